This is an optimization exercise on Yosys and OpenROAD, whose aim is small area, a short achievable clock period and few clock cycles per item, not a production implementation. At most, simulation tests tie the RTL to the original design; equivalence was not proved. Runs are listed by start time; runs that overlapped did not see each other's results, and the first one shown may already differ from the original design. Some runs may be left out. An edit can pass the tests and still lose a function that they never use. For runs 2 to 9, 11, 12, 20, 21, 37, 46 and 47, only the layout was checked, not whether the RTL still works. Power is estimated from default activity; no workload was simulated.

==> design/flow/design.v <==
module mult8(clk, nRST, c_ALL, m_busy, a_data, b_data, mult_out, m_finish);
input clk;
input nRST;
input c_ALL;
input m_busy;
input [7:0] a_data;
input [7:0] b_data;
output m_finish;
reg m_finish;
output [15:0] mult_out;
reg [15:0] mult_out;
always @(posedge clk or negedge nRST)
begin
    if(nRST == 1'b0)
        m_finish <= 1'b0;
    else if(c_ALL == 1'b1)
        m_finish <= 1'b0;
    else if(m_busy == 1'b0)
        m_finish <= 1'b1;
end
always @(posedge clk)
begin
    if(m_busy == 1'b0)
        mult_out <= {{8{a_data[7]}}, a_data} * {{8{b_data[7]}}, b_data};
end
endmodule
==> design/flow/run.sh <==
#!/bin/bash
# synth_recipe.tcl (not shown) runs the flow's synth.tcl, then flattens the netlist and writes it again
# the make line also repeats each setting of config.mk as NAME=value (left out here)
make -C /OpenROAD-flow-scripts/flow DESIGN_CONFIG=/design/flow/config.mk WORK_HOME=/design/flow/orfs CLKGATE_MAP_FILE= SYNTH_SCRIPT=/design/flow/synth_recipe.tcl finish
==> design/flow/config.mk <==
export PLATFORM = sky130hd
export DESIGN_NAME = mult8
export DESIGN_NICKNAME = mult8
export VERILOG_FILES = /design/flow/design.v
export SDC_FILE = /design/flow/constraint.sdc
export NUM_CORES = 4
export LEC_CHECK = 0
export CAP_MARGIN = 20
export CORE_MARGIN = 2
export CORE_UTILIZATION = 40
export PLACE_DENSITY = 0.6
export SLEW_MARGIN = 20
==> design/flow/constraint.sdc <==
create_clock -name core_clock -period 5.0 [get_ports {clk}]
set_input_delay 1.0000 -clock core_clock [delete_from_list [all_inputs] [get_ports {clk}]]
set_output_delay 1.0000 -clock core_clock [all_outputs]
set_load 0.01 [all_outputs]
==> results of run 1 <==
## cell families (layout without fill, tap and decap cells)
| group | count (synthesis) | in the layout |
|---|---|---|
| buf+inv | 85 | 177 |
| fa+ha+maj | 84 | 84 |
| simple gates | 81 | 81 |
| compound gates | 22 | 22 |
| flops | 17 | 17 |
| xor+xnor | 15 | 15 |
| mux | 1 | 1 |
## cells in the final DEF (no fill, tap or decap), types with 5 or more instances in the layout
master / n
a21oi_1: 8
and2_1: 39
and2_4: 6
buf_2: 5
buf_4: 48
buf_6: 6
clkbuf_2: 9
clkdlybuf4s50_1: 20
edfxtp_1: 16
fa_1: 53
ha_1: 21
ha_4: 6
inv_1: 78
inv_2: 7
nand2_1: 12
nor2_1: 7
nor2b_1: 5
xnor2_1: 14
## worst max-delay path, cell delays in order
cell	delay (ns)
buf_2	0.14
and2_4	0.15
fa_1	0.51
inv_2	0.04
fa_1	0.48
inv_2	0.04
fa_1	0.54
inv_2	0.04
fa_1	0.54
inv_2	0.04
ha_4	0.16
a211oi_2	0.16
o21bai_2	0.11
or4_4	0.55
a221oi_2	0.25
xnor2_1	0.09
## cell type report
| class | count | share of cell area (%) |
|---|---|---|
| clock buffer | 3 | 1.02 |
| clock inverter | 1 | 0.124 |
| inverter | 85 | 7.89 |
| multi-input combinational | 203 | 58.1 |
| sequential | 17 | 12.5 |
| tap | 99 | 3.07 |
| timing repair buffer | 88 | 17.3 |
## power by group
group / total [mW] / switching [mW] / internal, mW
logic: 1.54 / 0.717 / 0.826
registers: 0.287 / 0.0130 / 0.274
clock network: 0.102 / 0.0469 / 0.0553
total: 1.93 / 0.777 / 1.16
## flip-flops by register name (all words and copies together) (netlist names)
signal	flops
m_finish	1
mult_out	16
## repair_timing
action / 4_1_cts / 5_1_grt
gates resized for setup: 45 / 56
buffers inserted: 1 / 1
setup endpoints to repair: 6 / 4
hold endpoints to repair: 0 / 0
pin swaps: 17 / 23
## stage by stage
step	utilization (%)	total power, mW	worst slack [ns]	hold WS [ns]
3_3_place_gp	53.4	1.74	-0.557	0.502
4_1_cts	54.9	1.91	0.00756	0.535
2_1_floorplan	-	1.21	0.0672	0.542
5_1_grt	55.4	2.18	0.0126	0.568
3_5_place_dp	53.4	1.75	-0.582	0.524
6_report	55.4	1.93	0.140	0.524
## per-layer routing
metal / share of wire [%] / GRT usage (%) / vias up / wire [um]
li1: - / - / 1103 / -
met1: 42 / 19.1 / 1119 / 2430
met2: 54 / 29.3 / 25 / 3150
met3: 2.0 / 2.07 / 10 / 116
met4: 1.7 / 2.90 / 0 / 100
met5: 0 / 0 / - / 0
## worst max-delay path by stage
stage | from | to | cells after the start
after floorplan | b_data[4] | mult_out[14]$_DFFE_PN_ | 15
after global placement | b_data[4] | mult_out[14]$_DFFE_PN_ | 16
after detailed placement | b_data[4] | mult_out[14]$_DFFE_PN_ | 16
after CTS | b_data[2] | mult_out[14]$_DFFE_PN_ | 15
after global routing | a_data[7] | mult_out[14]$_DFFE_PN_ | 16
final | a_data[7] | mult_out[14]$_DFFE_PN_ | 16
==> impl_metrics.tcl, run 1 <==
set metrics [dict create \
    status "no timing/DRC/antenna violations" \
    netlist_top_cells_area "fa_1 (36%), edfxtp_1 (16%), ha_1 (12%)" \
    clkLatencyLatePin_ns 0.25 \
    io_buffer_count 36 \
    setup_tns_ns 0 \
    antenna_found_initial 0 \
    synth_top_family_by_area "adder cells" \
    critPathKind "in -> reg" \
    synth.most_common_cell "inv_1" \
    root_buffer "clkbuf_8" \
    cp-end-kind "flip-flop" \
    final_cells 496 \
    synthMuxAreaShare_pct 0.371 \
    required_ns 5.01 \
    rsz0062_at_grt "no" \
    setup_viol 0 \
    synth_cell_types 29 \
    postLayoutCellArea_um2 4040 \
    nets 502 \
    drt_iter0_markers 62 \
    syn_to_final_growth_pct 33.1 \
    die_x_um 91.1 \
    final.fill_count 716 \
    vias_per_cell 4.55 \
    clk_transition_reported_paths_ns 0.07 \
    tightest_slew_ns 0.606 \
    synthCells 305 \
    gp_congestion 0.778 \
    post_drt_wl_per_cell_um 11.7 \
    ys_seq_area_share_pct 16.7 \
    drive_above_1_share_pct 27.5 \
    multiInputGateArea_um2 2350 \
    ctsHoldBuffers 0 \
    synth_edf_count 16 \
    die_h_um 91.1 \
    slew_viol_final 0 \
    fmax_ghz 0.206 \
    boundaryPins 37 \
    synth-compound-area-share_pct 4.86 \
    ys_ff_latch 17 \
    drv_cap 0 \
    synth.top_cell.area_share_pct 36.3 \
    regArea_um2 505 \
    holdCritPathClass "reg -> reg" \
    cp_max_fo 8 \
    syn-num-nets 409 \
    fin_crit_sh_pct 97.2 \
    syn-cell-area_um2 3040 \
    placed_cells 490 \
    vias 2257 \
    grt_max_degree 17 \
    drc 0 \
    first_pass_iters 4 \
    core_um2 7290 \
    fp-row-count 31 \
    reg2reg_to "m_finish$_DFFE_PN0P_" \
    yosys_warnings 1 \
    dieArea_um2 8300 \
    antenna_left 0 \
    cts-htree-levels 1 \
    r2r_slack_ns 4.40 \
    wl_mm 5.79 \
    finClkSkew_ns 0 \
    grt_pass1_vias 2437 \
    hold_path_depth 2 \
    min_from "m_finish$_DFFE_PN0P_" \
    dp_hpwl_mm 5.11 \
    crit_path_start_kind "input pin" \
    postSynthAreaPerCell_um2 9.95 \
    yosys.area_share.xor_xnor_pct 4.33 \
    ff2ff_path_depth 2 \
    hold_viol 0 \
    n_antenna_cell 0 \
    r2r_start "m_finish$_DFFE_PN0P_" \
    initial_core_util_pct 41.6 \
    leakage_nw 1.96 \
    max-slew-margin-rel_pct 59.6 \
    synthSimpleGateAreaFrac_pct 15.0 \
    cts_buffers 3 \
    async_flop_share_pct 5.88 \
    power.density_nw_per_um2 478 \
    synth_fa_ha_area_share_pct 48.2 \
    grt_pass1_wl_mm 10.5 \
    cts_buffer_depth 2 \
    arrival_ns 4.87 \
    period_minus_slack_ns 4.86 \
    ys.flop_type "edfxtp_1" \
    synth_top_cell_by_area "fa_1" \
    track_usage_pct 15.6 \
    synth.top_cells.by_count "inv_1 (85), fa_1 (55), and2_1 (45)" \
    placed_cell_area_um2 3890 \
    gr-total-overflow 0 \
    peakVddDrop_mv 0.400 \
    cts.sinks 17 \
    min_to "m_finish$_DFFE_PN0P_" \
    tritoncts "built" \
]
Testbench counts, summed over its fixed seeds: cycles 3,200, items 3,200.
==> run 2, diff against run 1 <==
==> design/flow/design.v (replaced) <==
module mult8(clk, nRST, c_ALL, m_busy, a_data, b_data, mult_out, m_finish);
input clk;
input nRST;
input c_ALL;
input m_busy;
input [7:0] a_data;
input [7:0] b_data;
output m_finish;
reg m_finish;
output [15:0] mult_out;
reg [15:0] mult_out;
wire pp_0_0;
wire pp_0_1;
wire pp_0_2;
wire pp_0_3;
wire pp_0_4;
wire pp_0_5;
wire pp_0_6;
wire pp_0_7;
wire pp_1_0;
wire pp_1_1;
wire pp_1_2;
wire pp_1_3;
wire pp_1_4;
wire pp_1_5;
wire pp_1_6;
wire pp_1_7;
wire pp_2_0;
wire pp_2_1;
wire pp_2_2;
wire pp_2_3;
wire pp_2_4;
wire pp_2_5;
wire pp_2_6;
wire pp_2_7;
wire pp_3_0;
wire pp_3_1;
wire pp_3_2;
wire pp_3_3;
wire pp_3_4;
wire pp_3_5;
wire pp_3_6;
wire pp_3_7;
wire pp_4_0;
wire pp_4_1;
wire pp_4_2;
wire pp_4_3;
wire pp_4_4;
wire pp_4_5;
wire pp_4_6;
wire pp_4_7;
wire pp_5_0;
wire pp_5_1;
wire pp_5_2;
wire pp_5_3;
wire pp_5_4;
wire pp_5_5;
wire pp_5_6;
wire pp_5_7;
wire pp_6_0;
wire pp_6_1;
wire pp_6_2;
wire pp_6_3;
wire pp_6_4;
wire pp_6_5;
wire pp_6_6;
wire pp_6_7;
wire pp_7_0;
wire pp_7_1;
wire pp_7_2;
wire pp_7_3;
wire pp_7_4;
wire pp_7_5;
wire pp_7_6;
wire pp_7_7;
wire s1;
wire c2;
wire s3;
wire c4;
wire s5;
wire c6;
wire s7;
wire c8;
wire s9;
wire c10;
wire s11;
wire c12;
wire s13;
wire c14;
wire s15;
wire c16;
wire s17;
wire c18;
wire s19;
wire c20;
wire s21;
wire c22;
wire s23;
wire c24;
wire s25;
wire c26;
wire s27;
wire c28;
wire s29;
wire c30;
wire s31;
wire c32;
wire s33;
wire c34;
wire s35;
wire c36;
wire s37;
wire c38;
wire s39;
wire c40;
wire s41;
wire c42;
wire s43;
wire c44;
wire s45;
wire c46;
wire s47;
wire c48;
wire s49;
wire c50;
wire s51;
wire c52;
wire s53;
wire c54;
wire s55;
wire c56;
wire s57;
wire c58;
wire s59;
wire c60;
wire s61;
wire c62;
wire s63;
wire c64;
wire s65;
wire c66;
wire s67;
wire c68;
wire s69;
wire c70;
wire s71;
wire c72;
wire s73;
wire c74;
wire s75;
wire c76;
wire s77;
wire c78;
wire s79;
wire c80;
wire s81;
wire c82;
wire s83;
wire c84;
wire [15:0] row_a, row_b, prod;
assign pp_0_0 = a_data[0] & b_data[0];
assign pp_0_1 = a_data[0] & b_data[1];
assign pp_0_2 = a_data[0] & b_data[2];
assign pp_0_3 = a_data[0] & b_data[3];
assign pp_0_4 = a_data[0] & b_data[4];
assign pp_0_5 = a_data[0] & b_data[5];
assign pp_0_6 = a_data[0] & b_data[6];
assign pp_0_7 = ~(a_data[0] & b_data[7]);
assign pp_1_0 = a_data[1] & b_data[0];
assign pp_1_1 = a_data[1] & b_data[1];
assign pp_1_2 = a_data[1] & b_data[2];
assign pp_1_3 = a_data[1] & b_data[3];
assign pp_1_4 = a_data[1] & b_data[4];
assign pp_1_5 = a_data[1] & b_data[5];
assign pp_1_6 = a_data[1] & b_data[6];
assign pp_1_7 = ~(a_data[1] & b_data[7]);
assign pp_2_0 = a_data[2] & b_data[0];
assign pp_2_1 = a_data[2] & b_data[1];
assign pp_2_2 = a_data[2] & b_data[2];
assign pp_2_3 = a_data[2] & b_data[3];
assign pp_2_4 = a_data[2] & b_data[4];
assign pp_2_5 = a_data[2] & b_data[5];
assign pp_2_6 = a_data[2] & b_data[6];
assign pp_2_7 = ~(a_data[2] & b_data[7]);
assign pp_3_0 = a_data[3] & b_data[0];
assign pp_3_1 = a_data[3] & b_data[1];
assign pp_3_2 = a_data[3] & b_data[2];
assign pp_3_3 = a_data[3] & b_data[3];
assign pp_3_4 = a_data[3] & b_data[4];
assign pp_3_5 = a_data[3] & b_data[5];
assign pp_3_6 = a_data[3] & b_data[6];
assign pp_3_7 = ~(a_data[3] & b_data[7]);
assign pp_4_0 = a_data[4] & b_data[0];
assign pp_4_1 = a_data[4] & b_data[1];
assign pp_4_2 = a_data[4] & b_data[2];
assign pp_4_3 = a_data[4] & b_data[3];
assign pp_4_4 = a_data[4] & b_data[4];
assign pp_4_5 = a_data[4] & b_data[5];
assign pp_4_6 = a_data[4] & b_data[6];
assign pp_4_7 = ~(a_data[4] & b_data[7]);
assign pp_5_0 = a_data[5] & b_data[0];
assign pp_5_1 = a_data[5] & b_data[1];
assign pp_5_2 = a_data[5] & b_data[2];
assign pp_5_3 = a_data[5] & b_data[3];
assign pp_5_4 = a_data[5] & b_data[4];
assign pp_5_5 = a_data[5] & b_data[5];
assign pp_5_6 = a_data[5] & b_data[6];
assign pp_5_7 = ~(a_data[5] & b_data[7]);
assign pp_6_0 = a_data[6] & b_data[0];
assign pp_6_1 = a_data[6] & b_data[1];
assign pp_6_2 = a_data[6] & b_data[2];
assign pp_6_3 = a_data[6] & b_data[3];
assign pp_6_4 = a_data[6] & b_data[4];
assign pp_6_5 = a_data[6] & b_data[5];
assign pp_6_6 = a_data[6] & b_data[6];
assign pp_6_7 = ~(a_data[6] & b_data[7]);
assign pp_7_0 = ~(a_data[7] & b_data[0]);
assign pp_7_1 = ~(a_data[7] & b_data[1]);
assign pp_7_2 = ~(a_data[7] & b_data[2]);
assign pp_7_3 = ~(a_data[7] & b_data[3]);
assign pp_7_4 = ~(a_data[7] & b_data[4]);
assign pp_7_5 = ~(a_data[7] & b_data[5]);
assign pp_7_6 = ~(a_data[7] & b_data[6]);
assign pp_7_7 = a_data[7] & b_data[7];
assign s1 = pp_0_6 ^ pp_1_5;
assign c2 = pp_0_6 & pp_1_5;
assign s3 = pp_0_7 ^ pp_1_6 ^ pp_2_5;
assign c4 = (pp_0_7 & pp_1_6) | (pp_2_5 & (pp_0_7 ^ pp_1_6));
assign s5 = pp_3_4 ^ pp_4_3;
assign c6 = pp_3_4 & pp_4_3;
assign s7 = pp_1_7 ^ pp_2_6 ^ pp_3_5;
assign c8 = (pp_1_7 & pp_2_6) | (pp_3_5 & (pp_1_7 ^ pp_2_6));
assign s9 = pp_4_4 ^ pp_5_3 ^ pp_6_2;
assign c10 = (pp_4_4 & pp_5_3) | (pp_6_2 & (pp_4_4 ^ pp_5_3));
assign s11 = pp_2_7 ^ pp_3_6 ^ pp_4_5;
assign c12 = (pp_2_7 & pp_3_6) | (pp_4_5 & (pp_2_7 ^ pp_3_6));
assign s13 = pp_0_4 ^ pp_1_3;
assign c14 = pp_0_4 & pp_1_3;
assign s15 = pp_0_5 ^ pp_1_4 ^ pp_2_3;
assign c16 = (pp_0_5 & pp_1_4) | (pp_2_3 & (pp_0_5 ^ pp_1_4));
assign s17 = pp_3_2 ^ pp_4_1;
assign c18 = pp_3_2 & pp_4_1;
assign s19 = s1 ^ pp_2_4 ^ pp_3_3;
assign c20 = (s1 & pp_2_4) | (pp_3_3 & (s1 ^ pp_2_4));
assign s21 = pp_4_2 ^ pp_5_1 ^ pp_6_0;
assign c22 = (pp_4_2 & pp_5_1) | (pp_6_0 & (pp_4_2 ^ pp_5_1));
assign s23 = s3 ^ s5 ^ pp_5_2;
assign c24 = (s3 & s5) | (pp_5_2 & (s3 ^ s5));
assign s25 = pp_6_1 ^ pp_7_0 ^ c2;
assign c26 = (pp_6_1 & pp_7_0) | (c2 & (pp_6_1 ^ pp_7_0));
assign s27 = s7 ^ s9 ^ pp_7_1;
assign c28 = (s7 & s9) | (pp_7_1 & (s7 ^ s9));
assign s29 = 1'b1 ^ c4 ^ c6;
assign c30 = (1'b1 & c4) | (c6 & (1'b1 ^ c4));
assign s31 = s11 ^ pp_5_4 ^ pp_6_3;
assign c32 = (s11 & pp_5_4) | (pp_6_3 & (s11 ^ pp_5_4));
assign s33 = pp_7_2 ^ c8 ^ c10;
assign c34 = (pp_7_2 & c8) | (c10 & (pp_7_2 ^ c8));
assign s35 = pp_3_7 ^ pp_4_6 ^ pp_5_5;
assign c36 = (pp_3_7 & pp_4_6) | (pp_5_5 & (pp_3_7 ^ pp_4_6));
assign s37 = pp_6_4 ^ pp_7_3 ^ c12;
assign c38 = (pp_6_4 & pp_7_3) | (c12 & (pp_6_4 ^ pp_7_3));
assign s39 = pp_4_7 ^ pp_5_6 ^ pp_6_5;
assign c40 = (pp_4_7 & pp_5_6) | (pp_6_5 & (pp_4_7 ^ pp_5_6));
assign s41 = pp_0_3 ^ pp_1_2;
assign c42 = pp_0_3 & pp_1_2;
assign s43 = s13 ^ pp_2_2 ^ pp_3_1;
assign c44 = (s13 & pp_2_2) | (pp_3_1 & (s13 ^ pp_2_2));
assign s45 = s15 ^ s17 ^ pp_5_0;
assign c46 = (s15 & s17) | (pp_5_0 & (s15 ^ s17));
assign s47 = s19 ^ s21 ^ c16;
assign c48 = (s19 & s21) | (c16 & (s19 ^ s21));
assign s49 = s23 ^ s25 ^ c20;
assign c50 = (s23 & s25) | (c20 & (s23 ^ s25));
assign s51 = s27 ^ s29 ^ c24;
assign c52 = (s27 & s29) | (c24 & (s27 ^ s29));
assign s53 = s31 ^ s33 ^ c28;
assign c54 = (s31 & s33) | (c28 & (s31 ^ s33));
assign s55 = s35 ^ s37 ^ c32;
assign c56 = (s35 & s37) | (c32 & (s35 ^ s37));
assign s57 = s39 ^ pp_7_4 ^ c36;
assign c58 = (s39 & pp_7_4) | (c36 & (s39 ^ pp_7_4));
assign s59 = pp_5_7 ^ pp_6_6 ^ pp_7_5;
assign c60 = (pp_5_7 & pp_6_6) | (pp_7_5 & (pp_5_7 ^ pp_6_6));
assign s61 = pp_0_2 ^ pp_1_1;
assign c62 = pp_0_2 & pp_1_1;
assign s63 = s41 ^ pp_2_1 ^ pp_3_0;
assign c64 = (s41 & pp_2_1) | (pp_3_0 & (s41 ^ pp_2_1));
assign s65 = s43 ^ pp_4_0 ^ c42;
assign c66 = (s43 & pp_4_0) | (c42 & (s43 ^ pp_4_0));
assign s67 = s45 ^ c14 ^ c44;
assign c68 = (s45 & c14) | (c44 & (s45 ^ c14));
assign s69 = s47 ^ c18 ^ c46;
assign c70 = (s47 & c18) | (c46 & (s47 ^ c18));
assign s71 = s49 ^ c22 ^ c48;
assign c72 = (s49 & c22) | (c48 & (s49 ^ c22));
assign s73 = s51 ^ c26 ^ c50;
assign c74 = (s51 & c26) | (c50 & (s51 ^ c26));
assign s75 = s53 ^ c30 ^ c52;
assign c76 = (s53 & c30) | (c52 & (s53 ^ c30));
assign s77 = s55 ^ c34 ^ c54;
assign c78 = (s55 & c34) | (c54 & (s55 ^ c34));
assign s79 = s57 ^ c38 ^ c56;
assign c80 = (s57 & c38) | (c56 & (s57 ^ c38));
assign s81 = s59 ^ c40 ^ c58;
assign c82 = (s59 & c40) | (c58 & (s59 ^ c40));
assign s83 = pp_6_7 ^ pp_7_6 ^ c60;
assign c84 = (pp_6_7 & pp_7_6) | (c60 & (pp_6_7 ^ pp_7_6));
assign row_a = {1'b1, pp_7_7, s83, s81, s79, s77, s75, s73, s71, s69, s67, s65, s63, s61, pp_0_1, pp_0_0};
assign row_b = {1'b0, c84, c82, c80, c78, c76, c74, c72, c70, c68, c66, c64, c62, pp_2_0, pp_1_0, 1'b0};
assign prod[0:0] = row_a[0:0];
assign prod[15:1] = row_a[15:1] + row_b[15:1];
always @(posedge clk or negedge nRST)
begin
    if(nRST == 1'b0)
        m_finish <= 1'b0;
    else if(c_ALL == 1'b1)
        m_finish <= 1'b0;
    else if(m_busy == 1'b0)
        m_finish <= 1'b1;
end
always @(posedge clk)
begin
    if(m_busy == 1'b0)
        mult_out <= prod;
end
endmodule
==> impl_metrics.tcl, run 2 <==
set metrics [dict create \
    status "no timing/DRC/antenna violations" \
    antenna_left 0 \
    n_antenna_cell 0 \
    die_x_um 83.0 \
    top_register "mult_out" \
    drv_cap 0 \
    largest_reg_flops 16 \
    critPathKind "in -> reg" \
    gr-total-overflow 0 \
    initial_core_util_pct 41.7 \
    cts.sinks 17 \
    ctsHoldBuffers 0 \
    synth_edf_count 16 \
    synth.most_common_cell "inv_1" \
    syn-num-nets 339 \
    root_buffer "clkbuf_8" \
    syn_to_final_growth_pct 33.5 \
    fp-row-count 28 \
    drt_iter0_markers 59 \
    tightest_slew_ns 0.601 \
    fmax_ghz 0.207 \
    vias 2046 \
    cts_buffers 3 \
    peakVddDrop_mv 0.270 \
    tritoncts "built" \
    netlist_top_cells_area "fa_1 (29%), edfxtp_1 (19%), and2_1 (11%)" \
    power_mw 1.49 \
    core_um2 5990 \
    final_cell_mix "inv_1 (55), and2_1 (41), buf_4 (41)" \
    post_drt_wl_per_cell_um 12.5 \
    synth_top_cell_by_area "fa_1" \
    leakage_nw 1.60 \
    io_buffer_count 36 \
    dp_hpwl_mm 4.51 \
    ys_ff_latch 17 \
    cp_max_fo 3 \
    synth.top_cells.by_count "inv_1 (55), and2_1 (45), fa_1 (36)" \
    power.density_nw_per_um2 448 \
    synthCells 262 \
    max-slew-margin-rel_pct 59.9 \
    cp-end-kind "flip-flop" \
    fin_crit_sh_pct 96.6 \
    slew_viol_final 0 \
    wl_mm 5.21 \
    pwr-share-clk_pct 6.9 \
    vias_per_cell 4.91 \
    yosys_warnings 1 \
    internal-power_mw 0.884 \
    grt_pass1_wl_mm 9.53 \
    p_sw_mw 0.610 \
    track_usage_pct 16.4 \
    ys_seq_area_share_pct 20.2 \
    power_frac_comb_pct 75.7 \
    final_common_cell "inv_1" \
    nets 420 \
    cts-htree-levels 1 \
    synth.top_cell.area_share_pct 28.8 \
    setup_tns_ns 0 \
    synth_cell_types 34 \
    cts_buffer_depth 2 \
    postSynthAreaPerCell_um2 9.54 \
    placed_cells 412 \
    die_h_um 83.0 \
    antenna_found_initial 0 \
    required_ns 5.08 \
    drive_above_1_share_pct 17.0 \
    finClkSkew_ns 0 \
    async_flop_share_pct 5.88 \
    holdCritPathClass "reg -> reg" \
    grt_max_degree 17 \
    first_pass_iters 5 \
    ys.flop_type "edfxtp_1" \
    final_cells 417 \
    setup_viol 0 \
    reg.largest.list "mult_out: 16 flops, m_finish: 1 flops" \
    clkLatencyLatePin_ns 0.25 \
    gp_congestion 0.831 \
    drc 0 \
    boundaryPins 37 \
    postLayoutCoreUtil_pct 55.7 \
    arrival_ns 4.91 \
    grt_pass1_vias 2126 \
    p_sw_share_pct 40.8 \
    dieArea_um2 6890 \
    seqPwrFrac_pct 17.4 \
    fin_hold_ws_ns 0.516 \
    crit_path_start_kind "input pin" \
    period_minus_slack_ns 4.83 \
    clk_transition_reported_paths_ns 0.07 \
    hold_viol 0 \
    syn-cell-area_um2 2500 \
]
run 2: cell count changes after synthesis, sizes merged, moves of 4 or more:
cell   previous run  this run
nor2b             6         0
fa               55        36
nor3              2         6
nand2            14        26
inv              85        55
ha               29        21
xnor2            14         3
run 2: kinds of logic (layout without fill, tap and decap cells):
group / count (synthesis) / count (layout) / synth area share (%)
buffers and inverters: 56 / 136 / 8.41
AND/OR/NAND/NOR: 88 / 88 / 18.8
flip-flops: 17 / 17 / 20.2
AO/OA/AOI/OAI: 38 / 38 / 11.1
adder cells (fa/ha/maj): 57 / 57 / 39.4
XOR/XNOR: 6 / 6 / 2.10
run 2: path summary, 6_finish.rpt:
check / slack [ns] / to / from / depth (start not counted)
setup / recovery: 0.17 / mult_out[15]$_DFFE_PN_ / a_data[6] / 14
hold / removal: 0.52 / m_finish$_DFFE_PN0P_ / m_finish$_DFFE_PN0P_ / 2
setup reg to reg: 4.41 / m_finish$_DFFE_PN0P_ / m_finish$_DFFE_PN0P_ / 2
hold reg to reg: 0.52 / m_finish$_DFFE_PN0P_ / m_finish$_DFFE_PN0P_ / 2
max in group asynchronous: 4.02 / m_finish$_DFFE_PN0P_ / nRST / 1
min in group asynchronous: 0.88 / m_finish$_DFFE_PN0P_ / nRST / 1
run 2: metrics by stage:
step | setup WS [ns] | instance area [um2]
3_3_place_gp | -0.371 | 3250
2_1_floorplan | 0.108 | 2500
6_report | 0.170 | 3340
4_1_cts | 0.0406 | 3310
3_5_place_dp | -0.487 | 3250
5_1_grt | -0.00305 | 3340
run 2: area by class of cell:
| type | instances | area (um2) |
|---|---|---|
| Fill cell | 589 | 2660 |
| Clock buffer | 3 | 41.3 |
| Inverter | 55 | 206 |
| Clock inverter | 1 | 5.00 |
| Multi-Input combinational cell | 189 | 1820 |
| Sequential cell | 17 | 505 |
| Tap cell | 75 | 93.8 |
| Timing Repair Buffer | 77 | 664 |
run 2: worst max-delay path, stage by stage:
cell and delay, ns:
clkdlybuf4s50_1 0.43, and2_4 0.15, fa_1 0.49, fa_1 0.50, inv_1 0.05, fa_1 0.46
fa_1 0.49, inv_1 0.06, ha_4 0.22, a211oi_2 0.17, nor2_1 0.07, a311o_1 0.37
buf_4 0.17, a221oi_2 0.27
run 2: what timing repair did:
action / in CTS / in global routing
resized for setup: 12 / 12
buffers inserted: 1 / 0
cloned: 0 / 0
pin swaps: 4 / 10
endpoints found under the setup margin: 6 / 5
run 2: routing by layer:
layer	track usage (%)	part of all wire, %	vias up
li1	-	-	1013
met5	0	0	-
met4	3.58	0.65	0
met3	0.696	2.9	2
met1	22.6	46	982
met2	28.7	50	49
run 2: power groups by stage:
stage / combinational, mW / sequential, mW / clock [mW]
2_1_floorplan: 0.612 / 0.294 / 0
3_3_place_gp: 1.06 / 0.264 / 0
3_5_place_dp: 1.07 / 0.265 / 0
4_1_cts: 1.11 / 0.262 / 0.107
5_1_grt: 1.28 / 0.267 / 0.111
6_report: 1.13 / 0.260 / 0.103
==> run 3, diff against run 2 <==
--- a/design/flow/config.mk
+++ b/design/flow/config.mk
@@ -8,5 +8,6 @@
 export CAP_MARGIN = 20
 export CORE_MARGIN = 2
 export CORE_UTILIZATION = 40
+export GPL_TIMING_DRIVEN = 0
 export PLACE_DENSITY = 0.6
 export SLEW_MARGIN = 20
==> impl_metrics.tcl, run 3 <==
set metrics [dict create \
    wl_mm 4.77 \
    slew_viol_final 0 \
    critPathTopFamily "adder cells" \
    gp_congestion 0.780 \
    leakage_nw 1.38 \
    final_cells 378 \
    ys_seq_area_share_pct 20.2 \
    hold_viol 0 \
    ys_ff_latch 17 \
    placed_cell_area_um2 2950 \
    postLayoutCellArea_um2 3000 \
    power_frac_comb_pct 72.2 \
    power.density_nw_per_um2 438 \
    internal-power_mw 0.747 \
    grt_max_degree 17 \
    synth_cell_types 34 \
    root_buffer "clkbuf_8" \
    final_common_cell "inv_1" \
    boundaryPins 37 \
    cts.sinks 17 \
    peakVddDrop_mv 0.262 \
    period_minus_slack_ns 4.83 \
    reg.largest.list "mult_out: 16 flops, m_finish: 1 flops" \
    yosys_warnings 1 \
    initial_core_util_pct 41.7 \
    io_buffer_count 36 \
    power_mw 1.31 \
    rsz0062_at_grt "no" \
    synth.top_cell.area_share_pct 28.8 \
    crit_chain "clkdlybuf4s15_2 > and2_1 > fa_1 > fa_1 > inv_1 > fa_1 > fa_1 > inv_1 > ha_2 > o21ai_1 > nor2_1 > a311o_1 > buf_4 > nand4_1 > nand4b_1" \
    final_cell_mix "inv_1 (55), and2_1 (44), fa_1 (36)" \
    die_x_um 83.0 \
    critPathKind "in -> reg" \
    critPathBufInv 4 \
    cp_max_fo 8 \
    synth.top_cells.by_count "inv_1 (55), and2_1 (45), fa_1 (36)" \
    finClkSkew_ns 0 \
    holdCritPathClass "reg -> reg" \
    top_register "mult_out" \
    seqPwrFrac_pct 19.8 \
    async_flop_share_pct 5.88 \
    synth.most_common_cell "inv_1" \
    postSynthAreaPerCell_um2 9.54 \
    gr-total-overflow 0 \
    die_h_um 83.0 \
    first_pass_iters 4 \
    final.fill_count 571 \
    dpl_worst_slack_ns -0.752 \
    setup_viol 0 \
    drc 0 \
    synth_top_cell_by_area "fa_1" \
    fin_hold_ws_ns 0.509 \
    p_sw_mw 0.566 \
    arrival_ns 4.82 \
    synth_edf_count 16 \
    setup_ws_ns 0.165 \
    vias 1909 \
    cts_buffers 3 \
    cp-end-kind "flip-flop" \
    synthCells 262 \
    clkLatencyLatePin_ns 0.25 \
    multiInputGateArea_um2 1820 \
    cts_buffer_depth 2 \
    pwr-share-clk_pct 8.0 \
    syn-num-nets 339 \
    drt_iter0_markers 85 \
    cts-htree-levels 1 \
    dieArea_um2 6890 \
    cp_common_cell "fa_1" \
    netlist_top_cells_area "fa_1 (29%), edfxtp_1 (19%), and2_1 (11%)" \
    nets 381 \
    fin_crit_sh_pct 96.7 \
    max-slew-margin-rel_pct 58.1 \
    tritoncts "built" \
    core_um2 5990 \
    ys.flop_type "edfxtp_1" \
    status "no timing/DRC/antenna violations" \
    required_ns 4.99 \
    drv_cap 0 \
    syn-cell-area_um2 2500 \
    n_antenna_cell 0 \
    track_usage_pct 14.7 \
    dp_hpwl_mm 3.94 \
    antenna_found_initial 0 \
    crit_path_start_kind "input pin" \
    grt_pass1_vias 1894 \
    fp-row-count 28 \
    drive_above_1_share_pct 9.24 \
    vias_per_cell 5.05 \
    tightest_slew_ns 0.629 \
    placed_cells 373 \
    regArea_um2 505 \
    p_sw_share_pct 43.1 \
    clk_transition_reported_paths_ns 0.07 \
    setup_tns_ns 0 \
    antenna_left 0 \
    grt_pass1_wl_mm 8.61 \
    syn_to_final_growth_pct 20.1 \
    postLayoutCoreUtil_pct 50.1 \
    largest_reg_flops 16 \
    slowest_delay_ns 0.55 \
    slowest_stage "fa_1" \
    post_drt_wl_per_cell_um 12.6 \
    fmax_ghz 0.207 \
]
==> run 3: area by class of cell <==
type | instances | area share [%]
Buffer | 1 | 0.125
Clock buffer | 3 | 1.38
Clock inverter | 1 | 0.167
Inverter | 55 | 6.88
Multi-Input combinational cell | 189 | 60.6
Sequential cell | 17 | 16.8
Tap cell | 75 | 3.13
Timing Repair Buffer | 37 | 10.9
==> run 3: path summary, 6_finish.rpt <==
check	startpoint	endpoint	slack, ns	cells past startpoint
min in group asynchronous	nRST	m_finish$_DFFE_PN0P_	0.88	1
worst max-delay path	a_data[4]	mult_out[13]$_DFFE_PN_	0.17	15
max in group asynchronous	nRST	m_finish$_DFFE_PN0P_	4.02	1
worst min register to register	m_finish$_DFFE_PN0P_	m_finish$_DFFE_PN0P_	0.51	2
worst min-delay path	m_finish$_DFFE_PN0P_	m_finish$_DFFE_PN0P_	0.51	2
worst max register to register	m_finish$_DFFE_PN0P_	m_finish$_DFFE_PN0P_	4.42	2
==> run 3: cells by family after synthesis <==
logic type / after synthesis / synth area share [%]
AOI/OAI and AO/OA: 38 / 11.1
xor gates and xnor gates: 6 / 2.10
DFF: 17 / 20.2
and+or+nand+nor: 88 / 18.8
adders and majority gates: 57 / 39.4
buffers and inverters: 56 / 8.41
==> run 3: repair_timing <==
item,4_1_cts,5_1_grt
setup endpoints to repair,6,5
hold buffers,0,0
pin swaps,1,6
gates cloned,0,0
buffers inserted,1,0
gates resized for setup,29,27
==> run 3: worst reg2reg max path, stage by stage, from the launching register on <==
cell and delay, ns:
dfrtp_1 0.38, inv_1 0.05, a21oi_1 0.05
==> run 3: power groups by stage <==
stage / combinational [mW] / sequential [mW] / clock, mW
final: 0.949 / 0.260 / 0.104
after global routing: 1.09 / 0.266 / 0.113
after CTS: 0.923 / 0.261 / 0.108
after detailed placement: 0.887 / 0.264 / 0
after global placement: 0.885 / 0.262 / 0
after floorplan: 0.612 / 0.294 / 0
==> run 3: routing by layer <==
layer / track usage, % / up-vias / share of wire, %
met3: 0.795 / 5 / 3.2
met4: 3.58 / 0 / 1.1
met5: 0 / - / 0
met2: 25.3 / 46 / 48
met1: 20.5 / 927 / 48
li1: - / 931 / -
==> run 4, diff against run 3 <==
--- a/design/flow/config.mk
+++ b/design/flow/config.mk
@@ -10,4 +10,5 @@
 export CORE_UTILIZATION = 40
 export GPL_TIMING_DRIVEN = 0
 export PLACE_DENSITY = 0.6
+export SETUP_SLACK_MARGIN = 1.5
 export SLEW_MARGIN = 20
==> impl_metrics.tcl, run 4 <==
set metrics [dict create \
    cp_max_fo 4 \
    crit_chain "buf_12 > and2_4 > fa_1 > fa_1 > inv_1 > fa_2 > fa_1 > inv_2 > ha_4 > a211oi_2 > nor2_1 > a311o_1 > a2111oi_4 > nand4b_1" \
    endpoint "mult_out[13]$_DFFE_PN_" \
    reg.largest.list "mult_out: 16 flops, m_finish: 1 flops" \
    leakage_nw 1.50 \
    gr-total-overflow 0 \
    root_buffer "clkbuf_8" \
    yosys_warnings 1 \
    postSynthAreaPerCell_um2 9.54 \
    nets 389 \
    vias_per_cell 5.11 \
    period_minus_slack_ns 4.47 \
    clkLatencyLatePin_ns 0.26 \
    grt_max_degree 17 \
    slew_viol_final 0 \
    track_usage_pct 17.3 \
    hold_path_depth 2 \
    gp_congestion 0.857 \
    ff2ff_path_depth 2 \
    antenna_left 0 \
    cp.depth 14 \
    synth_cell_types 34 \
    n_antenna_cell 0 \
    synth_edf_count 16 \
    critPathKind "in -> reg" \
    wl_mm 5.39 \
    dp_hpwl_mm 4.34 \
    drive_above_1_share_pct 26.4 \
    status "no timing/DRC/antenna violations" \
    power.density_nw_per_um2 495 \
    largest_reg_flops 16 \
    critPathTopFamily "adder cells" \
    top_register "mult_out" \
    synth_top_cell_by_area "fa_1" \
    fmax_ghz 0.224 \
    crit_path_start_kind "input pin" \
    hold_viol 0 \
    async_flop_share_pct 5.88 \
    cp-startpoint "a_data[4]" \
    io_buffer_count 36 \
    final_cell_mix "inv_1 (48), and2_1 (35), fa_1 (34)" \
    die_x_um 83.0 \
    ctsHoldBuffers 0 \
    syn-cell-area_um2 2500 \
    power_mw 1.69 \
    slowest_delay_ns 0.52 \
    placed_cells 373 \
    clk_transition_reported_paths_ns 0.07 \
    synthCells 262 \
    multiInputGateArea_um2 2070 \
    boundaryPins 37 \
    tritoncts "built" \
    grt_pass1_vias 2138 \
    arrival_ns 4.58 \
    cts.sinks 17 \
    syn_to_final_growth_pct 36.6 \
    max-slew-margin-rel_pct 59.6 \
    fin_crit_sh_pct 89.4 \
    antenna_found_initial 0 \
    first_pass_iters 4 \
    drv_cap 0 \
    critPathBufInv 3 \
    setup_tns_ns 0 \
    synth.most_common_cell "inv_1" \
    ys_seq_area_share_pct 20.2 \
    holdCritPathClass "reg -> reg" \
    r2r_start "m_finish$_DFFE_PN0P_" \
    final_common_cell "inv_1" \
    netlist_top_cells_area "fa_1 (29%), edfxtp_1 (19%), and2_1 (11%)" \
    regArea_um2 505 \
    slowest_stage "fa_1" \
    ys_ff_latch 17 \
    ys.flop_type "edfxtp_1" \
    setup_viol 0 \
    final_cells 386 \
    required_ns 5.11 \
    core_um2 5990 \
    synth.top_cells.by_count "inv_1 (55), and2_1 (45), fa_1 (36)" \
    cts_buffer_depth 2 \
    finClkSkew_ns 0 \
    die_h_um 83.0 \
    cts_buffers 3 \
    reg2reg_to "m_finish$_DFFE_PN0P_" \
    final.fill_count 537 \
    drc 0 \
    vias 1973 \
    synth.top_cell.area_share_pct 28.8 \
    fp-row-count 28 \
    dieArea_um2 6890 \
    grt_pass1_wl_mm 9.79 \
    r2r_slack_ns 4.42 \
    post_drt_wl_per_cell_um 14.0 \
    rsz0062_at_grt "yes" \
    peakVddDrop_mv 0.316 \
    tightest_slew_ns 0.606 \
    cts-htree-levels 1 \
    cp_common_cell "fa_1" \
    drt_iter0_markers 28 \
    initial_core_util_pct 41.7 \
    syn-num-nets 339 \
    cp-end-kind "flip-flop" \
]
==> run 4: cell counts after synthesis <==
No cell type changed its count.
==> run 4: report_power, final <==
group / internal (mW) / total (mW) / switching (mW)
logic: 0.659 / 1.32 / 0.664
registers: 0.249 / 0.262 / 0.0134
clock network: 0.0554 / 0.104 / 0.0482
total: 0.963 / 1.69 / 0.726
==> run 4: per-stage QoR <==
step           hold slack [ns]  utilization [%]  instance area [um2]  worst slack, ns
2_1_floorplan            0.542                -                 2640            0.536
3_3_place_gp             0.499             51.6                 3090           -0.344
3_5_place_dp             0.504             51.6                 3090           -0.370
4_1_cts                  0.515             54.4                 3260            0.472
5_1_grt                  0.534             57.0                 3410            0.369
6_report                 0.509             57.0                 3410            0.531
==> run 4: worst min-delay path by stage <==
stage                               startpoint                   end
final                     m_finish$_DFFE_PN0P_  m_finish$_DFFE_PN0P_
after global routing      m_finish$_DFFE_PN0P_  m_finish$_DFFE_PN0P_
after CTS                 m_finish$_DFFE_PN0P_  m_finish$_DFFE_PN0P_
after detailed placement  m_finish$_DFFE_PN0P_  m_finish$_DFFE_PN0P_
after global placement    m_finish$_DFFE_PN0P_  m_finish$_DFFE_PN0P_
after floorplan           m_finish$_DFFE_PN0P_  m_finish$_DFFE_PN0P_
==> run 4: cells by family after synthesis <==
logic type               Yosys count  synth area share [%]
XOR/XNOR                           6                  2.10
AND/OR/NAND/NOR                   88                  18.8
buffers and inverters             56                  8.41
adder cells (fa/ha/maj)           57                  39.4
AO/OA/AOI/OAI                     38                  11.1
flip-flops                        17                  20.2
==> run 4: what timing repair did <==
item	in CTS	in global routing
cloned	0	0
pin swaps	12	17
gates resized for setup	113	28
buffers inserted	4	5
setup endpoints to repair	12	10
==> run 4: tightest hold or removal path, cell delays in order, from the launching register on <==
cell	delay [ns]
dfrtp_1	0.37
inv_1	0.05
a21oi_1	0.05
==> run 4: final cells by class <==
| class | instances | area share (%) |
|---|---|---|
| Clock inverter | 1 | 0.147 |
| Tap cell | 75 | 2.75 |
| Timing Repair Buffer | 45 | 14.2 |
| Buffer | 1 | 0.147 |
| Clock buffer | 3 | 1.21 |
| Inverter | 55 | 6.12 |
| Multi-Input combinational cell | 189 | 60.7 |
| Sequential cell | 17 | 14.8 |
==> run 4: per-layer routing <==
| metal | global-route usage, % | up-vias | wire, um |
|---|---|---|---|
| met5 | 0 | - | 0 |
| met2 | 32.3 | 44 | 2890 |
| met1 | 20.8 | 972 | 2290 |
| met3 | 2.19 | 8 | 145 |
| met4 | 4.32 | 0 | 70 |
| li1 | - | 949 | - |
==> run 5, diff against run 4 <==
--- a/design/flow/config.mk
+++ b/design/flow/config.mk
@@ -10,5 +10,5 @@
 export CORE_UTILIZATION = 40
 export GPL_TIMING_DRIVEN = 0
 export PLACE_DENSITY = 0.6
-export SETUP_SLACK_MARGIN = 1.5
+export SETUP_SLACK_MARGIN = 2.5
 export SLEW_MARGIN = 20
==> impl_metrics.tcl, run 5 <==
set metrics [dict create \
    grt_pass1_wl_mm 9.80 \
    r2r_start "m_finish$_DFFE_PN0P_" \
    synth.most_common_cell "inv_1" \
    ys_ff_latch 17 \
    synth.top_cell.area_share_pct 28.8 \
    period_minus_slack_ns 4.47 \
    root_buffer "clkbuf_8" \
    cts_buffer_depth 2 \
    power_mw 1.66 \
    endpoint "mult_out[13]$_DFFE_PN_" \
    drive_above_1_share_pct 28.4 \
    holdCritPathClass "reg -> reg" \
    leakage_nw 1.52 \
    wl_mm 5.27 \
    cp_common_cell "fa_1" \
    rsz0062_at_grt "yes" \
    peakVddDrop_mv 0.400 \
    slowest_stage "fa_1" \
    gr-total-overflow 0 \
    critPathKind "in -> reg" \
    finClkSkew_ns 0 \
    nets 395 \
    antenna_left 0 \
    cts_buffers 3 \
    ff2ff_path_depth 2 \
    synth_cell_types 34 \
    dieArea_um2 6890 \
    critPathTopFamily "adder cells" \
    syn_to_final_growth_pct 37.6 \
    final_cell_mix "inv_1 (46), fa_1 (35), and2_1 (32)" \
    drc 0 \
    tritoncts "built" \
    syn-num-nets 339 \
    dp_hpwl_mm 4.17 \
    ys_seq_area_share_pct 20.2 \
    slew_viol_final 0 \
    async_flop_share_pct 5.88 \
    netlist_top_cells_area "fa_1 (29%), edfxtp_1 (19%), and2_1 (11%)" \
    die_h_um 83.0 \
    drv_cap 0 \
    dpl_worst_slack_ns -0.303 \
    postSynthAreaPerCell_um2 9.54 \
    clkLatencyLatePin_ns 0.26 \
    final_common_cell "inv_1" \
    io_buffer_count 36 \
    synth_top_cell_by_area "fa_1" \
    placed_cells 373 \
    max-slew-margin-rel_pct 58.2 \
    vias_per_cell 5.05 \
    synth_edf_count 16 \
    track_usage_pct 17.0 \
    ys.flop_type "edfxtp_1" \
    reg.largest.list "mult_out: 16 flops, m_finish: 1 flops" \
    fin_crit_sh_pct 89.4 \
    critPathBufInv 3 \
    r2r_slack_ns 4.42 \
    largest_reg_flops 16 \
    placed_cell_area_um2 3140 \
    drt_iter0_markers 53 \
    grt_pass1_vias 2149 \
    fp-row-count 28 \
    power.density_nw_per_um2 484 \
    grt_max_degree 17 \
    cp-end-kind "flip-flop" \
    fin_hold_ws_ns 0.510 \
    setup_tns_ns 0 \
    gp_congestion 0.801 \
    boundaryPins 37 \
    status "no timing/DRC/antenna violations" \
    hold_viol 0 \
    required_ns 5.11 \
    post_drt_wl_per_cell_um 13.4 \
    cts-htree-levels 1 \
    setup_ws_ns 0.532 \
    core_um2 5990 \
    n_antenna_cell 0 \
    arrival_ns 4.58 \
    yosys_warnings 1 \
    syn-cell-area_um2 2500 \
    cts.sinks 17 \
    clk_transition_reported_paths_ns 0.07 \
    setup_viol 0 \
    tightest_slew_ns 0.626 \
    initial_core_util_pct 41.7 \
    reg2reg_to "m_finish$_DFFE_PN0P_" \
    cp-startpoint "a_data[4]" \
    crit_path_start_kind "input pin" \
    antenna_found_initial 0 \
    top_register "mult_out" \
    postLayoutCellArea_um2 3440 \
    postLayoutCoreUtil_pct 57.4 \
    vias 1980 \
    die_x_um 83.0 \
    crit_chain "buf_12 > and2_4 > fa_1 > fa_1 > inv_1 > fa_1 > fa_1 > inv_2 > ha_4 > a211oi_2 > nor2_1 > a311o_1 > a2111oi_2 > nand4b_1" \
    cp_max_fo 5 \
    synth.top_cells.by_count "inv_1 (55), and2_1 (45), fa_1 (36)" \
    synthCells 262 \
    final_cells 392 \
    slowest_delay_ns 0.52 \
    first_pass_iters 5 \
    cp.depth 14 \
    fmax_ghz 0.224 \
]
==> run 5: cell counts after synthesis <==
No cell type changed its count.
==> run 5: per-layer routing <==
metal / up-vias / wire (um) / track usage [%]
met2: 27 / 2950 / 32.0
li1: 959 / - / -
met5: - / 0 / 0
met1: 988 / 2160 / 21.1
met3: 6 / 113 / 2.58
met4: 0 / 40 / 2.09
==> run 5: cell type report <==
| class | count | area (um2) |
|---|---|---|
| Buffer | 1 | 5.00 |
| Clock buffer | 3 | 41.3 |
| Clock inverter | 1 | 5.00 |
| Fill cell | 539 | 2550 |
| Inverter | 55 | 209 |
| Multi-Input combinational cell | 189 | 2060 |
| Sequential cell | 17 | 505 |
| Tap cell | 75 | 93.8 |
| Timing Repair Buffer | 51 | 514 |
==> run 5: repair_timing <==
action | in CTS | in global routing
pin swaps | 20 | 12
hold buffers | 0 | 0
setup endpoints to repair | 14 | 13
buffers inserted | 10 | 5
resized for setup | 123 | 10
==> run 5: cell families after synthesis <==
logic type	share of synthesized area, %
simple gates	18.8
fa+ha+maj	39.4
buf+inv	8.41
compound gates	11.1
flops	20.2
xor+xnor	2.10
==> run 5: worst min path at each step <==
stage	startpoint	end	slack [ns]	cells after the start
CTS	m_finish$_DFFE_PN0P_	m_finish$_DFFE_PN0P_	0.52	2
global placement	m_finish$_DFFE_PN0P_	m_finish$_DFFE_PN0P_	0.50	2
detailed placement	m_finish$_DFFE_PN0P_	m_finish$_DFFE_PN0P_	0.51	2
global route	m_finish$_DFFE_PN0P_	m_finish$_DFFE_PN0P_	0.55	2
floorplan	m_finish$_DFFE_PN0P_	m_finish$_DFFE_PN0P_	0.54	2
finish	m_finish$_DFFE_PN0P_	m_finish$_DFFE_PN0P_	0.51	2
==> run 5: power breakdown <==
group          internal (mW)  switching, mW  leakage (nW)
registers              0.249         0.0109         0.169
clock network         0.0554         0.0497        0.0255
logic                  0.673          0.625          1.32
total                  0.977          0.686          1.52
==> run 5: worst reg2reg max path: cells and delay by family (launching register included) <==
kind	cells	cell delay, ns
flip-flops	1	0.38
AO/OA/AOI/OAI	1	0.05
buffers and inverters	1	0.05
==> run 6, diff against run 5 <==
==> design/flow/flow/run.sh (new file) <==
#!/bin/bash
# Own layout flow: the standard flow (standard.sh), with its synthesis
# script swapped for flow/synth.tcl, which sources the standard script
# synth_recipe.tcl but skips full-adder extraction and maps with flow/map.abc.
set -euo pipefail
work=$(pwd)
export MY_WORK_DIR=$work
export MY_FLOW_DIR=$work/flow
sed -e "s#SYNTH_SCRIPT=[^ ]*#SYNTH_SCRIPT=$work/flow/synth.tcl ADDER_MAP_FILE=#" standard.sh > own_standard.sh
bash own_standard.sh > own_flow.log 2>&1
==> design/flow/flow/map.abc (new file) <==
strash
dch
map -D 2000
topo
stime -c
buffer -c
upsize -c -D 2000
dnsize -c -D 2000
stime -c
==> design/flow/flow/synth.tcl (new file) <==
# Standard synthesis (synth_recipe.tcl, sourced unchanged) with two changes made
# from outside it: no full-adder extraction (ADDER_MAP_FILE is left empty on
# make's command line) and ABC mapped with a delay-driven script.
set my_abc_script $::env(MY_FLOW_DIR)/map.abc

proc abc {args} {
  set out {}
  set skip 0
  foreach a $args {
    if {$skip} { set skip 0; continue }
    if {$a eq "-script" || $a eq "-D"} { set skip 1; continue }
    lappend out $a
  }
  puts "abc override: -script $::my_abc_script"
  yosys abc -script $::my_abc_script {*}$out
}
source $::env(MY_WORK_DIR)/synth_recipe.tcl
==> design/flow/standard.sh (new file) <==
#!/bin/bash
# synth_recipe.tcl (not shown) runs the flow's synth.tcl, then flattens the netlist and writes it again
# the make line also repeats each setting of config.mk as NAME=value (left out here)
make -C /OpenROAD-flow-scripts/flow DESIGN_CONFIG=/design/flow/config.mk WORK_HOME=/design/flow/orfs CLKGATE_MAP_FILE= SYNTH_SCRIPT=/design/flow/synth_recipe.tcl "${@:-finish}"
--- a/design/flow/config.mk
+++ b/design/flow/config.mk
@@ -10,5 +10,4 @@
 export CORE_UTILIZATION = 40
 export GPL_TIMING_DRIVEN = 0
 export PLACE_DENSITY = 0.6
-export SETUP_SLACK_MARGIN = 2.5
 export SLEW_MARGIN = 20
removed: design/flow/run.sh
==> impl_metrics.tcl, run 6 <==
set metrics [dict create \
    status "no timing/DRC/antenna violations" \
    busiest_layer "met2" \
    grtUsageMet1_pct 27.1 \
    clk_transition_reported_paths_ns 0.07 \
    synth_top_cell_by_area "edfxtp_1" \
    r2r_start "m_finish$_DFFE_PN0P_" \
    tightest_slew_ns 0.612 \
    syn-num-nets 464 \
    vias 2925 \
    fin_crit_sh_pct 83.4 \
    async_flop_share_pct 5.88 \
    leakage_nw 1.57 \
    synthSimpleGateAreaFrac_pct 42.5 \
    post_drt_wl_per_cell_um 11.9 \
    placed_cell_area_um2 3270 \
    rsz0062_at_grt "no" \
    tritoncts "built" \
    synth_top_family_by_area "simple AND/OR/NAND/NOR gates" \
    nets 498 \
    peakVddDrop_mv 0.0891 \
    final_cell_mix "nand2_1 (123), inv_1 (37), nand3_1 (37)" \
    fmax_ghz 0.240 \
    synth_cell_types 51 \
    first_pass_iters 4 \
    placed_cells 569 \
    largest_reg_flops 16 \
    synth.top_cell.area_share_pct 16.8 \
    core_um2 6870 \
    seqPwrFrac_pct 22.8 \
    top_register "mult_out" \
    drc 0 \
    ys_ff_latch 17 \
    final.fill_count 726 \
    reg.largest.list "mult_out: 16 flops, m_finish: 1 flops" \
    power_frac_comb_pct 67.1 \
    cp-end-kind "flip-flop" \
    regArea_um2 505 \
    cts_resized 0 \
    yosys.area_share.xor_xnor_pct 11.3 \
    postSynthAreaPerCell_um2 6.45 \
    vias_per_cell 5.10 \
    ys.flop_type "edfxtp_1" \
    finClkSkew_ns 0 \
    required_ns 5.00 \
    io_buffer_count 29 \
    die_x_um 88.6 \
    setup_tns_ns 0 \
    min_from "m_finish$_DFFE_PN0P_" \
    n_antenna_cell 0 \
    wl_mm 6.82 \
    grt_pass1_vias 2668 \
    netlist_top_cells_area "edfxtp_1 (17%), nand2_1 (16%), nand3_1 (6.5%)" \
    critPathKind "in -> reg" \
    grtUsageMet2_pct 30.8 \
    met3_usage_pct 1.21 \
    dp_hpwl_mm 5.80 \
    crit_path_start_kind "input pin" \
    cts-htree-levels 1 \
    synthMuxAreaShare_pct 0 \
    ys_seq_area_share_pct 17.7 \
    grt_max_degree 18 \
    gp_congestion 0.895 \
    max-slew-margin-rel_pct 59.2 \
    setup_viol 0 \
    final_cells 573 \
    cp_max_fo 7 \
    hold_viol 0 \
    initial_core_util_pct 41.7 \
    die_h_um 88.6 \
    cts_buffer_depth 2 \
    drt_iter0_markers 92 \
    synth_fa_ha_area_share_pct 0 \
    slew_viol_final 0 \
    gr-total-overflow 0 \
    ctsHoldBuffers 0 \
    synth_edf_count 16 \
    drv_cap 0 \
    p_sw_share_pct 44.3 \
    internal-power_mw 0.568 \
    syn_to_final_growth_pct 16.0 \
    postLayoutCellArea_um2 3320 \
    fin_hold_ws_ns 0.508 \
    track_usage_pct 18.8 \
    fp-row-count 30 \
    pwr-share-clk_pct 10.1 \
    period_minus_slack_ns 4.17 \
    synth.most_common_cell "nand2_1" \
    cts_buffers 3 \
    power.density_nw_per_um2 307 \
    arrival_ns 4.17 \
    cts_setup_buffers 0 \
    yosys_warnings 1 \
    cp-startpoint "b_data[2]" \
    final_common_cell "nand2_1" \
    grt_pass1_wl_mm 12.0 \
    multiInputGateArea_um2 2120 \
    root_buffer "clkbuf_8" \
    holdCritPathClass "reg -> reg" \
    antenna_left 0 \
    synth.top_cells.by_count "nand2_1 (123), inv_1 (37), nand3_1 (37)" \
    cts.sinks 17 \
    antenna_found_initial 0 \
    synthCells 444 \
    drive_above_1_share_pct 11.5 \
    syn-cell-area_um2 2860 \
    dieArea_um2 7850 \
    p_sw_mw 0.451 \
    boundaryPins 37 \
    synth-compound-area-share_pct 20.1 \
    clkLatencyLatePin_ns 0.26 \
]
## run 6: cell count changes in the layout (fill, tap and decap cells not counted), moves of 12 or more
cell     change
buf_6       -12
nand4_1     +18
o21ai_1     +12
nand2_1    +100
o21ai_0     +17
and2_1      -32
fa_1        -35
nor2_1      +28
and2_4      -13
nand3_1     +36
xor2_1      +16
## run 6: layout make-up
class / count / share of cell area, %
clock buffer: 3 / 1.24
buffer: 10 / 1.96
clock inverter: 1 / 0.151
timing repair buffer: 29 / 8.74
tap: 96 / 3.62
multi-input combinational: 370 / 63.7
inverter: 47 / 5.31
sequential: 17 / 15.2
## run 6: worst max-delay path, cell delays in order
cell	delay [ns]
clkdlybuf4s50_1	0.71
nand4_1	0.34
nand2_1	0.15
o21ai_0	0.09
nand2_1	0.09
xor2_1	0.22
xor2_1	0.13
o21ai_0	0.25
inv_1	0.13
o211ai_2	0.19
nand2_1	0.11
o211ai_1	0.16
nand2_1	0.14
o22ai_4	0.21
nand3_2	0.10
nand3_1	0.08
nand2_1	0.05
## run 6: power by group through the flow
stage	combinational [mW]	sequential, mW	clock (mW)
floorplan	0.478	0.262	0
global placement	0.675	0.235	0
detailed placement	0.683	0.236	0
CTS	0.684	0.233	0.106
global route	0.779	0.238	0.110
finish	0.683	0.232	0.103
## run 6: kinds of logic after synthesis
kind of cell,Yosys count
xor gates and xnor gates,32
DFF,17
AOI/OAI and AO/OA,87
buffers and inverters,57
and+or+nand+nor,251
## run 6: worst paths after layout
| check | endpoint | slack (ns) | cells past startpoint |
|---|---|---|---|
| setup / recovery | mult_out[14]$_DFFE_PN_ | 0.83 | 17 |
| setup reg to reg | m_finish$_DFFE_PN0P_ | 4.37 | 2 |
| min in group asynchronous | m_finish$_DFFE_PN0P_ | 0.88 | 1 |
| hold / removal | m_finish$_DFFE_PN0P_ | 0.51 | 2 |
| max in group asynchronous | m_finish$_DFFE_PN0P_ | 4.03 | 1 |
| hold reg to reg | m_finish$_DFFE_PN0P_ | 0.51 | 2 |
## run 6: through the flow
| step | setup WS [ns] | total power [mW] | utilization (%) |
|---|---|---|---|
| 2_1_floorplan | 1.54 | 0.740 | - |
| 3_3_place_gp | 0.544 | 0.911 | 47.7 |
| 3_5_place_dp | 0.629 | 0.919 | 47.7 |
| 4_1_cts | 0.882 | 1.02 | 48.3 |
| 5_1_grt | 0.459 | 1.13 | 48.3 |
| 6_report | 0.832 | 1.02 | 48.3 |
## run 6: metal layers
layer	vias up	wire length, um
met5	-	0
met4	0	69
met3	7	235
met2	72	2960
met1	1255	3550
li1	1591	-
==> run 7, diff against run 6 <==
--- a/design/flow/config.mk
+++ b/design/flow/config.mk
@@ -10,4 +10,5 @@
 export CORE_UTILIZATION = 40
 export GPL_TIMING_DRIVEN = 0
 export PLACE_DENSITY = 0.6
+export SETUP_SLACK_MARGIN = 1.5
 export SLEW_MARGIN = 20
==> impl_metrics.tcl, run 7 <==
set metrics [dict create \
    grt_max_degree 18 \
    async_flop_share_pct 5.88 \
    die_h_um 88.6 \
    peakVddDrop_mv 0.124 \
    holdCritPathClass "reg -> reg" \
    synthSimpleGateAreaFrac_pct 42.5 \
    wl_met3_um 356 \
    reg2reg_to "m_finish$_DFFE_PN0P_" \
    setup_viol 0 \
    gr-total-overflow 0 \
    fin_hold_ws_ns 0.508 \
    multiInputGateArea_um2 2500 \
    core_um2 6870 \
    syn-num-nets 464 \
    synth-compound-area-share_pct 20.1 \
    first_pass_iters 6 \
    drive_above_1_share_pct 31.4 \
    boundaryPins 37 \
    r2r_start "m_finish$_DFFE_PN0P_" \
    fin_crit_sh_pct 72.1 \
    postSynthAreaPerCell_um2 6.45 \
    tritoncts "built" \
    wl_mm 7.80 \
    gp_congestion 0.895 \
    arrival_ns 3.60 \
    postLayoutCoreUtil_pct 57.8 \
    nets 527 \
    dr_wl_met2_mm 3.74 \
    antenna_left 0 \
    leakage_nw 1.80 \
    clkLatencyLatePin_ns 0.26 \
    min_from "m_finish$_DFFE_PN0P_" \
    vias_per_cell 5.29 \
    final_cell_mix "nand2_1 (103), buf_4 (33), inv_1 (33)" \
    critPathKind "in -> reg" \
    synthCells 444 \
    cts_buffer_depth 2 \
    vias 3184 \
    ctsHoldBuffers 0 \
    n_antenna_cell 0 \
    synthMuxAreaShare_pct 0 \
    status "no timing/DRC/antenna violations" \
    critPathTopFamily "simple AND/OR/NAND/NOR gates" \
    synth.top_cell.area_share_pct 16.8 \
    power.density_nw_per_um2 298 \
    yosys.area_share.xor_xnor_pct 11.3 \
    slew_viol_final 0 \
    grt_pass1_vias 2836 \
    antenna_found_initial 0 \
    syn-cell-area_um2 2860 \
    syn_to_final_growth_pct 38.7 \
    required_ns 4.99 \
    drv_cap 0 \
    finClkSkew_ns 0 \
    regArea_um2 505 \
    track_usage_pct 19.6 \
    post_drt_wl_per_cell_um 13.0 \
    cp_max_fo 7 \
    rsz0062_at_grt "yes" \
    largest_reg_flops 16 \
    ys.flop_type "edfxtp_1" \
    fmax_ghz 0.278 \
    synth.most_common_cell "nand2_1" \
    slowest_stage "or3b_4" \
    power_mw 1.18 \
    cts_buffers 3 \
    period_minus_slack_ns 3.60 \
    final.fill_count 655 \
    placed_cells 569 \
    critPathBufInv 2 \
    clk_transition_reported_paths_ns 0.07 \
    synth_edf_count 16 \
    ff2ff_path_depth 2 \
    cts.sinks 17 \
    initial_core_util_pct 41.7 \
    synth_top_cell_by_area "edfxtp_1" \
    synth.top_cells.by_count "nand2_1 (123), inv_1 (37), nand3_1 (37)" \
    setup_tns_ns 0 \
    hold_path_depth 2 \
    r2r_slack_ns 4.37 \
    final_common_cell "nand2_1" \
    dp_hpwl_mm 5.80 \
    drc 0 \
    netlist_top_cells_area "edfxtp_1 (17%), nand2_1 (16%), nand3_1 (6.5%)" \
    top_register "mult_out" \
    grt_pass1_wl_mm 12.5 \
    max-slew-margin-rel_pct 59.3 \
    cts-htree-levels 1 \
    wl_met1_mm 3.55 \
    dieArea_um2 7850 \
    crit_chain "buf_8 > buf_8 > nand2_4 > nand3_4 > nand2_4 > xor2_2 > nand3b_1 > a21oi_2 > or3b_4 > nand2_2 > nand2_1 > nand3b_1 > nand3_2 > nand2_2 > nand3_4 > o21ai_1 > a31oi_2 > nand3_2 > a31oi_1" \
    highest_layer "met4" \
    ys_ff_latch 17 \
    drt_iter0_markers 134 \
    synth_fa_ha_area_share_pct 0 \
    io_buffer_count 29 \
    cp-end-kind "flip-flop" \
    crit_path_start_kind "input pin" \
    die_x_um 88.6 \
    tightest_slew_ns 0.609 \
    synth_top_family_by_area "simple AND/OR/NAND/NOR gates" \
    slowest_delay_ns 0.42 \
    root_buffer "clkbuf_8" \
    final_cells 602 \
    fp-row-count 30 \
    hold_viol 0 \
    yosys_warnings 1 \
    reg.largest.list "mult_out: 16 flops, m_finish: 1 flops" \
    min_to "m_finish$_DFFE_PN0P_" \
    synth_cell_types 51 \
    ys_seq_area_share_pct 17.7 \
]
[run 7: cell count changes in the layout (fill, tap and decap cells not counted), sizes merged]
cell,before,now
buf,10,43
clkbuf,3,6
clkdlybuf4s15,0,1
clkdlybuf4s50,29,20
clkinvlp,0,1
dlygate4sd2,0,1
inv,47,46
[run 7: timing repair]
item / in CTS / in global routing
gates resized for setup: 80 / 75
endpoints found under the setup margin: 11 / 8
hold endpoints to repair: 0 / 0
pin swaps: 21 / 32
setup buffers: 16 / 13
[run 7: layout make-up]
type,count,area share [%]
Tap cell,96,3.03
Sequential cell,17,12.7
Multi-Input combinational cell,370,63.1
Inverter,47,4.92
Timing Repair Buffer,58,12.7
Clock inverter,1,0.126
Clock buffer,3,1.04
Buffer,10,2.40
[run 7: cell families after synthesis]
logic type	Yosys count
and+or+nand+nor	251
xor gates and xnor gates	32
buffers and inverters	57
DFF	17
AOI/OAI and AO/OA	87
[run 7: routing by layer]
metal,up-vias,GRT usage [%]
met1,1407,27.2
li1,1652,-
met3,19,1.49
met4,0,7.30
met2,106,31.9
met5,-,0
[run 7: worst max-delay path by stage]
stage               from                     end  slack [ns]  cells after the start
2_1_floorplan  a_data[0]  mult_out[14]$_DFFE_PN_        1.54                     18
3_3_place_gp   b_data[2]  mult_out[14]$_DFFE_PN_        0.54                     17
3_5_place_dp   b_data[2]  mult_out[14]$_DFFE_PN_        0.63                     17
4_1_cts        b_data[3]  mult_out[14]$_DFFE_PN_        1.50                     20
5_1_grt        b_data[6]  mult_out[15]$_DFFE_PN_        1.20                     20
6_report       b_data[6]  mult_out[15]$_DFFE_PN_        1.40                     19
[run 7: power breakdown]
part	switching, mW	total [mW]	internal [mW]
clock network	0.0476	0.103	0.0553
registers	0.00981	0.232	0.223
logic	0.476	0.848	0.373
[run 7: worst register-to-register path, stage by stage (launching register included)]
cell,delay [ns]
dfrtp_1,0.38
nor2_1,0.10
nor2_1,0.05
[run 7: through the flow]
stage               worst slack [ns]  area, um2
floorplan                       1.54       2860
global placement               0.544       3270
detailed placement             0.629       3270
CTS                             1.50       3590
global route                    1.20       3970
finish                          1.40       3970
==> run 8, diff against run 7 <==
--- a/design/flow/config.mk
+++ b/design/flow/config.mk
@@ -10,5 +10,5 @@
 export CORE_UTILIZATION = 40
 export GPL_TIMING_DRIVEN = 0
 export PLACE_DENSITY = 0.6
-export SETUP_SLACK_MARGIN = 1.5
+export SETUP_SLACK_MARGIN = 2.0
 export SLEW_MARGIN = 20
==> impl_metrics.tcl, run 8 <==
set metrics [dict create \
    status "no timing/DRC/antenna violations" \
    tritoncts "built" \
    die_h_um 88.6 \
    n_antenna_cell 0 \
    synthSimpleGateAreaFrac_pct 42.5 \
    netlist_top_cells_area "edfxtp_1 (17%), nand2_1 (16%), nand3_1 (6.5%)" \
    drv_cap 0 \
    period_minus_slack_ns 3.63 \
    boundaryPins 37 \
    dpl_worst_slack_ns 0.583 \
    reg.largest.list "mult_out: 16 flops, m_finish: 1 flops" \
    async_flop_share_pct 5.88 \
    synth.top_cell.area_share_pct 16.8 \
    power.density_nw_per_um2 302 \
    cts-htree-levels 1 \
    cp_max_fo 7 \
    nets 545 \
    dp_hpwl_mm 5.93 \
    yosys_warnings 1 \
    fmax_ghz 0.275 \
    synth_cell_types 51 \
    setup_tns_ns 0 \
    wl_mm 8.32 \
    cp-end-kind "flip-flop" \
    track_usage_pct 20.0 \
    syn-cell-area_um2 2860 \
    clkLatencyLatePin_ns 0.26 \
    synth_edf_count 16 \
    setup_ws_ns 1.37 \
    drc 0 \
    yosys.area_share.xor_xnor_pct 11.3 \
    grt_pass1_vias 2823 \
    tightest_slew_ns 0.620 \
    fin_crit_sh_pct 72.6 \
    drt_iter0_markers 116 \
    dieArea_um2 7850 \
    syn-num-nets 464 \
    gp_congestion 0.872 \
    synthMuxAreaShare_pct 0 \
    postSynthAreaPerCell_um2 6.45 \
    synth-compound-area-share_pct 20.1 \
    grt_pass1_wl_mm 12.7 \
    drive_above_1_share_pct 39.3 \
    cts_buffers 3 \
    ctsHoldBuffers 0 \
    placed_cell_area_um2 3410 \
    core_um2 6870 \
    grt_max_degree 18 \
    synth.most_common_cell "nand2_1" \
    clk_transition_reported_paths_ns 0.07 \
    antenna_left 0 \
    initial_core_util_pct 41.7 \
    peakVddDrop_mv 0.115 \
    synth_top_family_by_area "simple AND/OR/NAND/NOR gates" \
    crit_path_start_kind "input pin" \
    largest_reg_flops 16 \
    top_register "mult_out" \
    ys.flop_type "edfxtp_1" \
    ys_seq_area_share_pct 17.7 \
    syn_to_final_growth_pct 50.0 \
    gr-total-overflow 0 \
    antenna_found_initial 0 \
    vias_per_cell 5.34 \
    ys_ff_latch 17 \
    fp-row-count 30 \
    vias 3308 \
    synthCells 444 \
    synth_fa_ha_area_share_pct 0 \
    io_buffer_count 29 \
    final.fill_count 596 \
    cts.sinks 17 \
    hold_viol 0 \
    setup_viol 0 \
    critPathKind "in -> reg" \
    finClkSkew_ns 0 \
    required_ns 5.00 \
    holdCritPathClass "reg -> reg" \
    die_x_um 88.6 \
    leakage_nw 1.91 \
    synth_top_cell_by_area "edfxtp_1" \
    final_cell_mix "nand2_1 (87), buf_4 (46), nand2_2 (34)" \
    root_buffer "clkbuf_8" \
    first_pass_iters 4 \
    synth.top_cells.by_count "nand2_1 (123), inv_1 (37), nand3_1 (37)" \
    rsz0062_at_grt "yes" \
    slew_viol_final 0 \
    max-slew-margin-rel_pct 58.6 \
    r2r_slack_ns 4.36 \
    final_common_cell "nand2_1" \
    cts_buffer_depth 2 \
    post_drt_wl_per_cell_um 13.4 \
    postLayoutCellArea_um2 4290 \
    arrival_ns 3.63 \
]
[run 8: cell counts after synthesis]
Identical to the previous run, type by type.
[run 8: cell families (layout without fill, tap and decap cells)]
kind of cell,Yosys count,in the layout
and+or+nand+nor,251,251
AOI/OAI and AO/OA,87,87
buffers and inverters,57,137
xor gates and xnor gates,32,32
DFF,17,17
[run 8: layout make-up]
| class | count | area, um2 | area share [%] |
|---|---|---|---|
| timing repair buffer | 76 | 651 | 15.2 |
| inverter | 47 | 201 | 4.69 |
| tap | 96 | 120 | 2.80 |
| multi-input combinational | 370 | 2640 | 61.6 |
| clock inverter | 1 | 5.00 | 0.117 |
| buffer | 10 | 126 | 2.94 |
| sequential | 17 | 505 | 11.8 |
| clock buffer | 3 | 41.3 | 0.962 |
[run 8: metrics by stage]
step / utilization (%) / power [mW] / std cells / hold slack, ns
finish: 62.5 / 1.30 / 620 / 0.507
global route: 62.5 / 1.40 / 620 / 0.537
CTS: 55.1 / 1.15 / 591 / 0.520
detailed placement: 49.6 / 0.943 / 569 / 0.504
global placement: 49.6 / 0.932 / 569 / 0.480
floorplan: - / 0.761 / 444 / 0.535
[run 8: critical path, cell delays in order]
cell and delay (ns):
buf_6 0.08, buf_8 0.12, nand2_1 0.06, nand3_2 0.08, nand4_1 0.21, nand4_1 0.20, nand2_2 0.11, o31ai_4 0.27
o21bai_4 0.18, nand2_2 0.07, nand3_2 0.06, nand2_2 0.06, or2_4 0.25, nand3_2 0.08, nand2_2 0.07, inv_2 0.08
nand2_1 0.09, nor2_2 0.14, nand3b_1 0.18, nand3_2 0.14, a31oi_1 0.09
[run 8: worst paths after layout]
kind	from	endpoint	cells after the start
max	b_data[6]	mult_out[15]$_DFFE_PN_	21
min	m_finish$_DFFE_PN0P_	m_finish$_DFFE_PN0P_	2
max reg2reg	m_finish$_DFFE_PN0P_	m_finish$_DFFE_PN0P_	2
min reg2reg	m_finish$_DFFE_PN0P_	m_finish$_DFFE_PN0P_	2
max in group asynchronous	nRST	m_finish$_DFFE_PN0P_	1
min in group asynchronous	nRST	m_finish$_DFFE_PN0P_	1
[run 8: metal layers]
| metal | track usage, % | vias to the layer above | part of all wire [%] |
|---|---|---|---|
| met3 | 1.59 | 19 | 3.0 |
| met1 | 27.7 | 1523 | 45 |
| met2 | 32.5 | 76 | 50 |
| met4 | 7.30 | 0 | 2.5 |
| met5 | 0 | - | 0 |
| li1 | - | 1690 | - |
[run 8: power by group]
group | internal [mW] | switching, mW
sequential | 0.223 | 0.0104
clock | 0.0553 | 0.0483
combinational | 0.434 | 0.525
total | 0.712 | 0.584
[run 8: repair_timing]
item | in CTS | in global routing
buffers inserted | 18 | 29
setup endpoints to repair | 12 | 11
hold endpoints to repair | 0 | 0
pin swaps | 36 | 64
gates resized for setup | 93 | 74
==> run 9, diff against run 8 <==
--- a/design/flow/flow/run.sh
+++ b/design/flow/flow/run.sh
@@ -6,5 +6,5 @@
 work=$(pwd)
 export MY_WORK_DIR=$work
 export MY_FLOW_DIR=$work/flow
-sed -e "s#SYNTH_SCRIPT=[^ ]*#SYNTH_SCRIPT=$work/flow/synth.tcl ADDER_MAP_FILE=#" standard.sh > own_standard.sh
+sed -e "s#SYNTH_SCRIPT=[^ ]*#SYNTH_SCRIPT=$work/flow/synth.tcl ADDER_MAP_FILE= BUFFER_PORTS_ARGS=\"-buffer_cell sky130_fd_sc_hd__buf_2\"#" standard.sh > own_standard.sh
 bash own_standard.sh > own_flow.log 2>&1
--- a/design/flow/config.mk
+++ b/design/flow/config.mk
@@ -10,5 +10,4 @@
 export CORE_UTILIZATION = 40
 export GPL_TIMING_DRIVEN = 0
 export PLACE_DENSITY = 0.6
-export SETUP_SLACK_MARGIN = 2.0
 export SLEW_MARGIN = 20
==> impl_metrics.tcl, run 9 <==
set metrics [dict create \
    fin_hold_ws_ns 0.509 \
    grt_max_degree 18 \
    rsz0062_at_grt "no" \
    regArea_um2 505 \
    top_register "mult_out" \
    drc 0 \
    tightest_slew_ns 0.608 \
    vias 2882 \
    cts-htree-levels 1 \
    cts_buffer_depth 2 \
    cp-end-kind "flip-flop" \
    antenna_left 0 \
    core_um2 6870 \
    leakage_nw 1.57 \
    final_common_cell "nand2_1" \
    clk_transition_reported_paths_ns 0.07 \
    syn-cell-area_um2 2860 \
    async_flop_share_pct 5.88 \
    synthCells 444 \
    boundaryPins 37 \
    multiInputGateArea_um2 2120 \
    synth.most_common_cell "nand2_1" \
    track_usage_pct 17.6 \
    clkLatencyLatePin_ns 0.25 \
    setup_viol 0 \
    root_buffer "clkbuf_8" \
    ctsHoldBuffers 0 \
    postSynthAreaPerCell_um2 6.45 \
    critPathKind "in -> reg" \
    post_drt_wl_per_cell_um 11.5 \
    internal-power_mw 0.521 \
    p_sw_mw 0.446 \
    arrival_ns 3.69 \
    p_sw_share_pct 46.1 \
    syn_to_final_growth_pct 10.9 \
    gr-total-overflow 0 \
    final_cell_mix "nand2_1 (123), inv_1 (37), nand3_1 (37)" \
    grt_pass1_vias 2511 \
    required_ns 4.99 \
    cts_buffers 3 \
    r2r_slack_ns 4.36 \
    cts.sinks 17 \
    vias_per_cell 5.03 \
    setup_tns_ns 0 \
    drt_iter0_markers 147 \
    ys_ff_latch 17 \
    cts_resized 0 \
    first_pass_iters 4 \
    grt_pass1_wl_mm 11.2 \
    netlist_top_cells_area "edfxtp_1 (17%), nand2_1 (16%), nand3_1 (6.5%)" \
    cts_setup_buffers 0 \
    yosys_warnings 1 \
    initial_core_util_pct 41.7 \
    synth_edf_count 16 \
    peakVddDrop_mv 0.0787 \
    max-slew-margin-rel_pct 59.4 \
    tritoncts "built" \
    synth.top_cells.by_count "nand2_1 (123), inv_1 (37), nand3_1 (37)" \
    power_frac_comb_pct 65.5 \
    drv_cap 0 \
    setup_ws_ns 1.30 \
    synth.top_cell.area_share_pct 16.8 \
    drive_above_1_share_pct 17.6 \
    holdCritPathClass "in -> async" \
    io_buffer_count 29 \
    pwr-share-clk_pct 10.6 \
    die_h_um 88.6 \
    fmax_ghz 0.271 \
    synth_cell_types 51 \
    period_minus_slack_ns 3.70 \
    reg2reg_to "m_finish$_DFFE_PN0P_" \
    nets 498 \
    n_antenna_cell 0 \
    dieArea_um2 7850 \
    gp_congestion 0.902 \
    power.density_nw_per_um2 304 \
    crit_path_start_kind "input pin" \
    finClkSkew_ns 0 \
    ys_seq_area_share_pct 17.7 \
    die_x_um 88.6 \
    largest_reg_flops 16 \
    power_mw 0.966 \
    hold_viol 0 \
    synth_top_cell_by_area "edfxtp_1" \
    syn-num-nets 464 \
    fp-row-count 30 \
    status "no timing/DRC/antenna violations" \
    ff2ff_path_depth 2 \
    slew_viol_final 0 \
    postLayoutCoreUtil_pct 46.2 \
    reg.largest.list "mult_out: 16 flops, m_finish: 1 flops" \
    r2r_start "m_finish$_DFFE_PN0P_" \
    antenna_found_initial 0 \
    final.fill_count 731 \
    cp_max_fo 10 \
    fin_crit_sh_pct 73.9 \
    wl_mm 6.60 \
    dpl_worst_slack_ns 1.05 \
    dp_hpwl_mm 5.72 \
    seqPwrFrac_pct 23.9 \
    ys.flop_type "edfxtp_1" \
]
[run 9: routing by layer]
metal / up-vias / track usage (%) / wire (um)
li1: 1590 / - / -
met2: 52 / 28.9 / 2810
met4: 0 / 3.44 / 72
met3: 6 / 1.40 / 200
met1: 1234 / 25.5 / 3510
met5: - / 0 / 0
[run 9: how the worst max path moves through the flow]
stage | start | endpoint | slack [ns] | cells past startpoint
floorplan | a_data[0] | mult_out[14]$_DFFE_PN_ | 1.54 | 18
global placement | b_data[7] | mult_out[15]$_DFFE_PN_ | 1.09 | 21
detailed placement | b_data[7] | mult_out[15]$_DFFE_PN_ | 1.05 | 21
CTS | b_data[7] | mult_out[15]$_DFFE_PN_ | 1.31 | 21
global route | b_data[7] | mult_out[15]$_DFFE_PN_ | 0.91 | 20
finish | b_data[7] | mult_out[15]$_DFFE_PN_ | 1.30 | 20
[run 9: cell type report]
| cell class | count | area share, % |
|---|---|---|
| Buffer | 10 | 2.05 |
| Clock buffer | 3 | 1.30 |
| Clock inverter | 1 | 0.158 |
| Inverter | 47 | 5.56 |
| Multi-Input combinational cell | 370 | 66.7 |
| Sequential cell | 17 | 15.9 |
| Tap cell | 96 | 3.78 |
| Timing Repair Buffer | 29 | 4.57 |
[run 9: metrics by stage]
step                cell area [um2]  std cells
global route                   3170        573
detailed placement             3130        569
finish                         3170        573
floorplan                      2860        444
CTS                            3170        573
global placement               3130        569
[run 9: power by group through the flow]
stage               Sequential [mW]  Combinational (mW)  Clock (mW)
floorplan                     0.262               0.478           0
global placement              0.234               0.627           0
detailed placement            0.234               0.634           0
CTS                           0.231               0.635       0.105
global route                  0.237               0.730       0.110
finish                        0.231               0.633       0.103
[run 9: cells by family after synthesis]
logic type	Yosys count	share of synthesized area [%]
AOI/OAI and AO/OA	87	20.1
xor gates and xnor gates	32	11.3
buffers and inverters	57	8.44
DFF	17	17.7
and+or+nand+nor	251	42.5
[run 9: worst max-delay path: stages]
cell      delay [ns]
buf_2           0.11
buf_4           0.17
nand2_1         0.07
nand3_2         0.10
nand4_1         0.16
nand4_1         0.16
nand2_1         0.09
o31ai_1         0.31
nand2_1         0.16
nand3_1         0.14
nand2_1         0.09
or2_1           0.26
nand3_1         0.10
nand2_1         0.07
inv_1           0.09
nand2_1         0.06
nor2_1          0.14
nand3b_1        0.15
nand3_1         0.15
a31oi_1         0.08
==> run 10, diff against run 9 <==
--- a/design/flow/design.v
+++ b/design/flow/design.v
@@ -8,7 +8,6 @@
 output m_finish;
 reg m_finish;
 output [15:0] mult_out;
-reg [15:0] mult_out;
 wire pp_0_0;
 wire pp_0_1;
 wire pp_0_2;
@@ -157,7 +156,7 @@
 wire c82;
 wire s83;
 wire c84;
-wire [15:0] row_a, row_b, prod;
+wire [15:0] row_a, row_b;
 assign pp_0_0 = a_data[0] & b_data[0];
 assign pp_0_1 = a_data[0] & b_data[1];
 assign pp_0_2 = a_data[0] & b_data[2];
@@ -308,8 +307,13 @@
 assign c84 = (pp_6_7 & pp_7_6) | (c60 & (pp_6_7 ^ pp_7_6));
 assign row_a = {1'b1, pp_7_7, s83, s81, s79, s77, s75, s73, s71, s69, s67, s65, s63, s61, pp_0_1, pp_0_0};
 assign row_b = {1'b0, c84, c82, c80, c78, c76, c74, c72, c70, c68, c66, c64, c62, pp_2_0, pp_1_0, 1'b0};
-assign prod[0:0] = row_a[0:0];
-assign prod[15:1] = row_a[15:1] + row_b[15:1];
+wire [6:0] lo_sum;
+assign lo_sum[0:0] = row_a[0:0];
+assign lo_sum[6:1] = row_a[5:1] + row_b[5:1];
+reg [5:0] lo_q;
+reg lo_c;
+reg [8:0] hi_a;
+reg [8:0] hi_b;
 always @(posedge clk or negedge nRST)
 begin
     if(nRST == 1'b0)
@@ -322,6 +326,13 @@
 always @(posedge clk)
 begin
     if(m_busy == 1'b0)
-        mult_out <= prod;
+    begin
+        lo_q <= lo_sum[5:0];
+        lo_c <= lo_sum[6];
+        hi_a <= {row_a[14], row_a[13], row_a[12], row_a[11], row_a[10], row_a[9], row_a[8], row_a[7], row_a[6]};
+        hi_b <= {row_b[14], row_b[13], row_b[12], row_b[11], row_b[10], row_b[9], row_b[8], row_b[7], row_b[6]};
+    end
 end
+assign mult_out[5:0] = lo_q;
+assign mult_out[15:6] = {1'b1, hi_a[8], hi_a[7], hi_a[6], hi_a[5], hi_a[4], hi_a[3], hi_a[2], hi_a[1], hi_a[0]} + {1'b0, hi_b[8], hi_b[7], hi_b[6], hi_b[5], hi_b[4], hi_b[3], hi_b[2], hi_b[1], hi_b[0]} + lo_c;
 endmodule
==> impl_metrics.tcl, run 10 <==
set metrics [dict create \
    synthCells 389 \
    nets 443 \
    wl_mm 6.24 \
    cp_max_fo 3 \
    cp-startpoint "lo_c$_DFFE_PN_" \
    clk_transition_reported_paths_ns 0.10 \
    rsz0062_at_grt "no" \
    max-slew-margin-rel_pct 33.2 \
    peakVddDrop_mv 0.163 \
    io_buffer_count 29 \
    leakage_nw 1.45 \
    track_usage_pct 17.7 \
    ff2ff_path_depth 2 \
    hold_viol 0 \
    slowest_delay_ns 0.42 \
    synth.top_cells.by_count "nand2_1 (93), nor2_1 (48), inv_1 (44)" \
    vias 2550 \
    required_ns 4.00 \
    antenna_left 0 \
    tritoncts "built" \
    async_flop_share_pct 3.85 \
    root_buffer "clkbuf_8" \
    clkLatencyLatePin_ns 0.28 \
    period_minus_slack_ns 3.64 \
    cts-htree-levels 1 \
    ys.flop_type "edfxtp_1" \
    fin_crit_sh_pct 72.8 \
    power.density_nw_per_um2 333 \
    dp_hpwl_mm 4.90 \
    grt_pass1_wl_mm 10.6 \
    setup_tns_ns 0 \
    holdCritPathClass "in -> async" \
    die_h_um 85.6 \
    postLayoutCellArea_um2 2970 \
    boundaryPins 37 \
    synth_edf_count 25 \
    setup_ws_ns 1.36 \
    reg.largest.list "hi_a: 9 flops, hi_b: 9 flops, lo_q: 6 flops" \
    syn-num-nets 409 \
    drt_iter0_markers 107 \
    postSynthAreaPerCell_um2 6.84 \
    placed_cell_area_um2 2900 \
    cts.sinks 26 \
    arrival_ns 2.64 \
    slew_viol_final 0 \
    r2r_start "m_finish$_DFFE_PN0P_" \
    finClkSkew_ns 0 \
    ys_seq_area_share_pct 29.2 \
    netlist_top_cells_area "edfxtp_1 (28%), nand2_1 (13%), xor2_1 (11%)" \
    slowest_stage "edfxtp_1" \
    gr-total-overflow 0 \
    drv_cap 0 \
    fp-row-count 29 \
    post_drt_wl_per_cell_um 12.5 \
    cp-end-kind "primary output" \
    synth_cell_types 34 \
    status "no timing/DRC/antenna violations" \
    fmax_ghz 0.275 \
    cts_buffer_depth 2 \
    ys_ff_latch 26 \
    r2r_slack_ns 4.36 \
    crit_path_start_kind "flip-flop" \
    antenna_found_initial 0 \
    syn-cell-area_um2 2660 \
    grt_pass1_vias 2284 \
    cts_resized 0 \
    synth.top_cell.area_share_pct 28.2 \
    cts_buffers 3 \
    die_x_um 85.6 \
    setup_viol 0 \
    first_pass_iters 5 \
    dpl_worst_slack_ns 1.62 \
    n_antenna_cell 0 \
    final_cell_mix "nand2_1 (93), nor2_1 (48), inv_1 (44)" \
    power_mw 0.990 \
    initial_core_util_pct 41.7 \
    dieArea_um2 7320 \
    cts_setup_buffers 0 \
    drc 0 \
    yosys_warnings 1 \
    reg2reg_to "m_finish$_DFFE_PN0P_" \
    vias_per_cell 5.11 \
    core_um2 6390 \
    final_common_cell "nand2_1" \
    synth_top_cell_by_area "edfxtp_1" \
    cp_common_cell "a21oi_1" \
    synth.most_common_cell "nand2_1" \
    critPathKind "reg -> out" \
    ctsHoldBuffers 0 \
    grt_max_degree 27 \
    crit_chain "maj3_1 > a21oi_1 > o21ai_0 > a21oi_1 > a21oi_1 > nor2_1 > nor2_1 > a311oi_1 > xnor2_1 > buf_2" \
    tightest_slew_ns 1.00 \
    drive_above_1_share_pct 10.9 \
    syn_to_final_growth_pct 11.8 \
    gp_congestion 0.907 \
]
==> run 10: cell count changes after synthesis, moves of 9 or more <==
| cell | previous run | this run |
|---|---|---|
| edfxtp_1 | 16 | 25 |
| inv_2 | 10 | 1 |
| nand2_1 | 123 | 93 |
| nand3_2 | 11 | 0 |
| nor2_1 | 33 | 48 |
| o21ai_1 | 13 | 1 |
| xor2_1 | 19 | 32 |
==> run 10: layout make-up <==
| cell class | instances | area [um2] |
|---|---|---|
| repair buffers | 29 | 145 |
| plain buffers | 7 | 40.0 |
| flip-flops and latches | 26 | 776 |
| clock inverters | 1 | 30.0 |
| well taps | 77 | 96.3 |
| fillers | 697 | 3410 |
| inverters | 45 | 169 |
| multi-input cells | 311 | 1680 |
| clock buffers | 3 | 41.3 |
==> run 10: layer usage <==
| metal | vias to the layer above | share of wire, % | GRT usage, % |
|---|---|---|---|
| li1 | 1356 | - | - |
| met1 | 1127 | 51 | 25.7 |
| met2 | 62 | 44 | 27.6 |
| met3 | 5 | 4.1 | 1.54 |
| met4 | 0 | 1.0 | 5.92 |
| met5 | - | 0 | 0 |
==> run 10: logic make-up after synthesis <==
logic type	count (synthesis)	share of synthesized area [%]
xor gates and xnor gates	44	14.5
AOI/OAI and AO/OA	61	14.1
buffers and inverters	52	7.85
adders and majority gates	5	1.88
and+or+nand+nor	201	32.5
DFF	26	29.2
==> run 10: worst max-delay path by stage <==
stage | endpoint | slack, ns | cells after the start
floorplan | hi_a[3]$_DFFE_PN_ | 1.95 | 16
global placement | mult_out[14] | 1.63 | 10
detailed placement | mult_out[14] | 1.62 | 10
CTS | mult_out[14] | 1.29 | 10
global route | mult_out[14] | 1.10 | 10
finish | mult_out[14] | 1.36 | 10
==> run 10: where the power goes <==
part	switching (mW)	internal, mW
Combinational	0.288	0.200
Sequential	0.0183	0.302
Clock	0.0742	0.107
==> run 10: stage by stage <==
| stage | hold slack, ns | utilization, % | std cells |
|---|---|---|---|
| after floorplan | 0.535 | - | 389 |
| after global placement | 0.474 | 45.4 | 495 |
| after detailed placement | 0.490 | 45.4 | 495 |
| after CTS | 0.468 | 46.6 | 499 |
| after global routing | 0.458 | 46.6 | 499 |
| final | 0.470 | 46.6 | 499 |
==> run 10: worst max-delay path, delay by kind of cell (launching register included) <==
family          cells  cell delay, ns
buf+inv             1            0.14
flops               1            0.42
xor+xnor            1            0.15
compound gates      5            1.05
fa+ha+maj           1            0.41
simple gates        2            0.20
Testbench counts for the RTL of run 10, summed over its fixed seeds: cycles 3,200, items 3,200.
==> run 11, diff against run 10 <==
--- a/design/flow/design.v
+++ b/design/flow/design.v
@@ -307,13 +307,13 @@
 assign c84 = (pp_6_7 & pp_7_6) | (c60 & (pp_6_7 ^ pp_7_6));
 assign row_a = {1'b1, pp_7_7, s83, s81, s79, s77, s75, s73, s71, s69, s67, s65, s63, s61, pp_0_1, pp_0_0};
 assign row_b = {1'b0, c84, c82, c80, c78, c76, c74, c72, c70, c68, c66, c64, c62, pp_2_0, pp_1_0, 1'b0};
-wire [6:0] lo_sum;
+wire [10:0] lo_sum;
 assign lo_sum[0:0] = row_a[0:0];
-assign lo_sum[6:1] = row_a[5:1] + row_b[5:1];
-reg [5:0] lo_q;
+assign lo_sum[10:1] = row_a[9:1] + row_b[9:1];
+reg [9:0] lo_q;
 reg lo_c;
-reg [8:0] hi_a;
-reg [8:0] hi_b;
+reg [4:0] hi_a;
+reg [4:0] hi_b;
 always @(posedge clk or negedge nRST)
 begin
     if(nRST == 1'b0)
@@ -327,12 +327,12 @@
 begin
     if(m_busy == 1'b0)
     begin
-        lo_q <= lo_sum[5:0];
-        lo_c <= lo_sum[6];
-        hi_a <= {row_a[14], row_a[13], row_a[12], row_a[11], row_a[10], row_a[9], row_a[8], row_a[7], row_a[6]};
-        hi_b <= {row_b[14], row_b[13], row_b[12], row_b[11], row_b[10], row_b[9], row_b[8], row_b[7], row_b[6]};
+        lo_q <= lo_sum[9:0];
+        lo_c <= lo_sum[10];
+        hi_a <= {row_a[14], row_a[13], row_a[12], row_a[11], row_a[10]};
+        hi_b <= {row_b[14], row_b[13], row_b[12], row_b[11], row_b[10]};
     end
 end
-assign mult_out[5:0] = lo_q;
-assign mult_out[15:6] = {1'b1, hi_a[8], hi_a[7], hi_a[6], hi_a[5], hi_a[4], hi_a[3], hi_a[2], hi_a[1], hi_a[0]} + {1'b0, hi_b[8], hi_b[7], hi_b[6], hi_b[5], hi_b[4], hi_b[3], hi_b[2], hi_b[1], hi_b[0]} + lo_c;
+assign mult_out[9:0] = lo_q;
+assign mult_out[15:10] = {1'b1, hi_a[4], hi_a[3], hi_a[2], hi_a[1], hi_a[0]} + {1'b0, hi_b[4], hi_b[3], hi_b[2], hi_b[1], hi_b[0]} + lo_c;
 endmodule
==> impl_metrics.tcl, run 11 <==
set metrics [dict create \
    die_x_um 88.4 \
    gr-total-overflow 0 \
    fin_crit_sh_pct 68.9 \
    grt_pass1_wl_mm 10.6 \
    synth.most_common_cell "nand2_1" \
    cts_setup_buffers 0 \
    synth.top_cells.by_count "nand2_1 (105), nor2_1 (30), inv_1 (29), nand3_1 (29), xor2_1 (27)" \
    final.fill_count 733 \
    gp_congestion 0.942 \
    leakage_nw 1.51 \
    critPathTopFamily "simple AND/OR/NAND/NOR gates" \
    antenna_found_initial 0 \
    holdCritPathClass "in -> async" \
    setup_viol 0 \
    tritoncts "built" \
    cts.sinks 22 \
    largest_reg_flops 10 \
    cts_resized 0 \
    syn-num-nets 419 \
    dp_hpwl_mm 5.18 \
    power_frac_comb_pct 58.5 \
    track_usage_pct 17.1 \
    internal-power_mw 0.570 \
    p_sw_mw 0.413 \
    status "no timing/DRC/antenna violations" \
    slowest_delay_ns 0.26 \
    clk_transition_reported_paths_ns 0.08 \
    io_buffer_count 27 \
    drv_cap 0 \
    drt_iter0_markers 150 \
    crit_path_start_kind "input pin" \
    cp-end-kind "flip-flop" \
    postSynthAreaPerCell_um2 7.14 \
    power.density_nw_per_um2 311 \
    max-slew-margin-rel_pct 46.8 \
    arrival_ns 3.42 \
    core_um2 6830 \
    wl_mm 6.34 \
    slowest_stage "o22ai_1" \
    postLayoutCellArea_um2 3160 \
    seqPwrFrac_pct 28.8 \
    tightest_slew_ns 0.797 \
    ys.flop_type "edfxtp_1" \
    synth_edf_count 21 \
    highest_layer "met4" \
    p_sw_share_pct 42.0 \
    hold_viol 0 \
    ys_ff_latch 22 \
    cp_max_fo 10 \
    multiInputGateArea_um2 1980 \
    top_register "lo_q" \
    cp_common_cell "nand2_1" \
    nets 451 \
    period_minus_slack_ns 3.45 \
    dr_wl_met2_mm 2.86 \
    synth.top_cell.area_share_pct 22.1 \
    required_ns 4.97 \
    placed_cell_area_um2 3110 \
    drc 0 \
    pwr-share-clk_pct 12.7 \
    syn_to_final_growth_pct 10.9 \
    regArea_um2 656 \
    grt_max_degree 23 \
    synth_cell_types 50 \
    die_h_um 88.4 \
    cts_buffers 3 \
    async_flop_share_pct 4.55 \
    post_drt_wl_per_cell_um 12.1 \
    rsz0062_at_grt "no" \
    wl_met3_um 313 \
    syn-cell-area_um2 2850 \
    vias_per_cell 5.06 \
    dieArea_um2 7820 \
    first_pass_iters 4 \
    grt_pass1_vias 2417 \
    initial_core_util_pct 41.7 \
    netlist_top_cells_area "edfxtp_1 (22%), nand2_1 (14%), xor2_1 (8.3%)" \
    crit_chain "buf_2 > inv_1 > o22ai_1 > a22oi_1 > nor3_1 > inv_1 > nand2_1 > nand2_1 > nand2_1 > xor2_2 > xor2_1 > o21ai_1 > nand2_1 > nand2_1 > a21oi_2 > nand2_1 > nand2_1 > o221ai_1" \
    antenna_left 0 \
    ys_seq_area_share_pct 23.0 \
    cts-htree-levels 1 \
    slew_viol_final 0 \
    finClkSkew_ns 0 \
    boundaryPins 37 \
    ctsHoldBuffers 0 \
    fmax_ghz 0.290 \
    n_antenna_cell 0 \
    critPathBufInv 3 \
    peakVddDrop_mv 0.0897 \
    critPathKind "in -> reg" \
    wl_met1_mm 3.05 \
    clkLatencyLatePin_ns 0.26 \
    reg.largest.list "lo_q: 10 flops, hi_a: 5 flops, hi_b: 5 flops" \
    setup_tns_ns 0 \
    vias 2660 \
    yosys_warnings 1 \
    fp-row-count 30 \
    synthCells 399 \
    cts_buffer_depth 2 \
    synth_top_cell_by_area "edfxtp_1" \
    final_common_cell "nand2_1" \
    final_cell_mix "nand2_1 (105), nor2_1 (30), buf_2 (30)" \
    root_buffer "clkbuf_8" \
    drive_above_1_share_pct 20.7 \
]
-- run 11: cell count changes after synthesis, moves of 7 or more --
cell,delta
inv_1,-15
inv_2,+9
nand2_1,+12
nor2_1,-18
o21ai_0,-9
o21ai_1,+7
o21bai_1,-7
-- run 11: worst paths after layout --
path                                      start                    to  slack (ns)  cells past startpoint
setup / recovery                      b_data[6]        lo_c$_DFFE_PN_        1.55                     18
hold / removal                             nRST  m_finish$_DFFE_PN0P_        0.49                      1
setup reg to reg           m_finish$_DFFE_PN0P_  m_finish$_DFFE_PN0P_        4.37                      2
hold reg to reg            m_finish$_DFFE_PN0P_  m_finish$_DFFE_PN0P_        0.50                      2
max in group asynchronous                  nRST  m_finish$_DFFE_PN0P_        4.43                      1
min in group core_clock    m_finish$_DFFE_PN0P_  m_finish$_DFFE_PN0P_        0.50                      2
-- run 11: kinds of logic after synthesis --
family                     synth area share, %
xor gates and xnor gates                  15.9
adders and majority gates                 2.46
and+or+nand+nor                           36.2
buffers and inverters                     7.37
DFF                                       23.0
AOI/OAI and AO/OA                         15.1
-- run 11: power groups by stage --
stage | clock network [mW] | registers [mW] | logic [mW]
2_1_floorplan | 0 | 0.299 | 0.433
3_3_place_gp | 0 | 0.287 | 0.567
3_5_place_dp | 0 | 0.288 | 0.577
4_1_cts | 0.128 | 0.284 | 0.579
5_1_grt | 0.138 | 0.288 | 0.651
6_report | 0.125 | 0.283 | 0.575
-- run 11: area by class of cell --
| class | count | share of cell area [%] |
|---|---|---|
| Buffer | 10 | 2.02 |
| Clock buffer | 4 | 1.74 |
| Inverter | 39 | 4.63 |
| Multi-Input combinational cell | 328 | 62.8 |
| Sequential cell | 22 | 20.7 |
| Tap cell | 96 | 3.80 |
| Timing Repair Buffer | 27 | 4.28 |
-- run 11: metrics by stage --
stage / setup slack (ns) / instances / power, mW / hold slack (ns) / util (%)
finish: 1.55 / 526 / 0.983 / 0.492 / 46.3
global route: 1.19 / 526 / 1.08 / 0.485 / 46.3
CTS: 1.60 / 526 / 0.991 / 0.488 / 46.3
detailed placement: 1.33 / 522 / 0.865 / 0.483 / 45.5
global placement: 1.37 / 522 / 0.854 / 0.474 / 45.5
floorplan: 1.73 / 399 / 0.731 / 0.535 / -
-- run 11: routing by layer --
| metal | vias up | track usage [%] |
|---|---|---|
| li1 | 1401 | - |
| met1 | 1183 | 22.6 |
| met2 | 68 | 29.0 |
| met3 | 8 | 1.21 |
| met4 | 0 | 6.89 |
| met5 | - | 0 |
==> run 12, diff against run 11 <==
--- a/design/flow/design.v
+++ b/design/flow/design.v
@@ -307,13 +307,13 @@
 assign c84 = (pp_6_7 & pp_7_6) | (c60 & (pp_6_7 ^ pp_7_6));
 assign row_a = {1'b1, pp_7_7, s83, s81, s79, s77, s75, s73, s71, s69, s67, s65, s63, s61, pp_0_1, pp_0_0};
 assign row_b = {1'b0, c84, c82, c80, c78, c76, c74, c72, c70, c68, c66, c64, c62, pp_2_0, pp_1_0, 1'b0};
-wire [10:0] lo_sum;
+wire [12:0] lo_sum;
 assign lo_sum[0:0] = row_a[0:0];
-assign lo_sum[10:1] = row_a[9:1] + row_b[9:1];
-reg [9:0] lo_q;
+assign lo_sum[12:1] = row_a[11:1] + row_b[11:1];
+reg [11:0] lo_q;
 reg lo_c;
-reg [4:0] hi_a;
-reg [4:0] hi_b;
+reg [2:0] hi_a;
+reg [2:0] hi_b;
 always @(posedge clk or negedge nRST)
 begin
     if(nRST == 1'b0)
@@ -327,12 +327,12 @@
 begin
     if(m_busy == 1'b0)
     begin
-        lo_q <= lo_sum[9:0];
-        lo_c <= lo_sum[10];
-        hi_a <= {row_a[14], row_a[13], row_a[12], row_a[11], row_a[10]};
-        hi_b <= {row_b[14], row_b[13], row_b[12], row_b[11], row_b[10]};
+        lo_q <= lo_sum[11:0];
+        lo_c <= lo_sum[12];
+        hi_a <= {row_a[14], row_a[13], row_a[12]};
+        hi_b <= {row_b[14], row_b[13], row_b[12]};
     end
 end
-assign mult_out[9:0] = lo_q;
-assign mult_out[15:10] = {1'b1, hi_a[4], hi_a[3], hi_a[2], hi_a[1], hi_a[0]} + {1'b0, hi_b[4], hi_b[3], hi_b[2], hi_b[1], hi_b[0]} + lo_c;
+assign mult_out[11:0] = lo_q;
+assign mult_out[15:12] = {1'b1, hi_a[2], hi_a[1], hi_a[0]} + {1'b0, hi_b[2], hi_b[1], hi_b[0]} + lo_c;
 endmodule
==> impl_metrics.tcl, run 12 <==
set metrics [dict create \
    boundaryPins 37 \
    setup_tns_ns 0 \
    tritoncts "built" \
    largest_reg_flops 12 \
    arrival_ns 3.61 \
    cts.sinks 20 \
    yosys_warnings 1 \
    cts_resized 0 \
    drt_iter0_markers 103 \
    vias 2674 \
    track_usage_pct 17.8 \
    root_buffer "clkbuf_8" \
    final.fill_count 748 \
    peakVddDrop_mv 0.135 \
    cp_max_fo 10 \
    cts_setup_buffers 0 \
    fin_crit_sh_pct 71.9 \
    vias_per_cell 4.97 \
    reg.largest.list "lo_q: 12 flops, hi_a: 3 flops, hi_b: 3 flops" \
    postSynthAreaPerCell_um2 6.97 \
    grt_pass1_vias 2546 \
    fmax_ghz 0.278 \
    r2r_slack_ns 4.36 \
    core_um2 6830 \
    dp_hpwl_mm 5.36 \
    period_minus_slack_ns 3.59 \
    grt_pass1_wl_mm 11.2 \
    synthCells 407 \
    drv_cap 0 \
    synth_edf_count 19 \
    nets 463 \
    drc 0 \
    cts-htree-levels 1 \
    ys.flop_type "edfxtp_1" \
    ctsHoldBuffers 0 \
    synth.top_cell.area_share_pct 20.1 \
    slew_viol_final 0 \
    max-slew-margin-rel_pct 46.2 \
    clkLatencyLatePin_ns 0.27 \
    die_x_um 88.2 \
    grt_max_degree 21 \
    final_common_cell "nand2_1" \
    dieArea_um2 7780 \
    power_mw 1.05 \
    required_ns 5.02 \
    clk_transition_reported_paths_ns 0.09 \
    syn-num-nets 427 \
    io_buffer_count 31 \
    drive_above_1_share_pct 21.3 \
    syn_to_final_growth_pct 12.2 \
    antenna_found_initial 0 \
    hold_viol 0 \
    r2r_start "m_finish$_DFFE_PN0P_" \
    fp-row-count 30 \
    gr-total-overflow 0 \
    first_pass_iters 4 \
    async_flop_share_pct 5.00 \
    antenna_left 0 \
    leakage_nw 1.57 \
    final_cell_mix "nand2_1 (107), buf_2 (34), nor2_1 (34)" \
    ys_seq_area_share_pct 21.0 \
    synth_top_cell_by_area "edfxtp_1" \
    cp-end-kind "flip-flop" \
    die_h_um 88.2 \
    power.density_nw_per_um2 329 \
    top_register "lo_q" \
    tightest_slew_ns 0.805 \
    ff2ff_path_depth 2 \
    syn-cell-area_um2 2840 \
    ys_ff_latch 20 \
    status "no timing/DRC/antenna violations" \
    netlist_top_cells_area "edfxtp_1 (20%), nand2_1 (14%), xor2_1 (7.4%)" \
    synth.most_common_cell "nand2_1" \
    n_antenna_cell 0 \
    wl_mm 6.53 \
    initial_core_util_pct 41.5 \
    synth_cell_types 52 \
    cts_buffer_depth 2 \
    crit_path_start_kind "input pin" \
    gp_congestion 0.944 \
    critPathKind "in -> reg" \
    reg2reg_to "m_finish$_DFFE_PN0P_" \
    setup_viol 0 \
    synth.top_cells.by_count "nand2_1 (107), nor2_1 (34), inv_1 (31)" \
    cts_buffers 3 \
    finClkSkew_ns 0 \
    post_drt_wl_per_cell_um 12.1 \
    rsz0062_at_grt "no" \
    holdCritPathClass "in -> async" \
]
## run 12: layer usage
layer / routed length, um / vias to the layer above / part of all wire [%] / GRT usage (%)
li1: - / 1439 / - / -
met3: 307 / 2 / 4.7 / 2.24
met4: 35 / 0 / 0.54 / 3.58
met5: 0 / - / 0 / 0
met2: 3170 / 49 / 48 / 31.1
met1: 3020 / 1184 / 46 / 23.6
## run 12: area by class of cell
cell class / count / area (um2) / area share [%]
multi-input combinational: 335 / 2020 / 63.5
sequential: 20 / 596 / 18.7
inverter: 43 / 161 / 5.07
timing repair buffer: 31 / 155 / 4.87
tap: 96 / 120 / 3.77
buffer: 9 / 60.1 / 1.89
clock buffer: 3 / 41.3 / 1.30
clock inverter: 1 / 30.0 / 0.943
## run 12: per-stage QoR
| stage | setup WS, ns | hold WS [ns] | cells | cell area (um2) | utilization (%) |
|---|---|---|---|---|---|
| 6_report | 1.41 | 0.487 | 538 | 3180 | 46.6 |
| 3_3_place_gp | 1.14 | 0.473 | 534 | 3110 | 45.6 |
| 3_5_place_dp | 1.13 | 0.485 | 534 | 3110 | 45.6 |
| 5_1_grt | 1.07 | 0.477 | 538 | 3180 | 46.6 |
| 4_1_cts | 1.39 | 0.483 | 538 | 3180 | 46.6 |
| 2_1_floorplan | 1.62 | 0.535 | 407 | 2840 | - |
## run 12: worst max path at each step
| stage | end | slack [ns] | start |
|---|---|---|---|
| floorplan | lo_c$_DFFE_PN_ | 1.62 | a_data[0] |
| global placement | lo_c$_DFFE_PN_ | 1.14 | a_data[1] |
| detailed placement | lo_c$_DFFE_PN_ | 1.13 | a_data[1] |
| CTS | lo_c$_DFFE_PN_ | 1.39 | a_data[1] |
| global route | lo_c$_DFFE_PN_ | 1.07 | b_data[4] |
| finish | lo_c$_DFFE_PN_ | 1.41 | a_data[1] |
## run 12: kinds of logic after synthesis
family          after synthesis  synth area share, %
xor+xnor                     42                 14.5
simple gates                218                 36.5
fa+ha+maj                     5                 1.76
buf+inv                      52                 7.80
compound gates               70                 18.5
flops                        20                 21.0
## run 12: worst max-delay path, stage by stage
cell     delay, ns
buf_2         0.11
buf_4         0.17
nand4_1       0.21
a22oi_1       0.29
nor2_1        0.08
nand2_1       0.08
nand2_1       0.06
or2_1         0.24
nand2_1       0.10
xnor3_1       0.25
xnor2_1       0.20
nand2_1       0.14
a21oi_4       0.20
o21ai_1       0.12
nand3_1       0.14
nand2_1       0.09
nand2_1       0.07
o21ai_1       0.06
## run 12: where the power goes
group	internal [mW]	switching (mW)
clock	0.107	0.0627
combinational	0.252	0.363
sequential	0.250	0.0135
total	0.609	0.439
==> run 13, diff against run 12 <==
--- a/design/flow/design.v
+++ b/design/flow/design.v
@@ -307,13 +307,13 @@
 assign c84 = (pp_6_7 & pp_7_6) | (c60 & (pp_6_7 ^ pp_7_6));
 assign row_a = {1'b1, pp_7_7, s83, s81, s79, s77, s75, s73, s71, s69, s67, s65, s63, s61, pp_0_1, pp_0_0};
 assign row_b = {1'b0, c84, c82, c80, c78, c76, c74, c72, c70, c68, c66, c64, c62, pp_2_0, pp_1_0, 1'b0};
-wire [12:0] lo_sum;
+wire [6:0] lo_sum;
 assign lo_sum[0:0] = row_a[0:0];
-assign lo_sum[12:1] = row_a[11:1] + row_b[11:1];
-reg [11:0] lo_q;
+assign lo_sum[6:1] = row_a[5:1] + row_b[5:1];
+reg [5:0] lo_q;
 reg lo_c;
-reg [2:0] hi_a;
-reg [2:0] hi_b;
+reg [8:0] hi_a;
+reg [8:0] hi_b;
 always @(posedge clk or negedge nRST)
 begin
     if(nRST == 1'b0)
@@ -327,12 +327,12 @@
 begin
     if(m_busy == 1'b0)
     begin
-        lo_q <= lo_sum[11:0];
-        lo_c <= lo_sum[12];
-        hi_a <= {row_a[14], row_a[13], row_a[12]};
-        hi_b <= {row_b[14], row_b[13], row_b[12]};
+        lo_q <= lo_sum[5:0];
+        lo_c <= lo_sum[6];
+        hi_a <= {row_a[14], row_a[13], row_a[12], row_a[11], row_a[10], row_a[9], row_a[8], row_a[7], row_a[6]};
+        hi_b <= {row_b[14], row_b[13], row_b[12], row_b[11], row_b[10], row_b[9], row_b[8], row_b[7], row_b[6]};
     end
 end
-assign mult_out[11:0] = lo_q;
-assign mult_out[15:12] = {1'b1, hi_a[2], hi_a[1], hi_a[0]} + {1'b0, hi_b[2], hi_b[1], hi_b[0]} + lo_c;
+assign mult_out[5:0] = lo_q;
+assign mult_out[15:6] = {1'b1, hi_a[8], hi_a[7], hi_a[6], hi_a[5], hi_a[4], hi_a[3], hi_a[2], hi_a[1], hi_a[0]} + {1'b0, hi_b[8], hi_b[7], hi_b[6], hi_b[5], hi_b[4], hi_b[3], hi_b[2], hi_b[1], hi_b[0]} + lo_c;
 endmodule
==> design/flow/flow/map_out.abc (new file) <==
strash
dch
map -D 600
topo
stime -c
buffer -c
upsize -c -D 600
dnsize -c -D 600
stime -c
==> design/flow/flow/synth.tcl (replaced) <==
# Standard synthesis (synth_recipe.tcl, sourced unchanged) with two changes made
# from outside it: no full-adder extraction (ADDER_MAP_FILE is left empty on
# make's command line) and ABC technology mapping with delay-driven scripts:
# flow/map_out.abc for the logic between the registers and the outputs, then
# flow/map.abc for the rest.
proc abc {args} {
  set out {}
  set skip 0
  foreach a $args {
    if {$skip} { set skip 0; continue }
    if {$a eq "-script" || $a eq "-D"} { set skip 1; continue }
    lappend out $a
  }
  set dir $::env(MY_FLOW_DIR)
  if {[file exists $dir/map_out.abc]} {
    yosys select -set outcone o:* %ci*:-sky130_fd_sc_hd__edfxtp_1:-sky130_fd_sc_hd__dfrtp_1:-sky130_fd_sc_hd__dfxtp_1 t:\$_* %i
    puts "abc override: output cone with $dir/map_out.abc"
    yosys abc -script $dir/map_out.abc {*}$out @outcone
  }
  puts "abc override: rest with $dir/map.abc"
  yosys abc -script $dir/map.abc {*}$out
}
source $::env(MY_WORK_DIR)/synth_recipe.tcl
==> impl_metrics.tcl, run 13 <==
set metrics [dict create \
    syn_to_final_growth_pct 11.5 \
    status "no timing/DRC/antenna violations" \
    track_usage_pct 17.0 \
    postSynthAreaPerCell_um2 6.79 \
    cp-end-kind "flip-flop" \
    tritoncts "built" \
    netlist_top_cells_area "edfxtp_1 (26%), nand2_1 (14%), xor2_1 (7.3%)" \
    antenna_left 0 \
    setup_tns_ns 0 \
    ys_ff_latch 26 \
    die_x_um 89.1 \
    cts_buffers 3 \
    final_common_cell "nand2_1" \
    ys_seq_area_share_pct 26.8 \
    fmax_ghz 0.318 \
    wl_met3_um 269 \
    rsz0062_at_grt "no" \
    internal-power_mw 0.613 \
    synth.top_cells.by_count "nand2_1 (108), inv_1 (47), nor2_1 (46)" \
    drt_iter0_markers 116 \
    clk_transition_reported_paths_ns 0.09 \
    leakage_nw 1.56 \
    p_sw_mw 0.449 \
    reg.largest.list "hi_a: 9 flops, hi_b: 9 flops, lo_q: 6 flops" \
    dieArea_um2 7940 \
    io_buffer_count 31 \
    gp_congestion 0.933 \
    cp_max_fo 8 \
    finClkSkew_ns 0 \
    synthCells 427 \
    drive_above_1_share_pct 14.5 \
    period_minus_slack_ns 3.15 \
    cts_buffer_depth 2 \
    postLayoutCellArea_um2 3230 \
    cts.sinks 26 \
    nets 483 \
    cts_setup_buffers 0 \
    power.density_nw_per_um2 329 \
    boundaryPins 37 \
    cts-htree-levels 1 \
    root_buffer "clkbuf_8" \
    synth_cell_types 43 \
    gr-total-overflow 0 \
    cts_resized 0 \
    synth.top_cell.area_share_pct 25.9 \
    n_antenna_cell 0 \
    grt_pass1_vias 2456 \
    initial_core_util_pct 40.6 \
    dr_wl_met2_mm 2.80 \
    grt_max_degree 27 \
    synth.most_common_cell "nand2_1" \
    pwr-share-clk_pct 12.6 \
    vias 2763 \
    async_flop_share_pct 3.85 \
    power_mw 1.06 \
    core_um2 7140 \
    max-slew-margin-rel_pct 36.8 \
    fp-row-count 31 \
    peakVddDrop_mv 0.108 \
    synth_top_cell_by_area "edfxtp_1" \
    syn-num-nets 447 \
    yosys_warnings 1 \
    syn-cell-area_um2 2900 \
    vias_per_cell 4.93 \
    antenna_found_initial 0 \
    fin_hold_ws_ns 0.490 \
    highest_layer "met4" \
    fin_crit_sh_pct 62.9 \
    wl_mm 6.47 \
    ys.flop_type "edfxtp_1" \
    synth_edf_count 25 \
    tightest_slew_ns 0.947 \
    drc 0 \
    holdCritPathClass "in -> async" \
    ctsHoldBuffers 0 \
    post_drt_wl_per_cell_um 11.5 \
    critPathKind "in -> reg" \
    drv_cap 0 \
    arrival_ns 3.17 \
    p_sw_share_pct 42.3 \
    power_frac_comb_pct 56.8 \
    setup_viol 0 \
    hold_viol 0 \
    final_cell_mix "nand2_1 (108), inv_1 (47), nor2_1 (46)" \
    final_cells 561 \
    required_ns 5.02 \
    die_h_um 89.1 \
    grt_pass1_wl_mm 10.9 \
    placed_cell_area_um2 3180 \
    dp_hpwl_mm 5.36 \
    placed_cells 557 \
    wl_met1_mm 3.32 \
    crit_path_start_kind "input pin" \
    slew_viol_final 0 \
    seqPwrFrac_pct 30.6 \
    first_pass_iters 4 \
    clkLatencyLatePin_ns 0.26 \
    r2r_slack_ns 4.36 \
]
## run 13: metal layers
metal	global-route usage, %	vias to the layer above
met4	4.75	0
met2	27.9	64
met1	24.4	1200
met3	0.831	8
li1	-	1491
met5	0	-
## run 13: worst paths after layout
check | from | to | cells after the start
min reg2reg | m_finish$_DFFE_PN0P_ | m_finish$_DFFE_PN0P_ | 2
max in group asynchronous | nRST | m_finish$_DFFE_PN0P_ | 1
min | nRST | m_finish$_DFFE_PN0P_ | 1
max reg2reg | m_finish$_DFFE_PN0P_ | m_finish$_DFFE_PN0P_ | 2
max | a_data[4] | hi_a[3]$_DFFE_PN_ | 12
min in group core_clock | m_finish$_DFFE_PN0P_ | m_finish$_DFFE_PN0P_ | 2
## run 13: area by class of cell
class	count	area [um2]
Fill cell	789	3910
Multi-Input combinational cell	345	1910
Sequential cell	26	776
Inverter	51	191
Timing Repair Buffer	31	155
Tap cell	99	124
Clock buffer	4	55.1
Buffer	5	22.5
## run 13: critical path, stage by stage
cell	delay, ns
clkbuf_1	0.32
inv_1	0.23
o21ai_0	0.26
nand4_1	0.15
and2_1	0.20
o21bai_1	0.17
a22o_1	0.25
nand2_1	0.06
nand3_1	0.05
and2_1	0.16
xor2_1	0.16
xor2_1	0.15
## run 13: power by group through the flow
stage	Sequential, mW	Combinational (mW)	Clock, mW
floorplan	0.331	0.464	0
detailed placement	0.330	0.607	0
CTS	0.325	0.608	0.139
global placement	0.329	0.600	0
finish	0.325	0.604	0.134
global route	0.332	0.685	0.146
## run 13: logic make-up after synthesis
family                   synth area share (%)
buffers and inverters                    7.38
AO/OA/AOI/OAI                            16.2
AND/OR/NAND/NOR                          36.5
XOR/XNOR                                 11.8
adder cells (fa/ha/maj)                  1.38
flip-flops                               26.8
## run 13: stage by stage
stage          utilization, %  setup slack [ns]
2_1_floorplan               -              1.97
3_3_place_gp             44.5              1.54
3_5_place_dp             44.5              1.54
4_1_cts                  45.3              1.83
5_1_grt                  45.3              1.61
6_report                 45.3              1.85
Testbench counts for the RTL of run 13, summed over its fixed seeds: cycles 3,200, items 3,200.
==> run 14, diff against run 13 <==
==> design/flow/flow/map_out.abc (replaced) <==
strash
dch
map -D 900
topo
stime -c
buffer -c
upsize -c -D 900
dnsize -c -D 900
stime -c
==> impl_metrics.tcl, run 14 <==
set metrics [dict create \
    die_x_um 87.5 \
    boundaryPins 37 \
    finClkSkew_ns 0 \
    grt_pass1_vias 2268 \
    final_cell_mix "nand2_1 (96), nor2_1 (44), inv_1 (42)" \
    cts_buffer_depth 2 \
    max-slew-margin-rel_pct 38.8 \
    vias 2599 \
    setup_viol 0 \
    final_common_cell "nand2_1" \
    peakVddDrop_mv 0.118 \
    cts_buffers 3 \
    core_um2 6760 \
    gr-total-overflow 0 \
    synth.top_cells.by_count "nand2_1 (96), nor2_1 (44), inv_1 (42)" \
    rsz0062_at_grt "no" \
    dieArea_um2 7660 \
    final.fill_count 721 \
    root_buffer "clkbuf_8" \
    die_h_um 87.5 \
    clk_transition_reported_paths_ns 0.09 \
    grt_max_degree 27 \
    arrival_ns 3.25 \
    cts_setup_buffers 0 \
    cp_max_fo 8 \
    synthCells 398 \
    antenna_left 0 \
    clkLatencyLatePin_ns 0.27 \
    wl_mm 6.23 \
    syn_to_final_growth_pct 11.1 \
    track_usage_pct 16.9 \
    cts-htree-levels 1 \
    reg.largest.list "hi_a: 9 flops, hi_b: 9 flops, lo_q: 6 flops" \
    fmax_ghz 0.310 \
    drive_above_1_share_pct 13.9 \
    dp_hpwl_mm 5.15 \
    synth_cell_types 42 \
    postSynthAreaPerCell_um2 7.01 \
    multiInputGateArea_um2 1830 \
    synth.most_common_cell "nand2_1" \
    netlist_top_cells_area "edfxtp_1 (27%), nand2_1 (13%), xor2_1 (8.8%)" \
    cts.sinks 26 \
    final_cells 513 \
    hold_viol 0 \
    tritoncts "built" \
    synth_edf_count 25 \
    fp-row-count 30 \
    holdCritPathClass "in -> async" \
    ys_ff_latch 26 \
    setup_tns_ns 0 \
    ys.flop_type "edfxtp_1" \
    ctsHoldBuffers 0 \
    period_minus_slack_ns 3.23 \
    first_pass_iters 4 \
    critPathKind "in -> reg" \
    fin_crit_sh_pct 64.6 \
    n_antenna_cell 0 \
    nets 454 \
    io_buffer_count 31 \
    slew_viol_final 0 \
    ys_seq_area_share_pct 27.8 \
    leakage_nw 1.48 \
    status "no timing/DRC/antenna violations" \
    synth.top_cell.area_share_pct 26.9 \
    drc 0 \
    required_ns 5.02 \
    initial_core_util_pct 41.3 \
    r2r_slack_ns 4.36 \
    async_flop_share_pct 3.85 \
    grt_pass1_wl_mm 10.4 \
    drv_cap 0 \
    regArea_um2 776 \
    antenna_found_initial 0 \
    syn-num-nets 418 \
    post_drt_wl_per_cell_um 12.1 \
    drt_iter0_markers 163 \
    synth_top_cell_by_area "edfxtp_1" \
    power.density_nw_per_um2 335 \
    fin_hold_ws_ns 0.483 \
    crit_path_start_kind "input pin" \
    cp-end-kind "flip-flop" \
    placed_cells 509 \
    syn-cell-area_um2 2790 \
    vias_per_cell 5.07 \
    tightest_slew_ns 0.918 \
    yosys_warnings 1 \
    cts_resized 0 \
    gp_congestion 0.950 \
]
## run 14: power breakdown
part	internal (mW)	leakage, nW	switching [mW]
logic	0.239	1.20	0.344
registers	0.302	0.256	0.0190
clock network	0.0704	0.0288	0.0641
## run 14: logic make-up after synthesis
kind of cell	count (synthesis)	synth area share [%]
AND/OR/NAND/NOR	208	34.2
XOR/XNOR	44	13.8
AO/OA/AOI/OAI	68	16.2
buffers and inverters	48	6.59
adder cells (fa/ha/maj)	4	1.43
flip-flops	26	27.8
## run 14: final timing paths
kind,startpoint,end,cells after the start
min,nRST,m_finish$_DFFE_PN0P_,1
min reg2reg,m_finish$_DFFE_PN0P_,m_finish$_DFFE_PN0P_,2
min in group core_clock,m_finish$_DFFE_PN0P_,m_finish$_DFFE_PN0P_,2
max reg2reg,m_finish$_DFFE_PN0P_,m_finish$_DFFE_PN0P_,2
max,a_data[4],hi_a[3]$_DFFE_PN_,12
max in group asynchronous,nRST,m_finish$_DFFE_PN0P_,1
## run 14: per-layer routing
metal  GRT usage, %  share of wire (%)  vias up
li1               -                  -     1407
met3           1.04                4.2        5
met2           27.0                 44       57
met1           25.2                 51     1130
met4           3.92               0.93        0
met5              0                  0        -
## run 14: stage by stage
step                util [%]  setup WS, ns  power, mW  area [um2]
floorplan                  -          1.97      0.772        2790
global placement        45.1          1.52      0.906        3050
detailed placement      45.1          1.50      0.916        3050
CTS                     45.9          1.79       1.05        3100
global route            45.9          1.58       1.13        3100
finish                  45.9          1.77       1.04        3100
## run 14: cell type report
cell class                      instances  area share, %
Multi-Input combinational cell        324           59.1
Tap cell                               80           3.23
Buffer                                  5          0.726
Timing Repair Buffer                   31           5.00
Inverter                               43           5.20
Clock buffer                            4           1.77
Sequential cell                        26           25.0
## run 14: critical path, stage by stage
cell and delay, ns:
clkbuf_1 0.36, inv_1 0.25, o21ai_0 0.27, nand4_1 0.16, and2_1 0.21, o21bai_1 0.18
a22o_1 0.25, nand2_1 0.06, nand3_1 0.05, and2_1 0.16, xor2_1 0.16, xor2_1 0.14
==> run 15, diff against run 14 <==
--- a/design/flow/config.mk
+++ b/design/flow/config.mk
@@ -10,4 +10,5 @@
 export CORE_UTILIZATION = 40
 export GPL_TIMING_DRIVEN = 0
 export PLACE_DENSITY = 0.6
+export SETUP_SLACK_MARGIN = 2.0
 export SLEW_MARGIN = 20
==> impl_metrics.tcl, run 15 <==
set metrics [dict create \
    status "no timing/DRC/antenna violations" \
    dieArea_um2 7660 \
    cts_buffers 3 \
    syn-num-nets 418 \
    critPathKind "in -> reg" \
    cts_buffer_depth 2 \
    core_um2 6760 \
    ys_ff_latch 26 \
    r2r_start "m_finish$_DFFE_PN0P_" \
    vias_per_cell 5.16 \
    drive_above_1_share_pct 21.8 \
    final_common_cell "nand2_1" \
    postSynthAreaPerCell_um2 7.01 \
    max-slew-margin-rel_pct 37.2 \
    synthCells 398 \
    synth.top_cell.area_share_pct 26.9 \
    synth.top_cells.by_count "nand2_1 (96), nor2_1 (44), inv_1 (42)" \
    dp_hpwl_mm 5.25 \
    nets 462 \
    holdCritPathClass "in -> async" \
    clk_transition_reported_paths_ns 0.09 \
    leakage_nw 1.55 \
    post_drt_wl_per_cell_um 12.5 \
    arrival_ns 2.92 \
    syn_to_final_growth_pct 17.7 \
    first_pass_iters 4 \
    fin_crit_sh_pct 57.9 \
    hold_viol 0 \
    peakVddDrop_mv 0.108 \
    antenna_found_initial 0 \
    final.fill_count 702 \
    yosys_warnings 1 \
    postLayoutCoreUtil_pct 48.6 \
    gp_congestion 0.949 \
    n_antenna_cell 0 \
    die_x_um 87.5 \
    finClkSkew_ns 0 \
    regArea_um2 776 \
    vias 2689 \
    multiInputGateArea_um2 1920 \
    ys_seq_area_share_pct 27.8 \
    netlist_top_cells_area "edfxtp_1 (27%), nand2_1 (13%), xor2_1 (8.8%)" \
    synth.most_common_cell "nand2_1" \
    drt_iter0_markers 128 \
    power.density_nw_per_um2 326 \
    synth_edf_count 25 \
    syn-cell-area_um2 2790 \
    required_ns 5.03 \
    tightest_slew_ns 0.941 \
    reg.largest.list "hi_a: 9 flops, hi_b: 9 flops, lo_q: 6 flops" \
    rsz0062_at_grt "yes" \
    clkLatencyLatePin_ns 0.27 \
    drv_cap 0 \
    tritoncts "built" \
    wl_mm 6.51 \
    synth_top_cell_by_area "edfxtp_1" \
    period_minus_slack_ns 2.89 \
    placed_cell_area_um2 3050 \
    die_h_um 87.5 \
    grt_pass1_vias 2317 \
    drc 0 \
    setup_viol 0 \
    antenna_left 0 \
    fp-row-count 30 \
    cts-htree-levels 1 \
    fmax_ghz 0.346 \
    boundaryPins 37 \
    grt_pass1_wl_mm 10.8 \
    root_buffer "clkbuf_8" \
    postLayoutCellArea_um2 3290 \
    cp_max_fo 10 \
    io_buffer_count 31 \
    initial_core_util_pct 41.3 \
    ctsHoldBuffers 0 \
    setup_tns_ns 0 \
    cp-startpoint "a_data[2]" \
    setup_ws_ns 2.11 \
    final_cell_mix "nand2_1 (92), nor2_1 (40), inv_1 (34)" \
    cts.sinks 26 \
    crit_path_start_kind "input pin" \
    cp-end-kind "flip-flop" \
    slew_viol_final 0 \
    track_usage_pct 17.6 \
    synth_cell_types 42 \
    gr-total-overflow 0 \
    ys.flop_type "edfxtp_1" \
    async_flop_share_pct 3.85 \
    dpl_worst_slack_ns 1.72 \
    grt_max_degree 27 \
]
==> run 15: cell counts after synthesis <==
Identical to the previous run, type by type.
==> run 15: area by class of cell <==
| type | instances | area share, % |
|---|---|---|
| multi-input cells | 324 | 58.5 |
| flip-flops and latches | 26 | 23.6 |
| well taps | 80 | 3.05 |
| repair buffers | 39 | 7.04 |
| inverters | 43 | 5.22 |
| plain buffers | 5 | 0.914 |
| clock buffers | 4 | 1.68 |
==> run 15: cells by family after synthesis <==
logic type,synth area share (%)
AOI/OAI and AO/OA,16.2
and+or+nand+nor,34.2
DFF,27.8
xor gates and xnor gates,13.8
adders and majority gates,1.43
buffers and inverters,6.59
==> run 15: critical path, cell delays in order <==
cell and delay [ns]:
buf_4 0.15, inv_4 0.08, o21bai_1 0.19, nand4_1 0.24, buf_4 0.21, nand4_1 0.09, nand3_1 0.14, a22o_1 0.25
nand2_1 0.06, nand3_1 0.05, and2_1 0.17, xor2_2 0.16, xor2_1 0.14
==> run 15: final timing paths <==
kind | end | slack [ns] | cells past startpoint
max | hi_a[3]$_DFFE_PN_ | 2.11 | 13
min | m_finish$_DFFE_PN0P_ | 0.48 | 1
max reg2reg | m_finish$_DFFE_PN0P_ | 4.37 | 2
min reg2reg | m_finish$_DFFE_PN0P_ | 0.50 | 2
max in group asynchronous | m_finish$_DFFE_PN0P_ | 4.44 | 1
min in group core_clock | m_finish$_DFFE_PN0P_ | 0.50 | 2
==> run 15: layer usage <==
layer  track usage [%]  share of wire (%)  up-vias
li1                  -                  -     1421
met4              4.62                1.1        0
met1              26.0                 49     1211
met2              28.0                 46       52
met5                 0                  0        -
met3              1.23                3.5        5
==> run 15: per-stage QoR <==
step,std cells,power [mW],hold WS (ns)
2_1_floorplan,398,0.773,0.535
6_report,521,1.07,0.483
3_3_place_gp,509,0.907,0.473
5_1_grt,521,1.16,0.469
4_1_cts,513,1.05,0.477
3_5_place_dp,509,0.916,0.487
==> run 15: repair_timing <==
action,4_1_cts,5_1_grt
resized for setup,0,46
buffers inserted,0,8
endpoints found under the setup margin,0,12
==> run 15: report_power, final <==
group	internal (mW)	leakage, nW	total (mW)	switching, mW
combinational	0.259	1.26	0.615	0.356
clock	0.0704	0.0288	0.135	0.0648
sequential	0.302	0.256	0.321	0.0192
==> run 16, diff against run 15 <==
--- a/design/flow/config.mk
+++ b/design/flow/config.mk
@@ -10,5 +10,5 @@
 export CORE_UTILIZATION = 40
 export GPL_TIMING_DRIVEN = 0
 export PLACE_DENSITY = 0.6
-export SETUP_SLACK_MARGIN = 2.0
+export SETUP_SLACK_MARGIN = 2.3
 export SLEW_MARGIN = 20
==> impl_metrics.tcl, run 16 <==
set metrics [dict create \
    syn_to_final_growth_pct 45.0 \
    synth_cell_types 42 \
    root_buffer "clkbuf_8" \
    power_mw 1.27 \
    async_flop_share_pct 3.85 \
    slowest_delay_ns 0.25 \
    grt_pass1_vias 2481 \
    synth.top_cells.by_count "nand2_1 (96), nor2_1 (44), inv_1 (42)" \
    status "no timing/DRC/antenna violations" \
    cts.sinks 26 \
    vias_per_cell 5.18 \
    clk_transition_reported_paths_ns 0.09 \
    cts_buffer_depth 2 \
    postSynthAreaPerCell_um2 7.01 \
    synth_edf_count 25 \
    arrival_ns 2.80 \
    synth.most_common_cell "nand2_1" \
    max-slew-margin-rel_pct 37.1 \
    netlist_top_cells_area "edfxtp_1 (27%), nand2_1 (13%), xor2_1 (8.8%)" \
    grt_max_degree 27 \
    first_pass_iters 4 \
    dieArea_um2 7660 \
    drv_cap 0 \
    drc 0 \
    ys.flop_type "edfxtp_1" \
    reg.largest.list "hi_a: 9 flops, hi_b: 9 flops, lo_q: 6 flops" \
    final.fill_count 615 \
    ys_seq_area_share_pct 27.8 \
    tightest_slew_ns 0.943 \
    grt_pass1_wl_mm 11.3 \
    fmax_ghz 0.360 \
    synth_top_cell_by_area "edfxtp_1" \
    critPathKind "in -> reg" \
    nets 494 \
    core_um2 6760 \
    wl_mm 7.17 \
    gr-total-overflow 0 \
    holdCritPathClass "in -> async" \
    setup_tns_ns 0 \
    n_antenna_cell 0 \
    leakage_nw 1.84 \
    initial_core_util_pct 41.3 \
    drt_iter0_markers 93 \
    cp-end-kind "flip-flop" \
    period_minus_slack_ns 2.78 \
    syn-num-nets 418 \
    cts-htree-levels 1 \
    crit_chain "clkbuf_16 > inv_1 > o21ai_1 > nand2_1 > o21ai_0 > and2_1 > o21bai_1 > a22o_1 > nand2_1 > nand3_1 > and2_4 > xor2_2 > xor2_1" \
    dp_hpwl_mm 5.25 \
    final_cells 553 \
    die_x_um 87.5 \
    ff2ff_path_depth 2 \
    synth.top_cell.area_share_pct 26.9 \
    tritoncts "built" \
    setup_viol 0 \
    placed_cells 509 \
    final_cell_mix "nand2_1 (77), buf_4 (38), nor2_1 (28)" \
    wl_met1_mm 3.36 \
    peakVddDrop_mv 0.131 \
    io_buffer_count 31 \
    ys_ff_latch 26 \
    fin_crit_sh_pct 55.5 \
    post_drt_wl_per_cell_um 13.0 \
    cp_max_fo 8 \
    die_h_um 87.5 \
    track_usage_pct 18.3 \
    r2r_start "m_finish$_DFFE_PN0P_" \
    clkLatencyLatePin_ns 0.27 \
    wl_met3_um 160 \
    boundaryPins 37 \
    syn-cell-area_um2 2790 \
    highest_layer "met4" \
    power.density_nw_per_um2 313 \
    reg2reg_to "m_finish$_DFFE_PN0P_" \
    rsz0062_at_grt "yes" \
    gp_congestion 0.921 \
    drive_above_1_share_pct 41.6 \
    cts_buffers 3 \
    dr_wl_met2_mm 3.57 \
    finClkSkew_ns 0 \
    slew_viol_final 0 \
    hold_viol 0 \
    vias 2866 \
    critPathBufInv 2 \
    antenna_left 0 \
    slowest_stage "inv_1" \
    critPathTopFamily "compound AO/OA/AOI/OAI gates" \
    synthCells 398 \
    final_common_cell "nand2_1" \
    cp_common_cell "nand2_1" \
    crit_path_start_kind "input pin" \
    ctsHoldBuffers 0 \
    fp-row-count 30 \
    antenna_found_initial 0 \
    required_ns 5.02 \
    yosys_warnings 1 \
    r2r_slack_ns 4.36 \
]
## run 16: routing by layer
layer / GRT usage, % / up-vias
li1: - / 1488
met1: 25.1 / 1322
met2: 31.4 / 50
met3: 1.13 / 6
met4: 4.62 / 0
met5: 0 / -
## run 16: stage by stage
| stage | hold WS (ns) | instance area, um2 | utilization, % | setup slack (ns) |
|---|---|---|---|---|
| final | 0.479 | 4050 | 59.9 | 2.22 |
| after global routing | 0.475 | 4050 | 59.9 | 2.10 |
| after CTS | 0.474 | 3630 | 53.8 | 2.25 |
| after detailed placement | 0.482 | 3240 | 47.9 | 1.71 |
| after global placement | 0.474 | 3240 | 47.9 | 1.74 |
| after floorplan | 0.535 | 2980 | - | 2.17 |
## run 16: what timing repair did
| item | in CTS | in global routing |
|---|---|---|
| setup buffers | 25 | 15 |
| resized for setup | 46 | 78 |
| pin swaps | 33 | 50 |
| endpoints found under the setup margin | 19 | 21 |
## run 16: worst max path at each step
stage          depth (start not counted)                 to               from  slack, ns
2_1_floorplan                         14  hi_a[3]$_DFFE_PN_          b_data[7]       2.17
3_3_place_gp                          13  lo_q[5]$_DFFE_PN_          b_data[4]       1.74
3_5_place_dp                          13  lo_q[5]$_DFFE_PN_          b_data[4]       1.71
4_1_cts                                7       mult_out[13]  hi_b[0]$_DFFE_PN_       2.25
5_1_grt                               12  lo_q[5]$_DFFE_PN_          a_data[3]       2.10
6_report                              13  hi_a[3]$_DFFE_PN_          a_data[4]       2.22
## run 16: report_power, final
| part | internal [mW] | switching, mW |
|---|---|---|
| Sequential | 0.302 | 0.0238 |
| Clock | 0.0704 | 0.0660 |
| Combinational | 0.383 | 0.422 |
| Total | 0.756 | 0.512 |
## run 16: layout make-up
| type | count | area [um2] | share of cell area, % |
|---|---|---|---|
| multi-input combinational | 324 | 2270 | 56.1 |
| sequential | 26 | 776 | 19.2 |
| timing repair buffer | 71 | 548 | 13.5 |
| inverter | 43 | 203 | 5.01 |
| tap | 80 | 100 | 2.47 |
| buffer | 5 | 96.3 | 2.38 |
| clock buffer | 4 | 55.1 | 1.36 |
## run 16: kinds of logic after synthesis
| logic type | count (synthesis) | share of synthesized area (%) |
|---|---|---|
| adder cells (fa/ha/maj) | 4 | 1.43 |
| buffers and inverters | 48 | 6.59 |
| AO/OA/AOI/OAI | 68 | 16.2 |
| AND/OR/NAND/NOR | 208 | 34.2 |
| XOR/XNOR | 44 | 13.8 |
| flip-flops | 26 | 27.8 |
==> run 17, diff against run 16 <==
==> design/flow/flow/map.abc (replaced) <==
strash
dch
map -D 1400
topo
stime -c
buffer -c
upsize -c -D 1400
dnsize -c -D 1400
stime -c
--- a/design/flow/config.mk
+++ b/design/flow/config.mk
@@ -10,5 +10,5 @@
 export CORE_UTILIZATION = 40
 export GPL_TIMING_DRIVEN = 0
 export PLACE_DENSITY = 0.6
-export SETUP_SLACK_MARGIN = 2.3
+export SETUP_SLACK_MARGIN = 2.2
 export SLEW_MARGIN = 20
==> impl_metrics.tcl, run 17 <==
set metrics [dict create \
    status "no timing/DRC/antenna violations" \
    cts.sinks 26 \
    crit_path_start_kind "flip-flop" \
    cp_max_fo 3 \
    crit_chain "nor2_2 > o21ai_2 > a21o_2 > a21oi_4 > o221ai_2 > xor2_1 > buf_2" \
    antenna_found_initial 0 \
    p_sw_share_pct 41.4 \
    n_antenna_cell 0 \
    dieArea_um2 8120 \
    reg.largest.list "hi_a: 9 flops, hi_b: 9 flops, lo_q: 6 flops" \
    tightest_slew_ns 0.959 \
    grt_max_degree 27 \
    dp_hpwl_mm 5.65 \
    root_buffer "clkbuf_8" \
    critPathBufInv 1 \
    drive_above_1_share_pct 21.7 \
    boundaryPins 37 \
    grt_pass1_vias 2713 \
    placed_cell_area_um2 3230 \
    slew_viol_final 0 \
    die_h_um 90.1 \
    fin_crit_sh_pct 54.8 \
    async_flop_share_pct 3.85 \
    dpl_worst_slack_ns 2.00 \
    regArea_um2 776 \
    holdCritPathClass "in -> async" \
    postLayoutCoreUtil_pct 47.6 \
    io_buffer_count 27 \
    power_frac_comb_pct 56.8 \
    ys_seq_area_share_pct 26.1 \
    tritoncts "built" \
    nets 496 \
    slowest_stage "edfxtp_1" \
    synth.top_cell.area_share_pct 25.3 \
    rsz0062_at_grt "yes" \
    syn_to_final_growth_pct 15.8 \
    setup_viol 0 \
    gp_congestion 0.875 \
    required_ns 4.00 \
    yosys_warnings 1 \
    clk_transition_reported_paths_ns 0.10 \
    die_x_um 90.1 \
    slowest_delay_ns 0.41 \
    synth.top_cells.by_count "nand2_1 (134), nand3_1 (42), nor2_1 (36)" \
    drc 0 \
    hold_viol 0 \
    cts_buffers 3 \
    vias 2983 \
    syn-cell-area_um2 2970 \
    synthCells 434 \
    power.density_nw_per_um2 305 \
    core_um2 7210 \
    max-slew-margin-rel_pct 36.0 \
    fmax_ghz 0.365 \
    wl_mm 7.08 \
    syn-num-nets 454 \
    fp-row-count 31 \
    setup_ws_ns 2.26 \
    initial_core_util_pct 41.1 \
    multiInputGateArea_um2 2040 \
    fin_hold_ws_ns 0.481 \
    netlist_top_cells_area "edfxtp_1 (25%), nand2_1 (17%), nand3_1 (7.1%)" \
    gr-total-overflow 0 \
    leakage_nw 1.71 \
    internal-power_mw 0.613 \
    peakVddDrop_mv 0.100 \
    ys_ff_latch 26 \
    cts_buffer_depth 2 \
    first_pass_iters 4 \
    final_cells 574 \
    clkLatencyLatePin_ns 0.27 \
    critPathTopFamily "compound AO/OA/AOI/OAI gates" \
    seqPwrFrac_pct 29.9 \
    cts-htree-levels 1 \
    cp-end-kind "primary output" \
    synth_top_cell_by_area "edfxtp_1" \
    drt_iter0_markers 118 \
    post_drt_wl_per_cell_um 12.3 \
    placed_cells 560 \
    finClkSkew_ns 0 \
    final_cell_mix "nand2_1 (133), nand3_1 (38), nor2_1 (33)" \
    power_mw 1.05 \
    antenna_left 0 \
    ys.flop_type "edfxtp_1" \
    arrival_ns 1.74 \
    final_common_cell "nand2_1" \
    synth.most_common_cell "nand2_1" \
    drv_cap 0 \
    postLayoutCellArea_um2 3440 \
    track_usage_pct 17.9 \
    synth_edf_count 25 \
    postSynthAreaPerCell_um2 6.84 \
    pwr-share-clk_pct 13.2 \
    period_minus_slack_ns 2.74 \
    critPathKind "reg -> out" \
    final.fill_count 785 \
    setup_tns_ns 0 \
    vias_per_cell 5.20 \
    grt_pass1_wl_mm 12.2 \
    synth_cell_types 51 \
    p_sw_mw 0.433 \
]
[run 17: changes by cell type after synthesis, moves of 4 or more]
cell / before / now
nand4_1: 14 / 19
buf_4: 0 / 4
o21ai_0: 23 / 15
nor2_1: 44 / 36
o21bai_1: 9 / 3
and2_1: 7 / 3
inv_2: 1 / 8
o21ai_1: 1 / 10
inv_1: 42 / 34
nand2_1: 96 / 134
xor2_1: 28 / 15
nand3_1: 26 / 42
or2_2: 4 / 0
xnor2_1: 16 / 11
[run 17: what timing repair did]
item | in CTS | in global routing
gates resized for setup | 1 | 21
endpoints found under the setup margin | 1 | 16
setup buffers | 0 | 10
hold buffers | 0 | 0
pin swaps | 0 | 7
[run 17: layer usage]
layer	GRT usage (%)	part of all wire, %	vias up
li1	-	-	1558
met1	25.0	48	1328
met2	30.1	45	91
met3	1.59	5.1	6
met4	4.10	1.1	0
met5	0	0	-
[run 17: power groups by stage]
stage	Clock (mW)	Combinational [mW]	Sequential [mW]
4_1_cts	0.147	0.569	0.313
5_1_grt	0.153	0.665	0.319
2_1_floorplan	0	0.428	0.318
6_report	0.139	0.595	0.313
3_5_place_dp	0	0.565	0.317
3_3_place_gp	0	0.553	0.316
[run 17: path summary, 6_finish.rpt]
check | end | cells past startpoint | slack [ns] | from
worst max-delay path | mult_out[13] | 7 | 2.26 | hi_a[0]$_DFFE_PN_
worst min-delay path | m_finish$_DFFE_PN0P_ | 1 | 0.48 | nRST
worst max register to register | m_finish$_DFFE_PN0P_ | 2 | 4.36 | m_finish$_DFFE_PN0P_
worst min register to register | m_finish$_DFFE_PN0P_ | 2 | 0.51 | m_finish$_DFFE_PN0P_
max in group asynchronous | m_finish$_DFFE_PN0P_ | 1 | 4.44 | nRST
min in group core_clock | m_finish$_DFFE_PN0P_ | 2 | 0.51 | m_finish$_DFFE_PN0P_
[run 17: cell type report]
type | count | area share (%)
Tap cell | 99 | 3.61
Inverter | 42 | 4.77
Timing Repair Buffer | 37 | 6.26
Multi-Input combinational cell | 357 | 59.4
Buffer | 9 | 1.78
Clock buffer | 4 | 1.60
Sequential cell | 26 | 22.6
[run 17: cells by family after synthesis]
group           share of synthesized area (%)
flops                                    26.1
compound gates                           15.6
xor+xnor                                 9.78
buf+inv                                  7.17
simple gates                             40.6
fa+ha+maj                               0.675
[run 17: worst register-to-register path, cell delays in order, from the launching register on]
cell     delay [ns]
dfrtp_1        0.38
nor2_1         0.10
nor2_1         0.06
==> run 18, diff against run 17 <==
--- a/design/flow/config.mk
+++ b/design/flow/config.mk
@@ -10,5 +10,4 @@
 export CORE_UTILIZATION = 40
 export GPL_TIMING_DRIVEN = 0
 export PLACE_DENSITY = 0.6
-export SETUP_SLACK_MARGIN = 2.2
 export SLEW_MARGIN = 20
==> impl_metrics.tcl, run 18 <==
set metrics [dict create \
    clkLatencyLatePin_ns 0.27 \
    grt_pass1_vias 2715 \
    power_frac_comb_pct 55.6 \
    cts_resized 0 \
    fp-row-count 31 \
    arrival_ns 1.79 \
    r2r_slack_ns 4.36 \
    cp_max_fo 3 \
    rsz0062_at_grt "no" \
    synthCells 434 \
    drc 0 \
    p_sw_share_pct 41.7 \
    ctsHoldBuffers 0 \
    syn-cell-area_um2 2970 \
    cts_setup_buffers 0 \
    final_cells 564 \
    vias_per_cell 5.10 \
    cts-htree-levels 1 \
    yosys_warnings 1 \
    regArea_um2 776 \
    track_usage_pct 17.9 \
    internal-power_mw 0.589 \
    die_h_um 90.1 \
    placed_cells 560 \
    grt_max_degree 27 \
    netlist_top_cells_area "edfxtp_1 (25%), nand2_1 (17%), nand3_1 (7.1%)" \
    antenna_found_initial 0 \
    syn_to_final_growth_pct 10.6 \
    final.fill_count 800 \
    cts_buffer_depth 2 \
    status "no timing/DRC/antenna violations" \
    synth.top_cell.area_share_pct 25.3 \
    postSynthAreaPerCell_um2 6.84 \
    synth_top_cell_by_area "edfxtp_1" \
    nets 486 \
    pwr-share-clk_pct 13.7 \
    cts_buffers 3 \
    fin_crit_sh_pct 55.7 \
    crit_path_start_kind "flip-flop" \
    tightest_slew_ns 0.949 \
    syn-num-nets 454 \
    antenna_left 0 \
    boundaryPins 37 \
    fmax_ghz 0.359 \
    io_buffer_count 27 \
    post_drt_wl_per_cell_um 12.3 \
    slowest_stage "edfxtp_1" \
    setup_viol 0 \
    dp_hpwl_mm 5.65 \
    leakage_nw 1.64 \
    clk_transition_reported_paths_ns 0.09 \
    critPathTopFamily "XOR/XNOR gates" \
    n_antenna_cell 0 \
    setup_ws_ns 2.21 \
    wl_mm 6.93 \
    core_um2 7210 \
    hold_viol 0 \
    synth_cell_types 51 \
    setup_tns_ns 0 \
    dieArea_um2 8120 \
    max-slew-margin-rel_pct 36.6 \
    initial_core_util_pct 41.1 \
    tritoncts "built" \
    critPathBufInv 2 \
    postLayoutCoreUtil_pct 45.5 \
    synth.top_cells.by_count "nand2_1 (134), nand3_1 (42), nor2_1 (36)" \
    synth.most_common_cell "nand2_1" \
    vias 2879 \
    ys.flop_type "edfxtp_1" \
    crit_chain "xnor2_1 > inv_1 > a21oi_1 > o221ai_2 > xor2_1 > buf_2" \
    root_buffer "clkbuf_8" \
    peakVddDrop_mv 0.0997 \
    final_cell_mix "nand2_1 (134), nand3_1 (42), nor2_1 (36)" \
    gp_congestion 0.875 \
    drv_cap 0 \
    power_mw 1.01 \
    async_flop_share_pct 3.85 \
    power.density_nw_per_um2 308 \
    drive_above_1_share_pct 16.6 \
    first_pass_iters 4 \
    holdCritPathClass "in -> async" \
    ys_ff_latch 26 \
    ys_seq_area_share_pct 26.1 \
    critPathKind "reg -> out" \
    seqPwrFrac_pct 30.8 \
    gr-total-overflow 0 \
    synth_edf_count 25 \
    final_common_cell "nand2_1" \
    period_minus_slack_ns 2.79 \
    multiInputGateArea_um2 1980 \
    dpl_worst_slack_ns 2.00 \
    finClkSkew_ns 0 \
    die_x_um 90.1 \
    reg.largest.list "hi_a: 9 flops, hi_b: 9 flops, lo_q: 6 flops" \
    p_sw_mw 0.422 \
    required_ns 4.00 \
    cp-end-kind "primary output" \
    slew_viol_final 0 \
    drt_iter0_markers 115 \
    grt_pass1_wl_mm 12.2 \
    slowest_delay_ns 0.41 \
    cts.sinks 26 \
]
[run 18: cell families (layout without fill, tap and decap cells)]
| kind of cell | after synthesis | after routing | share of synthesized area [%] |
|---|---|---|---|
| fa+ha+maj | 2 | 2 | 0.675 |
| flops | 26 | 26 | 26.1 |
| simple gates | 259 | 259 | 40.6 |
| compound gates | 67 | 67 | 15.6 |
| xor+xnor | 29 | 29 | 9.78 |
| buf+inv | 51 | 82 | 7.17 |
[run 18: worst paths after layout]
kind | from | to | cells after the start
min in group core_clock | m_finish$_DFFE_PN0P_ | m_finish$_DFFE_PN0P_ | 2
max in group asynchronous | nRST | m_finish$_DFFE_PN0P_ | 1
setup reg to reg | m_finish$_DFFE_PN0P_ | m_finish$_DFFE_PN0P_ | 2
hold / removal | nRST | m_finish$_DFFE_PN0P_ | 1
setup / recovery | hi_a[6]$_DFFE_PN_ | mult_out[13] | 6
hold reg to reg | m_finish$_DFFE_PN0P_ | m_finish$_DFFE_PN0P_ | 2
[run 18: final cells by class]
| type | count | area share [%] |
|---|---|---|
| multi-input cells | 357 | 60.3 |
| flip-flops and latches | 26 | 23.6 |
| inverters | 42 | 4.81 |
| repair buffers | 27 | 4.12 |
| well taps | 99 | 3.78 |
| clock buffers | 4 | 1.68 |
| plain buffers | 9 | 1.68 |
[run 18: metrics by stage]
| step | instance area (um2) | hold WS (ns) |
|---|---|---|
| finish | 3280 | 0.481 |
| global route | 3280 | 0.465 |
| CTS | 3280 | 0.467 |
| detailed placement | 3230 | 0.491 |
| global placement | 3230 | 0.474 |
| floorplan | 2970 | 0.535 |
[run 18: power groups by stage]
stage                     sequential (mW)  clock (mW)  combinational [mW]
after floorplan                     0.318           0               0.428
after global placement              0.316           0               0.553
after detailed placement            0.317           0               0.565
after CTS                           0.312       0.147               0.567
after global routing                0.317       0.153               0.631
final                               0.311       0.138               0.562
[run 18: per-layer routing]
metal | wire length, um | GRT usage (%) | vias up
li1 | - | - | 1538
met1 | 3380 | 25.1 | 1278
met2 | 3160 | 30.1 | 59
met3 | 323 | 1.59 | 4
met4 | 67 | 4.10 | 0
met5 | 0 | 0 | -
==> run 19, diff against run 18 <==
==> design/flow/flow/map_out.abc (replaced) <==
strash
dch
map -D 600
topo
stime -c
buffer -c
upsize -c -D 600
dnsize -c -D 600
stime -c
==> impl_metrics.tcl, run 19 <==
set metrics [dict create \
    cts.sinks 26 \
    cp_max_fo 8 \
    arrival_ns 2.72 \
    gr-total-overflow 0 \
    cts_setup_buffers 0 \
    ys_ff_latch 26 \
    postSynthAreaPerCell_um2 6.64 \
    rsz0062_at_grt "no" \
    cts_buffers 3 \
    netlist_top_cells_area "edfxtp_1 (24%), nand2_1 (18%), nand3_1 (7.5%)" \
    synth_edf_count 25 \
    boundaryPins 37 \
    slowest_delay_ns 0.34 \
    seqPwrFrac_pct 30.9 \
    vias 3004 \
    grt_pass1_wl_mm 12.2 \
    wl_mm 7.02 \
    synth.top_cells.by_count "nand2_1 (146), nand3_1 (46), inv_1 (39)" \
    max-slew-margin-rel_pct 34.3 \
    required_ns 5.02 \
    holdCritPathClass "in -> async" \
    crit_path_start_kind "input pin" \
    p_sw_share_pct 43.4 \
    synth.top_cell.area_share_pct 24.4 \
    async_flop_share_pct 3.85 \
    n_antenna_cell 0 \
    setup_viol 0 \
    antenna_found_initial 0 \
    track_usage_pct 17.3 \
    grt_pass1_vias 2745 \
    fp-row-count 31 \
    postLayoutCellArea_um2 3380 \
    dp_hpwl_mm 5.72 \
    critPathBufInv 2 \
    tritoncts "built" \
    drv_cap 0 \
    tightest_slew_ns 0.985 \
    antenna_left 0 \
    ys_seq_area_share_pct 25.2 \
    cts_buffer_depth 2 \
    final_common_cell "nand2_1" \
    status "no timing/DRC/antenna violations" \
    ctsHoldBuffers 0 \
    post_drt_wl_per_cell_um 11.8 \
    dieArea_um2 8400 \
    first_pass_iters 4 \
    io_buffer_count 27 \
    placed_cell_area_um2 3330 \
    fin_crit_sh_pct 53.9 \
    peakVddDrop_mv 0.124 \
    grt_max_degree 27 \
    drt_iter0_markers 148 \
    vias_per_cell 5.07 \
    cts-htree-levels 1 \
    fmax_ghz 0.371 \
    drive_above_1_share_pct 16.8 \
    final.fill_count 759 \
    cp-end-kind "flip-flop" \
    clk_transition_reported_paths_ns 0.09 \
    die_x_um 91.7 \
    synth_cell_types 49 \
    power.density_nw_per_um2 302 \
    p_sw_mw 0.443 \
    final_cell_mix "nand2_1 (146), nand3_1 (46), inv_1 (39)" \
    dpl_worst_slack_ns 2.02 \
    gp_congestion 0.898 \
    die_h_um 91.7 \
    syn-cell-area_um2 3070 \
    clkLatencyLatePin_ns 0.27 \
    ys.flop_type "edfxtp_1" \
    critPathKind "in -> reg" \
    slowest_stage "xnor3_1" \
    initial_core_util_pct 41.9 \
    cts_resized 0 \
    pwr-share-clk_pct 12.6 \
    yosys_warnings 1 \
    setup_tns_ns 0 \
    drc 0 \
    syn-num-nets 483 \
    syn_to_final_growth_pct 9.89 \
    slew_viol_final 0 \
    hold_viol 0 \
    internal-power_mw 0.577 \
    power_frac_comb_pct 56.6 \
    reg.largest.list "hi_a: 9 flops, hi_b: 9 flops, lo_q: 6 flops" \
    setup_ws_ns 2.31 \
    root_buffer "clkbuf_8" \
    synthCells 463 \
    synth.most_common_cell "nand2_1" \
    core_um2 7330 \
    critPathTopFamily "simple AND/OR/NAND/NOR gates" \
    nets 515 \
    leakage_nw 1.71 \
    finClkSkew_ns 0 \
    fin_hold_ws_ns 0.483 \
    crit_chain "buf_2 > inv_1 > nor2_1 > nand3_1 > nand4_1 > nand2_1 > o21ai_0 > nand2_1 > or2_1 > nand2_1 > nand2_1 > xnor3_1" \
    period_minus_slack_ns 2.69 \
    cp_common_cell "nand2_1" \
    synth_top_cell_by_area "edfxtp_1" \
]
==> run 19: logic make-up (layout without fill, tap and decap cells) <==
| logic type | count (synthesis) | in the layout | synth area share [%] |
|---|---|---|---|
| simple gates | 283 | 283 | 42.5 |
| xor+xnor | 24 | 24 | 8.02 |
| buf+inv | 59 | 90 | 7.90 |
| fa+ha+maj | 2 | 2 | 0.651 |
| flops | 26 | 26 | 25.2 |
| compound gates | 69 | 69 | 15.7 |
==> run 19: path summary, 6_finish.rpt <==
path | start | end | slack, ns | cells after the start
setup / recovery | b_data[2] | lo_q[4]$_DFFE_PN_ | 2.31 | 12
hold / removal | nRST | m_finish$_DFFE_PN0P_ | 0.48 | 1
setup reg to reg | m_finish$_DFFE_PN0P_ | m_finish$_DFFE_PN0P_ | 4.36 | 2
hold reg to reg | m_finish$_DFFE_PN0P_ | m_finish$_DFFE_PN0P_ | 0.51 | 2
max in group asynchronous | nRST | m_finish$_DFFE_PN0P_ | 4.44 | 1
min in group core_clock | m_finish$_DFFE_PN0P_ | m_finish$_DFFE_PN0P_ | 0.51 | 2
==> run 19: final cells by class <==
class                   instances  area [um2]  share of cell area (%)
repair buffers                 27         135                    4.00
flip-flops and latches         26         776                    23.0
well taps                      99         124                    3.67
plain buffers                   9        55.1                    1.63
multi-input cells             378        2050                    60.8
clock buffers                   4        45.0                    1.33
inverters                      50         188                    5.56
==> run 19: power groups by stage <==
stage / combinational [mW] / sequential, mW / clock (mW)
floorplan: 0.446 / 0.321 / 0
global placement: 0.571 / 0.320 / 0
finish: 0.577 / 0.315 / 0.128
CTS: 0.581 / 0.315 / 0.135
global route: 0.654 / 0.322 / 0.140
detailed placement: 0.579 / 0.320 / 0
==> run 19: per-stage QoR <==
stage	utilization [%]	std cells	total power, mW
finish	46.1	593	1.02
global route	46.1	593	1.12
CTS	46.1	593	1.03
detailed placement	45.5	589	0.900
global placement	45.5	589	0.891
floorplan	-	463	0.767
==> run 19: routing by layer <==
metal	wire length (um)	track usage, %	vias up
li1	-	-	1623
met2	3180	29.4	53
met5	0	0	-
met3	277	1.97	4
met1	3510	24.0	1324
met4	48	3.16	0
==> run 20, diff against run 19 <==
--- a/design/flow/design.v
+++ b/design/flow/design.v
@@ -221,99 +221,99 @@
 assign pp_7_5 = ~(a_data[7] & b_data[5]);
 assign pp_7_6 = ~(a_data[7] & b_data[6]);
 assign pp_7_7 = a_data[7] & b_data[7];
-assign s1 = pp_0_6 ^ pp_1_5;
-assign c2 = pp_0_6 & pp_1_5;
-assign s3 = pp_0_7 ^ pp_1_6 ^ pp_2_5;
-assign c4 = (pp_0_7 & pp_1_6) | (pp_2_5 & (pp_0_7 ^ pp_1_6));
-assign s5 = pp_3_4 ^ pp_4_3;
-assign c6 = pp_3_4 & pp_4_3;
-assign s7 = pp_1_7 ^ pp_2_6 ^ pp_3_5;
-assign c8 = (pp_1_7 & pp_2_6) | (pp_3_5 & (pp_1_7 ^ pp_2_6));
-assign s9 = pp_4_4 ^ pp_5_3 ^ pp_6_2;
-assign c10 = (pp_4_4 & pp_5_3) | (pp_6_2 & (pp_4_4 ^ pp_5_3));
-assign s11 = pp_2_7 ^ pp_3_6 ^ pp_4_5;
-assign c12 = (pp_2_7 & pp_3_6) | (pp_4_5 & (pp_2_7 ^ pp_3_6));
-assign s13 = pp_0_4 ^ pp_1_3;
-assign c14 = pp_0_4 & pp_1_3;
-assign s15 = pp_0_5 ^ pp_1_4 ^ pp_2_3;
-assign c16 = (pp_0_5 & pp_1_4) | (pp_2_3 & (pp_0_5 ^ pp_1_4));
-assign s17 = pp_3_2 ^ pp_4_1;
-assign c18 = pp_3_2 & pp_4_1;
-assign s19 = s1 ^ pp_2_4 ^ pp_3_3;
-assign c20 = (s1 & pp_2_4) | (pp_3_3 & (s1 ^ pp_2_4));
-assign s21 = pp_4_2 ^ pp_5_1 ^ pp_6_0;
-assign c22 = (pp_4_2 & pp_5_1) | (pp_6_0 & (pp_4_2 ^ pp_5_1));
-assign s23 = s3 ^ s5 ^ pp_5_2;
-assign c24 = (s3 & s5) | (pp_5_2 & (s3 ^ s5));
-assign s25 = pp_6_1 ^ pp_7_0 ^ c2;
-assign c26 = (pp_6_1 & pp_7_0) | (c2 & (pp_6_1 ^ pp_7_0));
-assign s27 = s7 ^ s9 ^ pp_7_1;
-assign c28 = (s7 & s9) | (pp_7_1 & (s7 ^ s9));
-assign s29 = 1'b1 ^ c4 ^ c6;
-assign c30 = (1'b1 & c4) | (c6 & (1'b1 ^ c4));
-assign s31 = s11 ^ pp_5_4 ^ pp_6_3;
-assign c32 = (s11 & pp_5_4) | (pp_6_3 & (s11 ^ pp_5_4));
-assign s33 = pp_7_2 ^ c8 ^ c10;
-assign c34 = (pp_7_2 & c8) | (c10 & (pp_7_2 ^ c8));
-assign s35 = pp_3_7 ^ pp_4_6 ^ pp_5_5;
-assign c36 = (pp_3_7 & pp_4_6) | (pp_5_5 & (pp_3_7 ^ pp_4_6));
-assign s37 = pp_6_4 ^ pp_7_3 ^ c12;
-assign c38 = (pp_6_4 & pp_7_3) | (c12 & (pp_6_4 ^ pp_7_3));
-assign s39 = pp_4_7 ^ pp_5_6 ^ pp_6_5;
-assign c40 = (pp_4_7 & pp_5_6) | (pp_6_5 & (pp_4_7 ^ pp_5_6));
-assign s41 = pp_0_3 ^ pp_1_2;
-assign c42 = pp_0_3 & pp_1_2;
-assign s43 = s13 ^ pp_2_2 ^ pp_3_1;
-assign c44 = (s13 & pp_2_2) | (pp_3_1 & (s13 ^ pp_2_2));
-assign s45 = s15 ^ s17 ^ pp_5_0;
-assign c46 = (s15 & s17) | (pp_5_0 & (s15 ^ s17));
-assign s47 = s19 ^ s21 ^ c16;
-assign c48 = (s19 & s21) | (c16 & (s19 ^ s21));
-assign s49 = s23 ^ s25 ^ c20;
-assign c50 = (s23 & s25) | (c20 & (s23 ^ s25));
-assign s51 = s27 ^ s29 ^ c24;
-assign c52 = (s27 & s29) | (c24 & (s27 ^ s29));
-assign s53 = s31 ^ s33 ^ c28;
-assign c54 = (s31 & s33) | (c28 & (s31 ^ s33));
-assign s55 = s35 ^ s37 ^ c32;
-assign c56 = (s35 & s37) | (c32 & (s35 ^ s37));
-assign s57 = s39 ^ pp_7_4 ^ c36;
-assign c58 = (s39 & pp_7_4) | (c36 & (s39 ^ pp_7_4));
-assign s59 = pp_5_7 ^ pp_6_6 ^ pp_7_5;
-assign c60 = (pp_5_7 & pp_6_6) | (pp_7_5 & (pp_5_7 ^ pp_6_6));
-assign s61 = pp_0_2 ^ pp_1_1;
-assign c62 = pp_0_2 & pp_1_1;
-assign s63 = s41 ^ pp_2_1 ^ pp_3_0;
-assign c64 = (s41 & pp_2_1) | (pp_3_0 & (s41 ^ pp_2_1));
-assign s65 = s43 ^ pp_4_0 ^ c42;
-assign c66 = (s43 & pp_4_0) | (c42 & (s43 ^ pp_4_0));
-assign s67 = s45 ^ c14 ^ c44;
-assign c68 = (s45 & c14) | (c44 & (s45 ^ c14));
-assign s69 = s47 ^ c18 ^ c46;
-assign c70 = (s47 & c18) | (c46 & (s47 ^ c18));
-assign s71 = s49 ^ c22 ^ c48;
-assign c72 = (s49 & c22) | (c48 & (s49 ^ c22));
-assign s73 = s51 ^ c26 ^ c50;
-assign c74 = (s51 & c26) | (c50 & (s51 ^ c26));
-assign s75 = s53 ^ c30 ^ c52;
-assign c76 = (s53 & c30) | (c52 & (s53 ^ c30));
-assign s77 = s55 ^ c34 ^ c54;
-assign c78 = (s55 & c34) | (c54 & (s55 ^ c34));
-assign s79 = s57 ^ c38 ^ c56;
-assign c80 = (s57 & c38) | (c56 & (s57 ^ c38));
-assign s81 = s59 ^ c40 ^ c58;
-assign c82 = (s59 & c40) | (c58 & (s59 ^ c40));
-assign s83 = pp_6_7 ^ pp_7_6 ^ c60;
-assign c84 = (pp_6_7 & pp_7_6) | (c60 & (pp_6_7 ^ pp_7_6));
-assign row_a = {1'b1, pp_7_7, s83, s81, s79, s77, s75, s73, s71, s69, s67, s65, s63, s61, pp_0_1, pp_0_0};
-assign row_b = {1'b0, c84, c82, c80, c78, c76, c74, c72, c70, c68, c66, c64, c62, pp_2_0, pp_1_0, 1'b0};
+assign s1 = pp_0_2 ^ pp_1_1 ^ pp_2_0;
+assign c2 = (pp_0_2 & pp_1_1) | (pp_2_0 & (pp_0_2 ^ pp_1_1));
+assign s3 = pp_0_3 ^ pp_1_2 ^ pp_2_1;
+assign c4 = (pp_0_3 & pp_1_2) | (pp_2_1 & (pp_0_3 ^ pp_1_2));
+assign s5 = pp_3_0 ^ c2 ^ s3;
+assign c6 = (pp_3_0 & c2) | (s3 & (pp_3_0 ^ c2));
+assign s7 = pp_0_4 ^ pp_1_3 ^ pp_2_2;
+assign c8 = (pp_0_4 & pp_1_3) | (pp_2_2 & (pp_0_4 ^ pp_1_3));
+assign s9 = pp_3_1 ^ pp_4_0 ^ c4;
+assign c10 = (pp_3_1 & pp_4_0) | (c4 & (pp_3_1 ^ pp_4_0));
+assign s11 = s7 ^ c6 ^ s9;
+assign c12 = (s7 & c6) | (s9 & (s7 ^ c6));
+assign s13 = pp_0_5 ^ pp_1_4 ^ pp_2_3;
+assign c14 = (pp_0_5 & pp_1_4) | (pp_2_3 & (pp_0_5 ^ pp_1_4));
+assign s15 = pp_3_2 ^ pp_4_1 ^ pp_5_0;
+assign c16 = (pp_3_2 & pp_4_1) | (pp_5_0 & (pp_3_2 ^ pp_4_1));
+assign s17 = c8 ^ s13 ^ s15;
+assign c18 = (c8 & s13) | (s15 & (c8 ^ s13));
+assign s19 = c10 ^ s17 ^ c12;
+assign c20 = (c10 & s17) | (c12 & (c10 ^ s17));
+assign s21 = pp_0_6 ^ pp_1_5 ^ pp_2_4;
+assign c22 = (pp_0_6 & pp_1_5) | (pp_2_4 & (pp_0_6 ^ pp_1_5));
+assign s23 = pp_3_3 ^ pp_4_2 ^ pp_5_1;
+assign c24 = (pp_3_3 & pp_4_2) | (pp_5_1 & (pp_3_3 ^ pp_4_2));
+assign s25 = pp_6_0 ^ c14 ^ c16;
+assign c26 = (pp_6_0 & c14) | (c16 & (pp_6_0 ^ c14));
+assign s27 = s21 ^ s23 ^ c18;
+assign c28 = (s21 & s23) | (c18 & (s21 ^ s23));
+assign s29 = s25 ^ s27 ^ c20;
+assign c30 = (s25 & s27) | (c20 & (s25 ^ s27));
+assign s31 = pp_0_7 ^ pp_1_6 ^ pp_2_5;
+assign c32 = (pp_0_7 & pp_1_6) | (pp_2_5 & (pp_0_7 ^ pp_1_6));
+assign s33 = pp_3_4 ^ pp_4_3 ^ pp_5_2;
+assign c34 = (pp_3_4 & pp_4_3) | (pp_5_2 & (pp_3_4 ^ pp_4_3));
+assign s35 = pp_6_1 ^ pp_7_0 ^ c22;
+assign c36 = (pp_6_1 & pp_7_0) | (c22 & (pp_6_1 ^ pp_7_0));
+assign s37 = c24 ^ s31 ^ s33;
+assign c38 = (c24 & s31) | (s33 & (c24 ^ s31));
+assign s39 = c26 ^ s35 ^ s37;
+assign c40 = (c26 & s35) | (s37 & (c26 ^ s35));
+assign s41 = c28 ^ s39 ^ c30;
+assign c42 = (c28 & s39) | (c30 & (c28 ^ s39));
+assign s43 = 1'b1 ^ pp_1_7 ^ pp_2_6;
+assign c44 = (1'b1 & pp_1_7) | (pp_2_6 & (1'b1 ^ pp_1_7));
+assign s45 = pp_3_5 ^ pp_4_4 ^ pp_5_3;
+assign c46 = (pp_3_5 & pp_4_4) | (pp_5_3 & (pp_3_5 ^ pp_4_4));
+assign s47 = pp_6_2 ^ pp_7_1 ^ c32;
+assign c48 = (pp_6_2 & pp_7_1) | (c32 & (pp_6_2 ^ pp_7_1));
+assign s49 = c34 ^ s43 ^ s45;
+assign c50 = (c34 & s43) | (s45 & (c34 ^ s43));
+assign s51 = c36 ^ c38 ^ s47;
+assign c52 = (c36 & c38) | (s47 & (c36 ^ c38));
+assign s53 = s49 ^ c40 ^ s51;
+assign c54 = (s49 & c40) | (s51 & (s49 ^ c40));
+assign s55 = pp_2_7 ^ pp_3_6 ^ pp_4_5;
+assign c56 = (pp_2_7 & pp_3_6) | (pp_4_5 & (pp_2_7 ^ pp_3_6));
+assign s57 = pp_5_4 ^ pp_6_3 ^ pp_7_2;
+assign c58 = (pp_5_4 & pp_6_3) | (pp_7_2 & (pp_5_4 ^ pp_6_3));
+assign s59 = c44 ^ c46 ^ s55;
+assign c60 = (c44 & c46) | (s55 & (c44 ^ c46));
+assign s61 = s57 ^ c48 ^ c50;
+assign c62 = (s57 & c48) | (c50 & (s57 ^ c48));
+assign s63 = s59 ^ c52 ^ s61;
+assign c64 = (s59 & c52) | (s61 & (s59 ^ c52));
+assign s65 = pp_3_7 ^ pp_4_6 ^ pp_5_5;
+assign c66 = (pp_3_7 & pp_4_6) | (pp_5_5 & (pp_3_7 ^ pp_4_6));
+assign s67 = pp_6_4 ^ pp_7_3 ^ c56;
+assign c68 = (pp_6_4 & pp_7_3) | (c56 & (pp_6_4 ^ pp_7_3));
+assign s69 = c58 ^ s65 ^ c60;
+assign c70 = (c58 & s65) | (c60 & (c58 ^ s65));
+assign s71 = s67 ^ c62 ^ s69;
+assign c72 = (s67 & c62) | (s69 & (s67 ^ c62));
+assign s73 = pp_4_7 ^ pp_5_6 ^ pp_6_5;
+assign c74 = (pp_4_7 & pp_5_6) | (pp_6_5 & (pp_4_7 ^ pp_5_6));
+assign s75 = pp_7_4 ^ c66 ^ s73;
+assign c76 = (pp_7_4 & c66) | (s73 & (pp_7_4 ^ c66));
+assign s77 = c68 ^ s75 ^ c70;
+assign c78 = (c68 & s75) | (c70 & (c68 ^ s75));
+assign s79 = pp_5_7 ^ pp_6_6 ^ pp_7_5;
+assign c80 = (pp_5_7 & pp_6_6) | (pp_7_5 & (pp_5_7 ^ pp_6_6));
+assign s81 = c74 ^ s79 ^ c76;
+assign c82 = (c74 & s79) | (c76 & (c74 ^ s79));
+assign s83 = pp_6_7 ^ pp_7_6 ^ c80;
+assign c84 = (pp_6_7 & pp_7_6) | (c80 & (pp_6_7 ^ pp_7_6));
+assign row_a = {1'b1, pp_7_7, c82, c78, c72, c64, c54, c42, s41, s29, s19, s11, s5, s1, pp_0_1, pp_0_0};
+assign row_b = {1'b0, c84, s83, s81, s77, s71, s63, s53, 1'b0, 1'b0, 1'b0, 1'b0, 1'b0, 1'b0, pp_1_0, 1'b0};
 wire [6:0] lo_sum;
 assign lo_sum[0:0] = row_a[0:0];
 assign lo_sum[6:1] = row_a[5:1] + row_b[5:1];
 reg [5:0] lo_q;
 reg lo_c;
 reg [8:0] hi_a;
-reg [8:0] hi_b;
+reg [6:0] hi_b;
 always @(posedge clk or negedge nRST)
 begin
     if(nRST == 1'b0)
@@ -330,9 +330,9 @@
         lo_q <= lo_sum[5:0];
         lo_c <= lo_sum[6];
         hi_a <= {row_a[14], row_a[13], row_a[12], row_a[11], row_a[10], row_a[9], row_a[8], row_a[7], row_a[6]};
-        hi_b <= {row_b[14], row_b[13], row_b[12], row_b[11], row_b[10], row_b[9], row_b[8], row_b[7], row_b[6]};
+        hi_b <= {row_b[14], row_b[13], row_b[12], row_b[11], row_b[10], row_b[9], row_b[8]};
     end
 end
 assign mult_out[5:0] = lo_q;
-assign mult_out[15:6] = {1'b1, hi_a[8], hi_a[7], hi_a[6], hi_a[5], hi_a[4], hi_a[3], hi_a[2], hi_a[1], hi_a[0]} + {1'b0, hi_b[8], hi_b[7], hi_b[6], hi_b[5], hi_b[4], hi_b[3], hi_b[2], hi_b[1], hi_b[0]} + lo_c;
+assign mult_out[15:6] = {1'b1, hi_a[8], hi_a[7], hi_a[6], hi_a[5], hi_a[4], hi_a[3], hi_a[2], hi_a[1], hi_a[0]} + {1'b0, hi_b[6], hi_b[5], hi_b[4], hi_b[3], hi_b[2], hi_b[1], hi_b[0], 1'b0, 1'b0} + lo_c;
 endmodule
==> design/flow/flow/map_out.abc (replaced) <==
strash
dch
map -D 900
topo
stime -c
buffer -c
upsize -c -D 900
dnsize -c -D 900
stime -c
==> impl_metrics.tcl, run 20 <==
set metrics [dict create \
    cts_setup_buffers 0 \
    ff2ff_path_depth 2 \
    die_h_um 89.1 \
    fp-row-count 31 \
    required_ns 5.01 \
    synth.most_common_cell "nand2_1" \
    setup_viol 0 \
    initial_core_util_pct 40.6 \
    cp-end-kind "flip-flop" \
    ys_seq_area_share_pct 24.7 \
    largest_reg_flops 9 \
    cp_common_cell "nand2_1" \
    cts-htree-levels 1 \
    ys.flop_type "edfxtp_1" \
    peakVddDrop_mv 0.0913 \
    dpl_worst_slack_ns 1.90 \
    syn-num-nets 431 \
    rsz0062_at_grt "no" \
    dp_hpwl_mm 5.50 \
    fmax_ghz 0.351 \
    grt_pass1_vias 2491 \
    final_cell_mix "nand2_1 (115), inv_1 (34), nand3_1 (33)" \
    root_buffer "clkbuf_8" \
    drt_iter0_markers 179 \
    fin_crit_sh_pct 57.0 \
    dieArea_um2 7930 \
    synth_edf_count 23 \
    clk_transition_reported_paths_ns 0.08 \
    placed_cells 536 \
    post_drt_wl_per_cell_um 12.1 \
    tritoncts "built" \
    vias 2751 \
    reg2reg_to "m_finish$_DFFE_PN0P_" \
    grt_max_degree 25 \
    max-slew-margin-rel_pct 41.5 \
    synthCells 411 \
    die_x_um 89.1 \
    critPathKind "in -> reg" \
    slowest_stage "xnor3_1" \
    top_register "hi_a" \
    tightest_slew_ns 0.877 \
    syn_to_final_growth_pct 10.7 \
    vias_per_cell 5.09 \
    clkLatencyLatePin_ns 0.27 \
    drive_above_1_share_pct 18.1 \
    grt_pass1_wl_mm 11.2 \
    async_flop_share_pct 4.17 \
    status "no timing/DRC/antenna violations" \
    ys_ff_latch 24 \
    wl_mm 6.53 \
    synth.top_cell.area_share_pct 23.9 \
    ctsHoldBuffers 0 \
    synth_top_cell_by_area "edfxtp_1" \
    antenna_found_initial 0 \
    postSynthAreaPerCell_um2 7.04 \
    first_pass_iters 4 \
    gr-total-overflow 0 \
    postLayoutCoreUtil_pct 44.9 \
    synth_cell_types 51 \
    slew_viol_final 0 \
    cts.sinks 24 \
    finClkSkew_ns 0 \
    antenna_left 0 \
    io_buffer_count 26 \
    gp_congestion 0.944 \
    drc 0 \
    setup_ws_ns 2.15 \
    cts_buffer_depth 2 \
    syn-cell-area_um2 2890 \
    synth.top_cells.by_count "nand2_1 (115), inv_1 (34), nand3_1 (33)" \
    crit_path_start_kind "input pin" \
    r2r_slack_ns 4.36 \
    setup_tns_ns 0 \
    hold_viol 0 \
    final_common_cell "nand2_1" \
    cp_max_fo 8 \
    reg.largest.list "hi_a: 9 flops, hi_b: 7 flops, lo_q: 6 flops" \
    slowest_delay_ns 0.25 \
    critPathBufInv 2 \
    n_antenna_cell 0 \
    power.density_nw_per_um2 315 \
    crit_chain "buf_2 > inv_1 > o21ai_2 > nand2_1 > o21ai_1 > nand2_1 > xnor2_2 > nand3_1 > nand2_1 > nor2_1 > o21ai_1 > xnor3_1" \
    yosys_warnings 1 \
    leakage_nw 1.58 \
    period_minus_slack_ns 2.85 \
    drv_cap 0 \
    cts_resized 0 \
    critPathTopFamily "compound AO/OA/AOI/OAI gates" \
    r2r_start "m_finish$_DFFE_PN0P_" \
    track_usage_pct 17.4 \
    netlist_top_cells_area "edfxtp_1 (24%), nand2_1 (15%), xor2_1 (6.4%)" \
    boundaryPins 37 \
    holdCritPathClass "in -> async" \
    power_mw 1.01 \
    nets 462 \
    cts_buffers 3 \
    arrival_ns 2.86 \
    final_cells 540 \
    core_um2 7140 \
]
## run 20: layer usage
metal	GRT usage, %	routed length, um	vias up
li1	-	-	1456
met1	25.1	3420	1227
met2	28.5	2840	61
met3	1.11	211	7
met4	4.48	61	0
met5	0	0	-
## run 20: logic make-up (layout without fill, tap and decap cells)
family	count (synthesis)	count (layout)	share of synthesized area, %
DFF	24	24	24.7
xor gates and xnor gates	37	37	12.5
AOI/OAI and AO/OA	69	69	15.6
and+or+nand+nor	231	231	39.6
adders and majority gates	2	2	0.692
buffers and inverters	48	78	6.96
## run 20: worst max-delay path by stage
stage                     startpoint                end  slack [ns]  cells after the start
after floorplan            b_data[7]  hi_b[1]$_DFFE_PN_        2.24                     10
after global placement     b_data[7]  hi_b[1]$_DFFE_PN_        1.89                     12
after detailed placement   b_data[7]  hi_b[1]$_DFFE_PN_        1.90                     12
after CTS                  b_data[7]  hi_b[1]$_DFFE_PN_        2.18                     12
after global routing       b_data[7]  hi_b[1]$_DFFE_PN_        1.97                     12
final                      b_data[7]  hi_b[1]$_DFFE_PN_        2.15                     12
## run 20: area by class of cell
cell class / instances / area, um2
tap: 99 / 124
clock buffer: 4 / 55.1
fill: 774 / 3930
buffer: 10 / 58.8
inverter: 38 / 143
multi-input combinational: 339 / 1980
timing repair buffer: 26 / 130
sequential: 24 / 716
## run 20: power by group
part           total [mW]  internal [mW]  switching [mW]
registers           0.303          0.282          0.0207
clock network       0.131         0.0703          0.0610
logic               0.574          0.236           0.338
total                1.01          0.588           0.420
## run 20: worst register-to-register path, delay by kind of cell (launching register included)
family / cells / cell delay (ns)
simple gates: 2 / 0.16
flops: 1 / 0.38
## run 20: per-stage QoR
step	cell area [um2]	hold slack, ns
after floorplan	2890	0.535
final	3200	0.486
after global placement	3150	0.474
after CTS	3200	0.486
after detailed placement	3150	0.494
after global routing	3200	0.478
==> run 21, diff against run 20 <==
==> design/flow/flow/map.abc (replaced) <==
strash
dch
map -D 1600
topo
stime -c
buffer -c
upsize -c -D 1600
dnsize -c -D 1600
stime -c
==> impl_metrics.tcl, run 21 <==
set metrics [dict create \
    syn-cell-area_um2 2810 \
    holdCritPathClass "in -> async" \
    setup_viol 0 \
    initial_core_util_pct 41.4 \
    cts_setup_buffers 0 \
    antenna_left 0 \
    clkLatencyLatePin_ns 0.26 \
    syn-num-nets 422 \
    gr-total-overflow 0 \
    post_drt_wl_per_cell_um 11.4 \
    largest_reg_flops 9 \
    period_minus_slack_ns 2.94 \
    ys.flop_type "edfxtp_1" \
    final.fill_count 685 \
    ctsHoldBuffers 0 \
    rsz0062_at_grt "no" \
    die_h_um 87.8 \
    crit_path_start_kind "input pin" \
    final_cells 531 \
    ys_seq_area_share_pct 25.5 \
    finClkSkew_ns 0 \
    top_register "hi_a" \
    cp_max_fo 8 \
    clk_transition_reported_paths_ns 0.09 \
    critPathKind "in -> reg" \
    grt_pass1_wl_mm 10.8 \
    yosys_warnings 1 \
    placed_cells 527 \
    vias 2618 \
    placed_cell_area_um2 3080 \
    io_buffer_count 29 \
    netlist_top_cells_area "edfxtp_1 (25%), nand2_1 (15%), xor2_1 (8.4%)" \
    setup_ws_ns 2.06 \
    nets 456 \
    grt_max_degree 25 \
    synth.most_common_cell "nand2_1" \
    peakVddDrop_mv 0.117 \
    cp_common_cell "nand2_1" \
    leakage_nw 1.50 \
    fmax_ghz 0.340 \
    synthCells 402 \
    max-slew-margin-rel_pct 44.5 \
    cts_buffers 3 \
    drc 0 \
    drt_iter0_markers 61 \
    final_cell_mix "nand2_1 (110), nor2_1 (37), buf_2 (32)" \
    postLayoutCellArea_um2 3150 \
    setup_tns_ns 0 \
    multiInputGateArea_um2 1900 \
    synth.top_cell.area_share_pct 24.6 \
    antenna_found_initial 0 \
    tritoncts "built" \
    dieArea_um2 7710 \
    cts.sinks 24 \
    cts_buffer_depth 2 \
    dpl_worst_slack_ns 1.77 \
    die_x_um 87.8 \
    drive_above_1_share_pct 17.9 \
    fp-row-count 30 \
    track_usage_pct 17.1 \
    hold_viol 0 \
    power.density_nw_per_um2 336 \
    wl_mm 6.06 \
    crit_chain "buf_4 > inv_1 > o22ai_2 > nand4_1 > nand2_1 > xnor2_1 > xnor2_1 > xor2_1 > nand2_1 > o21ai_1 > a21oi_1 > nand3_1 > nand2_1" \
    regArea_um2 716 \
    fin_crit_sh_pct 58.8 \
    vias_per_cell 4.93 \
    async_flop_share_pct 4.17 \
    n_antenna_cell 0 \
    reg.largest.list "hi_a: 9 flops, hi_b: 7 flops, lo_q: 6 flops" \
    dp_hpwl_mm 5.22 \
    cts-htree-levels 1 \
    gp_congestion 0.876 \
    ys_ff_latch 24 \
    postSynthAreaPerCell_um2 6.99 \
    boundaryPins 37 \
    syn_to_final_growth_pct 12.0 \
    arrival_ns 2.97 \
    slew_viol_final 0 \
    core_um2 6790 \
    ff2ff_path_depth 2 \
    root_buffer "clkbuf_8" \
    synth_edf_count 23 \
    synth_cell_types 52 \
    cp-end-kind "flip-flop" \
    grt_pass1_vias 2375 \
    first_pass_iters 5 \
    status "no timing/DRC/antenna violations" \
    slowest_delay_ns 0.27 \
    required_ns 5.03 \
    final_common_cell "nand2_1" \
    synth.top_cells.by_count "nand2_1 (110), nor2_1 (37), inv_1 (30)" \
    drv_cap 0 \
    cts_resized 0 \
    tightest_slew_ns 0.832 \
    synth_top_cell_by_area "edfxtp_1" \
    slowest_stage "xnor2_1" \
]
run 21: cell types whose count changed in the layout (fill, tap and decap cells not counted), moves of 5 or more:
| cell | change |
|---|---|
| nand3_2 | -5 |
| nor2_1 | +6 |
| o21ai_1 | +5 |
| xor2_1 | +6 |
| nand2_1 | -5 |
| inv_2 | +6 |
| nand3_1 | -9 |
| xnor2_1 | +8 |
| o21ai_0 | -7 |
run 21: per-stage QoR:
step / power (mW) / util [%] / hold slack [ns]
after CTS: 1.07 / 46.3 / 0.483
after detailed placement: 0.902 / 45.3 / 0.494
after global routing: 1.16 / 46.3 / 0.477
after global placement: 0.893 / 45.3 / 0.474
final: 1.06 / 46.3 / 0.487
after floorplan: 0.757 / - / 0.535
run 21: worst paths after layout:
path	startpoint	endpoint	slack (ns)
max	a_data[1]	hi_a[1]$_DFFE_PN_	2.06
min	nRST	m_finish$_DFFE_PN0P_	0.49
max reg2reg	m_finish$_DFFE_PN0P_	m_finish$_DFFE_PN0P_	4.36
min reg2reg	m_finish$_DFFE_PN0P_	m_finish$_DFFE_PN0P_	0.51
max in group asynchronous	nRST	m_finish$_DFFE_PN0P_	4.43
min in group core_clock	m_finish$_DFFE_PN0P_	m_finish$_DFFE_PN0P_	0.51
run 21: cell type report:
class,instances,area share (%)
multi-input cells,330,60.4
flip-flops and latches,24,22.7
inverters,41,4.89
repair buffers,29,4.61
well taps,96,3.82
clock buffers,3,1.31
plain buffers,7,1.31
clock inverters,1,0.954
run 21: logic make-up (layout without fill, tap and decap cells):
family,Yosys count,count (layout),share of synthesized area [%]
AND/OR/NAND/NOR,212,212,35.0
AO/OA/AOI/OAI,66,66,16.0
XOR/XNOR,49,49,15.5
buffers and inverters,48,81,6.95
flip-flops,24,24,25.5
adder cells (fa/ha/maj),3,3,1.11
run 21: layer usage:
layer / up-vias / part of all wire, % / track usage, %
met5: - / 0 / 0
met4: 0 / 0.30 / 2.94
met3: 2 / 2.9 / 1.13
met2: 42 / 49 / 30.4
met1: 1169 / 48 / 23.0
li1: 1405 / - / -
run 21: power breakdown:
part	leakage [nW]	total [mW]	internal [mW]	switching [mW]
clock	0.0357	0.167	0.107	0.0596
sequential	0.237	0.307	0.285	0.0218
combinational	1.23	0.585	0.240	0.345
total	1.50	1.06	0.632	0.426
run 21: critical path, delay by kind of cell:
kind	cells	cell delay, ns
AO/OA/AOI/OAI	3	0.46
XOR/XNOR	3	0.71
buffers and inverters	2	0.29
AND/OR/NAND/NOR	5	0.50
==> run 22, diff against run 21 <==
==> design/flow/design.v (replaced) <==
module mult8(clk, nRST, c_ALL, m_busy, a_data, b_data, mult_out, m_finish);
input clk;
input nRST;
input c_ALL;
input m_busy;
input [7:0] a_data;
input [7:0] b_data;
output m_finish;
reg m_finish;
output [15:0] mult_out;
wire bo_0;
wire bt_0;
wire bn_0;
wire pp_0_0;
wire pp_0_1;
wire pp_0_2;
wire pp_0_3;
wire pp_0_4;
wire pp_0_5;
wire pp_0_6;
wire pp_0_7;
wire pe_0;
wire bo_1;
wire bt_1;
wire bn_1;
wire pp_1_0;
wire pp_1_1;
wire pp_1_2;
wire pp_1_3;
wire pp_1_4;
wire pp_1_5;
wire pp_1_6;
wire pp_1_7;
wire pe_1;
wire bo_2;
wire bt_2;
wire bn_2;
wire pp_2_0;
wire pp_2_1;
wire pp_2_2;
wire pp_2_3;
wire pp_2_4;
wire pp_2_5;
wire pp_2_6;
wire pp_2_7;
wire pe_2;
wire bo_3;
wire bt_3;
wire bn_3;
wire pp_3_0;
wire pp_3_1;
wire pp_3_2;
wire pp_3_3;
wire pp_3_4;
wire pp_3_5;
wire pp_3_6;
wire pp_3_7;
wire pe_3;
wire s1;
wire c2;
wire s3;
wire c4;
wire s5;
wire c6;
wire s7;
wire c8;
wire s9;
wire c10;
wire s11;
wire c12;
wire s13;
wire c14;
wire s15;
wire c16;
wire s17;
wire c18;
wire s19;
wire c20;
wire s21;
wire c22;
wire s23;
wire c24;
wire s25;
wire c26;
wire s27;
wire c28;
wire s29;
wire c30;
wire s31;
wire c32;
wire s33;
wire c34;
wire s35;
wire c36;
wire s37;
wire c38;
wire s39;
wire c40;
wire s41;
wire c42;
wire s43;
wire c44;
wire s45;
wire c46;
wire s47;
wire c48;
wire [15:0] row_a, row_b;
assign bo_0 = b_data[0] ^ 1'b0;
assign bt_0 = (b_data[1] & ~b_data[0] & ~1'b0) | (~b_data[1] & b_data[0] & 1'b0);
assign bn_0 = b_data[1];
assign pp_0_0 = ((bo_0 & a_data[0]) | (bt_0 & 1'b0)) ^ bn_0;
assign pp_0_1 = ((bo_0 & a_data[1]) | (bt_0 & a_data[0])) ^ bn_0;
assign pp_0_2 = ((bo_0 & a_data[2]) | (bt_0 & a_data[1])) ^ bn_0;
assign pp_0_3 = ((bo_0 & a_data[3]) | (bt_0 & a_data[2])) ^ bn_0;
assign pp_0_4 = ((bo_0 & a_data[4]) | (bt_0 & a_data[3])) ^ bn_0;
assign pp_0_5 = ((bo_0 & a_data[5]) | (bt_0 & a_data[4])) ^ bn_0;
assign pp_0_6 = ((bo_0 & a_data[6]) | (bt_0 & a_data[5])) ^ bn_0;
assign pp_0_7 = ((bo_0 & a_data[7]) | (bt_0 & a_data[6])) ^ bn_0;
assign pe_0 = ~(((bo_0 | bt_0) & a_data[7]) ^ bn_0);
assign bo_1 = b_data[2] ^ b_data[1];
assign bt_1 = (b_data[3] & ~b_data[2] & ~b_data[1]) | (~b_data[3] & b_data[2] & b_data[1]);
assign bn_1 = b_data[3];
assign pp_1_0 = ((bo_1 & a_data[0]) | (bt_1 & 1'b0)) ^ bn_1;
assign pp_1_1 = ((bo_1 & a_data[1]) | (bt_1 & a_data[0])) ^ bn_1;
assign pp_1_2 = ((bo_1 & a_data[2]) | (bt_1 & a_data[1])) ^ bn_1;
assign pp_1_3 = ((bo_1 & a_data[3]) | (bt_1 & a_data[2])) ^ bn_1;
assign pp_1_4 = ((bo_1 & a_data[4]) | (bt_1 & a_data[3])) ^ bn_1;
assign pp_1_5 = ((bo_1 & a_data[5]) | (bt_1 & a_data[4])) ^ bn_1;
assign pp_1_6 = ((bo_1 & a_data[6]) | (bt_1 & a_data[5])) ^ bn_1;
assign pp_1_7 = ((bo_1 & a_data[7]) | (bt_1 & a_data[6])) ^ bn_1;
assign pe_1 = ~(((bo_1 | bt_1) & a_data[7]) ^ bn_1);
assign bo_2 = b_data[4] ^ b_data[3];
assign bt_2 = (b_data[5] & ~b_data[4] & ~b_data[3]) | (~b_data[5] & b_data[4] & b_data[3]);
assign bn_2 = b_data[5];
assign pp_2_0 = ((bo_2 & a_data[0]) | (bt_2 & 1'b0)) ^ bn_2;
assign pp_2_1 = ((bo_2 & a_data[1]) | (bt_2 & a_data[0])) ^ bn_2;
assign pp_2_2 = ((bo_2 & a_data[2]) | (bt_2 & a_data[1])) ^ bn_2;
assign pp_2_3 = ((bo_2 & a_data[3]) | (bt_2 & a_data[2])) ^ bn_2;
assign pp_2_4 = ((bo_2 & a_data[4]) | (bt_2 & a_data[3])) ^ bn_2;
assign pp_2_5 = ((bo_2 & a_data[5]) | (bt_2 & a_data[4])) ^ bn_2;
assign pp_2_6 = ((bo_2 & a_data[6]) | (bt_2 & a_data[5])) ^ bn_2;
assign pp_2_7 = ((bo_2 & a_data[7]) | (bt_2 & a_data[6])) ^ bn_2;
assign pe_2 = ~(((bo_2 | bt_2) & a_data[7]) ^ bn_2);
assign bo_3 = b_data[6] ^ b_data[5];
assign bt_3 = (b_data[7] & ~b_data[6] & ~b_data[5]) | (~b_data[7] & b_data[6] & b_data[5]);
assign bn_3 = b_data[7];
assign pp_3_0 = ((bo_3 & a_data[0]) | (bt_3 & 1'b0)) ^ bn_3;
assign pp_3_1 = ((bo_3 & a_data[1]) | (bt_3 & a_data[0])) ^ bn_3;
assign pp_3_2 = ((bo_3 & a_data[2]) | (bt_3 & a_data[1])) ^ bn_3;
assign pp_3_3 = ((bo_3 & a_data[3]) | (bt_3 & a_data[2])) ^ bn_3;
assign pp_3_4 = ((bo_3 & a_data[4]) | (bt_3 & a_data[3])) ^ bn_3;
assign pp_3_5 = ((bo_3 & a_data[5]) | (bt_3 & a_data[4])) ^ bn_3;
assign pp_3_6 = ((bo_3 & a_data[6]) | (bt_3 & a_data[5])) ^ bn_3;
assign pp_3_7 = ((bo_3 & a_data[7]) | (bt_3 & a_data[6])) ^ bn_3;
assign pe_3 = ~(((bo_3 | bt_3) & a_data[7]) ^ bn_3);
assign s1 = pp_0_2 ^ pp_1_0 ^ bn_1;
assign c2 = (pp_0_2 & pp_1_0) | (bn_1 & (pp_0_2 ^ pp_1_0));
assign s3 = pp_0_3 ^ pp_1_1 ^ c2;
assign c4 = (pp_0_3 & pp_1_1) | (c2 & (pp_0_3 ^ pp_1_1));
assign s5 = pp_0_4 ^ pp_1_2 ^ pp_2_0;
assign c6 = (pp_0_4 & pp_1_2) | (pp_2_0 & (pp_0_4 ^ pp_1_2));
assign s7 = bn_2 ^ s5 ^ c4;
assign c8 = (bn_2 & s5) | (c4 & (bn_2 ^ s5));
assign s9 = pp_0_5 ^ pp_1_3 ^ pp_2_1;
assign c10 = (pp_0_5 & pp_1_3) | (pp_2_1 & (pp_0_5 ^ pp_1_3));
assign s11 = c6 ^ s9 ^ c8;
assign c12 = (c6 & s9) | (c8 & (c6 ^ s9));
assign s13 = pp_0_6 ^ pp_1_4 ^ pp_2_2;
assign c14 = (pp_0_6 & pp_1_4) | (pp_2_2 & (pp_0_6 ^ pp_1_4));
assign s15 = pp_3_0 ^ bn_3 ^ c10;
assign c16 = (pp_3_0 & bn_3) | (c10 & (pp_3_0 ^ bn_3));
assign s17 = s13 ^ s15 ^ c12;
assign c18 = (s13 & s15) | (c12 & (s13 ^ s15));
assign s19 = pp_0_7 ^ pp_1_5 ^ pp_2_3;
assign c20 = (pp_0_7 & pp_1_5) | (pp_2_3 & (pp_0_7 ^ pp_1_5));
assign s21 = pp_3_1 ^ c14 ^ s19;
assign c22 = (pp_3_1 & c14) | (s19 & (pp_3_1 ^ c14));
assign s23 = c16 ^ s21 ^ c18;
assign c24 = (c16 & s21) | (c18 & (c16 ^ s21));
assign s25 = 1'b1 ^ pe_0 ^ pp_1_6;
assign c26 = (1'b1 & pe_0) | (pp_1_6 & (1'b1 ^ pe_0));
assign s27 = pp_2_4 ^ pp_3_2 ^ c20;
assign c28 = (pp_2_4 & pp_3_2) | (c20 & (pp_2_4 ^ pp_3_2));
assign s29 = s25 ^ c22 ^ s27;
assign c30 = (s25 & c22) | (s27 & (s25 ^ c22));
assign s31 = 1'b1 ^ pp_1_7 ^ pp_2_5;
assign c32 = (1'b1 & pp_1_7) | (pp_2_5 & (1'b1 ^ pp_1_7));
assign s33 = pp_3_3 ^ c26 ^ s31;
assign c34 = (pp_3_3 & c26) | (s31 & (pp_3_3 ^ c26));
assign s35 = c28 ^ s33 ^ c30;
assign c36 = (c28 & s33) | (c30 & (c28 ^ s33));
assign s37 = pe_1 ^ pp_2_6 ^ pp_3_4;
assign c38 = (pe_1 & pp_2_6) | (pp_3_4 & (pe_1 ^ pp_2_6));
assign s39 = c32 ^ s37 ^ c34;
assign c40 = (c32 & s37) | (c34 & (c32 ^ s37));
assign s41 = 1'b1 ^ pp_2_7 ^ pp_3_5;
assign c42 = (1'b1 & pp_2_7) | (pp_3_5 & (1'b1 ^ pp_2_7));
assign s43 = c38 ^ s41 ^ c40;
assign c44 = (c38 & s41) | (c40 & (c38 ^ s41));
assign s45 = pe_2 ^ pp_3_6 ^ c42;
assign c46 = (pe_2 & pp_3_6) | (c42 & (pe_2 ^ pp_3_6));
assign s47 = 1'b1 ^ pp_3_7 ^ c46;
assign c48 = (1'b1 & pp_3_7) | (c46 & (1'b1 ^ pp_3_7));
assign row_a = {1'b1, pe_3, s47, c44, s43, c36, s35, c24, s23, s17, s11, s7, s3, s1, pp_0_1, pp_0_0};
assign row_b = {1'b0, c48, 1'b0, s45, 1'b0, s39, 1'b0, s29, 1'b0, 1'b0, 1'b0, 1'b0, 1'b0, 1'b0, 1'b0, bn_0};
wire [6:0] lo_sum;
assign lo_sum[6:0] = row_a[5:0] + row_b[5:0];
reg [5:0] lo_q;
reg lo_c;
reg [8:0] hi_a;
reg [3:0] hi_b;
always @(posedge clk or negedge nRST)
begin
    if(nRST == 1'b0)
        m_finish <= 1'b0;
    else if(c_ALL == 1'b1)
        m_finish <= 1'b0;
    else if(m_busy == 1'b0)
        m_finish <= 1'b1;
end
always @(posedge clk)
begin
    if(m_busy == 1'b0)
    begin
        lo_q <= lo_sum[5:0];
        lo_c <= lo_sum[6];
        hi_a <= {row_a[14], row_a[13], row_a[12], row_a[11], row_a[10], row_a[9], row_a[8], row_a[7], row_a[6]};
        hi_b <= {row_b[14], row_b[12], row_b[10], row_b[8]};
    end
end
assign mult_out[5:0] = lo_q;
assign mult_out[15:6] = {1'b1, hi_a[8], hi_a[7], hi_a[6], hi_a[5], hi_a[4], hi_a[3], hi_a[2], hi_a[1], hi_a[0]} + {1'b0, hi_b[3], 1'b0, hi_b[2], 1'b0, hi_b[1], 1'b0, hi_b[0], 1'b0, 1'b0} + lo_c;
endmodule
==> design/flow/flow/map.abc (replaced) <==
strash
dch
map -D 1400
topo
stime -c
buffer -c
upsize -c -D 1400
dnsize -c -D 1400
stime -c
==> impl_metrics.tcl, run 22 <==
set metrics [dict create \
    r2r_start "m_finish$_DFFE_PN0P_" \
    post_drt_wl_per_cell_um 11.5 \
    async_flop_share_pct 4.76 \
    crit_path_start_kind "input pin" \
    n_antenna_cell 0 \
    cts.sinks 21 \
    reg2reg_to "m_finish$_DFFE_PN0P_" \
    synth_edf_count 20 \
    syn_to_final_growth_pct 12.1 \
    fmax_ghz 0.340 \
    power.density_nw_per_um2 339 \
    setup_ws_ns 2.06 \
    synth.top_cells.by_count "nand2_1 (83), xor2_1 (39), inv_1 (35)" \
    yosys_warnings 1 \
    ys.flop_type "edfxtp_1" \
    vias 2440 \
    tightest_slew_ns 0.787 \
    postLayoutCoreUtil_pct 45.9 \
    finClkSkew_ns 0 \
    dieArea_um2 7110 \
    synth_top_cell_by_area "edfxtp_1" \
    tritoncts "built" \
    antenna_left 0 \
    final_common_cell "nand2_1" \
    boundaryPins 37 \
    drt_iter0_markers 81 \
    drv_cap 0 \
    cp-end-kind "flip-flop" \
    final_cell_mix "nand2_1 (83), xor2_1 (39), buf_2 (37)" \
    arrival_ns 2.97 \
    ys_seq_area_share_pct 24.2 \
    synth.most_common_cell "nand2_1" \
    setup_tns_ns 0 \
    track_usage_pct 16.1 \
    gp_congestion 0.919 \
    postSynthAreaPerCell_um2 7.06 \
    cp_max_fo 8 \
    ff2ff_path_depth 2 \
    netlist_top_cells_area "edfxtp_1 (23%), xor2_1 (13%), nand2_1 (12%)" \
    first_pass_iters 4 \
    root_buffer "clkbuf_8" \
    core_um2 6310 \
    slew_viol_final 0 \
    cts_setup_buffers 0 \
    grt_pass1_vias 2242 \
    clkLatencyLatePin_ns 0.26 \
    fp-row-count 29 \
    syn-cell-area_um2 2580 \
    wl_mm 5.52 \
    period_minus_slack_ns 2.94 \
    r2r_slack_ns 4.37 \
    cts_buffers 3 \
    cts_resized 0 \
    synth.top_cell.area_share_pct 23.3 \
    drc 0 \
    synthCells 366 \
    rsz0062_at_grt "no" \
    wl_met1_mm 2.71 \
    antenna_found_initial 0 \
    ctsHoldBuffers 0 \
    fin_crit_sh_pct 58.9 \
    dp_hpwl_mm 4.51 \
    cts_buffer_depth 2 \
    gr-total-overflow 0 \
    reg.largest.list "hi_a: 9 flops, lo_q: 6 flops, hi_b: 4 flops" \
    critPathKind "in -> reg" \
    wl_met3_um 197 \
    required_ns 5.03 \
    clk_transition_reported_paths_ns 0.08 \
    die_h_um 84.4 \
    dpl_worst_slack_ns 1.77 \
    top_register "hi_a" \
    peakVddDrop_mv 0.193 \
    cts-htree-levels 1 \
    synth_cell_types 48 \
    dr_wl_met2_mm 2.54 \
    initial_core_util_pct 40.9 \
    nets 425 \
    io_buffer_count 34 \
    highest_layer "met4" \
    grt_max_degree 22 \
    status "no timing/DRC/antenna violations" \
    die_x_um 84.4 \
    max-slew-margin-rel_pct 47.5 \
    holdCritPathClass "in -> async" \
    ys_ff_latch 21 \
    syn-num-nets 386 \
    drive_above_1_share_pct 19.6 \
    vias_per_cell 5.07 \
    hold_viol 0 \
    largest_reg_flops 9 \
    setup_viol 0 \
    leakage_nw 1.40 \
    grt_pass1_wl_mm 9.74 \
]
==> run 22: cell count changes in the layout (fill, tap and decap cells not counted), moves of 5 or more <==
cell / previous run / this run
nand2_1: 110 / 83
xnor2_1: 21 / 8
o21ai_1: 8 / 2
inv_1: 30 / 35
nand4_1: 9 / 2
o211ai_1: 5 / 0
o21ai_0: 15 / 6
xor2_1: 27 / 39
o22ai_1: 4 / 23
buf_2: 32 / 37
==> run 22: power breakdown <==
group,leakage (nW),total [mW],switching [mW],internal (mW)
sequential,0.208,0.279,0.0235,0.255
clock,0.0255,0.115,0.0598,0.0557
combinational,1.17,0.586,0.351,0.235
==> run 22: how the worst max path moves through the flow <==
stage                    from                end  slack [ns]
finish              b_data[3]  hi_a[4]$_DFFE_PN_        2.06
global route        b_data[7]  hi_a[1]$_DFFE_PN_        1.79
CTS                 b_data[3]  hi_a[4]$_DFFE_PN_        2.05
detailed placement  b_data[3]  hi_a[4]$_DFFE_PN_        1.77
global placement    b_data[3]  hi_a[4]$_DFFE_PN_        1.82
floorplan           b_data[1]  hi_a[2]$_DFFE_PN_        2.14
==> run 22: kinds of logic (layout without fill, tap and decap cells) <==
logic type / after synthesis / count (layout) / share of synthesized area [%]
compound gates: 77 / 77 / 21.0
simple gates: 175 / 175 / 31.6
buf+inv: 46 / 84 / 7.22
flops: 21 / 21 / 24.2
xor+xnor: 47 / 47 / 15.9
==> run 22: routing by layer <==
metal | vias up | global-route usage [%]
met1 | 1065 | 22.1
met3 | 5 | 1.77
met4 | 0 | 4.62
met2 | 48 | 26.8
met5 | - | 0
li1 | 1322 | -
==> run 22: metrics by stage <==
| step | instance area, um2 | std cells | power, mW | hold slack [ns] |
|---|---|---|---|---|
| after floorplan | 2580 | 366 | 0.737 | 0.535 |
| after global placement | 2850 | 477 | 0.859 | 0.474 |
| after detailed placement | 2850 | 477 | 0.873 | 0.492 |
| after CTS | 2900 | 481 | 0.989 | 0.481 |
| after global routing | 2900 | 481 | 1.08 | 0.479 |
| final | 2900 | 481 | 0.980 | 0.488 |
==> run 22: cell type report <==
class                      instances  area [um2]
fill                             687        3420
tap                               77        96.3
multi-input combinational        299        1770
sequential                        21         626
timing repair buffer              34         170
clock buffer                       3        41.3
buffer                             4        26.3
inverter                          42         160
clock inverter                     1        5.00
==> run 22: worst max-delay path, stage by stage <==
cell      delay [ns]
buf_2           0.12
inv_2           0.19
nand2_1         0.14
o21ai_4         0.15
o22ai_2         0.13
or2_0           0.24
nand3b_2        0.11
a21boi_2        0.23
nand2_1         0.11
nand4_4         0.14
a21o_1          0.17
o21ai_1         0.09
nand3_1         0.08
nand2_1         0.05
Testbench counts for the RTL of run 22, summed over its fixed seeds: cycles 3,200, items 3,200.
==> run 23, diff against run 22 <==
==> design/flow/flow/map.abc (replaced) <==
strash
dch
map -D 1600
topo
stime -c
buffer -c
upsize -c -D 1600
dnsize -c -D 1600
stime -c
==> impl_metrics.tcl, run 23 <==
set metrics [dict create \
    nets 382 \
    critPathBufInv 2 \
    drt_iter0_markers 82 \
    vias 2148 \
    crit_path_start_kind "input pin" \
    cts_setup_buffers 0 \
    drv_cap 0 \
    grt_pass1_vias 1950 \
    power.density_nw_per_um2 372 \
    internal-power_mw 0.586 \
    clk_transition_reported_paths_ns 0.08 \
    hold_viol 0 \
    p_sw_share_pct 43.3 \
    peakVddDrop_mv 0.194 \
    slowest_stage "xnor2_2" \
    gr-total-overflow 0 \
    cts_buffers 3 \
    root_buffer "clkbuf_8" \
    synthCells 323 \
    rsz0062_at_grt "no" \
    regArea_um2 626 \
    r2r_slack_ns 4.35 \
    arrival_ns 3.00 \
    clkLatencyLatePin_ns 0.27 \
    setup_tns_ns 0 \
    cts-htree-levels 1 \
    ff2ff_path_depth 2 \
    p_sw_mw 0.448 \
    reg2reg_to "m_finish$_DFFE_PN0P_" \
    fin_crit_sh_pct 59.5 \
    setup_viol 0 \
    multiInputGateArea_um2 1670 \
    dp_hpwl_mm 3.94 \
    synth_top_cell_by_area "edfxtp_1" \
    async_flop_share_pct 4.76 \
    cts_buffer_depth 2 \
    fmax_ghz 0.336 \
    ctsHoldBuffers 0 \
    dieArea_um2 6820 \
    die_h_um 82.6 \
    cp_max_fo 10 \
    r2r_start "m_finish$_DFFE_PN0P_" \
    status "no timing/DRC/antenna violations" \
    slew_viol_final 0 \
    die_x_um 82.6 \
    antenna_left 0 \
    top_register "hi_a" \
    wl_mm 4.84 \
    synth_cell_types 49 \
    leakage_nw 1.33 \
    grt_max_degree 22 \
    synth.top_cells.by_count "nand2_1 (63), xor2_1 (38), nor2_1 (29)" \
    largest_reg_flops 9 \
    core_um2 5960 \
    syn-num-nets 343 \
    fin_hold_ws_ns 0.485 \
    netlist_top_cells_area "edfxtp_1 (24%), xor2_1 (13%), nand2_1 (9.6%)" \
    n_antenna_cell 0 \
    syn-cell-area_um2 2470 \
    gp_congestion 0.935 \
    vias_per_cell 4.93 \
    cts_resized 0 \
    final.fill_count 616 \
    synth.most_common_cell "nand2_1" \
    final_cell_mix "nand2_1 (63), xor2_1 (38), buf_2 (35)" \
    final_common_cell "nand2_1" \
    seqPwrFrac_pct 28.3 \
    synth.top_cell.area_share_pct 24.3 \
    pwr-share-clk_pct 11.3 \
    postLayoutCoreUtil_pct 46.6 \
    track_usage_pct 15.7 \
    io_buffer_count 34 \
    slowest_delay_ns 0.38 \
    reg.largest.list "hi_a: 9 flops, lo_q: 6 flops, hi_b: 4 flops" \
    ys_seq_area_share_pct 25.3 \
    power_frac_comb_pct 60.4 \
    initial_core_util_pct 41.4 \
    ys.flop_type "edfxtp_1" \
    post_drt_wl_per_cell_um 11.1 \
    yosys_warnings 1 \
    synth_edf_count 20 \
    tritoncts "built" \
    drc 0 \
    antenna_found_initial 0 \
    drive_above_1_share_pct 23.5 \
    ys_ff_latch 21 \
    boundaryPins 37 \
    period_minus_slack_ns 2.98 \
    tightest_slew_ns 0.801 \
    finClkSkew_ns 0 \
    max-slew-margin-rel_pct 46.6 \
    syn_to_final_growth_pct 12.5 \
    grt_pass1_wl_mm 8.31 \
    required_ns 5.02 \
    fp-row-count 28 \
    postSynthAreaPerCell_um2 7.64 \
    critPathTopFamily "XOR/XNOR gates" \
    cp-end-kind "flip-flop" \
    first_pass_iters 4 \
    critPathKind "in -> reg" \
    cts.sinks 21 \
    crit_chain "buf_2 > buf_4 > xnor2_2 > nor2_1 > xor2_1 > o21bai_1 > nand3_1 > nand2_2 > o21ai_1 > nand3_1 > nand2_1 > a21oi_1 > o21bai_1" \
    holdCritPathClass "in -> async" \
]
## run 23: final cells by class
type                    instances  area share (%)
flip-flops and latches         21            22.5
clock buffers                   4            1.62
repair buffers                 34            6.13
inverters                      35            4.82
multi-input cells             263            60.3
plain buffers                   4            1.26
well taps                      75            3.38
## run 23: how the worst max path moves through the flow
stage              start                end  slack (ns)  cells past startpoint
2_1_floorplan  b_data[1]  hi_a[1]$_DFFE_PN_        2.11                     14
3_3_place_gp   b_data[3]  hi_a[2]$_DFFE_PN_        1.76                     13
3_5_place_dp   b_data[3]  hi_a[2]$_DFFE_PN_        1.74                     13
4_1_cts        b_data[3]  hi_a[2]$_DFFE_PN_        2.02                     13
5_1_grt        b_data[3]  hi_a[2]$_DFFE_PN_        1.71                     13
6_report       b_data[3]  hi_a[2]$_DFFE_PN_        2.02                     13
## run 23: kinds of logic (layout without fill, tap and decap cells)
kind of cell / count (synthesis) / after routing / share of synthesized area (%)
XOR/XNOR: 54 / 54 / 20.7
buffers and inverters: 39 / 77 / 6.84
AO/OA/AOI/OAI: 62 / 62 / 18.1
AND/OR/NAND/NOR: 147 / 147 / 29.0
flip-flops: 21 / 21 / 25.3
## run 23: layer usage
| layer | routed length, um | vias up | track usage (%) |
|---|---|---|---|
| li1 | - | 1166 | - |
| met1 | 2270 | 938 | 19.0 |
| met2 | 2300 | 37 | 28.4 |
| met3 | 164 | 7 | 1.20 |
| met4 | 99 | 0 | 6.72 |
| met5 | 0 | - | 0 |
## run 23: worst register-to-register path: cells and delay by family, from the launching register on
kind | cells | cell delay (ns)
DFF | 1 | 0.38
and+or+nand+nor | 2 | 0.16
## run 23: power by group through the flow
stage               combinational, mW  clock [mW]  sequential (mW)
finish                          0.625       0.117            0.293
global route                    0.723       0.124            0.300
global placement                0.621           0            0.295
floorplan                       0.491           0            0.299
CTS                             0.634       0.118            0.293
detailed placement              0.632           0            0.297
## run 23: metrics by stage
step | instances | power (mW) | setup WS, ns | instance area, um2
6_report | 436 | 1.03 | 2.02 | 2780
5_1_grt | 436 | 1.15 | 1.71 | 2780
4_1_cts | 436 | 1.04 | 2.02 | 2780
3_5_place_dp | 432 | 0.929 | 1.74 | 2730
3_3_place_gp | 432 | 0.917 | 1.76 | 2730
2_1_floorplan | 323 | 0.790 | 2.11 | 2470
==> run 24, diff against run 23 <==
--- a/design/flow/config.mk
+++ b/design/flow/config.mk
@@ -10,4 +10,5 @@
 export CORE_UTILIZATION = 40
 export GPL_TIMING_DRIVEN = 0
 export PLACE_DENSITY = 0.6
+export SETUP_SLACK_MARGIN = 2.2
 export SLEW_MARGIN = 20
==> impl_metrics.tcl, run 24 <==
set metrics [dict create \
    status "no timing/DRC/antenna violations" \
    p_sw_share_pct 43.4 \
    cp_max_fo 5 \
    synth.top_cell.area_share_pct 24.3 \
    postSynthAreaPerCell_um2 7.64 \
    power.density_nw_per_um2 349 \
    top_register "hi_a" \
    period_minus_slack_ns 2.85 \
    dpl_worst_slack_ns 1.80 \
    max-slew-margin-rel_pct 49.0 \
    crit_path_start_kind "input pin" \
    peakVddDrop_mv 0.172 \
    die_h_um 82.6 \
    synth_cell_types 49 \
    cts_buffers 3 \
    tritoncts "built" \
    n_antenna_cell 0 \
    final_cells 459 \
    core_um2 5960 \
    dp_hpwl_mm 4.00 \
    fmax_ghz 0.351 \
    gr-total-overflow 0 \
    root_buffer "clkbuf_8" \
    grt_pass1_vias 1977 \
    ff2ff_path_depth 2 \
    drive_above_1_share_pct 38.3 \
    synth_edf_count 20 \
    hold_viol 0 \
    initial_core_util_pct 41.4 \
    vias_per_cell 4.97 \
    async_flop_share_pct 4.76 \
    synth_top_cell_by_area "edfxtp_1" \
    holdCritPathClass "in -> async" \
    cts.sinks 21 \
    postLayoutCellArea_um2 3290 \
    cp-end-kind "flip-flop" \
    tightest_slew_ns 0.764 \
    ys_ff_latch 21 \
    wl_mm 5.38 \
    synthCells 323 \
    grt_max_degree 22 \
    post_drt_wl_per_cell_um 11.7 \
    cts-htree-levels 1 \
    rsz0062_at_grt "yes" \
    die_x_um 82.6 \
    ctsHoldBuffers 0 \
    setup_tns_ns 0 \
    vias 2283 \
    required_ns 5.02 \
    nets 405 \
    placed_cell_area_um2 2820 \
    syn-cell-area_um2 2470 \
    syn_to_final_growth_pct 33.4 \
    grt_pass1_wl_mm 8.59 \
    seqPwrFrac_pct 25.6 \
    ys.flop_type "edfxtp_1" \
    reg.largest.list "hi_a: 9 flops, lo_q: 6 flops, hi_b: 4 flops" \
    boundaryPins 37 \
    drv_cap 0 \
    placed_cells 432 \
    syn-num-nets 343 \
    clkLatencyLatePin_ns 0.26 \
    clk_transition_reported_paths_ns 0.08 \
    io_buffer_count 34 \
    fin_crit_sh_pct 56.9 \
    final_cell_mix "nand2_1 (58), xor2_1 (34), buf_2 (31)" \
    finClkSkew_ns 0 \
    arrival_ns 2.87 \
    first_pass_iters 6 \
    track_usage_pct 15.8 \
    synth.most_common_cell "nand2_1" \
    final_common_cell "nand2_1" \
    gp_congestion 0.863 \
    cts_buffer_depth 2 \
    netlist_top_cells_area "edfxtp_1 (24%), xor2_1 (13%), nand2_1 (9.6%)" \
    setup_viol 0 \
    p_sw_mw 0.498 \
    critPathKind "in -> reg" \
    antenna_found_initial 0 \
    postLayoutCoreUtil_pct 55.3 \
    leakage_nw 1.50 \
    antenna_left 0 \
    power_frac_comb_pct 64.5 \
    slew_viol_final 0 \
    yosys_warnings 1 \
    fp-row-count 28 \
    ys_seq_area_share_pct 25.3 \
    drt_iter0_markers 73 \
    internal-power_mw 0.650 \
    synth.top_cells.by_count "nand2_1 (63), xor2_1 (38), nor2_1 (29)" \
    drc 0 \
    setup_ws_ns 2.15 \
    largest_reg_flops 9 \
    pwr-share-clk_pct 9.9 \
    dieArea_um2 6820 \
]
[run 24: critical path: stages]
cell and delay [ns]:
buf_12 0.09, clkinv_8 0.05, o21ai_4 0.25, buf_12 0.15, o22ai_4 0.06, xor2_2 0.19
xor2_1 0.19, xnor2_1 0.26, a21o_1 0.19, a21oi_2 0.08, buf_4 0.14, o22ai_2 0.15
nand2_1 0.07
[run 24: timing repair]
item                                    CTS  global route
resized for setup                        18            38
endpoints found under the setup margin    9            13
pin swaps                                15            19
buffers inserted                         10            13
endpoints found under the hold margin     0             0
[run 24: logic make-up (layout without fill, tap and decap cells)]
family / count (synthesis) / count (layout) / share of synthesized area (%)
buffers and inverters: 39 / 100 / 6.84
flip-flops: 21 / 21 / 25.3
XOR/XNOR: 54 / 54 / 20.7
AND/OR/NAND/NOR: 147 / 147 / 29.0
AO/OA/AOI/OAI: 62 / 62 / 18.1
[run 24: metal layers]
metal | up-vias | global-route usage [%] | routed length, um | share of wire (%)
met5 | - | 0 | 0 | 0
met4 | 0 | 5.25 | 75 | 1.4
met3 | 7 | 1.30 | 143 | 2.7
met2 | 44 | 26.0 | 2660 | 49
met1 | 1017 | 21.7 | 2500 | 47
li1 | 1215 | - | - | -
[run 24: stage by stage]
step           power, mW  hold slack [ns]
2_1_floorplan      0.803            0.535
3_3_place_gp       0.932            0.475
3_5_place_dp       0.943            0.488
4_1_cts             1.09            0.492
5_1_grt             1.25            0.483
6_report            1.15            0.490
[run 24: worst paths after layout]
kind | startpoint | endpoint | slack [ns]
worst max-delay path | b_data[3] | hi_a[1]$_DFFE_PN_ | 2.15
worst min-delay path | nRST | m_finish$_DFFE_PN0P_ | 0.49
worst max register to register | m_finish$_DFFE_PN0P_ | m_finish$_DFFE_PN0P_ | 4.37
worst min register to register | m_finish$_DFFE_PN0P_ | m_finish$_DFFE_PN0P_ | 0.50
max in group asynchronous | nRST | m_finish$_DFFE_PN0P_ | 4.43
min in group core_clock | m_finish$_DFFE_PN0P_ | m_finish$_DFFE_PN0P_ | 0.50
[run 24: final cells by class]
class | count | area (um2)
multi-input cells | 263 | 1910
fillers | 587 | 2660
clock inverters | 1 | 5.00
well taps | 75 | 93.8
plain buffers | 4 | 62.6
repair buffers | 57 | 383
inverters | 35 | 169
flip-flops and latches | 21 | 626
clock buffers | 3 | 41.3
[run 24: power by group through the flow]
stage	Sequential [mW]	Clock [mW]	Combinational, mW
4_1_cts	0.293	0.114	0.681
3_5_place_dp	0.297	0	0.646
5_1_grt	0.303	0.120	0.826
6_report	0.294	0.114	0.740
3_3_place_gp	0.296	0	0.637
2_1_floorplan	0.299	0	0.504
==> run 25, diff against run 24 <==
==> design/flow/flow/map.abc (replaced) <==
strash
dch
map -D 1800
topo
stime -c
buffer -c
upsize -c -D 1800
dnsize -c -D 1800
stime -c
--- a/design/flow/config.mk
+++ b/design/flow/config.mk
@@ -10,5 +10,4 @@
 export CORE_UTILIZATION = 40
 export GPL_TIMING_DRIVEN = 0
 export PLACE_DENSITY = 0.6
-export SETUP_SLACK_MARGIN = 2.2
 export SLEW_MARGIN = 20
==> impl_metrics.tcl, run 25 <==
set metrics [dict create \
    status "no timing/DRC/antenna violations" \
    rsz0062_at_grt "no" \
    dp_hpwl_mm 3.55 \
    critPathKind "in -> reg" \
    boundaryPins 37 \
    synth.top_cell.area_share_pct 25.5 \
    required_ns 5.02 \
    nets 369 \
    cts-htree-levels 1 \
    yosys_warnings 1 \
    leakage_nw 1.25 \
    core_um2 5610 \
    ctsHoldBuffers 0 \
    max-slew-margin-rel_pct 50.6 \
    postSynthAreaPerCell_um2 7.59 \
    antenna_left 0 \
    netlist_top_cells_area "edfxtp_1 (25%), xor2_1 (16%), nand2_1 (10%)" \
    root_buffer "clkbuf_8" \
    syn-cell-area_um2 2360 \
    cts_setup_buffers 0 \
    postLayoutCellArea_um2 2660 \
    antenna_found_initial 0 \
    grt_pass1_wl_mm 7.69 \
    final_common_cell "nand2_1" \
    async_flop_share_pct 4.76 \
    slowest_delay_ns 0.49 \
    power.density_nw_per_um2 392 \
    synth_top_cell_by_area "edfxtp_1" \
    fin_crit_sh_pct 63.3 \
    fp-row-count 27 \
    synth.top_cells.by_count "nand2_1 (63), xor2_1 (44), nor2_1 (29)" \
    reg.largest.list "hi_a: 9 flops, lo_q: 6 flops, hi_b: 4 flops" \
    grt_pass1_vias 1785 \
    slew_viol_final 0 \
    fmax_ghz 0.316 \
    drive_above_1_share_pct 22.4 \
    tightest_slew_ns 0.740 \
    tritoncts "built" \
    initial_core_util_pct 42.1 \
    clkLatencyLatePin_ns 0.25 \
    post_drt_wl_per_cell_um 10.4 \
    final_cell_mix "nand2_1 (63), xor2_1 (44), buf_2 (34)" \
    largest_reg_flops 9 \
    gr-total-overflow 0 \
    peakVddDrop_mv 0.215 \
    fin_hold_ws_ns 0.502 \
    drc 0 \
    crit_path_start_kind "input pin" \
    finClkSkew_ns 0 \
    synthCells 311 \
    syn_to_final_growth_pct 12.7 \
    cp-end-kind "flip-flop" \
    setup_ws_ns 1.83 \
    ys.flop_type "edfxtp_1" \
    period_minus_slack_ns 3.17 \
    dpl_worst_slack_ns 1.58 \
    cp_max_fo 7 \
    top_register "hi_a" \
    crit_chain "buf_2 > clkinv_1 > o21ai_1 > o22ai_1 > xor2_1 > nand3_1 > nand2_1 > xnor2_1 > xor2_1 > xor2_1 > a21o_1 > nand2_1" \
    synth_edf_count 20 \
    cts_buffer_depth 2 \
    wl_mm 4.36 \
    cts_buffers 3 \
    n_antenna_cell 0 \
    hold_viol 0 \
    clk_transition_reported_paths_ns 0.07 \
    die_h_um 80.8 \
    setup_tns_ns 0 \
    gp_congestion 0.832 \
    arrival_ns 3.18 \
    track_usage_pct 14.5 \
    first_pass_iters 4 \
    drt_iter0_markers 87 \
    die_x_um 80.8 \
    holdCritPathClass "in -> async" \
    syn-num-nets 331 \
    synth_cell_types 41 \
    setup_viol 0 \
    drv_cap 0 \
    synth.most_common_cell "nand2_1" \
    ys_ff_latch 21 \
    slowest_stage "o21ai_1" \
    cts_resized 0 \
    io_buffer_count 33 \
    vias 2002 \
    grt_max_degree 22 \
    placed_cell_area_um2 2620 \
    ys_seq_area_share_pct 26.5 \
    cts.sinks 21 \
    vias_per_cell 4.77 \
    dieArea_um2 6530 \
    cp_common_cell "xor2_1" \
]
[run 25: cell count changes after synthesis, sizes merged, moves of 2 or more]
cell	before	now
xor2	39	46
inv	35	29
nand3	23	18
clkinv	0	4
o21ai	10	7
a21oi	9	7
nand3b	3	1
o211ai	2	0
o21bai	2	0
or2	11	13
[run 25: path summary, 6_finish.rpt]
| path | startpoint | end | slack, ns | depth (start not counted) |
|---|---|---|---|---|
| min reg2reg | m_finish$_DFFE_PN0P_ | m_finish$_DFFE_PN0P_ | 0.50 | 2 |
| min | nRST | m_finish$_DFFE_PN0P_ | 0.50 | 1 |
| max in group asynchronous | nRST | m_finish$_DFFE_PN0P_ | 4.41 | 1 |
| max reg2reg | m_finish$_DFFE_PN0P_ | m_finish$_DFFE_PN0P_ | 4.37 | 2 |
| min in group core_clock | m_finish$_DFFE_PN0P_ | m_finish$_DFFE_PN0P_ | 0.50 | 2 |
| max | b_data[5] | hi_a[1]$_DFFE_PN_ | 1.83 | 12 |
[run 25: routing by layer]
layer | share of wire [%] | GRT usage (%) | up-vias | wire length, um
li1 | - | - | 1109 | -
met4 | 1.1 | 4.41 | 0 | 48
met5 | 0 | 0 | - | 0
met2 | 42 | 23.4 | 42 | 1840
met3 | 3.5 | 0.667 | 4 | 153
met1 | 53 | 21.1 | 847 | 2320
[run 25: final cells by class]
| cell class | instances | area [um2] |
|---|---|---|
| Timing Repair Buffer | 33 | 165 |
| Buffer | 4 | 31.3 |
| Sequential cell | 21 | 626 |
| Inverter | 33 | 126 |
| Tap cell | 72 | 90.1 |
| Fill cell | 571 | 2950 |
| Multi-Input combinational cell | 253 | 1580 |
| Clock buffer | 4 | 45.0 |
[run 25: power by group]
| part | switching, mW | internal, mW |
|---|---|---|
| Combinational | 0.363 | 0.269 |
| Sequential | 0.0299 | 0.274 |
| Clock | 0.0506 | 0.0566 |
[run 25: cells by family (layout without fill, tap and decap cells)]
group           after synthesis  after routing  share of synthesized area [%]
simple gates                140            140                           27.8
xor+xnor                     62             62                           24.4
flops                        21             21                           26.5
compound gates               51             51                           14.6
buf+inv                      37             74                           6.68
[run 25: stage by stage]
| stage | std cells | util, % | total power, mW |
|---|---|---|---|
| 5_1_grt | 420 | 47.4 | 1.15 |
| 2_1_floorplan | 311 | - | 0.805 |
| 6_report | 420 | 47.4 | 1.04 |
| 3_3_place_gp | 416 | 46.6 | 0.935 |
| 4_1_cts | 420 | 47.4 | 1.06 |
| 3_5_place_dp | 416 | 46.6 | 0.946 |
[run 25: worst max-delay path, delay by kind of cell]
family | cells | cell delay [ns]
xor+xnor | 4 | 0.86
simple gates | 3 | 0.26
compound gates | 3 | 0.74
buf+inv | 2 | 0.31
==> run 26, diff against run 25 <==
==> design/flow/flow/run.sh (replaced) <==
#!/bin/bash
# Own layout flow: the standard flow (standard.sh), with its synthesis
# script swapped for flow/synth.tcl, which sources the standard script
# synth_recipe.tcl but skips full-adder extraction and maps with flow/map.abc.
set -euo pipefail
work=$(pwd)
export MY_WORK_DIR=$work
export MY_FLOW_DIR=$work/flow
sed -e "s#SYNTH_SCRIPT=[^ ]*#SYNTH_SCRIPT=$work/flow/synth.tcl ADDER_MAP_FILE= BUFFER_PORTS_ARGS=\"-buffer_cell sky130_fd_sc_hd__buf_1\"#" standard.sh > own_standard.sh
bash own_standard.sh > own_flow.log 2>&1
==> design/flow/flow/map.abc (replaced) <==
strash
dch
map -D 1600
topo
stime -c
buffer -c
upsize -c -D 1600
dnsize -c -D 1600
stime -c
==> impl_metrics.tcl, run 26 <==
set metrics [dict create \
    io_buffer_count 34 \
    reg.largest.list "hi_a: 9 flops, lo_q: 6 flops, hi_b: 4 flops" \
    r2r_slack_ns 4.36 \
    power_mw 1.02 \
    post_drt_wl_per_cell_um 11.3 \
    largest_reg_flops 9 \
    finClkSkew_ns 0 \
    synth_top_cell_by_area "edfxtp_1" \
    hold_viol 0 \
    grt_pass1_wl_mm 8.35 \
    wl_mm 4.91 \
    drc 0 \
    reg2reg_to "m_finish$_DFFE_PN0P_" \
    synth.top_cell.area_share_pct 24.3 \
    cts.sinks 21 \
    final_common_cell "nand2_1" \
    root_buffer "clkbuf_8" \
    grt_pass1_vias 1908 \
    peakVddDrop_mv 0.205 \
    holdCritPathClass "in -> async" \
    n_antenna_cell 0 \
    initial_core_util_pct 41.4 \
    p_sw_share_pct 44.7 \
    ys.flop_type "edfxtp_1" \
    clk_transition_reported_paths_ns 0.08 \
    max-slew-margin-rel_pct 47.5 \
    netlist_top_cells_area "edfxtp_1 (24%), xor2_1 (13%), nand2_1 (9.6%)" \
    antenna_found_initial 0 \
    slowest_stage "xnor2_2" \
    ctsHoldBuffers 0 \
    top_register "hi_a" \
    final.fill_count 641 \
    tritoncts "built" \
    dieArea_um2 6820 \
    synth.most_common_cell "nand2_1" \
    placed_cell_area_um2 2690 \
    tightest_slew_ns 0.787 \
    critPathTopFamily "XOR/XNOR gates" \
    setup_tns_ns 0 \
    postLayoutCoreUtil_pct 45.9 \
    drive_above_1_share_pct 14.4 \
    required_ns 5.03 \
    cp-end-kind "flip-flop" \
    yosys_warnings 1 \
    drt_iter0_markers 73 \
    grt_max_degree 22 \
    p_sw_mw 0.457 \
    pwr-share-clk_pct 11.4 \
    synth.top_cells.by_count "nand2_1 (63), xor2_1 (38), nor2_1 (29)" \
    regArea_um2 626 \
    nets 382 \
    r2r_start "m_finish$_DFFE_PN0P_" \
    seqPwrFrac_pct 28.7 \
    power.density_nw_per_um2 373 \
    gp_congestion 0.927 \
    internal-power_mw 0.564 \
    slowest_delay_ns 0.36 \
    power_frac_comb_pct 59.9 \
    ff2ff_path_depth 2 \
    synthCells 323 \
    vias_per_cell 4.97 \
    cts_setup_buffers 0 \
    setup_viol 0 \
    cts-htree-levels 1 \
    cts_buffer_depth 2 \
    async_flop_share_pct 4.76 \
    ys_seq_area_share_pct 25.3 \
    rsz0062_at_grt "no" \
    arrival_ns 3.01 \
    drv_cap 0 \
    antenna_left 0 \
    syn_to_final_growth_pct 10.8 \
    fp-row-count 28 \
    final_cell_mix "nand2_1 (63), xor2_1 (38), buf_1 (34)" \
    first_pass_iters 4 \
    critPathBufInv 2 \
    track_usage_pct 15.7 \
    postLayoutCellArea_um2 2740 \
    boundaryPins 37 \
    die_x_um 82.6 \
    cts_buffers 3 \
    dp_hpwl_mm 4.00 \
    period_minus_slack_ns 2.98 \
    status "no timing/DRC/antenna violations" \
    syn-cell-area_um2 2470 \
    fin_crit_sh_pct 59.6 \
    leakage_nw 1.24 \
    clkLatencyLatePin_ns 0.27 \
    synth_cell_types 49 \
    postSynthAreaPerCell_um2 7.64 \
    core_um2 5960 \
    syn-num-nets 343 \
    critPathKind "in -> reg" \
    multiInputGateArea_um2 1670 \
    crit_chain "buf_1 > buf_4 > xnor2_2 > nor2_1 > xor2_1 > o21bai_1 > nand3_1 > nand2_2 > o21ai_1 > nand3_1 > nand2_1 > a21oi_1 > o21bai_1" \
    vias 2168 \
    ys_ff_latch 21 \
    crit_path_start_kind "input pin" \
    slew_viol_final 0 \
    cp_max_fo 10 \
    synth_edf_count 20 \
    gr-total-overflow 0 \
    fmax_ghz 0.336 \
    die_h_um 82.6 \
    cts_resized 0 \
]
## run 26: cell count changes after synthesis, moves of 4 or more
cell / delta
xor2_1: -6
xnor2_2: +4
or2_1: +5
xnor2_1: -4
or2_2: -5
clkinv_1: -4
nand3_1: +6
## run 26: layout make-up
class                      count  share of cell area (%)
clock inverter                 1                   0.183
multi-input combinational    263                    61.2
clock buffer                   3                    1.51
sequential                    21                    22.9
buffer                         4                    1.28
inverter                      35                    4.89
timing repair buffer          34                    4.66
tap                           75                    3.43
## run 26: worst max path at each step
stage | end | cells past startpoint | slack, ns | start
3_5_place_dp | hi_a[1]$_DFFE_PN_ | 14 | 1.76 | b_data[3]
4_1_cts | hi_a[1]$_DFFE_PN_ | 14 | 2.04 | b_data[3]
3_3_place_gp | hi_a[2]$_DFFE_PN_ | 13 | 1.77 | b_data[3]
5_1_grt | hi_a[1]$_DFFE_PN_ | 15 | 1.74 | b_data[3]
6_report | hi_a[2]$_DFFE_PN_ | 13 | 2.02 | b_data[3]
2_1_floorplan | hi_a[1]$_DFFE_PN_ | 14 | 2.11 | b_data[1]
## run 26: power by group through the flow
| stage | registers (mW) | clock network [mW] | logic [mW] |
|---|---|---|---|
| after floorplan | 0.299 | 0 | 0.491 |
| after global placement | 0.296 | 0 | 0.603 |
| after detailed placement | 0.297 | 0 | 0.616 |
| after CTS | 0.293 | 0.119 | 0.619 |
| after global routing | 0.299 | 0.122 | 0.706 |
| final | 0.293 | 0.117 | 0.612 |
## run 26: stage by stage
step | hold WS (ns) | worst slack (ns) | std cells
2_1_floorplan | 0.535 | 2.11 | 323
3_3_place_gp | 0.479 | 1.77 | 432
3_5_place_dp | 0.498 | 1.76 | 432
4_1_cts | 0.475 | 2.04 | 436
5_1_grt | 0.483 | 1.74 | 436
6_report | 0.476 | 2.02 | 436
## run 26: logic make-up (layout without fill, tap and decap cells)
family	Yosys count	in the layout	synth area share, %
compound gates	62	62	18.1
xor+xnor	54	54	20.7
buf+inv	39	77	6.84
flops	21	21	25.3
simple gates	147	147	29.0
## run 26: per-layer routing
| layer | share of wire, % | vias up | GRT usage (%) |
|---|---|---|---|
| li1 | - | 1163 | - |
| met1 | 46 | 961 | 20.3 |
| met2 | 49 | 38 | 27.3 |
| met3 | 3.0 | 6 | 1.30 |
| met4 | 1.9 | 0 | 5.90 |
| met5 | 0 | - | 0 |
==> run 27, diff against run 26 <==
==> design/flow/flow/map_out.abc (replaced) <==
strash
dch
map -D 1200
topo
stime -c
buffer -c
upsize -c -D 1200
dnsize -c -D 1200
stime -c
--- a/design/flow/config.mk
+++ b/design/flow/config.mk
@@ -7,7 +7,7 @@
 export LEC_CHECK = 0
 export CAP_MARGIN = 20
 export CORE_MARGIN = 2
-export CORE_UTILIZATION = 40
+export CORE_UTILIZATION = 65
 export GPL_TIMING_DRIVEN = 0
-export PLACE_DENSITY = 0.6
+export PLACE_DENSITY = 0.75
 export SLEW_MARGIN = 20
==> impl_metrics.tcl, run 27 <==
set metrics [dict create \
    power_mw 0.995 \
    largest_reg_flops 9 \
    r2r_slack_ns 4.35 \
    die_h_um 65.0 \
    cts_buffers 3 \
    top_register "hi_a" \
    antenna_left 0 \
    fin_crit_sh_pct 60.9 \
    rsz0062_at_grt "no" \
    dieArea_um2 4230 \
    synthCells 318 \
    synth_edf_count 20 \
    ys.flop_type "edfxtp_1" \
    clkLatencyLatePin_ns 0.26 \
    tritoncts "built" \
    vias 2193 \
    fmax_ghz 0.328 \
    synth_top_cell_by_area "edfxtp_1" \
    syn-cell-area_um2 2420 \
    cts.sinks 21 \
    finClkSkew_ns 0 \
    post_drt_wl_per_cell_um 11.8 \
    root_buffer "clkbuf_8" \
    final_common_cell "nand2_1" \
    peakVddDrop_mv 0.136 \
    critPathKind "in -> reg" \
    cts_buffer_depth 2 \
    n_antenna_cell 0 \
    antenna_found_initial 0 \
    boundaryPins 37 \
    multiInputGateArea_um2 1640 \
    gp_congestion 0.883 \
    grt_pass1_vias 1993 \
    regArea_um2 626 \
    arrival_ns 3.06 \
    initial_core_util_pct 66.7 \
    dp_hpwl_mm 3.83 \
    tightest_slew_ns 0.775 \
    core_um2 3630 \
    required_ns 5.01 \
    setup_viol 0 \
    synth.most_common_cell "nand2_1" \
    critPathBufInv 2 \
    crit_path_start_kind "input pin" \
    first_pass_iters 4 \
    cts-htree-levels 1 \
    status "no timing/DRC/antenna violations" \
    grt_pass1_wl_mm 8.18 \
    slew_viol_final 0 \
    hold_viol 0 \
    die_x_um 65.0 \
    postSynthAreaPerCell_um2 7.62 \
    cp-end-kind "flip-flop" \
    netlist_top_cells_area "edfxtp_1 (25%), xor2_1 (14%), nand2_1 (10%)" \
    grt_max_degree 22 \
    leakage_nw 1.22 \
    max-slew-margin-rel_pct 48.3 \
    gr-total-overflow 0 \
    nets 377 \
    fp-row-count 22 \
    final_cell_mix "nand2_1 (65), xor2_1 (38), buf_1 (34)" \
    yosys_warnings 1 \
    synth_cell_types 45 \
    vias_per_cell 5.43 \
    holdCritPathClass "in -> async" \
    drt_iter0_markers 94 \
    async_flop_share_pct 4.76 \
    setup_tns_ns 0 \
    ys_seq_area_share_pct 25.8 \
    period_minus_slack_ns 3.05 \
    drive_above_1_share_pct 11.5 \
    track_usage_pct 24.0 \
    slowest_stage "xnor2_2" \
    wl_mm 4.75 \
    reg.largest.list "hi_a: 9 flops, lo_q: 6 flops, hi_b: 4 flops" \
    reg2reg_to "m_finish$_DFFE_PN0P_" \
    clk_transition_reported_paths_ns 0.08 \
    drv_cap 0 \
    r2r_start "m_finish$_DFFE_PN0P_" \
    synth.top_cells.by_count "nand2_1 (65), xor2_1 (38), nor2_1 (27)" \
    synth.top_cell.area_share_pct 24.8 \
    ctsHoldBuffers 0 \
    crit_chain "buf_1 > buf_4 > xnor2_2 > nor2_1 > xor2_1 > o21bai_1 > nand3_1 > nand2_2 > o21ai_1 > nand3_1 > nand2_1 > a21oi_1 > o21bai_1" \
    power.density_nw_per_um2 375 \
    ys_ff_latch 21 \
    final.fill_count 323 \
    cts_resized 0 \
    slowest_delay_ns 0.37 \
    critPathTopFamily "XOR/XNOR gates" \
    cp_max_fo 10 \
    syn-num-nets 338 \
    syn_to_final_growth_pct 9.61 \
    cts_setup_buffers 0 \
    io_buffer_count 34 \
    drc 0 \
    ff2ff_path_depth 2 \
]
## run 27: cell types whose count changed in the layout (fill, tap and decap cells not counted), moves of 2 or more
cell     delta
a21oi_1     +2
inv_2       -2
inv_1       -2
nand2_1     +2
nor2_1      -2
nand2_2     -2
nand3_1     +3
## run 27: worst reg2reg max path, delay by kind of cell (launching register included)
| kind | cells | cell delay (ns) |
|---|---|---|
| simple gates | 2 | 0.17 |
| flops | 1 | 0.38 |
## run 27: cell type report
type                    count  share of cell area, %
multi-input cells         262                   61.9
flip-flops and latches     21                   23.6
repair buffers             34                   4.81
inverters                  31                   4.48
well taps                  48                   2.26
clock buffers               4                   1.70
plain buffers               4                   1.32
## run 27: metrics by stage
stage	worst slack (ns)	utilization [%]	cell area, um2	instances	hold WS (ns)
2_1_floorplan	2.11	-	2420	318	0.535
5_1_grt	1.82	73.1	2660	404	0.482
3_3_place_gp	1.83	71.8	2610	400	0.482
3_5_place_dp	1.72	71.8	2610	400	0.508
4_1_cts	1.99	73.1	2660	404	0.490
6_report	1.95	73.1	2660	404	0.488
## run 27: per-layer routing
metal / wire, um / vias up / GRT usage (%)
li1: - / 1159 / -
met1: 2260 / 952 / 31.9
met2: 2180 / 71 / 42.0
met3: 201 / 11 / 1.04
met4: 110 / 0 / 8.07
met5: 0 / - / 0
## run 27: worst max-delay path by stage
stage	to	slack (ns)	start	cells after the start
5_1_grt	hi_a[2]$_DFFE_PN_	1.82	b_data[3]	15
6_report	hi_a[2]$_DFFE_PN_	1.95	b_data[3]	13
2_1_floorplan	hi_a[1]$_DFFE_PN_	2.11	b_data[1]	14
3_5_place_dp	hi_a[2]$_DFFE_PN_	1.72	b_data[3]	13
4_1_cts	hi_a[2]$_DFFE_PN_	1.99	b_data[3]	13
3_3_place_gp	hi_a[2]$_DFFE_PN_	1.83	b_data[3]	13
## run 27: cell families (layout without fill, tap and decap cells)
group           count (synthesis)  in the layout  share of synthesized area (%)
simple gates                  145            145                           28.6
compound gates                 63             63                           18.2
xor+xnor                       54             54                           21.1
buf+inv                        35             73                           6.35
flops                          21             21                           25.8
## run 27: power by group
part / total [mW] / internal (mW) / switching [mW] / leakage (nW)
registers: 0.292 / 0.266 / 0.0255 / 0.208
clock network: 0.111 / 0.0568 / 0.0545 / 0.0228
logic: 0.592 / 0.234 / 0.358 / 0.985
==> run 28, diff against run 27 <==
--- a/design/flow/config.mk
+++ b/design/flow/config.mk
@@ -7,7 +7,7 @@
 export LEC_CHECK = 0
 export CAP_MARGIN = 20
 export CORE_MARGIN = 2
-export CORE_UTILIZATION = 65
+export CORE_UTILIZATION = 40
 export GPL_TIMING_DRIVEN = 0
-export PLACE_DENSITY = 0.75
+export PLACE_DENSITY = 0.6
 export SLEW_MARGIN = 20
==> impl_metrics.tcl, run 28 <==
set metrics [dict create \
    vias_per_cell 4.90 \
    vias 2111 \
    cts_buffers 3 \
    synth_cell_types 45 \
    initial_core_util_pct 41.2 \
    ys_seq_area_share_pct 25.8 \
    synthCells 318 \
    arrival_ns 2.99 \
    synth.top_cell.area_share_pct 24.8 \
    crit_chain "buf_1 > buf_4 > nor2_1 > o21ai_2 > o22ai_1 > xor2_1 > nand3_2 > nand2_1 > nand2_1 > a21o_1 > a21oi_1 > nor2_1 > nand3_1 > nand2_1" \
    cts_resized 0 \
    netlist_top_cells_area "edfxtp_1 (25%), xor2_1 (14%), nand2_1 (10%)" \
    r2r_slack_ns 4.37 \
    leakage_nw 1.22 \
    die_x_um 81.8 \
    finClkSkew_ns 0 \
    regArea_um2 626 \
    ys_ff_latch 21 \
    antenna_found_initial 0 \
    holdCritPathClass "in -> async" \
    clkLatencyLatePin_ns 0.26 \
    ctsHoldBuffers 0 \
    gp_congestion 0.821 \
    slowest_stage "o21ai_2" \
    rsz0062_at_grt "no" \
    reg.largest.list "hi_a: 9 flops, lo_q: 6 flops, hi_b: 4 flops" \
    grt_max_degree 22 \
    grt_pass1_wl_mm 8.19 \
    period_minus_slack_ns 2.97 \
    synth.top_cells.by_count "nand2_1 (65), xor2_1 (38), nor2_1 (27)" \
    cts-htree-levels 1 \
    max-slew-margin-rel_pct 49.0 \
    slew_viol_final 0 \
    drv_cap 0 \
    drive_above_1_share_pct 11.5 \
    synth.most_common_cell "nand2_1" \
    final_common_cell "nand2_1" \
    fmax_ghz 0.337 \
    syn-num-nets 338 \
    n_antenna_cell 0 \
    drc 0 \
    crit_path_start_kind "input pin" \
    async_flop_share_pct 4.76 \
    cp-end-kind "flip-flop" \
    synth_top_cell_by_area "edfxtp_1" \
    track_usage_pct 15.6 \
    grt_pass1_vias 1902 \
    hold_viol 0 \
    critPathBufInv 2 \
    post_drt_wl_per_cell_um 11.0 \
    setup_viol 0 \
    wl_mm 4.72 \
    final.fill_count 604 \
    setup_tns_ns 0 \
    top_register "hi_a" \
    critPathKind "in -> reg" \
    largest_reg_flops 9 \
    multiInputGateArea_um2 1640 \
    syn_to_final_growth_pct 11.0 \
    tightest_slew_ns 0.764 \
    setup_ws_ns 2.03 \
    dieArea_um2 6690 \
    first_pass_iters 4 \
    status "no timing/DRC/antenna violations" \
    final_cell_mix "nand2_1 (65), xor2_1 (38), buf_1 (34)" \
    dpl_worst_slack_ns 1.76 \
    syn-cell-area_um2 2420 \
    cp_max_fo 10 \
    root_buffer "clkbuf_8" \
    io_buffer_count 34 \
    power.density_nw_per_um2 368 \
    r2r_start "m_finish$_DFFE_PN0P_" \
    fp-row-count 28 \
    fin_crit_sh_pct 59.3 \
    tritoncts "built" \
    ys.flop_type "edfxtp_1" \
    synth_edf_count 20 \
    boundaryPins 37 \
    ff2ff_path_depth 2 \
    clk_transition_reported_paths_ns 0.08 \
    cp_common_cell "nand2_1" \
    cts_buffer_depth 2 \
    required_ns 5.02 \
    dp_hpwl_mm 3.83 \
    cts.sinks 21 \
    die_h_um 81.8 \
    cts_setup_buffers 0 \
    slowest_delay_ns 0.30 \
    critPathTopFamily "compound AO/OA/AOI/OAI gates" \
    peakVddDrop_mv 0.136 \
    antenna_left 0 \
    yosys_warnings 1 \
    reg2reg_to "m_finish$_DFFE_PN0P_" \
    nets 377 \
    postSynthAreaPerCell_um2 7.62 \
    core_um2 5890 \
    drt_iter0_markers 76 \
    gr-total-overflow 0 \
]
==> run 28: layout make-up <==
cell class	instances	area share, %
Inverter	31	4.42
Clock buffer	4	1.68
Buffer	4	1.30
Multi-Input combinational cell	262	61.1
Timing Repair Buffer	34	4.75
Sequential cell	21	23.3
Tap cell	75	3.49
==> run 28: cell families after synthesis <==
kind of cell / Yosys count / synth area share [%]
and+or+nand+nor: 145 / 28.6
AOI/OAI and AO/OA: 63 / 18.2
xor gates and xnor gates: 54 / 21.1
buffers and inverters: 35 / 6.35
DFF: 21 / 25.8
==> run 28: layer usage <==
layer  vias up  part of all wire [%]  GRT usage, %
met4         0                   1.4          5.00
li1       1153                     -             -
met1       921                    50          21.2
met2        31                    46          26.2
met5         -                     0             0
met3         6                   3.0          1.32
==> run 28: per-stage QoR <==
stage               cell area (um2)  util, %  hold slack [ns]  power [mW]  instances
floorplan                      2420        -            0.535       0.763        318
global placement               2640     44.9            0.478       0.878        427
detailed placement             2640     44.9            0.487       0.888        427
CTS                            2690     45.7            0.481       0.998        431
global route                   2690     45.7            0.474        1.10        431
finish                         2690     45.7            0.484       0.990        431
==> run 28: worst max path at each step <==
stage	startpoint	depth (start not counted)	endpoint
6_report	b_data[3]	14	hi_a[1]$_DFFE_PN_
5_1_grt	b_data[3]	14	hi_a[1]$_DFFE_PN_
4_1_cts	b_data[3]	14	hi_a[1]$_DFFE_PN_
3_5_place_dp	b_data[3]	14	hi_a[1]$_DFFE_PN_
3_3_place_gp	b_data[3]	13	hi_a[2]$_DFFE_PN_
2_1_floorplan	b_data[1]	14	hi_a[1]$_DFFE_PN_
==> run 28: where the power goes <==
| part | internal, mW | switching, mW | total [mW] |
|---|---|---|---|
| Combinational | 0.234 | 0.356 | 0.590 |
| Clock | 0.0568 | 0.0532 | 0.110 |
| Sequential | 0.266 | 0.0246 | 0.291 |
==> run 29, diff against run 28 <==
--- a/design/flow/config.mk
+++ b/design/flow/config.mk
@@ -8,6 +8,8 @@
 export CAP_MARGIN = 20
 export CORE_MARGIN = 2
 export CORE_UTILIZATION = 40
+export CTS_BUF_LIST = sky130_fd_sc_hd__clkbuf_4
+export CTS_CLUSTER_SIZE = 8
 export GPL_TIMING_DRIVEN = 0
 export PLACE_DENSITY = 0.6
 export SLEW_MARGIN = 20
==> impl_metrics.tcl, run 29 <==
set metrics [dict create \
    dieArea_um2 6690 \
    max-slew-margin-rel_pct 49.1 \
    tritoncts "built" \
    p_sw_share_pct 44.6 \
    slew_viol_final 0 \
    die_x_um 81.8 \
    boundaryPins 37 \
    drive_above_1_share_pct 11.8 \
    synthCells 318 \
    root_buffer "clkbuf_4" \
    post_drt_wl_per_cell_um 10.9 \
    antenna_left 0 \
    pwr-share-clk_pct 9.0 \
    synth_edf_count 20 \
    initial_core_util_pct 41.2 \
    critPathKind "in -> reg" \
    io_buffer_count 34 \
    netlist_top_cells_area "edfxtp_1 (25%), xor2_1 (14%), nand2_1 (10%)" \
    setup_tns_ns 0 \
    holdCritPathClass "in -> async" \
    nets 377 \
    fin_hold_ws_ns 0.427 \
    crit_chain "buf_1 > buf_4 > xnor2_2 > o22ai_1 > xor2_1 > nand3_2 > nand2_1 > nand2_1 > a21o_1 > a21oi_1 > nor2_1 > nand3_1 > nand2_1" \
    ys_seq_area_share_pct 25.8 \
    setup_viol 0 \
    grt_pass1_wl_mm 8.18 \
    cts.sinks 21 \
    cts_buffer_depth 2 \
    power_frac_comb_pct 61.0 \
    syn-num-nets 338 \
    period_minus_slack_ns 2.92 \
    vias 2111 \
    hold_viol 0 \
    cts_buffers 3 \
    internal-power_mw 0.536 \
    clk_transition_reported_paths_ns 0.12 \
    dp_hpwl_mm 3.83 \
    wl_mm 4.71 \
    async_flop_share_pct 4.76 \
    clkLatencyLatePin_ns 0.31 \
    largest_reg_flops 9 \
    final_cell_mix "nand2_1 (65), xor2_1 (38), buf_1 (34)" \
    required_ns 5.08 \
    grt_max_degree 22 \
    cts-htree-levels 1 \
    grt_pass1_vias 1889 \
    final_common_cell "nand2_1" \
    synth_cell_types 45 \
    ctsHoldBuffers 0 \
    vias_per_cell 4.90 \
    antenna_found_initial 0 \
    die_h_um 81.8 \
    ys.flop_type "edfxtp_1" \
    postLayoutCoreUtil_pct 45.4 \
    reg.largest.list "hi_a: 9 flops, lo_q: 6 flops, hi_b: 4 flops" \
    crit_path_start_kind "input pin" \
    postSynthAreaPerCell_um2 7.62 \
    critPathTopFamily "XOR/XNOR gates" \
    n_antenna_cell 0 \
    peakVddDrop_mv 0.137 \
    p_sw_mw 0.431 \
    synth.most_common_cell "nand2_1" \
    rsz0062_at_grt "no" \
    cp_common_cell "nand2_1" \
    tightest_slew_ns 0.763 \
    drt_iter0_markers 79 \
    status "no timing/DRC/antenna violations" \
    critPathBufInv 2 \
    fp-row-count 28 \
    fmax_ghz 0.343 \
    syn-cell-area_um2 2420 \
    yosys_warnings 1 \
    seqPwrFrac_pct 30.0 \
    fin_crit_sh_pct 58.4 \
    finClkSkew_ns 0 \
    arrival_ns 2.99 \
    gp_congestion 0.821 \
    slowest_delay_ns 0.41 \
    syn_to_final_growth_pct 10.4 \
    synth_top_cell_by_area "edfxtp_1" \
    cp-end-kind "flip-flop" \
    leakage_nw 1.21 \
    gr-total-overflow 0 \
    core_um2 5890 \
    track_usage_pct 15.6 \
    ys_ff_latch 21 \
    slowest_stage "xnor2_2" \
    drc 0 \
    drv_cap 0 \
    power.density_nw_per_um2 362 \
    cts_resized 0 \
    cts_setup_buffers 0 \
    synth.top_cell.area_share_pct 24.8 \
    top_register "hi_a" \
    first_pass_iters 4 \
    synth.top_cells.by_count "nand2_1 (65), xor2_1 (38), nor2_1 (27)" \
    cp_max_fo 10 \
]
## run 29: cell counts after synthesis
No cell type changed its count.
## run 29: power by group through the flow
stage / combinational [mW] / clock, mW / sequential, mW
after floorplan: 0.467 / 0 / 0.296
after global placement: 0.583 / 0 / 0.294
after detailed placement: 0.592 / 0 / 0.296
after CTS: 0.594 / 0.0893 / 0.291
after global routing: 0.682 / 0.0972 / 0.298
final: 0.590 / 0.0870 / 0.290
## run 29: worst paths after layout
| kind | to | slack, ns | cells after the start | from |
|---|---|---|---|---|
| setup / recovery | hi_a[1]$_DFFE_PN_ | 2.08 | 13 | b_data[3] |
| hold / removal | m_finish$_DFFE_PN0P_ | 0.43 | 1 | nRST |
| setup reg to reg | m_finish$_DFFE_PN0P_ | 4.36 | 2 | m_finish$_DFFE_PN0P_ |
| hold reg to reg | m_finish$_DFFE_PN0P_ | 0.51 | 2 | m_finish$_DFFE_PN0P_ |
| max in group asynchronous | m_finish$_DFFE_PN0P_ | 4.48 | 1 | nRST |
| min in group core_clock | m_finish$_DFFE_PN0P_ | 0.51 | 2 | m_finish$_DFFE_PN0P_ |
## run 29: area by class of cell
class,instances,area [um2]
fillers,609,3210
well taps,75,93.8
repair buffers,34,128
flip-flops and latches,21,626
clock buffers,4,30.0
multi-input cells,262,1640
plain buffers,4,35.0
inverters,31,119
## run 29: logic make-up (layout without fill, tap and decap cells)
kind of cell / after synthesis / after routing / synth area share [%]
AOI/OAI and AO/OA: 63 / 63 / 18.2
xor gates and xnor gates: 54 / 54 / 21.1
buffers and inverters: 35 / 73 / 6.35
and+or+nand+nor: 145 / 145 / 28.6
DFF: 21 / 21 / 25.8
## run 29: metrics by stage
stage | area, um2 | worst slack, ns | power (mW) | cells
2_1_floorplan | 2420 | 2.11 | 0.763 | 318
3_3_place_gp | 2640 | 1.76 | 0.878 | 427
3_5_place_dp | 2640 | 1.76 | 0.888 | 427
4_1_cts | 2670 | 2.05 | 0.975 | 431
5_1_grt | 2670 | 1.81 | 1.08 | 431
6_report | 2670 | 2.08 | 0.967 | 431
## run 29: per-layer routing
| layer | vias up | global-route usage, % | wire (um) |
|---|---|---|---|
| li1 | 1152 | - | - |
| met1 | 927 | 21.2 | 2360 |
| met2 | 27 | 26.0 | 2170 |
| met3 | 5 | 1.65 | 118 |
| met4 | 0 | 5.00 | 67 |
| met5 | - | 0 | 0 |
==> run 30, diff against run 29 <==
--- a/design/flow/config.mk
+++ b/design/flow/config.mk
@@ -9,7 +9,6 @@
 export CORE_MARGIN = 2
 export CORE_UTILIZATION = 40
 export CTS_BUF_LIST = sky130_fd_sc_hd__clkbuf_4
-export CTS_CLUSTER_SIZE = 8
-export GPL_TIMING_DRIVEN = 0
+export GPL_TIMING_DRIVEN = 1
 export PLACE_DENSITY = 0.6
 export SLEW_MARGIN = 20
==> impl_metrics.tcl, run 30 <==
set metrics [dict create \
    hold_viol 0 \
    critPathKind "in -> reg" \
    grt_max_degree 22 \
    boundaryPins 37 \
    root_buffer "clkbuf_4" \
    syn-cell-area_um2 2420 \
    tritoncts "built" \
    cts_buffers 3 \
    internal-power_mw 0.534 \
    cts.sinks 21 \
    peakVddDrop_mv 0.153 \
    synth.top_cells.by_count "nand2_1 (65), xor2_1 (38), nor2_1 (27)" \
    grt_pass1_vias 1954 \
    cp-end-kind "flip-flop" \
    fp-row-count 28 \
    reg.largest.list "hi_a: 9 flops, lo_q: 6 flops, hi_b: 4 flops" \
    ys_seq_area_share_pct 25.8 \
    rsz0062_at_grt "no" \
    power_frac_comb_pct 61.0 \
    top_register "hi_a" \
    slowest_delay_ns 0.42 \
    n_antenna_cell 0 \
    nets 376 \
    dieArea_um2 6690 \
    multiInputGateArea_um2 1640 \
    pwr-share-clk_pct 8.9 \
    cts-htree-levels 1 \
    seqPwrFrac_pct 30.1 \
    synthCells 318 \
    yosys.area_share.xor_xnor_pct 21.1 \
    regArea_um2 626 \
    vias 2142 \
    synth.most_common_cell "nand2_1" \
    yosys_warnings 1 \
    fin_crit_sh_pct 66.4 \
    die_h_um 81.8 \
    synth_cell_types 45 \
    gr-total-overflow 0 \
    clk_transition_reported_paths_ns 0.12 \
    wl_met3_um 198 \
    max-slew-margin-rel_pct 48.0 \
    synth-compound-area-share_pct 18.2 \
    clkLatencyLatePin_ns 0.31 \
    power.density_nw_per_um2 363 \
    cts_setup_buffers 0 \
    ys_ff_latch 21 \
    ys.flop_type "edfxtp_1" \
    wl_met1_mm 2.49 \
    crit_chain "buf_1 > inv_2 > o21ai_4 > o22ai_1 > or2_1 > nand3b_2 > nand3_2 > nand2_1 > nand2_1 > a21o_1 > a21oi_1 > nor2_1 > nand3_1 > nand2_1" \
    first_pass_iters 4 \
    initial_core_util_pct 41.2 \
    slew_viol_final 0 \
    grt_pass1_wl_mm 8.37 \
    drive_above_1_share_pct 11.0 \
    final_cell_mix "nand2_1 (65), xor2_1 (38), buf_1 (36)" \
    antenna_found_initial 0 \
    vias_per_cell 4.98 \
    status "no timing/DRC/antenna violations" \
    synth_top_cell_by_area "edfxtp_1" \
    synth.top_cell.area_share_pct 24.8 \
    synth_fa_ha_area_share_pct 0 \
    critPathBufInv 2 \
    track_usage_pct 15.7 \
    antenna_left 0 \
    final.fill_count 614 \
    p_sw_share_pct 44.5 \
    io_buffer_count 36 \
    setup_tns_ns 0 \
    cts_resized 0 \
    synth_top_family_by_area "simple AND/OR/NAND/NOR gates" \
    netlist_top_cells_area "edfxtp_1 (25%), xor2_1 (14%), nand2_1 (10%)" \
    synthMuxAreaShare_pct 0 \
    period_minus_slack_ns 3.32 \
    async_flop_share_pct 4.76 \
    syn_to_final_growth_pct 9.56 \
    cts_buffer_depth 2 \
    synthSimpleGateAreaFrac_pct 28.6 \
    drv_cap 0 \
    largest_reg_flops 9 \
    gp_congestion 0.838 \
    drc 0 \
    crit_path_start_kind "input pin" \
    highest_layer "met4" \
    final_common_cell "nand2_1" \
    finClkSkew_ns 0 \
    arrival_ns 3.39 \
    ctsHoldBuffers 0 \
    syn-num-nets 338 \
    postSynthAreaPerCell_um2 7.62 \
    postLayoutCoreUtil_pct 45.1 \
    core_um2 5890 \
    die_x_um 81.8 \
    fmax_ghz 0.301 \
    wl_mm 4.88 \
    required_ns 5.07 \
    synth_edf_count 20 \
    critPathTopFamily "simple AND/OR/NAND/NOR gates" \
    holdCritPathClass "in -> async" \
    tightest_slew_ns 0.780 \
    drt_iter0_markers 56 \
    p_sw_mw 0.429 \
    dr_wl_met2_mm 2.11 \
    post_drt_wl_per_cell_um 11.3 \
    leakage_nw 1.20 \
    setup_viol 0 \
    cp_max_fo 11 \
    slowest_stage "buf_1" \
    cp_common_cell "nand2_1" \
    dp_hpwl_mm 3.92 \
]
## run 30: layout make-up
cell class,count,area share [%]
multi-input cells,262,61.9
flip-flops and latches,21,23.6
repair buffers,37,5.37
inverters,31,4.48
well taps,75,3.54
clock buffers,4,1.13
## run 30: path summary, 6_finish.rpt
kind	start	to	slack (ns)	depth (start not counted)
setup / recovery	b_data[3]	hi_a[1]$_DFFE_PN_	1.68	14
hold / removal	nRST	m_finish$_DFFE_PN0P_	0.43	1
setup reg to reg	m_finish$_DFFE_PN0P_	m_finish$_DFFE_PN0P_	4.36	2
hold reg to reg	m_finish$_DFFE_PN0P_	m_finish$_DFFE_PN0P_	0.51	2
max in group asynchronous	nRST	m_finish$_DFFE_PN0P_	4.48	1
min in group core_clock	m_finish$_DFFE_PN0P_	m_finish$_DFFE_PN0P_	0.51	2
## run 30: metrics by stage
stage | setup WS (ns) | power [mW] | cell area, um2 | hold WS (ns) | std cells
after global placement | 1.49 | 0.879 | 2620 | 0.478 | 426
final | 1.68 | 0.963 | 2650 | 0.427 | 430
after global routing | 1.46 | 1.07 | 2650 | 0.408 | 430
after floorplan | 2.11 | 0.763 | 2420 | 0.535 | 318
after CTS | 1.73 | 0.974 | 2650 | 0.417 | 430
after detailed placement | 1.39 | 0.886 | 2620 | 0.487 | 426
## run 30: power groups by stage
| stage | Sequential, mW | Clock (mW) | Combinational (mW) |
|---|---|---|---|
| final | 0.290 | 0.0858 | 0.587 |
| after global routing | 0.299 | 0.0977 | 0.675 |
| after CTS | 0.291 | 0.0901 | 0.593 |
| after detailed placement | 0.296 | 0 | 0.591 |
| after global placement | 0.294 | 0 | 0.585 |
| after floorplan | 0.296 | 0 | 0.467 |
## run 30: cell families after synthesis
logic type	after synthesis
AO/OA/AOI/OAI	63
flip-flops	21
AND/OR/NAND/NOR	145
XOR/XNOR	54
buffers and inverters	35
## run 30: worst register-to-register path: stages, from the launching register on
cell and delay, ns:
dfrtp_1 0.39, nor2_1 0.10, nor2_1 0.05
## run 30: per-layer routing
metal / GRT usage (%) / vias to the layer above
met2: 26.1 / 41
met3: 2.09 / 6
li1: - / 1159
met5: 0 / -
met4: 5.33 / 0
met1: 20.8 / 936
==> run 31, diff against run 30 <==
--- a/design/flow/config.mk
+++ b/design/flow/config.mk
@@ -9,6 +9,6 @@
 export CORE_MARGIN = 2
 export CORE_UTILIZATION = 40
 export CTS_BUF_LIST = sky130_fd_sc_hd__clkbuf_4
-export GPL_TIMING_DRIVEN = 1
+export GPL_TIMING_DRIVEN = 0
 export PLACE_DENSITY = 0.6
 export SLEW_MARGIN = 20
==> impl_metrics.tcl, run 31 <==
set metrics [dict create \
    tightest_slew_ns 0.763 \
    drive_above_1_share_pct 11.8 \
    die_x_um 81.8 \
    async_flop_share_pct 4.76 \
    fin_crit_sh_pct 58.4 \
    die_h_um 81.8 \
    nets 377 \
    dp_hpwl_mm 3.83 \
    boundaryPins 37 \
    top_register "hi_a" \
    vias 2111 \
    first_pass_iters 4 \
    vias_per_cell 4.90 \
    track_usage_pct 15.6 \
    fmax_ghz 0.343 \
    syn-cell-area_um2 2420 \
    core_um2 5890 \
    placed_cells 427 \
    root_buffer "clkbuf_4" \
    setup_viol 0 \
    drc 0 \
    grt_max_degree 22 \
    power.density_nw_per_um2 362 \
    antenna_left 0 \
    multiInputGateArea_um2 1640 \
    dr_wl_met2_mm 2.17 \
    cts.sinks 21 \
    dieArea_um2 6690 \
    arrival_ns 2.99 \
    finClkSkew_ns 0 \
    ys.flop_type "edfxtp_1" \
    critPathKind "in -> reg" \
    grt_pass1_wl_mm 8.18 \
    gp_congestion 0.821 \
    setup_tns_ns 0 \
    initial_core_util_pct 41.2 \
    cts_buffer_depth 2 \
    io_buffer_count 34 \
    post_drt_wl_per_cell_um 10.9 \
    drv_cap 0 \
    grt_pass1_vias 1889 \
    fp-row-count 28 \
    power_mw 0.967 \
    slew_viol_final 0 \
    syn_to_final_growth_pct 10.4 \
    leakage_nw 1.21 \
    cp_max_fo 10 \
    yosys_warnings 1 \
    reg.largest.list "hi_a: 9 flops, lo_q: 6 flops, hi_b: 4 flops" \
    drt_iter0_markers 79 \
    hold_viol 0 \
    cp-startpoint "b_data[3]" \
    synth.top_cell.area_share_pct 24.8 \
    highest_layer "met4" \
    tritoncts "built" \
    antenna_found_initial 0 \
    gr-total-overflow 0 \
    synth_cell_types 45 \
    syn-num-nets 338 \
    r2r_start "m_finish$_DFFE_PN0P_" \
    synth.most_common_cell "nand2_1" \
    wl_met3_um 118 \
    ctsHoldBuffers 0 \
    fin_hold_ws_ns 0.427 \
    period_minus_slack_ns 2.92 \
    required_ns 5.08 \
    n_antenna_cell 0 \
    synth.top_cells.by_count "nand2_1 (65), xor2_1 (38), nor2_1 (27)" \
    wl_met1_mm 2.36 \
    ys_ff_latch 21 \
    cts-htree-levels 1 \
    final_cell_mix "nand2_1 (65), xor2_1 (38), buf_1 (34)" \
    clkLatencyLatePin_ns 0.31 \
    largest_reg_flops 9 \
    final.fill_count 609 \
    cts_setup_buffers 0 \
    status "no timing/DRC/antenna violations" \
    holdCritPathClass "in -> async" \
    cts_resized 0 \
    cp-end-kind "flip-flop" \
    netlist_top_cells_area "edfxtp_1 (25%), xor2_1 (14%), nand2_1 (10%)" \
    wl_mm 4.71 \
    final_common_cell "nand2_1" \
    peakVddDrop_mv 0.137 \
    synth_top_cell_by_area "edfxtp_1" \
    ys_seq_area_share_pct 25.8 \
    regArea_um2 626 \
    synth_edf_count 20 \
    max-slew-margin-rel_pct 49.1 \
    synthCells 318 \
    cts_buffers 3 \
    postLayoutCoreUtil_pct 45.4 \
    postSynthAreaPerCell_um2 7.62 \
    rsz0062_at_grt "no" \
    clk_transition_reported_paths_ns 0.12 \
    final_cells 431 \
    crit_path_start_kind "input pin" \
]
[run 31: layout make-up]
type                            count  share of cell area (%)
Buffer                              4                    1.31
Clock buffer                        4                    1.12
Inverter                           31                    4.45
Multi-Input combinational cell    262                    61.4
Tap cell                           75                    3.51
Sequential cell                    21                    23.4
Timing Repair Buffer               34                    4.77
[run 31: layer usage]
| metal | track usage [%] | vias up |
|---|---|---|
| met5 | 0 | - |
| met4 | 5.00 | 0 |
| met3 | 1.65 | 5 |
| met2 | 26.0 | 27 |
| met1 | 21.2 | 927 |
| li1 | - | 1152 |
[run 31: final timing paths]
check | end | slack (ns) | depth (start not counted)
worst max-delay path | hi_a[1]$_DFFE_PN_ | 2.08 | 13
worst min-delay path | m_finish$_DFFE_PN0P_ | 0.43 | 1
worst max register to register | m_finish$_DFFE_PN0P_ | 4.36 | 2
worst min register to register | m_finish$_DFFE_PN0P_ | 0.51 | 2
max in group asynchronous | m_finish$_DFFE_PN0P_ | 4.48 | 1
min in group core_clock | m_finish$_DFFE_PN0P_ | 0.51 | 2
[run 31: through the flow]
stage,setup WS (ns),area [um2]
after global routing,1.81,2670
final,2.08,2670
after global placement,1.76,2640
after CTS,2.05,2670
after floorplan,2.11,2420
after detailed placement,1.76,2640
[run 31: worst max-delay path, stage by stage]
cell and delay, ns:
buf_1 0.09, buf_4 0.18, xnor2_2 0.41, o22ai_1 0.15
xor2_1 0.22, nand3_2 0.13, nand2_1 0.09, nand2_1 0.06
a21o_1 0.21, a21oi_1 0.22, nor2_1 0.08, nand3_1 0.08
nand2_1 0.05
[run 31: cell families (layout without fill, tap and decap cells)]
group	Yosys count	after routing	share of synthesized area (%)
simple gates	145	145	28.6
xor+xnor	54	54	21.1
flops	21	21	25.8
compound gates	63	63	18.2
buf+inv	35	73	6.35
[run 31: power by group]
part | total (mW) | internal [mW] | leakage, nW | switching [mW]
combinational | 0.590 | 0.234 | 0.985 | 0.356
sequential | 0.290 | 0.266 | 0.208 | 0.0246
clock | 0.0870 | 0.0366 | 0.0184 | 0.0505
total | 0.967 | 0.536 | 1.21 | 0.431
==> run 32, diff against run 31 <==
==> design/flow/flow/map_out.abc (replaced) <==
strash
dch
map -D 1500
topo
stime -c
buffer -c
upsize -c -D 1500
dnsize -c -D 1500
stime -c
==> impl_metrics.tcl, run 32 <==
set metrics [dict create \
    status "no timing/DRC/antenna violations" \
    vias 2147 \
    cp-startpoint "b_data[3]" \
    syn-cell-area_um2 2430 \
    period_minus_slack_ns 2.93 \
    ff2ff_path_depth 2 \
    tightest_slew_ns 0.770 \
    cp_common_cell "xor2_1" \
    boundaryPins 37 \
    ys_seq_area_share_pct 25.8 \
    core_um2 5890 \
    async_flop_share_pct 4.76 \
    postLayoutCoreUtil_pct 45.5 \
    top_register "hi_a" \
    setup_tns_ns 0 \
    postLayoutCellArea_um2 2680 \
    leakage_nw 1.22 \
    cts_resized 0 \
    gr-total-overflow 0 \
    peakVddDrop_mv 0.170 \
    fp-row-count 28 \
    grt_pass1_vias 1926 \
    syn_to_final_growth_pct 10.4 \
    cts_setup_buffers 0 \
    tritoncts "built" \
    slowest_stage "xnor2_2" \
    cp-end-kind "flip-flop" \
    hold_viol 0 \
    critPathKind "in -> reg" \
    track_usage_pct 15.3 \
    fin_crit_sh_pct 58.7 \
    vias_per_cell 4.97 \
    drc 0 \
    ctsHoldBuffers 0 \
    antenna_left 0 \
    synth_edf_count 20 \
    rsz0062_at_grt "no" \
    die_x_um 81.9 \
    clkLatencyLatePin_ns 0.29 \
    gp_congestion 0.804 \
    syn-num-nets 339 \
    slowest_delay_ns 0.40 \
    antenna_found_initial 0 \
    synth.top_cells.by_count "nand2_1 (64), xor2_1 (39), nor2_1 (28)" \
    nets 378 \
    required_ns 5.05 \
    power.density_nw_per_um2 360 \
    drive_above_1_share_pct 11.8 \
    cp.depth 10 \
    cts_buffer_depth 2 \
    arrival_ns 2.99 \
    postSynthAreaPerCell_um2 7.61 \
    first_pass_iters 4 \
    wl_mm 4.76 \
    synth_top_cell_by_area "edfxtp_1" \
    drt_iter0_markers 82 \
    final_common_cell "nand2_1" \
    synth_cell_types 45 \
    yosys_warnings 1 \
    final_cell_mix "nand2_1 (64), xor2_1 (39), buf_1 (34)" \
    holdCritPathClass "in -> async" \
    finClkSkew_ns 0 \
    io_buffer_count 34 \
    crit_path_start_kind "input pin" \
    r2r_start "m_finish$_DFFE_PN0P_" \
    grt_max_degree 22 \
    cts_buffers 3 \
    root_buffer "clkbuf_4" \
    synth.most_common_cell "nand2_1" \
    setup_viol 0 \
    crit_chain "buf_1 > buf_4 > xnor2_2 > o22ai_1 > xor2_1 > xor2_1 > or2_1 > a21boi_1 > o21ai_2 > xnor2_1" \
    cts-htree-levels 1 \
    placed_cell_area_um2 2650 \
    grt_pass1_wl_mm 8.20 \
    largest_reg_flops 9 \
    critPathTopFamily "XOR/XNOR gates" \
    cp_max_fo 10 \
    post_drt_wl_per_cell_um 11.0 \
    ys_ff_latch 21 \
    netlist_top_cells_area "edfxtp_1 (25%), xor2_1 (14%), nand2_1 (9.9%)" \
    dieArea_um2 6710 \
    initial_core_util_pct 41.3 \
    fin_hold_ws_ns 0.438 \
    slew_viol_final 0 \
    synth.top_cell.area_share_pct 24.7 \
    cts.sinks 21 \
    reg.largest.list "hi_a: 9 flops, lo_q: 6 flops, hi_b: 4 flops" \
    synthCells 319 \
    critPathBufInv 2 \
    n_antenna_cell 0 \
    dp_hpwl_mm 3.91 \
    ys.flop_type "edfxtp_1" \
    die_h_um 81.9 \
    drv_cap 0 \
    clk_transition_reported_paths_ns 0.11 \
    max-slew-margin-rel_pct 48.6 \
    fmax_ghz 0.341 \
]
run 32: changes by cell type in the layout (fill, tap and decap cells not counted), sizes merged:
cell   change
inv        +1
nand2      -1
nor2       +1
o21a       +1
o21ai      -1
xnor2      -1
xor2       +1
run 32: metal layers:
layer | vias to the layer above | global-route usage (%) | share of wire [%]
li1 | 1159 | - | -
met1 | 954 | 21.2 | 51
met2 | 32 | 25.3 | 46
met3 | 2 | 1.32 | 2.6
met4 | 0 | 4.50 | 0.71
met5 | - | 0 | 0
run 32: worst paths after layout:
| path | end | slack (ns) |
|---|---|---|
| min in group core_clock | m_finish$_DFFE_PN0P_ | 0.51 |
| max | hi_a[5]$_DFFE_PN_ | 2.07 |
| min | m_finish$_DFFE_PN0P_ | 0.44 |
| max in group asynchronous | m_finish$_DFFE_PN0P_ | 4.47 |
| max reg2reg | m_finish$_DFFE_PN0P_ | 4.36 |
| min reg2reg | m_finish$_DFFE_PN0P_ | 0.51 |
run 32: cell type report:
class / count / area [um2]
timing repair buffer: 34 / 128
multi-input combinational: 262 / 1650
fill: 632 / 3210
buffer: 4 / 35.0
tap: 75 / 93.8
inverter: 32 / 123
sequential: 21 / 626
clock buffer: 4 / 30.0
run 32: per-stage QoR:
stage | setup slack [ns] | power, mW | std cells
2_1_floorplan | 2.11 | 0.765 | 319
3_3_place_gp | 1.78 | 0.879 | 428
3_5_place_dp | 1.76 | 0.890 | 428
4_1_cts | 2.08 | 0.977 | 432
5_1_grt | 1.84 | 1.07 | 432
6_report | 2.07 | 0.965 | 432
run 32: logic make-up after synthesis:
group	share of synthesized area [%]
AND/OR/NAND/NOR	28.5
AO/OA/AOI/OAI	18.2
XOR/XNOR	21.0
buffers and inverters	6.49
flip-flops	25.8
run 32: power breakdown:
group	internal, mW	total [mW]	switching (mW)
sequential	0.266	0.290	0.0242
combinational	0.235	0.590	0.356
clock	0.0364	0.0846	0.0482
total	0.537	0.965	0.428
==> run 33, diff against run 32 <==
==> design/flow/flow/map_out.abc (replaced) <==
strash
dch
map -D 1200
topo
stime -c
buffer -c
upsize -c -D 1200
dnsize -c -D 1200
stime -c
--- a/design/flow/config.mk
+++ b/design/flow/config.mk
@@ -10,5 +10,5 @@
 export CORE_UTILIZATION = 40
 export CTS_BUF_LIST = sky130_fd_sc_hd__clkbuf_4
 export GPL_TIMING_DRIVEN = 0
-export PLACE_DENSITY = 0.6
+export PLACE_DENSITY = 0.5
 export SLEW_MARGIN = 20
==> impl_metrics.tcl, run 33 <==
set metrics [dict create \
    die_x_um 81.8 \
    reg2reg_to "m_finish$_DFFE_PN0P_" \
    cp_common_cell "nand2_1" \
    finClkSkew_ns 0 \
    gp_congestion 0.817 \
    cp.depth 14 \
    synth.top_cell.area_share_pct 24.8 \
    drive_above_1_share_pct 11.8 \
    seqPwrFrac_pct 30.1 \
    drt_iter0_markers 65 \
    synthCells 318 \
    netlist_top_cells_area "edfxtp_1 (25%), xor2_1 (14%), nand2_1 (10%)" \
    drc 0 \
    syn-cell-area_um2 2420 \
    ff2ff_path_depth 2 \
    internal-power_mw 0.536 \
    synth_fa_ha_area_share_pct 0 \
    setup_tns_ns 0 \
    clk_transition_reported_paths_ns 0.11 \
    required_ns 5.07 \
    dieArea_um2 6690 \
    p_sw_share_pct 44.4 \
    root_buffer "clkbuf_4" \
    cp_max_fo 10 \
    tritoncts "built" \
    syn_to_final_growth_pct 10.4 \
    max-slew-margin-rel_pct 47.2 \
    setup_viol 0 \
    ys_ff_latch 21 \
    die_h_um 81.8 \
    ys.flop_type "edfxtp_1" \
    wl_mm 5.03 \
    peakVddDrop_mv 0.192 \
    nets 377 \
    ctsHoldBuffers 0 \
    fp-row-count 28 \
    synth_cell_types 45 \
    arrival_ns 3.01 \
    boundaryPins 37 \
    n_antenna_cell 0 \
    dp_hpwl_mm 4.09 \
    first_pass_iters 4 \
    cts_setup_buffers 0 \
    async_flop_share_pct 4.76 \
    vias 2085 \
    largest_reg_flops 9 \
    critPathTopFamily "compound AO/OA/AOI/OAI gates" \
    crit_path_start_kind "input pin" \
    synth.most_common_cell "nand2_1" \
    cts_buffers 3 \
    critPathBufInv 2 \
    reg.largest.list "hi_a: 9 flops, lo_q: 6 flops, hi_b: 4 flops" \
    core_um2 5890 \
    slew_viol_final 0 \
    ys_seq_area_share_pct 25.8 \
    antenna_found_initial 0 \
    crit_chain "buf_1 > buf_4 > nor2_1 > o21ai_2 > o22ai_1 > xor2_1 > nand3_2 > nand2_1 > nand2_1 > a21o_1 > a21oi_1 > nor2_1 > nand3_1 > nand2_1" \
    grt_max_degree 22 \
    slowest_delay_ns 0.31 \
    yosys_warnings 1 \
    fmax_ghz 0.340 \
    top_register "hi_a" \
    final_common_cell "nand2_1" \
    synth_top_cell_by_area "edfxtp_1" \
    p_sw_mw 0.429 \
    postSynthAreaPerCell_um2 7.62 \
    fin_hold_ws_ns 0.431 \
    grt_pass1_vias 1854 \
    status "no timing/DRC/antenna violations" \
    drv_cap 0 \
    postLayoutCoreUtil_pct 45.4 \
    synthSimpleGateAreaFrac_pct 28.6 \
    cts-htree-levels 1 \
    final.fill_count 638 \
    vias_per_cell 4.84 \
    hold_viol 0 \
    yosys.area_share.xor_xnor_pct 21.1 \
    placed_cell_area_um2 2640 \
    cts_resized 0 \
    io_buffer_count 34 \
    postLayoutCellArea_um2 2670 \
    track_usage_pct 16.3 \
    power_frac_comb_pct 60.8 \
    slowest_stage "o21ai_2" \
    syn-num-nets 338 \
    synth.top_cells.by_count "nand2_1 (65), xor2_1 (38), nor2_1 (27)" \
    r2r_start "m_finish$_DFFE_PN0P_" \
    synth_edf_count 20 \
    cts_buffer_depth 2 \
    antenna_left 0 \
    tightest_slew_ns 0.791 \
    cts.sinks 21 \
    pwr-share-clk_pct 9.1 \
    gr-total-overflow 0 \
    dpl_worst_slack_ns 1.73 \
    grt_pass1_wl_mm 8.53 \
    cp-end-kind "flip-flop" \
    initial_core_util_pct 41.2 \
    period_minus_slack_ns 2.94 \
    clkLatencyLatePin_ns 0.30 \
    r2r_slack_ns 4.35 \
    setup_ws_ns 2.06 \
    leakage_nw 1.21 \
    holdCritPathClass "in -> async" \
    critPathKind "in -> reg" \
    power.density_nw_per_um2 361 \
    synth-compound-area-share_pct 18.2 \
    synth_top_family_by_area "simple AND/OR/NAND/NOR gates" \
    fin_crit_sh_pct 58.8 \
    post_drt_wl_per_cell_um 11.7 \
    synthMuxAreaShare_pct 0 \
    final_cell_mix "nand2_1 (65), xor2_1 (38), buf_1 (34)" \
    rsz0062_at_grt "no" \
]
==> run 33: changes by cell type after synthesis <==
cell and delta:
xnor2_1 +1, nand2_1 +1, o21ai_0 +1, nor2_1 -1, o21a_1 -1, xor2_1 -1, inv_1 -1
==> run 33: area by class of cell <==
| cell class | instances | area (um2) | share of cell area, % |
|---|---|---|---|
| inverters | 31 | 119 | 4.45 |
| flip-flops and latches | 21 | 626 | 23.4 |
| plain buffers | 4 | 35.0 | 1.31 |
| repair buffers | 34 | 128 | 4.77 |
| multi-input cells | 262 | 1640 | 61.4 |
| clock buffers | 4 | 30.0 | 1.12 |
| well taps | 75 | 93.8 | 3.51 |
==> run 33: power groups by stage <==
| stage | Clock, mW | Combinational, mW | Sequential (mW) |
|---|---|---|---|
| 6_report | 0.0874 | 0.586 | 0.291 |
| 5_1_grt | 0.0984 | 0.675 | 0.298 |
| 4_1_cts | 0.0908 | 0.593 | 0.292 |
| 3_3_place_gp | 0 | 0.585 | 0.294 |
| 3_5_place_dp | 0 | 0.591 | 0.296 |
| 2_1_floorplan | 0 | 0.467 | 0.296 |
==> run 33: per-layer routing <==
layer  share of wire, %  wire (um)  vias up  global-route usage (%)
met2                 43       2180       26                    25.4
met5                  0          0        -                       0
met1                 54       2700      897                    24.0
li1                   -          -     1157                       -
met3                1.7         86        5                    1.32
met4                1.3         66        0                    5.00
==> run 33: kinds of logic after synthesis <==
group | Yosys count
buffers and inverters | 35
AND/OR/NAND/NOR | 145
flip-flops | 21
AO/OA/AOI/OAI | 63
XOR/XNOR | 54
==> run 33: worst max-delay path by stage <==
stage	start	endpoint	slack, ns
after floorplan	b_data[1]	hi_a[1]$_DFFE_PN_	2.11
after CTS	b_data[3]	hi_a[2]$_DFFE_PN_	2.06
after global placement	b_data[3]	hi_a[2]$_DFFE_PN_	1.74
final	b_data[3]	hi_a[1]$_DFFE_PN_	2.06
after global routing	b_data[3]	hi_a[1]$_DFFE_PN_	1.82
after detailed placement	b_data[3]	hi_a[1]$_DFFE_PN_	1.73
==> run 33: worst reg2reg max path, stage by stage (launching register included) <==
cell and delay [ns]:
dfrtp_1 0.40, nor2_1 0.10, nor2_1 0.06
==> run 33: stage by stage <==
step	total power, mW	cells
after global routing	1.07	431
after detailed placement	0.887	427
after global placement	0.880	427
after CTS	0.975	431
after floorplan	0.763	318
final	0.965	431
==> run 34, diff against run 33 <==
==> design/flow/flow/run.sh (replaced) <==
#!/bin/bash
# Own layout flow: the standard flow (standard.sh), with its synthesis
# script swapped for flow/synth.tcl, which sources the standard script
# synth_recipe.tcl but skips full-adder extraction and maps with flow/map.abc.
set -euo pipefail
work=$(pwd)
export MY_WORK_DIR=$work
export MY_FLOW_DIR=$work/flow
sed -e "s#SYNTH_SCRIPT=[^ ]*#SYNTH_SCRIPT=$work/flow/synth.tcl ADDER_MAP_FILE= SETUP_MOVE_SEQUENCE=unbuffer,sizeup,swap BUFFER_PORTS_ARGS=\"-buffer_cell sky130_fd_sc_hd__buf_1\"#" standard.sh > own_standard.sh
bash own_standard.sh > own_flow.log 2>&1
--- a/design/flow/config.mk
+++ b/design/flow/config.mk
@@ -10,5 +10,7 @@
 export CORE_UTILIZATION = 40
 export CTS_BUF_LIST = sky130_fd_sc_hd__clkbuf_4
 export GPL_TIMING_DRIVEN = 0
-export PLACE_DENSITY = 0.5
+export PLACE_DENSITY = 0.6
+export SETUP_SLACK_MARGIN = 2.2
 export SLEW_MARGIN = 20
+export TNS_END_PERCENT = 5
==> impl_metrics.tcl, run 34 <==
set metrics [dict create \
    status "no timing/DRC/antenna violations" \
    tightest_slew_ns 0.788 \
    die_h_um 81.8 \
    synth_top_cell_by_area "edfxtp_1" \
    cts.sinks 21 \
    r2r_slack_ns 4.36 \
    antenna_found_initial 0 \
    boundaryPins 37 \
    wl_mm 5.00 \
    syn-cell-area_um2 2420 \
    required_ns 5.06 \
    ys_ff_latch 21 \
    postLayoutCellArea_um2 2940 \
    ys.flop_type "edfxtp_1" \
    cp-end-kind "flip-flop" \
    clkLatencyLatePin_ns 0.31 \
    setup_tns_ns 0 \
    placed_cell_area_um2 2640 \
    cts_buffers 3 \
    fmax_ghz 0.357 \
    highest_layer "met4" \
    post_drt_wl_per_cell_um 11.6 \
    reg.largest.list "hi_a: 9 flops, lo_q: 6 flops, hi_b: 4 flops" \
    wl_met3_um 124 \
    cts-htree-levels 1 \
    hold_viol 0 \
    first_pass_iters 4 \
    die_x_um 81.8 \
    clk_transition_reported_paths_ns 0.12 \
    synth.most_common_cell "nand2_1" \
    holdCritPathClass "in -> async" \
    largest_reg_flops 9 \
    crit_path_start_kind "input pin" \
    setup_viol 0 \
    syn_to_final_growth_pct 21.5 \
    drive_above_1_share_pct 24.4 \
    vias 2153 \
    vias_per_cell 5.00 \
    track_usage_pct 15.8 \
    drc 0 \
    yosys_warnings 1 \
    postSynthAreaPerCell_um2 7.62 \
    dp_hpwl_mm 3.95 \
    io_buffer_count 34 \
    antenna_left 0 \
    grt_pass1_vias 1934 \
    synth.top_cell.area_share_pct 24.8 \
    critPathKind "in -> reg" \
    synth.top_cells.by_count "nand2_1 (65), xor2_1 (38), nor2_1 (27)" \
    tritoncts "built" \
    synth_cell_types 45 \
    final_common_cell "nand2_1" \
    grt_max_degree 22 \
    n_antenna_cell 0 \
    finClkSkew_ns 0 \
    async_flop_share_pct 4.76 \
    period_minus_slack_ns 2.80 \
    ff2ff_path_depth 2 \
    rsz0062_at_grt "yes" \
    leakage_nw 1.29 \
    final.fill_count 611 \
    slew_viol_final 0 \
    initial_core_util_pct 41.2 \
    synth_edf_count 20 \
    ys_seq_area_share_pct 25.8 \
    syn-num-nets 338 \
    root_buffer "clkbuf_4" \
    ctsHoldBuffers 0 \
    top_register "hi_a" \
    grt_pass1_wl_mm 8.34 \
    arrival_ns 2.86 \
    peakVddDrop_mv 0.189 \
    cts_buffer_depth 2 \
    max-slew-margin-rel_pct 47.4 \
    r2r_start "m_finish$_DFFE_PN0P_" \
    dieArea_um2 6690 \
    final_cell_mix "nand2_1 (58), xor2_1 (31), buf_1 (29)" \
    fp-row-count 28 \
    power.density_nw_per_um2 351 \
    synthCells 318 \
    gr-total-overflow 0 \
    drv_cap 0 \
    drt_iter0_markers 70 \
    fin_crit_sh_pct 56.0 \
    cp_max_fo 10 \
    core_um2 5890 \
    gp_congestion 0.824 \
    wl_met1_mm 2.41 \
    netlist_top_cells_area "edfxtp_1 (25%), xor2_1 (14%), nand2_1 (10%)" \
    dr_wl_met2_mm 2.40 \
    nets 377 \
    cts_setup_buffers 0 \
    reg2reg_to "m_finish$_DFFE_PN0P_" \
]
## run 34: cell count changes in the layout (fill, tap and decap cells not counted), moves of 4 or more
cell,previous run,this run
o22ai_2,3,11
a21oi_1,10,5
nand2_1,65,58
xor2_1,38,31
buf_1,34,29
a21oi_2,0,4
xor2_2,1,8
nand2_2,3,9
o22ai_1,25,17
## run 34: critical path, cell delays in order
cell      delay (ns)
clkbuf_2        0.11
buf_8           0.16
nor2_1          0.08
o21ai_2         0.29
o22ai_2         0.16
xor2_2          0.19
xnor2_1         0.15
or2_1           0.28
a21boi_2        0.19
o21ai_2         0.14
xnor2_1         0.09
## run 34: where the power goes
| group | total [mW] | internal [mW] | switching, mW |
|---|---|---|---|
| combinational | 0.651 | 0.265 | 0.386 |
| clock | 0.0877 | 0.0366 | 0.0512 |
| sequential | 0.294 | 0.266 | 0.0276 |
## run 34: layer usage
layer	vias to the layer above	GRT usage, %
met5	-	0
met1	959	21.0
met4	0	5.00
met2	32	26.9
li1	1157	-
met3	5	1.32
## run 34: layout make-up
cell class	count	area (um2)	area share, %
clock buffers	4	30.0	1.02
plain buffers	4	55.1	1.87
multi-input cells	262	1860	63.2
inverters	31	131	4.46
well taps	75	93.8	3.19
flip-flops and latches	21	626	21.2
repair buffers	34	146	4.97
## run 34: worst max path at each step
stage                              to  slack [ns]              start  cells after the start
global route        hi_a[2]$_DFFE_PN_        2.07          b_data[1]                     15
CTS                      mult_out[15]        2.18  hi_a[0]$_DFFE_PN_                      7
finish              hi_a[5]$_DFFE_PN_        2.20          b_data[5]                     11
global placement    hi_a[2]$_DFFE_PN_        1.76          b_data[3]                     13
floorplan           hi_a[1]$_DFFE_PN_        2.11          b_data[1]                     14
detailed placement  hi_a[2]$_DFFE_PN_        1.74          b_data[3]                     13
## run 34: through the flow
| stage | instances | power [mW] | util, % | hold slack, ns | setup slack [ns] |
|---|---|---|---|---|---|
| after floorplan | 318 | 0.763 | - | 0.535 | 2.11 |
| after global placement | 427 | 0.878 | 44.9 | 0.478 | 1.76 |
| after detailed placement | 427 | 0.890 | 44.9 | 0.486 | 1.74 |
| after CTS | 431 | 1.00 | 47.0 | 0.418 | 2.18 |
| after global routing | 431 | 1.14 | 50.0 | 0.406 | 2.07 |
| final | 431 | 1.03 | 50.0 | 0.424 | 2.20 |
## run 34: logic make-up after synthesis
family	synth area share, %
AOI/OAI and AO/OA	18.2
xor gates and xnor gates	21.1
buffers and inverters	6.35
DFF	25.8
and+or+nand+nor	28.6
## run 34: what timing repair did
| action | CTS | global route |
|---|---|---|
| gates cloned | 0 | 0 |
| setup endpoints to repair | 13 | 17 |
| hold endpoints to repair | 0 | 0 |
| pin swaps | 12 | 23 |
| gates resized for setup | 22 | 45 |
==> run 35, diff against run 34 <==
==> design/flow/flow/run.sh (replaced) <==
#!/bin/bash
# Own layout flow: the standard flow (standard.sh), with its synthesis
# script swapped for flow/synth.tcl, which sources the standard script
# synth_recipe.tcl but skips full-adder extraction and maps with flow/map.abc.
set -euo pipefail
work=$(pwd)
export MY_WORK_DIR=$work
export MY_FLOW_DIR=$work/flow
sed -e "s#SYNTH_SCRIPT=[^ ]*#SYNTH_SCRIPT=$work/flow/synth.tcl ADDER_MAP_FILE= BUFFER_PORTS_ARGS=\"-buffer_cell sky130_fd_sc_hd__buf_1\"#" standard.sh > own_standard.sh
bash own_standard.sh > own_flow.log 2>&1
==> design/flow/flow/map.abc (replaced) <==
strash
dch
map -D 1600
topo
upsize -c -D 1600
dnsize -c -D 1600
--- a/design/flow/config.mk
+++ b/design/flow/config.mk
@@ -11,6 +11,4 @@
 export CTS_BUF_LIST = sky130_fd_sc_hd__clkbuf_4
 export GPL_TIMING_DRIVEN = 0
 export PLACE_DENSITY = 0.6
-export SETUP_SLACK_MARGIN = 2.2
 export SLEW_MARGIN = 20
-export TNS_END_PERCENT = 5
==> impl_metrics.tcl, run 35 <==
set metrics [dict create \
    synth.most_common_cell "nand2_1" \
    syn_to_final_growth_pct 10.9 \
    fin_crit_sh_pct 68.6 \
    cp_max_fo 11 \
    power.density_nw_per_um2 364 \
    critPathTopFamily "compound AO/OA/AOI/OAI gates" \
    regArea_um2 626 \
    leakage_nw 1.12 \
    synthSimpleGateAreaFrac_pct 28.7 \
    async_flop_share_pct 4.76 \
    synth.top_cells.by_count "nand2_1 (70), xor2_1 (38), nor2_1 (27)" \
    root_buffer "clkbuf_4" \
    cp_common_cell "nand2_1" \
    dp_hpwl_mm 3.91 \
    die_h_um 81.0 \
    drive_above_1_share_pct 9.89 \
    vias 2173 \
    ys_seq_area_share_pct 26.4 \
    drc 0 \
    die_x_um 81.0 \
    largest_reg_flops 9 \
    post_drt_wl_per_cell_um 11.3 \
    synth_top_family_by_area "simple AND/OR/NAND/NOR gates" \
    peakVddDrop_mv 0.150 \
    hold_viol 0 \
    slew_viol_final 0 \
    cts_buffer_depth 2 \
    ys.flop_type "edfxtp_1" \
    finClkSkew_ns 0 \
    r2r_slack_ns 4.35 \
    wl_mm 4.85 \
    final_common_cell "nand2_1" \
    track_usage_pct 16.0 \
    n_antenna_cell 0 \
    status "no timing/DRC/antenna violations" \
    drv_cap 0 \
    first_pass_iters 4 \
    antenna_left 0 \
    multiInputGateArea_um2 1630 \
    synth_fa_ha_area_share_pct 0 \
    fin_hold_ws_ns 0.426 \
    rsz0062_at_grt "no" \
    tightest_slew_ns 0.725 \
    critPathKind "in -> reg" \
    core_um2 5820 \
    yosys_warnings 1 \
    netlist_top_cells_area "edfxtp_1 (25%), xor2_1 (14%), nand2_1 (11%)" \
    grt_pass1_vias 1948 \
    holdCritPathClass "in -> async" \
    cts_setup_buffers 0 \
    gr-total-overflow 0 \
    initial_core_util_pct 40.7 \
    vias_per_cell 5.07 \
    crit_path_start_kind "input pin" \
    synth_edf_count 20 \
    cts_buffers 3 \
    cp-end-kind "flip-flop" \
    ctsHoldBuffers 0 \
    nets 375 \
    slowest_delay_ns 0.54 \
    yosys.area_share.xor_xnor_pct 21.5 \
    final_cells 429 \
    clk_transition_reported_paths_ns 0.12 \
    syn-cell-area_um2 2370 \
    setup_viol 0 \
    crit_chain "buf_1 > inv_2 > o21ai_2 > o22ai_1 > xor2_1 > nand3_2 > nand2_1 > nand2_1 > a21o_1 > a21oi_1 > nor2_1 > nand3_1 > nand2_1" \
    synthCells 314 \
    dieArea_um2 6560 \
    drt_iter0_markers 78 \
    period_minus_slack_ns 3.43 \
    cts-htree-levels 1 \
    synth_cell_types 41 \
    power_mw 0.958 \
    synth.top_cell.area_share_pct 25.3 \
    boundaryPins 37 \
    fp-row-count 28 \
    grt_max_degree 22 \
    grt_pass1_wl_mm 8.40 \
    synthMuxAreaShare_pct 0 \
    critPathBufInv 2 \
    fmax_ghz 0.292 \
    setup_tns_ns 0 \
    cts.sinks 21 \
    synth_top_cell_by_area "edfxtp_1" \
    ys_ff_latch 21 \
    slowest_stage "buf_1" \
    final.fill_count 655 \
    placed_cells 425 \
    top_register "hi_a" \
    synth-compound-area-share_pct 18.4 \
    final_cell_mix "nand2_1 (70), xor2_1 (38), buf_1 (36)" \
    max-slew-margin-rel_pct 51.7 \
    required_ns 5.07 \
    reg.largest.list "hi_a: 9 flops, lo_q: 6 flops, hi_b: 4 flops" \
    io_buffer_count 36 \
    antenna_found_initial 0 \
    postSynthAreaPerCell_um2 7.55 \
    tritoncts "built" \
    syn-num-nets 334 \
    arrival_ns 3.50 \
    cts_resized 0 \
    clkLatencyLatePin_ns 0.31 \
    gp_congestion 0.861 \
]
==> run 35: changes by cell type after synthesis, sizes merged <==
cell	before	now
inv	31	12
clkinv	0	19
buf	4	0
==> run 35: metal layers <==
metal	vias to the layer above	track usage (%)	share of wire, %
li1	1156	-	-
met1	963	22.7	50
met2	45	25.8	45
met3	9	1.11	3.4
met4	0	5.59	1.8
met5	-	0	0
==> run 35: layout make-up <==
class / count / area share [%]
tap: 75 / 3.57
sequential: 21 / 23.8
multi-input combinational: 262 / 61.8
inverter: 31 / 4.52
clock buffer: 4 / 1.14
timing repair buffer: 36 / 5.14
==> run 35: metrics by stage <==
| step | instance area (um2) | util [%] | worst slack, ns |
|---|---|---|---|
| floorplan | 2370 | - | 2.07 |
| CTS | 2630 | 45.2 | 1.62 |
| global placement | 2600 | 44.7 | 1.30 |
| detailed placement | 2600 | 44.7 | 1.29 |
| global route | 2630 | 45.2 | 1.33 |
| finish | 2630 | 45.2 | 1.57 |
==> run 35: cell families after synthesis <==
family / count (synthesis)
AOI/OAI and AO/OA: 63
and+or+nand+nor: 145
DFF: 21
xor gates and xnor gates: 54
buffers and inverters: 31
==> run 35: final timing paths <==
check / start / to / cells after the start
setup / recovery: b_data[5] / hi_a[1]$_DFFE_PN_ / 13
setup reg to reg: m_finish$_DFFE_PN0P_ / m_finish$_DFFE_PN0P_ / 2
max in group asynchronous: nRST / m_finish$_DFFE_PN0P_ / 1
min in group core_clock: m_finish$_DFFE_PN0P_ / m_finish$_DFFE_PN0P_ / 2
hold / removal: nRST / m_finish$_DFFE_PN0P_ / 1
hold reg to reg: m_finish$_DFFE_PN0P_ / m_finish$_DFFE_PN0P_ / 2
==> run 35: where the power goes <==
group,internal (mW),switching [mW],leakage [nW],total [mW]
logic,0.231,0.349,0.890,0.580
clock network,0.0366,0.0505,0.0184,0.0871
registers,0.266,0.0251,0.208,0.291
total,0.533,0.425,1.12,0.958
==> run 36, diff against run 35 <==
==> design/flow/flow/map.abc (replaced) <==
strash
dch
map -D 1500
topo
stime -c
buffer -c
upsize -c -D 1500
dnsize -c -D 1500
stime -c
==> impl_metrics.tcl, run 36 <==
set metrics [dict create \
    synthMuxAreaShare_pct 0 \
    grt_max_degree 22 \
    first_pass_iters 5 \
    vias 2219 \
    required_ns 5.08 \
    ys_ff_latch 21 \
    synthCells 326 \
    final_cell_mix "nand2_1 (67), xor2_1 (36), buf_1 (34)" \
    cts.sinks 21 \
    antenna_left 0 \
    hold_viol 0 \
    arrival_ns 3.07 \
    holdCritPathClass "in -> async" \
    grt_pass1_wl_mm 8.78 \
    top_register "hi_a" \
    clkLatencyLatePin_ns 0.31 \
    synth.top_cells.by_count "nand2_1 (67), xor2_1 (36), nor2_1 (33)" \
    io_buffer_count 34 \
    gp_congestion 0.865 \
    max-slew-margin-rel_pct 48.0 \
    synth.most_common_cell "nand2_1" \
    ys_seq_area_share_pct 25.6 \
    synth_cell_types 48 \
    setup_viol 0 \
    regArea_um2 626 \
    synth_top_family_by_area "simple AND/OR/NAND/NOR gates" \
    wl_mm 4.92 \
    reg.largest.list "hi_a: 9 flops, lo_q: 6 flops, hi_b: 4 flops" \
    placed_cell_area_um2 2660 \
    post_drt_wl_per_cell_um 11.2 \
    critPathKind "in -> reg" \
    finClkSkew_ns 0 \
    multiInputGateArea_um2 1680 \
    peakVddDrop_mv 0.186 \
    syn-num-nets 346 \
    track_usage_pct 16.6 \
    status "no timing/DRC/antenna violations" \
    drive_above_1_share_pct 11.3 \
    syn-cell-area_um2 2440 \
    pwr-share-clk_pct 9.1 \
    cts_buffer_depth 2 \
    p_sw_share_pct 44.4 \
    nets 385 \
    drt_iter0_markers 61 \
    p_sw_mw 0.406 \
    synth_top_cell_by_area "edfxtp_1" \
    power_frac_comb_pct 60.1 \
    dp_hpwl_mm 4.08 \
    yosys.area_share.xor_xnor_pct 17.9 \
    cts-htree-levels 1 \
    grt_pass1_vias 2016 \
    synth_edf_count 20 \
    async_flop_share_pct 4.76 \
    synth.top_cell.area_share_pct 24.6 \
    fp-row-count 28 \
    final_common_cell "nand2_1" \
    die_h_um 82.1 \
    final.fill_count 631 \
    netlist_top_cells_area "edfxtp_1 (25%), xor2_1 (13%), nand2_1 (10%)" \
    tritoncts "built" \
    vias_per_cell 5.05 \
    cp-startpoint "b_data[5]" \
    die_x_um 82.1 \
    fin_crit_sh_pct 59.8 \
    rsz0062_at_grt "no" \
    core_um2 5920 \
    drc 0 \
    postSynthAreaPerCell_um2 7.49 \
    postLayoutCellArea_um2 2690 \
    gr-total-overflow 0 \
    setup_tns_ns 0 \
    cts_buffers 3 \
    drv_cap 0 \
    n_antenna_cell 0 \
    antenna_found_initial 0 \
    syn_to_final_growth_pct 10.2 \
    root_buffer "clkbuf_4" \
    power_mw 0.913 \
    synth-compound-area-share_pct 18.9 \
    power.density_nw_per_um2 339 \
    yosys_warnings 1 \
    cts_setup_buffers 0 \
    seqPwrFrac_pct 30.7 \
    dieArea_um2 6750 \
    clk_transition_reported_paths_ns 0.12 \
    synth_fa_ha_area_share_pct 0 \
    cts_resized 0 \
    crit_path_start_kind "input pin" \
    ctsHoldBuffers 0 \
    tightest_slew_ns 0.779 \
    largest_reg_flops 9 \
    cp-end-kind "flip-flop" \
    slew_viol_final 0 \
    ys.flop_type "edfxtp_1" \
    boundaryPins 37 \
    fmax_ghz 0.334 \
    internal-power_mw 0.507 \
    period_minus_slack_ns 2.99 \
    synthSimpleGateAreaFrac_pct 31.9 \
    initial_core_util_pct 41.3 \
    r2r_start "m_finish$_DFFE_PN0P_" \
    cp_max_fo 7 \
    leakage_nw 1.20 \
]
run 36: cell count changes after synthesis, moves of 4 or more:
cell      change
xnor2_2       -4
inv_1        +18
nor2_1        +6
clkinv_1     -17
nand3b_1      +5
run 36: routing by layer:
metal,GRT usage (%),vias to the layer above,part of all wire [%]
met5,0,-,0
met4,5.33,0,2.1
met3,0.761,6,4.4
met2,29.0,53,47
met1,21.9,970,46
li1,-,1190,-
run 36: kinds of logic (layout without fill, tap and decap cells):
| group | after synthesis | in the layout |
|---|---|---|
| AND/OR/NAND/NOR | 158 | 158 |
| AO/OA/AOI/OAI | 65 | 65 |
| flip-flops | 21 | 21 |
| XOR/XNOR | 49 | 49 |
| buffers and inverters | 33 | 71 |
run 36: path summary, 6_finish.rpt:
path,end,slack [ns],cells after the start
max,hi_a[5]$_DFFE_PN_,2.01,13
min,m_finish$_DFFE_PN0P_,0.42,1
max reg2reg,m_finish$_DFFE_PN0P_,4.35,2
min reg2reg,m_finish$_DFFE_PN0P_,0.52,2
max in group asynchronous,m_finish$_DFFE_PN0P_,4.49,1
min in group core_clock,m_finish$_DFFE_PN0P_,0.52,2
run 36: final cells by class:
cell class / instances / area share [%]
clock buffer: 3 / 0.837
multi-input combinational: 272 / 62.3
tap: 75 / 3.49
buffer: 4 / 1.16
timing repair buffer: 34 / 4.74
inverter: 29 / 4.04
clock inverter: 1 / 0.186
sequential: 21 / 23.2
run 36: power groups by stage:
stage               clock network [mW]  registers, mW  logic, mW
finish                          0.0832          0.281      0.549
global route                    0.0933          0.286      0.638
CTS                             0.0854          0.281      0.556
detailed placement                   0          0.285      0.554
global placement                     0          0.284      0.546
floorplan                            0          0.287      0.438
run 36: stage by stage:
| stage | worst slack (ns) | std cells | hold slack, ns | util, % |
|---|---|---|---|---|
| 3_5_place_dp | 1.69 | 435 | 0.500 | 45.0 |
| 3_3_place_gp | 1.76 | 435 | 0.477 | 45.0 |
| 2_1_floorplan | 2.04 | 326 | 0.535 | - |
| 6_report | 2.01 | 439 | 0.421 | 45.5 |
| 4_1_cts | 2.03 | 439 | 0.420 | 45.5 |
| 5_1_grt | 1.75 | 439 | 0.397 | 45.5 |
run 36: critical path, stage by stage:
cell and delay, ns:
buf_1 0.20, inv_2 0.15, o21ai_2 0.36, o22ai_1 0.18, or2_2 0.30, nand3b_1 0.16, nand2_1 0.09, xnor2_1 0.14
or2_1 0.23, nand3b_1 0.10, nand2_1 0.07, nand2_1 0.06, nand2_1 0.04
==> run 37, diff against run 36 <==
--- a/design/flow/design.v
+++ b/design/flow/design.v
@@ -153,22 +153,22 @@
 assign pp_3_6 = ((bo_3 & a_data[6]) | (bt_3 & a_data[5])) ^ bn_3;
 assign pp_3_7 = ((bo_3 & a_data[7]) | (bt_3 & a_data[6])) ^ bn_3;
 assign pe_3 = ~(((bo_3 | bt_3) & a_data[7]) ^ bn_3);
-assign s1 = pp_0_2 ^ pp_1_0 ^ bn_1;
-assign c2 = (pp_0_2 & pp_1_0) | (bn_1 & (pp_0_2 ^ pp_1_0));
+assign s1 = bn_1 ^ pp_0_2 ^ pp_1_0;
+assign c2 = (bn_1 & pp_0_2) | (pp_1_0 & (bn_1 ^ pp_0_2));
 assign s3 = pp_0_3 ^ pp_1_1 ^ c2;
 assign c4 = (pp_0_3 & pp_1_1) | (c2 & (pp_0_3 ^ pp_1_1));
-assign s5 = pp_0_4 ^ pp_1_2 ^ pp_2_0;
-assign c6 = (pp_0_4 & pp_1_2) | (pp_2_0 & (pp_0_4 ^ pp_1_2));
-assign s7 = bn_2 ^ s5 ^ c4;
-assign c8 = (bn_2 & s5) | (c4 & (bn_2 ^ s5));
+assign s5 = bn_2 ^ pp_0_4 ^ pp_1_2;
+assign c6 = (bn_2 & pp_0_4) | (pp_1_2 & (bn_2 ^ pp_0_4));
+assign s7 = pp_2_0 ^ s5 ^ c4;
+assign c8 = (pp_2_0 & s5) | (c4 & (pp_2_0 ^ s5));
 assign s9 = pp_0_5 ^ pp_1_3 ^ pp_2_1;
 assign c10 = (pp_0_5 & pp_1_3) | (pp_2_1 & (pp_0_5 ^ pp_1_3));
 assign s11 = c6 ^ s9 ^ c8;
 assign c12 = (c6 & s9) | (c8 & (c6 ^ s9));
-assign s13 = pp_0_6 ^ pp_1_4 ^ pp_2_2;
-assign c14 = (pp_0_6 & pp_1_4) | (pp_2_2 & (pp_0_6 ^ pp_1_4));
-assign s15 = pp_3_0 ^ bn_3 ^ c10;
-assign c16 = (pp_3_0 & bn_3) | (c10 & (pp_3_0 ^ bn_3));
+assign s13 = bn_3 ^ pp_0_6 ^ pp_1_4;
+assign c14 = (bn_3 & pp_0_6) | (pp_1_4 & (bn_3 ^ pp_0_6));
+assign s15 = pp_2_2 ^ pp_3_0 ^ c10;
+assign c16 = (pp_2_2 & pp_3_0) | (c10 & (pp_2_2 ^ pp_3_0));
 assign s17 = s13 ^ s15 ^ c12;
 assign c18 = (s13 & s15) | (c12 & (s13 ^ s15));
 assign s19 = pp_0_7 ^ pp_1_5 ^ pp_2_3;
==> design/flow/flow/map.abc (replaced) <==
strash
dch
map -D 1600
topo
stime -c
buffer -c
upsize -c -D 1600
dnsize -c -D 1600
stime -c
==> impl_metrics.tcl, run 37 <==
set metrics [dict create \
    status "no timing/DRC/antenna violations" \
    rsz0062_at_grt "no" \
    leakage_nw 1.18 \
    cts_resized 0 \
    clkLatencyLatePin_ns 0.28 \
    drv_cap 0 \
    synth_cell_types 43 \
    crit_path_start_kind "input pin" \
    synthMuxAreaShare_pct 0 \
    synth.top_cell.area_share_pct 24.6 \
    pwr-share-clk_pct 8.4 \
    synthCells 309 \
    power.density_nw_per_um2 365 \
    holdCritPathClass "in -> async" \
    postLayoutCoreUtil_pct 45.5 \
    cp-end-kind "flip-flop" \
    clk_transition_reported_paths_ns 0.11 \
    cts_buffers 3 \
    cp-startpoint "b_data[0]" \
    hold_viol 0 \
    max-slew-margin-rel_pct 50.2 \
    grt_pass1_vias 1858 \
    gr-total-overflow 0 \
    synth_edf_count 20 \
    die_h_um 82.1 \
    wl_mm 4.42 \
    post_drt_wl_per_cell_um 10.5 \
    yosys.area_share.xor_xnor_pct 24.3 \
    p_sw_share_pct 43.2 \
    cts.sinks 21 \
    drt_iter0_markers 80 \
    syn-num-nets 329 \
    antenna_left 0 \
    first_pass_iters 4 \
    dieArea_um2 6740 \
    grt_max_degree 22 \
    drc 0 \
    fin_crit_sh_pct 59.1 \
    cts_setup_buffers 0 \
    placed_cells 418 \
    final_cells 422 \
    slew_viol_final 0 \
    ff2ff_path_depth 2 \
    final_cell_mix "nand2_1 (65), xor2_1 (50), buf_1 (34)" \
    final_common_cell "nand2_1" \
    fin_hold_ws_ns 0.452 \
    synth-compound-area-share_pct 17.8 \
    syn-cell-area_um2 2440 \
    tightest_slew_ns 0.747 \
    tritoncts "built" \
    synth_top_cell_by_area "edfxtp_1" \
    fmax_ghz 0.338 \
    io_buffer_count 34 \
    peakVddDrop_mv 0.162 \
    drive_above_1_share_pct 13.3 \
    arrival_ns 3.01 \
    setup_tns_ns 0 \
    die_x_um 82.1 \
    cts-htree-levels 1 \
    p_sw_mw 0.424 \
    ctsHoldBuffers 0 \
    netlist_top_cells_area "edfxtp_1 (25%), xor2_1 (18%), nand2_1 (10%)" \
    largest_reg_flops 9 \
    top_register "hi_a" \
    period_minus_slack_ns 2.95 \
    gp_congestion 0.838 \
    finClkSkew_ns 0 \
    required_ns 5.05 \
    synth.most_common_cell "nand2_1" \
    r2r_start "m_finish$_DFFE_PN0P_" \
    dp_hpwl_mm 3.76 \
    root_buffer "clkbuf_4" \
    grt_pass1_wl_mm 7.89 \
    vias 2018 \
    power_frac_comb_pct 61.1 \
    synth_top_family_by_area "simple AND/OR/NAND/NOR gates" \
    critPathKind "in -> reg" \
    ys_ff_latch 21 \
    fp-row-count 28 \
    seqPwrFrac_pct 30.6 \
    cts_buffer_depth 2 \
    initial_core_util_pct 41.2 \
    reg.largest.list "hi_a: 9 flops, lo_q: 6 flops, hi_b: 4 flops" \
    vias_per_cell 4.78 \
    core_um2 5920 \
    nets 368 \
    ys_seq_area_share_pct 25.6 \
    boundaryPins 37 \
    cp_max_fo 7 \
    postSynthAreaPerCell_um2 7.90 \
    synthSimpleGateAreaFrac_pct 25.6 \
    syn_to_final_growth_pct 10.3 \
    yosys_warnings 1 \
    n_antenna_cell 0 \
    synth.top_cells.by_count "nand2_1 (65), xor2_1 (50), nor2_1 (26)" \
    synth_fa_ha_area_share_pct 0.923 \
    antenna_found_initial 0 \
    track_usage_pct 14.4 \
    setup_viol 0 \
    async_flop_share_pct 4.76 \
    ys.flop_type "edfxtp_1" \
    internal-power_mw 0.559 \
]
-- run 37: layout make-up --
type                    instances  area, um2
flip-flops and latches         21        626
well taps                      75       93.8
clock buffers                   4       30.0
fillers                       617       3230
repair buffers                 34        128
inverters                      25       93.8
plain buffers                   5       46.3
multi-input cells             258       1670
-- run 37: power groups by stage --
stage	clock [mW]	sequential (mW)	combinational, mW
2_1_floorplan	0	0.306	0.485
3_3_place_gp	0	0.303	0.598
3_5_place_dp	0	0.305	0.607
4_1_cts	0.0881	0.301	0.608
5_1_grt	0.0937	0.310	0.691
6_report	0.0821	0.300	0.601
-- run 37: per-stage QoR --
| stage | setup slack [ns] | total power [mW] | cell area, um2 |
|---|---|---|---|
| after floorplan | 2.14 | 0.792 | 2440 |
| after global placement | 1.82 | 0.901 | 2660 |
| after detailed placement | 1.75 | 0.912 | 2660 |
| after CTS | 2.07 | 0.997 | 2690 |
| after global routing | 1.83 | 1.09 | 2690 |
| final | 2.05 | 0.983 | 2690 |
-- run 37: path summary, 6_finish.rpt --
path | slack (ns) | endpoint
hold reg to reg | 0.52 | m_finish$_DFFE_PN0P_
min in group core_clock | 0.52 | m_finish$_DFFE_PN0P_
setup / recovery | 2.05 | hi_a[5]$_DFFE_PN_
max in group asynchronous | 4.45 | m_finish$_DFFE_PN0P_
hold / removal | 0.45 | m_finish$_DFFE_PN0P_
setup reg to reg | 4.35 | m_finish$_DFFE_PN0P_
-- run 37: cells by family (layout without fill, tap and decap cells) --
kind of cell             Yosys count  in the layout
AO/OA/AOI/OAI                     59             59
XOR/XNOR                          65             65
adder cells (fa/ha/maj)            2              2
buffers and inverters             30             68
flip-flops                        21             21
AND/OR/NAND/NOR                  132            132
-- run 37: per-layer routing --
layer	vias to the layer above	GRT usage (%)	routed length [um]
met5	-	0	0
met4	0	3.83	36
met3	2	0.761	147
met2	34	24.6	2040
met1	870	19.8	2200
li1	1112	-	-
-- run 37: worst max-delay path: stages --
cell	delay, ns
buf_1	0.15
inv_1	0.20
nand2_1	0.14
o22ai_1	0.21
nor2_1	0.06
a21oi_1	0.25
nand2_1	0.15
xnor2_1	0.16
or2_1	0.24
a21boi_2	0.18
o21ai_2	0.17
xnor2_1	0.08
==> run 38, diff against run 37 <==
--- a/design/flow/design.v
+++ b/design/flow/design.v
@@ -153,22 +153,22 @@
 assign pp_3_6 = ((bo_3 & a_data[6]) | (bt_3 & a_data[5])) ^ bn_3;
 assign pp_3_7 = ((bo_3 & a_data[7]) | (bt_3 & a_data[6])) ^ bn_3;
 assign pe_3 = ~(((bo_3 | bt_3) & a_data[7]) ^ bn_3);
-assign s1 = bn_1 ^ pp_0_2 ^ pp_1_0;
-assign c2 = (bn_1 & pp_0_2) | (pp_1_0 & (bn_1 ^ pp_0_2));
+assign s1 = pp_0_2 ^ pp_1_0 ^ bn_1;
+assign c2 = (pp_0_2 & pp_1_0) | (bn_1 & (pp_0_2 ^ pp_1_0));
 assign s3 = pp_0_3 ^ pp_1_1 ^ c2;
 assign c4 = (pp_0_3 & pp_1_1) | (c2 & (pp_0_3 ^ pp_1_1));
-assign s5 = bn_2 ^ pp_0_4 ^ pp_1_2;
-assign c6 = (bn_2 & pp_0_4) | (pp_1_2 & (bn_2 ^ pp_0_4));
-assign s7 = pp_2_0 ^ s5 ^ c4;
-assign c8 = (pp_2_0 & s5) | (c4 & (pp_2_0 ^ s5));
+assign s5 = pp_0_4 ^ pp_1_2 ^ pp_2_0;
+assign c6 = (pp_0_4 & pp_1_2) | (pp_2_0 & (pp_0_4 ^ pp_1_2));
+assign s7 = bn_2 ^ s5 ^ c4;
+assign c8 = (bn_2 & s5) | (c4 & (bn_2 ^ s5));
 assign s9 = pp_0_5 ^ pp_1_3 ^ pp_2_1;
 assign c10 = (pp_0_5 & pp_1_3) | (pp_2_1 & (pp_0_5 ^ pp_1_3));
 assign s11 = c6 ^ s9 ^ c8;
 assign c12 = (c6 & s9) | (c8 & (c6 ^ s9));
-assign s13 = bn_3 ^ pp_0_6 ^ pp_1_4;
-assign c14 = (bn_3 & pp_0_6) | (pp_1_4 & (bn_3 ^ pp_0_6));
-assign s15 = pp_2_2 ^ pp_3_0 ^ c10;
-assign c16 = (pp_2_2 & pp_3_0) | (c10 & (pp_2_2 ^ pp_3_0));
+assign s13 = pp_0_6 ^ pp_1_4 ^ pp_2_2;
+assign c14 = (pp_0_6 & pp_1_4) | (pp_2_2 & (pp_0_6 ^ pp_1_4));
+assign s15 = pp_3_0 ^ bn_3 ^ c10;
+assign c16 = (pp_3_0 & bn_3) | (c10 & (pp_3_0 ^ bn_3));
 assign s17 = s13 ^ s15 ^ c12;
 assign c18 = (s13 & s15) | (c12 & (s13 ^ s15));
 assign s19 = pp_0_7 ^ pp_1_5 ^ pp_2_3;
==> design/flow/flow/map.abc (replaced) <==
strash
dch
map -D 1800
topo
stime -c
buffer -c
upsize -c -D 1800
dnsize -c -D 1800
stime -c
==> impl_metrics.tcl, run 38 <==
set metrics [dict create \
    status "no timing/DRC/antenna violations" \
    die_h_um 80.1 \
    postLayoutCellArea_um2 2550 \
    cp-end-kind "flip-flop" \
    fmax_ghz 0.318 \
    drt_iter0_markers 65 \
    boundaryPins 37 \
    drv_cap 0 \
    setup_tns_ns 0 \
    initial_core_util_pct 41.8 \
    clk_transition_reported_paths_ns 0.12 \
    antenna_left 0 \
    period_minus_slack_ns 3.15 \
    required_ns 5.07 \
    peakVddDrop_mv 0.156 \
    power.density_nw_per_um2 379 \
    ctsHoldBuffers 0 \
    grt_pass1_wl_mm 7.82 \
    drive_above_1_share_pct 10.5 \
    finClkSkew_ns 0 \
    die_x_um 80.1 \
    critPathKind "in -> reg" \
    vias 2015 \
    dp_hpwl_mm 3.51 \
    syn-num-nets 326 \
    setup_viol 0 \
    dieArea_um2 6410 \
    leakage_nw 1.14 \
    synth_top_cell_by_area "edfxtp_1" \
    gp_congestion 0.846 \
    async_flop_share_pct 4.76 \
    fp-row-count 27 \
    cts_setup_buffers 0 \
    tightest_slew_ns 0.786 \
    antenna_found_initial 0 \
    cts_resized 0 \
    vias_per_cell 4.86 \
    cts_buffers 3 \
    io_buffer_count 33 \
    wl_mm 4.42 \
    fin_crit_sh_pct 63.0 \
    ys.flop_type "edfxtp_1" \
    tritoncts "built" \
    cts-htree-levels 1 \
    syn_to_final_growth_pct 10.4 \
    synth.top_cell.area_share_pct 26.0 \
    clkLatencyLatePin_ns 0.31 \
    gr-total-overflow 0 \
    synth_edf_count 20 \
    synth_cell_types 39 \
    holdCritPathClass "in -> async" \
    track_usage_pct 15.2 \
    post_drt_wl_per_cell_um 10.6 \
    grt_max_degree 22 \
    postSynthAreaPerCell_um2 7.56 \
    rsz0062_at_grt "no" \
    synth.top_cells.by_count "nand2_1 (65), xor2_1 (44), nor2_1 (27)" \
    first_pass_iters 4 \
    synthCells 306 \
    arrival_ns 3.22 \
    max-slew-margin-rel_pct 47.5 \
    crit_path_start_kind "input pin" \
    yosys_warnings 1 \
    largest_reg_flops 9 \
    cts_buffer_depth 2 \
    placed_cell_area_um2 2530 \
    reg.largest.list "hi_a: 9 flops, lo_q: 6 flops, hi_b: 4 flops" \
    slew_viol_final 0 \
    grt_pass1_vias 1817 \
    drc 0 \
    synth.most_common_cell "nand2_1" \
    final_cell_mix "nand2_1 (65), xor2_1 (44), buf_1 (33)" \
    syn-cell-area_um2 2310 \
    root_buffer "clkbuf_4" \
    top_register "hi_a" \
    core_um2 5540 \
    ys_seq_area_share_pct 27.0 \
    cp_max_fo 7 \
    nets 364 \
    n_antenna_cell 0 \
    hold_viol 0 \
    cts.sinks 21 \
    ys_ff_latch 21 \
    final_common_cell "nand2_1" \
    netlist_top_cells_area "edfxtp_1 (26%), xor2_1 (17%), nand2_1 (11%)" \
]
[run 38: worst paths after layout]
check	from	to	slack [ns]	cells after the start
setup / recovery	b_data[5]	hi_a[5]$_DFFE_PN_	1.85	11
hold / removal	nRST	m_finish$_DFFE_PN0P_	0.43	1
setup reg to reg	m_finish$_DFFE_PN0P_	m_finish$_DFFE_PN0P_	4.35	2
hold reg to reg	m_finish$_DFFE_PN0P_	m_finish$_DFFE_PN0P_	0.52	2
max in group asynchronous	nRST	m_finish$_DFFE_PN0P_	4.47	1
min in group core_clock	m_finish$_DFFE_PN0P_	m_finish$_DFFE_PN0P_	0.52	2
[run 38: where the power goes]
group	internal, mW	switching [mW]
Sequential	0.273	0.0267
Clock	0.0299	0.0556
Combinational	0.237	0.346
[run 38: logic make-up after synthesis]
logic type             after synthesis  synth area share [%]
flip-flops                          21                  27.0
buffers and inverters               33                  6.16
AO/OA/AOI/OAI                       52                  14.6
AND/OR/NAND/NOR                    138                  27.3
XOR/XNOR                            62                  24.9
[run 38: worst max-delay path: stages]
cell	delay, ns
buf_1	0.09
clkinv_1	0.22
o21ai_1	0.51
o22ai_1	0.15
xor2_1	0.18
or2_2	0.32
nand2_1	0.09
xnor2_1	0.15
xnor2_1	0.18
o21ai_0	0.15
xor2_1	0.16
[run 38: routing by layer]
metal / vias to the layer above / share of wire, % / global-route usage [%]
met5: - / 0 / 0
met4: 0 / 1.6 / 4.58
met3: 8 / 2.4 / 1.69
met2: 34 / 44 / 24.8
met1: 866 / 51 / 21.2
li1: 1107 / - / -
[run 38: cell type report]
cell class / instances / area (um2)
fillers: 579 / 2990
multi-input cells: 252 / 1550
flip-flops and latches: 21 / 626
repair buffers: 33 / 124
inverters: 29 / 111
well taps: 72 / 90.1
plain buffers: 4 / 31.3
clock buffers: 3 / 22.5
clock inverters: 1 / 5.00
[run 38: per-stage QoR]
stage	cells	hold WS, ns	utilization [%]	power, mW	worst slack (ns)
floorplan	306	0.535	-	0.775	1.88
CTS	415	0.416	46.1	0.982	1.89
finish	415	0.428	46.1	0.969	1.85
global route	415	0.411	46.1	1.09	1.56
global placement	411	0.479	45.6	0.886	1.55
detailed placement	411	0.498	45.6	0.894	1.53
Testbench counts for the RTL of run 38, summed over its fixed seeds: cycles 3,200, items 3,200.
==> run 39, diff against run 38 <==
==> design/flow/flow/map.abc (replaced) <==
strash
dch
map -D 1900
topo
stime -c
buffer -c
upsize -c -D 1900
dnsize -c -D 1900
stime -c
==> impl_metrics.tcl, run 39 <==
set metrics [dict create \
    status "no timing/DRC/antenna violations" \
    synth.most_common_cell "nand2_1" \
    cts_resized 0 \
    cp_max_fo 8 \
    cts_buffer_depth 2 \
    required_ns 5.06 \
    seqPwrFrac_pct 31.4 \
    final.fill_count 600 \
    arrival_ns 3.19 \
    antenna_found_initial 0 \
    fmax_ghz 0.320 \
    final_common_cell "nand2_1" \
    clk_transition_reported_paths_ns 0.11 \
    setup_tns_ns 0 \
    final_cell_mix "nand2_1 (63), xor2_1 (43), buf_1 (32)" \
    track_usage_pct 14.2 \
    fin_hold_ws_ns 0.443 \
    syn-cell-area_um2 2320 \
    vias_per_cell 4.70 \
    post_drt_wl_per_cell_um 10.0 \
    n_antenna_cell 0 \
    cts_setup_buffers 0 \
    drt_iter0_markers 110 \
    fp-row-count 27 \
    grt_pass1_wl_mm 7.53 \
    syn-num-nets 327 \
    nets 364 \
    cts-htree-levels 1 \
    grt_pass1_vias 1755 \
    vias 1950 \
    internal-power_mw 0.546 \
    root_buffer "clkbuf_4" \
    grt_max_degree 22 \
    first_pass_iters 4 \
    gr-total-overflow 0 \
    gp_congestion 0.795 \
    finClkSkew_ns 0 \
    rsz0062_at_grt "no" \
    drc 0 \
    hold_viol 0 \
    tritoncts "built" \
    setup_ws_ns 1.87 \
    reg.largest.list "hi_a: 9 flops, lo_q: 6 flops, hi_b: 4 flops" \
    boundaryPins 37 \
    ys_ff_latch 21 \
    synth_cell_types 38 \
    core_um2 5540 \
    wl_mm 4.17 \
    max-slew-margin-rel_pct 51.0 \
    peakVddDrop_mv 0.193 \
    postSynthAreaPerCell_um2 7.54 \
    cts_buffers 3 \
    yosys_warnings 1 \
    holdCritPathClass "in -> async" \
    setup_viol 0 \
    postLayoutCoreUtil_pct 46.1 \
    leakage_nw 1.15 \
    cp-end-kind "flip-flop" \
    clkLatencyLatePin_ns 0.29 \
    placed_cell_area_um2 2530 \
    p_sw_share_pct 42.7 \
    synth_edf_count 20 \
    largest_reg_flops 9 \
    die_x_um 80.1 \
    pwr-share-clk_pct 8.8 \
    syn_to_final_growth_pct 10.4 \
    ctsHoldBuffers 0 \
    top_register "hi_a" \
    tightest_slew_ns 0.735 \
    cts.sinks 21 \
    p_sw_mw 0.407 \
    drv_cap 0 \
    ys.flop_type "edfxtp_1" \
    synth.top_cell.area_share_pct 25.9 \
    r2r_slack_ns 4.36 \
    fin_crit_sh_pct 62.6 \
    async_flop_share_pct 4.76 \
    netlist_top_cells_area "edfxtp_1 (26%), xor2_1 (16%), nand2_1 (10%)" \
    synth_top_cell_by_area "edfxtp_1" \
    dieArea_um2 6410 \
    drive_above_1_share_pct 11.7 \
    synthCells 307 \
    dp_hpwl_mm 3.45 \
    io_buffer_count 32 \
    power.density_nw_per_um2 373 \
    crit_path_start_kind "input pin" \
    synth.top_cells.by_count "nand2_1 (63), xor2_1 (43), nor2_1 (29)" \
    critPathKind "in -> reg" \
    antenna_left 0 \
    dpl_worst_slack_ns 1.54 \
    period_minus_slack_ns 3.13 \
    initial_core_util_pct 41.8 \
    slew_viol_final 0 \
    ys_seq_area_share_pct 27.0 \
    die_h_um 80.1 \
    power_frac_comb_pct 59.8 \
    postLayoutCellArea_um2 2560 \
]
run 39: cell count changes after synthesis, moves of 2 or more:
cell	before	now
nor2_1	27	29
nand2_1	65	63
or2_1	1	4
inv_2	1	5
o21ai_2	1	3
nand3_2	2	0
clkinv_1	4	1
run 39: path summary, 6_finish.rpt:
kind	start	depth (start not counted)	end
setup reg to reg	m_finish$_DFFE_PN0P_	2	m_finish$_DFFE_PN0P_
min in group core_clock	m_finish$_DFFE_PN0P_	2	m_finish$_DFFE_PN0P_
setup / recovery	b_data[2]	14	hi_a[2]$_DFFE_PN_
hold reg to reg	m_finish$_DFFE_PN0P_	2	m_finish$_DFFE_PN0P_
max in group asynchronous	nRST	1	m_finish$_DFFE_PN0P_
hold / removal	nRST	1	m_finish$_DFFE_PN0P_
run 39: layout make-up:
cell class	count	area, um2	area share [%]
multi-input cells	251	1540	60.3
repair buffers	32	120	4.70
well taps	72	90.1	3.52
flip-flops and latches	21	626	24.5
inverters	31	121	4.75
clock buffers	4	30.0	1.17
plain buffers	4	27.5	1.08
run 39: per-layer routing:
layer	share of wire, %	track usage, %
met1	53	20.9
met2	43	22.3
met3	2.9	0.674
met4	1.4	4.58
met5	0	0
run 39: kinds of logic after synthesis:
group	count (synthesis)	synth area share, %
DFF	21	27.0
buffers and inverters	35	6.43
xor gates and xnor gates	61	24.5
adders and majority gates	1	0.486
AOI/OAI and AO/OA	53	15.3
and+or+nand+nor	136	26.3
run 39: worst max-delay path, stage by stage:
cell and delay, ns:
buf_1 0.26, nand2_2 0.09, nand2_2 0.09, nand2_4 0.08, o22ai_2 0.16, xor2_1 0.24
or2_4 0.17, nand2_2 0.04, or2_4 0.23, nand2_2 0.08, xor2_2 0.17, xnor2_1 0.19
o21ai_2 0.10, maj3_2 0.29
run 39: per-stage QoR:
stage               power [mW]  instances
finish                   0.952        415
global route              1.05        415
CTS                      0.962        415
detailed placement       0.878        411
global placement         0.871        411
floorplan                0.765        307
run 39: power groups by stage:
stage               Sequential [mW]  Combinational [mW]  Clock, mW
floorplan                     0.305               0.459          0
global placement              0.302               0.569          0
detailed placement            0.303               0.575          0
CTS                           0.299               0.576     0.0879
global route                  0.307               0.652     0.0921
finish                        0.299               0.570     0.0837
==> run 40, diff against run 39 <==
==> design/flow/flow/map.abc (replaced) <==
strash
dch
map -D 1700
topo
stime -c
buffer -c
upsize -c -D 1700
dnsize -c -D 1700
stime -c
==> impl_metrics.tcl, run 40 <==
set metrics [dict create \
    final_cell_mix "nand2_1 (60), xor2_1 (44), nor2_1 (35)" \
    dp_hpwl_mm 3.65 \
    drc 0 \
    critPathKind "in -> reg" \
    fin_crit_sh_pct 58.9 \
    grt_pass1_vias 1809 \
    reg.largest.list "hi_a: 9 flops, lo_q: 6 flops, hi_b: 4 flops" \
    clk_transition_reported_paths_ns 0.12 \
    cts_buffer_depth 2 \
    fmax_ghz 0.340 \
    synthCells 307 \
    rsz0062_at_grt "no" \
    n_antenna_cell 0 \
    peakVddDrop_mv 0.133 \
    slew_viol_final 0 \
    synth-compound-area-share_pct 15.6 \
    antenna_left 0 \
    wl_mm 4.39 \
    antenna_found_initial 0 \
    grt_max_degree 22 \
    setup_viol 0 \
    gr-total-overflow 0 \
    io_buffer_count 34 \
    root_buffer "clkbuf_4" \
    cp-end-kind "flip-flop" \
    ys_seq_area_share_pct 26.2 \
    syn_to_final_growth_pct 10.4 \
    ctsHoldBuffers 0 \
    track_usage_pct 14.9 \
    netlist_top_cells_area "edfxtp_1 (25%), xor2_1 (16%), nand2_1 (9.4%)" \
    initial_core_util_pct 40.7 \
    first_pass_iters 4 \
    synthMuxAreaShare_pct 0 \
    fin_hold_ws_ns 0.433 \
    hold_viol 0 \
    holdCritPathClass "in -> async" \
    largest_reg_flops 9 \
    synth.top_cell.area_share_pct 25.2 \
    syn-num-nets 327 \
    cts_resized 0 \
    syn-cell-area_um2 2380 \
    final_common_cell "nand2_1" \
    setup_tns_ns 0 \
    synth_fa_ha_area_share_pct 0 \
    leakage_nw 1.18 \
    yosys_warnings 1 \
    crit_path_start_kind "input pin" \
    grt_pass1_wl_mm 7.85 \
    drt_iter0_markers 86 \
    die_x_um 81.2 \
    post_drt_wl_per_cell_um 10.5 \
    clkLatencyLatePin_ns 0.30 \
    cts-htree-levels 1 \
    ys.flop_type "edfxtp_1" \
    required_ns 5.08 \
    cts_setup_buffers 0 \
    synth_top_family_by_area "simple AND/OR/NAND/NOR gates" \
    tightest_slew_ns 0.775 \
    top_register "hi_a" \
    drv_cap 0 \
    vias 2048 \
    synth_edf_count 20 \
    boundaryPins 37 \
    dieArea_um2 6590 \
    fp-row-count 28 \
    cts_buffers 3 \
    async_flop_share_pct 4.76 \
    drive_above_1_share_pct 12.5 \
    tritoncts "built" \
    arrival_ns 3.02 \
    max-slew-margin-rel_pct 48.3 \
    synthSimpleGateAreaFrac_pct 28.7 \
    die_h_um 81.2 \
    nets 366 \
    period_minus_slack_ns 2.95 \
    gp_congestion 0.840 \
    status "no timing/DRC/antenna violations" \
    synth_top_cell_by_area "edfxtp_1" \
    final.fill_count 612 \
    synth.most_common_cell "nand2_1" \
    cts.sinks 21 \
    r2r_start "m_finish$_DFFE_PN0P_" \
    postSynthAreaPerCell_um2 7.76 \
    ys_ff_latch 21 \
    cp-startpoint "b_data[3]" \
    power.density_nw_per_um2 368 \
    synth_cell_types 42 \
    vias_per_cell 4.88 \
    core_um2 5850 \
    synth.top_cells.by_count "nand2_1 (60), xor2_1 (44), nor2_1 (35)" \
    yosys.area_share.xor_xnor_pct 23.3 \
    finClkSkew_ns 0 \
    cp_max_fo 7 \
]
==> run 40: cell type report <==
type | instances | area, um2 | area share (%)
buffer | 4 | 35.0 | 1.33
clock buffer | 3 | 22.5 | 0.856
sequential | 21 | 626 | 23.8
inverter | 26 | 111 | 4.23
multi-input combinational | 256 | 1610 | 61.2
clock inverter | 1 | 5.00 | 0.190
timing repair buffer | 34 | 128 | 4.85
tap | 75 | 93.8 | 3.56
==> run 40: power breakdown <==
part           total, mW  leakage (nW)  internal (mW)  switching [mW]
registers          0.298         0.208          0.272          0.0262
clock network     0.0824        0.0177         0.0298          0.0526
logic              0.589         0.952          0.244           0.346
total              0.970          1.18          0.546           0.424
==> run 40: cell families (layout without fill, tap and decap cells) <==
family	Yosys count	count (layout)
xor gates and xnor gates	60	60
DFF	21	21
and+or+nand+nor	141	141
buffers and inverters	30	68
AOI/OAI and AO/OA	55	55
==> run 40: routing by layer <==
layer  global-route usage (%)  routed length [um]  vias up
li1                         -                   -     1105
met1                     21.7                2230      884
met2                     23.7                1920       55
met3                     1.00                 200        4
met4                     4.58                  48        0
met5                        0                   0        -
==> run 40: metrics by stage <==
step,instance area [um2],std cells,total power [mW],utilization [%],setup slack [ns]
global placement,2610,416,0.891,44.5,1.75
floorplan,2380,307,0.783,-,1.95
CTS,2630,420,0.986,45.0,2.04
global route,2630,420,1.08,45.0,1.81
detailed placement,2610,416,0.901,44.5,1.70
finish,2630,420,0.970,45.0,2.05
==> run 40: final timing paths <==
path / end / slack, ns / cells after the start
setup / recovery: hi_a[1]$_DFFE_PN_ / 2.05 / 14
hold / removal: m_finish$_DFFE_PN0P_ / 0.43 / 1
setup reg to reg: m_finish$_DFFE_PN0P_ / 4.36 / 2
hold reg to reg: m_finish$_DFFE_PN0P_ / 0.52 / 2
max in group asynchronous: m_finish$_DFFE_PN0P_ / 4.47 / 1
min in group core_clock: m_finish$_DFFE_PN0P_ / 0.52 / 2
==> run 40: critical path, cell delays in order <==
cell      delay (ns)
buf_1           0.09
bufinv_8        0.20
o21ai_4         0.25
o22ai_2         0.10
xor2_1          0.24
or2_4           0.19
nand3b_4        0.08
nand2_2         0.07
xor2_1          0.16
and2_1          0.23
nor2_4          0.05
a21oi_2         0.16
o21bai_1        0.13
nand2_1         0.06
==> run 41, diff against run 40 <==
--- a/design/flow/config.mk
+++ b/design/flow/config.mk
@@ -9,6 +9,7 @@
 export CORE_MARGIN = 2
 export CORE_UTILIZATION = 40
 export CTS_BUF_LIST = sky130_fd_sc_hd__clkbuf_4
+export CTS_CLUSTER_DIAMETER = 20
 export GPL_TIMING_DRIVEN = 0
 export PLACE_DENSITY = 0.6
 export SLEW_MARGIN = 20
==> impl_metrics.tcl, run 41 <==
set metrics [dict create \
    status "no timing/DRC/antenna violations" \
    cp-end-kind "flip-flop" \
    required_ns 5.08 \
    arrival_ns 3.02 \
    postLayoutCellArea_um2 2630 \
    clkLatencyLatePin_ns 0.30 \
    cp_max_fo 7 \
    netlist_top_cells_area "edfxtp_1 (25%), xor2_1 (16%), nand2_1 (9.4%)" \
    ys_seq_area_share_pct 26.2 \
    fmax_ghz 0.340 \
    final_common_cell "nand2_1" \
    boundaryPins 37 \
    root_buffer "clkbuf_4" \
    power_mw 0.970 \
    max-slew-margin-rel_pct 48.3 \
    vias_per_cell 4.88 \
    synth_top_cell_by_area "edfxtp_1" \
    placed_cell_area_um2 2610 \
    ctsHoldBuffers 0 \
    leakage_nw 1.18 \
    nets 366 \
    fin_hold_ws_ns 0.433 \
    cts-htree-levels 1 \
    slew_viol_final 0 \
    top_register "hi_a" \
    period_minus_slack_ns 2.95 \
    antenna_found_initial 0 \
    fin_crit_sh_pct 58.9 \
    final.fill_count 612 \
    drive_above_1_share_pct 12.5 \
    die_h_um 81.2 \
    gr-total-overflow 0 \
    critPathKind "in -> reg" \
    setup_tns_ns 0 \
    synth_edf_count 20 \
    drt_iter0_markers 86 \
    cts_buffer_depth 2 \
    drv_cap 0 \
    synth.top_cell.area_share_pct 25.2 \
    syn-cell-area_um2 2380 \
    synth.most_common_cell "nand2_1" \
    reg.largest.list "hi_a: 9 flops, lo_q: 6 flops, hi_b: 4 flops" \
    rsz0062_at_grt "no" \
    postSynthAreaPerCell_um2 7.76 \
    die_x_um 81.2 \
    dieArea_um2 6590 \
    setup_viol 0 \
    grt_max_degree 22 \
    cts.sinks 21 \
    cts_resized 0 \
    dp_hpwl_mm 3.65 \
    grt_pass1_wl_mm 7.85 \
    cts_setup_buffers 0 \
    async_flop_share_pct 4.76 \
    cts_buffers 3 \
    core_um2 5850 \
    synth_cell_types 42 \
    first_pass_iters 4 \
    ys.flop_type "edfxtp_1" \
    postLayoutCoreUtil_pct 45.0 \
    synthCells 307 \
    tritoncts "built" \
    track_usage_pct 14.9 \
    post_drt_wl_per_cell_um 10.5 \
    final_cell_mix "nand2_1 (60), xor2_1 (44), nor2_1 (35)" \
    fp-row-count 28 \
    peakVddDrop_mv 0.133 \
    tightest_slew_ns 0.775 \
    crit_path_start_kind "input pin" \
    hold_viol 0 \
    syn-num-nets 327 \
    grt_pass1_vias 1809 \
    io_buffer_count 34 \
    largest_reg_flops 9 \
    gp_congestion 0.840 \
    power.density_nw_per_um2 368 \
    ys_ff_latch 21 \
    initial_core_util_pct 40.7 \
    n_antenna_cell 0 \
    wl_mm 4.39 \
    synth.top_cells.by_count "nand2_1 (60), xor2_1 (44), nor2_1 (35)" \
    drc 0 \
    syn_to_final_growth_pct 10.4 \
    vias 2048 \
    holdCritPathClass "in -> async" \
    yosys_warnings 1 \
    antenna_left 0 \
    clk_transition_reported_paths_ns 0.12 \
    finClkSkew_ns 0 \
]
[run 41: report_power, final]
group	internal [mW]	switching (mW)	total [mW]	leakage, nW
sequential	0.272	0.0262	0.298	0.208
combinational	0.244	0.346	0.589	0.952
clock	0.0298	0.0526	0.0824	0.0177
total	0.546	0.424	0.970	1.18
[run 41: cells by family after synthesis]
logic type      Yosys count  share of synthesized area [%]
xor+xnor                 60                           23.3
buf+inv                  30                           6.14
simple gates            141                           28.7
flops                    21                           26.2
compound gates           55                           15.6
[run 41: critical path, stage by stage]
cell and delay [ns]:
buf_1 0.09, bufinv_8 0.20, o21ai_4 0.25, o22ai_2 0.10, xor2_1 0.24, or2_4 0.19
nand3b_4 0.08, nand2_2 0.07, xor2_1 0.16, and2_1 0.23, nor2_4 0.05, a21oi_2 0.16
o21bai_1 0.13, nand2_1 0.06
[run 41: area by class of cell]
class	instances	area [um2]	area share, %
well taps	75	93.8	3.56
flip-flops and latches	21	626	23.8
inverters	26	111	4.23
repair buffers	34	128	4.85
clock inverters	1	5.00	0.190
plain buffers	4	35.0	1.33
multi-input cells	256	1610	61.2
clock buffers	3	22.5	0.856
[run 41: worst paths after layout]
path / from / to / slack [ns] / cells after the start
max reg2reg: m_finish$_DFFE_PN0P_ / m_finish$_DFFE_PN0P_ / 4.36 / 2
max: b_data[3] / hi_a[1]$_DFFE_PN_ / 2.05 / 14
max in group asynchronous: nRST / m_finish$_DFFE_PN0P_ / 4.47 / 1
min: nRST / m_finish$_DFFE_PN0P_ / 0.43 / 1
min in group core_clock: m_finish$_DFFE_PN0P_ / m_finish$_DFFE_PN0P_ / 0.52 / 2
min reg2reg: m_finish$_DFFE_PN0P_ / m_finish$_DFFE_PN0P_ / 0.52 / 2
[run 41: layer usage]
| layer | share of wire [%] | global-route usage (%) | up-vias | wire, um |
|---|---|---|---|---|
| met2 | 44 | 23.7 | 55 | 1920 |
| met4 | 1.1 | 4.58 | 0 | 48 |
| met3 | 4.6 | 1.00 | 4 | 200 |
| met5 | 0 | 0 | - | 0 |
| li1 | - | - | 1105 | - |
| met1 | 51 | 21.7 | 884 | 2230 |
[run 41: through the flow]
stage | worst slack [ns] | instances
after floorplan | 1.95 | 307
after global placement | 1.75 | 416
after detailed placement | 1.70 | 416
after CTS | 2.04 | 420
after global routing | 1.81 | 420
final | 2.05 | 420
==> run 42, diff against run 41 <==
==> design/flow/flow/run.sh (replaced) <==
#!/bin/bash
# Own layout flow: the standard flow (standard.sh), with its synthesis
# script swapped for flow/synth.tcl, which sources the standard script
# synth_recipe.tcl but skips full-adder extraction and maps with flow/map.abc.
set -euo pipefail
work=$(pwd)
export MY_WORK_DIR=$work
export MY_FLOW_DIR=$work/flow
sed -e "s#SYNTH_SCRIPT=[^ ]*#SYNTH_SCRIPT=$work/flow/synth.tcl ADDER_MAP_FILE= ABC_DRIVER_CELL=sky130_fd_sc_hd__buf_2 BUFFER_PORTS_ARGS=\"-buffer_cell sky130_fd_sc_hd__buf_2\"#" standard.sh > own_standard.sh
bash own_standard.sh > own_flow.log 2>&1
--- a/design/flow/config.mk
+++ b/design/flow/config.mk
@@ -9,7 +9,6 @@
 export CORE_MARGIN = 2
 export CORE_UTILIZATION = 40
 export CTS_BUF_LIST = sky130_fd_sc_hd__clkbuf_4
-export CTS_CLUSTER_DIAMETER = 20
 export GPL_TIMING_DRIVEN = 0
 export PLACE_DENSITY = 0.6
 export SLEW_MARGIN = 20
==> impl_metrics.tcl, run 42 <==
set metrics [dict create \
    status "no timing/DRC/antenna violations" \
    postLayoutCoreUtil_pct 47.3 \
    vias_per_cell 4.97 \
    synth.top_cell.area_share_pct 25.5 \
    syn-num-nets 327 \
    cts_setup_buffers 0 \
    synth_edf_count 20 \
    antenna_left 0 \
    die_x_um 80.8 \
    ys_seq_area_share_pct 26.5 \
    cp-end-kind "flip-flop" \
    slowest_delay_ns 0.39 \
    critPathBufInv 2 \
    setup_tns_ns 0 \
    synth.top_cells.by_count "nand2_1 (60), xor2_1 (43), nor2_1 (34)" \
    slew_viol_final 0 \
    core_um2 5610 \
    gr-total-overflow 0 \
    cts.sinks 21 \
    n_antenna_cell 0 \
    first_pass_iters 4 \
    fp-row-count 27 \
    io_buffer_count 34 \
    synthCells 307 \
    leakage_nw 1.26 \
    tightest_slew_ns 0.816 \
    root_buffer "clkbuf_4" \
    drive_above_1_share_pct 22.0 \
    post_drt_wl_per_cell_um 11.0 \
    slowest_stage "xnor2_2" \
    synth.most_common_cell "nand2_1" \
    wl_mm 4.59 \
    critPathKind "in -> reg" \
    initial_core_util_pct 42.1 \
    crit_chain "buf_2 > buf_4 > xnor2_2 > o22ai_1 > xor2_1 > nand3b_2 > nand2_2 > xor2_2 > and2_4 > nor2_4 > a21oi_2 > o21bai_1 > nand2_1" \
    boundaryPins 37 \
    reg.largest.list "hi_a: 9 flops, lo_q: 6 flops, hi_b: 4 flops" \
    dieArea_um2 6530 \
    ys_ff_latch 21 \
    async_flop_share_pct 4.76 \
    ys.flop_type "edfxtp_1" \
    synth_top_cell_by_area "edfxtp_1" \
    postSynthAreaPerCell_um2 7.69 \
    fmax_ghz 0.336 \
    period_minus_slack_ns 2.98 \
    top_register "hi_a" \
    final_common_cell "nand2_1" \
    hold_viol 0 \
    crit_path_start_kind "input pin" \
    dpl_worst_slack_ns 1.69 \
    cp_max_fo 10 \
    die_h_um 80.8 \
    grt_max_degree 22 \
    tritoncts "built" \
    holdCritPathClass "in -> async" \
    vias 2073 \
    track_usage_pct 14.8 \
    cts_resized 0 \
    cts-htree-levels 1 \
    gp_congestion 0.814 \
    critPathTopFamily "XOR/XNOR gates" \
    netlist_top_cells_area "edfxtp_1 (25%), xor2_1 (16%), nand2_1 (9.5%)" \
    drc 0 \
    syn_to_final_growth_pct 12.3 \
    power.density_nw_per_um2 378 \
    setup_ws_ns 2.02 \
    finClkSkew_ns 0 \
    nets 366 \
    dp_hpwl_mm 3.74 \
    ctsHoldBuffers 0 \
    syn-cell-area_um2 2360 \
    antenna_found_initial 0 \
    grt_pass1_vias 1825 \
    cts_buffer_depth 2 \
    grt_pass1_wl_mm 7.79 \
    clk_transition_reported_paths_ns 0.12 \
    max-slew-margin-rel_pct 45.5 \
    clkLatencyLatePin_ns 0.31 \
    setup_viol 0 \
    arrival_ns 3.06 \
    drv_cap 0 \
    synth_cell_types 41 \
    rsz0062_at_grt "no" \
    cts_buffers 3 \
    required_ns 5.08 \
    yosys_warnings 1 \
    drt_iter0_markers 123 \
    final_cell_mix "nand2_1 (60), xor2_1 (43), buf_2 (35)" \
    largest_reg_flops 9 \
    peakVddDrop_mv 0.169 \
    fin_crit_sh_pct 59.6 \
]
## run 42: cells by family (layout without fill, tap and decap cells)
logic type	Yosys count	after routing	share of synthesized area [%]
DFF	21	21	26.5
and+or+nand+nor	141	141	28.0
buffers and inverters	30	68	6.73
xor gates and xnor gates	60	60	23.5
AOI/OAI and AO/OA	55	55	15.2
## run 42: metal layers
layer,vias to the layer above,wire [um],global-route usage [%]
li1,1102,-,-
met1,903,2240,20.3
met2,59,2040,24.5
met3,9,236,2.00
met4,0,67,4.07
met5,-,0,0
## run 42: final timing paths
kind / start / endpoint / slack, ns / cells past startpoint
setup / recovery: b_data[3] / hi_a[1]$_DFFE_PN_ / 2.02 / 13
hold / removal: nRST / m_finish$_DFFE_PN0P_ / 0.44 / 1
setup reg to reg: m_finish$_DFFE_PN0P_ / m_finish$_DFFE_PN0P_ / 4.36 / 2
hold reg to reg: m_finish$_DFFE_PN0P_ / m_finish$_DFFE_PN0P_ / 0.51 / 2
max in group asynchronous: nRST / m_finish$_DFFE_PN0P_ / 4.48 / 1
min in group core_clock: m_finish$_DFFE_PN0P_ / m_finish$_DFFE_PN0P_ / 0.51 / 2
## run 42: cell type report
class | count | area (um2)
Inverter | 26 | 124
Sequential cell | 21 | 626
Buffer | 4 | 35.0
Tap cell | 72 | 90.1
Timing Repair Buffer | 34 | 170
Multi-Input combinational cell | 256 | 1580
Fill cell | 601 | 2960
Clock buffer | 4 | 30.0
## run 42: report_power, final
part / internal (mW) / total (mW) / switching, mW
clock: 0.0366 / 0.0901 / 0.0535
sequential: 0.272 / 0.299 / 0.0270
combinational: 0.265 / 0.612 / 0.347
total: 0.574 / 1.00 / 0.427
## run 42: per-stage QoR
step                power (mW)  hold WS [ns]  instances  area [um2]
floorplan                0.781         0.535        307        2360
global placement         0.910         0.475        413        2620
detailed placement       0.924         0.496        413        2620
CTS                       1.01         0.439        417        2650
global route              1.10         0.422        417        2650
finish                    1.00         0.440        417        2650
==> run 43, diff against run 42 <==
==> design/flow/flow/run.sh (replaced) <==
#!/bin/bash
# Own layout flow: the standard flow (standard.sh), with its synthesis
# script swapped for flow/synth.tcl, which sources the standard script
# synth_recipe.tcl but skips full-adder extraction and maps with flow/map.abc.
set -euo pipefail
work=$(pwd)
export MY_WORK_DIR=$work
export MY_FLOW_DIR=$work/flow
sed -e "s#SYNTH_SCRIPT=[^ ]*#SYNTH_SCRIPT=$work/flow/synth.tcl ADDER_MAP_FILE= ABC_DRIVER_CELL=sky130_fd_sc_hd__buf_4 BUFFER_PORTS_ARGS=\"-buffer_cell sky130_fd_sc_hd__buf_4\"#" standard.sh > own_standard.sh
bash own_standard.sh > own_flow.log 2>&1
==> impl_metrics.tcl, run 43 <==
set metrics [dict create \
    crit_path_start_kind "input pin" \
    final.fill_count 578 \
    n_antenna_cell 0 \
    fin_crit_sh_pct 57.7 \
    power.density_nw_per_um2 381 \
    r2r_slack_ns 4.36 \
    cp_common_cell "nand2_1" \
    dpl_worst_slack_ns 1.76 \
    cts.sinks 21 \
    r2r_start "m_finish$_DFFE_PN0P_" \
    slew_viol_final 0 \
    io_buffer_count 35 \
    multiInputGateArea_um2 1580 \
    drt_iter0_markers 77 \
    required_ns 5.07 \
    tritoncts "built" \
    top_register "hi_a" \
    final_cells 417 \
    status "no timing/DRC/antenna violations" \
    met3_usage_pct 1.12 \
    slowest_delay_ns 0.29 \
    antenna_found_initial 0 \
    cts_buffers 3 \
    drive_above_1_share_pct 22.3 \
    wl_mm 4.50 \
    reg.largest.list "hi_a: 9 flops, lo_q: 6 flops, hi_b: 4 flops" \
    fin_hold_ws_ns 0.439 \
    arrival_ns 2.95 \
    drv_cap 0 \
    tightest_slew_ns 0.796 \
    leakage_nw 1.30 \
    setup_viol 0 \
    async_flop_share_pct 4.76 \
    cts_buffer_depth 2 \
    gr-total-overflow 0 \
    cp-end-kind "flip-flop" \
    ys_seq_area_share_pct 26.6 \
    synth_edf_count 20 \
    cts_resized 0 \
    setup_ws_ns 2.11 \
    postSynthAreaPerCell_um2 7.67 \
    nets 366 \
    vias 2029 \
    netlist_top_cells_area "edfxtp_1 (26%), xor2_1 (16%), nand2_1 (9.7%)" \
    core_um2 5570 \
    clkLatencyLatePin_ns 0.30 \
    grt_pass1_wl_mm 7.99 \
    crit_chain "buf_4 > nand2_4 > nand2_1 > o21ai_2 > o22ai_1 > or2_1 > nand2_1 > or2_2 > nand2_2 > xor2_1 > nand2_1 > nor2_1 > nand2_1 > xor2_1" \
    yosys_warnings 1 \
    boundaryPins 37 \
    busiest_layer "met2" \
    postLayoutCellArea_um2 2730 \
    ff2ff_path_depth 2 \
    synth.top_cells.by_count "nand2_1 (61), xor2_1 (44), nor2_1 (34)" \
    postLayoutCoreUtil_pct 49.0 \
    die_h_um 80.6 \
    synth.most_common_cell "nand2_1" \
    slowest_stage "or2_2" \
    regArea_um2 626 \
    root_buffer "clkbuf_4" \
    ys_ff_latch 21 \
    syn-cell-area_um2 2350 \
    first_pass_iters 4 \
    holdCritPathClass "in -> async" \
    fp-row-count 27 \
    cp_max_fo 8 \
    hold_viol 0 \
    max-slew-margin-rel_pct 46.9 \
    dp_hpwl_mm 3.70 \
    rsz0062_at_grt "no" \
    syn_to_final_growth_pct 16.3 \
    ys.flop_type "edfxtp_1" \
    gp_congestion 0.822 \
    drc 0 \
    clk_transition_reported_paths_ns 0.12 \
    grtUsageMet1_pct 21.5 \
    synthCells 306 \
    placed_cells 413 \
    syn-num-nets 326 \
    finClkSkew_ns 0 \
    ctsHoldBuffers 0 \
    cts-htree-levels 1 \
    antenna_left 0 \
    final_cell_mix "nand2_1 (61), xor2_1 (44), buf_4 (36)" \
    track_usage_pct 15.2 \
    period_minus_slack_ns 2.89 \
    critPathKind "in -> reg" \
    placed_cell_area_um2 2700 \
    cp-startpoint "b_data[1]" \
    post_drt_wl_per_cell_um 10.8 \
    peakVddDrop_mv 0.178 \
    final_common_cell "nand2_1" \
    dieArea_um2 6500 \
    initial_core_util_pct 42.1 \
    fmax_ghz 0.346 \
    synth_cell_types 39 \
    vias_per_cell 4.87 \
    largest_reg_flops 9 \
    grt_pass1_vias 1839 \
    grtUsageMet2_pct 24.5 \
    setup_tns_ns 0 \
    die_x_um 80.6 \
    power_mw 1.04 \
    cts_setup_buffers 0 \
    reg2reg_to "m_finish$_DFFE_PN0P_" \
    synth_top_cell_by_area "edfxtp_1" \
    grt_max_degree 22 \
    synth.top_cell.area_share_pct 25.6 \
]
[run 43: cell types whose count changed in the layout (fill, tap and decap cells not counted), sizes merged]
cell	delta
inv	+1
clkinv	-1
[run 43: cell families after synthesis]
kind of cell	count (synthesis)	share of synthesized area (%)
AND/OR/NAND/NOR	141	28.4
XOR/XNOR	60	23.7
AO/OA/AOI/OAI	55	15.1
buffers and inverters	29	6.13
flip-flops	21	26.6
[run 43: how the worst max path moves through the flow]
stage / endpoint / slack [ns] / cells past startpoint
after floorplan: hi_a[1]$_DFFE_PN_ / 2.10 / 13
after global placement: hi_a[1]$_DFFE_PN_ / 1.79 / 13
after detailed placement: hi_a[1]$_DFFE_PN_ / 1.76 / 13
after CTS: lo_q[5]$_DFFE_PN_ / 2.11 / 14
after global routing: lo_q[5]$_DFFE_PN_ / 1.86 / 12
final: lo_q[5]$_DFFE_PN_ / 2.11 / 14
[run 43: layout make-up]
| cell class | count | area share (%) |
|---|---|---|
| Multi-Input combinational cell | 256 | 57.8 |
| Sequential cell | 21 | 22.9 |
| Timing Repair Buffer | 35 | 9.62 |
| Inverter | 26 | 4.17 |
| Tap cell | 72 | 3.30 |
| Clock buffer | 4 | 1.10 |
| Buffer | 3 | 1.10 |
[run 43: worst max-delay path: cells and delay by family]
family                    cells  cell delay, ns
AOI/OAI and AO/OA             2            0.31
xor gates and xnor gates      2            0.35
buffers and inverters         1            0.14
and+or+nand+nor               9            1.15
[run 43: per-layer routing]
layer | share of wire (%) | up-vias
li1 | - | 1108
met1 | 51 | 880
met2 | 45 | 37
met3 | 3.1 | 4
met4 | 0.93 | 0
met5 | 0 | -
[run 43: report_power, final]
group | total, mW | leakage (nW) | switching, mW | internal [mW]
Sequential | 0.300 | 0.208 | 0.0275 | 0.272
Clock | 0.0886 | 0.0184 | 0.0521 | 0.0365
Combinational | 0.653 | 1.07 | 0.347 | 0.306
Total | 1.04 | 1.30 | 0.427 | 0.615
==> run 44, diff against run 43 <==
==> design/flow/flow/run.sh (replaced) <==
#!/bin/bash
# Own layout flow: the standard flow (standard.sh), with its synthesis
# script swapped for flow/synth.tcl, which sources the standard script
# synth_recipe.tcl but skips full-adder extraction and maps with flow/map.abc.
set -euo pipefail
work=$(pwd)
export MY_WORK_DIR=$work
export MY_FLOW_DIR=$work/flow
sed -e "s#SYNTH_SCRIPT=[^ ]*#SYNTH_SCRIPT=$work/flow/synth.tcl ADDER_MAP_FILE= BUFFER_PORTS_ARGS=\"-buffer_cell sky130_fd_sc_hd__buf_1\"#" standard.sh > own_standard.sh
bash own_standard.sh > own_flow.log 2>&1
==> design/flow/flow/map_out.abc (replaced) <==
strash
dch
map -D 900
topo
stime -c
buffer -c
upsize -c -D 900
dnsize -c -D 900
stime -c
==> impl_metrics.tcl, run 44 <==
set metrics [dict create \
    status "no timing/DRC/antenna violations" \
    gr-total-overflow 0 \
    fin_crit_sh_pct 59.1 \
    syn-cell-area_um2 2430 \
    drive_above_1_share_pct 15.1 \
    cp_max_fo 7 \
    drv_cap 0 \
    final_cell_mix "nand2_1 (58), xor2_1 (44), nor2_1 (37)" \
    wl_mm 4.53 \
    vias_per_cell 4.84 \
    synth_edf_count 20 \
    netlist_top_cells_area "edfxtp_1 (25%), xor2_1 (16%), nand2_1 (9.0%)" \
    syn_to_final_growth_pct 10.4 \
    ys_seq_area_share_pct 25.7 \
    grt_max_degree 22 \
    core_um2 5890 \
    period_minus_slack_ns 2.96 \
    crit_path_start_kind "input pin" \
    clkLatencyLatePin_ns 0.31 \
    synthCells 312 \
    fmax_ghz 0.338 \
    track_usage_pct 15.0 \
    dp_hpwl_mm 3.71 \
    reg.largest.list "hi_a: 9 flops, lo_q: 6 flops, hi_b: 4 flops" \
    cts_setup_buffers 0 \
    initial_core_util_pct 41.3 \
    postLayoutCoreUtil_pct 45.6 \
    antenna_found_initial 0 \
    required_ns 5.08 \
    gp_congestion 0.820 \
    drt_iter0_markers 68 \
    power.density_nw_per_um2 377 \
    setup_ws_ns 2.04 \
    cts.sinks 21 \
    tritoncts "built" \
    grt_pass1_wl_mm 8.02 \
    post_drt_wl_per_cell_um 10.7 \
    synth.top_cells.by_count "nand2_1 (58), xor2_1 (44), nor2_1 (37)" \
    holdCritPathClass "in -> async" \
    boundaryPins 37 \
    ys.flop_type "edfxtp_1" \
    grt_pass1_vias 1937 \
    synth.most_common_cell "nand2_1" \
    antenna_left 0 \
    ctsHoldBuffers 0 \
    arrival_ns 3.04 \
    max-slew-margin-rel_pct 46.7 \
    leakage_nw 1.20 \
    vias 2056 \
    setup_tns_ns 0 \
    hold_viol 0 \
    cts_resized 0 \
    finClkSkew_ns 0 \
    fp-row-count 28 \
    die_x_um 81.9 \
    crit_chain "buf_1 > bufinv_8 > o21ai_4 > o22ai_2 > xor2_1 > or2_4 > nand3b_4 > nand2_2 > xor2_1 > and2_1 > nor2_4 > a21oi_2 > o21bai_1 > nand2_1" \
    n_antenna_cell 0 \
    clk_transition_reported_paths_ns 0.11 \
    yosys_warnings 1 \
    slowest_stage "o21ai_4" \
    ys_ff_latch 21 \
    first_pass_iters 5 \
    dieArea_um2 6710 \
    critPathBufInv 2 \
    rsz0062_at_grt "no" \
    drc 0 \
    io_buffer_count 34 \
    critPathKind "in -> reg" \
    async_flop_share_pct 4.76 \
    syn-num-nets 332 \
    synth.top_cell.area_share_pct 24.7 \
    synth_cell_types 44 \
    cp-end-kind "flip-flop" \
    largest_reg_flops 9 \
    critPathTopFamily "simple AND/OR/NAND/NOR gates" \
    postSynthAreaPerCell_um2 7.79 \
    die_h_um 81.9 \
    root_buffer "clkbuf_4" \
    cts_buffer_depth 2 \
    top_register "hi_a" \
    dpl_worst_slack_ns 1.71 \
    synth_top_cell_by_area "edfxtp_1" \
    slew_viol_final 0 \
    cts_buffers 3 \
    tightest_slew_ns 0.799 \
    cp_common_cell "xor2_1" \
    final_common_cell "nand2_1" \
    setup_viol 0 \
    nets 371 \
    slowest_delay_ns 0.25 \
    peakVddDrop_mv 0.182 \
    cts-htree-levels 1 \
]
[run 44: changes by cell type after synthesis, moves of 2 or more]
| cell | before | now |
|---|---|---|
| inv_1 | 21 | 23 |
| nand2_1 | 61 | 58 |
| a21oi_1 | 8 | 6 |
| inv_2 | 3 | 5 |
| nand3_2 | 2 | 4 |
| o22ai_2 | 0 | 2 |
| nor2_1 | 34 | 37 |
| nand3_1 | 17 | 13 |
| o22ai_1 | 27 | 25 |
| nand2_2 | 4 | 7 |
[run 44: power breakdown]
group          total [mW]  internal [mW]  leakage (nW)  switching, mW
Clock              0.0883         0.0366        0.0184         0.0517
Sequential          0.301          0.273         0.208         0.0287
Combinational       0.621          0.253         0.971          0.368
[run 44: path summary, 6_finish.rpt]
path,start,end,slack (ns),depth (start not counted)
setup / recovery,b_data[3],hi_a[1]$_DFFE_PN_,2.04,14
hold / removal,nRST,m_finish$_DFFE_PN0P_,0.43,1
setup reg to reg,m_finish$_DFFE_PN0P_,m_finish$_DFFE_PN0P_,4.36,2
hold reg to reg,m_finish$_DFFE_PN0P_,m_finish$_DFFE_PN0P_,0.51,2
max in group asynchronous,nRST,m_finish$_DFFE_PN0P_,4.48,1
min in group core_clock,m_finish$_DFFE_PN0P_,m_finish$_DFFE_PN0P_,0.51,2
[run 44: cell type report]
cell class | instances | area, um2
multi-input cells | 257 | 1640
flip-flops and latches | 21 | 626
plain buffers | 4 | 35.0
inverters | 30 | 126
fillers | 639 | 3200
well taps | 75 | 93.8
repair buffers | 34 | 128
clock buffers | 4 | 30.0
[run 44: cells by family (layout without fill, tap and decap cells)]
family	Yosys count	count (layout)	synth area share [%]
and+or+nand+nor	143	143	29.2
DFF	21	21	25.7
buffers and inverters	34	72	6.64
xor gates and xnor gates	60	60	22.9
AOI/OAI and AO/OA	54	54	15.6
[run 44: through the flow]
| stage | cells | power, mW | instance area, um2 | hold slack, ns |
|---|---|---|---|---|
| finish | 425 | 1.01 | 2680 | 0.426 |
| global route | 425 | 1.12 | 2680 | 0.428 |
| CTS | 425 | 1.02 | 2680 | 0.422 |
| detailed placement | 421 | 0.933 | 2650 | 0.495 |
| global placement | 421 | 0.923 | 2650 | 0.478 |
| floorplan | 312 | 0.812 | 2430 | 0.535 |
[run 44: worst register-to-register path: stages, from the launching register on]
cell and delay, ns:
dfrtp_1 0.39, nor2_1 0.10, nor2_1 0.05
[run 44: layer usage]
metal	GRT usage (%)	vias up	routed length, um
met5	0	-	0
met4	6.17	0	85
met3	0.769	7	143
met2	24.8	38	2030
met1	20.3	892	2270
li1	-	1119	-
==> run 45, diff against run 44 <==
==> design/flow/flow/run.sh (replaced) <==
#!/bin/bash
# Own layout flow: the standard flow (standard.sh, all steps, its logs in
# orfs/logs/), with two changes on make's command line:
# - the synthesis script is flow/synth.tcl: it sources the standard script
#   synth_recipe.tcl unchanged, but skips full-adder extraction
#   (ADDER_MAP_FILE empty) and maps with the ABC scripts in flow/;
# - every port still gets a buffer, but the smallest one (buf_1).
# make's own output goes to own_flow.log.
set -euo pipefail
work=$(pwd)
export MY_WORK_DIR=$work
export MY_FLOW_DIR=$work/flow
sed -e "s#SYNTH_SCRIPT=[^ ]*#SYNTH_SCRIPT=$work/flow/synth.tcl ADDER_MAP_FILE= BUFFER_PORTS_ARGS=\"-buffer_cell sky130_fd_sc_hd__buf_1\"#" standard.sh > own_standard.sh
bash own_standard.sh > own_flow.log 2>&1
==> design/flow/flow/map_out.abc (replaced) <==
strash
dch
map -D 1200
topo
stime -c
buffer -c
upsize -c -D 1200
dnsize -c -D 1200
stime -c
==> impl_metrics.tcl, run 45 <==
set metrics [dict create \
    hold_viol 0 \
    synthCells 307 \
    required_ns 5.08 \
    status "no timing/DRC/antenna violations" \
    synth.most_common_cell "nand2_1" \
    peakVddDrop_mv 0.133 \
    boundaryPins 37 \
    cts_setup_buffers 0 \
    gr-total-overflow 0 \
    final_common_cell "nand2_1" \
    core_um2 5850 \
    regArea_um2 626 \
    cts_buffers 3 \
    drive_above_1_share_pct 12.5 \
    cts_buffer_depth 2 \
    nets 366 \
    multiInputGateArea_um2 1610 \
    netlist_top_cells_area "edfxtp_1 (25%), xor2_1 (16%), nand2_1 (9.4%)" \
    post_drt_wl_per_cell_um 10.5 \
    drv_cap 0 \
    clkLatencyLatePin_ns 0.30 \
    reg.largest.list "hi_a: 9 flops, lo_q: 6 flops, hi_b: 4 flops" \
    cts_resized 0 \
    arrival_ns 3.02 \
    ys_ff_latch 21 \
    top_register "hi_a" \
    antenna_found_initial 0 \
    rsz0062_at_grt "no" \
    synth.top_cell.area_share_pct 25.2 \
    syn_to_final_growth_pct 10.4 \
    leakage_nw 1.18 \
    ys.flop_type "edfxtp_1" \
    cts.sinks 21 \
    setup_tns_ns 0 \
    grt_max_degree 22 \
    root_buffer "clkbuf_4" \
    synth_cell_types 42 \
    setup_viol 0 \
    yosys_warnings 1 \
    synth_top_cell_by_area "edfxtp_1" \
    syn-num-nets 327 \
    fin_hold_ws_ns 0.433 \
    fin_crit_sh_pct 58.9 \
    crit_path_start_kind "input pin" \
    tightest_slew_ns 0.775 \
    dp_hpwl_mm 3.65 \
    postSynthAreaPerCell_um2 7.76 \
    io_buffer_count 34 \
    largest_reg_flops 9 \
    grt_pass1_wl_mm 7.85 \
    fp-row-count 28 \
    vias 2048 \
    die_h_um 81.2 \
    async_flop_share_pct 4.76 \
    fmax_ghz 0.340 \
    critPathKind "in -> reg" \
    final_cell_mix "nand2_1 (60), xor2_1 (44), nor2_1 (35)" \
    cts-htree-levels 1 \
    holdCritPathClass "in -> async" \
    cp-end-kind "flip-flop" \
    grt_pass1_vias 1809 \
    drt_iter0_markers 86 \
    wl_mm 4.39 \
    antenna_left 0 \
    period_minus_slack_ns 2.95 \
    ctsHoldBuffers 0 \
    n_antenna_cell 0 \
    power.density_nw_per_um2 368 \
    gp_congestion 0.840 \
    tritoncts "built" \
    clk_transition_reported_paths_ns 0.12 \
    slew_viol_final 0 \
    first_pass_iters 4 \
    finClkSkew_ns 0 \
    track_usage_pct 14.9 \
    ys_seq_area_share_pct 26.2 \
    syn-cell-area_um2 2380 \
    max-slew-margin-rel_pct 48.3 \
    synth.top_cells.by_count "nand2_1 (60), xor2_1 (44), nor2_1 (35)" \
    synth_edf_count 20 \
    final.fill_count 612 \
    cp_max_fo 7 \
    initial_core_util_pct 40.7 \
    vias_per_cell 4.88 \
    die_x_um 81.2 \
    dieArea_um2 6590 \
    drc 0 \
]
[run 45: cell count changes in the layout (fill, tap and decap cells not counted), sizes merged]
cell / previous run / this run
clkbuf: 4 / 3
a311oi: 1 / 0
a31oi: 1 / 0
inv: 28 / 24
clkinv: 1 / 2
nand3: 17 / 19
nor3: 2 / 1
o21bai: 2 / 3
nand4: 0 / 1
nor4: 1 / 0
o211a: 0 / 1
a21oi: 8 / 9
nor2: 39 / 36
[run 45: metrics by stage]
step	setup slack, ns	instance area (um2)	std cells	power [mW]	utilization [%]
after floorplan	1.95	2380	307	0.783	-
after global placement	1.75	2610	416	0.891	44.5
after detailed placement	1.70	2610	416	0.901	44.5
after CTS	2.04	2630	420	0.986	45.0
after global routing	1.81	2630	420	1.08	45.0
final	2.05	2630	420	0.970	45.0
[run 45: path summary, 6_finish.rpt]
check | startpoint | endpoint | slack, ns | cells past startpoint
max reg2reg | m_finish$_DFFE_PN0P_ | m_finish$_DFFE_PN0P_ | 4.36 | 2
min in group core_clock | m_finish$_DFFE_PN0P_ | m_finish$_DFFE_PN0P_ | 0.52 | 2
min reg2reg | m_finish$_DFFE_PN0P_ | m_finish$_DFFE_PN0P_ | 0.52 | 2
max in group asynchronous | nRST | m_finish$_DFFE_PN0P_ | 4.47 | 1
min | nRST | m_finish$_DFFE_PN0P_ | 0.43 | 1
max | b_data[3] | hi_a[1]$_DFFE_PN_ | 2.05 | 14
[run 45: per-layer routing]
| metal | vias to the layer above | share of wire (%) | GRT usage (%) | routed length (um) |
|---|---|---|---|---|
| met2 | 55 | 44 | 23.7 | 1920 |
| met5 | - | 0 | 0 | 0 |
| li1 | 1105 | - | - | - |
| met3 | 4 | 4.6 | 1.00 | 200 |
| met4 | 0 | 1.1 | 4.58 | 48 |
| met1 | 884 | 51 | 21.7 | 2230 |
[run 45: cells by family after synthesis]
kind of cell / count (synthesis) / synth area share [%]
flops: 21 / 26.2
simple gates: 141 / 28.7
xor+xnor: 60 / 23.3
compound gates: 55 / 15.6
buf+inv: 30 / 6.14
[run 45: critical path, cell delays in order]
cell      delay [ns]
buf_1           0.09
bufinv_8        0.20
o21ai_4         0.25
o22ai_2         0.10
xor2_1          0.24
or2_4           0.19
nand3b_4        0.08
nand2_2         0.07
xor2_1          0.16
and2_1          0.23
nor2_4          0.05
a21oi_2         0.16
o21bai_1        0.13
nand2_1         0.06
[run 45: cell type report]
cell class,count,share of cell area [%]
sequential,21,23.8
tap,75,3.56
inverter,26,4.23
clock inverter,1,0.190
buffer,4,1.33
timing repair buffer,34,4.85
clock buffer,3,0.856
multi-input combinational,256,61.2
[run 45: power by group]
part | switching, mW | internal (mW)
logic | 0.346 | 0.244
clock network | 0.0526 | 0.0298
registers | 0.0262 | 0.272
==> run 46, diff against run 45 <==
--- a/design/flow/design.v
+++ b/design/flow/design.v
@@ -203,11 +203,11 @@
 assign c48 = (1'b1 & pp_3_7) | (c46 & (1'b1 ^ pp_3_7));
 assign row_a = {1'b1, pe_3, s47, c44, s43, c36, s35, c24, s23, s17, s11, s7, s3, s1, pp_0_1, pp_0_0};
 assign row_b = {1'b0, c48, 1'b0, s45, 1'b0, s39, 1'b0, s29, 1'b0, 1'b0, 1'b0, 1'b0, 1'b0, 1'b0, 1'b0, bn_0};
-wire [6:0] lo_sum;
-assign lo_sum[6:0] = row_a[5:0] + row_b[5:0];
-reg [5:0] lo_q;
+wire [4:0] lo_sum;
+assign lo_sum[4:0] = row_a[3:0] + row_b[3:0];
+reg [3:0] lo_q;
 reg lo_c;
-reg [8:0] hi_a;
+reg [10:0] hi_a;
 reg [3:0] hi_b;
 always @(posedge clk or negedge nRST)
 begin
@@ -222,12 +222,12 @@
 begin
     if(m_busy == 1'b0)
     begin
-        lo_q <= lo_sum[5:0];
-        lo_c <= lo_sum[6];
-        hi_a <= {row_a[14], row_a[13], row_a[12], row_a[11], row_a[10], row_a[9], row_a[8], row_a[7], row_a[6]};
+        lo_q <= lo_sum[3:0];
+        lo_c <= lo_sum[4];
+        hi_a <= {row_a[14], row_a[13], row_a[12], row_a[11], row_a[10], row_a[9], row_a[8], row_a[7], row_a[6], row_a[5], row_a[4]};
         hi_b <= {row_b[14], row_b[12], row_b[10], row_b[8]};
     end
 end
-assign mult_out[5:0] = lo_q;
-assign mult_out[15:6] = {1'b1, hi_a[8], hi_a[7], hi_a[6], hi_a[5], hi_a[4], hi_a[3], hi_a[2], hi_a[1], hi_a[0]} + {1'b0, hi_b[3], 1'b0, hi_b[2], 1'b0, hi_b[1], 1'b0, hi_b[0], 1'b0, 1'b0} + lo_c;
+assign mult_out[3:0] = lo_q;
+assign mult_out[15:4] = {1'b1, hi_a[10], hi_a[9], hi_a[8], hi_a[7], hi_a[6], hi_a[5], hi_a[4], hi_a[3], hi_a[2], hi_a[1], hi_a[0]} + {1'b0, hi_b[3], 1'b0, hi_b[2], 1'b0, hi_b[1], 1'b0, hi_b[0], 1'b0, 1'b0, 1'b0, 1'b0} + lo_c;
 endmodule
==> impl_metrics.tcl, run 46 <==
set metrics [dict create \
    gp_congestion 0.815 \
    cts_resized 0 \
    hold_viol 0 \
    slew_viol_final 0 \
    dieArea_um2 6910 \
    largest_reg_flops 11 \
    first_pass_iters 4 \
    grt_pass1_vias 1960 \
    synth.most_common_cell "nand2_1" \
    synth.top_cells.by_count "nand2_1 (55), xor2_1 (39), nor2_1 (38)" \
    antenna_left 0 \
    required_ns 4.00 \
    drc 0 \
    final_cells 434 \
    dp_hpwl_mm 4.06 \
    crit_chain "and2_2 > nand2_1 > nor2_1 > a21oi_1 > inv_1 > a21oi_2 > nor2_1 > a311oi_1 > buf_1" \
    core_um2 5990 \
    rsz0062_at_grt "no" \
    syn-num-nets 341 \
    setup_viol 0 \
    postLayoutCellArea_um2 2760 \
    cp-end-kind "primary output" \
    critPathTopFamily "compound AO/OA/AOI/OAI gates" \
    crit_path_start_kind "flip-flop" \
    wl_mm 4.94 \
    slowest_stage "edfxtp_1" \
    antenna_found_initial 0 \
    status "no timing/DRC/antenna violations" \
    yosys_warnings 1 \
    cts_buffer_depth 2 \
    drive_above_1_share_pct 16.4 \
    synthCells 321 \
    slowest_delay_ns 0.39 \
    clk_transition_reported_paths_ns 0.11 \
    drv_cap 0 \
    synth_top_cell_by_area "edfxtp_1" \
    grt_max_degree 22 \
    ys_ff_latch 21 \
    final.fill_count 617 \
    placed_cell_area_um2 2730 \
    cts_buffers 3 \
    drt_iter0_markers 117 \
    tritoncts "built" \
    initial_core_util_pct 41.8 \
    async_flop_share_pct 4.76 \
    cts_setup_buffers 0 \
    power.density_nw_per_um2 378 \
    grt_pass1_wl_mm 8.58 \
    leakage_nw 1.22 \
    track_usage_pct 14.6 \
    boundaryPins 37 \
    vias_per_cell 4.90 \
    die_h_um 83.1 \
    r2r_start "m_finish$_DFFE_PN0P_" \
    fin_crit_sh_pct 62.3 \
    clkLatencyLatePin_ns 0.30 \
    cts-htree-levels 1 \
    cp-startpoint "hi_a[0]$_DFFE_PN_" \
    reg.largest.list "hi_a: 11 flops, hi_b: 4 flops, lo_q: 4 flops" \
    syn-cell-area_um2 2500 \
    finClkSkew_ns 0 \
    synth.top_cell.area_share_pct 24.0 \
    ctsHoldBuffers 0 \
    period_minus_slack_ns 3.12 \
    cp_common_cell "nor2_1" \
    cp_max_fo 4 \
    nets 380 \
    top_register "hi_a" \
    root_buffer "clkbuf_4" \
    arrival_ns 2.12 \
    gr-total-overflow 0 \
    tightest_slew_ns 0.747 \
    max-slew-margin-rel_pct 50.1 \
    power_mw 1.04 \
    synth_cell_types 47 \
    critPathBufInv 2 \
    syn_to_final_growth_pct 10.0 \
    die_x_um 83.1 \
    final_cell_mix "nand2_1 (55), xor2_1 (39), nor2_1 (38)" \
    final_common_cell "nand2_1" \
    setup_tns_ns 0 \
    postSynthAreaPerCell_um2 7.80 \
    vias 2127 \
    holdCritPathClass "in -> async" \
    synth_edf_count 20 \
    netlist_top_cells_area "edfxtp_1 (24%), xor2_1 (14%), nand2_1 (8.2%)" \
    ys_seq_area_share_pct 25.0 \
    peakVddDrop_mv 0.187 \
    critPathKind "reg -> out" \
    cts.sinks 21 \
    post_drt_wl_per_cell_um 11.4 \
    ys.flop_type "edfxtp_1" \
    fp-row-count 28 \
    fmax_ghz 0.321 \
    placed_cells 430 \
    io_buffer_count 34 \
    n_antenna_cell 0 \
]
==> run 46: final cells by class <==
| type | count | area, um2 | share of cell area [%] |
|---|---|---|---|
| buffer | 4 | 31.3 | 1.13 |
| timing repair buffer | 34 | 128 | 4.63 |
| multi-input combinational | 262 | 1720 | 62.4 |
| clock buffer | 4 | 30.0 | 1.09 |
| tap | 75 | 93.8 | 3.40 |
| inverter | 34 | 128 | 4.63 |
| sequential | 21 | 626 | 22.7 |
==> run 46: final timing paths <==
kind	endpoint	slack, ns	depth (start not counted)
max	mult_out[15]	1.88	9
min	m_finish$_DFFE_PN0P_	0.44	1
max reg2reg	m_finish$_DFFE_PN0P_	4.36	2
min reg2reg	m_finish$_DFFE_PN0P_	0.52	2
max in group asynchronous	m_finish$_DFFE_PN0P_	4.46	1
min in group core_clock	m_finish$_DFFE_PN0P_	0.52	2
==> run 46: worst register-to-register path: stages, from the launching register on <==
cell	delay, ns
dfrtp_1	0.39
nor2_1	0.10
nor2_1	0.06
==> run 46: cells by family after synthesis <==
family	after synthesis	share of synthesized area, %
compound gates	56	17.0
xor+xnor	59	23.2
fa+ha+maj	1	0.400
buf+inv	38	6.34
flops	21	25.0
simple gates	146	28.1
==> run 46: through the flow <==
stage	setup WS (ns)	util [%]	hold WS, ns
5_1_grt	1.66	46.0	0.422
3_5_place_dp	1.67	45.5	0.500
3_3_place_gp	1.72	45.5	0.479
4_1_cts	1.82	46.0	0.434
2_1_floorplan	1.99	-	0.535
6_report	1.88	46.0	0.442
==> run 46: power by group <==
part	internal, mW	leakage, nW	switching [mW]	total [mW]
Combinational	0.262	0.997	0.396	0.659
Clock	0.0365	0.0184	0.0476	0.0841
Sequential	0.273	0.208	0.0268	0.300
==> run 46: routing by layer <==
layer	wire (um)	track usage [%]	vias to the layer above
met5	0	0	-
met4	69	6.11	0
met3	148	1.19	5
met2	2300	23.6	43
met1	2420	20.1	931
li1	-	-	1148
==> run 47, diff against run 46 <==
--- a/design/flow/design.v
+++ b/design/flow/design.v
@@ -98,13 +98,7 @@
 wire c40;
 wire s41;
 wire c42;
-wire s43;
-wire c44;
-wire s45;
-wire c46;
-wire s47;
-wire c48;
-wire [15:0] row_a, row_b;
+wire [15:0] row_a, row_b, row_c;
 assign bo_0 = b_data[0] ^ 1'b0;
 assign bt_0 = (b_data[1] & ~b_data[0] & ~1'b0) | (~b_data[1] & b_data[0] & 1'b0);
 assign bn_0 = b_data[1];
@@ -175,40 +169,36 @@
 assign c20 = (pp_0_7 & pp_1_5) | (pp_2_3 & (pp_0_7 ^ pp_1_5));
 assign s21 = pp_3_1 ^ c14 ^ s19;
 assign c22 = (pp_3_1 & c14) | (s19 & (pp_3_1 ^ c14));
-assign s23 = c16 ^ s21 ^ c18;
-assign c24 = (c16 & s21) | (c18 & (c16 ^ s21));
-assign s25 = 1'b1 ^ pe_0 ^ pp_1_6;
-assign c26 = (1'b1 & pe_0) | (pp_1_6 & (1'b1 ^ pe_0));
-assign s27 = pp_2_4 ^ pp_3_2 ^ c20;
-assign c28 = (pp_2_4 & pp_3_2) | (c20 & (pp_2_4 ^ pp_3_2));
-assign s29 = s25 ^ c22 ^ s27;
-assign c30 = (s25 & c22) | (s27 & (s25 ^ c22));
-assign s31 = 1'b1 ^ pp_1_7 ^ pp_2_5;
-assign c32 = (1'b1 & pp_1_7) | (pp_2_5 & (1'b1 ^ pp_1_7));
-assign s33 = pp_3_3 ^ c26 ^ s31;
-assign c34 = (pp_3_3 & c26) | (s31 & (pp_3_3 ^ c26));
-assign s35 = c28 ^ s33 ^ c30;
-assign c36 = (c28 & s33) | (c30 & (c28 ^ s33));
-assign s37 = pe_1 ^ pp_2_6 ^ pp_3_4;
-assign c38 = (pe_1 & pp_2_6) | (pp_3_4 & (pe_1 ^ pp_2_6));
-assign s39 = c32 ^ s37 ^ c34;
-assign c40 = (c32 & s37) | (c34 & (c32 ^ s37));
-assign s41 = 1'b1 ^ pp_2_7 ^ pp_3_5;
-assign c42 = (1'b1 & pp_2_7) | (pp_3_5 & (1'b1 ^ pp_2_7));
-assign s43 = c38 ^ s41 ^ c40;
-assign c44 = (c38 & s41) | (c40 & (c38 ^ s41));
-assign s45 = pe_2 ^ pp_3_6 ^ c42;
-assign c46 = (pe_2 & pp_3_6) | (c42 & (pe_2 ^ pp_3_6));
-assign s47 = 1'b1 ^ pp_3_7 ^ c46;
-assign c48 = (1'b1 & pp_3_7) | (c46 & (1'b1 ^ pp_3_7));
-assign row_a = {1'b1, pe_3, s47, c44, s43, c36, s35, c24, s23, s17, s11, s7, s3, s1, pp_0_1, pp_0_0};
-assign row_b = {1'b0, c48, 1'b0, s45, 1'b0, s39, 1'b0, s29, 1'b0, 1'b0, 1'b0, 1'b0, 1'b0, 1'b0, 1'b0, bn_0};
-wire [4:0] lo_sum;
-assign lo_sum[4:0] = row_a[3:0] + row_b[3:0];
-reg [3:0] lo_q;
+assign s23 = 1'b1 ^ pe_0 ^ pp_1_6;
+assign c24 = (1'b1 & pe_0) | (pp_1_6 & (1'b1 ^ pe_0));
+assign s25 = pp_2_4 ^ pp_3_2 ^ c20;
+assign c26 = (pp_2_4 & pp_3_2) | (c20 & (pp_2_4 ^ pp_3_2));
+assign s27 = 1'b1 ^ pp_1_7 ^ pp_2_5;
+assign c28 = (1'b1 & pp_1_7) | (pp_2_5 & (1'b1 ^ pp_1_7));
+assign s29 = pp_3_3 ^ c24 ^ s27;
+assign c30 = (pp_3_3 & c24) | (s27 & (pp_3_3 ^ c24));
+assign s31 = pe_1 ^ pp_2_6 ^ pp_3_4;
+assign c32 = (pe_1 & pp_2_6) | (pp_3_4 & (pe_1 ^ pp_2_6));
+assign s33 = c28 ^ s31 ^ c30;
+assign c34 = (c28 & s31) | (c30 & (c28 ^ s31));
+assign s35 = 1'b1 ^ pp_2_7 ^ pp_3_5;
+assign c36 = (1'b1 & pp_2_7) | (pp_3_5 & (1'b1 ^ pp_2_7));
+assign s37 = c32 ^ s35 ^ c34;
+assign c38 = (c32 & s35) | (c34 & (c32 ^ s35));
+assign s39 = pe_2 ^ pp_3_6 ^ c36;
+assign c40 = (pe_2 & pp_3_6) | (c36 & (pe_2 ^ pp_3_6));
+assign s41 = 1'b1 ^ pp_3_7 ^ c40;
+assign c42 = (1'b1 & pp_3_7) | (c40 & (1'b1 ^ pp_3_7));
+assign row_a = {1'b1, pe_3, s41, c38, s37, s33, c26, s23, c16, s17, s11, s7, s3, s1, pp_0_1, pp_0_0};
+assign row_b = {1'b0, c42, 1'b0, s39, 1'b0, 1'b0, s29, c22, c18, 1'b0, 1'b0, 1'b0, 1'b0, 1'b0, 1'b0, bn_0};
+assign row_c = {1'b0, 1'b0, 1'b0, 1'b0, 1'b0, 1'b0, 1'b0, s25, s21, 1'b0, 1'b0, 1'b0, 1'b0, 1'b0, 1'b0, 1'b0};
+wire [6:0] lo_sum;
+assign lo_sum[6:0] = row_a[5:0] + row_b[5:0];
+reg [5:0] lo_q;
 reg lo_c;
-reg [10:0] hi_a;
-reg [3:0] hi_b;
+reg [8:0] hi_a;
+reg [4:0] hi_b;
+reg [1:0] hi_c;
 always @(posedge clk or negedge nRST)
 begin
     if(nRST == 1'b0)
@@ -222,12 +212,13 @@
 begin
     if(m_busy == 1'b0)
     begin
-        lo_q <= lo_sum[3:0];
-        lo_c <= lo_sum[4];
-        hi_a <= {row_a[14], row_a[13], row_a[12], row_a[11], row_a[10], row_a[9], row_a[8], row_a[7], row_a[6], row_a[5], row_a[4]};
-        hi_b <= {row_b[14], row_b[12], row_b[10], row_b[8]};
+        lo_q <= lo_sum[5:0];
+        lo_c <= lo_sum[6];
+        hi_a <= {row_a[14], row_a[13], row_a[12], row_a[11], row_a[10], row_a[9], row_a[8], row_a[7], row_a[6]};
+        hi_b <= {row_b[14], row_b[12], row_b[9], row_b[8], row_b[7]};
+        hi_c <= {row_c[8], row_c[7]};
     end
 end
-assign mult_out[3:0] = lo_q;
-assign mult_out[15:4] = {1'b1, hi_a[10], hi_a[9], hi_a[8], hi_a[7], hi_a[6], hi_a[5], hi_a[4], hi_a[3], hi_a[2], hi_a[1], hi_a[0]} + {1'b0, hi_b[3], 1'b0, hi_b[2], 1'b0, hi_b[1], 1'b0, hi_b[0], 1'b0, 1'b0, 1'b0, 1'b0} + lo_c;
+assign mult_out[5:0] = lo_q;
+assign mult_out[15:6] = {1'b1, hi_a[8], hi_a[7], hi_a[6], hi_a[5], hi_a[4], hi_a[3], hi_a[2], hi_a[1], hi_a[0]} + {1'b0, hi_b[4], 1'b0, hi_b[3], 1'b0, 1'b0, hi_b[2], hi_b[1], hi_b[0], 1'b0} + {1'b0, 1'b0, 1'b0, 1'b0, 1'b0, 1'b0, 1'b0, hi_c[1], hi_c[0], 1'b0} + lo_c;
 endmodule
==> impl_metrics.tcl, run 47 <==
set metrics [dict create \
    status "no timing/DRC/antenna violations" \
    period_minus_slack_ns 3.21 \
    hold_viol 0 \
    tightest_slew_ns 0.835 \
    cts_buffers 3 \
    grt_max_degree 25 \
    synth.top_cell.area_share_pct 26.6 \
    clkLatencyLatePin_ns 0.30 \
    final_common_cell "nand2_1" \
    async_flop_share_pct 4.17 \
    cp-startpoint "hi_a[2]$_DFFE_PN_" \
    yosys_warnings 1 \
    reg.largest.list "hi_a: 9 flops, lo_q: 6 flops, hi_b: 5 flops" \
    grt_pass1_wl_mm 8.21 \
    ctsHoldBuffers 0 \
    finClkSkew_ns 0 \
    power.density_nw_per_um2 378 \
    io_buffer_count 34 \
    cts_resized 0 \
    fin_crit_sh_pct 64.2 \
    met3_usage_pct 0.885 \
    netlist_top_cells_area "edfxtp_1 (27%), xor2_1 (14%), nand2_1 (7.2%)" \
    core_um2 6310 \
    max-slew-margin-rel_pct 44.3 \
    ys_ff_latch 24 \
    internal-power_mw 0.597 \
    drt_iter0_markers 64 \
    antenna_found_initial 0 \
    holdCritPathClass "in -> async" \
    dieArea_um2 7140 \
    syn-cell-area_um2 2590 \
    critPathKind "reg -> out" \
    p_sw_mw 0.479 \
    first_pass_iters 5 \
    fmax_ghz 0.311 \
    crit_path_start_kind "flip-flop" \
    p_sw_share_pct 44.6 \
    reg2reg_to "m_finish$_DFFE_PN0P_" \
    antenna_left 0 \
    boundaryPins 37 \
    ys_seq_area_share_pct 27.6 \
    postSynthAreaPerCell_um2 8.26 \
    cts_buffer_depth 2 \
    setup_tns_ns 0 \
    gr-total-overflow 0 \
    pwr-share-clk_pct 7.6 \
    cp-end-kind "primary output" \
    top_register "hi_a" \
    wl_mm 4.67 \
    drive_above_1_share_pct 17.6 \
    cts.sinks 24 \
    synthCells 314 \
    n_antenna_cell 0 \
    largest_reg_flops 9 \
    peakVddDrop_mv 0.296 \
    r2r_start "m_finish$_DFFE_PN0P_" \
    die_h_um 84.5 \
    power_mw 1.08 \
    fp-row-count 29 \
    vias_per_cell 4.90 \
    power_frac_comb_pct 63.1 \
    synth.most_common_cell "nand2_1" \
    grtUsageMet2_pct 25.2 \
    drv_cap 0 \
    final.fill_count 646 \
    synth_cell_types 46 \
    seqPwrFrac_pct 29.3 \
    clk_transition_reported_paths_ns 0.12 \
    leakage_nw 1.22 \
    arrival_ns 2.21 \
    grt_pass1_vias 2004 \
    post_drt_wl_per_cell_um 10.9 \
    syn_to_final_growth_pct 9.65 \
    cts-htree-levels 1 \
    gp_congestion 0.798 \
    rsz0062_at_grt "no" \
    root_buffer "clkbuf_4" \
    cp_max_fo 5 \
    initial_core_util_pct 41.1 \
    setup_viol 0 \
    tritoncts "built" \
    r2r_slack_ns 4.34 \
    busiest_layer "met2" \
    synth_edf_count 23 \
    synth.top_cells.by_count "nand2_1 (50), xor2_1 (42), nor2_1 (28)" \
    nets 373 \
    final_cell_mix "nand2_1 (50), xor2_1 (42), buf_1 (34)" \
    die_x_um 84.5 \
    ys.flop_type "edfxtp_1" \
    dp_hpwl_mm 3.93 \
    synth_top_cell_by_area "edfxtp_1" \
    required_ns 4.00 \
    slew_viol_final 0 \
    grtUsageMet1_pct 17.0 \
    syn-num-nets 334 \
    ff2ff_path_depth 2 \
    track_usage_pct 13.6 \
    vias 2104 \
    drc 0 \
    cts_setup_buffers 0 \
]
==> run 47: worst max-delay path by stage <==
stage,to,slack (ns),depth (start not counted)
detailed placement,hi_b[0]$_DFFE_PN_,1.72,13
finish,mult_out[13],1.79,10
global placement,hi_b[0]$_DFFE_PN_,1.77,13
CTS,mult_out[14],1.74,10
global route,mult_out[12],1.58,10
floorplan,lo_q[5]$_DFFE_PN_,2.01,15
==> run 47: kinds of logic after synthesis <==
family	count (synthesis)	share of synthesized area, %
AO/OA/AOI/OAI	62	17.5
XOR/XNOR	58	21.3
adder cells (fa/ha/maj)	3	1.21
buffers and inverters	36	6.13
flip-flops	24	27.6
AND/OR/NAND/NOR	131	26.2
==> run 47: critical path: stages (launching register included) <==
cell and delay, ns:
edfxtp_1 0.42, and2_4 0.20, nor2_4 0.09, nand2_2 0.06
nand2_2 0.07, xor2_2 0.23, o31ai_4 0.11, a221oi_4 0.35
o22ai_1 0.12, o31a_1 0.12, buf_1 0.13
==> run 47: area by class of cell <==
| cell class | count | area, um2 | share of cell area [%] |
|---|---|---|---|
| plain buffers | 4 | 38.8 | 1.36 |
| clock buffers | 3 | 22.5 | 0.792 |
| clock inverters | 1 | 3.75 | 0.132 |
| inverters | 32 | 120 | 4.22 |
| multi-input cells | 254 | 1720 | 60.4 |
| flip-flops and latches | 24 | 716 | 25.2 |
| well taps | 77 | 96.3 | 3.39 |
| repair buffers | 34 | 128 | 4.49 |
==> run 47: power by group through the flow <==
stage	clock (mW)	combinational, mW	sequential, mW
global placement	0	0.672	0.319
floorplan	0	0.553	0.322
global route	0.0931	0.757	0.322
finish	0.0814	0.679	0.315
detailed placement	0	0.686	0.321
CTS	0.0852	0.688	0.316
==> run 47: metrics by stage <==
step / setup slack, ns / hold slack, ns / instance area [um2] / std cells / utilization (%)
after floorplan: 2.01 / 0.535 / 2590 / 314 / -
after global placement: 1.77 / 0.478 / 2820 / 425 / 44.6
after detailed placement: 1.72 / 0.490 / 2820 / 425 / 44.6
after CTS: 1.74 / 0.416 / 2840 / 429 / 45.0
after global routing: 1.58 / 0.403 / 2840 / 429 / 45.0
final: 1.79 / 0.427 / 2840 / 429 / 45.0
==> run 47: routing by layer <==
metal,vias to the layer above,wire length (um)
li1,1136,-
met4,0,36
met5,-,0
met2,34,2310
met3,2,135
met1,932,2190

## re-timing with driven ports
Ports are ideal in the flow. The routed layouts listed here were re-timed in OpenROAD. Step 1 sets driving cells, clkbuf_16 on the clock port and buf_2 on the other inputs (assumed; they add their load-dependent delay and slew). Step 2 adds t to the input delays and takes it off the output delays; t is the mean of the earliest and latest rising clock arrival at the registers after step 1. Input paths then give back, and output paths get back, about the clock's delay inside the block. a / b / c = ideal / step 1 / step 2; a / b = the first two.
| run | t, ns | setup slack, ns | worst setup path at the end |
|---|---|---|---|
| run 1 | 0.279 | 0.140 / 0.135 / -0.143 | input to register |
| run 2 | 0.275 | 0.170 / 0.169 / -0.106 | input to register |
| run 3 | 0.277 | 0.165 / 0.167 / -0.110 | input to register |
| run 4 | 0.278 | 0.531 / 0.507 / 0.229 | input to register |
| run 5 | 0.280 | 0.532 / 0.509 / 0.229 | input to register |
| run 6 | 0.279 | 0.832 / 0.838 / 0.559 | input to register |
| run 7 | 0.278 | 1.397 / 1.386 / 1.107 | input to register |
| run 8 | 0.280 | 1.370 / 1.358 / 1.078 | input to register |
| run 9 | 0.272 | 1.303 / 1.309 / 1.037 | input to register |
| run 10 | 0.307 | 1.358 / 1.330 / 1.637 | register to output |
| run 11 | 0.287 | 1.555 / 1.561 / 1.273 | input to register |
| run 12 | 0.293 | 1.405 / 1.415 / 1.121 | input to register |
| run 13 | 0.295 | 1.855 / 1.860 / 1.565 | input to register |
| run 14 | 0.293 | 1.770 / 1.773 / 1.480 | input to register |
| run 15 | 0.297 | 2.107 / 2.110 / 1.813 | input to register |
| run 16 | 0.298 | 2.224 / 2.213 / 1.915 | input to register |
| run 17 | 0.299 | 2.262 / 2.231 / 2.017 | input to register |
| run 18 | 0.299 | 2.214 / 2.183 / 1.984 | input to register |
| run 19 | 0.299 | 2.305 / 2.288 / 2.014 | input to register |
| run 20 | 0.290 | 2.150 / 2.154 / 1.864 | input to register |
| run 21 | 0.285 | 2.058 / 2.063 / 1.777 | input to register |
| run 22 | 0.291 | 2.055 / 2.064 / 1.773 | input to register |
| run 23 | 0.297 | 2.024 / 2.033 / 1.736 | input to register |
| run 24 | 0.289 | 2.154 / 2.121 / 1.832 | input to register |
| run 25 | 0.278 | 1.833 / 1.839 / 1.561 | input to register |
| run 26 | 0.298 | 2.020 / 2.032 / 1.733 | input to register |
| run 27 | 0.282 | 1.955 / 1.960 / 1.678 | input to register |
| run 28 | 0.284 | 2.033 / 2.037 / 1.753 | input to register |
| run 29 | 0.325 | 2.082 / 2.087 / 1.762 | input to register |
| run 30 | 0.326 | 1.681 / 1.686 / 1.360 | input to register |
| run 31 | 0.325 | 2.082 / 2.087 / 1.762 | input to register |
| run 32 | 0.316 | 2.066 / 2.070 / 1.754 | input to register |
| run 33 | 0.328 | 2.062 / 2.066 / 1.738 | input to register |
| run 34 | 0.327 | 2.201 / 2.202 / 1.875 | input to register |
| run 35 | 0.327 | 1.570 / 1.569 / 1.243 | input to register |
| run 36 | 0.328 | 2.009 / 2.008 / 1.681 | input to register |
| run 37 | 0.306 | 2.045 / 2.048 / 1.741 | input to register |
| run 38 | 0.334 | 1.851 / 1.855 / 1.521 | input to register |
| run 39 | 0.318 | 1.870 / 1.872 / 1.554 | input to register |
| run 40 | 0.330 | 2.055 / 2.060 / 1.731 | input to register |
| run 41 | 0.330 | 2.055 / 2.060 / 1.731 | input to register |
| run 42 | 0.333 | 2.020 / 2.027 / 1.694 | input to register |
| run 43 | 0.325 | 2.113 / 2.115 / 1.790 | input to register |
| run 44 | 0.333 | 2.044 / 2.045 / 1.712 | input to register |
| run 45 | 0.330 | 2.055 / 2.060 / 1.731 | input to register |
| run 46 | 0.320 | 1.883 / 1.860 / 1.685 | input to register |
| run 47 | 0.325 | 1.789 / 1.765 / 1.739 | input to register |
Met with ideal ports but missed after step 2: setup timing in run 1, run 2 and run 3. The setup slack of run 44, which loses most, moves by +0.001 ns with the drivers and by -0.332 ns with both steps.
